From an optimization exercise on the open Yosys and OpenROAD flow, aimed at small area and a short achievable clock period; shortcuts taken in it are not production practice.
Where RTL was checked, it was by simulation tests only, not by an equivalence proof against the original.
The runs stand in the order in which they began. Some may have run side by side, so a run need not build on the results above it, and the first need not be the original design.
The series may have gaps, and a smaller design here may also do less where the tests do not look.
Only the layout flow was run in runs 1 to 9, 12 and 16; the RTL was not checked for function there.
No driver is modelled on the clock port, so clocking that relies on it looks cheaper here than on a real chip.
Power figures rest on the tool's default switching activity, not on a simulated workload.

$ cat flow/run.sh
#!/bin/bash
# synth_recipe.tcl (not shown) runs the flow's synth.tcl, then flattens the netlist and writes it again
# the make line also repeats each setting of config.mk as NAME=value (left out here)
make -C /OpenROAD-flow-scripts/flow DESIGN_CONFIG=/design/flow/config.mk WORK_HOME=/design/flow/orfs CLKGATE_MAP_FILE= SYNTH_SCRIPT=/design/flow/synth_recipe.tcl finish
$ cat flow/config.mk
export PLATFORM = sky130hd
export DESIGN_NAME = APB_TOP
export DESIGN_NICKNAME = APB_TOP
export VERILOG_FILES = /design/flow/design.v
export SDC_FILE = /design/flow/constraint.sdc
export NUM_CORES = 4
export LEC_CHECK = 0
export CAP_MARGIN = 20
export CORE_MARGIN = 2
export CORE_UTILIZATION = 40
export SETUP_SLACK_MARGIN = 1.0
export SLEW_MARGIN = 20
$ cat flow/constraint.sdc
create_clock -name core_clock -period 2.7 [get_ports {PCLK}]
set_input_delay 0.5400 -clock core_clock [delete_from_list [all_inputs] [get_ports {PCLK}]]
set_output_delay 0.5400 -clock core_clock [all_outputs]
set_load 0.01 [all_outputs]
$ cat flow/design.v
module APB_MASTER(PCLK,PRESETn,PREADY,ST,WEN,APB_WADRS,APB_RADRS,APB_WDATA,PRDATA,PSEL,PLSVERR,PENABLE,PWRITE,PADDR,PWDATA,APB_RDATA_OUT);
input ST,WEN;
input [8:0] APB_WADRS,APB_RADRS;
input [7:0] APB_WDATA;
output [7:0] APB_RDATA_OUT;
input PCLK,PRESETn,PREADY;
input [7:0] PRDATA;
output reg PSEL,PLSVERR;
output reg PENABLE,PWRITE;
output reg [8:0] PADDR;
output reg [7:0] PWDATA;
reg [1:0] PS,NS;
localparam  IDLE=2'b00,
            SETUP=2'b01,
            ACCESS=2'b10;
reg setup_error;
reg invalid_setup_error;
reg [7:0] rdata;
assign APB_RDATA_OUT = rdata;
always @(posedge PCLK)
begin
    if(!PRESETn)
        PS<=IDLE;
    else
        PS<=NS;
end
always @(*)
begin
    case(PS)
        IDLE:
        begin
            if(ST)
            begin
                NS=SETUP;
            end
            else
            begin
                NS=IDLE;
            end
        end
        SETUP:
        begin
            NS=ACCESS;
        end
        ACCESS:
        begin
            if(!PREADY)
                NS=ACCESS;
            else
            begin
                if(ST)
                    NS=SETUP;
                else
                    NS=IDLE;
            end
        end
        default:NS=IDLE;
    endcase
end
always @(posedge PCLK)
begin
    if(!PRESETn)
    begin
        PSEL     <= 0;
        PENABLE  <= 0;
        PWRITE   <= 0;
        PADDR    <= 0;
        PWDATA   <= 0;
    end
    else
    case(NS)
        IDLE:
        begin
            PSEL     <= 0;
            PENABLE  <= 0;
            PWRITE   <= 0;
            PADDR    <= 0;
            PWDATA   <= 0;
        end
        SETUP:
        begin
            PSEL    <= 1;
            PENABLE <= 0;
            PWRITE  <= WEN;
            PADDR   <= WEN ? APB_WADRS : APB_RADRS;
            PWDATA  <= APB_WDATA;
        end
        ACCESS:
        begin
            PSEL    <= 1;
            PENABLE <= 1;
        end
        default:
        begin
            PSEL     <= 0;
            PENABLE  <= 0;
            PWRITE   <= 0;
            PADDR    <= 0;
            PWDATA   <= 0;
        end
    endcase
end
always @(posedge PCLK)
begin
    if(!PRESETn)
        rdata <= 0;
    else if (PS == ACCESS && !PWRITE && PREADY)
        rdata <= PRDATA;
end
always @(*)
begin
    if (PADDR > 9'h03F)
        setup_error = 1'b1;
    else
        setup_error = 1'b0;
    invalid_setup_error = setup_error;
end
always @(posedge PCLK)
begin
    if(!PRESETn)
        PLSVERR <= 0;
    else
        PLSVERR <= invalid_setup_error;
end
endmodule
module APB_SLAVE(
 input PCLK,PRESETn,
 input PSEL,PENABLE,PWRITE,
 input [7:0]PADDR,PWDATA,
 output [7:0]PRDATA,
 output reg PREADY );
reg [7:0] mem [0:63];
assign PRDATA = (PADDR < 8'd64) ? mem[PADDR[5:0]] : 8'h00;
always @(*)
begin
 if(!PRESETn)
      PREADY = 0;
 else if(PSEL && PENABLE)
      PREADY = 1;
 else
      PREADY = 0;
end
always @(posedge PCLK)
begin
 if(PREADY && PWRITE && (PADDR < 8'd64))
      mem[PADDR[5:0]] <= PWDATA;
end
endmodule
module APB_TOP(
    input PCLK, PRESETn,
    input ST, WEN,
    input [8:0] APB_WADRS, APB_RADRS,
    input [7:0] APB_WDATA,
    output [7:0] APB_RDATA_OUT,
    output PSLVERR
);
    wire PSEL, PENABLE, PWRITE, PREADY;
    wire [8:0] PADDR;
    wire [7:0] PWDATA, PRDATA;
    APB_MASTER MASTER_INST (
        .PCLK(PCLK),
        .PRESETn(PRESETn),
        .PREADY(PREADY),
        .ST(ST),
        .WEN(WEN),
        .APB_WADRS(APB_WADRS),
        .APB_RADRS(APB_RADRS),
        .APB_WDATA(APB_WDATA),
        .PRDATA(PRDATA),
        .PSEL(PSEL),
        .PLSVERR(PSLVERR),
        .PENABLE(PENABLE),
        .PWRITE(PWRITE),
        .PADDR(PADDR),
        .PWDATA(PWDATA),
        .APB_RDATA_OUT(APB_RDATA_OUT)
    );
    APB_SLAVE SLAVE_INST (
        .PCLK(PCLK),
        .PRESETn(PRESETn),
        .PSEL(PSEL),
        .PENABLE(PENABLE),
        .PWRITE(PWRITE),
        .PADDR(PADDR[7:0]),  
        .PWDATA(PWDATA),
        .PRDATA(PRDATA),
        .PREADY(PREADY)
    );
endmodule
==> summary.txt, run 1 <==
Ys Warns -> 2
Root buffer selected by CTS -> sky130_fd_sc_hd__clkbuf_16
Leakage Power -> 8.90 nW
CP Capture Type -> flip-flop
Final hold violations -> 0
Post-synthesis register bit count -> 549
Crit Path Category -> reg2reg
Gpl congestion -> 0.789
Max rail drop VDD -> 523 uV
Sink of the worst hold path -> MASTER_INST.PADDR[8]
Post-synthesis cell type with the largest combined area -> sky130_fd_sc_hd__edfxtp_1
Post-detailed-route wirelength per cell -> 26.0 um
Worst-case clock buffer depth -> 3
Final Non-Filler Cells -> 1,955
Xor-xnor portion of the synthesized cell area -> 0%
Maximum net fanout on the critical path -> 7
Family of cells with the greatest summed delay on the critical path -> multiplexers
Cell-by-cell listing of the critical path -> buf_12 > buf_12 > mux4_2 > mux4_2 > mux2_4 > a221o_1
Worst hold path stage count -> 2
Number of design rule violations left after detail routing -> 0
Setup repair after global routing missed its margin -> yes
Clock-pin slew reported for the worst setup and hold paths after clock tree synthesis -> 0.07 ns
Layout fillers -> 4,061
Overall fraction of global-route tracks in use -> 19.2%
Avg Cell Area, Syn -> 20.7 sq um
Highest-delay cell along the critical path -> sky130_fd_sc_hd__mux4_2
Initial Util -> 40.4%
First-pass GRT wire length -> 76,000 um
Area of all placed cells without fillers -> 27,000 sq um
Port buffer count -> 38
Vias in the first global route -> 11,159
Highest clock rate -> 415 MHz
Post-Route WL -> 50,900 um
Estimated wirelength of the detail-placed design -> 31,800 um
Via count normalized by instance count -> 5.53
Final number of max-transition violations -> 0
Residual antenna-violating net count after detailed routing -> 0
Outcome -> timing/DRC/antenna clean
Detailed-routing iteration count for the pre-antenna-repair pass -> 5
Count of endpoints failing setup in the final report -> 0
Final worst path period share -> 89.2%
Tightest slew margin relative to the limit -> 47.3%
Kind of launch point of the worst setup path -> flip-flop
Data required time at the worst endpoint -> 3.17 ns
Core Box Area -> 52,400 sq um
Clock period minus worst slack -> 2.41 ns
Total grt overflow -> 0
Asr flop ratio synth -> 0%
Post-synthesis compound-gate area fraction -> 2.21%
Number of different library cells in the post-synthesis netlist -> 50
Layout cells sized above 1 -> 42.4%
Synthesized netlist cell count -> 1,024
Endpoint of the most critical register-to-register path -> MASTER_INST.rdata[4]
Placed standard-cell area -> 23,700 sq um
Stage delay of the slowest cell on the critical path -> 0.57 ns
Layout net count -> 1,253
Cell types occupying the most area after synthesis -> sky130_fd_sc_hd__edfxtp_1 (72%), sky130_fd_sc_hd__mux4_2 (14%), sky130_fd_sc_hd__dfxtp_1 (3.5%), sky130_fd_sc_hd__mux2i_1 (1.7%), sky130_fd_sc_hd__nor2_1 (1.5%)
Areal power density over the cells -> 667 nW/um^2
Area of the die -> 54,900 sq um
Instance count after placement with tap cells included -> 1,771
Hold Crit Class -> reg2reg
Top-level port count -> 39
Cell depth of the worst flop-to-flop path -> 6
Commonest non-fill, non-tap cells in the layout -> sky130_fd_sc_hd__edfxtp_1 (512), sky130_fd_sc_hd__mux4_2 (133), sky130_fd_sc_hd__nor2_4 (68), sky130_fd_sc_hd__buf_4 (65), sky130_fd_sc_hd__buf_12 (61)
Arithmetic-cell share of the synthesized area counting full adders, half adders and majority gates -> 0.118%
Sequential element share of the synthesized area -> 76.0%
Most frequent standard cell in the layout excluding fill and tap cells -> sky130_fd_sc_hd__edfxtp_1
Number of CTS-inserted buffers -> 54
Violation count after the first detailed-route iteration -> 810
Dominant combinational cell family by area after synthesis -> multiplexers
Predominant post-synthesis flop cell -> sky130_fd_sc_hd__edfxtp_1
Initial antenna violation count -> 0
Total via count in the routed design -> 10,804
Internal reg-to-reg setup slack -> 0.29 ns
Largest net degree at the start of global routing -> 66
Mux contribution to synthesized area -> 16.9%
Die height -> 234 um
Horizontal die dimension -> 234 um
Final antenna diode count -> 0
Arrival time reported for the critical path endpoint -> 2.88 ns
CTS H-tree lvls -> 2
Row count -> 84
Post-synth top area share -> 72.5%
CTS hold repair buffers -> 0
Start point of the worst min-delay path -> MASTER_INST.PADDR[8]
Pin slew with the least headroom to its limit -> 0.791 ns
Fin Setup TNS -> 0 ns
CP Buf/Inv Count -> 2
Max-cap violations -> 0
Worst Clk Skew -> 0.0198 ns
Area Overhead vs Synth -> 27.3%
Net count of the mapped netlist -> 1,056
Worst hold margin -> 0.474 ns
Simple-gate share of the synthesized area -> 3.42%
Post-synthesis instance area -> 21,200 sq um
EDFF count, synth -> 512
CTS tree -> yes
Clock Sinks -> 549
Worst-Skew Late Latency -> 0.58 ns
## area by class of cell
| class | instances | area, sq um | area share (%) |
|---|---|---|---|
| Multi-Input combinational cell | 416 | 5670 | 21.0 |
| Clock buffer | 83 | 1640 | 6.09 |
| Tap cell | 688 | 861 | 3.19 |
| Timing Repair Buffer | 193 | 2450 | 9.09 |
| Inverter | 7 | 26.3 | 0.0973 |
| Clock inverter | 19 | 178 | 0.658 |
| Sequential cell | 549 | 16200 | 59.9 |
## cells in the mapped netlist, types with 2 or more instances
library cell / number
sky130_fd_sc_hd__mux2_2: 19
sky130_fd_sc_hd__a221oi_1: 4
sky130_fd_sc_hd__clkbuf_1: 18
sky130_fd_sc_hd__nand4_1: 3
sky130_fd_sc_hd__inv_1: 7
sky130_fd_sc_hd__nand3_1: 12
sky130_fd_sc_hd__a2111oi_0: 3
sky130_fd_sc_hd__nor2b_1: 5
sky130_fd_sc_hd__or3b_2: 3
sky130_fd_sc_hd__a32oi_1: 3
sky130_fd_sc_hd__a21oi_1: 6
sky130_fd_sc_hd__a211oi_1: 2
sky130_fd_sc_hd__and2_1: 2
sky130_fd_sc_hd__buf_4: 8
sky130_fd_sc_hd__a31oi_1: 6
sky130_fd_sc_hd__buf_2: 20
sky130_fd_sc_hd__a22o_1: 13
sky130_fd_sc_hd__dfxtp_1: 37
sky130_fd_sc_hd__nand2b_1: 5
sky130_fd_sc_hd__ha_1: 2
sky130_fd_sc_hd__nor3b_1: 5
sky130_fd_sc_hd__o2111ai_1: 2
sky130_fd_sc_hd__nand2_1: 25
sky130_fd_sc_hd__a211o_1: 3
sky130_fd_sc_hd__o21ai_0: 11
sky130_fd_sc_hd__nor2_1: 85
sky130_fd_sc_hd__mux4_2: 133
sky130_fd_sc_hd__mux2i_1: 37
sky130_fd_sc_hd__and3_1: 3
sky130_fd_sc_hd__nand3b_1: 4
sky130_fd_sc_hd__buf_1: 8
sky130_fd_sc_hd__edfxtp_1: 512
## cells by family after synthesis
family                   after synthesis
adder cells (fa/ha/maj)                2
buffers and inverters                 62
AND/OR/NAND/NOR                      159
multiplexers                         189
AO/OA/AOI/OAI                         63
flip-flops                           549
## worst register-to-register path, delay by kind of cell (launching register included)
family                 cells  cell delay [ns]
multiplexers               3             1.36
buffers and inverters      2             0.28
AO/OA/AOI/OAI              1             0.29
flip-flops                 1             0.38
## metrics by stage
stage / power, mW / setup slack (ns) / util [%]
6_report: 18.0 / 0.291 / 51.5
5_1_grt: 18.5 / 0.230 / 51.5
4_1_cts: 18.1 / 0.286 / 51.2
3_5_place_dp: 10.5 / 0.104 / 45.1
3_3_place_gp: 10.5 / 0.117 / 45.1
2_1_floorplan: 10.1 / 0.552 / -
## what timing repair did
item	CTS	global route
gates resized for setup	103	24
setup buffers	69	6
setup endpoints to repair	553	451
pin swaps	50	51
gates cloned	5	2
hold endpoints to repair	0	0
## flip-flops by register name, indices dropped and copies added, names as in the netlist, named ones only
| signal | flops |
|---|---|
| MASTER_INST.PADDR | 9 |
| MASTER_INST.PENABLE | 1 |
| MASTER_INST.PLSVERR | 1 |
| MASTER_INST.PS | 2 |
| MASTER_INST.PSEL | 1 |
| MASTER_INST.PWDATA | 8 |
| MASTER_INST.PWRITE | 1 |
| MASTER_INST.rdata | 8 |
| SLAVE_INST.mem | 512 |
## report_power, final
group          internal (mW)  switching [mW]  leakage (nW)  total (mW)
registers               9.31          0.0885          5.37        9.39
clock network           4.48            3.13         0.894        7.62
logic                  0.485           0.520          2.64        1.00
## per-layer routing
metal,global-route usage (%),up-vias,wire [um]
met1,28.0,5720,22600
met2,29.7,345,23800
li1,-,4650,-
met5,0,-,0
met4,5.46,0,1350
met3,3.68,89,3130
## how the worst max path moves through the flow
stage	from	to	slack, ns	depth (start not counted)
4_1_cts	flip-flop	MASTER_INST.rdata[4]	0.29	6
6_report	flip-flop	MASTER_INST.rdata[4]	0.29	6
5_1_grt	flip-flop	MASTER_INST.rdata[4]	0.23	6
2_1_floorplan	flip-flop	MASTER_INST.rdata[4]	0.55	6
3_5_place_dp	PRESETn	SLAVE_INST.mem[43][5]	0.10	7
3_3_place_gp	PRESETn	SLAVE_INST.mem[51][7]	0.12	7
==> inputs of run 2 (changes only) <==
==> flow/design.v (replaced) <==
module APB_MASTER(
    input            PCLK, PRESETn,
    input            ST, WEN,
    input      [8:0] APB_WADRS, APB_RADRS,
    input      [7:0] APB_WDATA,
    input      [7:0] PRDATA,
    output           WE,
    output reg [7:0] HI, LO,
    output reg [7:0] PWDATA,
    output reg       PSLVERR,
    output reg [7:0] APB_RDATA_OUT
);
reg setup, access;    
reg pwrite;           
reg aerr;             
wire       take = PRESETn & ST & ~setup;
wire [8:0] adr  = WEN ? APB_WADRS : APB_RADRS;
always @(posedge PCLK)
begin
    setup  <= take;
    access <= PRESETn & setup;
end
always @(posedge PCLK)
begin
    if (!setup)
    begin
        pwrite <= WEN;
        aerr   <= |adr[8:6];
        PWDATA <= APB_WDATA;
        LO     <= 8'd1 << adr[2:0];
        HI     <= (adr[7:6] == 2'b00) ? (8'd1 << adr[5:3]) : 8'd0;
    end
end
assign WE = PRESETn & access & pwrite;
always @(posedge PCLK)
begin
    if (!PRESETn)
        APB_RDATA_OUT <= 8'd0;
    else if (access & ~pwrite)
        APB_RDATA_OUT <= PRDATA;
end
always @(posedge PCLK)
    PSLVERR <= PRESETn & (setup | access) & aerr;
endmodule
module APB_SLAVE(
    input            PCLK,
    input            WE,
    input      [7:0] HI, LO,
    input      [7:0] PWDATA,
    output reg [7:0] PRDATA
);
reg [7:0] mem [0:63];
integer g, j;
always @(posedge PCLK)
begin
    for (g = 0; g < 8; g = g + 1)
        for (j = 0; j < 8; j = j + 1)
            if (WE & HI[g] & LO[j])
                mem[8*g+j] <= PWDATA;
end
always @(*)
begin
    PRDATA = 8'd0;
    for (g = 0; g < 8; g = g + 1)
        for (j = 0; j < 8; j = j + 1)
            PRDATA = PRDATA | ({8{HI[g] & LO[j]}} & mem[8*g+j]);
end
endmodule
module APB_TOP(
    input PCLK, PRESETn,
    input ST, WEN,
    input [8:0] APB_WADRS, APB_RADRS,
    input [7:0] APB_WDATA,
    output [7:0] APB_RDATA_OUT,
    output PSLVERR
);
    wire       WE;       
    wire [7:0] HI, LO;   
    wire [7:0] PWDATA, PRDATA;
    APB_MASTER MASTER_INST (
        .PCLK(PCLK),
        .PRESETn(PRESETn),
        .ST(ST),
        .WEN(WEN),
        .APB_WADRS(APB_WADRS),
        .APB_RADRS(APB_RADRS),
        .APB_WDATA(APB_WDATA),
        .PRDATA(PRDATA),
        .WE(WE),
        .HI(HI),
        .LO(LO),
        .PWDATA(PWDATA),
        .PSLVERR(PSLVERR),
        .APB_RDATA_OUT(APB_RDATA_OUT)
    );
    APB_SLAVE SLAVE_INST (
        .PCLK(PCLK),
        .WE(WE),
        .HI(HI),
        .LO(LO),
        .PWDATA(PWDATA),
        .PRDATA(PRDATA)
    );
endmodule
==> run 2 against run 1 <==
  * Clock skew fell by 0.0047 ns
  * Sequential power is 0.9% higher
  * Highest routed layer is now met5
  * Largest cell class unchanged
  * Synthesized cell count up 21%
  * Largest power group unchanged
  * Count of clock-buffer cells in the layout unchanged
  * Synthesized area down 2.6%
  * Die area is 2.5% lower
  * Non-clock buffer count increased by 4
  * Register-to-register slack hardly changed
==> summary.txt, run 2 <==
Row count -> 83 (-1.2%)
Horizontal die dimension -> 231 um (-1.3%)
Vias in the first global route -> 13,135 (+18%)
Synthesized netlist cell count -> 1,239 (+21%)
Outcome -> timing/DRC/antenna clean
Highest Signal Layer -> met5
Worst Clk Skew -> 0.0152 ns (-0.00465 ns)
DR WL met3 -> 10,100 um (+220%)
Final number of max-transition violations -> 0 (unchanged)
EDFF count, synth -> 538 (+5.1%)
Layout cells sized above 1 -> 25.7% (-17 points)
Launching instance or port of the critical path -> MASTER_INST.HI[6]
Areal power density over the cells -> 733 nW/um^2 (+9.9%)
Overall fraction of global-route tracks in use -> 27.4% (+8.2 points)
Maximum net fanout on the critical path -> 10 (+3)
Worst slack, placed -> -0.122 ns (-0.225 ns)
Final hold violations -> 0 (unchanged)
Post-synthesis register bit count -> 549 (unchanged)
Tightest slew margin relative to the limit -> 36.8% (-10 points)
Met2 WL -> 32,100 um (+35%)
Largest net degree at the start of global routing -> 65 (-1.5%)
CP Capture Type -> flip-flop
Source of the worst register-to-register timing path -> MASTER_INST.HI[6]
Worst-case clock buffer depth -> 3 (unchanged)
Max rail drop VDD -> 528 uV (+0.88%)
Estimated wirelength of the detail-placed design -> 43,800 um (+38%)
Leakage Power -> 8.32 nW (-6.5%)
Most instantiated library cell after synthesis -> sky130_fd_sc_hd__edfxtp_1
Initial antenna violation count -> 2 (+2)
Root buffer selected by CTS -> sky130_fd_sc_hd__clkbuf_16
Post-Route WL -> 73,600 um (+45%)
Hold Crit Class -> in2reg
Predominant post-synthesis flop cell -> sky130_fd_sc_hd__edfxtp_1
Initial Util -> 40.4% (-0.085 points)
Core Box Area -> 51,200 sq um (-2.4%)
Asr flop ratio synth -> 0% (unchanged)
Via count normalized by instance count -> 6.54 (+18%)
Sequential element share of the synthesized area -> 79.3% (+3.3 points)
Number of different library cells in the post-synthesis netlist -> 49 (-2.0%)
CTS H-tree lvls -> 2 (unchanged)
Total grt overflow -> 0 (unchanged)
Avg Cell Area, Syn -> 16.7 sq um (-19%)
Detailed-routing iteration count for the pre-antenna-repair pass -> 7 (+2)
Data required time at the worst endpoint -> 3.20 ns (+0.03 ns)
Ys Warns -> 3 (+1)
Kind of launch point of the worst setup path -> flip-flop
CTS hold repair buffers -> 0 (unchanged)
Layout net count -> 1,426 (+14%)
Smallest setup slack after layout -> 0.277 ns (-0.0132 ns)
List of most frequent post-synthesis cells -> sky130_fd_sc_hd__edfxtp_1 (538), sky130_fd_sc_hd__a22oi_1 (126), sky130_fd_sc_hd__and3_1 (74)
Clock period minus worst slack -> 2.42 ns (+0.0132 ns)
Area of the die -> 53,500 sq um (-2.5%)
Gpl congestion -> 0.953 (+21%)
Net count of the mapped netlist -> 1,269 (+20%)
Max-cap violations -> 0 (unchanged)
Residual antenna-violating net count after detailed routing -> 0 (unchanged)
CTS tree -> yes
Top-level port count -> 39 (unchanged)
Post-synth top area share -> 78.2% (+5.7 points)
Area Overhead vs Synth -> 22.5%
Number of CTS-inserted buffers -> 54 (unchanged)
Cell types occupying the most area after synthesis -> sky130_fd_sc_hd__edfxtp_1 (78%), sky130_fd_sc_hd__a22oi_1 (4.6%), sky130_fd_sc_hd__and3_1 (2.2%), sky130_fd_sc_hd__nand3_1 (1.7%), sky130_fd_sc_hd__a222oi_1 (1.6%)
Internal reg-to-reg setup slack -> 0.28 ns (about the same)
First-pass GRT wire length -> 103,000 um (+35%)
Arrival time reported for the critical path endpoint -> 2.92 ns (+0.04 ns)
Fin Setup TNS -> 0 ns (unchanged)
Endpoint of the most critical register-to-register path -> MASTER_INST.APB_RDATA_OUT[1]
Violation count after the first detailed-route iteration -> 2,373 (+190%)
Worst Setup EP -> MASTER_INST.APB_RDATA_OUT[1]
Total via count in the routed design -> 13,869 (+28%)
Post-detailed-route wirelength per cell -> 34.7 um (+33%)
Number of design rule violations left after detail routing -> 0 (unchanged)
Clock Sinks -> 549 (unchanged)
Post-layout total power -> 18.6 mW (+3.1%)
Port buffer count -> 38 (unchanged)
Flip-flop count of the largest register after layout -> 512 (unchanged)
Cell depth of the worst flop-to-flop path -> 7 (+1)
Die height -> 231 um (-1.3%)
Highest clock rate -> 413 MHz (-0.54%)
Pin slew with the least headroom to its limit -> 0.947 ns (+0.156 ns)
Final worst path period share -> 89.7% (+0.49 points)
Total routed wire length on the met1 layer -> 26,200 um (+16%)
Count of endpoints failing setup in the final report -> 0 (unchanged)
Most frequent standard cell in the layout excluding fill and tap cells -> sky130_fd_sc_hd__edfxtp_1
Clock-pin slew reported for the worst setup and hold paths after clock tree synthesis -> 0.06 ns (about the same)
Post-synthesis cell type with the largest combined area -> sky130_fd_sc_hd__edfxtp_1
Crit Path Category -> reg2reg
Worst-Skew Late Latency -> 0.62 ns (+0.04 ns)
Setup repair after global routing missed its margin -> yes
Commonest non-fill, non-tap cells in the layout -> sky130_fd_sc_hd__edfxtp_1 (538), sky130_fd_sc_hd__a22oi_1 (115), sky130_fd_sc_hd__buf_4 (109), sky130_fd_sc_hd__nand3_1 (70), sky130_fd_sc_hd__clkbuf_16 (58)
Post-synthesis instance area -> 20,700 sq um (-2.6%)
run 2: cell types whose count changed after synthesis, moves of 32 or more:
cell                       previous run  this run
sky130_fd_sc_hd__nor2_1              85        32
sky130_fd_sc_hd__a22oi_1              1       126
sky130_fd_sc_hd__mux4_2             133         0
sky130_fd_sc_hd__clkbuf_1            18        67
sky130_fd_sc_hd__mux2i_1             37         4
sky130_fd_sc_hd__nand3_1             12        70
sky130_fd_sc_hd__a222oi_1             0        32
sky130_fd_sc_hd__and3_1               3        74
run 2: final cells by class:
cell class | count | area [sq um]
Antenna cell | 1 | 2.50
Clock buffer | 83 | 1560
Clock inverter | 18 | 136
Fill cell | 4227 | 25900
Inverter | 15 | 60.1
Multi-Input combinational cell | 579 | 4270
Sequential cell | 549 | 16400
Tap cell | 680 | 851
Timing Repair Buffer | 197 | 2040
run 2: kinds of logic (layout without fill, tap and decap cells):
logic type / after synthesis / count (layout) / share of synthesized area [%]
AO/OA/AOI/OAI: 319 / 319 / 11.6
buffers and inverters: 111 / 313 / 2.19
flip-flops: 549 / 549 / 79.3
multiplexers: 8 / 8 / 0.412
other: 0 / 1 / 0
AND/OR/NAND/NOR: 252 / 252 / 6.55
run 2: critical path, cell delays in order (launching register included):
cell and delay [ns]:
sky130_fd_sc_hd__edfxtp_1 0.43, sky130_fd_sc_hd__buf_6 0.18, sky130_fd_sc_hd__buf_4 0.19, sky130_fd_sc_hd__a22o_1 0.20
sky130_fd_sc_hd__a222oi_1 0.68, sky130_fd_sc_hd__o2111ai_2 0.34, sky130_fd_sc_hd__a21oi_2 0.20, sky130_fd_sc_hd__a31oi_1 0.09
run 2: routing by layer:
layer	GRT usage, %	vias to the layer above
li1	-	5447
met1	36.4	6897
met2	40.9	1239
met3	7.62	284
met4	15.2	2
met5	0	-
run 2: repair_timing:
item / 4_1_cts / 5_1_grt
gates resized for setup: 110 / 53
gates cloned: 7 / 1
setup buffers: 49 / 13
pin swaps: 32 / 28
endpoints found under the setup margin: 358 / 133
run 2: per-stage QoR:
stage / utilization, % / instances / hold WS [ns] / instance area [sq um]
floorplan: - / 1239 / 0.455 / 20700
global route: 49.4 / 2121 / 0.499 / 25300
detailed placement: 43.8 / 1950 / 0.485 / 22400
finish: 49.5 / 2122 / 0.487 / 25300
global placement: 43.8 / 1950 / 0.477 / 22400
CTS: 48.8 / 2107 / 0.470 / 25000
run 2: worst min-delay path by stage:
| stage | start | end | slack, ns | depth (start not counted) |
|---|---|---|---|---|
| 3_5_place_dp | MASTER_INST.setup | MASTER_INST.access | 0.48 | 1 |
| 6_report | APB_WDATA[6] | MASTER_INST.PWDATA[6] | 0.49 | 1 |
| 3_3_place_gp | MASTER_INST.setup | MASTER_INST.access | 0.48 | 1 |
| 5_1_grt | APB_WDATA[5] | MASTER_INST.PWDATA[5] | 0.50 | 1 |
| 2_1_floorplan | MASTER_INST.aerr | MASTER_INST.PSLVERR | 0.46 | 1 |
| 4_1_cts | APB_WDATA[6] | MASTER_INST.PWDATA[6] | 0.47 | 1 |
run 2: report_power, final:
part	total (mW)	internal [mW]	leakage (nW)	switching, mW
clock network	7.39	4.16	0.824	3.22
registers	9.47	9.44	4.98	0.0322
logic	1.71	0.586	2.52	1.13
total	18.6	14.2	8.32	4.38
==> inputs of run 3 (changes only) <==
--- a/flow/design.v
+++ b/flow/design.v
@@ -58,13 +58,22 @@
             if (WE & HI[g] & LO[j])
                 mem[8*g+j] <= PWDATA;
 end
+reg [7:0] grp [0:7];
+reg [7:0] rd;
 always @(*)
 begin
-    PRDATA = 8'd0;
     for (g = 0; g < 8; g = g + 1)
+    begin
+        grp[g] = 8'd0;
         for (j = 0; j < 8; j = j + 1)
-            PRDATA = PRDATA | ({8{HI[g] & LO[j]}} & mem[8*g+j]);
+            grp[g] = grp[g] | ({8{LO[j]}} & mem[8*g+j]);
+    end
+    rd = 8'd0;
+    for (g = 0; g < 8; g = g + 1)
+        rd = rd | ({8{HI[g]}} & grp[g]);
 end
+always @(posedge PCLK)
+    PRDATA <= rd;
 endmodule
 module APB_TOP(
     input PCLK, PRESETn,
--- a/flow/config.mk
+++ b/flow/config.mk
@@ -8,5 +8,5 @@
 export CAP_MARGIN = 20
 export CORE_MARGIN = 2
 export CORE_UTILIZATION = 40
-export SETUP_SLACK_MARGIN = 1.0
+export SETUP_SLACK_MARGIN = 1.3
 export SLEW_MARGIN = 20
==> run 3 against run 2 <==
  * Still clean on timing, DRC and antenna
  * Sequential cell count increased by 8
  * Largest cell class unchanged
  * Global-route usage fell by 7.5 points
  * Combinational power is 15% lower
  * Clock skew up 0.0030 ns
==> summary.txt, run 3 <==
CTS tree -> yes
CTS H-tree lvls -> 2 (unchanged)
Max-cap violations -> 0 (unchanged)
Commonest non-fill, non-tap cells in the layout -> sky130_fd_sc_hd__edfxtp_1 (538), sky130_fd_sc_hd__a22oi_1 (218), sky130_fd_sc_hd__nand4_1 (72), sky130_fd_sc_hd__a22oi_2 (71), sky130_fd_sc_hd__and3_4 (63)
Area Overhead vs Synth -> 22.3%
Predominant post-synthesis flop cell -> sky130_fd_sc_hd__edfxtp_1
Residual antenna-violating net count after detailed routing -> 0 (unchanged)
Tightest slew margin relative to the limit -> 55.2% (+18 points)
Max rail drop VDD -> 541 uV (+2.4%)
Multi-input logic area -> 4120 sq um (-3.5%)
Avg Cell Area, Syn -> 18.0 sq um (+8.1%)
Row count -> 82 (-1.2%)
Top-level port count -> 39 (unchanged)
Register Area -> 16,600 sq um (+0.95%)
Net count of the mapped netlist -> 1,165 (-8.2%)
Total via count in the routed design -> 11,473 (-17%)
Source of the worst register-to-register timing path -> MASTER_INST.LO[1]
Initial Util -> 40.6% (+0.26 points)
Vias in the first global route -> 11,420 (-13%)
Port buffer count -> 38 (unchanged)
Most frequent standard cell in the layout excluding fill and tap cells -> sky130_fd_sc_hd__edfxtp_1
Via count normalized by instance count -> 5.90 (-9.7%)
Arrival time reported for the critical path endpoint -> 2.28 ns (-0.64 ns)
Final worst path period share -> 67.2% (-23 points)
Overall fraction of global-route tracks in use -> 20.0% (-7.5 points)
Internal reg-to-reg setup slack -> 0.89 ns (+0.61 ns)
Stage delay of the slowest cell on the critical path -> 0.38 ns (-0.30 ns)
Path length in cells of the critical path -> 7 (unchanged)
CP Capture Type -> flip-flop
Gpl congestion -> 0.825 (-13%)
Sequential element share of the synthesized area -> 80.8% (+1.6 points)
EDFF count, synth -> 538 (unchanged)
Layout net count -> 1,259 (-12%)
Number of CTS-inserted buffers -> 55 (+1.9%)
Post-synthesis register bit count -> 557 (+1.5%)
Total grt overflow -> 0 (unchanged)
Final hold violations -> 0 (unchanged)
Cell-by-cell listing of the critical path -> buf_6 > buf_12 > clkbuf_16 > a22oi_1 > nand4_1 > a22oi_2 > nand4_1
Portion of total power attributed to the clock network -> 42.0% (+2.2 points)
Ys Warns -> 4 (+1)
Estimated wirelength of the detail-placed design -> 28,200 um (-35%)
Crit Path Category -> reg2reg
Worst-Skew Late Latency -> 0.60 ns (-0.02 ns)
CTS hold repair buffers -> 0 (unchanged)
Area of the die -> 53,000 sq um (-0.96%)
Number of design rule violations left after detail routing -> 0 (unchanged)
Worst Setup EP -> SLAVE_INST.PRDATA[7]
Outcome -> timing/DRC/antenna clean
Clock period minus worst slack -> 1.81 ns (-0.608 ns)
Post-synthesis instance area -> 20,500 sq um (-0.97%)
Synthesized netlist cell count -> 1,135 (-8.4%)
Psw -> 4.16 mW (-5.0%)
Post-Route WL -> 53,400 um (-27%)
Cell types occupying the most area after synthesis -> sky130_fd_sc_hd__edfxtp_1 (79%), sky130_fd_sc_hd__a22oi_1 (11%), sky130_fd_sc_hd__nand4_1 (2.2%), sky130_fd_sc_hd__and3_1 (2.0%), sky130_fd_sc_hd__dfxtp_1 (1.9%)
Portion of total power attributed to sequential cells -> 50.4% (-0.6 points)
Internal power -> 14.9 mW (+5.3%)
Worst Clk Skew -> 0.0181 ns (+0.00295 ns)
Root buffer selected by CTS -> sky130_fd_sc_hd__clkbuf_16
Busiest layer in global routing -> met2
Data required time at the worst endpoint -> 3.17 ns (-0.03 ns)
Final number of max-transition violations -> 0 (unchanged)
Most instantiated library cell after synthesis -> sky130_fd_sc_hd__edfxtp_1
List of most frequent post-synthesis cells -> sky130_fd_sc_hd__edfxtp_1 (538), sky130_fd_sc_hd__a22oi_1 (289), sky130_fd_sc_hd__nand4_1 (72)
Initial antenna violation count -> 0 (-2)
Asr flop ratio synth -> 0% (unchanged)
Post-detailed-route wirelength per cell -> 27.5 um (-21%)
Maximum net fanout on the critical path -> 18 (+8)
Clock-pin slew reported for the worst setup and hold paths after clock tree synthesis -> 0.06 ns (about the same)
First-pass GRT wire length -> 77,200 um (-25%)
Die height -> 230 um (-0.48%)
Horizontal die dimension -> 230 um (-0.48%)
Post-synthesis cell type with the largest combined area -> sky130_fd_sc_hd__edfxtp_1
Layout Utilization -> 49.7% (+0.24 points)
Number of different library cells in the post-synthesis netlist -> 26 (-47%)
Kind of launch point of the worst setup path -> flip-flop
Post-synth top area share -> 79.0% (+0.77 points)
Placed standard-cell area -> 21,900 sq um (-2.2%)
Highest-delay cell along the critical path -> sky130_fd_sc_hd__edfxtp_1
Violation count after the first detailed-route iteration -> 1,478 (-38%)
Global routing met2 resource utilization -> 30.7% (-10 points)
Switching fraction of total power -> 21.8% (-1.8 points)
Family of cells with the greatest summed delay on the critical path -> buffers and inverters
Layout cells sized above 1 -> 25.2% (-0.51 points)
Share of total power in combinational logic -> 7.6% (-1.6 points)
Hold Crit Class -> reg2reg
CP Buf/Inv Count -> 3 (+1)
Fin Setup TNS -> 0 ns (unchanged)
Core Box Area -> 50,400 sq um (-1.6%)
Area of all placed cells without fillers -> 25,000 sq um (-1.1%)
Global-route track usage on met3 -> 3.52% (-4.1 points)
Endpoint of the most critical register-to-register path -> SLAVE_INST.PRDATA[7]
Cell depth of the worst flop-to-flop path -> 7 (unchanged)
Layout fillers -> 4,037 (-4.5%)
Clock Sinks -> 557 (+1.5%)
CP dominant cell by count -> sky130_fd_sc_hd__nand4_1
Largest net degree at the start of global routing -> 73 (+12%)
Areal power density over the cells -> 763 nW/um^2 (+4.1%)
Leakage Power -> 7.85 nW (-5.7%)
Flip-flop count of the largest register after layout -> 512 (unchanged)
Count of endpoints failing setup in the final report -> 0 (unchanged)
Worst-case clock buffer depth -> 3 (unchanged)
Highest clock rate -> 551 MHz (+33%)
Detailed-routing iteration count for the pre-antenna-repair pass -> 5 (-2)
Setup repair after global routing missed its margin -> yes
Final antenna diode count -> 0 (-1)
Launching instance or port of the critical path -> MASTER_INST.LO[1]
Met1 capacity usage during global routing -> 29.2% (-7.2 points)
Pin slew with the least headroom to its limit -> 0.673 ns (-0.275 ns)
## run 3: changes by cell type in the layout (fill, tap and decap cells not counted), moves of 32 or more
cell / before / now
sky130_fd_sc_hd__a22oi_2: 11 / 71
sky130_fd_sc_hd__nand4_1: 18 / 72
sky130_fd_sc_hd__and3_4: 13 / 63
sky130_fd_sc_hd__a222oi_1: 32 / 0
sky130_fd_sc_hd__a22o_1: 34 / 0
sky130_fd_sc_hd__and3_2: 49 / 2
sky130_fd_sc_hd__buf_4: 109 / 34
sky130_fd_sc_hd__a22oi_1: 115 / 218
sky130_fd_sc_hd__nand3_1: 70 / 0
## run 3: power by group through the flow
stage	combinational (mW)	sequential (mW)	clock, mW
after floorplan	0.610	9.88	0
after global placement	1.14	9.89	0
after detailed placement	1.15	9.89	0
after CTS	1.39	9.63	8.12
after global routing	1.54	9.63	8.47
final	1.46	9.63	8.02
## run 3: final cells by class
| class | instances | area share [%] |
|---|---|---|
| inverters | 5 | 0.0750 |
| flip-flops and latches | 557 | 66.1 |
| well taps | 672 | 3.36 |
| multi-input cells | 490 | 16.5 |
| clock buffers | 73 | 6.18 |
| repair buffers | 120 | 6.39 |
| clock inverters | 27 | 1.41 |
## run 3: how the worst min path moves through the flow
stage / start / to / slack [ns] / cells after the start
2_1_floorplan: MASTER_INST.aerr / MASTER_INST.PSLVERR / 0.46 / 1
4_1_cts: APB_WDATA[6] / MASTER_INST.PWDATA[6] / 0.47 / 1
5_1_grt: APB_WDATA[0] / MASTER_INST.PWDATA[0] / 0.48 / 1
3_5_place_dp: MASTER_INST.aerr / MASTER_INST.PSLVERR / 0.48 / 1
3_3_place_gp: MASTER_INST.setup / MASTER_INST.access / 0.47 / 1
6_report: MASTER_INST.setup / MASTER_INST.access / 0.49 / 1
## run 3: repair_timing
item | CTS | global route
setup buffers | 41 | 4
resized for setup | 137 | 22
gates cloned | 8 | 3
pin swaps | 51 | 23
setup endpoints to repair | 541 | 591
## run 3: cell families after synthesis
family,Yosys count,share of synthesized area (%)
buffers and inverters,88,2.39
DFF,557,80.8
and+or+nand+nor,180,5.23
muxes,11,0.550
AOI/OAI and AO/OA,299,11.0
## run 3: layer usage
metal / vias up / share of wire (%)
li1: 4958 / -
met1: 5876 / 43
met2: 550 / 46
met3: 89 / 7.6
met4: 0 / 2.5
met5: - / 0
## run 3: per-stage QoR
step | hold slack (ns) | std cells | worst slack [ns] | power, mW
after floorplan | 0.455 | 1135 | 1.21 | 10.5
after global placement | 0.471 | 1788 | 0.420 | 11.0
after detailed placement | 0.480 | 1788 | 0.421 | 11.0
after CTS | 0.475 | 1937 | 0.963 | 19.1
after global routing | 0.482 | 1944 | 0.870 | 19.6
final | 0.489 | 1944 | 0.885 | 19.1
==> inputs of run 4 (changes only) <==
--- a/flow/config.mk
+++ b/flow/config.mk
@@ -8,5 +8,5 @@
 export CAP_MARGIN = 20
 export CORE_MARGIN = 2
 export CORE_UTILIZATION = 40
-export SETUP_SLACK_MARGIN = 1.3
+export SETUP_SLACK_MARGIN = 1.0
 export SLEW_MARGIN = 20
==> run 4 against run 3 <==
  * Critical path depth is 2 lower
  * Largest power group unchanged
  * Worst setup slack got worse by 0.085 ns
  * Total power is 5.9% lower
==> summary.txt, run 4 <==
Number of design rule violations left after detail routing -> 0 (unchanged)
Largest net degree at the start of global routing -> 73 (unchanged)
Arrival time reported for the critical path endpoint -> 2.32 ns (+0.04 ns)
Count of endpoints failing setup in the final report -> 0 (unchanged)
Stage delay of the slowest cell on the critical path -> 0.42 ns (+0.04 ns)
Initial antenna violation count -> 2 (+2)
Internal reg-to-reg setup slack -> 0.80 ns (-0.08 ns)
Horizontal die dimension -> 230 um (unchanged)
Synthesized netlist cell count -> 1,135 (unchanged)
Setup repair after global routing missed its margin -> yes
CP Buf/Inv Count -> 1 (-2)
Multi-input logic area -> 3910 sq um (-5.1%)
Gpl congestion -> 0.819 (-0.67%)
Post-synth top area share -> 79.0% (unchanged)
Final hold violations -> 0 (unchanged)
Most frequent standard cell in the layout excluding fill and tap cells -> sky130_fd_sc_hd__edfxtp_1
Clock Sinks -> 557 (unchanged)
Predominant post-synthesis flop cell -> sky130_fd_sc_hd__edfxtp_1
List of most frequent post-synthesis cells -> sky130_fd_sc_hd__edfxtp_1 (538), sky130_fd_sc_hd__a22oi_1 (289), sky130_fd_sc_hd__nand4_1 (72)
Area Overhead vs Synth -> 15.8%
Flip-flop count of the largest register after layout -> 512 (unchanged)
Worst Clk Skew -> 0.0337 ns (+0.0156 ns)
Worst hold path stage count -> 1 (unchanged)
Leakage Power -> 7.40 nW (-5.7%)
Pin slew with the least headroom to its limit -> 0.950 ns (+0.278 ns)
Clock period minus worst slack -> 1.90 ns (+0.0849 ns)
Data required time at the worst endpoint -> 3.12 ns (-0.05 ns)
Share of total power in combinational logic -> 7.1% (-0.5 points)
Final worst path period share -> 70.4% (+3.1 points)
Via count normalized by instance count -> 5.88 (-0.34%)
Violation count after the first detailed-route iteration -> 1,382 (-6.5%)
Post-synthesis register bit count -> 557 (unchanged)
Avg Cell Area, Syn -> 18.0 sq um (unchanged)
Cell types occupying the most area after synthesis -> sky130_fd_sc_hd__edfxtp_1 (79%), sky130_fd_sc_hd__a22oi_1 (11%), sky130_fd_sc_hd__nand4_1 (2.2%), sky130_fd_sc_hd__and3_1 (2.0%), sky130_fd_sc_hd__dfxtp_1 (1.9%)
Net count of the mapped netlist -> 1,165 (unchanged)
Initial Util -> 40.6% (unchanged)
Root buffer selected by CTS -> sky130_fd_sc_hd__clkbuf_16
Layout net count -> 1,208 (-4.1%)
Path length in cells of the critical path -> 5 (-2)
Die height -> 230 um (unchanged)
Residual antenna-violating net count after detailed routing -> 0 (unchanged)
Commonest non-fill, non-tap cells in the layout -> sky130_fd_sc_hd__edfxtp_1 (538), sky130_fd_sc_hd__a22oi_1 (212), sky130_fd_sc_hd__a22oi_2 (77), sky130_fd_sc_hd__nand4_1 (72), sky130_fd_sc_hd__and3_2 (63)
Worst Setup EP -> SLAVE_INST.PRDATA[1]
Post-synthesis cell type with the largest combined area -> sky130_fd_sc_hd__edfxtp_1
Number of CTS-inserted buffers -> 54 (-1.8%)
Switching fraction of total power -> 22.3% (+0.49 points)
CTS tree -> yes
Internal power -> 14.0 mW (-6.5%)
Portion of total power attributed to sequential cells -> 53.7% (+3.3 points)
Vias in the first global route -> 10,964 (-4.0%)
Most instantiated library cell after synthesis -> sky130_fd_sc_hd__edfxtp_1
Post-layout total power -> 18.0 mW (-5.9%)
Final number of max-transition violations -> 0 (unchanged)
Layout cells sized above 1 -> 21.3% (-3.9 points)
Sequential element share of the synthesized area -> 80.8% (unchanged)
Psw -> 4.00 mW (-3.8%)
Post-Route WL -> 49,900 um (-6.6%)
Areal power density over the cells -> 759 nW/um^2 (-0.60%)
CTS hold repair buffers -> 0 (unchanged)
Worst-Skew Late Latency -> 0.60 ns (about the same)
EDFF count, synth -> 538 (unchanged)
Total via count in the routed design -> 11,116 (-3.1%)
First-pass GRT wire length -> 72,600 um (-5.9%)
Outcome -> timing/DRC/antenna clean
Kind of launch point of the worst setup path -> flip-flop
Layout fillers -> 4,147 (+2.7%)
Clock-pin slew reported for the worst setup and hold paths after clock tree synthesis -> 0.06 ns (about the same)
Number of different library cells in the post-synthesis netlist -> 26 (unchanged)
Post-detailed-route wirelength per cell -> 26.4 um (-4.0%)
Hold Crit Class -> reg2reg
Overall fraction of global-route tracks in use -> 18.5% (-1.5 points)
Cell-by-cell listing of the critical path -> buf_12 > a22oi_1 > nand4_1 > a22oi_1 > nand4_1
Estimated wirelength of the detail-placed design -> 26,800 um (-5.0%)
Max-cap violations -> 0 (unchanged)
Final antenna diode count -> 0 (unchanged)
Asr flop ratio synth -> 0% (unchanged)
CTS H-tree lvls -> 2 (unchanged)
Top-level port count -> 39 (unchanged)
Row count -> 82 (unchanged)
Total grt overflow -> 0 (unchanged)
Area of the die -> 53,000 sq um (unchanged)
Portion of total power attributed to the clock network -> 39.2% (-2.8 points)
Core Box Area -> 50,400 sq um (unchanged)
Fin Setup TNS -> 0 ns (unchanged)
Highest-delay cell along the critical path -> sky130_fd_sc_hd__edfxtp_1
Crit Path Category -> reg2reg
Register Area -> 16,500 sq um (about the same)
Highest clock rate -> 526 MHz (-4.5%)
Detailed-routing iteration count for the pre-antenna-repair pass -> 5 (unchanged)
Layout Utilization -> 47.0% (-2.7 points)
Launching instance or port of the critical path -> MASTER_INST.LO[7]
Tightest slew margin relative to the limit -> 36.6% (-19 points)
Cell depth of the worst flop-to-flop path -> 5 (-2)
Maximum net fanout on the critical path -> 72 (+54)
Port buffer count -> 38 (unchanged)
Post-synthesis instance area -> 20,500 sq um (unchanged)
Family of cells with the greatest summed delay on the critical path -> compound AO/OA/AOI/OAI gates
Ys Warns -> 4 (unchanged)
CP Capture Type -> flip-flop
Max rail drop VDD -> 438 uV (-19%)
Endpoint of the most critical register-to-register path -> SLAVE_INST.PRDATA[1]
Source of the worst register-to-register timing path -> MASTER_INST.LO[7]
Worst-case clock buffer depth -> 3 (unchanged)
-- run 4: what timing repair did --
item	in CTS	in global routing
pin swaps	13	23
buffers inserted	4	4
setup endpoints to repair	344	226
hold endpoints to repair	0	0
gates cloned	0	1
gates resized for setup	122	61
-- run 4: power groups by stage --
stage                     Combinational, mW  Sequential (mW)  Clock (mW)
after floorplan                       0.591             9.88           0
after CTS                              1.21             9.66        7.12
after detailed placement               1.15             9.84           0
after global placement                 1.14             9.84           0
final                                  1.28             9.65        7.04
after global routing                   1.36             9.66        7.46
-- run 4: final cells by class --
type,count,area share [%]
sequential,557,69.8
multi-input combinational,490,16.5
clock buffer,69,6.03
tap,672,3.55
timing repair buffer,70,3.19
clock inverter,27,0.834
inverter,5,0.0792
-- run 4: cells by family after synthesis --
family | count (synthesis) | synth area share [%]
simple gates | 180 | 5.23
buf+inv | 88 | 2.39
mux | 11 | 0.550
compound gates | 299 | 11.0
flops | 557 | 80.8
-- run 4: worst min path at each step --
stage                                    start                      endpoint  slack (ns)
after global routing              APB_WDATA[6]         MASTER_INST.PWDATA[6]        0.48
after detailed placement      MASTER_INST.aerr           MASTER_INST.PSLVERR        0.47
after floorplan               MASTER_INST.aerr           MASTER_INST.PSLVERR        0.46
after CTS                         APB_WDATA[5]         MASTER_INST.PWDATA[5]        0.47
final                         MASTER_INST.aerr           MASTER_INST.PSLVERR        0.49
after global placement    SLAVE_INST.PRDATA[3]  MASTER_INST.APB_RDATA_OUT[3]        0.47
-- run 4: worst register-to-register path, delay by kind of cell, from the launching register on --
kind | cells | cell delay (ns)
simple gates | 2 | 0.45
buf+inv | 1 | 0.21
compound gates | 2 | 0.64
flops | 1 | 0.42
-- run 4: stage by stage --
| stage | hold slack (ns) | instances | instance area [sq um] | setup slack [ns] |
|---|---|---|---|---|
| floorplan | 0.455 | 1135 | 20500 | 1.02 |
| global placement | 0.467 | 1785 | 21500 | 0.337 |
| detailed placement | 0.474 | 1785 | 21500 | 0.325 |
| CTS | 0.466 | 1885 | 23400 | 0.860 |
| global route | 0.482 | 1890 | 23700 | 0.764 |
| finish | 0.491 | 1890 | 23700 | 0.800 |
-- run 4: layer usage --
layer	wire [um]	track usage, %	vias to the layer above	part of all wire (%)
li1	-	-	4842	-
met1	21300	26.2	5709	43
met2	23300	28.3	484	47
met3	4260	4.66	77	8.5
met4	1080	5.12	4	2.2
met5	28	0	-	0.056
==> inputs of run 5 (changes only) <==
--- a/flow/config.mk
+++ b/flow/config.mk
@@ -8,5 +8,6 @@
 export CAP_MARGIN = 20
 export CORE_MARGIN = 2
 export CORE_UTILIZATION = 40
+export CTS_BUF_LIST = sky130_fd_sc_hd__clkbuf_4 sky130_fd_sc_hd__clkbuf_8
 export SETUP_SLACK_MARGIN = 1.0
 export SLEW_MARGIN = 20
==> run 5 against run 4 <==
  * Still clean on timing, DRC and antenna
  * Combinational power increased by 21%
  * Total power is essentially flat
  * Wire length is 11% higher
  * Fmax is 0.92% higher
  * Critical endpoint is now SLAVE_INST.PRDATA[3]
  * Largest cell class unchanged
  * Highest routed layer unchanged
==> summary.txt, run 5 <==
Post-detailed-route wirelength per cell -> 28.0 um (+6.0%)
Clock period minus worst slack -> 1.88 ns (-0.0172 ns)
Commonest non-fill, non-tap cells in the layout -> sky130_fd_sc_hd__edfxtp_1 (538), sky130_fd_sc_hd__a22oi_1 (187), sky130_fd_sc_hd__a22oi_2 (102), sky130_fd_sc_hd__clkbuf_8 (92), sky130_fd_sc_hd__nand4_1 (72)
Layout cells sized above 1 -> 29.3% (+8.0 points)
Area Overhead vs Synth -> 19.1%
Maximum net fanout on the critical path -> 36 (-50%)
Number of design rule violations left after detail routing -> 0 (unchanged)
Internal reg-to-reg setup slack -> 0.82 ns (+0.02 ns)
Post-synthesis compound-gate area fraction -> 11.0% (unchanged)
Horizontal die dimension -> 230 um (unchanged)
Layout net count -> 1,268 (+5.0%)
Gpl congestion -> 0.819 (unchanged)
Launching instance or port of the critical path -> MASTER_INST.LO[7]
Post-synthesis register bit count -> 557 (unchanged)
Worst-case clock buffer depth -> 3 (unchanged)
Initial Util -> 40.6% (unchanged)
Area of the die -> 53,000 sq um (unchanged)
Total via count in the routed design -> 11,827 (+6.4%)
Max-cap violations -> 0 (unchanged)
Final hold violations -> 0 (unchanged)
Cell depth of the worst flop-to-flop path -> 5 (unchanged)
Arrival time reported for the critical path endpoint -> 2.36 ns (+0.04 ns)
Top-level port count -> 39 (unchanged)
Ys Warns -> 4 (unchanged)
Fin Setup TNS -> 0 ns (unchanged)
Clock Sinks -> 557 (unchanged)
Overall fraction of global-route tracks in use -> 19.8% (+1.3 points)
Final antenna diode count -> 0 (unchanged)
Largest net degree at the start of global routing -> 73 (unchanged)
Total grt overflow -> 0 (unchanged)
Worst-Skew Late Latency -> 0.64 ns (+0.04 ns)
Predominant post-synthesis flop cell -> sky130_fd_sc_hd__edfxtp_1
Net count of the mapped netlist -> 1,165 (unchanged)
Pin slew with the least headroom to its limit -> 0.919 ns (-0.0318 ns)
List of most frequent post-synthesis cells -> sky130_fd_sc_hd__edfxtp_1 (538), sky130_fd_sc_hd__a22oi_1 (289), sky130_fd_sc_hd__nand4_1 (72)
Flip-flop count of the largest register after layout -> 512 (unchanged)
Areal power density over the cells -> 738 nW/um^2 (-2.7%)
Max rail drop VDD -> 306 uV (-30%)
Arithmetic-cell share of the synthesized area counting full adders, half adders and majority gates -> 0% (unchanged)
Layout fillers -> 4,114 (-0.80%)
Post-synthesis instance area -> 20,500 sq um (unchanged)
Asr flop ratio synth -> 0% (unchanged)
CTS hold repair buffers -> 0 (unchanged)
First-pass GRT wire length -> 76,500 um (+5.4%)
Sequential element share of the synthesized area -> 80.8% (unchanged)
Via count normalized by instance count -> 5.98 (+1.6%)
Violation count after the first detailed-route iteration -> 1,385 (+0.22%)
Clock-pin slew reported for the worst setup and hold paths after clock tree synthesis -> 0.06 ns (about the same)
Worst Clk Skew -> 0.0229 ns (-0.0109 ns)
Cell types occupying the most area after synthesis -> sky130_fd_sc_hd__edfxtp_1 (79%), sky130_fd_sc_hd__a22oi_1 (11%), sky130_fd_sc_hd__nand4_1 (2.2%), sky130_fd_sc_hd__and3_1 (2.0%), sky130_fd_sc_hd__dfxtp_1 (1.9%)
Source of the worst register-to-register timing path -> MASTER_INST.LO[7]
Final number of max-transition violations -> 0 (unchanged)
Synthesized netlist cell count -> 1,135 (unchanged)
Simple-gate share of the synthesized area -> 5.23% (unchanged)
Post-Route WL -> 55,400 um (+11%)
Tightest slew margin relative to the limit -> 38.8% (+2.1 points)
Initial antenna violation count -> 2 (unchanged)
Mux contribution to synthesized area -> 0.550% (unchanged)
Count of endpoints failing setup in the final report -> 0 (unchanged)
Vias in the first global route -> 11,441 (+4.4%)
Outcome -> timing/DRC/antenna clean
Post-synth top area share -> 79.0% (unchanged)
Kind of launch point of the worst setup path -> flip-flop
Most frequent standard cell in the layout excluding fill and tap cells -> sky130_fd_sc_hd__edfxtp_1
Worst Setup EP -> SLAVE_INST.PRDATA[3]
EDFF count, synth -> 538 (unchanged)
Data required time at the worst endpoint -> 3.17 ns (+0.05 ns)
Xor-xnor portion of the synthesized cell area -> 0% (unchanged)
Layout Utilization -> 48.4% (+1.3 points)
Post-synthesis cell type with the largest combined area -> sky130_fd_sc_hd__edfxtp_1
Setup repair after global routing missed its margin -> yes
Avg Cell Area, Syn -> 18.0 sq um (unchanged)
Final worst path period share -> 69.7% (-0.64 points)
Leakage Power -> 7.74 nW (+4.6%)
Crit Path Category -> reg2reg
Endpoint of the most critical register-to-register path -> SLAVE_INST.PRDATA[3]
Core Box Area -> 50,400 sq um (unchanged)
Root buffer selected by CTS -> sky130_fd_sc_hd__clkbuf_8
Port buffer count -> 38 (unchanged)
Dominant combinational cell family by area after synthesis -> compound AO/OA/AOI/OAI gates
Hold Crit Class -> in2reg
Detailed-routing iteration count for the pre-antenna-repair pass -> 5 (unchanged)
Highest clock rate -> 531 MHz (+0.92%)
Row count -> 82 (unchanged)
CP Capture Type -> flip-flop
Die height -> 230 um (unchanged)
CTS H-tree lvls -> 3 (+1)
Number of different library cells in the post-synthesis netlist -> 26 (unchanged)
Number of CTS-inserted buffers -> 88 (+63%)
Residual antenna-violating net count after detailed routing -> 0 (unchanged)
CTS tree -> yes
Most instantiated library cell after synthesis -> sky130_fd_sc_hd__edfxtp_1
Estimated wirelength of the detail-placed design -> 26,800 um (unchanged)
[run 5: repair_timing]
item | 4_1_cts | 5_1_grt
endpoints found under the setup margin | 35 | 484
gates cloned | 7 | 6
buffers inserted | 12 | 10
resized for setup | 136 | 100
pin swaps | 51 | 25
[run 5: layout make-up]
cell class	count	area, sq um	share of cell area [%]
clock inverters	39	204	0.837
repair buffers	96	1240	5.09
flip-flops and latches	557	16500	67.9
well taps	672	841	3.45
multi-input cells	490	4040	16.6
clock buffers	120	1480	6.06
inverters	5	18.8	0.0770
[run 5: critical path: stages, from the launching register on]
cell and delay, ns:
sky130_fd_sc_hd__edfxtp_1 0.43, sky130_fd_sc_hd__clkbuf_16 0.25, sky130_fd_sc_hd__a22oi_2 0.23, sky130_fd_sc_hd__nand4_1 0.21
sky130_fd_sc_hd__a22oi_2 0.36, sky130_fd_sc_hd__nand4_1 0.20
[run 5: metrics by stage]
stage | cells | hold slack [ns] | total power [mW] | setup slack [ns] | cell area, sq um
final | 1979 | 0.466 | 18.0 | 0.818 | 24400
after global routing | 1979 | 0.436 | 18.5 | 0.791 | 24400
after CTS | 1963 | 0.427 | 17.9 | 0.889 | 23900
after detailed placement | 1785 | 0.474 | 11.0 | 0.325 | 21500
after global placement | 1785 | 0.467 | 11.0 | 0.337 | 21500
after floorplan | 1135 | 0.455 | 10.5 | 1.02 | 20500
[run 5: cells by family (layout without fill, tap and decap cells)]
group,after synthesis,in the layout
buffers and inverters,88,260
multiplexers,11,11
AND/OR/NAND/NOR,180,180
flip-flops,557,557
AO/OA/AOI/OAI,299,299
[run 5: per-layer routing]
layer,GRT usage [%],vias to the layer above,share of wire [%]
li1,-,4990,-
met1,27.0,6034,41
met2,29.9,685,45
met3,5.82,114,11
met4,7.50,4,3.2
met5,0,-,0.051
[run 5: worst min path at each step]
| stage | slack (ns) | depth (start not counted) | from | end |
|---|---|---|---|---|
| floorplan | 0.46 | 1 | MASTER_INST.aerr | MASTER_INST.PSLVERR |
| global placement | 0.47 | 2 | SLAVE_INST.PRDATA[3] | MASTER_INST.APB_RDATA_OUT[3] |
| detailed placement | 0.47 | 1 | MASTER_INST.aerr | MASTER_INST.PSLVERR |
| CTS | 0.43 | 1 | APB_WDATA[5] | MASTER_INST.PWDATA[5] |
| global route | 0.44 | 1 | APB_WDATA[6] | MASTER_INST.PWDATA[6] |
| finish | 0.47 | 1 | APB_WDATA[5] | MASTER_INST.PWDATA[5] |
[run 5: where the power goes]
group	internal [mW]	switching [mW]	leakage (nW)
Clock	3.64	3.16	0.897
Sequential	9.59	0.0439	5.04
Combinational	0.511	1.04	1.80
Total	13.7	4.25	7.74
==> inputs of run 6 (changes only) <==
--- a/flow/design.v
+++ b/flow/design.v
@@ -11,6 +11,7 @@
     output reg [7:0] APB_RDATA_OUT
 );
 reg setup, access;    
+reg free;             
 reg pwrite;           
 reg aerr;             
 wire       take = PRESETn & ST & ~setup;
@@ -18,18 +19,18 @@
 always @(posedge PCLK)
 begin
     setup  <= take;
+    free   <= ~take;
     access <= PRESETn & setup;
 end
+wire [7:0] lo_n = 8'd1 << adr[2:0];
+wire [7:0] hi_n = (adr[7:6] == 2'b00) ? (8'd1 << adr[5:3]) : 8'd0;
 always @(posedge PCLK)
 begin
-    if (!setup)
-    begin
-        pwrite <= WEN;
-        aerr   <= |adr[8:6];
-        PWDATA <= APB_WDATA;
-        LO     <= 8'd1 << adr[2:0];
-        HI     <= (adr[7:6] == 2'b00) ? (8'd1 << adr[5:3]) : 8'd0;
-    end
+    pwrite <= (pwrite & setup) | (WEN & free);
+    aerr   <= (aerr & setup) | ((|adr[8:6]) & free);
+    PWDATA <= (PWDATA & {8{setup}}) | (APB_WDATA & {8{free}});
+    LO     <= (LO & {8{setup}}) | (lo_n & {8{free}});
+    HI     <= (HI & {8{setup}}) | (hi_n & {8{free}});
 end
 assign WE = PRESETn & access & pwrite;
 always @(posedge PCLK)
--- a/flow/config.mk
+++ b/flow/config.mk
@@ -8,6 +8,5 @@
 export CAP_MARGIN = 20
 export CORE_MARGIN = 2
 export CORE_UTILIZATION = 40
-export CTS_BUF_LIST = sky130_fd_sc_hd__clkbuf_4 sky130_fd_sc_hd__clkbuf_8
 export SETUP_SLACK_MARGIN = 1.0
 export SLEW_MARGIN = 20
==> run 6 against run 5 <==
  * Total power increased by 2.1%
  * Register-to-register slack improved by 0.13 ns
  * Count of clock-buffer cells in the layout shrank 57
  * Still clean on timing, DRC and antenna
  * Sequential power up 0.5%
  * Critical path depth unchanged
  * Final area is 1.3% lower
==> summary.txt, run 6 <==
Outcome -> timing/DRC/antenna clean
Endpoint of the most critical register-to-register path -> SLAVE_INST.PRDATA[6]
Gpl congestion -> 0.837 (+2.1%)
Post-synthesis register bit count -> 558 (+0.18%)
Fin Setup TNS -> 0 ns (unchanged)
EDFF count, synth -> 512 (-4.8%)
Post-synthesis compound-gate area fraction -> 11.8% (+0.75 points)
Hold Crit Class -> reg2reg
Core Box Area -> 51,000 sq um (+1.2%)
Worst hold path stage count -> 2 (+1)
Leakage Power -> 7.47 nW (-3.5%)
Sequential element share of the synthesized area -> 79.3% (-1.5 points)
Via count normalized by instance count -> 5.90 (-1.3%)
Number of different library cells in the post-synthesis netlist -> 31 (+19%)
DR WL met3 -> 4060 um (-31%)
Commonest non-fill, non-tap cells in the layout -> sky130_fd_sc_hd__edfxtp_1 (512), sky130_fd_sc_hd__a22oi_1 (240), sky130_fd_sc_hd__nand4_1 (72), sky130_fd_sc_hd__clkbuf_16 (57), sky130_fd_sc_hd__a22oi_2 (48)
Post-synthesis instance area -> 20,500 sq um (+0.40%)
Top-level port count -> 39 (unchanged)
Highest Signal Layer -> met4
Arithmetic-cell share of the synthesized area counting full adders, half adders and majority gates -> 0% (unchanged)
Clock Sinks -> 558 (+0.18%)
Vias in the first global route -> 11,123 (-2.8%)
Post-synthesis cell type with the largest combined area -> sky130_fd_sc_hd__edfxtp_1
Arrival time reported for the critical path endpoint -> 2.17 ns (-0.19 ns)
Number of CTS-inserted buffers -> 53 (-40%)
Avg Cell Area, Syn -> 17.4 sq um (-3.3%)
Cell depth of the worst flop-to-flop path -> 5 (unchanged)
Cell types occupying the most area after synthesis -> sky130_fd_sc_hd__edfxtp_1 (75%), sky130_fd_sc_hd__a22oi_1 (10%), sky130_fd_sc_hd__dfxtp_1 (4.5%), sky130_fd_sc_hd__nand4_1 (2.2%), sky130_fd_sc_hd__and3_1 (2.0%)
Register Area -> 16,300 sq um (-1.2%)
Internal reg-to-reg setup slack -> 0.94 ns (+0.13 ns)
Flip-flop count of the largest register after layout -> 512 (unchanged)
Final hold violations -> 0 (unchanged)
Number of design rule violations left after detail routing -> 0 (unchanged)
Worst-Skew Late Latency -> 0.58 ns (-0.06 ns)
Post-synth top area share -> 74.8% (-4.1 points)
Maximum net fanout on the critical path -> 6 (-83%)
Synthesized netlist cell count -> 1,178 (+3.8%)
Highest clock rate -> 569 MHz (+7.1%)
Estimated wirelength of the detail-placed design -> 29,600 um (+10%)
Overall fraction of global-route tracks in use -> 18.9% (-0.89 points)
Dominant combinational cell family by area after synthesis -> compound AO/OA/AOI/OAI gates
Net count of the mapped netlist -> 1,208 (+3.7%)
Multi-input logic area -> 4040 sq um (about the same)
Max-cap violations -> 0 (unchanged)
Residual antenna-violating net count after detailed routing -> 0 (unchanged)
Most instantiated library cell after synthesis -> sky130_fd_sc_hd__edfxtp_1
Portion of total power attributed to sequential cells -> 52.8% (-0.8 points)
Sink of the worst hold path -> MASTER_INST.APB_RDATA_OUT[0]
Xor-xnor portion of the synthesized cell area -> 0% (unchanged)
Share of total power in combinational logic -> 6.1% (-2.5 points)
Die height -> 231 um (+0.19%)
Area of the die -> 53,200 sq um (+0.39%)
Violation count after the first detailed-route iteration -> 1,364 (-1.5%)
Count of endpoints failing setup in the final report -> 0 (unchanged)
CTS H-tree lvls -> 2 (-1)
Final number of max-transition violations -> 0 (unchanged)
Start point of the worst min-delay path -> SLAVE_INST.PRDATA[0]
Tightest slew margin relative to the limit -> 39.3% (+0.58 points)
Ys Warns -> 4 (unchanged)
Port buffer count -> 38 (unchanged)
Total grt overflow -> 0 (unchanged)
Horizontal die dimension -> 231 um (+0.19%)
Portion of total power attributed to the clock network -> 41.2% (+3.4 points)
Max rail drop VDD -> 437 uV (+43%)
Switching fraction of total power -> 21.6% (-2.0 points)
Internal power -> 14.4 mW (+4.8%)
Most frequent standard cell in the layout excluding fill and tap cells -> sky130_fd_sc_hd__edfxtp_1
Predominant post-synthesis flop cell -> sky130_fd_sc_hd__edfxtp_1
Simple-gate share of the synthesized area -> 5.30% (+0.065 points)
Mux contribution to synthesized area -> 0.487% (-0.063 points)
Post-Route WL -> 52,500 um (-5.1%)
Total via count in the routed design -> 11,490 (-2.8%)
Root buffer selected by CTS -> sky130_fd_sc_hd__clkbuf_16
Final antenna diode count -> 0 (unchanged)
CP Capture Type -> flip-flop
Final Non-Filler Cells -> 1,948 (-1.6%)
Area Overhead vs Synth -> 17.0%
Met2 WL -> 24,800 um (-1.4%)
Worst-case clock buffer depth -> 3 (unchanged)
Post-detailed-route wirelength per cell -> 27.0 um (-3.6%)
Row count -> 83 (+1.2%)
First-pass GRT wire length -> 74,200 um (-3.0%)
Initial Util -> 40.3% (-0.33 points)
Clock period minus worst slack -> 1.76 ns (-0.125 ns)
Layout net count -> 1,258 (-0.79%)
Asr flop ratio synth -> 0% (unchanged)
Data required time at the worst endpoint -> 3.11 ns (-0.06 ns)
Detailed-routing iteration count for the pre-antenna-repair pass -> 5 (unchanged)
Setup repair after global routing missed its margin -> yes
CTS tree -> yes
Worst hold margin -> 0.496 ns (+0.0298 ns)
Initial antenna violation count -> 0 (-2)
Largest net degree at the start of global routing -> 66 (-9.6%)
Clock-pin slew reported for the worst setup and hold paths after clock tree synthesis -> 0.06 ns (about the same)
Total routed wire length on the met1 layer -> 22,200 um (-1.3%)
Layout cells sized above 1 -> 21.9% (-7.4 points)
Worst Clk Skew -> 0.0166 ns (-0.00627 ns)
Pin slew with the least headroom to its limit -> 0.909 ns (-0.00988 ns)
Instance count after placement with tap cells included -> 1,833 (+2.7%)
Final worst path period share -> 65.1% (-4.6 points)
Kind of launch point of the worst setup path -> flip-flop
Psw -> 3.97 mW (-6.5%)
Areal power density over the cells -> 764 nW/um^2 (+3.5%)
Layout fillers -> 4,206 (+2.2%)
Crit Path Category -> reg2reg
List of most frequent post-synthesis cells -> sky130_fd_sc_hd__edfxtp_1 (512), sky130_fd_sc_hd__a22oi_1 (287), sky130_fd_sc_hd__nand4_1 (72)
Source of the worst register-to-register timing path -> MASTER_INST.LO[5]
[run 6: cell count changes after synthesis, sizes merged, moves of 10 or more]
cell,delta
a22o,+10
dfxtp,+27
edfxtp,-26
nand2,+16
nor2,-16
o21ai,+17
[run 6: cell families (layout without fill, tap and decap cells)]
| logic type | after synthesis | after routing |
|---|---|---|
| DFF | 558 | 558 |
| AOI/OAI and AO/OA | 325 | 325 |
| and+or+nand+nor | 185 | 185 |
| buffers and inverters | 100 | 190 |
| muxes | 10 | 10 |
[run 6: worst max-delay path by stage]
stage / cells after the start / endpoint / slack (ns) / start
detailed placement: 4 / SLAVE_INST.mem[7][2] / 0.33 / PRESETn
floorplan: 4 / SLAVE_INST.mem[0][0] / 1.02 / PRESETn
global placement: 4 / SLAVE_INST.mem[7][6] / 0.33 / PRESETn
finish: 5 / SLAVE_INST.PRDATA[6] / 0.94 / MASTER_INST.LO[5]
CTS: 5 / SLAVE_INST.PRDATA[4] / 0.94 / MASTER_INST.LO[1]
global route: 5 / SLAVE_INST.PRDATA[2] / 0.93 / MASTER_INST.LO[5]
[run 6: critical path: stages, from the launching register on]
cell	delay (ns)
sky130_fd_sc_hd__dfxtp_4	0.39
sky130_fd_sc_hd__buf_4	0.18
sky130_fd_sc_hd__a22oi_1	0.24
sky130_fd_sc_hd__nand4_1	0.21
sky130_fd_sc_hd__a22oi_2	0.37
sky130_fd_sc_hd__nand4_1	0.20
[run 6: power groups by stage]
stage          Clock, mW  Sequential, mW  Combinational [mW]
2_1_floorplan          0            9.86               0.519
3_3_place_gp           0            9.91               0.941
3_5_place_dp           0            9.91               0.945
4_1_cts             7.65            9.70                1.03
5_1_grt             7.97            9.69                1.17
6_report            7.56            9.69                1.12
[run 6: what timing repair did]
action	4_1_cts	5_1_grt
setup buffers	8	9
pin swaps	15	27
endpoints found under the setup margin	521	301
resized for setup	134	62
hold buffers	0	0
gates cloned	0	3
[run 6: through the flow]
step	cell area (sq um)	setup slack, ns	util, %	power, mW
finish	24000	0.943	47.1	18.4
global route	24000	0.928	47.1	18.8
CTS	23700	0.944	46.4	18.4
detailed placement	21600	0.331	42.3	10.9
global placement	21600	0.328	42.3	10.9
floorplan	20500	1.02	-	10.4
[run 6: cell type report]
type                            instances  share of cell area, %
Clock inverter                         32                   1.54
Sequential cell                       558                   68.0
Inverter                                5                 0.0781
Timing Repair Buffer                   90                   4.18
Clock buffer                           63                   5.85
Multi-Input combinational cell        520                   16.8
Tap cell                              680                   3.54
[run 6: per-layer routing]
layer | vias to the layer above | track usage (%)
met5 | - | 0
met4 | 0 | 5.79
met3 | 93 | 2.58
met2 | 567 | 30.3
met1 | 5847 | 26.9
li1 | 4983 | -
==> inputs of run 7 (changes only) <==
==> flow/flow/run.sh (new file) <==
#!/bin/bash
set -euo pipefail
sed "s|CLKGATE_MAP_FILE= |CLKGATE_MAP_FILE= MATCH_CELL_FOOTPRINT=0 'BUFFER_PORTS_ARGS=-buffer_cell sky130_fd_sc_hd__buf_2' |" standard.sh > own_standard.sh
grep -q MATCH_CELL_FOOTPRINT=0 own_standard.sh
bash own_standard.sh > own_flow.log 2>&1
==> flow/standard.sh (new file) <==
#!/bin/bash
# synth_recipe.tcl (not shown) runs the flow's synth.tcl, then flattens the netlist and writes it again
# the make line also repeats each setting of config.mk as NAME=value (left out here)
make -C /OpenROAD-flow-scripts/flow DESIGN_CONFIG=/design/flow/config.mk WORK_HOME=/design/flow/orfs CLKGATE_MAP_FILE= SYNTH_SCRIPT=/design/flow/synth_recipe.tcl "${@:-finish}"
removed: flow/run.sh
==> run 7 against run 6 <==
  * Fmax increased by 2.1%
  * Sequential share of layout area rose by 1.4 points
  * Die area did not move
  * Sequential power about the same
  * First-iteration DRC count increased by 16%
  * Synthesized area did not move
  * Core utilization is 0.99 points lower
  * Count of clock-buffer cells in the layout up 2
  * Combinational power about the same
  * Clock power decreased by 5.0%
  * Largest cell class unchanged
  * Highest routed layer unchanged
==> summary.txt, run 7 <==
Source of the worst register-to-register timing path -> MASTER_INST.LO[0]
Highest-delay cell along the critical path -> sky130_fd_sc_hd__a22oi_1
Worst Clk Skew -> 0.0292 ns (+0.0126 ns)
Start point of the worst min-delay path -> APB_WDATA[0]
Number of CTS-inserted buffers -> 52 (-1.9%)
Most frequent standard cell in the layout excluding fill and tap cells -> sky130_fd_sc_hd__edfxtp_1
Vias in the first global route -> 11,088 (-0.31%)
Layout net count -> 1,247 (-0.87%)
Clock period minus worst slack -> 1.72 ns (-0.0365 ns)
Synthesized netlist cell count -> 1,178 (unchanged)
Horizontal die dimension -> 231 um (unchanged)
Global-route track usage on met3 -> 2.88% (+0.30 points)
Leakage Power -> 7.41 nW (-0.76%)
Final worst path period share -> 63.7% (-1.4 points)
Via count normalized by instance count -> 6.00 (+1.8%)
Global routing met2 resource utilization -> 31.7% (+1.4 points)
Internal reg-to-reg setup slack -> 0.98 ns (+0.04 ns)
Busiest layer in global routing -> met2
Area Overhead vs Synth -> 14.6%
CTS hold repair buffers -> 0 (unchanged)
Cell-by-cell listing of the critical path -> buf_12 > a22oi_1 > nand4_1 > a22oi_1 > nand4_1
Clock Sinks -> 558 (unchanged)
Placed standard-cell area -> 21,400 sq um (-0.95%)
Number of different library cells in the post-synthesis netlist -> 31 (unchanged)
Fin Setup TNS -> 0 ns (unchanged)
List of most frequent post-synthesis cells -> sky130_fd_sc_hd__edfxtp_1 (512), sky130_fd_sc_hd__a22oi_1 (287), sky130_fd_sc_hd__nand4_1 (72)
Layout fillers -> 4,295 (+2.1%)
First-pass GRT wire length -> 77,100 um (+3.9%)
Pin slew with the least headroom to its limit -> 0.899 ns (-0.0102 ns)
Violation count after the first detailed-route iteration -> 1,576 (+16%)
Layout Utilization -> 46.2% (-0.99 points)
Area of all placed cells without fillers -> 23,500 sq um (-2.1%)
Final antenna diode count -> 0 (unchanged)
Net count of the mapped netlist -> 1,208 (unchanged)
Worst hold path stage count -> 2 (unchanged)
Initial Util -> 40.3% (unchanged)
Predominant post-synthesis flop cell -> sky130_fd_sc_hd__edfxtp_1
Setup repair after global routing missed its margin -> yes
Commonest non-fill, non-tap cells in the layout -> sky130_fd_sc_hd__edfxtp_1 (512), sky130_fd_sc_hd__a22oi_1 (255), sky130_fd_sc_hd__nand4_1 (72), sky130_fd_sc_hd__clkbuf_16 (53), sky130_fd_sc_hd__and3_2 (46)
Data required time at the worst endpoint -> 3.15 ns (+0.04 ns)
Met1 capacity usage during global routing -> 27.9% (+1.0 points)
Total via count in the routed design -> 11,641 (+1.3%)
Total grt overflow -> 0 (unchanged)
Post-detailed-route wirelength per cell -> 27.5 um (+1.9%)
Post-synth top area share -> 74.8% (unchanged)
Core Box Area -> 51,000 sq um (unchanged)
Post-layout total power -> 18.0 mW (-2.3%)
Post-synthesis instance area -> 20,500 sq um (unchanged)
Max-cap violations -> 0 (unchanged)
Die height -> 231 um (unchanged)
CP Buf/Inv Count -> 1 (unchanged)
Tightest slew margin relative to the limit -> 40.0% (+0.64 points)
Crit Path Category -> reg2reg
Ys Warns -> 4 (unchanged)
Hold Crit Class -> in2reg
Final number of max-transition violations -> 0 (unchanged)
Sink of the worst hold path -> MASTER_INST.PWDATA[0]
Post-Route WL -> 53,200 um (+1.4%)
Port buffer count -> 38 (unchanged)
Clock-pin slew reported for the worst setup and hold paths after clock tree synthesis -> 0.06 ns (about the same)
Number of design rule violations left after detail routing -> 0 (unchanged)
Avg Cell Area, Syn -> 17.4 sq um (unchanged)
Family of cells with the greatest summed delay on the critical path -> compound AO/OA/AOI/OAI gates
Final Non-Filler Cells -> 1,939 (-0.46%)
Layout cells sized above 1 -> 21.4% (-0.56 points)
Final hold violations -> 0 (unchanged)
Endpoint of the most critical register-to-register path -> SLAVE_INST.PRDATA[1]
Post-synthesis register bit count -> 558 (unchanged)
Row count -> 83 (unchanged)
CP Capture Type -> flip-flop
Count of endpoints failing setup in the final report -> 0 (unchanged)
Outcome -> timing/DRC/antenna clean
Flip-flop count of the largest register after layout -> 512 (unchanged)
Arrival time reported for the critical path endpoint -> 2.17 ns (about the same)
Stage delay of the slowest cell on the critical path -> 0.37 ns (-0.02 ns)
Asr flop ratio synth -> 0% (unchanged)
Initial antenna violation count -> 0 (unchanged)
Root buffer selected by CTS -> sky130_fd_sc_hd__clkbuf_16
Largest net degree at the start of global routing -> 74 (+12%)
Worst-case clock buffer depth -> 3 (unchanged)
Estimated wirelength of the detail-placed design -> 30,700 um (+3.6%)
Instance count after placement with tap cells included -> 1,826 (-0.38%)
Residual antenna-violating net count after detailed routing -> 0 (unchanged)
Cell depth of the worst flop-to-flop path -> 5 (unchanged)
Sequential element share of the synthesized area -> 79.3% (unchanged)
Kind of launch point of the worst setup path -> flip-flop
EDFF count, synth -> 512 (unchanged)
Overall fraction of global-route tracks in use -> 19.8% (+0.94 points)
CTS tree -> yes
Top-level port count -> 39 (unchanged)
Cell types occupying the most area after synthesis -> sky130_fd_sc_hd__edfxtp_1 (75%), sky130_fd_sc_hd__a22oi_1 (10%), sky130_fd_sc_hd__dfxtp_1 (4.5%), sky130_fd_sc_hd__nand4_1 (2.2%), sky130_fd_sc_hd__and3_1 (2.0%)
CTS H-tree lvls -> 2 (unchanged)
Areal power density over the cells -> 763 nW/um^2 (-0.16%)
Gpl congestion -> 0.862 (+3.1%)
Worst-Skew Late Latency -> 0.61 ns (+0.03 ns)
Most instantiated library cell after synthesis -> sky130_fd_sc_hd__edfxtp_1
Detailed-routing iteration count for the pre-antenna-repair pass -> 7 (+2)
Post-synthesis cell type with the largest combined area -> sky130_fd_sc_hd__edfxtp_1
Maximum net fanout on the critical path -> 73 (+67)
Highest clock rate -> 581 MHz (+2.1%)
Area of the die -> 53,200 sq um (unchanged)
Max rail drop VDD -> 465 uV (+6.3%)
[run 7: changes by cell type in the layout (fill, tap and decap cells not counted), sizes merged]
cell           previous run  this run
buf                      54        79
clkinvlp                  5         2
bufinv                    8         5
clkinv                   18        23
clkdlybuf4s15             4         0
clkdlybuf4s50            29         0
[run 7: power breakdown]
part / total, mW / internal (mW) / switching (mW) / leakage [nW]
Clock: 7.18 / 4.10 / 3.08 / 0.817
Combinational: 1.10 / 0.333 / 0.768 / 1.59
Sequential: 9.67 / 9.55 / 0.120 / 5.00
[run 7: routing by layer]
metal	vias to the layer above	wire [um]
met1	5966	22200
met4	0	1800
li1	4964	-
met5	-	0
met3	111	4030
met2	600	25200
[run 7: kinds of logic after synthesis]
logic type | synth area share [%]
buffers and inverters | 3.13
AO/OA/AOI/OAI | 11.8
AND/OR/NAND/NOR | 5.30
flip-flops | 79.3
multiplexers | 0.487
[run 7: cell type report]
class                   instances  area (sq um)  share of cell area [%]
flip-flops and latches        558         16300                    69.4
multi-input cells             520          3890                    16.5
clock buffers                  65          1380                    5.86
well taps                     680           851                    3.62
repair buffers                 80           763                    3.24
clock inverters                31           290                    1.23
inverters                       5          18.8                  0.0798
[run 7: repair_timing]
item                                    in CTS  in global routing
pin swaps                                    5                  9
cloned                                       0                  0
endpoints found under the setup margin     465                262
resized for setup                           69                 48
buffers inserted                            13                  4
[run 7: worst max path at each step]
stage,startpoint,endpoint,slack [ns],cells past startpoint
final,MASTER_INST.LO[0],SLAVE_INST.PRDATA[1],0.98,5
after global placement,MASTER_INST.LO[2],SLAVE_INST.PRDATA[7],0.56,5
after detailed placement,MASTER_INST.LO[2],SLAVE_INST.PRDATA[7],0.52,5
after floorplan,PRESETn,SLAVE_INST.mem[0][0],1.02,4
after CTS,MASTER_INST.LO[3],SLAVE_INST.PRDATA[7],0.95,5
after global routing,MASTER_INST.LO[0],SLAVE_INST.PRDATA[5],0.97,5
[run 7: metrics by stage]
step | hold slack (ns) | worst slack, ns
2_1_floorplan | 0.445 | 1.02
5_1_grt | 0.139 | 0.971
3_3_place_gp | 0.505 | 0.558
4_1_cts | 0.118 | 0.950
3_5_place_dp | 0.506 | 0.521
6_report | 0.144 | 0.979
==> inputs of run 8 (changes only) <==
==> flow/run.sh (new file) <==
#!/bin/bash
# synth_recipe.tcl (not shown) runs the flow's synth.tcl, then flattens the netlist and writes it again
# the make line also repeats each setting of config.mk as NAME=value (left out here)
make -C /OpenROAD-flow-scripts/flow DESIGN_CONFIG=/design/flow/config.mk WORK_HOME=/design/flow/orfs CLKGATE_MAP_FILE= SYNTH_SCRIPT=/design/flow/synth_recipe.tcl finish
--- a/flow/config.mk
+++ b/flow/config.mk
@@ -8,5 +8,7 @@
 export CAP_MARGIN = 20
 export CORE_MARGIN = 2
 export CORE_UTILIZATION = 40
+export CTS_CLUSTER_DIAMETER = 80
+export CTS_CLUSTER_SIZE = 25
 export SETUP_SLACK_MARGIN = 1.0
 export SLEW_MARGIN = 20
removed: flow/flow/run.sh
removed: flow/standard.sh
==> run 8 against run 7 <==
  * Fmax is 0.12% lower
  * Wire length down 4.3%
  * Final cell count fell by 2.0%
  * Synthesized cell count stayed put
  * Sequential cell count unchanged
  * Clock power fell by 37%
  * Global-route usage is 1.3 points lower
  * Sequential power about the same
  * Combinational power barely moved
  * Worst setup slack worse by 0.0021 ns
  * Non-clock buffer count up 9
  * Hold slack improved by 0.35 ns
  * Highest routed layer unchanged
==> summary.txt, run 8 <==
Outcome -> timing/DRC/antenna clean
Post-synthesis instance area -> 20,500 sq um (unchanged)
Layout fillers -> 4,332 (+0.86%)
Detailed-routing iteration count for the pre-antenna-repair pass -> 8 (+1)
Data required time at the worst endpoint -> 3.13 ns (-0.02 ns)
Areal power density over the cells -> 668 nW/um^2 (-12%)
CP Capture Type -> flip-flop
Area Overhead vs Synth -> 11.4%
Die height -> 231 um (unchanged)
Ys Warns -> 4 (unchanged)
Smallest setup slack after layout -> 0.977 ns (-0.00207 ns)
Source of the worst register-to-register timing path -> MASTER_INST.LO[5]
Worst hold margin -> 0.498 ns (+0.354 ns)
Total grt overflow -> 0 (unchanged)
Area of the die -> 53,200 sq um (unchanged)
Commonest non-fill, non-tap cells in the layout -> sky130_fd_sc_hd__edfxtp_1 (512), sky130_fd_sc_hd__a22oi_1 (245), sky130_fd_sc_hd__nand4_1 (72), sky130_fd_sc_hd__and3_2 (61), sky130_fd_sc_hd__a22oi_2 (43)
Highest-delay cell along the critical path -> sky130_fd_sc_hd__dfxtp_4
Worst slack, placed -> 0.331 ns (-0.191 ns)
Number of design rule violations left after detail routing -> 0 (unchanged)
Internal reg-to-reg setup slack -> 0.98 ns (about the same)
Overall fraction of global-route tracks in use -> 18.5% (-1.3 points)
Highest clock rate -> 580 MHz (-0.12%)
Root buffer selected by CTS -> sky130_fd_sc_hd__clkbuf_16
Worst Clk Skew -> 0.0186 ns (-0.0106 ns)
Hold Crit Class -> reg2reg
Arrival time reported for the critical path endpoint -> 2.15 ns (-0.02 ns)
Post-Route WL -> 51,000 um (-4.3%)
Gpl congestion -> 0.837 (-3.0%)
EDFF count, synth -> 512 (unchanged)
Stage delay of the slowest cell on the critical path -> 0.40 ns (+0.03 ns)
Fin Setup TNS -> 0 ns (unchanged)
Cell depth of the worst flop-to-flop path -> 5 (unchanged)
Crit Path Category -> reg2reg
Asr flop ratio synth -> 0% (unchanged)
Sink of the worst hold path -> MASTER_INST.APB_RDATA_OUT[1]
Number of CTS-inserted buffers -> 26 (-50%)
Predominant post-synthesis flop cell -> sky130_fd_sc_hd__edfxtp_1
Max-cap violations -> 0 (unchanged)
Cell-by-cell listing of the critical path -> buf_4 > a22oi_1 > nand4_1 > a22oi_2 > nand4_1
Cell types occupying the most area after synthesis -> sky130_fd_sc_hd__edfxtp_1 (75%), sky130_fd_sc_hd__a22oi_1 (10%), sky130_fd_sc_hd__dfxtp_1 (4.5%), sky130_fd_sc_hd__nand4_1 (2.2%), sky130_fd_sc_hd__and3_1 (2.0%)
Worst-case clock buffer depth -> 3 (unchanged)
Clock Sinks -> 558 (unchanged)
Port buffer count -> 38 (unchanged)
Number of different library cells in the post-synthesis netlist -> 31 (unchanged)
CTS tree -> yes
Most frequent standard cell in the layout excluding fill and tap cells -> sky130_fd_sc_hd__edfxtp_1
Worst hold path stage count -> 2 (unchanged)
Largest net degree at the start of global routing -> 66 (-11%)
Count of endpoints failing setup in the final report -> 0 (unchanged)
Row count -> 83 (unchanged)
Initial antenna violation count -> 0 (unchanged)
Avg Cell Area, Syn -> 17.4 sq um (unchanged)
Pin slew with the least headroom to its limit -> 0.883 ns (-0.0159 ns)
Start point of the worst min-delay path -> SLAVE_INST.PRDATA[1]
Residual antenna-violating net count after detailed routing -> 0 (unchanged)
First-pass GRT wire length -> 73,000 um (-5.4%)
Instance count after placement with tap cells included -> 1,833 (+0.38%)
Synthesized netlist cell count -> 1,178 (unchanged)
Sequential element share of the synthesized area -> 79.3% (unchanged)
Max rail drop VDD -> 402 uV (-13%)
Tightest slew margin relative to the limit -> 41.2% (+1.2 points)
Post-synth top area share -> 74.8% (unchanged)
Clock-pin slew reported for the worst setup and hold paths after clock tree synthesis -> 0.10 ns (+0.04 ns)
Leakage Power -> 7.04 nW (-4.9%)
Total via count in the routed design -> 11,128 (-4.4%)
Estimated wirelength of the detail-placed design -> 29,600 um (-3.5%)
Most instantiated library cell after synthesis -> sky130_fd_sc_hd__edfxtp_1
Horizontal die dimension -> 231 um (unchanged)
Final worst path period share -> 63.8% (+0.077 points)
Vias in the first global route -> 10,778 (-2.8%)
Final Non-Filler Cells -> 1,900 (-2.0%)
Layout net count -> 1,230 (-1.4%)
Post-detailed-route wirelength per cell -> 26.8 um (-2.3%)
Final number of max-transition violations -> 0 (unchanged)
Post-synthesis register bit count -> 558 (unchanged)
Core Box Area -> 51,000 sq um (unchanged)
Worst-Skew Late Latency -> 0.58 ns (-0.03 ns)
Post-synthesis cell type with the largest combined area -> sky130_fd_sc_hd__edfxtp_1
Endpoint of the most critical register-to-register path -> SLAVE_INST.PRDATA[6]
Top-level port count -> 39 (unchanged)
Initial Util -> 40.3% (unchanged)
Clock period minus worst slack -> 1.72 ns (+0.00207 ns)
Via count normalized by instance count -> 5.86 (-2.4%)
Layout Utilization -> 44.9% (-1.3 points)
Final hold violations -> 0 (unchanged)
Maximum net fanout on the critical path -> 6 (-92%)
Violation count after the first detailed-route iteration -> 1,271 (-19%)
Kind of launch point of the worst setup path -> flip-flop
Layout cells sized above 1 -> 18.6% (-2.8 points)
CP dominant cell by count -> sky130_fd_sc_hd__nand4_1
Net count of the mapped netlist -> 1,208 (unchanged)
List of most frequent post-synthesis cells -> sky130_fd_sc_hd__edfxtp_1 (512), sky130_fd_sc_hd__a22oi_1 (287), sky130_fd_sc_hd__nand4_1 (72)
Setup repair after global routing missed its margin -> yes
CTS hold repair buffers -> 0 (unchanged)
Final antenna diode count -> 0 (unchanged)
Flip-flop count of the largest register after layout -> 512 (unchanged)
CTS H-tree lvls -> 1 (-1)
## run 8: cell counts after synthesis
Identical to the previous run, type by type.
## run 8: cell families (layout without fill, tap and decap cells)
group | count (synthesis) | count (layout) | synth area share, %
buf+inv | 100 | 142 | 3.13
mux | 10 | 10 | 0.487
flops | 558 | 558 | 79.3
compound gates | 325 | 325 | 11.8
simple gates | 185 | 185 | 5.30
## run 8: area by class of cell
type / count / area, sq um / area share, %
repair buffers: 89 / 988 / 4.32
inverters: 5 / 18.8 / 0.0820
multi-input cells: 520 / 3890 / 17.0
flip-flops and latches: 558 / 16400 / 71.4
clock buffers: 46 / 777 / 3.39
well taps: 680 / 851 / 3.72
clock inverters: 2 / 13.8 / 0.0601
## run 8: per-layer routing
metal  part of all wire, %  wire length [um]  up-vias  GRT usage [%]
met5                     0                 0        -              0
met2                    47             24000      497           30.2
met4                   2.4              1230        0           4.52
li1                      -                 -     4900              -
met1                    43             22100     5657           26.9
met3                   7.0              3570       74           1.88
## run 8: where the power goes
part	total, mW	leakage, nW	internal (mW)	switching [mW]
Combinational	1.10	1.66	0.370	0.734
Sequential	9.67	5.00	9.54	0.131
Clock	4.51	0.382	1.98	2.53
Total	15.3	7.04	11.9	3.40
## run 8: how the worst max path moves through the flow
| stage | from | end |
|---|---|---|
| after floorplan | PRESETn | SLAVE_INST.mem[0][0] |
| after global placement | PRESETn | SLAVE_INST.mem[7][6] |
| after detailed placement | PRESETn | SLAVE_INST.mem[7][2] |
| after CTS | MASTER_INST.LO[5] | SLAVE_INST.PRDATA[5] |
| after global routing | MASTER_INST.LO[1] | SLAVE_INST.PRDATA[1] |
| final | MASTER_INST.LO[5] | SLAVE_INST.PRDATA[6] |
## run 8: per-stage QoR
step / total power [mW] / area, sq um
after floorplan: 10.4 / 20500
after global placement: 10.9 / 21600
after detailed placement: 10.9 / 21600
after CTS: 15.3 / 22600
after global routing: 15.7 / 22900
final: 15.3 / 22900
## run 8: critical path, delay by kind of cell, from the launching register on
kind,cells,cell delay (ns)
AOI/OAI and AO/OA,2,0.61
DFF,1,0.40
and+or+nand+nor,2,0.40
buffers and inverters,1,0.15
## run 8: repair_timing
item                       CTS  global route
cloned                       0             1
setup buffers               10             8
pin swaps                   14            19
setup endpoints to repair  528           239
gates resized for setup    112            54
==> inputs of run 9 (changes only) <==
==> flow/flow/run.sh (new file) <==
#!/bin/bash
set -euo pipefail
sed "s|CLKGATE_MAP_FILE= |CLKGATE_MAP_FILE= MATCH_CELL_FOOTPRINT=0 'BUFFER_PORTS_ARGS=-buffer_cell sky130_fd_sc_hd__buf_2' |" standard.sh > own_standard.sh
grep -q MATCH_CELL_FOOTPRINT=0 own_standard.sh
bash own_standard.sh > own_flow.log 2>&1
==> flow/standard.sh (new file) <==
#!/bin/bash
# synth_recipe.tcl (not shown) runs the flow's synth.tcl, then flattens the netlist and writes it again
# the make line also repeats each setting of config.mk as NAME=value (left out here)
make -C /OpenROAD-flow-scripts/flow DESIGN_CONFIG=/design/flow/config.mk WORK_HOME=/design/flow/orfs CLKGATE_MAP_FILE= SYNTH_SCRIPT=/design/flow/synth_recipe.tcl "${@:-finish}"
--- a/flow/config.mk
+++ b/flow/config.mk
@@ -7,8 +7,7 @@
 export LEC_CHECK = 0
 export CAP_MARGIN = 20
 export CORE_MARGIN = 2
-export CORE_UTILIZATION = 40
-export CTS_CLUSTER_DIAMETER = 80
-export CTS_CLUSTER_SIZE = 25
-export SETUP_SLACK_MARGIN = 1.0
+export CORE_UTILIZATION = 65
+export PLACE_DENSITY = 0.72
+export SETUP_SLACK_MARGIN = 1.3
 export SLEW_MARGIN = 20
removed: flow/run.sh
==> run 9 against run 8 <==
  * Synthesized area unchanged
  * Core utilization increased by 34 points
  * Synthesized cell count unchanged
  * Final cell count decreased by 11%
  * Critical path type unchanged
  * Highest routed layer unchanged
==> summary.txt, run 9 <==
Final Non-Filler Cells -> 1,692 (-11%)
Post-synthesis instance area -> 20,500 sq um (unchanged)
Sequential element share of the synthesized area -> 79.3% (unchanged)
Instance count after placement with tap cells included -> 1,547 (-16%)
Pin slew with the least headroom to its limit -> 0.646 ns (-0.237 ns)
Final worst path period share -> 60.4% (-3.4 points)
Final antenna diode count -> 0 (unchanged)
Highest Signal Layer -> met4
Setup repair after global routing missed its margin -> yes
Crit Path Category -> reg2reg
Tightest slew margin relative to the limit -> 57.0% (+16 points)
Worst Clk Skew -> 0.0187 ns (+0.0000909 ns)
Most instantiated library cell after synthesis -> sky130_fd_sc_hd__edfxtp_1
Number of design rule violations left after detail routing -> 0 (unchanged)
First-pass GRT wire length -> 77,200 um (+5.9%)
Met2 WL -> 24,800 um (+3.0%)
Post-synthesis cell type with the largest combined area -> sky130_fd_sc_hd__edfxtp_1
Estimated wirelength of the detail-placed design -> 27,900 um (-5.8%)
Top-level port count -> 39 (unchanged)
CTS H-tree lvls -> 2 (+1)
Hold Crit Class -> in2reg
Layout net count -> 1,278 (+3.9%)
CTS tree -> yes
Worst-case clock buffer depth -> 3 (unchanged)
Area of all placed cells without fillers -> 24,600 sq um (+7.3%)
Largest net degree at the start of global routing -> 66 (unchanged)
Outcome -> timing/DRC/antenna clean
Detailed-routing iteration count for the pre-antenna-repair pass -> 6 (-2)
Horizontal die dimension -> 182 um (-21%)
Gpl congestion -> 0.879 (+5.1%)
Source of the worst register-to-register timing path -> MASTER_INST.LO[6]
Total via count in the routed design -> 12,082 (+8.6%)
DR WL met3 -> 6850 um (+92%)
Cell-by-cell listing of the critical path -> buf_12 > a22oi_1 > nand4_1 > a22oi_2 > nand4_1
EDFF count, synth -> 512 (unchanged)
Total grt overflow -> 0 (unchanged)
Layout cells sized above 1 -> 30.7% (+12 points)
Overall fraction of global-route tracks in use -> 32.8% (+14 points)
Root buffer selected by CTS -> sky130_fd_sc_hd__clkbuf_16
Synthesized netlist cell count -> 1,178 (unchanged)
Core Box Area -> 31,300 sq um (-39%)
Number of different library cells in the post-synthesis netlist -> 31 (unchanged)
Net count of the mapped netlist -> 1,208 (unchanged)
Flip-flop count of the largest register after layout -> 512 (unchanged)
Most frequent standard cell in the layout excluding fill and tap cells -> sky130_fd_sc_hd__edfxtp_1
Clock period minus worst slack -> 1.63 ns (-0.0930 ns)
Commonest non-fill, non-tap cells in the layout -> sky130_fd_sc_hd__edfxtp_1 (512), sky130_fd_sc_hd__a22oi_1 (194), sky130_fd_sc_hd__a22oi_2 (94), sky130_fd_sc_hd__nand4_1 (72)
Total routed wire length on the met1 layer -> 20,700 um (-6.6%)
Ys Warns -> 4 (unchanged)
Post-Route WL -> 54,100 um (+6.1%)
Leakage Power -> 7.73 nW (+9.8%)
Area Overhead vs Synth -> 19.6%
Highest-delay cell along the critical path -> sky130_fd_sc_hd__dfxtp_4
Arrival time reported for the critical path endpoint -> 2.07 ns (-0.08 ns)
CTS hold repair buffers -> 0 (unchanged)
CP Capture Type -> flip-flop
Initial Util -> 65.6% (+25 points)
Worst hold margin -> 0.164 ns (-0.334 ns)
Count of endpoints failing setup in the final report -> 0 (unchanged)
Max-cap violations -> 0 (unchanged)
Launching instance or port of the critical path -> MASTER_INST.LO[6]
CP dominant cell by count -> sky130_fd_sc_hd__nand4_1
Worst-Skew Late Latency -> 0.58 ns (about the same)
Number of CTS-inserted buffers -> 51 (+96%)
List of most frequent post-synthesis cells -> sky130_fd_sc_hd__edfxtp_1 (512), sky130_fd_sc_hd__a22oi_1 (287), sky130_fd_sc_hd__nand4_1 (72)
Port buffer count -> 38 (unchanged)
Residual antenna-violating net count after detailed routing -> 0 (unchanged)
Data required time at the worst endpoint -> 3.14 ns (about the same)
Initial antenna violation count -> 0 (unchanged)
Predominant post-synthesis flop cell -> sky130_fd_sc_hd__edfxtp_1
Placed standard-cell area -> 21,300 sq um (-1.2%)
Violation count after the first detailed-route iteration -> 1,978 (+56%)
Post-synth top area share -> 74.8% (unchanged)
Asr flop ratio synth -> 0% (unchanged)
Cell types occupying the most area after synthesis -> sky130_fd_sc_hd__edfxtp_1 (75%), sky130_fd_sc_hd__a22oi_1 (10%), sky130_fd_sc_hd__dfxtp_1 (4.5%), sky130_fd_sc_hd__nand4_1 (2.2%), sky130_fd_sc_hd__and3_1 (2.0%)
Start point of the worst min-delay path -> APB_WDATA[1]
Post-detailed-route wirelength per cell -> 32.0 um (+19%)
Max rail drop VDD -> 582 uV (+45%)
Clock Sinks -> 558 (unchanged)
Avg Cell Area, Syn -> 17.4 sq um (unchanged)
Kind of launch point of the worst setup path -> flip-flop
Final hold violations -> 0 (unchanged)
Fin Setup TNS -> 0 ns (unchanged)
Final number of max-transition violations -> 0 (unchanged)
Stage delay of the slowest cell on the critical path -> 0.41 ns (about the same)
Areal power density over the cells -> 765 nW/um^2 (+15%)
Die height -> 182 um (-21%)
Clock-pin slew reported for the worst setup and hold paths after clock tree synthesis -> 0.07 ns (-0.03 ns)
Highest clock rate -> 614 MHz (+5.7%)
Post-synthesis register bit count -> 558 (unchanged)
Vias in the first global route -> 11,435 (+6.1%)
Via count normalized by instance count -> 7.14 (+22%)
Row count -> 65 (-22%)
Maximum net fanout on the critical path -> 28 (+22)
Area of the die -> 33,000 sq um (-38%)
-- run 9: final timing paths --
kind / endpoint / slack, ns / depth (start not counted)
worst max-delay path: SLAVE_INST.PRDATA[6] / 1.07 / 5
worst max register to register: SLAVE_INST.PRDATA[6] / 1.07 / 5
worst min register to register: MASTER_INST.PSLVERR / 0.47 / 1
worst min-delay path: MASTER_INST.PWDATA[1] / 0.16 / 2
-- run 9: through the flow --
step	setup slack [ns]	util, %	power [mW]
after floorplan	1.23	-	10.4
after global placement	0.656	68.0	10.8
after detailed placement	0.607	68.0	10.8
after CTS	1.09	77.9	18.7
after global routing	1.03	78.4	19.2
final	1.07	78.4	18.8
-- run 9: worst max-delay path, delay by kind of cell (launching register included) --
kind / cells / cell delay (ns)
AOI/OAI and AO/OA: 2 / 0.56
buffers and inverters: 1 / 0.19
and+or+nand+nor: 2 / 0.31
DFF: 1 / 0.41
-- run 9: layer usage --
| layer | up-vias | track usage, % |
|---|---|---|
| met4 | 0 | 9.72 |
| met1 | 5977 | 48.0 |
| li1 | 5042 | - |
| met2 | 925 | 50.1 |
| met5 | - | 0 |
| met3 | 138 | 7.80 |
-- run 9: power by group --
part	internal, mW	switching [mW]	total, mW
clock network	4.77	3.12	7.89
registers	9.55	0.146	9.69
logic	0.427	0.791	1.22
-- run 9: cell type report --
cell class	count	area, sq um
fillers	1535	6750
well taps	402	503
clock inverters	31	433
inverters	5	18.8
multi-input cells	520	4390
clock buffers	64	1440
flip-flops and latches	558	16400
repair buffers	112	1390
-- run 9: kinds of logic (layout without fill, tap and decap cells) --
logic type | Yosys count | in the layout | synth area share, %
DFF | 558 | 558 | 79.3
AOI/OAI and AO/OA | 325 | 325 | 11.8
and+or+nand+nor | 185 | 185 | 5.30
buffers and inverters | 100 | 212 | 3.13
muxes | 10 | 10 | 0.487
-- run 9: repair_timing --
action / CTS / global route
gates resized for setup: 141 / 26
setup endpoints to repair: 548 / 537
buffers inserted: 35 / 2
pin swaps: 42 / 27
gates cloned: 11 / 2
==> inputs of run 10 (changes only) <==
==> flow/design.v (replaced) <==
module APB_MASTER(
    input            PCLK, PRESETn,
    input            ST, WEN,
    input      [8:0] APB_WADRS, APB_RADRS,
    input      [7:0] APB_WDATA,
    input      [7:0] PRDATA,
    output reg [7:0] RHI, RLO,
    output reg [7:0] WHI, WLO,
    output reg [7:0] PWDATA,
    output reg       PSLVERR,
    output reg [7:0] APB_RDATA_OUT
);
reg setup;    
reg free;     
reg pwrite;   
reg aerr;     
reg rdacc;    
reg erracc;   
wire       take = PRESETn & ST & ~setup;
wire [8:0] adr  = WEN ? APB_WADRS : APB_RADRS;
always @(posedge PCLK)
begin
    setup  <= take;
    free   <= ~take;
end
always @(posedge PCLK)
begin
    pwrite <= WEN;
    aerr   <= |adr[8:6];
    RLO    <= 8'd1 << adr[2:0];
    RHI    <= (adr[7:6] == 2'b00) ? (8'd1 << adr[5:3]) : 8'd0;
    PWDATA <= (PWDATA & {8{setup}}) | (APB_WDATA & {8{free}});
end
wire go = PRESETn & setup;
always @(posedge PCLK)
begin
    rdacc  <= go & ~pwrite;
    erracc <= go & aerr;
    WHI    <= RHI & {8{go & pwrite}};
    WLO    <= RLO;
end
always @(posedge PCLK)
begin
    if (!PRESETn)
        APB_RDATA_OUT <= 8'd0;
    else if (rdacc)
        APB_RDATA_OUT <= PRDATA;
end
always @(posedge PCLK)
    PSLVERR <= PRESETn & ((setup & aerr) | erracc);
endmodule
module APB_SLAVE(
    input            PCLK, PRESETn,
    input      [7:0] RHI, RLO,
    input      [7:0] WHI, WLO,
    input      [7:0] PWDATA,
    output reg [7:0] PRDATA
);
reg [7:0] mem [0:63];
integer g, j;
always @(posedge PCLK)
begin
    for (g = 0; g < 8; g = g + 1)
        for (j = 0; j < 8; j = j + 1)
            if (PRESETn & WHI[g] & WLO[j])
                mem[8*g+j] <= PWDATA;
end
reg [7:0] grp [0:7];
reg [7:0] rd;
always @(*)
begin
    for (g = 0; g < 8; g = g + 1)
    begin
        grp[g] = 8'd0;
        for (j = 0; j < 8; j = j + 1)
            grp[g] = grp[g] | ({8{RLO[j]}} & mem[8*g+j]);
    end
    rd = 8'd0;
    for (g = 0; g < 8; g = g + 1)
        rd = rd | ({8{RHI[g]}} & grp[g]);
end
always @(posedge PCLK)
    PRDATA <= rd;
endmodule
module APB_TOP(
    input PCLK, PRESETn,
    input ST, WEN,
    input [8:0] APB_WADRS, APB_RADRS,
    input [7:0] APB_WDATA,
    output [7:0] APB_RDATA_OUT,
    output PSLVERR
);
    wire [7:0] RHI, RLO;    
    wire [7:0] WHI, WLO;    
    wire [7:0] PWDATA, PRDATA;
    APB_MASTER MASTER_INST (
        .PCLK(PCLK),
        .PRESETn(PRESETn),
        .ST(ST),
        .WEN(WEN),
        .APB_WADRS(APB_WADRS),
        .APB_RADRS(APB_RADRS),
        .APB_WDATA(APB_WDATA),
        .PRDATA(PRDATA),
        .RHI(RHI),
        .RLO(RLO),
        .WHI(WHI),
        .WLO(WLO),
        .PWDATA(PWDATA),
        .PSLVERR(PSLVERR),
        .APB_RDATA_OUT(APB_RDATA_OUT)
    );
    APB_SLAVE SLAVE_INST (
        .PCLK(PCLK),
        .PRESETn(PRESETn),
        .RHI(RHI),
        .RLO(RLO),
        .WHI(WHI),
        .WLO(WLO),
        .PWDATA(PWDATA),
        .PRDATA(PRDATA)
    );
endmodule
--- a/flow/config.mk
+++ b/flow/config.mk
@@ -7,7 +7,8 @@
 export LEC_CHECK = 0
 export CAP_MARGIN = 20
 export CORE_MARGIN = 2
-export CORE_UTILIZATION = 65
-export PLACE_DENSITY = 0.72
-export SETUP_SLACK_MARGIN = 1.3
+export CORE_UTILIZATION = 60
+export CTS_CLUSTER_DIAMETER = 80
+export CTS_CLUSTER_SIZE = 25
+export SETUP_SLACK_MARGIN = 1.0
 export SLEW_MARGIN = 20
==> run 10 against run 9 <==
  * Count of clock-buffer cells in the layout fell by 21
  * Global-route usage fell by 3.7 points
  * Die area rose by 10%
  * Wire length fell by 3.5%
  * Sequential power rose by 2.9%
  * Synthesized cell count fell by 1.1%
  * Core utilization fell by 12 points
  * Clock power fell by 43%
  * Hold slack improved by 0.0084 ns
  * Total power fell by 18%
  * Via count fell by 6.0%
  * Sequential cell count rose by 17
  * Largest power group unchanged
==> summary.txt, run 10 <==
Cell depth of the worst flop-to-flop path -> 6 (+1)
Overall fraction of global-route tracks in use -> 29.1% (-3.7 points)
Detailed-routing iteration count for the pre-antenna-repair pass -> 5 (-1)
Worst-case clock buffer depth -> 3 (unchanged)
Commonest non-fill, non-tap cells in the layout -> sky130_fd_sc_hd__edfxtp_1 (512), sky130_fd_sc_hd__a22oi_1 (217), sky130_fd_sc_hd__nand4_1 (72), sky130_fd_sc_hd__a22oi_2 (71), sky130_fd_sc_hd__and3_1 (65)
First-pass GRT wire length -> 75,100 um (-2.8%)
Post-synthesis register bit count -> 575 (+3.0%)
Core Box Area -> 34,500 sq um (+10%)
Placed standard-cell area -> 21,500 sq um (+1.2%)
Violation count after the first detailed-route iteration -> 1,469 (-26%)
Hold Crit Class -> in2reg
Post-Route WL -> 52,200 um (-3.5%)
Source of the worst register-to-register timing path -> MASTER_INST.RLO[1]
Initial antenna violation count -> 2 (+2)
Highest clock rate -> 574 MHz (-6.4%)
Leakage Power -> 7.33 nW (-5.3%)
Layout cells sized above 1 -> 18.5% (-12 points)
Layout net count -> 1,252 (-2.0%)
Internal reg-to-reg setup slack -> 0.96 ns (-0.11 ns)
Predominant post-synthesis flop cell -> sky130_fd_sc_hd__edfxtp_1
Via count normalized by instance count -> 6.69 (-6.3%)
Largest net degree at the start of global routing -> 66 (unchanged)
Number of different library cells in the post-synthesis netlist -> 28 (-9.7%)
Row count -> 68 (+4.6%)
Ys Warns -> 4 (unchanged)
Sink of the worst hold path -> MASTER_INST.PWDATA[3]
Total via count in the routed design -> 11,355 (-6.0%)
Clock-pin slew reported for the worst setup and hold paths after clock tree synthesis -> 0.09 ns (+0.02 ns)
Root buffer selected by CTS -> sky130_fd_sc_hd__clkbuf_16
Post-detailed-route wirelength per cell -> 30.7 um (-3.8%)
Final worst path period share -> 64.5% (+4.1 points)
Asr flop ratio synth -> 0% (unchanged)
Final antenna diode count -> 0 (unchanged)
Total grt overflow -> 0 (unchanged)
CTS H-tree lvls -> 1 (-1)
Clock Sinks -> 575 (+3.0%)
Outcome -> timing/DRC/antenna clean
Clock period minus worst slack -> 1.74 ns (+0.112 ns)
Estimated wirelength of the detail-placed design -> 31,800 um (+14%)
Number of design rule violations left after detail routing -> 0 (unchanged)
Most instantiated library cell after synthesis -> sky130_fd_sc_hd__edfxtp_1
Worst hold margin -> 0.172 ns (+0.00838 ns)
Flip-flop count of the largest register after layout -> 512 (unchanged)
Residual antenna-violating net count after detailed routing -> 0 (unchanged)
Gpl congestion -> 0.837 (-4.9%)
Vias in the first global route -> 10,699 (-6.4%)
CTS hold repair buffers -> 0 (unchanged)
EDFF count, synth -> 512 (unchanged)
Stage delay of the slowest cell on the critical path -> 0.40 ns (about the same)
Maximum net fanout on the critical path -> 11 (-61%)
Post-synthesis instance area -> 20,900 sq um (+1.8%)
Cell-by-cell listing of the critical path -> buf_4 > buf_4 > a22oi_1 > nand4_1 > a22oi_1 > nand4_1
Highest-delay cell along the critical path -> sky130_fd_sc_hd__dfxtp_4
Start point of the worst min-delay path -> APB_WDATA[3]
Max-cap violations -> 0 (unchanged)
Area Overhead vs Synth -> 9.67%
Top-level port count -> 39 (unchanged)
Die height -> 191 um (+4.9%)
CTS tree -> yes
Fin Setup TNS -> 0 ns (unchanged)
Most frequent standard cell in the layout excluding fill and tap cells -> sky130_fd_sc_hd__edfxtp_1
Kind of launch point of the worst setup path -> flip-flop
Tightest slew margin relative to the limit -> 44.6% (-12 points)
CP Capture Type -> flip-flop
Sequential element share of the synthesized area -> 79.5% (+0.22 points)
Crit Path Category -> reg2reg
Worst hold path stage count -> 2 (unchanged)
Count of endpoints failing setup in the final report -> 0 (unchanged)
Worst Clk Skew -> 0.0202 ns (+0.00152 ns)
Post-synth top area share -> 73.5% (-1.3 points)
Port buffer count -> 38 (unchanged)
Initial Util -> 60.7% (-4.9 points)
Endpoint of the most critical register-to-register path -> SLAVE_INST.PRDATA[0]
Avg Cell Area, Syn -> 18.0 sq um (+2.9%)
Horizontal die dimension -> 191 um (+4.9%)
Arrival time reported for the critical path endpoint -> 2.18 ns (+0.11 ns)
Number of CTS-inserted buffers -> 27 (-47%)
Net count of the mapped netlist -> 1,195 (-1.1%)
Max rail drop VDD -> 650 uV (+12%)
Data required time at the worst endpoint -> 3.14 ns (about the same)
Final hold violations -> 0 (unchanged)
Final number of max-transition violations -> 0 (unchanged)
List of most frequent post-synthesis cells -> sky130_fd_sc_hd__edfxtp_1 (512), sky130_fd_sc_hd__a22oi_1 (254), sky130_fd_sc_hd__nand4_1 (72)
Synthesized netlist cell count -> 1,165 (-1.1%)
Setup repair after global routing missed its margin -> yes
Post-synthesis cell type with the largest combined area -> sky130_fd_sc_hd__edfxtp_1
Area of the die -> 36,400 sq um (+10%)
Pin slew with the least headroom to its limit -> 0.831 ns (+0.185 ns)
Worst-Skew Late Latency -> 0.58 ns (about the same)
Cell types occupying the most area after synthesis -> sky130_fd_sc_hd__edfxtp_1 (74%), sky130_fd_sc_hd__a22oi_1 (9.1%), sky130_fd_sc_hd__dfxtp_1 (6.0%), sky130_fd_sc_hd__nand4_1 (2.2%), sky130_fd_sc_hd__a22oi_2 (2.0%)
Area of all placed cells without fillers -> 22,900 sq um (-6.6%)
Areal power density over the cells -> 672 nW/um^2 (-12%)
==> run 10: logic make-up after synthesis <==
kind of cell / after synthesis / synth area share [%]
AO/OA/AOI/OAI: 306 / 11.9
multiplexers: 12 / 0.586
flip-flops: 575 / 79.5
AND/OR/NAND/NOR: 190 / 5.30
buffers and inverters: 82 / 2.72
==> run 10: layout make-up <==
cell class                 instances  area (sq um)
clock buffer                      43           736
clock inverter                     6          36.3
fill                            2342         11500
inverter                           5          18.8
multi-input combinational        508          3900
sequential                       575         16700
tap                              455           569
timing repair buffer             105          1000
==> run 10: repair_timing <==
| item | in CTS | in global routing |
|---|---|---|
| endpoints found under the hold margin | 0 | 0 |
| setup buffers | 18 | 14 |
| gates resized for setup | 36 | 22 |
| pin swaps | 8 | 18 |
| endpoints found under the setup margin | 72 | 15 |
==> run 10: per-layer routing <==
layer  global-route usage [%]  up-vias  wire [um]
met5                        0        -          0
met4                     4.98        0        769
met3                     4.32       46       4840
met2                     44.5      571      24300
met1                     45.7     5809      22200
li1                         -     4929          -
==> run 10: worst max path at each step <==
stage                       start                    to
3_5_place_dp   MASTER_INST.RLO[1]  SLAVE_INST.PRDATA[2]
5_1_grt        MASTER_INST.RLO[4]  SLAVE_INST.PRDATA[2]
4_1_cts        MASTER_INST.RLO[5]  SLAVE_INST.PRDATA[4]
6_report       MASTER_INST.RLO[1]  SLAVE_INST.PRDATA[0]
2_1_floorplan             PRESETn  SLAVE_INST.mem[0][0]
3_3_place_gp   MASTER_INST.RLO[5]  SLAVE_INST.PRDATA[6]
==> run 10: critical path: cells and delay by family (launching register included) <==
family                 cells  cell delay (ns)
AO/OA/AOI/OAI              2             0.57
buffers and inverters      2             0.37
flip-flops                 1             0.40
AND/OR/NAND/NOR            2             0.26
==> run 10: power by group <==
part	total [mW]	switching [mW]	internal [mW]
Combinational	0.914	0.590	0.324
Clock	4.52	2.61	1.91
Sequential	9.97	0.183	9.79
Total	15.4	3.38	12.0
==> run 10: metrics by stage <==
step / std cells / total power, mW / worst slack, ns / utilization (%)
global placement: 1616 / 11.0 / 0.521 / 62.5
CTS: 1683 / 15.4 / 0.980 / 65.9
finish: 1697 / 15.4 / 0.958 / 66.6
detailed placement: 1616 / 11.0 / 0.504 / 62.5
floorplan: 1165 / 10.5 / 1.08 / -
global route: 1697 / 15.8 / 0.928 / 66.6
==> inputs of run 11 (changes only) <==
--- a/flow/config.mk
+++ b/flow/config.mk
@@ -7,7 +7,7 @@
 export LEC_CHECK = 0
 export CAP_MARGIN = 20
 export CORE_MARGIN = 2
-export CORE_UTILIZATION = 60
+export CORE_UTILIZATION = 40
 export CTS_CLUSTER_DIAMETER = 80
 export CTS_CLUSTER_SIZE = 25
 export SETUP_SLACK_MARGIN = 1.0
==> run 11 against run 10 <==
  * Register-to-register slack better by 0.05 ns
  * First-iteration DRC count down 15%
  * Still clean on timing, DRC and antenna
  * Hold slack worse by 0.017 ns
  * Core utilization down 22 points
  * Clock power up 9.7%
  * Final cell count up 12%
  * Fmax up 3.2%
  * Sequential power about the same
  * Critical path depth down 1
  * Sequential share of layout area down 0.59 points
  * Highest routed layer is now met5
  * Critical path type unchanged
  * Largest power group unchanged
  * Die area up 49%
  * Wire length down 2.0%
==> summary.txt, run 11 <==
Simple-gate share of the synthesized area -> 5.30% (unchanged)
Number of design rule violations left after detail routing -> 0 (unchanged)
Area Overhead vs Synth -> 10.6%
Worst Clk Skew -> 0.0189 ns (-0.00130 ns)
Ys Warns -> 4 (unchanged)
Worst-case clock buffer depth -> 3 (unchanged)
Overall fraction of global-route tracks in use -> 18.8% (-10 points)
Vias in the first global route -> 10,884 (+1.7%)
Kind of launch point of the worst setup path -> flip-flop
Core Box Area -> 51,500 sq um (+49%)
Arithmetic-cell share of the synthesized area counting full adders, half adders and majority gates -> 0% (unchanged)
Total grt overflow -> 0 (unchanged)
Initial Util -> 40.6% (-20 points)
Final hold violations -> 0 (unchanged)
Total via count in the routed design -> 11,157 (-1.7%)
Highest clock rate -> 592 MHz (+3.2%)
Most instantiated library cell after synthesis -> sky130_fd_sc_hd__edfxtp_1
Layout cells sized above 1 -> 17.8% (-0.75 points)
Horizontal die dimension -> 233 um (+22%)
Area of the die -> 54,100 sq um (+49%)
Net count of the mapped netlist -> 1,195 (unchanged)
Largest net degree at the start of global routing -> 78 (+18%)
Number of CTS-inserted buffers -> 28 (+3.7%)
Register Area -> 16,700 sq um (about the same)
CTS hold repair buffers -> 0 (unchanged)
Leakage Power -> 7.24 nW (-1.2%)
Clock-pin slew reported for the worst setup and hold paths after clock tree synthesis -> 0.09 ns (about the same)
Post-detailed-route wirelength per cell -> 26.9 um (-13%)
Post-layout total power -> 15.8 mW (+2.5%)
Die height -> 233 um (+22%)
Xor-xnor portion of the synthesized cell area -> 0% (unchanged)
Initial antenna violation count -> 2 (unchanged)
Cell types occupying the most area after synthesis -> sky130_fd_sc_hd__edfxtp_1 (74%), sky130_fd_sc_hd__a22oi_1 (9.1%), sky130_fd_sc_hd__dfxtp_1 (6.0%), sky130_fd_sc_hd__nand4_1 (2.2%), sky130_fd_sc_hd__a22oi_2 (2.0%)
Clock period minus worst slack -> 1.69 ns (-0.0535 ns)
Post-synthesis register bit count -> 575 (unchanged)
Area of all placed cells without fillers -> 23,100 sq um (+0.84%)
Worst-Skew Late Latency -> 0.60 ns (+0.02 ns)
Avg Cell Area, Syn -> 18.0 sq um (unchanged)
Setup repair after global routing missed its margin -> no
EDFF count, synth -> 512 (unchanged)
Most frequent standard cell in the layout excluding fill and tap cells -> sky130_fd_sc_hd__edfxtp_1
Predominant post-synthesis flop cell -> sky130_fd_sc_hd__edfxtp_1
Max-cap violations -> 0 (unchanged)
Crit Path Category -> reg2reg
Post-synthesis compound-gate area fraction -> 11.9% (unchanged)
Flip-flop count of the largest register after layout -> 512 (unchanged)
Maximum net fanout on the critical path -> 19 (+8)
Pin slew with the least headroom to its limit -> 0.946 ns (+0.116 ns)
Placed standard-cell area -> 21,700 sq um (+0.77%)
Tightest slew margin relative to the limit -> 36.9% (-7.7 points)
Row count -> 83 (+22%)
Outcome -> timing/DRC/antenna clean
List of most frequent post-synthesis cells -> sky130_fd_sc_hd__edfxtp_1 (512), sky130_fd_sc_hd__a22oi_1 (254), sky130_fd_sc_hd__nand4_1 (72)
Root buffer selected by CTS -> sky130_fd_sc_hd__clkbuf_16
Count of endpoints failing setup in the final report -> 0 (unchanged)
CP Capture Type -> flip-flop
Sequential element share of the synthesized area -> 79.5% (unchanged)
Synthesized netlist cell count -> 1,165 (unchanged)
Top-level port count -> 39 (unchanged)
Final number of max-transition violations -> 0 (unchanged)
Arrival time reported for the critical path endpoint -> 2.16 ns (-0.02 ns)
Number of different library cells in the post-synthesis netlist -> 28 (unchanged)
Clock Sinks -> 575 (unchanged)
Final worst path period share -> 62.5% (-2.0 points)
Estimated wirelength of the detail-placed design -> 31,300 um (-1.7%)
Asr flop ratio synth -> 0% (unchanged)
Areal power density over the cells -> 683 nW/um^2 (+1.7%)
Multi-input logic area -> 3920 sq um (+0.61%)
Detailed-routing iteration count for the pre-antenna-repair pass -> 5 (unchanged)
Hold Crit Class -> in2reg
Residual antenna-violating net count after detailed routing -> 0 (unchanged)
Post-synthesis cell type with the largest combined area -> sky130_fd_sc_hd__edfxtp_1
Post-synthesis instance area -> 20,900 sq um (unchanged)
CTS tree -> yes
Violation count after the first detailed-route iteration -> 1,250 (-15%)
Layout Utilization -> 44.9% (-22 points)
Via count normalized by instance count -> 5.87 (-12%)
Mux contribution to synthesized area -> 0.586% (unchanged)
Layout net count -> 1,229 (-1.8%)
Max rail drop VDD -> 424 uV (-35%)
Dominant combinational cell family by area after synthesis -> compound AO/OA/AOI/OAI gates
Layout fillers -> 4,442 (+90%)
Final antenna diode count -> 0 (unchanged)
Fin Setup TNS -> 0 ns (unchanged)
CTS H-tree lvls -> 1 (unchanged)
Data required time at the worst endpoint -> 3.18 ns (+0.04 ns)
Port buffer count -> 38 (unchanged)
Post-Route WL -> 51,100 um (-2.0%)
First-pass GRT wire length -> 74,200 um (-1.1%)
Commonest non-fill, non-tap cells in the layout -> sky130_fd_sc_hd__edfxtp_1 (512), sky130_fd_sc_hd__a22oi_1 (212), sky130_fd_sc_hd__a22oi_2 (76), sky130_fd_sc_hd__nand4_1 (72), sky130_fd_sc_hd__and3_1 (66)
Gpl congestion -> 0.796 (-4.9%)
Post-synth top area share -> 73.5% (unchanged)
-- run 11: cell types whose count changed in the layout (fill, tap and decap cells not counted), moves of 3 or more --
cell                        change
sky130_fd_sc_hd__dfxtp_1        -3
sky130_fd_sc_hd__dfxtp_2        +3
sky130_fd_sc_hd__buf_4         -19
sky130_fd_sc_hd__buf_12         -3
sky130_fd_sc_hd__a22oi_2        +5
sky130_fd_sc_hd__a22oi_1        -5
sky130_fd_sc_hd__clkbuf_16      +3
-- run 11: what timing repair did --
action                                  in CTS  in global routing
pin swaps                                   12                 14
cloned                                       0                  0
resized for setup                           44                 19
setup buffers                                7                  8
endpoints found under the setup margin     132                  8
-- run 11: logic make-up (layout without fill, tap and decap cells) --
| group | count (synthesis) | after routing |
|---|---|---|
| DFF | 575 | 575 |
| AOI/OAI and AO/OA | 306 | 306 |
| and+or+nand+nor | 190 | 190 |
| buffers and inverters | 82 | 138 |
| muxes | 12 | 12 |
-- run 11: layer usage --
layer | track usage (%) | part of all wire [%] | vias up
li1 | - | - | 4884
met1 | 27.3 | 43 | 5715
met2 | 28.8 | 45 | 488
met3 | 3.52 | 8.8 | 66
met4 | 5.89 | 2.9 | 4
met5 | 0 | 0.067 | -
-- run 11: layout make-up --
cell class | count | area share [%]
Inverter | 5 | 0.0811
Timing Repair Buffer | 81 | 3.29
Clock inverter | 6 | 0.335
Sequential cell | 575 | 72.1
Tap cell | 680 | 3.68
Multi-Input combinational cell | 508 | 16.9
Clock buffer | 46 | 3.55
-- run 11: path summary, 6_finish.rpt --
path | from | endpoint | slack (ns) | depth (start not counted)
hold reg to reg | MASTER_INST.RLO[6] | MASTER_INST.WLO[6] | 0.41 | 0
setup / recovery | MASTER_INST.RLO[1] | SLAVE_INST.PRDATA[4] | 1.01 | 5
hold / removal | APB_WDATA[0] | MASTER_INST.PWDATA[0] | 0.16 | 2
setup reg to reg | MASTER_INST.RLO[1] | SLAVE_INST.PRDATA[4] | 1.01 | 5
-- run 11: through the flow --
stage,setup WS (ns),hold slack (ns),std cells
floorplan,1.08,0.351,1165
global placement,0.510,0.417,1834
detailed placement,0.473,0.445,1834
CTS,0.939,0.129,1893
global route,0.975,0.132,1901
finish,1.01,0.155,1901
-- run 11: worst max-delay path, stage by stage (launching register included) --
cell and delay [ns]:
sky130_fd_sc_hd__dfxtp_4 0.42, sky130_fd_sc_hd__buf_4 0.22, sky130_fd_sc_hd__a22oi_1 0.32, sky130_fd_sc_hd__nand4_1 0.19, sky130_fd_sc_hd__a22oi_2 0.30, sky130_fd_sc_hd__nand4_1 0.10
-- run 11: power breakdown --
part | internal (mW) | total [mW] | switching [mW]
logic | 0.294 | 0.864 | 0.570
registers | 9.79 | 9.97 | 0.180
clock network | 2.23 | 4.96 | 2.73
==> inputs of run 12 (changes only) <==
--- a/flow/design.v
+++ b/flow/design.v
@@ -4,7 +4,8 @@
     input      [8:0] APB_WADRS, APB_RADRS,
     input      [7:0] APB_WDATA,
     input      [7:0] PRDATA,
-    output reg [7:0] RHI, RLO,
+    output reg [7:0] RHI,
+    output reg [15:0] RLO,
     output reg [7:0] WHI, WLO,
     output reg [7:0] PWDATA,
     output reg       PSLVERR,
@@ -27,7 +28,7 @@
 begin
     pwrite <= WEN;
     aerr   <= |adr[8:6];
-    RLO    <= 8'd1 << adr[2:0];
+    RLO    <= {{8{adr[5]}}, {8{~adr[5]}}} & {2{8'd1 << adr[2:0]}};
     RHI    <= (adr[7:6] == 2'b00) ? (8'd1 << adr[5:3]) : 8'd0;
     PWDATA <= (PWDATA & {8{setup}}) | (APB_WDATA & {8{free}});
 end
@@ -37,7 +38,7 @@
     rdacc  <= go & ~pwrite;
     erracc <= go & aerr;
     WHI    <= RHI & {8{go & pwrite}};
-    WLO    <= RLO;
+    WLO    <= RLO[15:8] | RLO[7:0];
 end
 always @(posedge PCLK)
 begin
@@ -51,7 +52,8 @@
 endmodule
 module APB_SLAVE(
     input            PCLK, PRESETn,
-    input      [7:0] RHI, RLO,
+    input      [7:0] RHI,
+    input      [15:0] RLO,
     input      [7:0] WHI, WLO,
     input      [7:0] PWDATA,
     output reg [7:0] PRDATA
@@ -73,7 +75,7 @@
     begin
         grp[g] = 8'd0;
         for (j = 0; j < 8; j = j + 1)
-            grp[g] = grp[g] | ({8{RLO[j]}} & mem[8*g+j]);
+            grp[g] = grp[g] | ({8{RLO[8*(g/4)+j]}} & mem[8*g+j]);
     end
     rd = 8'd0;
     for (g = 0; g < 8; g = g + 1)
@@ -90,7 +92,8 @@
     output [7:0] APB_RDATA_OUT,
     output PSLVERR
 );
-    wire [7:0] RHI, RLO;    
+    wire [7:0] RHI;         
+    wire [15:0] RLO;        
     wire [7:0] WHI, WLO;    
     wire [7:0] PWDATA, PRDATA;
     APB_MASTER MASTER_INST (
==> run 12 against run 11 <==
  * Total power fell by 0.69%
  * First-iteration DRC count increased by 1.3%
  * Synthesized cell count rose by 3.6%
  * Final area is 0.21% higher
  * Core utilization is 0.092 points higher
  * Synthesized area hardly changed
  * Fmax rose by 0.88%
  * Via count up 1.0%
  * Register-to-register slack barely moved
  * Critical path type unchanged
==> summary.txt, run 12 <==
Row count -> 83 (unchanged)
Maximum net fanout on the critical path -> 27 (+8)
Post-synthesis instance area -> 20,900 sq um (about the same)
Ys Warns -> 4 (unchanged)
Horizontal die dimension -> 233 um (about the same)
CTS H-tree lvls -> 1 (unchanged)
Max-cap violations -> 0 (unchanged)
Worst Clk Skew -> 0.0276 ns (+0.00870 ns)
Sequential element share of the synthesized area -> 80.3% (+0.77 points)
Post-detailed-route wirelength per cell -> 26.5 um (-1.5%)
Root buffer selected by CTS -> sky130_fd_sc_hd__clkbuf_16
Final antenna diode count -> 0 (unchanged)
Largest net degree at the start of global routing -> 65 (-17%)
Most instantiated library cell after synthesis -> sky130_fd_sc_hd__edfxtp_1
Outcome -> timing/DRC/antenna clean
Leakage Power -> 7.33 nW (+1.4%)
Total via count in the routed design -> 11,269 (+1.0%)
Source of the worst register-to-register timing path -> MASTER_INST.RLO[14]
Max rail drop VDD -> 585 uV (+38%)
Worst-case clock buffer depth -> 3 (unchanged)
Kind of launch point of the worst setup path -> flip-flop
Core Box Area -> 51,500 sq um (unchanged)
Vias in the first global route -> 11,071 (+1.7%)
Die height -> 233 um (about the same)
Setup repair after global routing missed its margin -> yes
Overall fraction of global-route tracks in use -> 18.9% (about the same)
Estimated wirelength of the detail-placed design -> 32,800 um (+4.8%)
Post-synthesis register bit count -> 583 (+1.4%)
Worst-Skew Late Latency -> 0.60 ns (about the same)
EDFF count, synth -> 512 (unchanged)
Initial antenna violation count -> 2 (unchanged)
Layout cells sized above 1 -> 16.4% (-1.3 points)
Gpl congestion -> 0.833 (+4.7%)
Predominant post-synthesis flop cell -> sky130_fd_sc_hd__edfxtp_1
Avg Cell Area, Syn -> 17.3 sq um (-3.5%)
Clock-pin slew reported for the worst setup and hold paths after clock tree synthesis -> 0.10 ns (about the same)
Initial Util -> 40.6% (about the same)
Layout net count -> 1,260 (+2.5%)
Crit Path Category -> reg2reg
Net count of the mapped netlist -> 1,237 (+3.5%)
Residual antenna-violating net count after detailed routing -> 0 (unchanged)
Top-level port count -> 39 (unchanged)
Area Overhead vs Synth -> 10.8%
Pin slew with the least headroom to its limit -> 0.827 ns (-0.120 ns)
Number of CTS-inserted buffers -> 29 (+3.6%)
Violation count after the first detailed-route iteration -> 1,266 (+1.3%)
Flip-flop count of the largest register after layout -> 512 (unchanged)
CTS tree -> yes
Post-synth top area share -> 73.5% (about the same)
Commonest non-fill, non-tap cells in the layout -> sky130_fd_sc_hd__edfxtp_1 (512), sky130_fd_sc_hd__a22oi_1 (247), sky130_fd_sc_hd__nand4_1 (72), sky130_fd_sc_hd__and3_1 (65), sky130_fd_sc_hd__a22oi_2 (43)
Asr flop ratio synth -> 0% (unchanged)
Highest clock rate -> 598 MHz (+0.88%)
Arrival time reported for the critical path endpoint -> 2.14 ns (-0.02 ns)
Clock Sinks -> 583 (+1.4%)
Via count normalized by instance count -> 5.83 (-0.67%)
Start point of the worst min-delay path -> APB_WDATA[1]
Post-layout total power -> 15.7 mW (-0.69%)
Synthesized netlist cell count -> 1,207 (+3.6%)
CP Capture Type -> flip-flop
Final number of max-transition violations -> 0 (unchanged)
Number of design rule violations left after detail routing -> 0 (unchanged)
Cell types occupying the most area after synthesis -> sky130_fd_sc_hd__edfxtp_1 (74%), sky130_fd_sc_hd__a22oi_1 (10%), sky130_fd_sc_hd__dfxtp_1 (6.8%), sky130_fd_sc_hd__nand4_1 (2.2%), sky130_fd_sc_hd__and3_1 (2.0%)
Number of different library cells in the post-synthesis netlist -> 31 (+11%)
Areal power density over the cells -> 677 nW/um^2 (-0.89%)
Tightest slew margin relative to the limit -> 44.9% (+8.0 points)
Post-Route WL -> 51,200 um (+0.18%)
Total grt overflow -> 0 (unchanged)
Data required time at the worst endpoint -> 3.17 ns (about the same)
Final hold violations -> 0 (unchanged)
Post-synthesis cell type with the largest combined area -> sky130_fd_sc_hd__edfxtp_1
Final worst path period share -> 62.0% (-0.55 points)
Area of the die -> 54,100 sq um (about the same)
Detailed-routing iteration count for the pre-antenna-repair pass -> 5 (unchanged)
Port buffer count -> 38 (unchanged)
Fin Setup TNS -> 0 ns (unchanged)
Hold Crit Class -> in2reg
Layout Utilization -> 45.0% (+0.092 points)
List of most frequent post-synthesis cells -> sky130_fd_sc_hd__edfxtp_1 (512), sky130_fd_sc_hd__a22oi_1 (290), sky130_fd_sc_hd__nand4_1 (72)
Count of endpoints failing setup in the final report -> 0 (unchanged)
Clock period minus worst slack -> 1.67 ns (-0.0148 ns)
First-pass GRT wire length -> 74,600 um (+0.51%)
Launching instance or port of the critical path -> MASTER_INST.RLO[14]
Most frequent standard cell in the layout excluding fill and tap cells -> sky130_fd_sc_hd__edfxtp_1
Worst hold margin -> 0.147 ns (-0.00782 ns)
run 12: changes by cell type after synthesis, moves of 2 or more:
cell / delta
sky130_fd_sc_hd__buf_4: -3
sky130_fd_sc_hd__buf_6: -26
sky130_fd_sc_hd__a22oi_1: +36
sky130_fd_sc_hd__dfxtp_1: +8
sky130_fd_sc_hd__or2_2: +7
sky130_fd_sc_hd__mux2i_1: -2
sky130_fd_sc_hd__mux2_2: -2
sky130_fd_sc_hd__a22oi_2: -34
sky130_fd_sc_hd__buf_2: +29
sky130_fd_sc_hd__clkbuf_1: +8
sky130_fd_sc_hd__inv_1: +2
sky130_fd_sc_hd__nor2_1: +11
run 12: worst paths after layout:
check,endpoint,depth (start not counted),slack [ns]
hold reg to reg,MASTER_INST.rdacc,1,0.42
setup / recovery,SLAVE_INST.PRDATA[1],5,1.03
setup reg to reg,SLAVE_INST.PRDATA[1],5,1.03
hold / removal,MASTER_INST.PWDATA[1],2,0.15
run 12: metrics by stage:
stage	instances	cell area (sq um)	worst slack (ns)
2_1_floorplan	1207	20900	1.08
3_3_place_gp	1872	21900	0.614
3_5_place_dp	1872	21900	0.581
4_1_cts	1926	22900	0.987
5_1_grt	1933	23200	0.958
6_report	1933	23200	1.03
run 12: where the power goes:
part           internal [mW]  switching (mW)
Sequential              9.90           0.195
Combinational          0.205           0.424
Clock                   2.20            2.77
Total                   12.3            3.38
run 12: timing repair:
action,in CTS,in global routing
setup endpoints to repair,16,45
buffers inserted,0,7
pin swaps,0,7
gates resized for setup,37,42
hold buffers,0,0
run 12: kinds of logic after synthesis:
| family | share of synthesized area [%] |
|---|---|
| AOI/OAI and AO/OA | 11.3 |
| buffers and inverters | 2.10 |
| muxes | 0.383 |
| and+or+nand+nor | 5.92 |
| DFF | 80.3 |
run 12: critical path: stages (launching register included):
cell,delay (ns)
sky130_fd_sc_hd__dfxtp_4,0.46
sky130_fd_sc_hd__buf_4,0.21
sky130_fd_sc_hd__a22oi_1,0.22
sky130_fd_sc_hd__nand4_1,0.18
sky130_fd_sc_hd__a22oi_1,0.34
sky130_fd_sc_hd__nand4_1,0.12
run 12: layout make-up:
class | instances | area, sq um
inverters | 7 | 26.3
flip-flops and latches | 583 | 16900
multi-input cells | 531 | 3890
clock inverters | 8 | 85.1
well taps | 680 | 851
repair buffers | 78 | 618
fillers | 4476 | 28300
clock buffers | 46 | 835
run 12: metal layers:
layer	share of wire [%]	GRT usage, %
met3	7.2	2.71
met1	42	26.3
met2	48	31.1
met5	0.025	0
met4	2.7	5.12
==> inputs of run 13 (changes only) <==
--- a/flow/design.v
+++ b/flow/design.v
@@ -4,8 +4,7 @@
     input      [8:0] APB_WADRS, APB_RADRS,
     input      [7:0] APB_WDATA,
     input      [7:0] PRDATA,
-    output reg [7:0] RHI,
-    output reg [15:0] RLO,
+    output reg [7:0] RHI, RLO,
     output reg [7:0] WHI, WLO,
     output reg [7:0] PWDATA,
     output reg       PSLVERR,
@@ -28,7 +27,7 @@
 begin
     pwrite <= WEN;
     aerr   <= |adr[8:6];
-    RLO    <= {{8{adr[5]}}, {8{~adr[5]}}} & {2{8'd1 << adr[2:0]}};
+    RLO    <= 8'd1 << adr[2:0];
     RHI    <= (adr[7:6] == 2'b00) ? (8'd1 << adr[5:3]) : 8'd0;
     PWDATA <= (PWDATA & {8{setup}}) | (APB_WDATA & {8{free}});
 end
@@ -38,7 +37,7 @@
     rdacc  <= go & ~pwrite;
     erracc <= go & aerr;
     WHI    <= RHI & {8{go & pwrite}};
-    WLO    <= RLO[15:8] | RLO[7:0];
+    WLO    <= RLO;
 end
 always @(posedge PCLK)
 begin
@@ -52,8 +51,7 @@
 endmodule
 module APB_SLAVE(
     input            PCLK, PRESETn,
-    input      [7:0] RHI,
-    input      [15:0] RLO,
+    input      [7:0] RHI, RLO,
     input      [7:0] WHI, WLO,
     input      [7:0] PWDATA,
     output reg [7:0] PRDATA
@@ -75,7 +73,7 @@
     begin
         grp[g] = 8'd0;
         for (j = 0; j < 8; j = j + 1)
-            grp[g] = grp[g] | ({8{RLO[8*(g/4)+j]}} & mem[8*g+j]);
+            grp[g] = grp[g] | ({8{RLO[j]}} & mem[8*g+j]);
     end
     rd = 8'd0;
     for (g = 0; g < 8; g = g + 1)
@@ -92,8 +90,7 @@
     output [7:0] APB_RDATA_OUT,
     output PSLVERR
 );
-    wire [7:0] RHI;         
-    wire [15:0] RLO;        
+    wire [7:0] RHI, RLO;    
     wire [7:0] WHI, WLO;    
     wire [7:0] PWDATA, PRDATA;
     APB_MASTER MASTER_INST (
==> flow/flow/run.sh (replaced) <==
#!/bin/bash
set -euo pipefail
sed "s|CLKGATE_MAP_FILE= |CLKGATE_MAP_FILE= MATCH_CELL_FOOTPRINT=0 'BUFFER_PORTS_ARGS=-buffer_cell sky130_fd_sc_hd__buf_2' 'CTS_ARGS=-sink_clustering_enable -repair_clock_nets -sink_clustering_size 25 -sink_clustering_max_diameter 80 -dont_use_dummy_load' |" standard.sh > own_standard.sh
grep -q MATCH_CELL_FOOTPRINT=0 own_standard.sh
bash own_standard.sh > own_flow.log 2>&1
--- a/flow/config.mk
+++ b/flow/config.mk
@@ -8,7 +8,5 @@
 export CAP_MARGIN = 20
 export CORE_MARGIN = 2
 export CORE_UTILIZATION = 40
-export CTS_CLUSTER_DIAMETER = 80
-export CTS_CLUSTER_SIZE = 25
-export SETUP_SLACK_MARGIN = 1.0
+export SETUP_SLACK_MARGIN = 0.5
 export SLEW_MARGIN = 20
==> run 13 against run 12 <==
  * Still clean on timing, DRC and antenna
  * Sequential share of layout area grew 1.5 points
  * Critical path depth stayed put
  * Total power fell by 3.3%
  * Clock skew grew 0.0049 ns
  * Sequential cell count down 8
  * Synthesized area barely moved
  * Non-clock buffer count down 12
  * Wire length fell by 3.2%
  * Count of clock-buffer cells in the layout decreased by 18
  * Sequential power barely moved
  * Critical path type unchanged
  * Critical endpoint is now SLAVE_INST.PRDATA[4]
  * Highest routed layer is now met4
==> summary.txt, run 13 <==
Layout cells sized above 1 -> 12.5% (-3.9 points)
Final number of max-transition violations -> 0 (unchanged)
Area of the die -> 54,100 sq um (about the same)
Port buffer count -> 38 (unchanged)
Smallest setup slack after layout -> 0.574 ns (-0.453 ns)
Row count -> 83 (unchanged)
Initial Util -> 40.6% (about the same)
Top-level port count -> 39 (unchanged)
Post-layout total power -> 15.2 mW (-3.3%)
Vias in the first global route -> 10,728 (-3.1%)
Maximum net fanout on the critical path -> 34 (+26%)
Areal power density over the cells -> 677 nW/um^2 (about the same)
Layout net count -> 1,214 (-3.7%)
Fin Setup TNS -> 0 ns (unchanged)
Area of all placed cells without fillers -> 22,400 sq um (-3.3%)
Placed standard-cell area -> 21,700 sq um (-0.88%)
Worst-Skew Late Latency -> 0.59 ns (about the same)
Post-synthesis instance area -> 20,900 sq um (about the same)
Final worst path period share -> 78.7% (+17 points)
Kind of launch point of the worst setup path -> flip-flop
Total via count in the routed design -> 10,986 (-2.5%)
Sequential element share of the synthesized area -> 79.5% (-0.77 points)
Net count of the mapped netlist -> 1,195 (-3.4%)
Avg Cell Area, Syn -> 18.0 sq um (+3.6%)
Root buffer selected by CTS -> sky130_fd_sc_hd__clkbuf_16
Area Overhead vs Synth -> 7.20%
EDFF count, synth -> 512 (unchanged)
CTS H-tree lvls -> 1 (unchanged)
Largest net degree at the start of global routing -> 78 (+20%)
Pin slew with the least headroom to its limit -> 0.973 ns (+0.147 ns)
Portion of total power attributed to the clock network -> 29.2% (-2.4 points)
Worst slack, placed -> 0.473 ns (-0.107 ns)
Hold Crit Class -> in2reg
Ys Warns -> 4 (unchanged)
Post-synth top area share -> 73.5% (about the same)
Crit Path Category -> reg2reg
Outcome -> timing/DRC/antenna clean
Commonest non-fill, non-tap cells in the layout -> sky130_fd_sc_hd__edfxtp_1 (512), sky130_fd_sc_hd__a22oi_1 (253), sky130_fd_sc_hd__nand4_1 (72), sky130_fd_sc_hd__and3_1 (66), sky130_fd_sc_hd__dfxtp_1 (47)
Psw -> 3.28 mW (-3.0%)
Data required time at the worst endpoint -> 3.16 ns (about the same)
Asr flop ratio synth -> 0% (unchanged)
Overall fraction of global-route tracks in use -> 18.3% (-0.58 points)
Detailed-routing iteration count for the pre-antenna-repair pass -> 5 (unchanged)
Post-detailed-route wirelength per cell -> 26.6 um (+0.41%)
Max-cap violations -> 0 (unchanged)
Most instantiated library cell after synthesis -> sky130_fd_sc_hd__edfxtp_1
Worst hold margin -> 0.171 ns (+0.0238 ns)
Portion of total power attributed to sequential cells -> 66.1% (+1.7 points)
CTS tree -> yes
Post-synthesis register bit count -> 575 (-1.4%)
Number of design rule violations left after detail routing -> 0 (unchanged)
Worst Clk Skew -> 0.0325 ns (+0.00494 ns)
Horizontal die dimension -> 233 um (about the same)
Arrival time reported for the critical path endpoint -> 2.58 ns (+0.44 ns)
Post-Route WL -> 49,500 um (-3.2%)
Most frequent standard cell in the layout excluding fill and tap cells -> sky130_fd_sc_hd__edfxtp_1
Clock period minus worst slack -> 2.13 ns (+0.453 ns)
Residual antenna-violating net count after detailed routing -> 0 (unchanged)
Estimated wirelength of the detail-placed design -> 31,300 um (-4.6%)
Core Box Area -> 51,500 sq um (unchanged)
Start point of the worst min-delay path -> APB_WDATA[5]
Clock Sinks -> 575 (-1.4%)
Count of endpoints failing setup in the final report -> 0 (unchanged)
Source of the worst register-to-register timing path -> MASTER_INST.RLO[3]
Switching fraction of total power -> 21.6% (+0.072 points)
List of most frequent post-synthesis cells -> sky130_fd_sc_hd__edfxtp_1 (512), sky130_fd_sc_hd__a22oi_1 (254), sky130_fd_sc_hd__nand4_1 (72)
Gpl congestion -> 0.796 (-4.5%)
Launching instance or port of the critical path -> MASTER_INST.RLO[3]
Setup repair after global routing missed its margin -> no
Max rail drop VDD -> 422 uV (-28%)
Initial antenna violation count -> 0 (-2)
Share of total power in combinational logic -> 4.8% (+0.8 points)
Total grt overflow -> 0 (unchanged)
Tightest slew margin relative to the limit -> 35.1% (-9.8 points)
Leakage Power -> 7.01 nW (-4.4%)
Predominant post-synthesis flop cell -> sky130_fd_sc_hd__edfxtp_1
Highest clock rate -> 470 MHz (-21%)
Number of different library cells in the post-synthesis netlist -> 28 (-9.7%)
Violation count after the first detailed-route iteration -> 1,280 (+1.1%)
Clock-pin slew reported for the worst setup and hold paths after clock tree synthesis -> 0.08 ns (-0.02 ns)
Synthesized netlist cell count -> 1,165 (-3.5%)
Flip-flop count of the largest register after layout -> 512 (unchanged)
Via count normalized by instance count -> 5.90 (+1.2%)
Worst-case clock buffer depth -> 3 (unchanged)
Die height -> 233 um (about the same)
Cell types occupying the most area after synthesis -> sky130_fd_sc_hd__edfxtp_1 (74%), sky130_fd_sc_hd__a22oi_1 (9.1%), sky130_fd_sc_hd__dfxtp_1 (6.0%), sky130_fd_sc_hd__nand4_1 (2.2%), sky130_fd_sc_hd__a22oi_2 (2.0%)
Final hold violations -> 0 (unchanged)
Internal power -> 11.9 mW (-3.4%)
Post-synthesis cell type with the largest combined area -> sky130_fd_sc_hd__edfxtp_1
Number of CTS-inserted buffers -> 28 (-3.4%)
First-pass GRT wire length -> 72,300 um (-3.0%)
CP Capture Type -> flip-flop
## run 13: cell types whose count changed after synthesis, sizes merged, moves of 8 or more
cell    previous run  this run
clkbuf            25        17
dfxtp             71        63
or2                9         1
nor2              34        23
## run 13: per-stage QoR
step	instances	util (%)
floorplan	1165	-
global placement	1834	42.1
detailed placement	1834	42.1
CTS	1862	43.5
global route	1862	43.5
finish	1863	43.5
## run 13: power groups by stage
| stage | Combinational [mW] | Clock, mW | Sequential (mW) |
|---|---|---|---|
| 3_3_place_gp | 0.710 | 0 | 10.2 |
| 6_report | 0.723 | 4.42 | 10.0 |
| 2_1_floorplan | 0.428 | 0 | 10.1 |
| 4_1_cts | 0.723 | 4.47 | 10.0 |
| 5_1_grt | 0.779 | 4.74 | 10.0 |
| 3_5_place_dp | 0.722 | 0 | 10.2 |
## run 13: worst paths after layout
path                           end  slack [ns]  cells after the start
max           SLAVE_INST.PRDATA[4]        0.57                      5
min          MASTER_INST.PWDATA[5]        0.17                      2
max reg2reg   SLAVE_INST.PRDATA[4]        0.57                      5
min reg2reg    MASTER_INST.PSLVERR        0.45                      1
## run 13: cells by family after synthesis
| family | Yosys count | share of synthesized area [%] |
|---|---|---|
| flops | 575 | 79.5 |
| compound gates | 306 | 11.9 |
| simple gates | 190 | 5.30 |
| buf+inv | 82 | 2.72 |
| mux | 12 | 0.586 |
## run 13: worst max-delay path, stage by stage (launching register included)
cell,delay [ns]
sky130_fd_sc_hd__dfxtp_2,0.55
sky130_fd_sc_hd__buf_4,0.39
sky130_fd_sc_hd__a22oi_2,0.25
sky130_fd_sc_hd__nand4_1,0.16
sky130_fd_sc_hd__a22oi_1,0.49
sky130_fd_sc_hd__nand4_1,0.14
## run 13: metal layers
metal | up-vias | track usage (%) | share of wire (%) | wire, um
li1 | 4825 | - | - | -
met1 | 5646 | 26.6 | 44 | 21900
met2 | 454 | 27.9 | 45 | 22300
met3 | 61 | 3.38 | 8.0 | 3940
met4 | 0 | 5.73 | 2.9 | 1420
met5 | - | 0 | 0 | 0
## run 13: final cells by class
cell class	instances	area, sq um
flip-flops and latches	575	16700
fillers	4506	29100
well taps	680	851
diodes	1	2.50
inverters	5	18.8
multi-input cells	508	3710
clock buffers	28	701
repair buffers	66	475
## run 13: what timing repair did
action                     4_1_cts  5_1_grt
buffers inserted                 0        0
resized for setup                1        0
setup endpoints to repair        1        0
hold buffers                     0        0
==> inputs of run 14 (changes only) <==
--- a/flow/config.mk
+++ b/flow/config.mk
@@ -5,8 +5,9 @@
 export SDC_FILE = /design/flow/constraint.sdc
 export NUM_CORES = 4
 export LEC_CHECK = 0
+export ABC_AREA = 1
 export CAP_MARGIN = 20
 export CORE_MARGIN = 2
 export CORE_UTILIZATION = 40
-export SETUP_SLACK_MARGIN = 0.5
+export SETUP_SLACK_MARGIN = 1.0
 export SLEW_MARGIN = 20
==> run 14 against run 13 <==
  * First-iteration DRC count increased by 2.0%
  * Sequential power is essentially flat
  * Highest routed layer unchanged
  * Global-route usage barely moved
  * Still clean on timing, DRC and antenna
  * Largest power group unchanged
==> summary.txt, run 14 <==
Gpl congestion -> 0.898 (+13%)
Top-level port count -> 39 (unchanged)
Pin slew with the least headroom to its limit -> 0.767 ns (-0.207 ns)
Detailed-routing iteration count for the pre-antenna-repair pass -> 6 (+1)
Asr flop ratio synth -> 0% (unchanged)
Residual antenna-violating net count after detailed routing -> 0 (unchanged)
Maximum net fanout on the critical path -> 8 (-76%)
Hold Crit Class -> in2reg
Number of CTS-inserted buffers -> 28 (unchanged)
Cell-by-cell listing of the critical path -> inv_1 > nor2_1
Via count normalized by instance count -> 4.84 (-18%)
Clock-pin slew reported for the worst setup and hold paths after clock tree synthesis -> 0.09 ns (about the same)
Area Overhead vs Synth -> 8.33%
CP Capture Type -> flip-flop
Initial Util -> 40.4% (-0.25 points)
Max rail drop VDD -> 497 uV (+18%)
Post-Route WL -> 52,800 um (+6.6%)
Areal power density over the cells -> 639 nW/um^2 (-5.5%)
Predominant post-synthesis flop cell -> sky130_fd_sc_hd__edfxtp_1
Layout net count -> 2,004 (+65%)
Stage delay of the slowest cell on the critical path -> 0.63 ns (+0.08 ns)
Highest clock rate -> 596 MHz (+27%)
Final worst path period share -> 62.2% (-17 points)
Outcome -> timing/DRC/antenna clean
Worst slack, placed -> 0.530 ns (+0.0569 ns)
Post-synth top area share -> 69.3% (-4.2 points)
Clock Sinks -> 575 (unchanged)
Smallest setup slack after layout -> 1.02 ns (+0.447 ns)
Initial antenna violation count -> 0 (unchanged)
Die height -> 240 um (+2.9%)
Post-detailed-route wirelength per cell -> 19.4 um (-27%)
Most instantiated library cell after synthesis -> sky130_fd_sc_hd__nand2_1
Vias in the first global route -> 12,976 (+21%)
Fin Setup TNS -> 0 ns (unchanged)
Cell types occupying the most area after synthesis -> sky130_fd_sc_hd__edfxtp_1 (69%), sky130_fd_sc_hd__nand2_1 (16%), sky130_fd_sc_hd__dfxtp_1 (5.7%), sky130_fd_sc_hd__nor2_1 (4.2%), sky130_fd_sc_hd__buf_6 (2.3%)
Worst-case clock buffer depth -> 3 (unchanged)
Crit Path Category -> reg2reg
Layout Utilization -> 43.7% (+0.19 points)
Post-synthesis cell type with the largest combined area -> sky130_fd_sc_hd__edfxtp_1
Core Box Area -> 55,000 sq um (+6.7%)
Row count -> 86 (+3.6%)
Total via count in the routed design -> 13,175 (+20%)
First-pass GRT wire length -> 77,800 um (+7.6%)
Horizontal die dimension -> 240 um (+2.9%)
Ys Warns -> 4 (unchanged)
CTS hold repair buffers -> 0 (unchanged)
Arrival time reported for the critical path endpoint -> 1.90 ns (-0.68 ns)
Layout fillers -> 5,149 (+14%)
Violation count after the first detailed-route iteration -> 1,306 (+2.0%)
Estimated wirelength of the detail-placed design -> 32,900 um (+5.2%)
Post-synthesis register bit count -> 575 (unchanged)
Largest net degree at the start of global routing -> 66 (-15%)
Instance count after placement with tap cells included -> 2,688 (+47%)
Setup repair after global routing missed its margin -> yes
Final number of max-transition violations -> 0 (unchanged)
Final Non-Filler Cells -> 2,720 (+46%)
Net count of the mapped netlist -> 1,949 (+63%)
Sequential element share of the synthesized area -> 75.0% (-4.6 points)
Worst Clk Skew -> 0.0729 ns (+0.0404 ns)
Port buffer count -> 38 (unchanged)
Highest-delay cell along the critical path -> sky130_fd_sc_hd__nor2_1
Root buffer selected by CTS -> sky130_fd_sc_hd__clkbuf_16
Most frequent standard cell in the layout excluding fill and tap cells -> sky130_fd_sc_hd__nand2_1
Total grt overflow -> 0 (unchanged)
Clock period minus worst slack -> 1.68 ns (-0.447 ns)
Avg Cell Area, Syn -> 11.6 sq um (-36%)
Count of endpoints failing setup in the final report -> 0 (unchanged)
Flip-flop count of the largest register after layout -> 512 (unchanged)
Worst-Skew Late Latency -> 0.62 ns (+0.03 ns)
Number of design rule violations left after detail routing -> 0 (unchanged)
Synthesized netlist cell count -> 1,919 (+65%)
Layout cells sized above 1 -> 8.57% (-4.0 points)
Overall fraction of global-route tracks in use -> 18.3% (about the same)
CTS H-tree lvls -> 1 (unchanged)
Final hold violations -> 0 (unchanged)
Data required time at the worst endpoint -> 2.92 ns (-0.24 ns)
Commonest non-fill, non-tap cells in the layout -> sky130_fd_sc_hd__nand2_1 (952), sky130_fd_sc_hd__edfxtp_1 (512), sky130_fd_sc_hd__nor2_1 (236), sky130_fd_sc_hd__dfxtp_1 (42)
EDFF count, synth -> 512 (unchanged)
Kind of launch point of the worst setup path -> flip-flop
Tightest slew margin relative to the limit -> 48.8% (+14 points)
Max-cap violations -> 0 (unchanged)
List of most frequent post-synthesis cells -> sky130_fd_sc_hd__nand2_1 (952), sky130_fd_sc_hd__edfxtp_1 (512), sky130_fd_sc_hd__nor2_1 (250)
CTS tree -> yes
CP Buf/Inv Count -> 1 (unchanged)
Family of cells with the greatest summed delay on the critical path -> simple AND/OR/NAND/NOR gates
Final antenna diode count -> 0 (-1)
Area of the die -> 57,400 sq um (+6.0%)
Post-synthesis instance area -> 22,200 sq um (+6.1%)
Leakage Power -> 9.28 nW (+32%)
Number of different library cells in the post-synthesis netlist -> 19 (-32%)
[run 14: stage by stage]
stage | total power, mW | hold slack (ns) | instance area, sq um
3_5_place_dp | 11.2 | 0.404 | 23200
6_report | 15.4 | 0.131 | 24000
3_3_place_gp | 11.1 | 0.407 | 23200
4_1_cts | 15.4 | 0.109 | 23900
5_1_grt | 15.9 | 0.124 | 24000
2_1_floorplan | 10.7 | 0.351 | 22200
[run 14: repair_timing]
item,4_1_cts,5_1_grt
gates cloned,0,0
gates resized for setup,17,16
setup endpoints to repair,13,61
pin swaps,0,0
setup buffers,0,4
[run 14: cell families (layout without fill, tap and decap cells)]
group / count (synthesis) / count (layout) / share of synthesized area (%)
AO/OA/AOI/OAI: 25 / 25 / 0.744
buffers and inverters: 103 / 156 / 3.55
flip-flops: 575 / 575 / 75.0
AND/OR/NAND/NOR: 1216 / 1216 / 20.7
[run 14: worst reg2reg max path: stages (launching register included)]
cell                      delay (ns)
sky130_fd_sc_hd__dfxtp_1        0.32
sky130_fd_sc_hd__inv_1          0.33
sky130_fd_sc_hd__nor2_1         0.64
[run 14: worst paths after layout]
kind | end | start | slack (ns) | cells past startpoint
worst min-delay path | MASTER_INST.PWDATA[6] | APB_WDATA[6] | 0.13 | 2
worst min register to register | MASTER_INST.rdacc | MASTER_INST.pwrite | 0.42 | 1
worst max-delay path | SLAVE_INST.mem[57][7] | MASTER_INST.WLO[1] | 1.02 | 2
worst max register to register | SLAVE_INST.mem[57][7] | MASTER_INST.WLO[1] | 1.02 | 2
[run 14: routing by layer]
| layer | up-vias | wire, um | GRT usage (%) |
|---|---|---|---|
| met5 | - | 0 | 0 |
| met4 | 0 | 1080 | 4.30 |
| met2 | 388 | 24800 | 30.0 |
| li1 | 6339 | - | - |
| met1 | 6378 | 23400 | 25.7 |
| met3 | 70 | 3570 | 2.73 |
[run 14: cell type report]
class / instances / area [sq um] / share of cell area (%)
clock buffers: 28 / 701 / 2.92
inverters: 34 / 128 / 0.531
multi-input cells: 1241 / 4800 / 20.0
flip-flops and latches: 575 / 16700 / 69.4
well taps: 748 / 936 / 3.89
repair buffers: 94 / 788 / 3.28
[run 14: report_power, final]
part | leakage [nW] | internal, mW | switching (mW) | total [mW]
clock network | 0.345 | 1.85 | 2.56 | 4.40
logic | 3.80 | 0.268 | 0.752 | 1.02
registers | 5.14 | 9.80 | 0.144 | 9.94
==> inputs of run 15 (changes only) <==
--- a/flow/config.mk
+++ b/flow/config.mk
@@ -5,7 +5,7 @@
 export SDC_FILE = /design/flow/constraint.sdc
 export NUM_CORES = 4
 export LEC_CHECK = 0
-export ABC_AREA = 1
+export ABC_CLOCK_PERIOD_IN_PS = 1500
 export CAP_MARGIN = 20
 export CORE_MARGIN = 2
 export CORE_UTILIZATION = 40
==> run 15 against run 14 <==
  * Sequential power rose by 0.4%
  * Largest power group unchanged
  * Count of clock-buffer cells in the layout unchanged
  * Sequential share of layout area rose by 3.5 points
  * Synthesized cell count shrank 39%
  * Still clean on timing, DRC and antenna
  * Combinational power decreased by 17%
==> summary.txt, run 15 <==
Core Box Area -> 51,500 sq um (-6.3%)
Tightest slew margin relative to the limit -> 36.8% (-12 points)
Initial Util -> 40.6% (+0.25 points)
Total via count in the routed design -> 11,087 (-16%)
Flip-flop count of the largest register after layout -> 512 (unchanged)
Worst Clk Skew -> 0.0353 ns (-0.0377 ns)
Final number of max-transition violations -> 0 (unchanged)
Initial antenna violation count -> 2 (+2)
Hold Crit Class -> in2reg
Post-synthesis instance area -> 20,900 sq um (-5.7%)
Most instantiated library cell after synthesis -> sky130_fd_sc_hd__edfxtp_1
Internal reg-to-reg setup slack -> 1.01 ns (about the same)
Layout cells sized above 1 -> 17.0% (+8.4 points)
Layout fillers -> 4,457 (-13%)
Count of endpoints failing setup in the final report -> 0 (unchanged)
Root buffer selected by CTS -> sky130_fd_sc_hd__clkbuf_16
Largest net degree at the start of global routing -> 78 (+18%)
Vias in the first global route -> 10,857 (-16%)
List of most frequent post-synthesis cells -> sky130_fd_sc_hd__edfxtp_1 (512), sky130_fd_sc_hd__a22oi_1 (254), sky130_fd_sc_hd__nand4_1 (72)
Family of cells with the greatest summed delay on the critical path -> compound AO/OA/AOI/OAI gates
Arrival time reported for the critical path endpoint -> 2.16 ns (+0.26 ns)
Post-synthesis register bit count -> 575 (unchanged)
Setup repair after global routing missed its margin -> yes
Final antenna diode count -> 0 (unchanged)
Asr flop ratio synth -> 0% (unchanged)
Violation count after the first detailed-route iteration -> 1,454 (+11%)
Gpl congestion -> 0.796 (-11%)
CTS tree -> yes
Horizontal die dimension -> 233 um (-2.9%)
Pin slew with the least headroom to its limit -> 0.947 ns (+0.181 ns)
Number of CTS-inserted buffers -> 28 (unchanged)
Final hold violations -> 0 (unchanged)
Worst-Skew Late Latency -> 0.60 ns (-0.02 ns)
Row count -> 83 (-3.5%)
CP Buf/Inv Count -> 2 (+1)
Stage delay of the slowest cell on the critical path -> 0.42 ns (-0.21 ns)
Clock Sinks -> 575 (unchanged)
First-pass GRT wire length -> 73,900 um (-5.0%)
Max-cap violations -> 0 (unchanged)
Post-detailed-route wirelength per cell -> 27.1 um (+40%)
Post-synth top area share -> 73.5% (+4.2 points)
Residual antenna-violating net count after detailed routing -> 0 (unchanged)
Fin Setup TNS -> 0 ns (unchanged)
Ys Warns -> 4 (unchanged)
Layout net count -> 1,227 (-39%)
Net count of the mapped netlist -> 1,195 (-39%)
Total grt overflow -> 0 (unchanged)
EDFF count, synth -> 512 (unchanged)
Highest-delay cell along the critical path -> sky130_fd_sc_hd__dfxtp_4
Post-Route WL -> 50,800 um (-3.8%)
Number of different library cells in the post-synthesis netlist -> 28 (+9)
Synthesized netlist cell count -> 1,165 (-39%)
Sequential element share of the synthesized area -> 79.5% (+4.6 points)
Worst hold margin -> 0.166 ns (+0.0355 ns)
Estimated wirelength of the detail-placed design -> 31,300 um (-4.9%)
Cell-by-cell listing of the critical path -> buf_4 > buf_6 > a22oi_1 > nand4_1 > a22oi_1 > nand4_1
Data required time at the worst endpoint -> 3.17 ns (+0.25 ns)
Clock-pin slew reported for the worst setup and hold paths after clock tree synthesis -> 0.10 ns (about the same)
Clock period minus worst slack -> 1.69 ns (+0.00802 ns)
Post-synthesis cell type with the largest combined area -> sky130_fd_sc_hd__edfxtp_1
Areal power density over the cells -> 667 nW/um^2 (+4.2%)
Avg Cell Area, Syn -> 18.0 sq um (+55%)
Highest clock rate -> 593 MHz (-0.48%)
CTS hold repair buffers -> 0 (unchanged)
Predominant post-synthesis flop cell -> sky130_fd_sc_hd__edfxtp_1
Maximum net fanout on the critical path -> 10 (+2)
Detailed-routing iteration count for the pre-antenna-repair pass -> 5 (-1)
CP Capture Type -> flip-flop
Most frequent standard cell in the layout excluding fill and tap cells -> sky130_fd_sc_hd__edfxtp_1
Final worst path period share -> 62.5% (+0.30 points)
Placed standard-cell area -> 21,700 sq um (-6.4%)
Layout Utilization -> 44.4% (+0.70 points)
Leakage Power -> 7.14 nW (-23%)
Top-level port count -> 39 (unchanged)
Overall fraction of global-route tracks in use -> 18.8% (+0.53 points)
CTS H-tree lvls -> 1 (unchanged)
Max rail drop VDD -> 424 uV (-15%)
Commonest non-fill, non-tap cells in the layout -> sky130_fd_sc_hd__edfxtp_1 (512), sky130_fd_sc_hd__a22oi_1 (215), sky130_fd_sc_hd__a22oi_2 (73), sky130_fd_sc_hd__nand4_1 (72), sky130_fd_sc_hd__and3_1 (66)
Cell types occupying the most area after synthesis -> sky130_fd_sc_hd__edfxtp_1 (74%), sky130_fd_sc_hd__a22oi_1 (9.1%), sky130_fd_sc_hd__dfxtp_1 (6.0%), sky130_fd_sc_hd__nand4_1 (2.2%), sky130_fd_sc_hd__a22oi_2 (2.0%)
Area of the die -> 54,100 sq um (-5.6%)
Worst-case clock buffer depth -> 3 (unchanged)
Kind of launch point of the worst setup path -> flip-flop
Outcome -> timing/DRC/antenna clean
Via count normalized by instance count -> 5.91 (+22%)
Number of design rule violations left after detail routing -> 0 (unchanged)
Area of all placed cells without fillers -> 22,900 sq um (-4.8%)
Area Overhead vs Synth -> 9.38%
Port buffer count -> 38 (unchanged)
Die height -> 233 um (-2.9%)
Crit Path Category -> reg2reg
run 15: changes by cell type after synthesis, sizes merged, moves of 29 or more:
cell,previous run,this run
nand2,963,8
and3,0,66
inv,34,5
nand4,0,72
a22oi,0,288
nor2,250,23
run 15: kinds of logic (layout without fill, tap and decap cells):
group                  after synthesis  in the layout  synth area share [%]
AO/OA/AOI/OAI                      306            306                  11.9
multiplexers                        12             12                 0.586
AND/OR/NAND/NOR                    190            190                  5.30
flip-flops                         575            575                  79.5
buffers and inverters               82            112                  2.72
run 15: final cells by class:
type	count	area [sq um]	share of cell area [%]
Timing Repair Buffer	79	719	3.14
Sequential cell	575	16700	72.9
Inverter	5	18.8	0.0820
Multi-Input combinational cell	508	3910	17.1
Tap cell	680	851	3.72
Clock buffer	28	701	3.06
run 15: path summary, 6_finish.rpt:
check,start,to,depth (start not counted)
max,MASTER_INST.RLO[4],SLAVE_INST.PRDATA[1],6
min,APB_WDATA[0],MASTER_INST.PWDATA[0],2
max reg2reg,MASTER_INST.RLO[4],SLAVE_INST.PRDATA[1],6
min reg2reg,MASTER_INST.RLO[6],MASTER_INST.WLO[6],0
run 15: per-stage QoR:
step	worst slack, ns	total power, mW	instances
finish	1.01	15.2	1875
global route	0.935	15.6	1875
CTS	0.968	15.3	1870
detailed placement	0.473	11.0	1834
global placement	0.510	10.9	1834
floorplan	1.08	10.5	1165
run 15: repair_timing:
| action | CTS | global route |
|---|---|---|
| setup buffers | 8 | 5 |
| pin swaps | 14 | 13 |
| gates resized for setup | 48 | 12 |
| setup endpoints to repair | 132 | 8 |
run 15: worst register-to-register path, delay by kind of cell (launching register included):
family,cells,cell delay (ns)
AO/OA/AOI/OAI,2,0.50
buffers and inverters,2,0.30
flip-flops,1,0.42
AND/OR/NAND/NOR,2,0.36
run 15: report_power, final:
group          leakage (nW)  internal, mW  switching, mW  total [mW]
logic                  1.66         0.287          0.556       0.842
registers              5.13          9.79          0.190        9.98
clock network         0.345          1.85           2.58        4.42
total                  7.14          11.9           3.32        15.2
run 15: per-layer routing:
layer	routed length, um	vias up	track usage, %
li1	-	4854	-
met2	23100	464	28.8
met1	21900	5693	27.3
met4	1550	4	5.99
met3	4270	72	3.39
met5	34	-	0
==> inputs of run 16 (changes only) <==
--- a/flow/design.v
+++ b/flow/design.v
@@ -4,7 +4,8 @@
     input      [8:0] APB_WADRS, APB_RADRS,
     input      [7:0] APB_WDATA,
     input      [7:0] PRDATA,
-    output reg [7:0] RHI, RLO,
+    output reg [1:0] RHI,
+    output reg [31:0] RLO,
     output reg [7:0] WHI, WLO,
     output reg [7:0] PWDATA,
     output reg       PSLVERR,
@@ -27,8 +28,9 @@
 begin
     pwrite <= WEN;
     aerr   <= |adr[8:6];
-    RLO    <= 8'd1 << adr[2:0];
-    RHI    <= (adr[7:6] == 2'b00) ? (8'd1 << adr[5:3]) : 8'd0;
+    RLO    <= {{8{adr[5:4] == 2'd3}}, {8{adr[5:4] == 2'd2}},
+               {8{adr[5:4] == 2'd1}}, {8{adr[5:4] == 2'd0}}} & {4{8'd1 << adr[2:0]}};
+    RHI    <= (adr[7:6] == 2'b00) ? {adr[3], ~adr[3]} : 2'b00;
     PWDATA <= (PWDATA & {8{setup}}) | (APB_WDATA & {8{free}});
 end
 wire go = PRESETn & setup;
@@ -36,8 +38,10 @@
 begin
     rdacc  <= go & ~pwrite;
     erracc <= go & aerr;
-    WHI    <= RHI & {8{go & pwrite}};
-    WLO    <= RLO;
+    WHI    <= {RHI[1], RHI[0], RHI[1], RHI[0], RHI[1], RHI[0], RHI[1], RHI[0]}
+              & {{2{|RLO[31:24]}}, {2{|RLO[23:16]}}, {2{|RLO[15:8]}}, {2{|RLO[7:0]}}}
+              & {8{go & pwrite}};
+    WLO    <= RLO[31:24] | RLO[23:16] | RLO[15:8] | RLO[7:0];
 end
 always @(posedge PCLK)
 begin
@@ -51,7 +55,8 @@
 endmodule
 module APB_SLAVE(
     input            PCLK, PRESETn,
-    input      [7:0] RHI, RLO,
+    input      [1:0] RHI,
+    input      [31:0] RLO,
     input      [7:0] WHI, WLO,
     input      [7:0] PWDATA,
     output reg [7:0] PRDATA
@@ -73,11 +78,11 @@
     begin
         grp[g] = 8'd0;
         for (j = 0; j < 8; j = j + 1)
-            grp[g] = grp[g] | ({8{RLO[j]}} & mem[8*g+j]);
+            grp[g] = grp[g] | ({8{RLO[8*(g/2)+j]}} & mem[8*g+j]);
     end
     rd = 8'd0;
     for (g = 0; g < 8; g = g + 1)
-        rd = rd | ({8{RHI[g]}} & grp[g]);
+        rd = rd | ({8{RHI[g%2]}} & grp[g]);
 end
 always @(posedge PCLK)
     PRDATA <= rd;
@@ -90,7 +95,8 @@
     output [7:0] APB_RDATA_OUT,
     output PSLVERR
 );
-    wire [7:0] RHI, RLO;    
+    wire [1:0] RHI;         
+    wire [31:0] RLO;        
     wire [7:0] WHI, WLO;    
     wire [7:0] PWDATA, PRDATA;
     APB_MASTER MASTER_INST (
--- a/flow/config.mk
+++ b/flow/config.mk
@@ -5,7 +5,6 @@
 export SDC_FILE = /design/flow/constraint.sdc
 export NUM_CORES = 4
 export LEC_CHECK = 0
-export ABC_CLOCK_PERIOD_IN_PS = 1500
 export CAP_MARGIN = 20
 export CORE_MARGIN = 2
 export CORE_UTILIZATION = 40
==> run 16 against run 15 <==
  * Register-to-register slack worse by 0.13 ns
  * Worst setup slack worse by 0.13 ns
  * Sequential share of layout area hardly changed
  * Wire length is 14% higher
  * Critical path type unchanged
  * Largest power group unchanged
  * Highest routed layer unchanged
==> summary.txt, run 16 <==
Crit Path Category -> reg2reg
Fin Setup TNS -> 0 ns (unchanged)
Final worst path period share -> 67.4% (+4.9 points)
Synthesized netlist cell count -> 1,212 (+4.0%)
Cell depth of the worst flop-to-flop path -> 5 (-1)
Layout net count -> 1,275 (+3.9%)
Post-synthesis instance area -> 21,500 sq um (+2.6%)
Most frequent standard cell in the layout excluding fill and tap cells -> sky130_fd_sc_hd__edfxtp_1
Worst-Skew Late Latency -> 0.62 ns (+0.02 ns)
Instance count after placement with tap cells included -> 1,879 (+2.5%)
First-pass GRT wire length -> 82,700 um (+12%)
Pin slew with the least headroom to its limit -> 0.796 ns (-0.151 ns)
Flip-flop count of the largest register after layout -> 512 (unchanged)
CTS tree -> yes
Highest clock rate -> 549 MHz (-7.3%)
Core Box Area -> 52,800 sq um (+2.4%)
Overall fraction of global-route tracks in use -> 20.4% (+1.6 points)
Clock period minus worst slack -> 1.82 ns (+0.133 ns)
Initial Util -> 40.7% (+0.078 points)
Residual antenna-violating net count after detailed routing -> 0 (unchanged)
Area Overhead vs Synth -> 9.30% (about the same)
Net count of the mapped netlist -> 1,242 (+3.9%)
Port buffer count -> 38 (unchanged)
Setup repair after global routing missed its margin -> yes
Top-level port count -> 39 (unchanged)
Largest net degree at the start of global routing -> 42 (-46%)
Worst hold path stage count -> 2 (unchanged)
Row count -> 84 (+1.2%)
CP Capture Type -> flip-flop
Horizontal die dimension -> 236 um (+1.3%)
Clock Sinks -> 593 (+3.1%)
Gpl congestion -> 0.947 (+19%)
Leakage Power -> 7.65 nW (+7.2%)
Kind of launch point of the worst setup path -> flip-flop
Asr flop ratio synth -> 0% (unchanged)
Worst Clk Skew -> 0.0705 ns (+0.0352 ns)
EDFF count, synth -> 512 (unchanged)
Layout Utilization -> 44.5% (+0.054 points)
CTS hold repair buffers -> 0 (unchanged)
Clock-pin slew reported for the worst setup and hold paths after clock tree synthesis -> 0.10 ns (about the same)
Post-Route WL -> 57,700 um (+14%)
Predominant post-synthesis flop cell -> sky130_fd_sc_hd__edfxtp_1
Layout cells sized above 1 -> 17.9% (+0.95 points)
Violation count after the first detailed-route iteration -> 1,585 (+9.0%)
Max-cap violations -> 0 (unchanged)
Estimated wirelength of the detail-placed design -> 37,800 um (+21%)
Total grt overflow -> 0 (unchanged)
Max rail drop VDD -> 520 uV (+22%)
Total via count in the routed design -> 11,877 (+7.1%)
Number of different library cells in the post-synthesis netlist -> 35 (+25%)
Commonest non-fill, non-tap cells in the layout -> sky130_fd_sc_hd__edfxtp_1 (512), sky130_fd_sc_hd__a22oi_1 (200), sky130_fd_sc_hd__and3_1 (64), sky130_fd_sc_hd__nor2_1 (54), sky130_fd_sc_hd__nand4_1 (50)
Post-synthesis cell type with the largest combined area -> sky130_fd_sc_hd__edfxtp_1
Data required time at the worst endpoint -> 3.18 ns (about the same)
Root buffer selected by CTS -> sky130_fd_sc_hd__clkbuf_16
Final Non-Filler Cells -> 1,931 (+3.0%)
Via count normalized by instance count -> 6.15 (+4.0%)
Detailed-routing iteration count for the pre-antenna-repair pass -> 5 (unchanged)
Post-synth top area share -> 71.6% (-1.9 points)
Ys Warns -> 4 (unchanged)
Maximum net fanout on the critical path -> 3 (-7)
Post-detailed-route wirelength per cell -> 29.9 um (+10%)
Area of the die -> 55,500 sq um (+2.6%)
Number of CTS-inserted buffers -> 29 (+3.6%)
Initial antenna violation count -> 1 (-1)
Arrival time reported for the critical path endpoint -> 2.30 ns (+0.14 ns)
Avg Cell Area, Syn -> 17.7 sq um (-1.4%)
Post-synthesis register bit count -> 593 (+3.1%)
Worst-case clock buffer depth -> 3 (unchanged)
Most instantiated library cell after synthesis -> sky130_fd_sc_hd__edfxtp_1
Tightest slew margin relative to the limit -> 46.8% (+10 points)
Die height -> 236 um (+1.3%)
Number of design rule violations left after detail routing -> 0 (unchanged)
Areal power density over the cells -> 663 nW/um^2 (-0.60%)
Final number of max-transition violations -> 0 (unchanged)
Outcome -> timing/DRC/antenna clean
List of most frequent post-synthesis cells -> sky130_fd_sc_hd__edfxtp_1 (512), sky130_fd_sc_hd__a22oi_1 (214), sky130_fd_sc_hd__dfxtp_1 (81)
Final antenna diode count -> 0 (unchanged)
Hold Crit Class -> in2reg
Vias in the first global route -> 11,379 (+4.8%)
Count of endpoints failing setup in the final report -> 0 (unchanged)
Final hold violations -> 0 (unchanged)
CTS H-tree lvls -> 1 (unchanged)
Cell types occupying the most area after synthesis -> sky130_fd_sc_hd__edfxtp_1 (72%), sky130_fd_sc_hd__dfxtp_1 (7.6%), sky130_fd_sc_hd__a22oi_1 (7.5%), sky130_fd_sc_hd__and3_1 (1.9%), sky130_fd_sc_hd__buf_6 (1.8%)
Sequential element share of the synthesized area -> 79.2% (-0.36 points)
==> run 16: critical path: stages (launching register included) <==
cell,delay (ns)
sky130_fd_sc_hd__dfxtp_4,0.37
sky130_fd_sc_hd__buf_12,0.13
sky130_fd_sc_hd__a22oi_2,0.18
sky130_fd_sc_hd__nand4_1,0.38
sky130_fd_sc_hd__o41ai_4,0.51
sky130_fd_sc_hd__nand2_1,0.12
==> run 16: stage by stage <==
step                total power [mW]  area, sq um  hold WS, ns  worst slack [ns]
floorplan                       10.7        21500        0.407              1.07
finish                          15.5        23500        0.133             0.879
CTS                             15.5        23200        0.120             0.978
detailed placement              11.1        22100        0.420             0.549
global route                    15.9        23500        0.131             0.880
global placement                11.1        22100        0.414             0.502
==> run 16: cells by family after synthesis <==
logic type / Yosys count / synth area share (%)
muxes: 15 / 0.717
and+or+nand+nor: 235 / 5.98
DFF: 593 / 79.2
AOI/OAI and AO/OA: 287 / 11.1
buffers and inverters: 82 / 3.03
==> run 16: report_power, final <==
group / total [mW] / leakage (nW) / switching (mW) / internal [mW]
sequential: 10.3 / 5.29 / 0.245 / 10.0
combinational: 0.629 / 2.00 / 0.421 / 0.208
clock: 4.62 / 0.357 / 2.71 / 1.91
==> run 16: routing by layer <==
metal | GRT usage [%] | vias up | part of all wire [%]
li1 | - | 4997 | -
met1 | 28.2 | 6188 | 41
met5 | 0 | - | 0.090
met3 | 4.42 | 123 | 8.5
met4 | 8.53 | 2 | 4.5
met2 | 31.3 | 567 | 46
==> run 16: what timing repair did <==
item | 4_1_cts | 5_1_grt
pin swaps | 14 | 17
gates cloned | 0 | 0
setup endpoints to repair | 13 | 11
setup buffers | 9 | 14
endpoints found under the hold margin | 0 | 0
resized for setup | 81 | 25
==> run 16: area by class of cell <==
class	count	area (sq um)
Sequential cell	593	17100
Multi-Input combinational cell	537	4100
Tap cell	688	861
Timing Repair Buffer	81	654
Clock buffer	29	726
Fill cell	4554	29300
Inverter	3	11.3
==> run 16: final timing paths <==
check                                        endpoint  slack [ns]               start
worst max-delay path             SLAVE_INST.PRDATA[1]        0.88  MASTER_INST.RLO[8]
worst min-delay path            MASTER_INST.PWDATA[4]        0.13        APB_WDATA[4]
worst max register to register   SLAVE_INST.PRDATA[1]        0.88  MASTER_INST.RLO[8]
worst min register to register    MASTER_INST.PSLVERR        0.42  MASTER_INST.erracc
==> inputs of run 17 (changes only) <==
--- a/flow/design.v
+++ b/flow/design.v
@@ -4,8 +4,7 @@
     input      [8:0] APB_WADRS, APB_RADRS,
     input      [7:0] APB_WDATA,
     input      [7:0] PRDATA,
-    output reg [1:0] RHI,
-    output reg [31:0] RLO,
+    output reg [7:0] RHI, RLO,
     output reg [7:0] WHI, WLO,
     output reg [7:0] PWDATA,
     output reg       PSLVERR,
@@ -28,9 +27,8 @@
 begin
     pwrite <= WEN;
     aerr   <= |adr[8:6];
-    RLO    <= {{8{adr[5:4] == 2'd3}}, {8{adr[5:4] == 2'd2}},
-               {8{adr[5:4] == 2'd1}}, {8{adr[5:4] == 2'd0}}} & {4{8'd1 << adr[2:0]}};
-    RHI    <= (adr[7:6] == 2'b00) ? {adr[3], ~adr[3]} : 2'b00;
+    RLO    <= 8'd1 << adr[2:0];
+    RHI    <= (adr[7:6] == 2'b00) ? (8'd1 << adr[5:3]) : 8'd0;
     PWDATA <= (PWDATA & {8{setup}}) | (APB_WDATA & {8{free}});
 end
 wire go = PRESETn & setup;
@@ -38,10 +36,8 @@
 begin
     rdacc  <= go & ~pwrite;
     erracc <= go & aerr;
-    WHI    <= {RHI[1], RHI[0], RHI[1], RHI[0], RHI[1], RHI[0], RHI[1], RHI[0]}
-              & {{2{|RLO[31:24]}}, {2{|RLO[23:16]}}, {2{|RLO[15:8]}}, {2{|RLO[7:0]}}}
-              & {8{go & pwrite}};
-    WLO    <= RLO[31:24] | RLO[23:16] | RLO[15:8] | RLO[7:0];
+    WHI    <= RHI & {8{go & pwrite}};
+    WLO    <= RLO;
 end
 always @(posedge PCLK)
 begin
@@ -55,8 +51,7 @@
 endmodule
 module APB_SLAVE(
     input            PCLK, PRESETn,
-    input      [1:0] RHI,
-    input      [31:0] RLO,
+    input      [7:0] RHI, RLO,
     input      [7:0] WHI, WLO,
     input      [7:0] PWDATA,
     output reg [7:0] PRDATA
@@ -78,11 +73,11 @@
     begin
         grp[g] = 8'd0;
         for (j = 0; j < 8; j = j + 1)
-            grp[g] = grp[g] | ({8{RLO[8*(g/2)+j]}} & mem[8*g+j]);
+            grp[g] = grp[g] | ({8{RLO[j]}} & mem[8*g+j]);
     end
     rd = 8'd0;
     for (g = 0; g < 8; g = g + 1)
-        rd = rd | ({8{RHI[g%2]}} & grp[g]);
+        rd = rd | ({8{RHI[g]}} & grp[g]);
 end
 always @(posedge PCLK)
     PRDATA <= rd;
@@ -95,8 +90,7 @@
     output [7:0] APB_RDATA_OUT,
     output PSLVERR
 );
-    wire [1:0] RHI;         
-    wire [31:0] RLO;        
+    wire [7:0] RHI, RLO;    
     wire [7:0] WHI, WLO;    
     wire [7:0] PWDATA, PRDATA;
     APB_MASTER MASTER_INST (
--- a/flow/config.mk
+++ b/flow/config.mk
@@ -8,5 +8,5 @@
 export CAP_MARGIN = 20
 export CORE_MARGIN = 2
 export CORE_UTILIZATION = 40
-export SETUP_SLACK_MARGIN = 1.0
+export SETUP_SLACK_MARGIN = 1.15
 export SLEW_MARGIN = 20
==> run 17 against run 16 <==
  * Final area rose by 0.34%
  * Hold slack improved by 0.023 ns
  * Global-route usage shrank 0.21 points
  * Worst setup slack improved by 0.14 ns
  * Die area decreased by 2.5%
  * Wire length decreased by 6.1%
  * Final cell count shrank 1.6%
  * Combinational power rose by 58%
  * First-iteration DRC count shrank 23%
==> summary.txt, run 17 <==
Outcome -> timing/DRC/antenna clean
Die height -> 233 um (-1.3%)
Area of all placed cells without fillers -> 23,500 sq um (+0.34%)
Detailed-routing iteration count for the pre-antenna-repair pass -> 5 (unchanged)
Number of different library cells in the post-synthesis netlist -> 28 (-20%)
Worst-case clock buffer depth -> 3 (unchanged)
Placed standard-cell area -> 21,800 sq um (-1.5%)
Violation count after the first detailed-route iteration -> 1,221 (-23%)
Endpoint of the most critical register-to-register path -> SLAVE_INST.PRDATA[1]
Estimated wirelength of the detail-placed design -> 31,100 um (-18%)
Net count of the mapped netlist -> 1,195 (-3.8%)
Initial Util -> 40.6% (-0.078 points)
Multi-input logic area -> 4180 sq um (+1.9%)
Port buffer count -> 38 (unchanged)
Total grt overflow -> 0 (unchanged)
Predominant post-synthesis flop cell -> sky130_fd_sc_hd__edfxtp_1
Clock-pin slew reported for the worst setup and hold paths after clock tree synthesis -> 0.10 ns (about the same)
Final worst path period share -> 62.1% (-5.3 points)
Row count -> 83 (-1.2%)
Final number of max-transition violations -> 0 (unchanged)
Setup repair after global routing missed its margin -> yes
Tightest slew margin relative to the limit -> 50.0% (+3.2 points)
Areal power density over the cells -> 649 nW/um^2 (-2.1%)
Largest net degree at the start of global routing -> 59 (+40%)
Post-synthesis instance area -> 20,900 sq um (-2.6%)
Asr flop ratio synth -> 0% (unchanged)
Initial antenna violation count -> 4 (+3)
CP Capture Type -> flip-flop
Post-synthesis register bit count -> 575 (-3.0%)
Layout cells sized above 1 -> 26.0% (+8.0 points)
Commonest non-fill, non-tap cells in the layout -> sky130_fd_sc_hd__edfxtp_1 (512), sky130_fd_sc_hd__a22oi_1 (169), sky130_fd_sc_hd__a22oi_2 (119), sky130_fd_sc_hd__nand4_1 (72), sky130_fd_sc_hd__buf_4 (35)
Hold Crit Class -> in2reg
Gpl congestion -> 0.814 (-14%)
Top-level port count -> 39 (unchanged)
Max-cap violations -> 0 (unchanged)
Internal reg-to-reg setup slack -> 1.02 ns (+0.14 ns)
Arrival time reported for the critical path endpoint -> 2.13 ns (-0.17 ns)
Worst Clk Skew -> 0.0275 ns (-0.0430 ns)
Sink of the worst hold path -> MASTER_INST.PWDATA[3]
Crit Path Category -> reg2reg
Total via count in the routed design -> 11,344 (-4.5%)
Start point of the worst min-delay path -> APB_WDATA[3]
Ys Warns -> 4 (unchanged)
First-pass GRT wire length -> 78,700 um (-4.8%)
Leakage Power -> 7.32 nW (-4.3%)
Overall fraction of global-route tracks in use -> 20.2% (-0.21 points)
Clock period minus worst slack -> 1.68 ns (-0.143 ns)
Vias in the first global route -> 11,198 (-1.6%)
Area Overhead vs Synth -> 12.6%
Most frequent standard cell in the layout excluding fill and tap cells -> sky130_fd_sc_hd__edfxtp_1
Worst hold path stage count -> 2 (unchanged)
Pin slew with the least headroom to its limit -> 0.750 ns (-0.0463 ns)
Root buffer selected by CTS -> sky130_fd_sc_hd__clkbuf_16
Residual antenna-violating net count after detailed routing -> 0 (unchanged)
List of most frequent post-synthesis cells -> sky130_fd_sc_hd__edfxtp_1 (512), sky130_fd_sc_hd__a22oi_1 (254), sky130_fd_sc_hd__nand4_1 (72)
Kind of launch point of the worst setup path -> flip-flop
Source of the worst register-to-register timing path -> MASTER_INST.RLO[1]
Highest clock rate -> 596 MHz (+8.5%)
Most instantiated library cell after synthesis -> sky130_fd_sc_hd__edfxtp_1
Layout fillers -> 4,456 (-2.2%)
Data required time at the worst endpoint -> 3.16 ns (-0.02 ns)
CTS H-tree lvls -> 1 (unchanged)
Cell depth of the worst flop-to-flop path -> 5 (unchanged)
Post-Route WL -> 54,200 um (-6.1%)
Clock Sinks -> 575 (-3.0%)
Post-synthesis cell type with the largest combined area -> sky130_fd_sc_hd__edfxtp_1
Horizontal die dimension -> 233 um (-1.3%)
Fin Setup TNS -> 0 ns (unchanged)
Register Area -> 16,700 sq um (-2.4%)
Layout net count -> 1,252 (-1.8%)
Core Box Area -> 51,500 sq um (-2.4%)
Avg Cell Area, Syn -> 18.0 sq um (+1.4%)
Cell types occupying the most area after synthesis -> sky130_fd_sc_hd__edfxtp_1 (74%), sky130_fd_sc_hd__a22oi_1 (9.1%), sky130_fd_sc_hd__dfxtp_1 (6.0%), sky130_fd_sc_hd__nand4_1 (2.2%), sky130_fd_sc_hd__a22oi_2 (2.0%)
Number of design rule violations left after detail routing -> 0 (unchanged)
Area of the die -> 54,100 sq um (-2.5%)
Synthesized netlist cell count -> 1,165 (-3.9%)
EDFF count, synth -> 512 (unchanged)
Flip-flop count of the largest register after layout -> 512 (unchanged)
Maximum net fanout on the critical path -> 13 (+10)
Final hold violations -> 0 (unchanged)
Post-detailed-route wirelength per cell -> 28.5 um (-4.7%)
Number of CTS-inserted buffers -> 27 (-6.9%)
Post-synth top area share -> 73.5% (+1.9 points)
Worst-Skew Late Latency -> 0.59 ns (-0.03 ns)
Sequential element share of the synthesized area -> 79.5% (+0.36 points)
CTS tree -> yes
CTS hold repair buffers -> 0 (unchanged)
Max rail drop VDD -> 394 uV (-24%)
Count of endpoints failing setup in the final report -> 0 (unchanged)
Via count normalized by instance count -> 5.97 (-3.0%)
[run 17: how the worst max path moves through the flow]
stage	start	to	slack, ns
after floorplan	PRESETn	SLAVE_INST.mem[0][0]	1.16
after global placement	MASTER_INST.RLO[2]	SLAVE_INST.PRDATA[7]	0.56
after detailed placement	MASTER_INST.RLO[3]	SLAVE_INST.PRDATA[3]	0.57
after CTS	MASTER_INST.APB_RDATA_OUT[4]	APB_RDATA_OUT[4]	1.05
after global routing	MASTER_INST.RLO[1]	SLAVE_INST.PRDATA[1]	0.99
final	MASTER_INST.RLO[1]	SLAVE_INST.PRDATA[1]	1.02
[run 17: worst max-delay path, cell delays in order, from the launching register on]
cell and delay (ns):
sky130_fd_sc_hd__dfxtp_4 0.44, sky130_fd_sc_hd__clkbuf_16 0.23, sky130_fd_sc_hd__a22oi_1 0.18, sky130_fd_sc_hd__nand4_1 0.20, sky130_fd_sc_hd__a22oi_2 0.34, sky130_fd_sc_hd__nand4_1 0.14
[run 17: final cells by class]
cell class	count	share of cell area, %
tap	680	3.61
timing repair buffer	105	4.74
multi-input combinational	508	17.7
inverter	5	0.0797
sequential	575	71.0
clock buffer	27	2.87
antenna	1	0.0106
[run 17: kinds of logic (layout without fill, tap and decap cells)]
kind of cell	after synthesis	in the layout	synth area share, %
simple gates	190	190	5.30
buf+inv	82	137	2.72
mux	12	12	0.586
other cells	0	1	0
compound gates	306	306	11.9
flops	575	575	79.5
[run 17: what timing repair did]
| action | 4_1_cts | 5_1_grt |
|---|---|---|
| cloned | 8 | 1 |
| pin swaps | 28 | 27 |
| endpoints found under the setup margin | 278 | 24 |
| resized for setup | 106 | 31 |
| setup buffers | 29 | 4 |
[run 17: per-stage QoR]
stage	setup slack, ns	cells	utilization, %	power [mW]	hold WS [ns]
global route	0.993	1900	45.7	15.7	0.139
floorplan	1.16	1165	-	10.5	0.351
CTS	1.05	1895	45.3	15.3	0.129
global placement	0.557	1831	42.3	11.0	0.434
finish	1.02	1901	45.7	15.3	0.156
detailed placement	0.570	1831	42.3	11.0	0.421
[run 17: layer usage]
layer,track usage [%],part of all wire [%],vias up
li1,-,-,4914
met1,29.0,43,5839
met2,31.5,46,517
met3,3.85,8.7,72
met4,5.45,2.6,2
met5,0,0.024,-
[run 17: where the power goes]
group	internal (mW)	leakage (nW)	switching, mW
Clock	1.78	0.333	2.54
Sequential	9.79	5.14	0.170
Combinational	0.343	1.85	0.649
==> inputs of run 18 (changes only) <==
--- a/flow/design.v
+++ b/flow/design.v
@@ -4,7 +4,8 @@
     input      [8:0] APB_WADRS, APB_RADRS,
     input      [7:0] APB_WDATA,
     input      [7:0] PRDATA,
-    output reg [7:0] RHI, RLO,
+    output reg [7:0] RHI,
+    output reg [31:0] RLO,
     output reg [7:0] WHI, WLO,
     output reg [7:0] PWDATA,
     output reg       PSLVERR,
@@ -27,7 +28,8 @@
 begin
     pwrite <= WEN;
     aerr   <= |adr[8:6];
-    RLO    <= 8'd1 << adr[2:0];
+    RLO    <= {{8{adr[5:4] == 2'd3}}, {8{adr[5:4] == 2'd2}},
+               {8{adr[5:4] == 2'd1}}, {8{adr[5:4] == 2'd0}}} & {4{8'd1 << adr[2:0]}};
     RHI    <= (adr[7:6] == 2'b00) ? (8'd1 << adr[5:3]) : 8'd0;
     PWDATA <= (PWDATA & {8{setup}}) | (APB_WDATA & {8{free}});
 end
@@ -37,7 +39,7 @@
     rdacc  <= go & ~pwrite;
     erracc <= go & aerr;
     WHI    <= RHI & {8{go & pwrite}};
-    WLO    <= RLO;
+    WLO    <= RLO[31:24] | RLO[23:16] | RLO[15:8] | RLO[7:0];
 end
 always @(posedge PCLK)
 begin
@@ -51,7 +53,8 @@
 endmodule
 module APB_SLAVE(
     input            PCLK, PRESETn,
-    input      [7:0] RHI, RLO,
+    input      [7:0] RHI,
+    input      [31:0] RLO,
     input      [7:0] WHI, WLO,
     input      [7:0] PWDATA,
     output reg [7:0] PRDATA
@@ -73,7 +76,7 @@
     begin
         grp[g] = 8'd0;
         for (j = 0; j < 8; j = j + 1)
-            grp[g] = grp[g] | ({8{RLO[j]}} & mem[8*g+j]);
+            grp[g] = grp[g] | ({8{RLO[8*(g/2)+j]}} & mem[8*g+j]);
     end
     rd = 8'd0;
     for (g = 0; g < 8; g = g + 1)
@@ -90,7 +93,8 @@
     output [7:0] APB_RDATA_OUT,
     output PSLVERR
 );
-    wire [7:0] RHI, RLO;    
+    wire [7:0] RHI;         
+    wire [31:0] RLO;        
     wire [7:0] WHI, WLO;    
     wire [7:0] PWDATA, PRDATA;
     APB_MASTER MASTER_INST (
--- a/flow/config.mk
+++ b/flow/config.mk
@@ -8,5 +8,5 @@
 export CAP_MARGIN = 20
 export CORE_MARGIN = 2
 export CORE_UTILIZATION = 40
-export SETUP_SLACK_MARGIN = 1.15
+export SETUP_SLACK_MARGIN = 1.0
 export SLEW_MARGIN = 20
==> run 18 against run 17 <==
  * Still clean
  * First-iteration DRC count is 24% higher
  * Wire length is 1.3% higher
  * Count of clock-buffer cells in the layout is 3 higher
  * Synthesized cell count is 6.0% higher
  * Sequential cell count is 24 higher
  * Combinational power is 46% lower
  * Non-clock buffer count is 58 lower
  * Core utilization is 2.1 points lower
  * Sequential power is 4% higher
  * Total power is 2.1% higher
  * Register-to-register slack worse by 0.02 ns
  * Via count is 3.0% higher
  * Critical endpoint is now SLAVE_INST.PRDATA[2]
==> summary.txt, run 18 <==
Outcome -> timing/DRC/antenna clean
Leakage Power -> 7.24 nW (-1.1%)
Number of different library cells in the post-synthesis netlist -> 29 (+3.6%)
Row count -> 84 (+1.2%)
Count of endpoints failing setup in the final report -> 0 (unchanged)
Stage delay of the slowest cell on the critical path -> 0.46 ns (+0.02 ns)
Overall fraction of global-route tracks in use -> 19.3% (-0.83 points)
Avg Cell Area, Syn -> 17.4 sq um (-3.0%)
Number of CTS-inserted buffers -> 30 (+11%)
Worst hold path stage count -> 2 (unchanged)
Source of the worst register-to-register timing path -> MASTER_INST.RLO[21]
Final hold violations -> 0 (unchanged)
Simple-gate share of the synthesized area -> 6.07% (+0.77 points)
Most frequent standard cell in the layout excluding fill and tap cells -> sky130_fd_sc_hd__edfxtp_1
Net count of the mapped netlist -> 1,265 (+5.9%)
First-pass GRT wire length -> 79,100 um (+0.47%)
List of most frequent post-synthesis cells -> sky130_fd_sc_hd__edfxtp_1 (512), sky130_fd_sc_hd__a22oi_1 (289), sky130_fd_sc_hd__dfxtp_1 (87)
Worst Clk Skew -> 0.0534 ns (+0.0260 ns)
Total via count in the routed design -> 11,681 (+3.0%)
Worst slack, placed -> 0.611 ns (+0.0412 ns)
Smallest setup slack after layout -> 1.00 ns (-0.0208 ns)
Worst-case clock buffer depth -> 3 (unchanged)
Root buffer selected by CTS -> sky130_fd_sc_hd__clkbuf_16
Post-synthesis cell type with the largest combined area -> sky130_fd_sc_hd__edfxtp_1
Detailed-routing iteration count for the pre-antenna-repair pass -> 5 (unchanged)
Area Overhead vs Synth -> 7.21%
Clock Sinks -> 599 (+4.2%)
Cell depth of the worst flop-to-flop path -> 4 (-1)
Setup repair after global routing missed its margin -> no
Kind of launch point of the worst setup path -> flip-flop
Synthesized netlist cell count -> 1,235 (+6.0%)
Area of the die -> 55,600 sq um (+2.8%)
Cell-by-cell listing of the critical path -> a22oi_1 > nand4_1 > a22oi_2 > nand4_1
CTS H-tree lvls -> 1 (unchanged)
Worst hold margin -> 0.139 ns (-0.0172 ns)
Vias in the first global route -> 11,431 (+2.1%)
CP dominant cell by count -> sky130_fd_sc_hd__nand4_1
Post-synthesis instance area -> 21,500 sq um (+2.8%)
Post-detailed-route wirelength per cell -> 28.6 um (+0.44%)
Pin slew with the least headroom to its limit -> 0.871 ns (+0.121 ns)
Ys Warns -> 4 (unchanged)
Crit Path Category -> reg2reg
Residual antenna-violating net count after detailed routing -> 0 (unchanged)
Clock period minus worst slack -> 1.70 ns (+0.0208 ns)
Post-synthesis compound-gate area fraction -> 10.8% (-1.0 points)
Final worst path period share -> 62.9% (+0.77 points)
Worst-Skew Late Latency -> 0.61 ns (+0.02 ns)
Highest clock rate -> 589 MHz (-1.2%)
Start point of the worst min-delay path -> APB_WDATA[2]
Cell types occupying the most area after synthesis -> sky130_fd_sc_hd__edfxtp_1 (71%), sky130_fd_sc_hd__a22oi_1 (10%), sky130_fd_sc_hd__dfxtp_1 (8.1%), sky130_fd_sc_hd__nand4_1 (2.1%), sky130_fd_sc_hd__and3_1 (1.9%)
Layout fillers -> 4,571 (+2.6%)
Estimated wirelength of the detail-placed design -> 35,200 um (+13%)
Layout Utilization -> 43.6% (-2.1 points)
Mux contribution to synthesized area -> 0.844% (+0.26 points)
Total grt overflow -> 0 (unchanged)
EDFF count, synth -> 512 (unchanged)
Via count normalized by instance count -> 6.09 (+2.1%)
Highest-delay cell along the critical path -> sky130_fd_sc_hd__dfxtp_2
Max-cap violations -> 0 (unchanged)
Arrival time reported for the critical path endpoint -> 2.16 ns (+0.03 ns)
Initial antenna violation count -> 3 (-1)
Layout cells sized above 1 -> 12.1% (-14 points)
Sink of the worst hold path -> MASTER_INST.PWDATA[2]
Maximum net fanout on the critical path -> 17 (+4)
Areal power density over the cells -> 677 nW/um^2 (+4.3%)
CTS tree -> yes
Post-synthesis register bit count -> 599 (+4.2%)
Die height -> 236 um (+1.4%)
Top-level port count -> 39 (unchanged)
Endpoint of the most critical register-to-register path -> SLAVE_INST.PRDATA[2]
Post-Route WL -> 54,900 um (+1.3%)
Asr flop ratio synth -> 0% (unchanged)
CTS hold repair buffers -> 0 (unchanged)
Data required time at the worst endpoint -> 3.17 ns (about the same)
Final number of max-transition violations -> 0 (unchanged)
Most instantiated library cell after synthesis -> sky130_fd_sc_hd__edfxtp_1
Post-synth top area share -> 71.5% (-2.0 points)
Flip-flop count of the largest register after layout -> 512 (unchanged)
Family of cells with the greatest summed delay on the critical path -> compound AO/OA/AOI/OAI gates
CP Buf/Inv Count -> 0 (-1)
Tightest slew margin relative to the limit -> 41.9% (-8.1 points)
Internal reg-to-reg setup slack -> 1.00 ns (-0.02 ns)
Max rail drop VDD -> 573 uV (+45%)
Core Box Area -> 52,900 sq um (+2.6%)
Violation count after the first detailed-route iteration -> 1,516 (+24%)
Fin Setup TNS -> 0 ns (unchanged)
Commonest non-fill, non-tap cells in the layout -> sky130_fd_sc_hd__edfxtp_1 (512), sky130_fd_sc_hd__a22oi_1 (275), sky130_fd_sc_hd__nand4_1 (72), sky130_fd_sc_hd__and3_1 (66), sky130_fd_sc_hd__dfxtp_1 (46)
Arithmetic-cell share of the synthesized area counting full adders, half adders and majority gates -> 0% (unchanged)
CP Capture Type -> flip-flop
Port buffer count -> 38 (unchanged)
Sequential element share of the synthesized area -> 79.6% (about the same)
Horizontal die dimension -> 236 um (+1.4%)
Largest net degree at the start of global routing -> 78 (+32%)
Xor-xnor portion of the synthesized cell area -> 0% (unchanged)
Layout net count -> 1,259 (+0.56%)
Gpl congestion -> 0.906 (+11%)
Clock-pin slew reported for the worst setup and hold paths after clock tree synthesis -> 0.10 ns (about the same)
Number of design rule violations left after detail routing -> 0 (unchanged)
Dominant combinational cell family by area after synthesis -> compound AO/OA/AOI/OAI gates
Initial Util -> 40.7% (+0.083 points)
Hold Crit Class -> in2reg
Predominant post-synthesis flop cell -> sky130_fd_sc_hd__edfxtp_1
-- run 18: cell count changes after synthesis, moves of 3 or more --
cell                       delta
sky130_fd_sc_hd__o32ai_2      +4
sky130_fd_sc_hd__buf_6        -6
sky130_fd_sc_hd__clkbuf_1     -3
sky130_fd_sc_hd__nor2_1      +18
sky130_fd_sc_hd__buf_2       +12
sky130_fd_sc_hd__buf_1        +3
sky130_fd_sc_hd__nand2_1     +10
sky130_fd_sc_hd__dfxtp_1     +24
sky130_fd_sc_hd__a22oi_2     -34
sky130_fd_sc_hd__or4_1        +8
sky130_fd_sc_hd__a22oi_1     +35
-- run 18: worst max path at each step --
| stage | slack (ns) | to | startpoint | cells past startpoint |
|---|---|---|---|---|
| final | 1.00 | SLAVE_INST.PRDATA[2] | MASTER_INST.RLO[21] | 4 |
| after global routing | 1.00 | SLAVE_INST.PRDATA[7] | MASTER_INST.RLO[3] | 4 |
| after CTS | 0.98 | SLAVE_INST.PRDATA[2] | MASTER_INST.RLO[21] | 4 |
| after detailed placement | 0.61 | SLAVE_INST.PRDATA[2] | MASTER_INST.RLO[0] | 4 |
| after global placement | 0.63 | MASTER_INST.RHI[7] | WEN | 5 |
| after floorplan | 1.08 | SLAVE_INST.mem[0][0] | PRESETn | 3 |
-- run 18: power breakdown --
| part | leakage [nW] | internal (mW) | total [mW] | switching [mW] |
|---|---|---|---|---|
| registers | 5.34 | 10.1 | 10.4 | 0.241 |
| clock network | 0.370 | 1.97 | 4.67 | 2.70 |
| logic | 1.54 | 0.169 | 0.539 | 0.370 |
| total | 7.24 | 12.3 | 15.6 | 3.31 |
-- run 18: cells by family after synthesis --
logic type | Yosys count
flops | 599
simple gates | 228
compound gates | 303
mux | 16
buf+inv | 89
-- run 18: what timing repair did --
| action | in CTS | in global routing |
|---|---|---|
| pin swaps | 2 | 2 |
| endpoints found under the hold margin | 0 | 0 |
| cloned | 0 | 0 |
| gates resized for setup | 40 | 12 |
| endpoints found under the setup margin | 177 | 7 |
| buffers inserted | 0 | 0 |
-- run 18: final cells by class --
type,instances,area (sq um),share of cell area (%)
Antenna cell,2,5.00,0.0217
Clock buffer,30,751,3.26
Inverter,4,15.0,0.0651
Multi-Input combinational cell,547,3890,16.9
Sequential cell,599,17200,74.5
Tap cell,688,861,3.73
Timing Repair Buffer,47,358,1.55
-- run 18: per-layer routing --
| metal | global-route usage (%) | wire [um] |
|---|---|---|
| met1 | 27.1 | 22900 |
| met2 | 30.2 | 25300 |
| met5 | 0 | 0 |
| met3 | 4.44 | 4970 |
| met4 | 5.79 | 1620 |
-- run 18: metrics by stage --
step	std cells	cell area [sq um]	total power [mW]
final	1917	23100	15.6
after global routing	1917	23100	16.0
after CTS	1915	23000	15.6
after detailed placement	1885	22200	11.1
after global placement	1885	22200	11.1
after floorplan	1235	21500	10.7
==> inputs of run 19 (changes only) <==
--- a/flow/design.v
+++ b/flow/design.v
@@ -4,8 +4,7 @@
     input      [8:0] APB_WADRS, APB_RADRS,
     input      [7:0] APB_WDATA,
     input      [7:0] PRDATA,
-    output reg [7:0] RHI,
-    output reg [31:0] RLO,
+    output reg [7:0] RHI, RLO,
     output reg [7:0] WHI, WLO,
     output reg [7:0] PWDATA,
     output reg       PSLVERR,
@@ -28,8 +27,7 @@
 begin
     pwrite <= WEN;
     aerr   <= |adr[8:6];
-    RLO    <= {{8{adr[5:4] == 2'd3}}, {8{adr[5:4] == 2'd2}},
-               {8{adr[5:4] == 2'd1}}, {8{adr[5:4] == 2'd0}}} & {4{8'd1 << adr[2:0]}};
+    RLO    <= 8'd1 << adr[2:0];
     RHI    <= (adr[7:6] == 2'b00) ? (8'd1 << adr[5:3]) : 8'd0;
     PWDATA <= (PWDATA & {8{setup}}) | (APB_WDATA & {8{free}});
 end
@@ -39,7 +37,7 @@
     rdacc  <= go & ~pwrite;
     erracc <= go & aerr;
     WHI    <= RHI & {8{go & pwrite}};
-    WLO    <= RLO[31:24] | RLO[23:16] | RLO[15:8] | RLO[7:0];
+    WLO    <= RLO;
 end
 always @(posedge PCLK)
 begin
@@ -53,8 +51,7 @@
 endmodule
 module APB_SLAVE(
     input            PCLK, PRESETn,
-    input      [7:0] RHI,
-    input      [31:0] RLO,
+    input      [7:0] RHI, RLO,
     input      [7:0] WHI, WLO,
     input      [7:0] PWDATA,
     output reg [7:0] PRDATA
@@ -76,7 +73,7 @@
     begin
         grp[g] = 8'd0;
         for (j = 0; j < 8; j = j + 1)
-            grp[g] = grp[g] | ({8{RLO[8*(g/2)+j]}} & mem[8*g+j]);
+            grp[g] = grp[g] | ({8{RLO[j]}} & mem[8*g+j]);
     end
     rd = 8'd0;
     for (g = 0; g < 8; g = g + 1)
@@ -93,8 +90,7 @@
     output [7:0] APB_RDATA_OUT,
     output PSLVERR
 );
-    wire [7:0] RHI;         
-    wire [31:0] RLO;        
+    wire [7:0] RHI, RLO;    
     wire [7:0] WHI, WLO;    
     wire [7:0] PWDATA, PRDATA;
     APB_MASTER MASTER_INST (
==> run 19 against run 18 <==
  * Final cell count decreased by 2.2%
  * Sequential power decreased by 4%
  * Fmax increased by 0.66%
  * Non-clock buffer count increased by 32
  * Core utilization increased by 0.79 points
  * Still clean
  * Via count decreased by 5.1%
  * Sequential cell count decreased by 24
  * Synthesized area decreased by 2.8%
  * Count of clock-buffer cells in the layout decreased by 2
  * Hold slack improved by 0.027 ns
  * Largest power group unchanged
==> summary.txt, run 19 <==
Layout fillers -> 4,457 (-2.5%)
Instance count after placement with tap cells included -> 1,834 (-2.7%)
Initial antenna violation count -> 2 (-1)
Sequential element share of the synthesized area -> 79.5% (about the same)
Gpl congestion -> 0.796 (-12%)
Crit Path Category -> reg2reg
Final antenna diode count -> 0 (-2)
Layout net count -> 1,227 (-2.5%)
Pin slew with the least headroom to its limit -> 0.947 ns (+0.0760 ns)
Via count normalized by instance count -> 5.91 (-3.0%)
Setup repair after global routing missed its margin -> yes
Row count -> 83 (-1.2%)
Worst-Skew Late Latency -> 0.60 ns (about the same)
Root buffer selected by CTS -> sky130_fd_sc_hd__clkbuf_16
Maximum net fanout on the critical path -> 10 (-7)
CTS tree -> yes
Number of CTS-inserted buffers -> 28 (-6.7%)
Leakage Power -> 7.14 nW (-1.5%)
Post-synthesis cell type with the largest combined area -> sky130_fd_sc_hd__edfxtp_1
Post-detailed-route wirelength per cell -> 27.1 um (-5.3%)
Layout cells sized above 1 -> 17.0% (+4.8 points)
Total grt overflow -> 0 (unchanged)
Flip-flop count of the largest register after layout -> 512 (unchanged)
Commonest non-fill, non-tap cells in the layout -> sky130_fd_sc_hd__edfxtp_1 (512), sky130_fd_sc_hd__a22oi_1 (215), sky130_fd_sc_hd__a22oi_2 (73), sky130_fd_sc_hd__nand4_1 (72), sky130_fd_sc_hd__and3_1 (66)
Layout Utilization -> 44.4% (+0.79 points)
Clock-pin slew reported for the worst setup and hold paths after clock tree synthesis -> 0.10 ns (about the same)
CTS hold repair buffers -> 0 (unchanged)
Net count of the mapped netlist -> 1,195 (-5.5%)
Worst Clk Skew -> 0.0353 ns (-0.0182 ns)
Outcome -> timing/DRC/antenna clean
Path length in cells of the critical path -> 6 (+2)
Final hold violations -> 0 (unchanged)
Initial Util -> 40.6% (-0.083 points)
Core Box Area -> 51,500 sq um (-2.6%)
CP Capture Type -> flip-flop
Area Overhead vs Synth -> 9.38%
Residual antenna-violating net count after detailed routing -> 0 (unchanged)
Max-cap violations -> 0 (unchanged)
Most instantiated library cell after synthesis -> sky130_fd_sc_hd__edfxtp_1
Clock period minus worst slack -> 1.69 ns (-0.0112 ns)
Die height -> 233 um (-1.4%)
Post-synthesis register bit count -> 575 (-4.0%)
Estimated wirelength of the detail-placed design -> 31,300 um (-11%)
Worst hold path stage count -> 2 (unchanged)
Count of endpoints failing setup in the final report -> 0 (unchanged)
Asr flop ratio synth -> 0% (unchanged)
Post-synth top area share -> 73.5% (+2.0 points)
Port buffer count -> 38 (unchanged)
Avg Cell Area, Syn -> 18.0 sq um (+3.1%)
Cell types occupying the most area after synthesis -> sky130_fd_sc_hd__edfxtp_1 (74%), sky130_fd_sc_hd__a22oi_1 (9.1%), sky130_fd_sc_hd__dfxtp_1 (6.0%), sky130_fd_sc_hd__nand4_1 (2.2%), sky130_fd_sc_hd__a22oi_2 (2.0%)
Vias in the first global route -> 10,857 (-5.0%)
Largest net degree at the start of global routing -> 78 (unchanged)
Highest clock rate -> 593 MHz (+0.66%)
Highest-delay cell along the critical path -> sky130_fd_sc_hd__dfxtp_4
EDFF count, synth -> 512 (unchanged)
Tightest slew margin relative to the limit -> 36.8% (-5.1 points)
Top-level port count -> 39 (unchanged)
Final worst path period share -> 62.5% (-0.41 points)
List of most frequent post-synthesis cells -> sky130_fd_sc_hd__edfxtp_1 (512), sky130_fd_sc_hd__a22oi_1 (254), sky130_fd_sc_hd__nand4_1 (72)
Ys Warns -> 4 (unchanged)
Post-synthesis instance area -> 20,900 sq um (-2.8%)
Post-Route WL -> 50,800 um (-7.3%)
Clock Sinks -> 575 (-4.0%)
Synthesized netlist cell count -> 1,165 (-5.7%)
Cell-by-cell listing of the critical path -> buf_4 > buf_6 > a22oi_1 > nand4_1 > a22oi_1 > nand4_1
Family of cells with the greatest summed delay on the critical path -> compound AO/OA/AOI/OAI gates
Fin Setup TNS -> 0 ns (unchanged)
Total via count in the routed design -> 11,087 (-5.1%)
Areal power density over the cells -> 667 nW/um^2 (-1.5%)
Number of different library cells in the post-synthesis netlist -> 28 (-3.4%)
Hold Crit Class -> in2reg
Detailed-routing iteration count for the pre-antenna-repair pass -> 5 (unchanged)
CTS H-tree lvls -> 1 (unchanged)
Worst-case clock buffer depth -> 3 (unchanged)
Kind of launch point of the worst setup path -> flip-flop
Cell depth of the worst flop-to-flop path -> 6 (+2)
Number of design rule violations left after detail routing -> 0 (unchanged)
Max rail drop VDD -> 424 uV (-26%)
Area of the die -> 54,100 sq um (-2.7%)
Most frequent standard cell in the layout excluding fill and tap cells -> sky130_fd_sc_hd__edfxtp_1
Horizontal die dimension -> 233 um (-1.4%)
Final Non-Filler Cells -> 1,875 (-2.2%)
Arrival time reported for the critical path endpoint -> 2.16 ns (about the same)
Predominant post-synthesis flop cell -> sky130_fd_sc_hd__edfxtp_1
CP Buf/Inv Count -> 2 (+2)
First-pass GRT wire length -> 73,900 um (-6.5%)
Final number of max-transition violations -> 0 (unchanged)
Data required time at the worst endpoint -> 3.17 ns (about the same)
Stage delay of the slowest cell on the critical path -> 0.42 ns (-0.04 ns)
Violation count after the first detailed-route iteration -> 1,454 (-4.1%)
Overall fraction of global-route tracks in use -> 18.8% (-0.53 points)
run 19: timing repair:
item	4_1_cts	5_1_grt
gates cloned	0	0
gates resized for setup	48	12
pin swaps	14	13
setup endpoints to repair	132	8
buffers inserted	8	5
run 19: area by class of cell:
| cell class | instances | area, sq um | area share, % |
|---|---|---|---|
| Multi-Input combinational cell | 508 | 3910 | 17.1 |
| Clock buffer | 28 | 701 | 3.06 |
| Timing Repair Buffer | 79 | 719 | 3.14 |
| Sequential cell | 575 | 16700 | 72.9 |
| Inverter | 5 | 18.8 | 0.0820 |
| Tap cell | 680 | 851 | 3.72 |
run 19: kinds of logic (layout without fill, tap and decap cells):
group           after synthesis  count (layout)  share of synthesized area [%]
mux                          12              12                          0.586
compound gates              306             306                           11.9
buf+inv                      82             112                           2.72
simple gates                190             190                           5.30
flops                       575             575                           79.5
run 19: through the flow:
stage / total power [mW] / hold slack [ns] / instance area, sq um / worst slack [ns]
floorplan: 10.5 / 0.351 / 20900 / 1.08
global placement: 10.9 / 0.417 / 21700 / 0.510
detailed placement: 11.0 / 0.445 / 21700 / 0.473
CTS: 15.3 / 0.145 / 22700 / 0.968
global route: 15.6 / 0.148 / 22900 / 0.935
finish: 15.2 / 0.166 / 22900 / 1.01
run 19: power breakdown:
part / switching [mW] / total [mW] / leakage [nW] / internal [mW]
sequential: 0.190 / 9.98 / 5.13 / 9.79
clock: 2.58 / 4.42 / 0.345 / 1.85
combinational: 0.556 / 0.842 / 1.66 / 0.287
total: 3.32 / 15.2 / 7.14 / 11.9
run 19: worst paths after layout:
path	from	slack, ns	end
setup / recovery	MASTER_INST.RLO[4]	1.01	SLAVE_INST.PRDATA[1]
hold reg to reg	MASTER_INST.RLO[6]	0.41	MASTER_INST.WLO[6]
setup reg to reg	MASTER_INST.RLO[4]	1.01	SLAVE_INST.PRDATA[1]
hold / removal	APB_WDATA[0]	0.17	MASTER_INST.PWDATA[0]
run 19: routing by layer:
metal / up-vias / share of wire [%] / GRT usage (%)
met3: 72 / 8.4 / 3.39
li1: 4854 / - / -
met5: - / 0.067 / 0
met1: 5693 / 43 / 27.3
met2: 464 / 45 / 28.8
met4: 4 / 3.1 / 5.99
==> inputs of run 20 (changes only) <==
--- a/flow/design.v
+++ b/flow/design.v
@@ -4,7 +4,8 @@
     input      [8:0] APB_WADRS, APB_RADRS,
     input      [7:0] APB_WDATA,
     input      [7:0] PRDATA,
-    output reg [7:0] RHI, RLO,
+    output reg [7:0] RHI,
+    output reg [31:0] RLO,
     output reg [7:0] WHI, WLO,
     output reg [7:0] PWDATA,
     output reg       PSLVERR,
@@ -27,7 +28,8 @@
 begin
     pwrite <= WEN;
     aerr   <= |adr[8:6];
-    RLO    <= 8'd1 << adr[2:0];
+    RLO    <= {{8{adr[5:4] == 2'd3}}, {8{adr[5:4] == 2'd2}},
+               {8{adr[5:4] == 2'd1}}, {8{adr[5:4] == 2'd0}}} & {4{8'd1 << adr[2:0]}};
     RHI    <= (adr[7:6] == 2'b00) ? (8'd1 << adr[5:3]) : 8'd0;
     PWDATA <= (PWDATA & {8{setup}}) | (APB_WDATA & {8{free}});
 end
@@ -37,7 +39,7 @@
     rdacc  <= go & ~pwrite;
     erracc <= go & aerr;
     WHI    <= RHI & {8{go & pwrite}};
-    WLO    <= RLO;
+    WLO    <= RLO[31:24] | RLO[23:16] | RLO[15:8] | RLO[7:0];
 end
 always @(posedge PCLK)
 begin
@@ -51,7 +53,8 @@
 endmodule
 module APB_SLAVE(
     input            PCLK, PRESETn,
-    input      [7:0] RHI, RLO,
+    input      [7:0] RHI,
+    input      [31:0] RLO,
     input      [7:0] WHI, WLO,
     input      [7:0] PWDATA,
     output reg [7:0] PRDATA
@@ -73,7 +76,7 @@
     begin
         grp[g] = 8'd0;
         for (j = 0; j < 8; j = j + 1)
-            grp[g] = grp[g] | ({8{RLO[j]}} & mem[8*g+j]);
+            grp[g] = grp[g] | ({8{RLO[8*(g/2)+j]}} & mem[8*g+j]);
     end
     rd = 8'd0;
     for (g = 0; g < 8; g = g + 1)
@@ -90,7 +93,8 @@
     output [7:0] APB_RDATA_OUT,
     output PSLVERR
 );
-    wire [7:0] RHI, RLO;    
+    wire [7:0] RHI;         
+    wire [31:0] RLO;        
     wire [7:0] WHI, WLO;    
     wire [7:0] PWDATA, PRDATA;
     APB_MASTER MASTER_INST (
--- a/flow/config.mk
+++ b/flow/config.mk
@@ -8,5 +8,5 @@
 export CAP_MARGIN = 20
 export CORE_MARGIN = 2
 export CORE_UTILIZATION = 40
-export SETUP_SLACK_MARGIN = 1.0
+export SETUP_SLACK_MARGIN = 1.25
 export SLEW_MARGIN = 20
==> run 20 against run 19 <==
  * Synthesized cell count up 6.0%
  * Combinational power decreased by 28%
  * Sequential power about the same
  * Worst setup slack improved by 0.053 ns
  * Wire length up 10%
  * Sequential cell count increased by 24
  * Fmax increased by 3.3%
  * Critical path type unchanged
  * Critical endpoint is now SLAVE_INST.PRDATA[0]
  * Largest power group unchanged
  * Highest routed layer is now met4
==> summary.txt, run 20 <==
Most instantiated library cell after synthesis -> sky130_fd_sc_hd__edfxtp_1
Post-layout total power -> 15.5 mW (+1.6%)
Leakage Power -> 7.39 nW (+3.6%)
Residual antenna-violating net count after detailed routing -> 0 (unchanged)
Max rail drop VDD -> 450 uV (+6.1%)
Number of design rule violations left after detail routing -> 0 (unchanged)
Post-synthesis cell type with the largest combined area -> sky130_fd_sc_hd__edfxtp_1
Post-detailed-route wirelength per cell -> 28.7 um (+6.0%)
Internal power -> 12.2 mW (+2.0%)
Final hold violations -> 0 (unchanged)
Avg Cell Area, Syn -> 17.4 sq um (-3.0%)
Portion of total power attributed to sequential cells -> 66.7% (+1.2 points)
Post-synthesis instance area -> 21,500 sq um (+2.8%)
Overall fraction of global-route tracks in use -> 19.9% (+1.1 points)
Met1 capacity usage during global routing -> 28.6% (+1.3 points)
First-pass GRT wire length -> 81,600 um (+10%)
List of most frequent post-synthesis cells -> sky130_fd_sc_hd__edfxtp_1 (512), sky130_fd_sc_hd__a22oi_1 (289), sky130_fd_sc_hd__dfxtp_1 (87)
Arrival time reported for the critical path endpoint -> 2.11 ns (-0.05 ns)
Largest net degree at the start of global routing -> 78 (unchanged)
Tightest slew margin relative to the limit -> 41.4% (+4.6 points)
Maximum net fanout on the critical path -> 17 (+7)
Clock Sinks -> 599 (+4.2%)
Worst hold margin -> 0.154 ns (-0.0125 ns)
Final worst path period share -> 60.5% (-2.0 points)
Area of the die -> 55,600 sq um (+2.8%)
Multi-input logic area -> 4370 sq um (+12%)
Asr flop ratio synth -> 0% (unchanged)
Cell types occupying the most area after synthesis -> sky130_fd_sc_hd__edfxtp_1 (71%), sky130_fd_sc_hd__a22oi_1 (10%), sky130_fd_sc_hd__dfxtp_1 (8.1%), sky130_fd_sc_hd__nand4_1 (2.1%), sky130_fd_sc_hd__and3_1 (1.9%)
Top-level port count -> 39 (unchanged)
Post-Route WL -> 56,000 um (+10%)
Stage delay of the slowest cell on the critical path -> 0.45 ns (+0.03 ns)
Sequential element share of the synthesized area -> 79.6% (about the same)
Global-route track usage on met3 -> 2.64% (-0.75 points)
CP Capture Type -> flip-flop
CP dominant cell by count -> sky130_fd_sc_hd__nand4_1
Detailed-routing iteration count for the pre-antenna-repair pass -> 6 (+1)
Number of CTS-inserted buffers -> 28 (unchanged)
Outcome -> timing/DRC/antenna clean
Worst-case clock buffer depth -> 3 (unchanged)
Root buffer selected by CTS -> sky130_fd_sc_hd__clkbuf_16
Final number of max-transition violations -> 0 (unchanged)
Highest clock rate -> 612 MHz (+3.3%)
Port buffer count -> 38 (unchanged)
Fin Setup TNS -> 0 ns (unchanged)
Total via count in the routed design -> 11,875 (+7.1%)
CTS tree -> yes
Pin slew with the least headroom to its limit -> 0.879 ns (-0.0686 ns)
Portion of total power attributed to the clock network -> 29.4% (+0.4 points)
Worst-Skew Late Latency -> 0.60 ns (about the same)
Gpl congestion -> 0.914 (+15%)
Post-synth top area share -> 71.5% (-2.0 points)
Setup repair after global routing missed its margin -> yes
Net count of the mapped netlist -> 1,265 (+5.9%)
Estimated wirelength of the detail-placed design -> 34,900 um (+12%)
Register Area -> 17,300 sq um (+3.5%)
Global routing met2 resource utilization -> 31.9% (+3.1 points)
Clock-pin slew reported for the worst setup and hold paths after clock tree synthesis -> 0.10 ns (about the same)
Commonest non-fill, non-tap cells in the layout -> sky130_fd_sc_hd__edfxtp_1 (512), sky130_fd_sc_hd__a22oi_1 (211), sky130_fd_sc_hd__a22oi_2 (78), sky130_fd_sc_hd__nand4_1 (72), sky130_fd_sc_hd__nor2_1 (41)
Most frequent standard cell in the layout excluding fill and tap cells -> sky130_fd_sc_hd__edfxtp_1
Flip-flop count of the largest register after layout -> 512 (unchanged)
Highest-delay cell along the critical path -> sky130_fd_sc_hd__dfxtp_4
Die height -> 236 um (+1.4%)
Layout net count -> 1,294 (+5.5%)
Initial Util -> 40.7% (+0.083 points)
Worst Clk Skew -> 0.0480 ns (+0.0127 ns)
Total grt overflow -> 0 (unchanged)
Post-synthesis register bit count -> 599 (+4.2%)
Final Non-Filler Cells -> 1,950 (+4.0%)
Via count normalized by instance count -> 6.09 (+3.0%)
Initial antenna violation count -> 1 (-1)
Predominant post-synthesis flop cell -> sky130_fd_sc_hd__edfxtp_1
Vias in the first global route -> 11,666 (+7.5%)
Count of endpoints failing setup in the final report -> 0 (unchanged)
Max-cap violations -> 0 (unchanged)
Busiest layer in global routing -> met2
Data required time at the worst endpoint -> 3.18 ns (about the same)
Kind of launch point of the worst setup path -> flip-flop
Horizontal die dimension -> 236 um (+1.4%)
Switching fraction of total power -> 21.5% (-0.31 points)
Row count -> 84 (+1.2%)
Crit Path Category -> reg2reg
Synthesized netlist cell count -> 1,235 (+6.0%)
Cell-by-cell listing of the critical path -> a22oi_1 > nand4_1 > a22oi_2 > nand4_1
Hold Crit Class -> in2reg
Instance count after placement with tap cells included -> 1,888 (+2.9%)
Area Overhead vs Synth -> 11.1%
Layout cells sized above 1 -> 23.9% (+6.9 points)
Final antenna diode count -> 0 (unchanged)
Psw -> 3.33 mW (+0.18%)
Layout fillers -> 4,465 (+0.18%)
Core Box Area -> 52,900 sq um (+2.6%)
Clock period minus worst slack -> 1.63 ns (-0.0532 ns)
CTS H-tree lvls -> 1 (unchanged)
Ys Warns -> 4 (unchanged)
Number of different library cells in the post-synthesis netlist -> 29 (+3.6%)
Violation count after the first detailed-route iteration -> 1,762 (+21%)
Share of total power in combinational logic -> 3.9% (-1.6 points)
EDFF count, synth -> 512 (unchanged)
Areal power density over the cells -> 648 nW/um^2 (-2.7%)
==> run 20: cell count changes after synthesis, sizes merged, moves of 3 or more <==
| cell | before | now |
|---|---|---|
| dfxtp | 63 | 87 |
| or4 | 0 | 8 |
| o32ai | 1 | 4 |
| nor2 | 23 | 41 |
| buf | 60 | 71 |
| nand2 | 8 | 22 |
| clkbuf | 17 | 14 |
==> run 20: worst paths after layout <==
| check | from | end | slack (ns) | cells past startpoint |
|---|---|---|---|---|
| worst max-delay path | MASTER_INST.RLO[6] | SLAVE_INST.PRDATA[0] | 1.07 | 4 |
| worst min-delay path | APB_WDATA[0] | MASTER_INST.PWDATA[0] | 0.15 | 2 |
| worst max register to register | MASTER_INST.RLO[6] | SLAVE_INST.PRDATA[0] | 1.07 | 4 |
| worst min register to register | MASTER_INST.erracc | MASTER_INST.PSLVERR | 0.45 | 1 |
==> run 20: worst max-delay path: cells and delay by family (launching register included) <==
kind               cells  cell delay [ns]
AOI/OAI and AO/OA      2             0.65
DFF                    1             0.45
and+or+nand+nor        2             0.39
==> run 20: kinds of logic (layout without fill, tap and decap cells) <==
| logic type | after synthesis | after routing | synth area share, % |
|---|---|---|---|
| and+or+nand+nor | 228 | 228 | 6.07 |
| DFF | 599 | 599 | 79.6 |
| buffers and inverters | 89 | 116 | 2.66 |
| AOI/OAI and AO/OA | 303 | 303 | 10.8 |
| muxes | 16 | 16 | 0.843 |
==> run 20: timing repair <==
item / in CTS / in global routing
hold buffers: 0 / 0
setup buffers: 30 / 4
resized for setup: 141 / 42
cloned: 0 / 0
pin swaps: 26 / 35
endpoints found under the setup margin: 490 / 47
==> run 20: layout make-up <==
cell class / count / area share, %
timing repair buffer: 84 / 2.90
multi-input combinational: 547 / 18.3
clock buffer: 28 / 2.93
sequential: 599 / 72.2
tap: 688 / 3.60
inverter: 4 / 0.0628
==> run 20: power groups by stage <==
stage | logic, mW | clock network [mW] | registers (mW)
final | 0.607 | 4.55 | 10.3
after global routing | 0.644 | 4.90 | 10.4
after CTS | 0.595 | 4.59 | 10.3
after detailed placement | 0.555 | 0 | 10.6
after global placement | 0.547 | 0 | 10.6
after floorplan | 0.271 | 0 | 10.5
==> run 20: metrics by stage <==
step | instance area (sq um) | util [%] | setup WS [ns]
finish | 23900 | 45.2 | 1.07
global route | 23900 | 45.2 | 1.05
CTS | 23700 | 44.8 | 1.05
floorplan | 21700 | - | 1.27
global placement | 22300 | 42.2 | 0.733
detailed placement | 22300 | 42.2 | 0.729
==> run 20: metal layers <==
metal	vias up	share of wire [%]
met5	-	0
met1	6091	42
met4	0	2.8
met3	90	8.5
li1	5073	-
met2	621	47
==> inputs of run 21 (changes only) <==
--- a/flow/design.v
+++ b/flow/design.v
@@ -4,8 +4,7 @@
     input      [8:0] APB_WADRS, APB_RADRS,
     input      [7:0] APB_WDATA,
     input      [7:0] PRDATA,
-    output reg [7:0] RHI,
-    output reg [31:0] RLO,
+    output reg [7:0] RHI, RLO,
     output reg [7:0] WHI, WLO,
     output reg [7:0] PWDATA,
     output reg       PSLVERR,
@@ -28,8 +27,7 @@
 begin
     pwrite <= WEN;
     aerr   <= |adr[8:6];
-    RLO    <= {{8{adr[5:4] == 2'd3}}, {8{adr[5:4] == 2'd2}},
-               {8{adr[5:4] == 2'd1}}, {8{adr[5:4] == 2'd0}}} & {4{8'd1 << adr[2:0]}};
+    RLO    <= 8'd1 << adr[2:0];
     RHI    <= (adr[7:6] == 2'b00) ? (8'd1 << adr[5:3]) : 8'd0;
     PWDATA <= (PWDATA & {8{setup}}) | (APB_WDATA & {8{free}});
 end
@@ -39,7 +37,7 @@
     rdacc  <= go & ~pwrite;
     erracc <= go & aerr;
     WHI    <= RHI & {8{go & pwrite}};
-    WLO    <= RLO[31:24] | RLO[23:16] | RLO[15:8] | RLO[7:0];
+    WLO    <= RLO;
 end
 always @(posedge PCLK)
 begin
@@ -53,8 +51,7 @@
 endmodule
 module APB_SLAVE(
     input            PCLK, PRESETn,
-    input      [7:0] RHI,
-    input      [31:0] RLO,
+    input      [7:0] RHI, RLO,
     input      [7:0] WHI, WLO,
     input      [7:0] PWDATA,
     output reg [7:0] PRDATA
@@ -76,7 +73,7 @@
     begin
         grp[g] = 8'd0;
         for (j = 0; j < 8; j = j + 1)
-            grp[g] = grp[g] | ({8{RLO[8*(g/2)+j]}} & mem[8*g+j]);
+            grp[g] = grp[g] | ({8{RLO[j]}} & mem[8*g+j]);
     end
     rd = 8'd0;
     for (g = 0; g < 8; g = g + 1)
@@ -93,8 +90,7 @@
     output [7:0] APB_RDATA_OUT,
     output PSLVERR
 );
-    wire [7:0] RHI;         
-    wire [31:0] RLO;        
+    wire [7:0] RHI, RLO;    
     wire [7:0] WHI, WLO;    
     wire [7:0] PWDATA, PRDATA;
     APB_MASTER MASTER_INST (
--- a/flow/config.mk
+++ b/flow/config.mk
@@ -8,5 +8,6 @@
 export CAP_MARGIN = 20
 export CORE_MARGIN = 2
 export CORE_UTILIZATION = 40
-export SETUP_SLACK_MARGIN = 1.25
+export GPL_TIMING_DRIVEN = 0
+export SETUP_SLACK_MARGIN = 1.0
 export SLEW_MARGIN = 20
==> run 21 against run 20 <==
  * Sequential share of layout area is essentially flat
  * Final cell count down 1.8%
  * Clock skew rose by 0.014 ns
  * Critical path type unchanged
  * Critical endpoint is now SLAVE_INST.PRDATA[2]
  * Largest cell class unchanged
==> summary.txt, run 21 <==
Crit Path Category -> reg2reg
Ys Warns -> 4 (unchanged)
Post-synthesis register bit count -> 575 (-4.0%)
Detailed-routing iteration count for the pre-antenna-repair pass -> 5 (-1)
Final number of max-transition violations -> 0 (unchanged)
Source of the worst register-to-register timing path -> MASTER_INST.RLO[1]
Number of different library cells in the post-synthesis netlist -> 28 (-3.4%)
Max rail drop VDD -> 559 uV (+24%)
Worst slack, placed -> 0.378 ns (-0.351 ns)
Net count of the mapped netlist -> 1,195 (-5.5%)
Setup repair after global routing missed its margin -> yes
Flip-flop count of the largest register after layout -> 512 (unchanged)
List of most frequent post-synthesis cells -> sky130_fd_sc_hd__edfxtp_1 (512), sky130_fd_sc_hd__a22oi_1 (254), sky130_fd_sc_hd__nand4_1 (72)
Largest net degree at the start of global routing -> 66 (-15%)
Clock Sinks -> 575 (-4.0%)
CP Buf/Inv Count -> 2 (+2)
Cell-by-cell listing of the critical path -> buf_12 > clkbuf_16 > a22oi_2 > nand4_1 > a22oi_2 > nand4_1
Final hold violations -> 0 (unchanged)
First-pass GRT wire length -> 73,500 um (-10%)
Family of cells with the greatest summed delay on the critical path -> compound AO/OA/AOI/OAI gates
Vias in the first global route -> 10,903 (-6.5%)
Final Non-Filler Cells -> 1,915 (-1.8%)
Number of CTS-inserted buffers -> 29 (+3.6%)
Arrival time reported for the critical path endpoint -> 2.35 ns (+0.24 ns)
Violation count after the first detailed-route iteration -> 1,247 (-29%)
Root buffer selected by CTS -> sky130_fd_sc_hd__clkbuf_16
Post-synthesis instance area -> 20,900 sq um (-2.8%)
CTS hold repair buffers -> 0 (unchanged)
Estimated wirelength of the detail-placed design -> 33,600 um (-3.7%)
Core Box Area -> 51,500 sq um (-2.6%)
Maximum net fanout on the critical path -> 8 (-9)
Outcome -> timing/DRC/antenna clean
Post-synthesis cell type with the largest combined area -> sky130_fd_sc_hd__edfxtp_1
Initial antenna violation count -> 3 (+2)
Top-level port count -> 39 (unchanged)
Post-Route WL -> 51,000 um (-8.9%)
Fin Setup TNS -> 0 ns (unchanged)
Highest-delay cell along the critical path -> sky130_fd_sc_hd__a22oi_2
Clock-pin slew reported for the worst setup and hold paths after clock tree synthesis -> 0.10 ns (about the same)
Highest clock rate -> 513 MHz (-16%)
Sequential element share of the synthesized area -> 79.5% (about the same)
Synthesized netlist cell count -> 1,165 (-5.7%)
Final worst path period share -> 72.1% (+12 points)
Worst-Skew Late Latency -> 0.61 ns (about the same)
Number of design rule violations left after detail routing -> 0 (unchanged)
Post-synth top area share -> 73.5% (+2.0 points)
Leakage Power -> 7.27 nW (-1.6%)
CTS H-tree lvls -> 1 (unchanged)
Asr flop ratio synth -> 0% (unchanged)
Kind of launch point of the worst setup path -> flip-flop
Tightest slew margin relative to the limit -> 48.6% (+7.2 points)
Predominant post-synthesis flop cell -> sky130_fd_sc_hd__edfxtp_1
Layout net count -> 1,267 (-2.1%)
Avg Cell Area, Syn -> 18.0 sq um (+3.1%)
Most instantiated library cell after synthesis -> sky130_fd_sc_hd__edfxtp_1
Layout cells sized above 1 -> 18.6% (-5.3 points)
Post-detailed-route wirelength per cell -> 26.6 um (-7.3%)
Layout Utilization -> 44.8% (-0.37 points)
Row count -> 83 (-1.2%)
Total via count in the routed design -> 11,302 (-4.8%)
Via count normalized by instance count -> 5.90 (-3.1%)
Start point of the worst min-delay path -> WEN
Area Overhead vs Synth -> 10.4%
Overall fraction of global-route tracks in use -> 18.7% (-1.2 points)
Final antenna diode count -> 0 (unchanged)
Multi-input logic area -> 3940 sq um (-9.9%)
Total grt overflow -> 0 (unchanged)
Worst Clk Skew -> 0.0620 ns (+0.0140 ns)
Stage delay of the slowest cell on the critical path -> 0.37 ns (-0.08 ns)
Hold Crit Class -> in2reg
Launching instance or port of the critical path -> MASTER_INST.RLO[1]
Gpl congestion -> 0.888 (-2.8%)
Max-cap violations -> 0 (unchanged)
Residual antenna-violating net count after detailed routing -> 0 (unchanged)
EDFF count, synth -> 512 (unchanged)
Area of the die -> 54,100 sq um (-2.7%)
Worst hold margin -> 0.0966 ns (-0.0573 ns)
Smallest setup slack after layout -> 0.752 ns (-0.314 ns)
CP Capture Type -> flip-flop
Port buffer count -> 37 (-2.6%)
Instance count after placement with tap cells included -> 1,883 (-0.26%)
Count of endpoints failing setup in the final report -> 0 (unchanged)
Most frequent standard cell in the layout excluding fill and tap cells -> sky130_fd_sc_hd__edfxtp_1
Areal power density over the cells -> 664 nW/um^2 (+2.5%)
Pin slew with the least headroom to its limit -> 0.772 ns (-0.107 ns)
Data required time at the worst endpoint -> 3.10 ns (-0.08 ns)
Initial Util -> 40.6% (-0.083 points)
Clock period minus worst slack -> 1.95 ns (+0.314 ns)
Commonest non-fill, non-tap cells in the layout -> sky130_fd_sc_hd__edfxtp_1 (512), sky130_fd_sc_hd__a22oi_1 (209), sky130_fd_sc_hd__a22oi_2 (79), sky130_fd_sc_hd__nand4_1 (72), sky130_fd_sc_hd__and3_1 (63)
Horizontal die dimension -> 233 um (-1.4%)
Cell types occupying the most area after synthesis -> sky130_fd_sc_hd__edfxtp_1 (74%), sky130_fd_sc_hd__a22oi_1 (9.1%), sky130_fd_sc_hd__dfxtp_1 (6.0%), sky130_fd_sc_hd__nand4_1 (2.2%), sky130_fd_sc_hd__a22oi_2 (2.0%)
CTS tree -> yes
Die height -> 233 um (-1.4%)
Worst-case clock buffer depth -> 3 (unchanged)
Internal reg-to-reg setup slack -> 0.75 ns (-0.31 ns)
Register Area -> 16,700 sq um (-3.4%)
Layout fillers -> 4,428 (-0.83%)
run 21: final timing paths:
path	cells past startpoint	to
hold / removal	1	MASTER_INST.pwrite
hold reg to reg	0	MASTER_INST.WLO[2]
setup reg to reg	6	SLAVE_INST.PRDATA[2]
setup / recovery	6	SLAVE_INST.PRDATA[2]
run 21: what timing repair did:
item / 4_1_cts / 5_1_grt
pin swaps: 31 / 17
setup buffers: 2 / 0
resized for setup: 83 / 11
gates cloned: 1 / 0
endpoints found under the setup margin: 38 / 18
run 21: stage by stage:
step                area, sq um  power, mW
floorplan                 20900       10.5
global route              23100       15.8
global placement          21900       11.0
detailed placement        22000       11.0
CTS                       23000       15.4
finish                    23100       15.3
run 21: cell families after synthesis:
logic type	Yosys count	share of synthesized area, %
flops	575	79.5
buf+inv	82	2.72
compound gates	306	11.9
mux	12	0.586
simple gates	190	5.30
run 21: report_power, final:
part	leakage, nW	switching [mW]	internal (mW)
Combinational	1.78	0.539	0.292
Clock	0.357	2.58	1.91
Sequential	5.13	0.231	9.80
run 21: cell type report:
class	count	share of cell area (%)
Sequential cell	575	72.2
Multi-Input combinational cell	508	17.1
Tap cell	680	3.68
Clock buffer	29	3.14
Buffer	77	2.75
Timing Repair Buffer	41	1.09
Inverter	5	0.0813
run 21: layer usage:
| metal | global-route usage, % | vias to the layer above | share of wire (%) |
|---|---|---|---|
| met2 | 29.3 | 405 | 47 |
| met4 | 5.00 | 0 | 2.6 |
| met3 | 3.08 | 62 | 6.8 |
| met1 | 27.2 | 5887 | 44 |
| met5 | 0 | - | 0 |
| li1 | - | 4948 | - |
==> inputs of run 22 (changes only) <==
--- a/flow/config.mk
+++ b/flow/config.mk
@@ -7,7 +7,6 @@
 export LEC_CHECK = 0
 export CAP_MARGIN = 20
 export CORE_MARGIN = 2
-export CORE_UTILIZATION = 40
-export GPL_TIMING_DRIVEN = 0
+export CORE_UTILIZATION = 50
 export SETUP_SLACK_MARGIN = 1.0
 export SLEW_MARGIN = 20
==> run 22 against run 21 <==
  * Still clean on timing, DRC and antenna
  * Sequential power about the same
  * Worst setup slack better by 0.23 ns
  * Register-to-register slack improved by 0.23 ns
  * Critical path type unchanged
  * Critical endpoint is now SLAVE_INST.PRDATA[0]
==> summary.txt, run 22 <==
Outcome -> timing/DRC/antenna clean
Highest-delay cell along the critical path -> sky130_fd_sc_hd__dfxtp_4
EDFF count, synth -> 512 (unchanged)
Highest clock rate -> 581 MHz (+13%)
Kind of launch point of the worst setup path -> flip-flop
Synthesized netlist cell count -> 1,165 (unchanged)
Arrival time reported for the critical path endpoint -> 2.17 ns (-0.18 ns)
Violation count after the first detailed-route iteration -> 1,440 (+15%)
Final Non-Filler Cells -> 1,733 (-9.5%)
Post-Route WL -> 52,100 um (+2.1%)
Fin Setup TNS -> 0 ns (unchanged)
Instance count after placement with tap cells included -> 1,682 (-11%)
Overall fraction of global-route tracks in use -> 23.5% (+4.8 points)
Initial antenna violation count -> 4 (+1)
Horizontal die dimension -> 209 um (-10%)
Top-level port count -> 39 (unchanged)
Number of design rule violations left after detail routing -> 0 (unchanged)
Crit Path Category -> reg2reg
List of most frequent post-synthesis cells -> sky130_fd_sc_hd__edfxtp_1 (512), sky130_fd_sc_hd__a22oi_1 (254), sky130_fd_sc_hd__nand4_1 (72)
Port buffer count -> 38 (+2.7%)
Asr flop ratio synth -> 0% (unchanged)
Clock Sinks -> 575 (unchanged)
CP dominant cell by count -> sky130_fd_sc_hd__nand4_1
Post-detailed-route wirelength per cell -> 30.0 um (+13%)
First-pass GRT wire length -> 74,300 um (+1.1%)
Final number of max-transition violations -> 0 (unchanged)
Avg Cell Area, Syn -> 18.0 sq um (unchanged)
Pin slew with the least headroom to its limit -> 0.783 ns (+0.0116 ns)
Worst-case clock buffer depth -> 3 (unchanged)
Commonest non-fill, non-tap cells in the layout -> sky130_fd_sc_hd__edfxtp_1 (512), sky130_fd_sc_hd__a22oi_1 (223), sky130_fd_sc_hd__nand4_1 (72), sky130_fd_sc_hd__and3_1 (66), sky130_fd_sc_hd__a22oi_2 (65)
Count of endpoints failing setup in the final report -> 0 (unchanged)
Detailed-routing iteration count for the pre-antenna-repair pass -> 7 (+2)
Hold Crit Class -> in2reg
Estimated wirelength of the detail-placed design -> 31,200 um (-7.3%)
Residual antenna-violating net count after detailed routing -> 0 (unchanged)
Worst Clk Skew -> 0.0275 ns (-0.0345 ns)
Leakage Power -> 7.17 nW (-1.4%)
Setup repair after global routing missed its margin -> yes
Max rail drop VDD -> 443 uV (-21%)
Tightest slew margin relative to the limit -> 47.8% (-0.78 points)
Predominant post-synthesis flop cell -> sky130_fd_sc_hd__edfxtp_1
Sequential element share of the synthesized area -> 79.5% (unchanged)
Data required time at the worst endpoint -> 3.15 ns (+0.05 ns)
Area of the die -> 43,500 sq um (-20%)
Core Box Area -> 41,000 sq um (-20%)
Post-synthesis instance area -> 20,900 sq um (unchanged)
CTS H-tree lvls -> 1 (unchanged)
Max-cap violations -> 0 (unchanged)
CP Capture Type -> flip-flop
Root buffer selected by CTS -> sky130_fd_sc_hd__clkbuf_16
Areal power density over the cells -> 668 nW/um^2 (+0.55%)
Most instantiated library cell after synthesis -> sky130_fd_sc_hd__edfxtp_1
Area Overhead vs Synth -> 8.66%
Final hold violations -> 0 (unchanged)
Post-synthesis cell type with the largest combined area -> sky130_fd_sc_hd__edfxtp_1
Post-synthesis register bit count -> 575 (unchanged)
Gpl congestion -> 0.822 (-7.5%)
Via count normalized by instance count -> 6.52 (+11%)
Flip-flop count of the largest register after layout -> 512 (unchanged)
Die height -> 209 um (-10%)
Total via count in the routed design -> 11,304 (+0.018%)
Worst-Skew Late Latency -> 0.58 ns (-0.03 ns)
Number of different library cells in the post-synthesis netlist -> 28 (unchanged)
Largest net degree at the start of global routing -> 78 (+18%)
Layout cells sized above 1 -> 16.5% (-2.1 points)
Layout net count -> 1,232 (-2.8%)
Maximum net fanout on the critical path -> 32 (+24)
Post-synth top area share -> 73.5% (unchanged)
Cell-by-cell listing of the critical path -> clkbuf_16 > a22oi_1 > nand4_1 > a22oi_2 > nand4_1
Total grt overflow -> 0 (unchanged)
CTS tree -> yes
Stage delay of the slowest cell on the critical path -> 0.41 ns (+0.04 ns)
Cell types occupying the most area after synthesis -> sky130_fd_sc_hd__edfxtp_1 (74%), sky130_fd_sc_hd__a22oi_1 (9.1%), sky130_fd_sc_hd__dfxtp_1 (6.0%), sky130_fd_sc_hd__nand4_1 (2.2%), sky130_fd_sc_hd__a22oi_2 (2.0%)
Net count of the mapped netlist -> 1,195 (unchanged)
Initial Util -> 51.0% (+10 points)
Number of CTS-inserted buffers -> 27 (-6.9%)
Most frequent standard cell in the layout excluding fill and tap cells -> sky130_fd_sc_hd__edfxtp_1
Row count -> 74 (-11%)
Ys Warns -> 4 (unchanged)
Vias in the first global route -> 10,757 (-1.3%)
Final worst path period share -> 63.8% (-8.4 points)
Clock-pin slew reported for the worst setup and hold paths after clock tree synthesis -> 0.10 ns (about the same)
Clock period minus worst slack -> 1.72 ns (-0.226 ns)
run 22: cell counts after synthesis:
No cell type changed its count.
run 22: what timing repair did:
action	in CTS	in global routing
endpoints found under the hold margin	0	0
pin swaps	4	15
setup endpoints to repair	8	48
resized for setup	23	22
gates cloned	0	2
buffers inserted	10	11
hold buffers	0	0
run 22: routing by layer:
| layer | track usage (%) | vias up | routed length [um] |
|---|---|---|---|
| met2 | 35.8 | 471 | 23900 |
| met3 | 3.68 | 57 | 4250 |
| li1 | - | 4863 | - |
| met5 | 0 | - | 0 |
| met1 | 35.5 | 5913 | 22700 |
| met4 | 6.50 | 0 | 1280 |
run 22: logic make-up after synthesis:
logic type	synth area share [%]
buffers and inverters	2.72
AND/OR/NAND/NOR	5.30
multiplexers	0.586
AO/OA/AOI/OAI	11.9
flip-flops	79.5
run 22: through the flow:
step           setup slack (ns)  power, mW  cell area (sq um)  hold WS [ns]  util, %
6_report                  0.978       15.2              22700         0.158     55.4
5_1_grt                   0.983       15.6              22700         0.149     55.4
4_1_cts                   0.994       15.2              22500         0.143     54.8
3_5_place_dp              0.567       11.0              21600         0.419     52.6
3_3_place_gp              0.587       11.0              21600         0.417     52.6
2_1_floorplan              1.08       10.5              20900         0.351        -
run 22: worst max-delay path: cells and delay by family (launching register included):
family                 cells  cell delay (ns)
AO/OA/AOI/OAI              2             0.56
buffers and inverters      1             0.24
flip-flops                 1             0.41
AND/OR/NAND/NOR            2             0.36
run 22: final cells by class:
type                    instances  area [sq um]
diodes                          1          2.50
clock buffers                  27           676
fillers                      3131         18300
inverters                       5          18.8
multi-input cells             508          3860
flip-flops and latches        575         16700
well taps                     532           666
repair buffers                 85           822
run 22: where the power goes:
group	switching (mW)	leakage, nW	internal, mW
clock network	2.54	0.333	1.79
registers	0.200	5.13	9.79
logic	0.560	1.71	0.300
total	3.30	7.17	11.9
run 22: worst paths after layout:
kind                                    startpoint                     to  slack [ns]  cells after the start
worst max register to register  MASTER_INST.RLO[5]   SLAVE_INST.PRDATA[0]        0.98                      5
worst max-delay path            MASTER_INST.RLO[5]   SLAVE_INST.PRDATA[0]        0.98                      5
worst min register to register  MASTER_INST.erracc    MASTER_INST.PSLVERR        0.44                      1
worst min-delay path                  APB_WDATA[2]  MASTER_INST.PWDATA[2]        0.16                      2
==> inputs of run 23 (changes only) <==
--- a/flow/design.v
+++ b/flow/design.v
@@ -4,7 +4,8 @@
     input      [8:0] APB_WADRS, APB_RADRS,
     input      [7:0] APB_WDATA,
     input      [7:0] PRDATA,
-    output reg [7:0] RHI, RLO,
+    output reg [7:0] RHI,
+    output reg [31:0] RLO,
     output reg [7:0] WHI, WLO,
     output reg [7:0] PWDATA,
     output reg       PSLVERR,
@@ -27,7 +28,8 @@
 begin
     pwrite <= WEN;
     aerr   <= |adr[8:6];
-    RLO    <= 8'd1 << adr[2:0];
+    RLO    <= {{8{adr[5:4] == 2'd3}}, {8{adr[5:4] == 2'd2}},
+               {8{adr[5:4] == 2'd1}}, {8{adr[5:4] == 2'd0}}} & {4{8'd1 << adr[2:0]}};
     RHI    <= (adr[7:6] == 2'b00) ? (8'd1 << adr[5:3]) : 8'd0;
     PWDATA <= (PWDATA & {8{setup}}) | (APB_WDATA & {8{free}});
 end
@@ -37,7 +39,7 @@
     rdacc  <= go & ~pwrite;
     erracc <= go & aerr;
     WHI    <= RHI & {8{go & pwrite}};
-    WLO    <= RLO;
+    WLO    <= RLO[31:24] | RLO[23:16] | RLO[15:8] | RLO[7:0];
 end
 always @(posedge PCLK)
 begin
@@ -51,7 +53,8 @@
 endmodule
 module APB_SLAVE(
     input            PCLK, PRESETn,
-    input      [7:0] RHI, RLO,
+    input      [7:0] RHI,
+    input      [31:0] RLO,
     input      [7:0] WHI, WLO,
     input      [7:0] PWDATA,
     output reg [7:0] PRDATA
@@ -73,7 +76,7 @@
     begin
         grp[g] = 8'd0;
         for (j = 0; j < 8; j = j + 1)
-            grp[g] = grp[g] | ({8{RLO[j]}} & mem[8*g+j]);
+            grp[g] = grp[g] | ({8{RLO[8*(g/2)+j]}} & mem[8*g+j]);
     end
     rd = 8'd0;
     for (g = 0; g < 8; g = g + 1)
@@ -90,7 +93,8 @@
     output [7:0] APB_RDATA_OUT,
     output PSLVERR
 );
-    wire [7:0] RHI, RLO;    
+    wire [7:0] RHI;         
+    wire [31:0] RLO;        
     wire [7:0] WHI, WLO;    
     wire [7:0] PWDATA, PRDATA;
     APB_MASTER MASTER_INST (
--- a/flow/config.mk
+++ b/flow/config.mk
@@ -7,6 +7,6 @@
 export LEC_CHECK = 0
 export CAP_MARGIN = 20
 export CORE_MARGIN = 2
-export CORE_UTILIZATION = 50
-export SETUP_SLACK_MARGIN = 1.0
+export CORE_UTILIZATION = 40
+export SETUP_SLACK_MARGIN = 1.1
 export SLEW_MARGIN = 20
==> run 23 against run 22 <==
  * Combinational power is 37% lower
  * Global-route usage shrank 4.1 points
  * Core utilization is 11 points lower
  * Still clean
==> summary.txt, run 23 <==
Outcome -> timing/DRC/antenna clean
Post-synthesis instance area -> 21,500 sq um (+2.8%)
Port buffer count -> 38 (unchanged)
CP dominant cell by count -> sky130_fd_sc_hd__nand4_1
Via count normalized by instance count -> 6.06 (-7.1%)
EDFF count, synth -> 512 (unchanged)
Most instantiated library cell after synthesis -> sky130_fd_sc_hd__edfxtp_1
Leakage Power -> 7.29 nW (+1.6%)
Area of the die -> 55,600 sq um (+28%)
Final Non-Filler Cells -> 1,928 (+11%)
Commonest non-fill, non-tap cells in the layout -> sky130_fd_sc_hd__edfxtp_1 (512), sky130_fd_sc_hd__a22oi_1 (262), sky130_fd_sc_hd__nand4_1 (72), sky130_fd_sc_hd__dfxtp_2 (45), sky130_fd_sc_hd__nor2_1 (41)
Top-level port count -> 39 (unchanged)
Residual antenna-violating net count after detailed routing -> 0 (unchanged)
Max-cap violations -> 0 (unchanged)
Stage delay of the slowest cell on the critical path -> 0.45 ns (+0.04 ns)
Area of all placed cells without fillers -> 23,300 sq um (+2.5%)
Final hold violations -> 0 (unchanged)
Pin slew with the least headroom to its limit -> 0.824 ns (+0.0410 ns)
Worst-case clock buffer depth -> 3 (unchanged)
Gpl congestion -> 0.908 (+11%)
List of most frequent post-synthesis cells -> sky130_fd_sc_hd__edfxtp_1 (512), sky130_fd_sc_hd__a22oi_1 (289), sky130_fd_sc_hd__dfxtp_1 (87)
Area Overhead vs Synth -> 8.27%
Clock Sinks -> 599 (+4.2%)
Maximum net fanout on the critical path -> 17 (-47%)
Violation count after the first detailed-route iteration -> 1,601 (+11%)
Avg Cell Area, Syn -> 17.4 sq um (-3.0%)
Fin Setup TNS -> 0 ns (unchanged)
Post-synthesis register bit count -> 599 (+4.2%)
Worst hold margin -> 0.118 ns (-0.0398 ns)
Die height -> 236 um (+13%)
Cell types occupying the most area after synthesis -> sky130_fd_sc_hd__edfxtp_1 (71%), sky130_fd_sc_hd__a22oi_1 (10%), sky130_fd_sc_hd__dfxtp_1 (8.1%), sky130_fd_sc_hd__nand4_1 (2.1%), sky130_fd_sc_hd__and3_1 (1.9%)
Final number of max-transition violations -> 0 (unchanged)
CP Capture Type -> flip-flop
Post-synth top area share -> 71.5% (-2.0 points)
Core Box Area -> 52,900 sq um (+29%)
Clock period minus worst slack -> 1.61 ns (-0.115 ns)
Estimated wirelength of the detail-placed design -> 36,300 um (+16%)
Tightest slew margin relative to the limit -> 45.1% (-2.7 points)
Layout cells sized above 1 -> 17.6% (+1.1 points)
Sequential element share of the synthesized area -> 79.6% (about the same)
Overall fraction of global-route tracks in use -> 19.4% (-4.1 points)
Net count of the mapped netlist -> 1,265 (+5.9%)
Cell-by-cell listing of the critical path -> a22oi_1 > nand4_1 > a22oi_2 > nand4_1
Most frequent standard cell in the layout excluding fill and tap cells -> sky130_fd_sc_hd__edfxtp_1
Vias in the first global route -> 11,321 (+5.2%)
CTS tree -> yes
Post-detailed-route wirelength per cell -> 28.7 um (-4.4%)
Data required time at the worst endpoint -> 3.16 ns (about the same)
Number of different library cells in the post-synthesis netlist -> 29 (+3.6%)
Post-synthesis cell type with the largest combined area -> sky130_fd_sc_hd__edfxtp_1
Highest clock rate -> 622 MHz (+7.2%)
Clock-pin slew reported for the worst setup and hold paths after clock tree synthesis -> 0.10 ns (about the same)
Worst Clk Skew -> 0.0607 ns (+0.0332 ns)
Initial Util -> 40.7% (-10 points)
Flip-flop count of the largest register after layout -> 512 (unchanged)
Row count -> 84 (+14%)
Max rail drop VDD -> 509 uV (+15%)
Largest net degree at the start of global routing -> 54 (-31%)
Total grt overflow -> 0 (unchanged)
Post-Route WL -> 55,400 um (+6.4%)
Endpoint of the most critical register-to-register path -> SLAVE_INST.PRDATA[3]
CTS H-tree lvls -> 1 (unchanged)
Family of cells with the greatest summed delay on the critical path -> compound AO/OA/AOI/OAI gates
Final worst path period share -> 59.5% (-4.3 points)
Initial antenna violation count -> 5 (+1)
Hold Crit Class -> in2reg
Cell depth of the worst flop-to-flop path -> 4 (-1)
Predominant post-synthesis flop cell -> sky130_fd_sc_hd__edfxtp_1
Ys Warns -> 4 (unchanged)
Placed standard-cell area -> 22,200 sq um (+3.1%)
Smallest setup slack after layout -> 1.09 ns (+0.115 ns)
Horizontal die dimension -> 236 um (+13%)
Kind of launch point of the worst setup path -> flip-flop
Arrival time reported for the critical path endpoint -> 2.07 ns (-0.10 ns)
First-pass GRT wire length -> 79,200 um (+6.6%)
Root buffer selected by CTS -> sky130_fd_sc_hd__clkbuf_16
Instance count after placement with tap cells included -> 1,889 (+12%)
Detailed-routing iteration count for the pre-antenna-repair pass -> 5 (-2)
Total via count in the routed design -> 11,686 (+3.4%)
Setup repair after global routing missed its margin -> yes
Crit Path Category -> reg2reg
Number of CTS-inserted buffers -> 28 (+3.7%)
Count of endpoints failing setup in the final report -> 0 (unchanged)
Number of design rule violations left after detail routing -> 0 (unchanged)
Worst slack, placed -> 0.671 ns (+0.104 ns)
CP Buf/Inv Count -> 0 (-1)
Sink of the worst hold path -> MASTER_INST.PWDATA[3]
Internal reg-to-reg setup slack -> 1.09 ns (+0.12 ns)
Source of the worst register-to-register timing path -> MASTER_INST.RLO[28]
Synthesized netlist cell count -> 1,235 (+6.0%)
Areal power density over the cells -> 664 nW/um^2 (-0.61%)
Start point of the worst min-delay path -> APB_WDATA[3]
Highest-delay cell along the critical path -> sky130_fd_sc_hd__dfxtp_2
Asr flop ratio synth -> 0% (unchanged)
Layout net count -> 1,269 (+3.0%)
Worst hold path stage count -> 2 (unchanged)
Worst-Skew Late Latency -> 0.62 ns (+0.04 ns)
run 23: worst max-delay path by stage:
stage	from	endpoint	slack (ns)	depth (start not counted)
finish	MASTER_INST.RLO[28]	SLAVE_INST.PRDATA[3]	1.09	4
floorplan	PRESETn	SLAVE_INST.mem[0][0]	1.16	3
global placement	MASTER_INST.RLO[1]	SLAVE_INST.PRDATA[4]	0.67	4
CTS	MASTER_INST.RLO[1]	SLAVE_INST.PRDATA[4]	1.02	4
global route	MASTER_INST.RLO[21]	SLAVE_INST.PRDATA[4]	1.06	4
detailed placement	MASTER_INST.RLO[1]	SLAVE_INST.PRDATA[4]	0.67	4
run 23: per-stage QoR:
stage,power [mW],util (%)
finish,15.5,44.1
global route,15.8,44.0
CTS,15.5,43.7
detailed placement,11.1,42.1
global placement,11.1,42.1
floorplan,10.7,-
run 23: power by group:
group / internal, mW / total (mW) / switching (mW)
combinational: 0.178 / 0.540 / 0.362
clock: 1.85 / 4.52 / 2.67
sequential: 10.1 / 10.4 / 0.257
run 23: cell type report:
class | instances | area, sq um
flip-flops and latches | 599 | 17200
inverters | 4 | 15.0
clock buffers | 28 | 701
repair buffers | 59 | 493
diodes | 3 | 7.51
well taps | 688 | 861
fillers | 4592 | 29600
multi-input cells | 547 | 3990
run 23: logic make-up (layout without fill, tap and decap cells):
group                  Yosys count  in the layout  share of synthesized area (%)
flip-flops                     599            599                           79.6
multiplexers                    16             16                          0.843
AND/OR/NAND/NOR                228            228                           6.07
buffers and inverters           89             91                           2.66
other                            0              3                              0
AO/OA/AOI/OAI                  303            303                           10.8
run 23: routing by layer:
metal	share of wire [%]	up-vias	GRT usage, %
met4	2.9	2	5.10
li1	-	5028	-
met5	0.023	-	0
met3	9.0	85	4.27
met1	43	6011	28.2
met2	45	560	29.8
run 23: worst reg2reg max path, delay by kind of cell (launching register included):
kind | cells | cell delay, ns
flip-flops | 1 | 0.45
AND/OR/NAND/NOR | 2 | 0.35
AO/OA/AOI/OAI | 2 | 0.65
run 23: what timing repair did:
action	CTS	global route
gates resized for setup	63	33
hold buffers	0	0
pin swaps	5	9
buffers inserted	3	5
setup endpoints to repair	319	56
==> inputs of run 24 (changes only) <==
--- a/flow/config.mk
+++ b/flow/config.mk
@@ -8,5 +8,5 @@
 export CAP_MARGIN = 20
 export CORE_MARGIN = 2
 export CORE_UTILIZATION = 40
-export SETUP_SLACK_MARGIN = 1.1
+export SETUP_SLACK_MARGIN = 1.15
 export SLEW_MARGIN = 20
==> run 24 against run 23 <==
  * Core utilization rose by 0.32 points
  * Die area unchanged
  * Final area increased by 0.72%
  * Sequential share of layout area decreased by 0.42 points
  * Global-route usage is essentially flat
==> summary.txt, run 24 <==
Data required time at the worst endpoint -> 3.15 ns (about the same)
Largest net degree at the start of global routing -> 54 (unchanged)
Tightest slew margin relative to the limit -> 46.2% (+1.2 points)
Number of design rule violations left after detail routing -> 0 (unchanged)
Endpoint of the most critical register-to-register path -> SLAVE_INST.PRDATA[0]
Final Non-Filler Cells -> 1,931 (+0.16%)
CTS hold repair buffers -> 0 (unchanged)
Commonest non-fill, non-tap cells in the layout -> sky130_fd_sc_hd__edfxtp_1 (512), sky130_fd_sc_hd__a22oi_1 (246), sky130_fd_sc_hd__nand4_1 (72), sky130_fd_sc_hd__a22oi_2 (43), sky130_fd_sc_hd__nor2_1 (41)
Worst-case clock buffer depth -> 3 (unchanged)
Clock period minus worst slack -> 1.62 ns (+0.0120 ns)
Xor-xnor portion of the synthesized cell area -> 0% (unchanged)
Most instantiated library cell after synthesis -> sky130_fd_sc_hd__edfxtp_1
Root buffer selected by CTS -> sky130_fd_sc_hd__clkbuf_16
Internal reg-to-reg setup slack -> 1.08 ns (about the same)
Crit Path Category -> reg2reg
Synthesized netlist cell count -> 1,235 (unchanged)
CP Capture Type -> flip-flop
Post-synth top area share -> 71.5% (unchanged)
Outcome -> timing/DRC/antenna clean
Area Overhead vs Synth -> 9.05%
Simple-gate share of the synthesized area -> 6.07% (unchanged)
Total via count in the routed design -> 11,745 (+0.50%)
Kind of launch point of the worst setup path -> flip-flop
Highest-delay cell along the critical path -> sky130_fd_sc_hd__dfxtp_4
Row count -> 84 (unchanged)
Source of the worst register-to-register timing path -> MASTER_INST.RLO[4]
Post-synthesis instance area -> 21,500 sq um (unchanged)
Post-synthesis cell type with the largest combined area -> sky130_fd_sc_hd__edfxtp_1
Most frequent standard cell in the layout excluding fill and tap cells -> sky130_fd_sc_hd__edfxtp_1
Hold Crit Class -> in2reg
Arrival time reported for the critical path endpoint -> 2.07 ns (about the same)
Ys Warns -> 4 (unchanged)
Estimated wirelength of the detail-placed design -> 36,300 um (unchanged)
Avg Cell Area, Syn -> 17.4 sq um (unchanged)
Dominant combinational cell family by area after synthesis -> compound AO/OA/AOI/OAI gates
Initial antenna violation count -> 4 (-1)
Setup repair after global routing missed its margin -> yes
Residual antenna-violating net count after detailed routing -> 0 (unchanged)
CP dominant cell by count -> sky130_fd_sc_hd__nand4_1
Total grt overflow -> 0 (unchanged)
Stage delay of the slowest cell on the critical path -> 0.41 ns (-0.04 ns)
Layout cells sized above 1 -> 19.1% (+1.5 points)
Post-synthesis register bit count -> 599 (unchanged)
Worst Clk Skew -> 0.0558 ns (-0.00497 ns)
Final number of max-transition violations -> 0 (unchanged)
Instance count after placement with tap cells included -> 1,889 (unchanged)
Post-Route WL -> 55,500 um (+0.14%)
Flip-flop count of the largest register after layout -> 512 (unchanged)
Gpl congestion -> 0.908 (unchanged)
Asr flop ratio synth -> 0% (unchanged)
Overall fraction of global-route tracks in use -> 19.5% (about the same)
Final hold violations -> 0 (unchanged)
Maximum net fanout on the critical path -> 7 (-10)
Layout net count -> 1,271 (+0.16%)
Post-synthesis compound-gate area fraction -> 10.8% (unchanged)
Initial Util -> 40.7% (unchanged)
Top-level port count -> 39 (unchanged)
Horizontal die dimension -> 236 um (unchanged)
List of most frequent post-synthesis cells -> sky130_fd_sc_hd__edfxtp_1 (512), sky130_fd_sc_hd__a22oi_1 (289), sky130_fd_sc_hd__dfxtp_1 (87)
Mux contribution to synthesized area -> 0.844% (unchanged)
Violation count after the first detailed-route iteration -> 1,603 (+0.12%)
Launching instance or port of the critical path -> MASTER_INST.RLO[4]
Fin Setup TNS -> 0 ns (unchanged)
Predominant post-synthesis flop cell -> sky130_fd_sc_hd__edfxtp_1
Highest clock rate -> 618 MHz (-0.74%)
Area of the die -> 55,600 sq um (unchanged)
Areal power density over the cells -> 659 nW/um^2 (-0.75%)
Port buffer count -> 38 (unchanged)
Worst-Skew Late Latency -> 0.62 ns (about the same)
Number of CTS-inserted buffers -> 28 (unchanged)
Die height -> 236 um (unchanged)
Detailed-routing iteration count for the pre-antenna-repair pass -> 5 (unchanged)
Net count of the mapped netlist -> 1,265 (unchanged)
Final worst path period share -> 59.9% (+0.44 points)
CTS H-tree lvls -> 1 (unchanged)
Arithmetic-cell share of the synthesized area counting full adders, half adders and majority gates -> 0% (unchanged)
Post-detailed-route wirelength per cell -> 28.7 um (about the same)
Cell depth of the worst flop-to-flop path -> 5 (+1)
Cell-by-cell listing of the critical path -> buf_4 > a22oi_1 > nand4_1 > a22oi_2 > nand4_1
Cell types occupying the most area after synthesis -> sky130_fd_sc_hd__edfxtp_1 (71%), sky130_fd_sc_hd__a22oi_1 (10%), sky130_fd_sc_hd__dfxtp_1 (8.1%), sky130_fd_sc_hd__nand4_1 (2.1%), sky130_fd_sc_hd__and3_1 (1.9%)
First-pass GRT wire length -> 79,200 um (about the same)
Pin slew with the least headroom to its limit -> 0.806 ns (-0.0178 ns)
Count of endpoints failing setup in the final report -> 0 (unchanged)
Vias in the first global route -> 11,369 (+0.42%)
Sequential element share of the synthesized area -> 79.6% (unchanged)
CTS tree -> yes
Core Box Area -> 52,900 sq um (unchanged)
Via count normalized by instance count -> 6.08 (+0.35%)
Number of different library cells in the post-synthesis netlist -> 29 (unchanged)
Max-cap violations -> 0 (unchanged)
Clock Sinks -> 599 (unchanged)
Clock-pin slew reported for the worst setup and hold paths after clock tree synthesis -> 0.10 ns (about the same)
Leakage Power -> 7.31 nW (+0.38%)
EDFF count, synth -> 512 (unchanged)
Max rail drop VDD -> 511 uV (+0.40%)
Worst Setup EP -> SLAVE_INST.PRDATA[0]
[run 24: cell counts after synthesis]
No cell type changed its count.
[run 24: layout make-up]
| type | count | area [sq um] |
|---|---|---|
| inverter | 4 | 15.0 |
| fill | 4563 | 29400 |
| tap | 688 | 861 |
| multi-input combinational | 547 | 4070 |
| antenna | 4 | 10.0 |
| timing repair buffer | 61 | 552 |
| sequential | 599 | 17200 |
| clock buffer | 28 | 701 |
[run 24: logic make-up (layout without fill, tap and decap cells)]
| logic type | after synthesis | after routing |
|---|---|---|
| buf+inv | 89 | 93 |
| mux | 16 | 16 |
| simple gates | 228 | 228 |
| other cells | 0 | 4 |
| compound gates | 303 | 303 |
| flops | 599 | 599 |
[run 24: what timing repair did]
action                                  CTS  global route
buffers inserted                          6             4
pin swaps                                 7            20
endpoints found under the setup margin  410            23
gates resized for setup                  80            46
cloned                                    0             0
[run 24: how the worst min path moves through the flow]
| stage | start | to | slack (ns) | depth (start not counted) |
|---|---|---|---|---|
| after global placement | MASTER_INST.pwrite | MASTER_INST.rdacc | 0.39 | 1 |
| after floorplan | MASTER_INST.pwrite | MASTER_INST.rdacc | 0.38 | 1 |
| after global routing | APB_WDATA[2] | MASTER_INST.PWDATA[2] | 0.12 | 2 |
| final | APB_WDATA[0] | MASTER_INST.PWDATA[0] | 0.13 | 2 |
| after CTS | APB_WDATA[3] | MASTER_INST.PWDATA[3] | 0.11 | 2 |
| after detailed placement | MASTER_INST.pwrite | MASTER_INST.rdacc | 0.41 | 1 |
[run 24: critical path, delay by kind of cell (launching register included)]
| kind | cells | cell delay (ns) |
|---|---|---|
| DFF | 1 | 0.41 |
| buffers and inverters | 1 | 0.21 |
| and+or+nand+nor | 2 | 0.35 |
| AOI/OAI and AO/OA | 2 | 0.49 |
[run 24: metrics by stage]
step | util (%) | worst slack [ns] | total power [mW] | instance area (sq um) | hold slack, ns
global placement | 42.1 | 0.666 | 11.1 | 22200 | 0.394
global route | 44.3 | 1.06 | 15.8 | 23400 | 0.122
CTS | 43.9 | 1.03 | 15.5 | 23200 | 0.110
detailed placement | 42.1 | 0.671 | 11.1 | 22200 | 0.408
floorplan | - | 1.16 | 10.7 | 21500 | 0.383
finish | 44.4 | 1.08 | 15.5 | 23500 | 0.127
[run 24: layer usage]
metal  global-route usage, %  vias to the layer above  routed length (um)
li1                        -                     5041                   -
met1                    28.0                     6105               23900
met2                    29.8                      521               25300
met3                    4.35                       76                4550
met4                    5.39                        2                1640
met5                       0                        -                  70
[run 24: report_power, final]
part / internal, mW / switching, mW
clock: 1.85 / 2.67
sequential: 10.1 / 0.255
combinational: 0.183 / 0.366
==> inputs of run 25 (changes only) <==
--- a/flow/config.mk
+++ b/flow/config.mk
@@ -7,6 +7,6 @@
 export LEC_CHECK = 0
 export CAP_MARGIN = 20
 export CORE_MARGIN = 2
-export CORE_UTILIZATION = 40
-export SETUP_SLACK_MARGIN = 1.15
+export CORE_UTILIZATION = 45
+export SETUP_SLACK_MARGIN = 1.1
 export SLEW_MARGIN = 20
==> run 25 against run 24 <==
  * Still clean on timing, DRC and antenna
  * Critical path depth decreased by 1
  * Core utilization increased by 4.5 points
  * Clock power increased by 2%
  * Synthesized cell count unchanged
  * Hold slack improved by 0.021 ns
  * Worst setup slack improved by 0.031 ns
  * Clock skew decreased by 0.029 ns
  * Non-clock buffer count decreased by 9
  * Critical endpoint is now SLAVE_INST.PRDATA[4]
  * Largest power group unchanged
==> summary.txt, run 25 <==
Vias in the first global route -> 11,342 (-0.24%)
Total grt overflow -> 0 (unchanged)
Port buffer count -> 38 (unchanged)
Most instantiated library cell after synthesis -> sky130_fd_sc_hd__edfxtp_1
Worst Clk Skew -> 0.0269 ns (-0.0288 ns)
Post-synthesis register bit count -> 599 (unchanged)
Smallest setup slack after layout -> 1.11 ns (+0.0311 ns)
CP Capture Type -> flip-flop
Post-synthesis instance area -> 21,500 sq um (unchanged)
Overall fraction of global-route tracks in use -> 21.6% (+2.1 points)
Initial Util -> 45.3% (+4.6 points)
Row count -> 80 (-4.8%)
Clock-pin slew reported for the worst setup and hold paths after clock tree synthesis -> 0.09 ns (about the same)
Layout cells sized above 1 -> 17.8% (-1.3 points)
Tightest slew margin relative to the limit -> 49.9% (+3.6 points)
Core Box Area -> 47,400 sq um (-10%)
CTS hold repair buffers -> 0 (unchanged)
CTS tree -> yes
Worst hold margin -> 0.148 ns (+0.0214 ns)
Post-Route WL -> 53,900 um (-2.7%)
Arrival time reported for the critical path endpoint -> 2.05 ns (-0.02 ns)
Leakage Power -> 7.26 nW (-0.72%)
Most frequent standard cell in the layout excluding fill and tap cells -> sky130_fd_sc_hd__edfxtp_1
Post-layout total power -> 15.5 mW (+0.36%)
Final number of max-transition violations -> 0 (unchanged)
Violation count after the first detailed-route iteration -> 1,590 (-0.81%)
Worst-case clock buffer depth -> 3 (unchanged)
Horizontal die dimension -> 223 um (-5.6%)
Root buffer selected by CTS -> sky130_fd_sc_hd__clkbuf_16
Clock Sinks -> 599 (unchanged)
Number of different library cells in the post-synthesis netlist -> 29 (unchanged)
Net count of the mapped netlist -> 1,265 (unchanged)
Number of design rule violations left after detail routing -> 0 (unchanged)
Max-cap violations -> 0 (unchanged)
Area of the die -> 49,600 sq um (-11%)
Estimated wirelength of the detail-placed design -> 34,700 um (-4.3%)
Via count normalized by instance count -> 6.35 (+4.3%)
Final worst path period share -> 58.8% (-1.2 points)
Residual antenna-violating net count after detailed routing -> 0 (unchanged)
Predominant post-synthesis flop cell -> sky130_fd_sc_hd__edfxtp_1
Initial antenna violation count -> 1 (-3)
Final hold violations -> 0 (unchanged)
Highest clock rate -> 630 MHz (+2.0%)
Layout fillers -> 3,955 (-13%)
Final Non-Filler Cells -> 1,846 (-4.4%)
Detailed-routing iteration count for the pre-antenna-repair pass -> 5 (unchanged)
Maximum net fanout on the critical path -> 17 (+10)
CTS H-tree lvls -> 1 (unchanged)
Post-synthesis cell type with the largest combined area -> sky130_fd_sc_hd__edfxtp_1
Largest net degree at the start of global routing -> 78 (+44%)
Kind of launch point of the worst setup path -> flip-flop
Ys Warns -> 4 (unchanged)
Area Overhead vs Synth -> 7.83%
Avg Cell Area, Syn -> 17.4 sq um (unchanged)
Asr flop ratio synth -> 0% (unchanged)
EDFF count, synth -> 512 (unchanged)
Commonest non-fill, non-tap cells in the layout -> sky130_fd_sc_hd__edfxtp_1 (512), sky130_fd_sc_hd__a22oi_1 (258), sky130_fd_sc_hd__nand4_1 (72), sky130_fd_sc_hd__dfxtp_2 (42), sky130_fd_sc_hd__nor2_1 (41)
Worst-Skew Late Latency -> 0.60 ns (-0.02 ns)
First-pass GRT wire length -> 78,200 um (-1.3%)
Pin slew with the least headroom to its limit -> 0.752 ns (-0.0544 ns)
Cell types occupying the most area after synthesis -> sky130_fd_sc_hd__edfxtp_1 (71%), sky130_fd_sc_hd__a22oi_1 (10%), sky130_fd_sc_hd__dfxtp_1 (8.1%), sky130_fd_sc_hd__nand4_1 (2.1%), sky130_fd_sc_hd__and3_1 (1.9%)
Crit Path Category -> reg2reg
Top-level port count -> 39 (unchanged)
Data required time at the worst endpoint -> 3.16 ns (about the same)
Areal power density over the cells -> 669 nW/um^2 (+1.5%)
Hold Crit Class -> in2reg
Setup repair after global routing missed its margin -> yes
Worst slack, placed -> 0.467 ns (-0.204 ns)
Number of CTS-inserted buffers -> 29 (+3.6%)
Count of endpoints failing setup in the final report -> 0 (unchanged)
Flip-flop count of the largest register after layout -> 512 (unchanged)
Final antenna diode count -> 0 (-4)
Layout net count -> 1,263 (-0.63%)
Total via count in the routed design -> 11,713 (-0.27%)
Outcome -> timing/DRC/antenna clean
Fin Setup TNS -> 0 ns (unchanged)
Die height -> 223 um (-5.6%)
Clock period minus worst slack -> 1.59 ns (-0.0311 ns)
Synthesized netlist cell count -> 1,235 (unchanged)
Gpl congestion -> 0.910 (+0.20%)
Post-detailed-route wirelength per cell -> 29.2 um (+1.7%)
Sequential element share of the synthesized area -> 79.6% (unchanged)
Post-synth top area share -> 71.5% (unchanged)
List of most frequent post-synthesis cells -> sky130_fd_sc_hd__edfxtp_1 (512), sky130_fd_sc_hd__a22oi_1 (289), sky130_fd_sc_hd__dfxtp_1 (87)
Max rail drop VDD -> 422 uV (-18%)
Instance count after placement with tap cells included -> 1,812 (-4.1%)
-- run 25: cell counts after synthesis --
Identical to the previous run, type by type.
-- run 25: kinds of logic after synthesis --
family	synth area share, %
flops	79.6
compound gates	10.8
simple gates	6.07
mux	0.843
buf+inv	2.66
-- run 25: worst paths after layout --
path | start | endpoint | slack (ns) | depth (start not counted)
setup / recovery | MASTER_INST.RLO[24] | SLAVE_INST.PRDATA[4] | 1.11 | 4
hold / removal | APB_WDATA[0] | MASTER_INST.PWDATA[0] | 0.15 | 2
setup reg to reg | MASTER_INST.RLO[24] | SLAVE_INST.PRDATA[4] | 1.11 | 4
hold reg to reg | MASTER_INST.pwrite | MASTER_INST.rdacc | 0.44 | 1
-- run 25: layout make-up --
| class | count | area (sq um) | area share [%] |
|---|---|---|---|
| Clock buffer | 29 | 726 | 3.13 |
| Inverter | 4 | 15.0 | 0.0647 |
| Timing Repair Buffer | 52 | 445 | 1.92 |
| Multi-Input combinational cell | 547 | 4020 | 17.3 |
| Tap cell | 615 | 769 | 3.32 |
| Sequential cell | 599 | 17200 | 74.2 |
-- run 25: worst max-delay path, cell delays in order, from the launching register on --
cell and delay (ns):
sky130_fd_sc_hd__dfxtp_2 0.46, sky130_fd_sc_hd__a22oi_1 0.34, sky130_fd_sc_hd__nand4_1 0.22, sky130_fd_sc_hd__a22oi_2 0.30, sky130_fd_sc_hd__nand4_1 0.13
-- run 25: report_power, final --
part           switching (mW)  leakage (nW)  total (mW)  internal (mW)
Combinational           0.348          1.56       0.523          0.176
Clock                    2.68         0.357        4.59           1.91
Sequential              0.252          5.34        10.4           10.1
-- run 25: metal layers --
layer	up-vias	track usage, %	routed length, um
met3	91	3.76	4100
li1	5017	-	-
met2	524	33.2	24800
met4	2	6.34	1770
met1	6079	31.7	23200
met5	-	0.293	11
-- run 25: stage by stage --
step / util, % / cell area (sq um)
6_report: 48.9 / 23200
5_1_grt: 48.9 / 23200
4_1_cts: 48.6 / 23100
3_5_place_dp: 46.7 / 22100
3_3_place_gp: 46.7 / 22100
2_1_floorplan: - / 21500
-- run 25: timing repair --
item                                    4_1_cts  5_1_grt
pin swaps                                     2        9
gates resized for setup                      63       38
buffers inserted                              3        2
endpoints found under the setup margin      200       46
==> inputs of run 26 (changes only) <==
--- a/flow/config.mk
+++ b/flow/config.mk
@@ -7,6 +7,6 @@
 export LEC_CHECK = 0
 export CAP_MARGIN = 20
 export CORE_MARGIN = 2
-export CORE_UTILIZATION = 45
+export CORE_UTILIZATION = 35
 export SETUP_SLACK_MARGIN = 1.1
 export SLEW_MARGIN = 20
==> run 26 against run 25 <==
  * Worst setup slack got worse by 0.0063 ns
  * Sequential power barely moved
  * Total power shrank 0.35%
  * Final area rose by 0.94%
  * Synthesized cell count did not move
  * Sequential share of layout area fell by 0.64 points
  * Combinational power up 4.4%
  * Hold slack worse by 0.019 ns
  * Critical path type unchanged
==> summary.txt, run 26 <==
Areal power density over the cells -> 660 nW/um^2 (-1.3%)
CP Capture Type -> flip-flop
Sequential element share of the synthesized area -> 79.6% (unchanged)
Number of CTS-inserted buffers -> 28 (-3.4%)
Data required time at the worst endpoint -> 3.19 ns (+0.03 ns)
Estimated wirelength of the detail-placed design -> 35,500 um (+2.3%)
Layout fillers -> 5,463 (+38%)
Post-layout total power -> 15.5 mW (-0.35%)
Ys Warns -> 4 (unchanged)
Mux contribution to synthesized area -> 0.844% (unchanged)
Final antenna diode count -> 0 (unchanged)
Horizontal die dimension -> 252 um (+13%)
Cell types occupying the most area after synthesis -> sky130_fd_sc_hd__edfxtp_1 (71%), sky130_fd_sc_hd__a22oi_1 (10%), sky130_fd_sc_hd__dfxtp_1 (8.1%), sky130_fd_sc_hd__nand4_1 (2.1%), sky130_fd_sc_hd__and3_1 (1.9%)
Hold Crit Class -> in2reg
Arrival time reported for the critical path endpoint -> 2.08 ns (+0.03 ns)
Vias in the first global route -> 11,317 (-0.22%)
CTS H-tree lvls -> 1 (unchanged)
Dominant combinational cell family by area after synthesis -> compound AO/OA/AOI/OAI gates
Arithmetic-cell share of the synthesized area counting full adders, half adders and majority gates -> 0% (unchanged)
Layout net count -> 1,266 (+0.24%)
Setup repair after global routing missed its margin -> yes
Total grt overflow -> 0 (unchanged)
Leakage Power -> 7.27 nW (+0.18%)
Total via count in the routed design -> 11,752 (+0.33%)
Predominant post-synthesis flop cell -> sky130_fd_sc_hd__edfxtp_1
Post-Route WL -> 54,600 um (+1.2%)
Post-detailed-route wirelength per cell -> 27.1 um (-7.3%)
Kind of launch point of the worst setup path -> flip-flop
Endpoint of the most critical register-to-register path -> SLAVE_INST.PRDATA[0]
Root buffer selected by CTS -> sky130_fd_sc_hd__clkbuf_16
Number of design rule violations left after detail routing -> 0 (unchanged)
Fin Setup TNS -> 0 ns (unchanged)
Clock period minus worst slack -> 1.59 ns (+0.00627 ns)
Internal reg-to-reg setup slack -> 1.11 ns (about the same)
EDFF count, synth -> 512 (unchanged)
Asr flop ratio synth -> 0% (unchanged)
Most instantiated library cell after synthesis -> sky130_fd_sc_hd__edfxtp_1
Gpl congestion -> 0.872 (-4.2%)
Avg Cell Area, Syn -> 17.4 sq um (unchanged)
Residual antenna-violating net count after detailed routing -> 0 (unchanged)
Post-synth top area share -> 71.5% (unchanged)
Row count -> 90 (+13%)
Outcome -> timing/DRC/antenna clean
Violation count after the first detailed-route iteration -> 1,565 (-1.6%)
CTS tree -> yes
Worst-case clock buffer depth -> 3 (unchanged)
Clock-pin slew reported for the worst setup and hold paths after clock tree synthesis -> 0.10 ns (about the same)
List of most frequent post-synthesis cells -> sky130_fd_sc_hd__edfxtp_1 (512), sky130_fd_sc_hd__a22oi_1 (289), sky130_fd_sc_hd__dfxtp_1 (87)
Flip-flop count of the largest register after layout -> 512 (unchanged)
Post-synthesis instance area -> 21,500 sq um (unchanged)
Xor-xnor portion of the synthesized cell area -> 0% (unchanged)
Final number of max-transition violations -> 0 (unchanged)
Crit Path Category -> reg2reg
Initial antenna violation count -> 3 (+2)
Maximum net fanout on the critical path -> 10 (-7)
Highest clock rate -> 628 MHz (-0.39%)
Port buffer count -> 38 (unchanged)
Commonest non-fill, non-tap cells in the layout -> sky130_fd_sc_hd__edfxtp_1 (512), sky130_fd_sc_hd__a22oi_1 (260), sky130_fd_sc_hd__nand4_1 (72), sky130_fd_sc_hd__nor2_1 (41), sky130_fd_sc_hd__dfxtp_2 (40)
Worst-Skew Late Latency -> 0.62 ns (+0.02 ns)
Worst Clk Skew -> 0.0612 ns (+0.0343 ns)
Max-cap violations -> 0 (unchanged)
Overall fraction of global-route tracks in use -> 17.0% (-4.6 points)
Layout cells sized above 1 -> 17.7% (-0.12 points)
Worst Setup EP -> SLAVE_INST.PRDATA[0]
Tightest slew margin relative to the limit -> 43.5% (-6.4 points)
Launching instance or port of the critical path -> MASTER_INST.RLO[25]
Final hold violations -> 0 (unchanged)
Cell depth of the worst flop-to-flop path -> 5 (+1)
Area Overhead vs Synth -> 8.85%
Area of the die -> 63,500 sq um (+28%)
Pin slew with the least headroom to its limit -> 0.848 ns (+0.0961 ns)
Top-level port count -> 39 (unchanged)
Worst hold margin -> 0.129 ns (-0.0193 ns)
Core Box Area -> 60,600 sq um (+28%)
Clock Sinks -> 599 (unchanged)
Synthesized netlist cell count -> 1,235 (unchanged)
Die height -> 252 um (+13%)
Simple-gate share of the synthesized area -> 6.07% (unchanged)
Largest net degree at the start of global routing -> 66 (-15%)
Via count normalized by instance count -> 5.83 (-8.1%)
Max rail drop VDD -> 511 uV (+21%)
Number of different library cells in the post-synthesis netlist -> 29 (unchanged)
Post-synthesis compound-gate area fraction -> 10.8% (unchanged)
Initial Util -> 35.5% (-9.8 points)
Post-synthesis cell type with the largest combined area -> sky130_fd_sc_hd__edfxtp_1
Post-synthesis register bit count -> 599 (unchanged)
Most frequent standard cell in the layout excluding fill and tap cells -> sky130_fd_sc_hd__edfxtp_1
Detailed-routing iteration count for the pre-antenna-repair pass -> 5 (unchanged)
Worst slack, placed -> 0.658 ns (+0.191 ns)
First-pass GRT wire length -> 79,300 um (+1.3%)
Count of endpoints failing setup in the final report -> 0 (unchanged)
Net count of the mapped netlist -> 1,265 (unchanged)
Source of the worst register-to-register timing path -> MASTER_INST.RLO[25]
Final worst path period share -> 59.0% (+0.23 points)
Smallest setup slack after layout -> 1.11 ns (-0.00627 ns)
run 26: worst min-delay path by stage:
stage	startpoint	end	slack, ns	depth (start not counted)
2_1_floorplan	MASTER_INST.pwrite	MASTER_INST.rdacc	0.38	1
3_3_place_gp	MASTER_INST.erracc	MASTER_INST.PSLVERR	0.42	1
3_5_place_dp	MASTER_INST.erracc	MASTER_INST.PSLVERR	0.44	1
4_1_cts	APB_WDATA[0]	MASTER_INST.PWDATA[0]	0.1	2
5_1_grt	APB_WDATA[5]	MASTER_INST.PWDATA[5]	0.11	2
6_report	APB_WDATA[5]	MASTER_INST.PWDATA[5]	0.13	2
run 26: per-stage QoR:
stage | utilization (%) | area [sq um] | std cells
finish | 38.6 | 23400 | 2016
global route | 38.6 | 23400 | 2016
CTS | 38.4 | 23200 | 2013
detailed placement | 36.9 | 22400 | 1983
global placement | 36.9 | 22400 | 1983
floorplan | - | 21500 | 1235
run 26: logic make-up (layout without fill, tap and decap cells):
group	count (synthesis)	after routing
AO/OA/AOI/OAI	303	303
flip-flops	599	599
AND/OR/NAND/NOR	228	228
buffers and inverters	89	88
multiplexers	16	16
run 26: worst max-delay path, cell delays in order (launching register included):
cell and delay [ns]:
sky130_fd_sc_hd__dfxtp_4 0.40, sky130_fd_sc_hd__buf_6 0.17, sky130_fd_sc_hd__a22oi_1 0.30, sky130_fd_sc_hd__nand4_1 0.15
sky130_fd_sc_hd__a22oi_2 0.30, sky130_fd_sc_hd__nand4_1 0.13
run 26: what timing repair did:
item / in CTS / in global routing
hold buffers: 0 / 0
endpoints found under the setup margin: 200 / 31
resized for setup: 63 / 40
pin swaps: 4 / 10
buffers inserted: 2 / 3
cloned: 0 / 0
run 26: power breakdown:
part	leakage, nW	total, mW	switching (mW)	internal, mW
combinational	1.58	0.546	0.373	0.173
clock	0.345	4.54	2.69	1.85
sequential	5.35	10.4	0.232	10.1
run 26: per-layer routing:
metal / wire (um) / share of wire, % / GRT usage [%]
met1: 23600 / 43 / 24.9
met2: 24700 / 45 / 25.9
met3: 4990 / 9.1 / 3.59
met4: 1310 / 2.4 / 3.99
met5: 0 / 0 / 0
run 26: cell type report:
type	instances	area, sq um	share of cell area [%]
clock buffer	28	701	2.99
sequential	599	17200	73.6
inverter	4	15.0	0.0641
timing repair buffer	56	485	2.07
tap	782	978	4.18
multi-input combinational	547	4010	17.1
==> inputs of run 27 (changes only) <==
--- a/flow/design.v
+++ b/flow/design.v
@@ -4,8 +4,7 @@
     input      [8:0] APB_WADRS, APB_RADRS,
     input      [7:0] APB_WDATA,
     input      [7:0] PRDATA,
-    output reg [7:0] RHI,
-    output reg [31:0] RLO,
+    output reg [7:0] RHI, RLO,
     output reg [7:0] WHI, WLO,
     output reg [7:0] PWDATA,
     output reg       PSLVERR,
@@ -28,8 +27,7 @@
 begin
     pwrite <= WEN;
     aerr   <= |adr[8:6];
-    RLO    <= {{8{adr[5:4] == 2'd3}}, {8{adr[5:4] == 2'd2}},
-               {8{adr[5:4] == 2'd1}}, {8{adr[5:4] == 2'd0}}} & {4{8'd1 << adr[2:0]}};
+    RLO    <= 8'd1 << adr[2:0];
     RHI    <= (adr[7:6] == 2'b00) ? (8'd1 << adr[5:3]) : 8'd0;
     PWDATA <= (PWDATA & {8{setup}}) | (APB_WDATA & {8{free}});
 end
@@ -39,7 +37,7 @@
     rdacc  <= go & ~pwrite;
     erracc <= go & aerr;
     WHI    <= RHI & {8{go & pwrite}};
-    WLO    <= RLO[31:24] | RLO[23:16] | RLO[15:8] | RLO[7:0];
+    WLO    <= RLO;
 end
 always @(posedge PCLK)
 begin
@@ -53,8 +51,7 @@
 endmodule
 module APB_SLAVE(
     input            PCLK, PRESETn,
-    input      [7:0] RHI,
-    input      [31:0] RLO,
+    input      [7:0] RHI, RLO,
     input      [7:0] WHI, WLO,
     input      [7:0] PWDATA,
     output reg [7:0] PRDATA
@@ -76,7 +73,7 @@
     begin
         grp[g] = 8'd0;
         for (j = 0; j < 8; j = j + 1)
-            grp[g] = grp[g] | ({8{RLO[8*(g/2)+j]}} & mem[8*g+j]);
+            grp[g] = grp[g] | ({8{RLO[j]}} & mem[8*g+j]);
     end
     rd = 8'd0;
     for (g = 0; g < 8; g = g + 1)
@@ -93,8 +90,7 @@
     output [7:0] APB_RDATA_OUT,
     output PSLVERR
 );
-    wire [7:0] RHI;         
-    wire [31:0] RLO;        
+    wire [7:0] RHI, RLO;    
     wire [7:0] WHI, WLO;    
     wire [7:0] PWDATA, PRDATA;
     APB_MASTER MASTER_INST (
==> flow/flow/run.sh (replaced) <==
#!/bin/bash
set -euo pipefail
HOOK="$(pwd)/flow/cts_hook.tcl"
sed "s|CLKGATE_MAP_FILE= |CLKGATE_MAP_FILE= MATCH_CELL_FOOTPRINT=0 'BUFFER_PORTS_ARGS=-buffer_cell sky130_fd_sc_hd__buf_2' 'CTS_ARGS=-sink_clustering_enable -repair_clock_nets -sink_clustering_size 25 -sink_clustering_max_diameter 80 -dont_use_dummy_load' 'PRE_CTS_TCL=$HOOK' |" standard.sh > own_standard.sh
grep -q PRE_CTS_TCL own_standard.sh
bash own_standard.sh > own_flow.log 2>&1
==> flow/flow/cts_hook.tcl (new file) <==
# Sourced before CTS (PRE_CTS_TCL). Wraps clock_tree_synthesis so that, once
# the clock tree is built, the read pipeline register SLAVE_INST.PRDATA gets
# its clock through one more buffer (useful skew): the read of the memory in
# the SETUP cycle, which ends at PRDATA, gets a little more time, and PRDATA's
# own path (to the APB_RDATA_OUT register, in the ACCESS cycle) is short.
# PRDATA is fed only by registers and feeds only a register, so no path from
# an input or to an output changes. The buffer is placed at the flip-flops'
# centroid; cts.tcl legalizes it with the rest of the tree.
rename clock_tree_synthesis my_orig_clock_tree_synthesis
proc clock_tree_synthesis {args} {
  my_orig_clock_tree_synthesis {*}$args
  set block [ord::get_db_block]
  set master [[ord::get_db] findMaster sky130_fd_sc_hd__clkbuf_8]
  set flops {}
  foreach inst [$block getInsts] {
    if {[string match {SLAVE_INST.PRDATA*} [$inst getName]]} { lappend flops $inst }
  }
  puts "useful skew: [llength $flops] PRDATA flip-flops"
  if {[llength $flops] == 0} { return }
  set src [[[lindex $flops 0] findITerm CLK] getNet]
  set net [odb::dbNet_create $block prdata_skew_clk]
  $net setSigType CLOCK
  set buf [odb::dbInst_create $block $master prdata_skew_buf]
  set sx 0
  set sy 0
  foreach f $flops {
    set it [$f findITerm CLK]
    $it disconnect
    $it connect $net
    set loc [$f getLocation]
    set sx [expr {$sx + [lindex $loc 0]}]
    set sy [expr {$sy + [lindex $loc 1]}]
  }
  [$buf findITerm A] connect $src
  [$buf findITerm X] connect $net
  $buf setLocation [expr {int($sx / [llength $flops])}] [expr {int($sy / [llength $flops])}]
  $buf setPlacementStatus PLACED
}
--- a/flow/config.mk
+++ b/flow/config.mk
@@ -7,6 +7,6 @@
 export LEC_CHECK = 0
 export CAP_MARGIN = 20
 export CORE_MARGIN = 2
-export CORE_UTILIZATION = 35
-export SETUP_SLACK_MARGIN = 1.1
+export CORE_UTILIZATION = 40
+export SETUP_SLACK_MARGIN = 1.0
 export SLEW_MARGIN = 20
==> run 27 against run 26 <==
  * Clock skew grew 0.13 ns
  * Still clean on timing, DRC and antenna
  * Core utilization up 5.2 points
  * Critical path depth unchanged
  * Register-to-register slack worse by 0.07 ns
  * Clock power shrank 1%
  * Synthesized cell count fell by 5.7%
  * Via count shrank 7.1%
  * Total power is 1.3% lower
  * Sequential power is 4% lower
==> summary.txt, run 27 <==
Ys Warns -> 4 (unchanged)
Estimated wirelength of the detail-placed design -> 31,300 um (-12%)
Core Box Area -> 51,500 sq um (-15%)
Most instantiated library cell after synthesis -> sky130_fd_sc_hd__edfxtp_1
Cell types occupying the most area after synthesis -> sky130_fd_sc_hd__edfxtp_1 (74%), sky130_fd_sc_hd__a22oi_1 (9.1%), sky130_fd_sc_hd__dfxtp_1 (6.0%), sky130_fd_sc_hd__nand4_1 (2.2%), sky130_fd_sc_hd__a22oi_2 (2.0%)
Layout net count -> 1,216 (-3.9%)
Initial antenna violation count -> 0 (-3)
Arrival time reported for the critical path endpoint -> 2.29 ns (+0.21 ns)
Instance count after placement with tap cells included -> 1,834 (-7.5%)
Asr flop ratio synth -> 0% (unchanged)
CTS tree -> yes
Gpl congestion -> 0.796 (-8.7%)
Area of the die -> 54,100 sq um (-15%)
Count of endpoints failing setup in the final report -> 0 (unchanged)
Initial Util -> 40.6% (+5.1 points)
Data required time at the worst endpoint -> 3.33 ns (+0.14 ns)
Tightest slew margin relative to the limit -> 37.2% (-6.2 points)
Xor-xnor portion of the synthesized cell area -> 0% (unchanged)
Final antenna diode count -> 0 (unchanged)
Final number of max-transition violations -> 0 (unchanged)
Flip-flop count of the largest register after layout -> 512 (unchanged)
Hold Crit Class -> in2reg
Highest clock rate -> 600 MHz (-4.3%)
Max rail drop VDD -> 424 uV (-17%)
Crit Path Category -> reg2reg
Number of different library cells in the post-synthesis netlist -> 28 (-3.4%)
Top-level port count -> 39 (unchanged)
Post-synth top area share -> 73.5% (+2.0 points)
Overall fraction of global-route tracks in use -> 18.3% (+1.3 points)
Most frequent standard cell in the layout excluding fill and tap cells -> sky130_fd_sc_hd__edfxtp_1
Placed standard-cell area -> 21,700 sq um (-2.9%)
Horizontal die dimension -> 233 um (-7.6%)
Arithmetic-cell share of the synthesized area counting full adders, half adders and majority gates -> 0% (unchanged)
Areal power density over the cells -> 676 nW/um^2 (+2.4%)
Layout cells sized above 1 -> 14.5% (-3.1 points)
Leakage Power -> 7.04 nW (-3.3%)
Post-synthesis cell type with the largest combined area -> sky130_fd_sc_hd__edfxtp_1
Avg Cell Area, Syn -> 18.0 sq um (+3.1%)
Synthesized netlist cell count -> 1,165 (-5.7%)
CTS hold repair buffers -> 0 (unchanged)
Clock-pin slew reported for the worst setup and hold paths after clock tree synthesis -> 0.09 ns (about the same)
Largest net degree at the start of global routing -> 78 (+18%)
Worst Clk Skew -> 0.195 ns (+0.134 ns)
Worst-Skew Late Latency -> 0.76 ns (+0.14 ns)
Post-layout total power -> 15.3 mW (-1.3%)
Number of design rule violations left after detail routing -> 0 (unchanged)
Residual antenna-violating net count after detailed routing -> 0 (unchanged)
Area Overhead vs Synth -> 7.92%
EDFF count, synth -> 512 (unchanged)
Clock Sinks -> 575 (-4.0%)
Simple-gate share of the synthesized area -> 5.30% (-0.77 points)
First-pass GRT wire length -> 72,400 um (-8.6%)
Pin slew with the least headroom to its limit -> 0.942 ns (+0.0937 ns)
List of most frequent post-synthesis cells -> sky130_fd_sc_hd__edfxtp_1 (512), sky130_fd_sc_hd__a22oi_1 (254), sky130_fd_sc_hd__nand4_1 (72)
Post-synthesis instance area -> 20,900 sq um (-2.8%)
Kind of launch point of the worst setup path -> flip-flop
Total grt overflow -> 0 (unchanged)
Vias in the first global route -> 10,751 (-5.0%)
Max-cap violations -> 0 (unchanged)
Outcome -> timing/DRC/antenna clean
Post-synthesis register bit count -> 575 (-4.0%)
Fin Setup TNS -> 0 ns (unchanged)
Die height -> 233 um (-7.6%)
Setup repair after global routing missed its margin -> yes
CP Capture Type -> flip-flop
Final Non-Filler Cells -> 1,864 (-7.5%)
Violation count after the first detailed-route iteration -> 1,237 (-21%)
Commonest non-fill, non-tap cells in the layout -> sky130_fd_sc_hd__edfxtp_1 (512), sky130_fd_sc_hd__a22oi_1 (235), sky130_fd_sc_hd__nand4_1 (72), sky130_fd_sc_hd__and3_1 (66), sky130_fd_sc_hd__a22oi_2 (53)
Via count normalized by instance count -> 5.86 (+0.52%)
Predominant post-synthesis flop cell -> sky130_fd_sc_hd__edfxtp_1
Maximum net fanout on the critical path -> 23 (+13)
Final worst path period share -> 61.7% (+2.7 points)
Detailed-routing iteration count for the pre-antenna-repair pass -> 5 (unchanged)
Row count -> 83 (-7.8%)
Post-detailed-route wirelength per cell -> 26.7 um (-1.3%)
Post-synthesis compound-gate area fraction -> 11.9% (+1.0 points)
Area of all placed cells without fillers -> 22,600 sq um (-3.6%)
Post-Route WL -> 49,800 um (-8.8%)
Total via count in the routed design -> 10,922 (-7.1%)
Port buffer count -> 38 (unchanged)
Dominant combinational cell family by area after synthesis -> compound AO/OA/AOI/OAI gates
Clock period minus worst slack -> 1.67 ns (+0.0720 ns)
Net count of the mapped netlist -> 1,195 (-5.5%)
Mux contribution to synthesized area -> 0.586% (-0.26 points)
Final hold violations -> 0 (unchanged)
Smallest setup slack after layout -> 1.03 ns (-0.0720 ns)
Number of CTS-inserted buffers -> 28 (unchanged)
Sequential element share of the synthesized area -> 79.5% (about the same)
Worst slack, placed -> 0.473 ns (-0.185 ns)
## run 27: cell types whose count changed after synthesis, moves of 3 or more
| cell | before | now |
|---|---|---|
| sky130_fd_sc_hd__o32ai_2 | 4 | 0 |
| sky130_fd_sc_hd__nor2_1 | 41 | 23 |
| sky130_fd_sc_hd__dfxtp_1 | 87 | 63 |
| sky130_fd_sc_hd__a22oi_2 | 0 | 34 |
| sky130_fd_sc_hd__or4_1 | 8 | 0 |
| sky130_fd_sc_hd__a22oi_1 | 289 | 254 |
| sky130_fd_sc_hd__buf_1 | 4 | 1 |
| sky130_fd_sc_hd__nand2_1 | 18 | 8 |
| sky130_fd_sc_hd__buf_6 | 21 | 27 |
| sky130_fd_sc_hd__buf_2 | 37 | 25 |
| sky130_fd_sc_hd__clkbuf_1 | 14 | 17 |
## run 27: routing by layer
| layer | up-vias | share of wire [%] | track usage (%) |
|---|---|---|---|
| li1 | 4827 | - | - |
| met1 | 5611 | 44 | 26.6 |
| met2 | 421 | 45 | 28.0 |
| met3 | 63 | 7.4 | 3.35 |
| met4 | 0 | 2.7 | 5.73 |
| met5 | - | 0 | 0 |
## run 27: logic make-up after synthesis
logic type	after synthesis
DFF	575
AOI/OAI and AO/OA	306
and+or+nand+nor	190
buffers and inverters	82
muxes	12
## run 27: timing repair
action	CTS	global route
gates cloned	0	0
pin swaps	1	3
buffers inserted	0	1
setup endpoints to repair	132	7
resized for setup	22	10
## run 27: path summary, 6_finish.rpt
| check | start | end | slack, ns | depth (start not counted) |
|---|---|---|---|---|
| worst max-delay path | MASTER_INST.RLO[1] | SLAVE_INST.PRDATA[7] | 1.03 | 5 |
| worst min-delay path | APB_WDATA[0] | MASTER_INST.PWDATA[0] | 0.17 | 2 |
| worst max register to register | MASTER_INST.RLO[1] | SLAVE_INST.PRDATA[7] | 1.03 | 5 |
| worst min register to register | SLAVE_INST.mem[51][2] | SLAVE_INST.PRDATA[2] | 0.45 | 4 |
## run 27: power by group
part	internal [mW]	leakage, nW	switching [mW]	total (mW)
clock network	1.88	0.352	2.61	4.49
logic	0.249	1.55	0.497	0.746
registers	9.79	5.13	0.222	10.0
## run 27: through the flow
stage | utilization [%] | hold slack (ns)
after floorplan | - | 0.351
after global placement | 42.1 | 0.417
after detailed placement | 42.1 | 0.445
after CTS | 43.7 | 0.145
after global routing | 43.8 | 0.148
final | 43.8 | 0.168
## run 27: area by class of cell, without the clock buffers
type	count	area [sq um]
plain buffers	1	13.8
fillers	4487	28900
inverters	5	18.8
multi-input cells	508	3800
flip-flops and latches	575	16700
well taps	680	851
repair buffers	67	503
## run 27: critical path, cell delays in order, from the launching register on
cell and delay [ns]:
sky130_fd_sc_hd__dfxtp_4 0.46, sky130_fd_sc_hd__buf_4 0.24, sky130_fd_sc_hd__a22oi_1 0.31, sky130_fd_sc_hd__nand4_1 0.25
sky130_fd_sc_hd__a22oi_2 0.30, sky130_fd_sc_hd__nand4_1 0.13
==> inputs of run 28 (changes only) <==
--- a/flow/config.mk
+++ b/flow/config.mk
@@ -8,5 +8,5 @@
 export CAP_MARGIN = 20
 export CORE_MARGIN = 2
 export CORE_UTILIZATION = 40
-export SETUP_SLACK_MARGIN = 1.0
+export SETUP_SLACK_MARGIN = 1.1
 export SLEW_MARGIN = 20
==> run 28 against run 27 <==
  * Final area rose by 1.4%
  * Core utilization rose by 0.61 points
  * Total power fell by 0.31%
  * Global-route usage rose by 0.44 points
  * Synthesized cell count did not move
  * Sequential power barely moved
  * Sequential cell count did not move
  * Wire length rose by 1.8%
  * First-iteration DRC count rose by 8.2%
  * Worst setup slack improved by 0.051 ns
  * Combinational power rose by 14%
  * Fmax rose by 3.2%
  * Largest power group unchanged
==> summary.txt, run 28 <==
Vias in the first global route -> 10,867 (+1.1%)
Final worst path period share -> 59.8% (-1.9 points)
Post-synthesis instance area -> 20,900 sq um (unchanged)
Area Overhead vs Synth -> 9.42%
Layout cells sized above 1 -> 19.0% (+4.5 points)
Pin slew with the least headroom to its limit -> 0.748 ns (-0.194 ns)
Largest net degree at the start of global routing -> 59 (-24%)
Number of design rule violations left after detail routing -> 0 (unchanged)
Final hold violations -> 0 (unchanged)
Post-layout total power -> 15.2 mW (-0.31%)
Count of endpoints failing setup in the final report -> 0 (unchanged)
Gpl congestion -> 0.814 (+2.2%)
Detailed-routing iteration count for the pre-antenna-repair pass -> 5 (unchanged)
Arrival time reported for the critical path endpoint -> 1.07 ns (-1.22 ns)
Post-synthesis cell type with the largest combined area -> sky130_fd_sc_hd__edfxtp_1
Areal power density over the cells -> 665 nW/um^2 (-1.7%)
Number of CTS-inserted buffers -> 27 (-3.6%)
Max rail drop VDD -> 405 uV (-4.5%)
Clock period minus worst slack -> 1.61 ns (-0.0510 ns)
Crit Path Category -> reg2out
Max-cap violations -> 0 (unchanged)
Kind of launch point of the worst setup path -> flip-flop
Family of cells with the greatest summed delay on the critical path -> flip-flops
Via count normalized by instance count -> 5.93 (+1.1%)
First-pass GRT wire length -> 74,200 um (+2.4%)
Final number of max-transition violations -> 0 (unchanged)
Die height -> 233 um (unchanged)
Row count -> 83 (unchanged)
Avg Cell Area, Syn -> 18.0 sq um (unchanged)
Ys Warns -> 4 (unchanged)
Fin Setup TNS -> 0 ns (unchanged)
CTS tree -> yes
Most frequent standard cell in the layout excluding fill and tap cells -> sky130_fd_sc_hd__edfxtp_1
CP Buf/Inv Count -> 1 (unchanged)
List of most frequent post-synthesis cells -> sky130_fd_sc_hd__edfxtp_1 (512), sky130_fd_sc_hd__a22oi_1 (254), sky130_fd_sc_hd__nand4_1 (72)
Worst Clk Skew -> 0.217 ns (+0.0216 ns)
Layout Utilization -> 44.4% (+0.61 points)
Asr flop ratio synth -> 0% (unchanged)
Initial antenna violation count -> 4 (+4)
CTS hold repair buffers -> 0 (unchanged)
Clock-pin slew reported for the worst setup and hold paths after clock tree synthesis -> 0.09 ns (about the same)
CP Capture Type -> primary output
Commonest non-fill, non-tap cells in the layout -> sky130_fd_sc_hd__edfxtp_1 (512), sky130_fd_sc_hd__a22oi_1 (231), sky130_fd_sc_hd__nand4_1 (72), sky130_fd_sc_hd__a22oi_2 (57), sky130_fd_sc_hd__and3_1 (36)
Sequential element share of the synthesized area -> 79.5% (unchanged)
Layout net count -> 1,226 (+0.82%)
Stage delay of the slowest cell on the critical path -> 0.38 ns (-0.08 ns)
Area of the die -> 54,100 sq um (unchanged)
Synthesized netlist cell count -> 1,165 (unchanged)
Tightest slew margin relative to the limit -> 50.1% (+13 points)
Data required time at the worst endpoint -> 2.16 ns (-1.17 ns)
Initial Util -> 40.6% (unchanged)
Violation count after the first detailed-route iteration -> 1,338 (+8.2%)
Overall fraction of global-route tracks in use -> 18.7% (+0.44 points)
Horizontal die dimension -> 233 um (unchanged)
Post-synthesis register bit count -> 575 (unchanged)
Cell types occupying the most area after synthesis -> sky130_fd_sc_hd__edfxtp_1 (74%), sky130_fd_sc_hd__a22oi_1 (9.1%), sky130_fd_sc_hd__dfxtp_1 (6.0%), sky130_fd_sc_hd__nand4_1 (2.2%), sky130_fd_sc_hd__a22oi_2 (2.0%)
Worst-Skew Late Latency -> 0.78 ns (+0.02 ns)
Clock Sinks -> 575 (unchanged)
Net count of the mapped netlist -> 1,195 (unchanged)
Residual antenna-violating net count after detailed routing -> 0 (unchanged)
Post-Route WL -> 50,700 um (+1.8%)
Setup repair after global routing missed its margin -> yes
Top-level port count -> 39 (unchanged)
Flip-flop count of the largest register after layout -> 512 (unchanged)
Outcome -> timing/DRC/antenna clean
Number of different library cells in the post-synthesis netlist -> 28 (unchanged)
Worst hold margin -> 0.152 ns (-0.0163 ns)
Cell-by-cell listing of the critical path -> buf_6
Leakage Power -> 7.11 nW (+1.1%)
Highest clock rate -> 619 MHz (+3.2%)
Post-synth top area share -> 73.5% (unchanged)
Port buffer count -> 38 (unchanged)
Core Box Area -> 51,500 sq um (unchanged)
Predominant post-synthesis flop cell -> sky130_fd_sc_hd__edfxtp_1
Estimated wirelength of the detail-placed design -> 31,100 um (-0.47%)
Highest-delay cell along the critical path -> sky130_fd_sc_hd__dfxtp_4
Total grt overflow -> 0 (unchanged)
Hold Crit Class -> in2reg
Maximum net fanout on the critical path -> 2 (-91%)
Total via count in the routed design -> 11,111 (+1.7%)
EDFF count, synth -> 512 (unchanged)
Post-detailed-route wirelength per cell -> 27.0 um (+1.2%)
Most instantiated library cell after synthesis -> sky130_fd_sc_hd__edfxtp_1
[run 28: cell count changes in the layout (fill, tap and decap cells not counted), sizes merged]
cell / before / now
clkbuf: 29 / 28
diode: 0 / 1
buf: 67 / 78
[run 28: worst paths after layout]
kind	startpoint	end	slack [ns]	cells after the start
hold / removal	APB_WDATA[3]	MASTER_INST.PWDATA[3]	0.15	2
hold reg to reg	MASTER_INST.erracc	MASTER_INST.PSLVERR	0.45	1
setup / recovery	MASTER_INST.APB_RDATA_OUT[5]	APB_RDATA_OUT[5]	1.09	1
setup reg to reg	MASTER_INST.RLO[1]	SLAVE_INST.PRDATA[2]	1.11	5
[run 28: logic make-up (layout without fill, tap and decap cells)]
| group | Yosys count | after routing | share of synthesized area (%) |
|---|---|---|---|
| other cells | 0 | 1 | 0 |
| flops | 575 | 575 | 79.5 |
| compound gates | 306 | 306 | 11.9 |
| buf+inv | 82 | 111 | 2.72 |
| mux | 12 | 12 | 0.586 |
| simple gates | 190 | 190 | 5.30 |
[run 28: worst register-to-register path, delay by kind of cell, from the launching register on]
kind	cells	cell delay, ns
compound gates	2	0.74
buf+inv	1	0.20
flops	1	0.43
simple gates	2	0.28
[run 28: routing by layer]
metal	vias up	global-route usage [%]	wire [um]
li1	4857	-	-
met1	5705	27.8	22400
met2	470	28.8	23100
met3	75	3.08	3980
met4	4	4.88	1250
met5	-	0	25
[run 28: metrics by stage]
step,cells,area (sq um),setup WS [ns]
finish,1875,22900,1.09
global route,1874,22900,1.05
CTS,1862,22700,1.03
detailed placement,1831,21800,0.570
global placement,1831,21800,0.557
floorplan,1165,21000,1.16
[run 28: cell type report, without the clock buffers]
type,instances,area [sq um]
flip-flops and latches,575,16700
inverters,5,18.8
repair buffers,78,759
plain buffers,1,13.8
well taps,680,851
fillers,4495,28600
diodes,1,2.50
multi-input cells,508,3860
[run 28: report_power, final]
group          switching, mW  internal [mW]  total (mW)
registers              0.175           9.79        9.96
logic                  0.572          0.279       0.851
clock network           2.58           1.82        4.39
total                   3.32           11.9        15.2
[run 28: timing repair]
action,in CTS,in global routing
endpoints found under the setup margin,147,17
buffers inserted,3,12
pin swaps,4,4
gates resized for setup,45,20

## re-timing with driven ports
How much do the figures lean on ideal ports? The routed layouts below were timed once more, with nothing changed but the port constraints.
Step 1 (the two cells are an assumption about what drives the block):
set clk [get_ports {PCLK}]
set_driving_cell -lib_cell sky130_fd_sc_hd__clkbuf_16 $clk
set_driving_cell -lib_cell sky130_fd_sc_hd__buf_2 [delete_from_list [all_inputs] $clk]
Step 2 moves the port delays by t, midway between the first and last clock arrival at a register: inputs arrive t later, outputs are due t later. That takes back most of the time a late clock gives input paths.
Three values: ideal, step 1, step 2; two values: the first two.
run | shift t [ns] | setup slack, ns | worst data-port slew with drivers (ns)
run 1 | 0.625 | 0.291 / 0.291 / 0.291 | 0.04
run 2 | 0.669 | 0.277 / 0.277 / 0.277 | 0.04
run 3 | 0.653 | 0.885 / 0.885 / 0.694 | 0.04
run 4 | 0.637 | 0.800 / 0.800 / 0.409 | 0.12
run 5 | 0.680 | 0.818 / 0.818 / 0.374 | 0.15
run 6 | 0.629 | 0.943 / 0.943 / 0.419 | 0.04
run 7 | 0.649 | 0.979 / 0.979 / 0.739 | 0.04
run 8 | 0.632 | 0.977 / 0.977 / 0.457 | 0.04
run 9 | 0.621 | 1.070 / 1.046 / 0.640 | 0.03
run 10 | 0.628 | 0.958 / 0.958 / 0.601 | 0.03
run 11 | 0.643 | 1.012 / 1.012 / 0.829 | 0.04
run 12 | 0.636 | 1.027 / 0.977 / 0.554 | 0.06
run 13 | 0.631 | 0.574 / 0.574 / 0.574 | 0.04
run 14 | 0.637 | 1.021 / 0.995 / 0.522 | 0.06
run 15 | 0.633 | 1.013 / 1.013 / 0.827 | 0.04
run 16 | 0.645 | 0.879 / 0.879 / 0.732 | 0.04
run 17 | 0.628 | 1.023 / 1.020 / 0.705 | 0.03
run 18 | 0.642 | 1.002 / 0.993 / 0.516 | 0.10
run 19 | 0.633 | 1.013 / 1.013 / 0.827 | 0.04
run 20 | 0.642 | 1.066 / 1.023 / 0.711 | 0.04
run 21 | 0.638 | 0.752 / 0.752 / 0.442 | 0.13
run 22 | 0.629 | 0.978 / 0.978 / 0.825 | 0.03
run 23 | 0.653 | 1.094 / 1.033 / 0.659 | 0.08
run 24 | 0.655 | 1.082 / 1.026 / 0.677 | 0.08
run 25 | 0.647 | 1.113 / 1.054 / 0.568 | 0.05
run 26 | 0.651 | 1.106 / 1.078 / 0.534 | 0.08
run 27 | 0.712 | 1.034 / 1.034 / 0.726 | 0.03
run 28 | 0.723 | 1.085 / 1.031 / 0.625 | 0.03
After both steps every run listed still meets setup and hold. For run 26, which loses most, drivers alone change the setup slack by -0.028 ns; drivers and shift together by -0.572 ns.
